Context: an optimization exercise on an open-source flow, tuned for small area, a short achievable clock period and few clock cycles. The choices shown serve that exercise and are no tape-out recipe.
At most, simulation tests tie the RTL to the original design; equivalence was not proved.
Runs are listed by start time; runs that overlapped did not see each other's results, and the first one shown may already differ from the original design.
Some runs may be left out. An edit can pass the tests and still lose a function that they never use.
For runs 2 to 5, 7, 17, 18 and 28, only the layout was checked, not whether the RTL still works.
The flow treats the clock pin as an ideal source, which a real chip does not have.
Power figures rest on the tool's default switching activity, not on a simulated workload.

File: design/flow/design.v
module branch_alu (A, B, opcode, bcond);
	input [16-1:0] A, B;
	input [3:0] opcode;
	output reg bcond;
	always @(*) begin
		case (opcode)
			0: bcond = A != B;
			1: bcond = A == B;
			2: bcond = (A[15] == 0) && (A != 0);
			3: bcond = A[15] == 1;
			default: bcond = 0;
		endcase
	end
endmodule		
module alu (A, B, func_code, alu_out);
	input [16-1:0] A;
	input [16-1:0] B;
	input [3:0] func_code;
	output reg [16-1:0] alu_out;
	always @(*) begin
		case (func_code)
			0 : alu_out = A + B;
			1 : alu_out = A - B;
			2 : alu_out = A & B;
			3 : alu_out = A | B;
			4 : alu_out = ~A;
			5 : alu_out = -A;
			6 : alu_out = A << 1;
			7 : alu_out = A >> 1;
			8 : alu_out = B << 8;
			9 : alu_out = A;
			default: alu_out = A + B;
		endcase
	end
endmodule
module register_file (read_out1, read_out2, read1, read2, dest, write_data, reg_write, clk, reset_n);
	input clk, reset_n;
	input [1:0] read1;
	input [1:0] read2;
	input [1:0] dest;
	input reg_write;
	input [16-1:0] write_data;
	output [16-1:0] read_out1;
	output [16-1:0] read_out2;
	reg [15:0] register[3:0];
	assign read_out1 = register[read1];
	assign read_out2 = register[read2];
	always @(negedge clk)begin
		if (!reset_n) begin
			register[0] <= 16'b0;
			register[1] <= 16'b0;
			register[2] <= 16'b0;
			register[3] <= 16'b0;	
		end
		else begin
			if (reg_write == 1)
				register[dest] <= write_data;
		end
	end
endmodule
module control_unit (opcode, func_code, is_available, clk, reset_n, branch, reg_dst, alu_op, alu_src, mem_write, mem_read, mem_to_reg, pc_src, pc_to_reg, halt, wwd, reg_write, alu,jr, use_rs, use_rt, id_use_rs, id_use_rt);
	input [3:0] opcode;
	input [5:0] func_code;
	input is_available;
	input clk;
	input reset_n;
	output branch, alu_src, mem_write, mem_read, mem_to_reg;
  	output pc_to_reg, halt, wwd, reg_write, alu, jr, use_rs, use_rt, id_use_rs, id_use_rt;
  	output [1:0] reg_dst, pc_src;
	output [3:0] alu_op;
	wire br, alui, lwd, swd, jmp, jal, jpr, jrl, rtype, jimm;
	assign rtype = opcode == 15;
	assign branch = is_available && opcode == 0 || opcode == 1 || opcode == 2 || opcode == 3;
	assign alu = rtype && ~func_code[5] && ~func_code[4] && ~func_code[3];
	assign alui = opcode == 4 || opcode == 5 || opcode == 6;
	assign lwd = opcode == 7;
	assign swd = opcode == 8;
	assign jmp = opcode == 9;
	assign jal = opcode == 10;
	assign jpr = rtype && func_code == 25;
	assign jrl = rtype && func_code == 26;
	assign jimm = jmp || jal;
	assign jr = jpr || jrl;
	assign reg_dst[1] = jal || jrl;
	assign reg_dst[0] = lwd || alui;  
	assign alu_src = ~rtype;
	assign mem_write = swd;
	assign mem_read = lwd;
	assign mem_to_reg = lwd;
	assign pc_to_reg = jal || jrl;
	assign pc_src[1] = jimm || jr;
	assign pc_src[0] = is_available && branch || jr;  
	assign wwd = rtype && func_code == 28;
	assign halt = rtype && func_code == 29; 
	assign reg_write = alu || alui || lwd || jal || jrl;
	assign alu_op = alu ? func_code[2:0] :
					(opcode == 5) ? 4'd3 :
					(opcode == 6) ? 4'd8 :
					(wwd || jr) ? 4'd9 : 4'd0;
	assign id_use_rs = branch || jr;
	assign id_use_rt = is_available && (opcode == 0 || opcode == 1);  
	assign use_rs = !(opcode == 6 || jmp || jal || halt);
	assign use_rt = rtype && !func_code[3] && !func_code[2] || mem_write || id_use_rt; 
endmodule
module forwarding(IDEX_rs, IDEX_rt, id_rs, id_rt, id_use_rs, id_use_rt, EXMEM_rdest, MEMWB_rdest, EXMEMC_regwrite, MEMWBC_regwrite, ALU1_sel, ALU2_sel, id1_sel, id2_sel);
	input [1:0] IDEX_rs, IDEX_rt, id_rs, id_rt, EXMEM_rdest, MEMWB_rdest;  
	input id_use_rs, id_use_rt;
	input EXMEMC_regwrite, MEMWBC_regwrite;
	output [1:0] ALU1_sel, ALU2_sel;
	output [1:0] id1_sel, id2_sel;
	assign ALU1_sel[1] = EXMEMC_regwrite && IDEX_rs == EXMEM_rdest;
	assign ALU1_sel[0] = MEMWBC_regwrite && IDEX_rs == MEMWB_rdest;
	assign ALU2_sel[1] = EXMEMC_regwrite && IDEX_rt == EXMEM_rdest;
	assign ALU2_sel[0] = MEMWBC_regwrite && IDEX_rt == MEMWB_rdest;
	assign id1_sel[1] = id_use_rs && EXMEMC_regwrite && id_rs == EXMEM_rdest;
	assign id1_sel[0] = id_use_rs && MEMWBC_regwrite && id_rs == MEMWB_rdest;
	assign id2_sel[1] = id_use_rt && EXMEMC_regwrite && id_rt == EXMEM_rdest;
	assign id2_sel[0] = id_use_rt && MEMWBC_regwrite && id_rt == MEMWB_rdest;
endmodule
module hazard_detect(id_rs, id_rt, id_jpr, id_branch, id_users, id_usert, idex_memread, exmem_memread, idex_rd, idex_rw, exmem_rd, exmem_rw, ex_datahazard, id_datahazard);
	input [1:0] id_rs, id_rt;
	input id_users, id_usert, id_jpr, id_branch, idex_memread, exmem_memread;
	input [1:0] idex_rd, exmem_rd;
	input idex_rw, exmem_rw;
	output ex_datahazard;
	output id_datahazard;
	wire ieh, emh, mwh;
	assign ieh = (idex_rd == id_rs && id_users || idex_rd == id_rt && id_usert) && idex_rw;
	assign emh = (exmem_rd == id_rs && id_users || exmem_rd == id_rt && id_usert) && exmem_rw;
	assign ex_datahazard = idex_memread && ieh;
	assign id_datahazard = (id_jpr || id_branch) && (ieh || emh && exmem_memread);
endmodule
module branch_predictor(clk, reset_n, PC, is_flush, taken, datahazard, is_branch, is_jump, actual_next_PC, actual_PC, next_PC);
	input clk;
	input reset_n;
	input [16-1:0] PC;
	input is_flush;
	input taken;
	input datahazard;
	input is_branch, is_jump;
	input [16-1:0] actual_next_PC;  
	input [16-1:0] actual_PC;  
	output [16-1:0] next_PC;
	wire [7:0] actual_pc_idx;
	wire [7:0] actual_pc_tag;
	wire [7:0] pc_idx;
	wire [7:0] pc_tag;
	wire cache_hit;
	reg [255:0] VALID;
	reg [7:0] TAG [0:255];
	reg [16-1:0] TARGET [0:255];
	reg [1:0] SATURATION;
	assign actual_pc_idx = actual_PC[7:0];
	assign actual_pc_tag = actual_PC[15:8];
	assign pc_idx = PC[7:0];
	assign pc_tag = PC[15:8];
	assign cache_hit = VALID[pc_idx] && pc_tag == TAG[pc_idx];
	assign next_PC = is_flush ? actual_next_PC : ((cache_hit && (SATURATION[1] || is_jump)) ? TARGET[pc_idx] : PC + 1);
	always @(posedge clk) begin
		if (!reset_n) begin
			VALID <= 0;
			SATURATION <= 2;
		end
		else begin
			if ((is_branch || is_jump) && !datahazard) begin
				if (is_branch) begin
					if (taken)
						SATURATION <= SATURATION == 3 ? 3 : SATURATION + 1;
					else
						SATURATION <= SATURATION == 0 ? 0 : SATURATION - 1;
				end
				VALID[actual_pc_idx] <= 1'b1;
			end	
		end
	end
	always @(posedge clk) begin
		if (reset_n && (is_branch || is_jump) && !datahazard) begin
			TAG[actual_pc_idx] <= actual_pc_tag;
			TARGET[actual_pc_idx] <= actual_next_PC;
		end
	end
endmodule
module datapath(clk, reset_n, read_m1, address1, data1, read_m2, write_m2, address2, data2_in, data2_out, num_inst, output_port, is_halted);
	input clk;
	input reset_n;
	output read_m1;
	output [16-1:0] address1;
	output read_m2;
	output write_m2;
	output [16-1:0] address2;
	input [16-1:0] data1;
	input [16-1:0] data2_in;
	output [16-1:0] data2_out;
	output reg [16-1:0] num_inst;
	output reg [16-1:0] output_port;
	output is_halted;
	reg [16-1:0] PRE_PC;
	reg IFID_EVAL_BCOND;
	reg [16-1:0] IFID_PC, IFID_INSTR;
	reg [16-1:0] IDEX_PC, IDEX_REG1, IDEX_REG2, IDEX_IMM;
	reg [16-1:0] EXMEM_PC, EXMEM_ALUOUT, EXMEM_ALUIN2;
	reg [16-1:0] MEMWB_PC, MEMWB_MEMOUT, MEMWB_OUT;
	reg [16-1:0] IDEX_INSTR, EXMEM_REG2, EXMEM_INSTR, MEMWB_INSTR;
	reg IDEX_FLUSH;
	reg IDEXC_ALUSRC, IDEXC_REGWRITE, IDEXC_MEMWRITE, IDEXC_MEMREAD, IDEXC_MEMTOREG, IDEXC_PCTOREG, IDEXC_WWD, IDEXC_NEWINST, IDEXC_ALU, IDEXC_HALTED, IDEXC_AVAILABLE;
	reg [1:0] IDEXC_REGDST;
	reg [3:0] IDEXC_ALUOP;
	reg EXMEMC_MEMWRITE, EXMEMC_MEMREAD, EXMEMC_REGWRITE, EXMEMC_MEMTOREG, EXMEMC_PCTOREG, EXMEMC_WWD, EXMEMC_NEWINST, EXMEMC_HALTED, EXMEMC_AVAILABLE;
	reg MEMWBC_PCTOREG, MEMWBC_WWD, MEMWBC_NEWINST, MEMWBC_MEMTOREG, MEMWBC_REGWRITE, MEMWBC_HALTED, MEMWBC_AVAILABLE;
	reg [1:0] IDEX_RS, IDEX_RT, IDEX_RDEST, EXMEM_RDEST, MEMWB_RDEST; 
	wire c_alusrc, c_memwrite, c_regwrite, c_memread, c_memtoreg, c_pctoreg, c_wwd, c_newinst, c_branch, c_alu, c_halted, c_available, c_users, c_usert, c_id_users, c_id_usert;
	wire [3:0] c_aluop;
	wire [1:0] c_pcsrc, c_regdst;
	wire c_jr;
	wire if_stall;
	wire [16-1:0] actual_next_pc, next_PC;
	wire is_flush;
	wire [16-1:0] id_next_pc, id_next_pc_branch, id_next_pc_jmp, id_next_pc_jalr;
	wire [16-1:0] id_instruction, id_immediate, id_reg1, id_reg2;
	wire [16-1:0] id_bj_input1, id_bj_input2;
	wire [3:0] id_instr_opcode;
	wire [1:0] id_instr_rs;
	wire [1:0] id_instr_rt;
	wire [1:0] id_instr_rd;
	wire [1:0] id_rdest;
	wire [5:0] id_instr_func;
	wire [7:0] id_instr_imm;
	wire [11:0] id_instr_jmp;
	wire [1:0] id1_sel;
	wire [1:0] id2_sel;
	wire id_bcond;
	wire ex_datahazard, id_datahazard;
	wire [16-1:0] ex_alu_input1;
	wire [16-1:0] ex_alu_input2;
	wire [16-1:0] ex_alu_output;
	wire [1:0] ex_alu_sel1;
	wire [1:0] ex_alu_sel2;
	wire [16-1:0] ex_alu2_temp;
	wire [16-1:0] ex_writedata;
	wire [16-1:0] wb_writedata;
	assign address1 = PRE_PC;
	assign id_instruction = IFID_INSTR;
	assign id_instr_opcode = id_instruction[15:12];
	assign id_instr_rs = id_instruction[11:10];
	assign id_instr_rt = id_instruction[9:8];
	assign id_instr_rd = id_instruction[7:6];
	assign id_instr_func = id_instruction[5:0];
	assign id_instr_imm = id_instruction[7:0];
	assign id_instr_jmp = id_instruction[11:0];
	assign id_immediate[7:0] = id_instr_imm;
	assign id_immediate[15:8] = id_instr_imm[7] == 1 ? 8'hff : 8'h00;
	assign data2_out = EXMEM_REG2;
	assign address2 = reset_n ? EXMEM_ALUOUT : 0;
	assign read_m1 = 1;
	assign read_m2 = reset_n && EXMEMC_MEMREAD;
	assign write_m2 = reset_n && EXMEMC_MEMWRITE;
	assign is_halted = MEMWBC_HALTED;
	assign c_available = (id_instruction != 0);
	assign c_newinst = !(id_datahazard || ex_datahazard || IDEX_FLUSH);
	assign ex_writedata = EXMEMC_PCTOREG ? EXMEM_PC + 1 : EXMEM_ALUOUT;
	assign wb_writedata = MEMWBC_PCTOREG ? MEMWB_PC + 1 : MEMWB_OUT;
	assign id_rdest = c_regdst == 0 ? id_instr_rd : c_regdst == 1 ? id_instr_rt : 2;
	assign id_bj_input1 = id1_sel[1] ? ex_writedata :
						  id1_sel[0] ? wb_writedata : id_reg1;
	assign id_bj_input2 = id2_sel[1] ? ex_writedata :
						  id2_sel[0] ? wb_writedata : id_reg2;
	assign id_next_pc_branch = id_bcond ? IFID_PC + id_immediate + 1 : IFID_PC + 1;
	assign id_next_pc = IFID_PC + 1;
	assign id_next_pc_jmp[11:0] = id_instr_jmp;
	assign id_next_pc_jmp[15:12] = 4'h0;
	assign id_next_pc_jalr = id_bj_input1;
	assign actual_next_pc = IDEX_FLUSH ? PRE_PC : 
				(c_pcsrc == 1 ? id_next_pc_branch :
				c_pcsrc == 2 ? id_next_pc_jmp :
				c_pcsrc == 3 ? id_next_pc_jalr :
				id_next_pc);
	assign is_flush = PRE_PC != actual_next_pc;
	assign ex_alu2_temp = ex_alu_sel2[1] ? ex_writedata :
						  ex_alu_sel2[0] ? wb_writedata : IDEX_REG2;
	assign ex_alu_input1 = ex_alu_sel1[1] ? ex_writedata :
						   ex_alu_sel1[0] ? wb_writedata : IDEX_REG1;
	assign ex_alu_input2 = IDEXC_ALUSRC ? IDEX_IMM : ex_alu2_temp;
	control_unit unit_control(
		.opcode(id_instr_opcode), 
		.func_code(id_instr_func), 
		.is_available(c_available),
		.clk(clk), 
		.reset_n(reset_n), 
		.branch(c_branch), 
		.reg_dst(c_regdst), 
		.alu_op(c_aluop), 
		.alu_src(c_alusrc), 
		.mem_write(c_memwrite), 
		.mem_read(c_memread), 
		.mem_to_reg(c_memtoreg), 
		.pc_src(c_pcsrc), 
		.pc_to_reg(c_pctoreg), 
		.halt(c_halted), 
		.wwd(c_wwd), 
		.reg_write(c_regwrite),
		.alu(c_alu),
		.jr(c_jr),
		.use_rs(c_users),
		.use_rt(c_usert),
		.id_use_rs(c_id_users),
		.id_use_rt(c_id_usert)
	);
	register_file unit_register(
		.read_out1(id_reg1), 
		.read_out2(id_reg2), 
		.read1(id_instr_rs), 
		.read2(id_instr_rt), 
		.dest(MEMWB_RDEST),
		.write_data(wb_writedata),
		.reg_write(MEMWBC_REGWRITE),
		.clk(clk), 
		.reset_n(reset_n)
	);
	branch_predictor unit_bp(clk, reset_n, PRE_PC, is_flush, id_bcond, id_datahazard, c_branch, c_pcsrc[1], actual_next_pc, IFID_PC, next_PC);
	branch_alu unit_branch_alu(id_bj_input1, id_bj_input2, id_instr_opcode, id_bcond);
	hazard_detect unit_hazard(id_instr_rs, id_instr_rt, c_jr, c_branch, c_users, c_usert, IDEXC_MEMREAD, EXMEMC_MEMREAD, IDEX_RDEST, IDEXC_REGWRITE, EXMEM_RDEST, EXMEMC_REGWRITE, ex_datahazard, id_datahazard);	
	alu unit_alu(ex_alu_input1, ex_alu_input2, IDEXC_ALUOP,ex_alu_output);
	forwarding forwarding_unit(IDEX_RS, IDEX_RT, id_instr_rs, id_instr_rt, c_id_users, c_id_usert, EXMEM_RDEST, MEMWB_RDEST, EXMEMC_REGWRITE, MEMWBC_REGWRITE, ex_alu_sel1, ex_alu_sel2, id1_sel, id2_sel);
	always @(posedge clk) begin
		if (!reset_n) begin
			PRE_PC <= 0;
			IFID_PC <= 0;
			num_inst <= 0;
			output_port <= 0;
			IFID_INSTR <= 16'h0000;
			IDEX_RDEST <= 0;
			IDEX_RS <= 0;
			IDEX_RT <= 0;
			IDEX_RDEST <= 0;
			IDEX_IMM <= 0;
			IDEX_REG1 <= 0;
			IDEX_REG2 <= 0;
			IDEX_PC <= 0;
			IDEX_FLUSH <= 1;
			EXMEM_ALUOUT <= 0;
			EXMEM_ALUIN2 <= 0;
			EXMEM_RDEST <= 0;
			EXMEM_PC <= 0;
			EXMEM_REG2 <= 0;
			MEMWB_MEMOUT <= 0;
			MEMWB_OUT <= 0;
			MEMWB_RDEST <= 0;
			MEMWB_PC <= 0;
			IDEXC_REGDST <= 0;
			IDEXC_ALUOP <= 0;
			IDEXC_ALUSRC <= 0;
			IDEXC_MEMWRITE <= 0;
			IDEXC_MEMREAD <= 0;
			IDEXC_MEMTOREG <= 0;
			IDEXC_PCTOREG <= 0;
			IDEXC_REGWRITE <= 0;
			IDEXC_WWD <= 0;
			IDEXC_NEWINST <= 0;
			IDEXC_ALU <= 0;
			IDEXC_HALTED <= 0;
			IDEXC_AVAILABLE <= 0;
			EXMEMC_MEMWRITE <= 0;
			EXMEMC_MEMREAD <= 0;
			EXMEMC_MEMTOREG <= 0;
			EXMEMC_PCTOREG <= 0;
			EXMEMC_REGWRITE <= 0;
			EXMEMC_WWD <= 0;
			EXMEMC_NEWINST <= 0;
			EXMEMC_HALTED <= 0;
			EXMEMC_AVAILABLE <= 0;
			MEMWBC_MEMTOREG <= 0;
			MEMWBC_PCTOREG <= 0;
			MEMWBC_REGWRITE <= 0;
			MEMWBC_WWD <= 0;
			MEMWBC_NEWINST <= 0;
			MEMWBC_HALTED <= 0;
			MEMWBC_AVAILABLE <= 0;
		end
		else begin	
			if (!id_datahazard && !ex_datahazard) begin
				PRE_PC <= next_PC;
				IFID_PC <= PRE_PC;
				IFID_INSTR <= (is_flush) ? 16'h0000 : data1;
				IDEX_RS <= id_instr_rs;
				IDEX_RT <= id_instr_rt;
				IDEX_RDEST <= id_rdest;
				IDEX_IMM <= id_immediate;
				IDEX_REG1 <= id_reg1;
				IDEX_REG2 <= id_reg2;
				IDEX_PC <= IFID_PC;
				IDEX_INSTR <= IFID_INSTR;
				IDEX_FLUSH <= is_flush;
				IDEXC_REGDST <= c_regdst;
				IDEXC_ALUOP <= c_aluop;
				IDEXC_ALUSRC <= c_alusrc;
				IDEXC_MEMWRITE <= c_memwrite;
				IDEXC_MEMREAD <= c_memread;
				IDEXC_MEMTOREG <= c_memtoreg;
				IDEXC_PCTOREG <= c_pctoreg;
				IDEXC_REGWRITE <= c_regwrite;
				IDEXC_WWD <= c_wwd;
				IDEXC_NEWINST <= c_newinst;
				IDEXC_ALU <= c_alu;
				IDEXC_HALTED <= c_halted;
				IDEXC_AVAILABLE <= c_available;
			end
			else begin
				IDEX_RS <= 0;
				IDEX_RT <= 0;
				IDEX_RDEST <= 0;
				IDEX_IMM <= 0;
				IDEX_REG1 <=0;
				IDEX_REG2 <= 0;
				IDEX_PC <= 0;
				IDEX_INSTR <= 16'h0000;
				IDEXC_REGDST <= 0;
				IDEXC_ALUOP <= 0;
				IDEXC_ALUSRC <= 0;
				IDEXC_MEMWRITE <= 0;
				IDEXC_MEMREAD <= 0;
				IDEXC_MEMTOREG <= 0;
				IDEXC_PCTOREG <= 0;
				IDEXC_REGWRITE <= 0;
				IDEXC_WWD <= 0;
				IDEXC_NEWINST <= 0;
				IDEXC_ALU <= 0;
				IDEXC_HALTED <= 0;
				IDEXC_AVAILABLE <= 0;
			end
			EXMEM_ALUOUT <= ex_alu_output;
			EXMEM_ALUIN2 <= ex_alu_input2;
			EXMEM_RDEST <= IDEX_RDEST;
			EXMEM_PC <= IDEX_PC;
			EXMEM_INSTR <= IDEX_INSTR;
			EXMEM_REG2 <= ex_alu2_temp;
			MEMWB_MEMOUT <= data2_in;
			MEMWB_OUT <= EXMEMC_MEMTOREG ? data2_in : EXMEM_ALUOUT;
			MEMWB_RDEST <= EXMEM_RDEST;
			MEMWB_PC <= EXMEM_PC;
			MEMWB_INSTR <= EXMEM_INSTR;
			EXMEMC_MEMWRITE <= IDEXC_MEMWRITE;
			EXMEMC_MEMREAD <= IDEXC_MEMREAD;
			EXMEMC_MEMTOREG <= IDEXC_MEMTOREG;
			EXMEMC_PCTOREG <= IDEXC_PCTOREG;
			EXMEMC_REGWRITE <= IDEXC_REGWRITE;
			EXMEMC_WWD <= IDEXC_WWD;
			EXMEMC_NEWINST <= IDEXC_NEWINST;
			EXMEMC_HALTED <= IDEXC_HALTED;
			EXMEMC_AVAILABLE <= IDEXC_AVAILABLE;
			MEMWBC_MEMTOREG <= EXMEMC_MEMTOREG;
			MEMWBC_PCTOREG <= EXMEMC_PCTOREG;
			MEMWBC_REGWRITE <= EXMEMC_REGWRITE;
			MEMWBC_WWD <= EXMEMC_WWD;
			MEMWBC_NEWINST <= EXMEMC_NEWINST;
			MEMWBC_HALTED <= EXMEMC_HALTED;
			MEMWBC_AVAILABLE <= EXMEMC_AVAILABLE;
			if (MEMWBC_NEWINST)
				num_inst <= num_inst + 1;
			if (MEMWBC_WWD)
				output_port <= MEMWB_OUT;
		end
	end
endmodule
`timescale 1ns/1ns
module cpu(clk, reset_n, read_m1, address1, data1, read_m2, write_m2, address2, data2_in, data2_out, num_inst, output_port, is_halted);
	input clk;
	input reset_n;
	output read_m1;
	output [16-1:0] address1;
	output read_m2;
	output write_m2;
	output [16-1:0] address2;
	input [16-1:0] data1;
	input [16-1:0] data2_in;
	output [16-1:0] data2_out;
	output [16-1:0] num_inst;
	output [16-1:0] output_port;
	output is_halted;
	datapath main(clk, reset_n, read_m1, address1, data1, read_m2, write_m2, address2, data2_in, data2_out, num_inst, output_port, is_halted);
endmodule
File: design/flow/run.sh
#!/bin/bash
# synth_recipe.tcl (not shown) runs the flow's synth.tcl, then flattens the netlist and writes it again
# the make line also repeats each setting of config.mk as NAME=value (left out here)
make -C /OpenROAD-flow-scripts/flow DESIGN_CONFIG=/design/flow/config.mk WORK_HOME=/design/flow/orfs CLKGATE_MAP_FILE= SYNTH_SCRIPT=/design/flow/synth_recipe.tcl finish
File: design/flow/config.mk
export PLATFORM = sky130hd
export DESIGN_NAME = cpu
export DESIGN_NICKNAME = cpu
export VERILOG_FILES = /design/flow/design.v
export SDC_FILE = /design/flow/constraint.sdc
export NUM_CORES = 4
export LEC_CHECK = 0
export CAP_MARGIN = 20
export CORE_MARGIN = 2
export CORE_UTILIZATION = 40
export PLACE_DENSITY = 0.6
export SLEW_MARGIN = 20
File: design/flow/constraint.sdc
create_clock -name core_clock -period 15.0 [get_ports {clk}]
set_input_delay 3.0000 -clock core_clock [delete_from_list [all_inputs] [get_ports {clk}]]
set_output_delay 3.0000 -clock core_clock [all_outputs]
set_load 0.01 [all_outputs]
==> results of run 1 <==
-- layout by cell type, fill, tap and decap left out, types with 84 or more instances in the layout --
cell type and n:
mux4_2 2157, o21ai_0 135, nand2_1 232, a31oi_1 158, clkinv_2 94, clkbuf_1 144
a21oi_1 272, nor2_4 247, xnor2_1 84, and2_1 101, clkdlybuf4s50_1 115, buf_4 351
dfxtp_1 499, clkinv_1 152, nor2_1 589, inv_1 119, edfxtp_1 6208, clkbuf_16 685
-- state kept, by name (all words and copies together) (netlist names), 64 cells and up, named ones only --
| name | cells |
|---|---|
| main.unit_register.register | 64 |
| main.unit_bp.TAG | 2048 |
| main.unit_bp.VALID | 256 |
| main.unit_bp.TARGET | 4096 |
-- where the power goes --
part,internal [mW],total [mW],switching [mW]
clock,9.50,16.7,7.18
sequential,21.3,21.5,0.230
combinational,3.13,8.23,5.09
-- area by class of cell --
cell class                 count  area (µm²)
multi-input combinational   4856       66100
tap                         8700       10900
clock buffer                 837       17800
fill                       54400      356000
timing repair buffer         549        5640
clock inverter               437        3920
inverter                      58         225
sequential                  6725      197000
antenna                       28        70.1
-- layer usage --
layer / share of wire (%) / track usage (%) / up-vias
met5: 0.0054 / 0 / -
met4: 3.3 / 6.28 / 6
met3: 8.3 / 3.72 / 1093
met2: 48 / 34.6 / 6163
met1: 41 / 30.4 / 72000
li1: - / - / 53000
-- through the flow --
stage	std cells	instance area (µm²)	setup WS (ns)	utilization, %	hold slack [ns]
after floorplan	12400	264000	-2.72	-	0.412
after detailed placement	20900	279000	1.48	42.5	0.418
after global routing	22200	301000	1.00	45.8	0.451
final	22200	301000	1.29	45.8	0.428
after CTS	22100	301000	1.57	45.8	0.428
after global placement	20900	279000	1.53	42.4	0.418
-- cell families after synthesis --
| logic type | after synthesis | share of synthesized area [%] |
|---|---|---|
| adders and majority gates | 49 | 0.235 |
| DFF | 6725 | 74.6 |
| other | 1 | 0.00142 |
| and+or+nand+nor | 1563 | 2.65 |
| buffers and inverters | 856 | 1.24 |
| xor gates and xnor gates | 145 | 0.481 |
| AOI/OAI and AO/OA | 845 | 2.01 |
| muxes | 2253 | 18.8 |
-- worst max-delay path by stage --
| stage | startpoint | endpoint |
|---|---|---|
| detailed placement | main.unit_register.register[2][3] | flip-flop |
| floorplan | main.unit_register.register[3][2] | main.unit_bp.TARGET[0][8] |
| global route | main.unit_register.register[2][3] | flip-flop |
| global placement | main.unit_register.register[3][3] | flip-flop |
| finish | main.unit_register.register[2][3] | flip-flop |
| CTS | main.unit_register.register[2][3] | flip-flop |
-- critical path: cells and delay by family, from the launching register on --
| family | cells | cell delay (ns) |
|---|---|---|
| buf+inv | 1 | 0.31 |
| simple gates | 5 | 2.06 |
| mux | 2 | 0.75 |
| compound gates | 6 | 2.33 |
| flops | 1 | 0.38 |
| xor+xnor | 2 | 0.31 |
==> summary.txt, run 1 <==
DR vias -> 132000
CTS Buf Count -> 668
Crit Path Category -> flip-flop to flip-flop
Hold Path Stages -> 1
Worst R2R Path Depth -> 16
FF-to-FF setup slack -> 1.29 ns
Post-synth ARST share -> 0%
status -> timing/DRC/antenna clean
Horiz. Die Dim -> 816 µm
Routed Antenna Nets -> 0
WP data required -> 16.00 ns
VDD IR max -> 139 µV
Crit-path slowest cell -> nand3_1
initial core utilization -> 40.1%
Hold Crit Start -> main.IDEXC_PCTOREG
Root Buffer Master -> clkbuf_16
Hold Crit Endpoint -> main.EXMEMC_PCTOREG
Crit Path Max Fanout -> 30
crit-path max cell delay -> 0.61 ns
gr ovfl total -> 0
# Post-CTS Setup Buffers -> 0
Synth area leaders -> edfxtp_1, mux4_2, dfxtp_1
row cnt -> 298
Synth warnings -> 5
Synth top cells by count -> edfxtp_1, mux4_2, nor2_1
syn_nets -> 12500
total track usage -> 21.5%
RSZ-0062 raised after global routing -> no
fraction of layout cells with a size suffix above 1 -> 28.9%
Final Setup Violations -> 0
Post-synth top flop -> edfxtp_1
DRC Markers -> 0
Initial DRC Count -> 16700
Via density -> 5.96
Synth top area share -> 70.7%
number of H-tree levels -> 6
Synth area leader -> edfxtp_1
global-route wire length before repair -> 1030000 µm
Leak Pwr -> 93.3 nW
# IOs -> 118
Syn Area/Cell -> 21.2 µm²
number of enable flip-flop cells after synthesis -> 6208
Max Cap Violations -> 0
clk sink count -> 6725
Max Slew Vio Count -> 0
hold_buf cts -> 0
WL/cell -> 33.1 µm
Hold Crit Class -> flip-flop to flip-flop
count of different cell masters after synthesis -> 94
largest net degree at the start of global routing -> 194
Post-Synthesis Cells -> 12400
CP cell instances -> mux4_2, o21a_1, a211oi_1, xor2_1, nor3_1, nand2_1, o31ai_1, nand3_1, mux2i_1, o21ai_0, xnor2_1, nor4b_2, a21oi_4, buf_4, or2_0, a221oi_1
Layout Skew -> 0.0944 ns
worst skew pair latency -> 1.14 ns
P&R area growth vs syn -> 14.3%
final hold vios -> 0
Worst setup SP type -> flip-flop
register area share after synthesis -> 74.6%
r2r startpoint -> main.unit_register.register[2][3]
die area -> 666000 µm²
Post-Route WL -> 734000 µm
routability cong. -> 0.889
post-synthesis cell area -> 264000 µm²
vias in the first global route -> 130000
clk slew on worst S/H paths -> 0.06 ns
nets@finish -> 13000
synthesis-stage register bit count -> 6725
setup TNS -> 0 ns
Arr. time, crit path -> 14.71 ns
die height -> 816 µm
Longest Clk Path Bufs -> 4
antenna violations before repair -> 33
CTS resizes -> 0
Pwr Total -> 46.4 mW
most frequent cell after synthesis -> edfxtp_1
core area -> 658000 µm²
drt pass-1 iters -> 8
CTS tree -> done
Slew headroom -> 9.77%
Slew @ Worst Pin -> 1.35 ns
port bufs -> 116
post-DP HPWL -> 412000 µm
pwr/cell area -> 154 nW/µm²
Worst Setup End Kind -> flip-flop
Testbench counts, summed over its fixed seeds: cycles 42,788.
==> run 2, diff against run 1 <==
==> design/flow/design.v (replaced) <==
`timescale 1ns/1ns
module cpu(clk, reset_n, read_m1, address1, data1, read_m2, write_m2, address2, data2_in, data2_out, num_inst, output_port, is_halted);
	input clk;
	input reset_n;
	output read_m1;
	output [16-1:0] address1;
	output read_m2;
	output write_m2;
	output [16-1:0] address2;
	input [16-1:0] data1;
	input [16-1:0] data2_in;
	output [16-1:0] data2_out;
	output reg [16-1:0] num_inst;
	output reg [16-1:0] output_port;
	output is_halted;
	reg [15:0] pc;                  
	reg        dv;                  
	reg [15:0] di;                  
	reg [15:0] dpc1;                
	reg        mv, m_we, m_ld, m_st, m_wwd, m_hlt;
	reg [1:0]  m_dst;
	reg [15:0] m_res;               
	reg [15:0] m_sd;                
	reg [15:0] r0, r1, r2, r3;
	assign read_m1 = 1'b1;
	assign address1 = pc;
	assign read_m2 = m_ld;
	assign write_m2 = m_st;
	assign address2 = m_res;
	assign data2_out = m_sd;
	assign is_halted = m_hlt;
	wire [3:0] op = di[15:12];
	wire [1:0] rs = di[11:10];
	wire [1:0] rt = di[9:8];
	wire [1:0] rd = di[7:6];
	wire [5:0] fn = di[5:0];
	wire [15:0] imm = {{8{di[7]}}, di[7:0]};
	wire op_br   = (op[3:2] == 2'b00);           
	wire op_adi  = (op == 4'd4);
	wire op_ori  = (op == 4'd5);
	wire op_lhi  = (op == 4'd6);
	wire op_lwd  = (op == 4'd7);
	wire op_swd  = (op == 4'd8);
	wire op_jal  = (op == 4'd10);
	wire op_r    = (op == 4'd15);
	wire r_alu   = op_r & ~fn[3];                
	wire r_spec  = op_r &  fn[3];                
	wire r_jpr   = r_spec & ~fn[2] & ~fn[1];
	wire r_jrl   = r_spec & ~fn[2] &  fn[1];
	wire r_wwd   = r_spec &  fn[2] & ~fn[0];
	wire r_hlt   = r_spec &  fn[2] &  fn[0];
	wire jr      = r_jpr | r_jrl;
	wire use_rs  = ~(op_lhi | op == 4'd9 | op_jal);
	wire use_rt  = (op_br & ~op[1]) | op_swd | (r_alu & ~fn[2]);
	wire we      = op_adi | op_ori | op_lhi | op_lwd | r_alu | op_jal | r_jrl;
	wire [1:0] dst = (op_jal | r_jrl) ? 2'd2 : op_r ? rd : rt;
	wire fwd_ok = mv & m_we & ~m_ld;
	wire [15:0] rf_a = rs[1] ? (rs[0] ? r3 : r2) : (rs[0] ? r1 : r0);
	wire [15:0] rf_b = rt[1] ? (rt[0] ? r3 : r2) : (rt[0] ? r1 : r0);
	wire [15:0] A = (fwd_ok && m_dst == rs) ? m_res : rf_a;
	wire [15:0] B = (fwd_ok && m_dst == rt) ? m_res : rf_b;
	wire stall = dv & mv & m_ld & ((use_rs && m_dst == rs) || (use_rt && m_dst == rt));
	wire d_hlt = dv & r_hlt;
	wire hold  = stall | d_hlt;
	wire issue = dv & ~hold;
	wire is_sub = r_alu & (fn[2:0] == 3'd1);
	wire is_tcp = r_alu & (fn[2:0] == 3'd5);
	wire [15:0] add_x = is_tcp ? ~A : A;
	wire [15:0] add_y = is_tcp ? 16'd0 : r_alu ? (is_sub ? ~B : B) : imm;
	wire [15:0] sum = add_x + add_y + {15'd0, is_sub | is_tcp};
	reg [15:0] res;
	always @(*) begin
		if (op_r) begin
			case (fn[2:0])
				3'd2: res = A & B;
				3'd3: res = A | B;
				3'd4: res = ~A;
				3'd6: res = {A[14:0], 1'b0};
				3'd7: res = {1'b0, A[15:1]};
				default: res = sum;
			endcase
			if (r_spec) res = fn[1] ? dpc1 : A;       
		end
		else if (op_ori) res = A | imm;
		else if (op_lhi) res = {di[7:0], 8'h00};
		else if (op_jal) res = dpc1;
		else res = sum;
	end
	wire a_zero = (A == 16'd0);
	wire eq = (A == B);
	reg taken;
	always @(*) begin
		case (op[1:0])
			2'd0: taken = ~eq;
			2'd1: taken = eq;
			2'd2: taken = ~A[15] & ~a_zero;
			default: taken = A[15];
		endcase
	end
	wire [15:0] btarget = dpc1 + imm;
	wire br_redirect = issue & op_br & taken & (di[7:0] != 8'd0);
	wire jr_redirect = issue & jr;
	wire redirect = br_redirect | jr_redirect;
	wire f_jump = (data1[15:12] == 4'd9) | (data1[15:12] == 4'd10);
	wire [15:0] pc_inc = pc + 16'd1;
	wire [15:0] pc_next = hold ? pc :
	                      br_redirect ? btarget :
	                      jr_redirect ? A :
	                      f_jump ? {4'h0, data1[11:0]} : pc_inc;
	always @(posedge clk) begin
		if (!reset_n) begin
			pc <= 16'd0;
			dv <= 1'b0;
			mv <= 1'b0;
			m_we <= 1'b0;
			m_ld <= 1'b0;
			m_st <= 1'b0;
			m_wwd <= 1'b0;
			m_hlt <= 1'b0;
			num_inst <= 16'd0;
			output_port <= 16'd0;
			r0 <= 16'd0; r1 <= 16'd0; r2 <= 16'd0; r3 <= 16'd0;
		end
		else begin
			pc <= pc_next;
			if (!hold) begin
				dv <= ~redirect;
				di <= data1;
				dpc1 <= pc_inc;
			end
			mv <= issue;
			m_we <= issue & we;
			m_ld <= issue & op_lwd;
			m_st <= issue & op_swd;
			m_wwd <= issue & r_wwd;
			m_hlt <= d_hlt;
			m_dst <= dst;
			m_res <= res;
			m_sd <= B;
			if (mv & m_we) begin
				case (m_dst)
					2'd0: r0 <= m_ld ? data2_in : m_res;
					2'd1: r1 <= m_ld ? data2_in : m_res;
					2'd2: r2 <= m_ld ? data2_in : m_res;
					2'd3: r3 <= m_ld ? data2_in : m_res;
				endcase
			end
			if (mv) num_inst <= num_inst + 16'd1;
			if (mv & m_wwd) output_port <= m_res;
		end
	end
endmodule
==> run 2 against run 1 <==
Global-route usage is 5.3 points higher. Non-clock buffer count is 404 lower. Register-to-register slack better by 8.0 ns. Core utilization increased by 1.5 points. Power is 97% lower. Largest power group unchanged.
==> summary.txt, run 2 <==
worst skew pair latency -> 0.45 ns (was 1.14 ns)
most frequent cells in the layout -> nor2_1, nand2_1, dfxtp_1 (was edfxtp_1, mux4_2, clkbuf_16)
Post-Route WL -> 42400 µm (was 734000 µm)
Slew headroom -> 22.8% (was 9.77%)
Layout Skew -> 0.0136 ns (was 0.0944 ns)
RSZ-0062 raised after global routing -> no (unchanged)
Leak Pwr -> 5.20 nW (was 93.3 nW)
r2r startpoint -> di[11] (was main.unit_register.register[2][3])
number of H-tree levels -> 4 (was 6)
Root Buffer Master -> clkbuf_16 (unchanged)
Crit Path Max Fanout -> 27 (was 30)
gr ovfl total -> 0 (unchanged)
pwr/cell area -> 86.7 nW/µm² (was 154 nW/µm²)
largest net degree at the start of global routing -> 97 (was 194)
Longest Clk Path Bufs -> 2 (was 4)
number of enable flip-flop cells after synthesis -> 66 (was 6208)
status -> timing/DRC/antenna clean (unchanged)
worst r2r dst -> pc[14]
Synth top area share -> 19.5% (was 70.7%)
fmax -> 175 MHz
Hold Path Stages -> 2 (was 1)
setup TNS -> 0 ns (unchanged)
die height -> 179 µm (was 816 µm)
fin util -> 47.3% (was 45.8%)
row cnt -> 64 (was 298)
post-synthesis cell area -> 12200 µm² (was 264000 µm²)
FF-to-FF setup slack -> 9.29 ns (was 1.29 ns)
Final Setup Violations -> 0 (unchanged)
syn_nets -> 1448 (was 12500)
Initial DRC Count -> 1143 (was 16700)
antenna violations before repair -> 1 (was 33)
Hold Crit Class -> flip-flop to flip-flop (unchanged)
core area -> 30300 µm² (was 658000 µm²)
Pwr Total -> 1.25 mW (was 46.4 mW)
hold_ws -> 0.458 ns (was 0.428 ns)
routability cong. -> 1.02 (was 0.889)
commonest non-fill, non-tap cell in the layout -> nor2_1 (was edfxtp_1)
nets@finish -> 1523 (was 13000)
drt pass-1 iters -> 6 (was 8)
port bufs -> 116 (unchanged)
Hold Crit Endpoint -> output_port[10] (was main.EXMEMC_PCTOREG)
WL/cell -> 23.2 µm (was 33.1 µm)
Max Cap Violations -> 0 (unchanged)
Post-synth ARST share -> 0% (unchanged)
clk slew on worst S/H paths -> 0.09 ns (was 0.06 ns)
Hold Crit Start -> output_port[10] (was main.IDEXC_PCTOREG)
Synth top cells by count -> nor2_1, nand2_1, dfxtp_1 (was edfxtp_1, mux4_2, nor2_1)
post-DP HPWL -> 31000 µm (was 412000 µm)
vias in the first global route -> 10600 (was 130000)
Slew @ Worst Pin -> 1.13 ns (was 1.35 ns)
die area -> 32000 µm² (was 666000 µm²)
Syn Area/Cell -> 9.08 µm² (was 21.2 µm²)
most frequent cell after synthesis -> nor2_1 (was edfxtp_1)
DR vias -> 11000 (was 132000)
initial core utilization -> 40.3% (was 40.1%)
CTS Buf Count -> 17 (was 668)
Arr. time, crit path -> 6.06 ns (was 14.71 ns)
# IOs -> 118 (unchanged)
Post-Synthesis Cells -> 1348 (was 12400)
DRC Markers -> 0 (unchanged)
Worst R2R Path Depth -> 13 (was 16)
P&R area growth vs syn -> 17.4% (was 14.3%)
VDD IR max -> 71.8 µV (was 139 µV)
CTS resizes -> 0 (unchanged)
Horiz. Die Dim -> 179 µm (was 816 µm)
fin crit period -> 5.71 ns
Max Slew Vio Count -> 0 (unchanged)
Synth warnings -> 1 (was 5)
Post-synth top flop -> dfxtp_1 (was edfxtp_1)
total track usage -> 26.8% (was 21.5%)
CTS tree -> done (unchanged)
clk sink count -> 185 (was 6725)
setup ws final -> 9.29 ns (was 1.29 ns)
count of different cell masters after synthesis -> 69 (was 94)
Worst setup SP type -> flip-flop (unchanged)
WP data required -> 15.35 ns (was 16.00 ns)
synthesis-stage register bit count -> 185 (was 6725)
Crit Path Category -> flip-flop to flip-flop (unchanged)
Via density -> 6.02 (was 5.96)
# Post-CTS Setup Buffers -> 0 (unchanged)
final hold vios -> 0 (unchanged)
register area share after synthesis -> 35.7% (was 74.6%)
Place WS -> 9.39 ns (was 1.48 ns)
final worst-path cycle share -> 38.0%
Worst Setup End Kind -> flip-flop (unchanged)
fraction of layout cells with a size suffix above 1 -> 9.61% (was 28.9%)
hold_buf cts -> 0 (unchanged)
Synth area leaders -> dfxtp_1, edfxtp_1, ha_1 (was edfxtp_1, mux4_2, dfxtp_1)
global-route wire length before repair -> 64300 µm (was 1030000 µm)
Synth area leader -> dfxtp_1 (was edfxtp_1)
Routed Antenna Nets -> 0 (unchanged)
## run 2: cell count changes after synthesis, sizes merged, moves of 62 or more
cell	delta
a211oi	+62
buf	-213
and3	-62
edfxtp	-6142
a31oi	-149
clkbuf	-495
mux4	-2122
and2	-97
dfxtp	-398
nor2	-712
a21oi	-201
nand2	-123
## run 2: kinds of logic (layout without fill, tap and decap cells)
kind of cell    after synthesis  count (layout)  share of synthesized area (%)
flops                       185             185                           35.6
compound gates              362             362                           19.6
simple gates                406             406                           15.0
xor+xnor                     79              79                           5.65
other cells                   1               2                         0.0306
fa+ha+maj                    66              66                           6.93
mux                         103             103                           12.3
buf+inv                     146             234                           4.83
## run 2: report_power, final
group	switching (mW)	internal, mW	total, mW
Clock	0.242	0.226	0.468
Combinational	0.118	0.0868	0.205
Sequential	0.0325	0.540	0.573
Total	0.393	0.853	1.25
## run 2: stage by stage
stage / cell area, µm² / instances
final: 14400 / 1833
after global routing: 14400 / 1832
after CTS: 14400 / 1832
after detailed placement: 13800 / 1800
after global placement: 13800 / 1800
after floorplan: 12200 / 1348
## run 2: layout make-up
class	count	area, µm²
tap	396	495
clock inverter	15	169
inverter	57	215
fill	2946	16000
sequential	185	4360
antenna	1	2.50
clock buffer	17	425
multi-input combinational	1017	7320
timing repair buffer	145	1370
## run 2: how the worst max path moves through the flow
stage               cells after the start  endpoint  startpoint  slack [ns]
floorplan                               4     di[0]     reset_n        9.76
global placement                       13    pc[11]      di[11]        9.57
detailed placement                     13    pc[14]      di[11]        9.39
CTS                                    13    pc[14]      di[11]        9.40
global route                           13    pc[11]      di[11]        9.02
finish                                 13    pc[14]      di[11]        9.29
## run 2: worst max-delay path: stages (launching register included)
cell	delay (ns)
edfxtp_1	0.97
xor2_1	0.27
nor3_4	0.79
mux2i_1	0.98
inv_1	0.20
ha_1	0.33
nor4_1	0.40
nand4_1	0.22
xor2_1	0.20
o2111ai_1	0.17
a311oi_4	0.23
buf_4	0.37
o21ai_1	0.14
a311oi_1	0.30
## run 2: layer usage
layer	up-vias	GRT usage, %	routed length (µm)
li1	5124	-	-
met1	5282	35.7	17900
met2	546	43.0	19400
met3	78	4.94	3730
met4	0	10.7	1420
met5	-	0	0
==> run 3, diff against run 2 <==
==> design/flow/flow/run.sh (new file) <==
#!/bin/bash
# Standard ORFS layout, with repair_timing asked for extra setup margin so that the
# resizer works on the critical paths even though the clock constraint is loose.
set -euo pipefail
bash standard.sh SETUP_SLACK_MARGIN=11 finish > standard_flow.log 2>&1
==> design/flow/standard.sh (new file) <==
#!/bin/bash
# synth_recipe.tcl (not shown) runs the flow's synth.tcl, then flattens the netlist and writes it again
# the make line also repeats each setting of config.mk as NAME=value (left out here)
make -C /OpenROAD-flow-scripts/flow DESIGN_CONFIG=/design/flow/config.mk WORK_HOME=/design/flow/orfs CLKGATE_MAP_FILE= SYNTH_SCRIPT=/design/flow/synth_recipe.tcl "${@:-finish}"
removed: design/flow/run.sh
==> run 3 against run 2 <==
Clock skew is 0.0032 ns lower. Wire length is 14% higher. Combinational power is 29% higher. Setup slack better by 1.4 ns. Synthesized cell count stayed put. Non-clock buffer count is 139 higher. Design area is 13% higher. Final cell count is 7.6% higher. Largest cell class unchanged. Clock power is 4% lower. Global-route usage is 3.2 points higher. Sequential share of layout area is 2.9 points lower. First-iteration DRC count is 9.3% higher.
==> summary.txt, run 3 <==
status -> timing/DRC/antenna clean (unchanged)
Placed Area -> 13800 µm² (about the same)
Synth area leader -> dfxtp_1 (unchanged)
die area -> 32000 µm² (unchanged)
# IOs -> 118 (unchanged)
synthesis-stage register bit count -> 185 (unchanged)
Root Buffer Master -> clkbuf_16 (unchanged)
Post-Route WL -> 48200 µm (was 42400 µm)
CTS Buf Count -> 17 (unchanged)
Initial DRC Count -> 1249 (was 1143)
antenna violations before repair -> 0 (was 1)
Pwr Total -> 1.28 mW (was 1.25 mW)
fmax -> 233 MHz (was 175 MHz)
Worst setup SP type -> flip-flop (unchanged)
CTS tree -> done (unchanged)
Hold Crit Class -> flip-flop to flip-flop (unchanged)
initial core utilization -> 40.3% (unchanged)
setup ws final -> 10.72 ns (was 9.29 ns)
Final Setup Violations -> 0 (unchanged)
post-DP HPWL -> 31400 µm (was 31000 µm)
vias in the first global route -> 11500 (was 10600)
VDD IR max -> 86.6 µV (was 71.8 µV)
final worst-path cycle share -> 28.6% (was 38.0%)
Setup crit start -> di[15] (was di[11])
Worst Setup End Kind -> flip-flop (unchanged)
RSZ-0062 raised after global routing -> yes (was no)
hold_ws -> 0.450 ns (was 0.458 ns)
syn_nets -> 1448 (unchanged)
P&R area growth vs syn -> 32.8% (was 17.4%)
WP data required -> 15.29 ns (was 15.35 ns)
Max Cap Violations -> 0 (unchanged)
Leak Pwr -> 6.34 nW (was 5.20 nW)
Max Slew Vio Count -> 0 (unchanged)
Slew @ Worst Pin -> 1.03 ns (was 1.13 ns)
Via density -> 6.16 (was 6.02)
Horiz. Die Dim -> 179 µm (unchanged)
Post-synth ARST share -> 0% (unchanged)
core area -> 30300 µm² (unchanged)
Syn Area/Cell -> 9.08 µm² (unchanged)
count of different cell masters after synthesis -> 69 (unchanged)
most frequent cells in the layout -> nor2_1, buf_4, nand2_1 (was nor2_1, nand2_1, dfxtp_1)
clk sink count -> 185 (unchanged)
fin util -> 53.5% (was 47.3%)
r2r startpoint -> di[15] (was di[11])
fin crit period -> 4.28 ns (was 5.71 ns)
FF-to-FF setup slack -> 10.72 ns (was 9.29 ns)
final hold vios -> 0 (unchanged)
number of enable flip-flop cells after synthesis -> 66 (unchanged)
Slew headroom -> 31.2% (was 22.8%)
Crit Path Max Fanout -> 19 (was 27)
Routed Antenna Nets -> 0 (unchanged)
row cnt -> 64 (unchanged)
Layout Skew -> 0.0104 ns (was 0.0136 ns)
number of H-tree levels -> 4 (unchanged)
drt pass-1 iters -> 8 (was 6)
gr ovfl total -> 0 (unchanged)
worst skew pair latency -> 0.44 ns (was 0.45 ns)
Synth warnings -> 1 (unchanged)
post-synthesis cell area -> 12200 µm² (unchanged)
final instance area -> 16300 µm² (was 14400 µm²)
die height -> 179 µm (unchanged)
WL met3 -> 4470 µm (was 3730 µm)
Synth top area share -> 19.5% (unchanged)
port bufs -> 116 (unchanged)
largest net degree at the start of global routing -> 108 (was 97)
Crit Path Category -> flip-flop to flip-flop (unchanged)
pwr/cell area -> 78.6 nW/µm² (was 86.7 nW/µm²)
Met2 Routed Length -> 22000 µm (was 19400 µm)
routability cong. -> 0.962 (was 1.02)
global-route wire length before repair -> 71200 µm (was 64300 µm)
Synth area leaders -> dfxtp_1, edfxtp_1, ha_1 (unchanged)
Non-Filler Instances -> 1972 (was 1833)
WL/cell -> 24.5 µm (was 23.2 µm)
total track usage -> 30.0% (was 26.8%)
worst r2r dst -> m_res[11] (was pc[14])
DRT met1 WL -> 19500 µm (was 17900 µm)
nets@finish -> 1663 (was 1523)
Inserted Diodes -> 0 (was 1)
Highest Signal Layer -> met4 (unchanged)
setup TNS -> 0 ns (unchanged)
Post-synth top flop -> dfxtp_1 (unchanged)
Longest Clk Path Bufs -> 2 (unchanged)
Post-Synthesis Cells -> 1348 (unchanged)
DR vias -> 12100 (was 11000)
Synth top cells by count -> nor2_1, nand2_1, dfxtp_1 (unchanged)
register area share after synthesis -> 35.7% (unchanged)
clk slew on worst S/H paths -> 0.08 ns (was 0.09 ns)
Place WS -> 9.42 ns (was 9.39 ns)
CP Capture Point -> m_res[11] (was pc[14])
fraction of layout cells with a size suffix above 1 -> 32.0% (was 9.61%)
Placed Cells -> 1795 (was 1800)
Worst R2R Path Depth -> 15 (was 13)
Arr. time, crit path -> 4.57 ns (was 6.06 ns)
hold_buf cts -> 0 (unchanged)
DRC Markers -> 0 (unchanged)
most frequent cell after synthesis -> nor2_1 (unchanged)
## run 3: worst max-delay path, cell delays in order (launching register included)
cell and delay (ns):
edfxtp_1 0.46, buf_4 0.21, nand4_1 0.12, buf_4 0.25, nor2_1 0.07, buf_4 0.23, nor2_1 0.58, a21oi_1 0.15
ha_1 0.39, o2111a_1 0.21, o41a_1 0.27, nor3_2 0.07, or3_1 0.32, and2_1 0.14, mux4_2 0.45, o211ai_1 0.17
## run 3: logic make-up after synthesis
logic type | count (synthesis) | synth area share, %
and+or+nand+nor | 406 | 15.0
other | 1 | 0.0306
buffers and inverters | 146 | 4.83
adders and majority gates | 66 | 6.93
muxes | 103 | 12.3
xor gates and xnor gates | 79 | 5.65
DFF | 185 | 35.6
AOI/OAI and AO/OA | 362 | 19.6
## run 3: what timing repair did
| action | 4_1_cts | 5_1_grt |
|---|---|---|
| setup buffers | 117 | 21 |
| setup endpoints to repair | 152 | 66 |
| endpoints found under the hold margin | 0 | 0 |
| cloned | 6 | 1 |
| pin swaps | 56 | 38 |
| resized for setup | 522 | 72 |
## run 3: layout make-up
class,count,area [µm²]
Inverter,57,236
Sequential cell,185,4460
Clock buffer,18,439
Multi-Input combinational cell,1018,8120
Clock inverter,14,129
Timing Repair Buffer,284,2380
Fill cell,2695,14100
Tap cell,396,495
## run 3: how the worst min path moves through the flow
stage	startpoint	to	slack [ns]	depth (start not counted)
2_1_floorplan	output_port[0]	output_port[0]	0.48	2
3_3_place_gp	output_port[10]	output_port[10]	0.44	2
3_5_place_dp	output_port[8]	output_port[8]	0.45	2
4_1_cts	output_port[9]	output_port[9]	0.45	2
5_1_grt	output_port[8]	output_port[8]	0.47	2
6_report	output_port[8]	output_port[8]	0.45	2
## run 3: per-layer routing
layer / vias up / track usage (%)
li1: 5417 / -
met4: 0 / 14.6
met2: 711 / 48.1
met5: - / 0
met3: 130 / 5.03
met1: 5882 / 39.2
## run 3: power by group
part	internal, mW	leakage, nW	switching (mW)
Sequential	0.540	1.65	0.0223
Combinational	0.111	4.41	0.153
Clock	0.225	0.285	0.226
==> run 4, diff against run 3 <==
==> design/flow/flow/run.sh (replaced) <==
#!/bin/bash
# Standard ORFS layout; flow/args adds make variables (a larger SETUP_SLACK_MARGIN makes the
# resizer work on the critical paths even though the clock constraint is loose).
set -euo pipefail
bash standard.sh $(cat flow/args) finish > standard_flow.log 2>&1
==> design/flow/flow/args (new file) <==
SETUP_SLACK_MARGIN=11
--- a/design/flow/config.mk
+++ b/design/flow/config.mk
@@ -6,4 +6,5 @@
 export NUM_CORES = 4
 export LEC_CHECK = 0
+export ABC_AREA = 1
 export CAP_MARGIN = 20
 export CORE_MARGIN = 2
==> run 4 against run 3 <==
Clock-buffer cell count unchanged. Non-clock buffer count down 53. Still clean on timing, DRC and antenna. Highest routed layer unchanged. Core utilization decreased by 4.0 points. Design area decreased by 1.5%. Die area grew 6.1%.
==> summary.txt, run 4 <==
status -> timing/DRC/antenna clean (unchanged)
Hold Crit Start -> num_inst[5] (was output_port[8])
sw frac -> 35.2% (was 31.4%)
CTS tree -> done (unchanged)
Max Cap Violations -> 0 (unchanged)
die area -> 34000 µm² (was 32000 µm²)
antenna violations before repair -> 0 (unchanged)
Placed Cells -> 2356 (was 1795)
drt pass-1 iters -> 5 (was 8)
Multi-input gate area -> 7780 µm² (was 8120 µm²)
register area share after synthesis -> 33.6% (was 35.7%)
commonest non-fill, non-tap cell in the layout -> nand2_1
fin crit period -> 4.19 ns (was 4.28 ns)
largest net degree at the start of global routing -> 71 (was 108)
cell-internal power -> 0.905 mW (was 0.876 mW)
VDD IR max -> 85.0 µV (was 86.6 µV)
Synth area leaders -> dfxtp_1, edfxtp_1, nand2_1 (was dfxtp_1, edfxtp_1, ha_1)
clk slew on worst S/H paths -> 0.08 ns (about the same)
Leak Pwr -> 7.17 nW (was 6.34 nW)
Horiz. Die Dim -> 184 µm (was 179 µm)
port bufs -> 116 (unchanged)
delay-heaviest family, CP -> flip-flops (was simple AND/OR/NAND/NOR gates)
Worst R2R Path Depth -> 20 (was 15)
row cnt -> 66 (was 64)
Post-Route WL -> 51700 µm (was 48200 µm)
Synth warnings -> 1 (unchanged)
Inserted Diodes -> 0 (unchanged)
DR vias -> 13900 (was 12100)
post-DP HPWL -> 36200 µm (was 31400 µm)
worst skew pair latency -> 0.47 ns (was 0.44 ns)
core area -> 32300 µm² (was 30300 µm²)
synthesis-stage register bit count -> 185 (unchanged)
total track usage -> 30.3% (was 30.0%)
Routed Antenna Nets -> 0 (unchanged)
Worst Setup End Kind -> output pin (was flip-flop)
final hold vios -> 0 (unchanged)
DRC Markers -> 0 (unchanged)
fin util -> 49.6% (was 53.5%)
most frequent cells in the layout -> nand2_1, nor2_1, inv_1 (was nor2_1, buf_4, nand2_1)
setup TNS -> 0 ns (unchanged)
Worst setup SP type -> flip-flop (unchanged)
vias in the first global route -> 12700 (was 11500)
r2r startpoint -> di[10] (was di[15])
clk sink count -> 185 (unchanged)
Post-Synthesis Cells -> 1874 (was 1348)
syn_nets -> 1974 (was 1448)
FF+latch area -> 4430 µm² (was 4460 µm²)
most frequent cell after synthesis -> nand2_1 (was nor2_1)
Setup crit start -> m_res[15] (was di[15])
final worst-path cycle share -> 27.9% (was 28.6%)
Max Slew Vio Count -> 0 (unchanged)
die height -> 184 µm (was 179 µm)
# IOs -> 118 (unchanged)
Hold Crit Class -> flip-flop to flip-flop (unchanged)
Syn Area/Cell -> 6.94 µm² (was 9.08 µm²)
initial core utilization -> 40.3% (about the same)
Initial DRC Count -> 1409 (was 1249)
Synth top cells by count -> nand2_1, nor2_1, inv_1 (was nor2_1, nand2_1, dfxtp_1)
Synth top area share -> 18.3% (was 19.5%)
part of the power in registers -> 40.8% (was 44.0%)
Longest Clk Path Bufs -> 2 (unchanged)
Via density -> 5.58 (was 6.16)
CTS Buf Count -> 17 (unchanged)
Place WS -> 9.36 ns (was 9.42 ns)
Non-Filler Instances -> 2490 (was 1972)
number of enable flip-flop cells after synthesis -> 66 (unchanged)
Crit Path Max Fanout -> 2 (was 19)
Crit Path Category -> flip-flop to output pin (was flip-flop to flip-flop)
sw power -> 0.491 mW (was 0.402 mW)
Final Setup Violations -> 0 (unchanged)
Arr. time, crit path -> 1.19 ns (was 4.57 ns)
CP cell instances -> buf_2 (was buf_4, nand4_1, buf_4, nor2_1, buf_4, nor2_1, a21oi_1, ha_1, o2111a_1, o41a_1, nor3_2, or3_1, and2_1, mux4_2, o211ai_1)
Post-synth ARST share -> 0% (unchanged)
hold_buf cts -> 0 (unchanged)
routability cong. -> 1.01 (was 0.962)
Hold Path Stages -> 1 (was 2)
Slew headroom -> 35.2% (was 31.2%)
number of H-tree levels -> 4 (unchanged)
Synth area leader -> dfxtp_1 (unchanged)
Crit-path slowest cell -> edfxtp_1 (was nor2_1)
Clk pwr share -> 33.4% (was 35.3%)
WL/cell -> 20.8 µm (was 24.5 µm)
Buf/Inv on CP -> 1 (was 3)
count of different cell masters after synthesis -> 56 (was 69)
# fillers -> 3246 (was 2695)
fraction of layout cells with a size suffix above 1 -> 18.4% (was 32.0%)
Root Buffer Master -> clkbuf_16 (unchanged)
Stages on worst setup path -> 1 (was 15)
global-route wire length before repair -> 77400 µm (was 71200 µm)
Slew @ Worst Pin -> 0.971 ns (was 1.03 ns)
pwr/cell area -> 87.2 nW/µm² (was 78.6 nW/µm²)
nets@finish -> 2135 (was 1663)
Layout Skew -> 0.0204 ns (was 0.0104 ns)
WP data required -> 12.00 ns (was 15.29 ns)
post-synthesis cell area -> 13000 µm² (was 12200 µm²)
fmax -> 239 MHz (was 233 MHz)
P&R area growth vs syn -> 23.1% (was 32.8%)
Post-synth top flop -> dfxtp_1 (unchanged)
Comb pwr share -> 25.9% (was 20.7%)
gr ovfl total -> 0 (unchanged)
crit-path max cell delay -> 0.53 ns (was 0.58 ns)
setup ws final -> 10.81 ns (was 10.72 ns)
RSZ-0062 raised after global routing -> yes (unchanged)
-- run 4: path summary, 6_finish.rpt --
kind              slack, ns            to
hold reg to reg        0.45   num_inst[5]
setup / recovery      10.81  address2[15]
hold / removal         0.45   num_inst[5]
setup reg to reg      11.06     m_res[12]
-- run 4: metal layers --
layer / track usage [%] / routed length [µm] / vias to the layer above
li1: - / - / 6611
met1: 41.0 / 22200 / 6463
met2: 47.4 / 23200 / 697
met3: 5.87 / 4370 / 113
met4: 12.1 / 1890 / 0
met5: 0 / 0 / -
-- run 4: layout make-up --
type,instances,area share [%]
Multi-Input combinational cell,1381,48.6
Sequential cell,185,27.7
Timing Repair Buffer,231,11.2
Inverter,217,5.32
Tap cell,442,3.45
Clock buffer,18,2.74
Clock inverter,14,0.938
Timing Repair inverter,2,0.0860
-- run 4: cell families after synthesis --
family / after synthesis / share of synthesized area [%]
muxes: 9 / 0.760
and+or+nand+nor: 786 / 26.0
buffers and inverters: 313 / 9.54
xor gates and xnor gates: 56 / 3.92
AOI/OAI and AO/OA: 458 / 19.7
other: 1 / 0.0288
DFF: 185 / 33.6
adders and majority gates: 66 / 6.52
-- run 4: timing repair --
action,4_1_cts,5_1_grt
resized for setup,430,83
cloned,9,0
pin swaps,12,20
setup endpoints to repair,206,85
buffers inserted,67,26
-- run 4: power groups by stage --
stage	Clock, mW	Combinational, mW	Sequential (mW)
final	0.466	0.361	0.570
after CTS	0.472	0.334	0.569
after global placement	0	0.306	0.588
after global routing	0.493	0.391	0.571
after detailed placement	0	0.306	0.588
after floorplan	0	0.190	0.577
-- run 4: through the flow --
step / total power [mW] / cell area, µm² / hold WS (ns)
2_1_floorplan: 0.767 / 13100 / 0.439
3_3_place_gp: 0.894 / 14500 / 0.453
3_5_place_dp: 0.894 / 14500 / 0.458
4_1_cts: 1.37 / 15600 / 0.467
5_1_grt: 1.45 / 16000 / 0.475
6_report: 1.40 / 16000 / 0.454
==> run 5, diff against run 4 <==
==> design/flow/flow/args (replaced) <==
SETUP_SLACK_MARGIN=10.5
--- a/design/flow/config.mk
+++ b/design/flow/config.mk
@@ -6,5 +6,4 @@
 export NUM_CORES = 4
 export LEC_CHECK = 0
-export ABC_AREA = 1
 export CAP_MARGIN = 20
 export CORE_MARGIN = 2
==> run 5 against run 4 <==
Global-route usage shrank 2.9 points. Still clean on timing, DRC and antenna. Clock skew shrank 0.0039 ns. Critical endpoint is now address2[1]. Clock-buffer cell count is the same. First-iteration DRC count shrank 17%. Setup slack lost 0.30 ns. Hold slack gained 0.0021 ns. Flip-flop and latch count is the same. Final cell count shrank 24%.
==> summary.txt, run 5 <==
Comb pwr share -> 18.2% (was 25.9%)
most frequent cell after synthesis -> nor2_1 (was nand2_1)
Clk pwr share -> 37.6% (was 33.4%)
Worst R2R Path Depth -> 16 (was 20)
most frequent cells in the layout -> nor2_1, nand2_1, dfxtp_1 (was nand2_1, nor2_1, inv_1)
Hold Path Stages -> 2 (was 1)
CP cell instances -> clkdlybuf4s50_1 (was buf_2)
sw frac -> 32.2% (was 35.2%)
cell-internal power -> 0.867 mW (was 0.905 mW)
Placed Cells -> 1797 (was 2356)
Post-Route WL -> 44500 µm (was 51700 µm)
final instance area -> 15100 µm² (was 16000 µm²)
Slew headroom -> 34.4% (was 35.2%)
final worst-path cycle share -> 29.9% (was 27.9%)
Synth top cells by count -> nor2_1, nand2_1, dfxtp_1 (was nand2_1, nor2_1, inv_1)
P&R area growth vs syn -> 23.6% (was 23.1%)
fin crit period -> 4.49 ns (was 4.19 ns)
Initial DRC Count -> 1174 (was 1409)
Max Slew Vio Count -> 0 (unchanged)
Root Buffer Master -> clkbuf_16 (unchanged)
gr ovfl total -> 0 (unchanged)
post-synthesis cell area -> 12200 µm² (was 13000 µm²)
initial core utilization -> 40.3% (about the same)
Slew @ Worst Pin -> 0.978 ns (was 0.971 ns)
Non-Filler Instances -> 1888 (was 2490)
syn_nets -> 1448 (was 1974)
Hold Crit Class -> flip-flop to flip-flop (unchanged)
synthesis-stage register bit count -> 185 (unchanged)
Longest Clk Path Bufs -> 2 (unchanged)
Crit-path slowest cell -> clkdlybuf4s50_1 (was edfxtp_1)
Via density -> 6.06 (was 5.58)
Multi-input gate area -> 7550 µm² (was 7780 µm²)
CTS Buf Count -> 17 (unchanged)
total track usage -> 27.4% (was 30.3%)
# fillers -> 2857 (was 3246)
CTS tree -> done (unchanged)
Worst Setup End Kind -> output pin (unchanged)
number of enable flip-flop cells after synthesis -> 66 (unchanged)
# IOs -> 118 (unchanged)
sw power -> 0.412 mW (was 0.491 mW)
Routed Antenna Nets -> 0 (unchanged)
Post-Synthesis Cells -> 1348 (was 1874)
port bufs -> 116 (unchanged)
post-DP HPWL -> 30800 µm (was 36200 µm)
largest net degree at the start of global routing -> 97 (was 71)
row cnt -> 64 (was 66)
nets@finish -> 1578 (was 2135)
final hold vios -> 0 (unchanged)
status -> timing/DRC/antenna clean (unchanged)
Place WS -> 9.43 ns (was 9.36 ns)
met2 GRT Util -> 43.0% (was 47.4%)
grt peak-use layer -> met2 (unchanged)
routability cong. -> 0.969 (was 1.01)
die area -> 32000 µm² (was 34000 µm²)
Layout Skew -> 0.0165 ns (was 0.0204 ns)
WL/cell -> 23.6 µm (was 20.8 µm)
Synth area leaders -> dfxtp_1, edfxtp_1, ha_1 (was dfxtp_1, edfxtp_1, nand2_1)
vias in the first global route -> 10600 (was 12700)
delay-heaviest family, CP -> buffers and inverters (was flip-flops)
Leak Pwr -> 5.60 nW (was 7.17 nW)
count of different cell masters after synthesis -> 69 (was 56)
Placed Area -> 13800 µm² (was 14500 µm²)
grt met3 use -> 5.60% (was 5.87%)
fraction of layout cells with a size suffix above 1 -> 15.4% (was 18.4%)
Synth warnings -> 1 (unchanged)
Crit Path Category -> flip-flop to output pin (unchanged)
Buf/Inv on CP -> 1 (unchanged)
FF+latch area -> 4380 µm² (was 4430 µm²)
Max Cap Violations -> 0 (unchanged)
Syn Area/Cell -> 9.08 µm² (was 6.94 µm²)
part of the power in registers -> 44.2% (was 40.8%)
Synth area leader -> dfxtp_1 (unchanged)
global-route wire length before repair -> 65100 µm (was 77400 µm)
Horiz. Die Dim -> 179 µm (was 184 µm)
Final Setup Violations -> 0 (unchanged)
Post-synth ARST share -> 0% (unchanged)
number of H-tree levels -> 4 (unchanged)
antenna violations before repair -> 3 (was 0)
core area -> 30300 µm² (was 32300 µm²)
crit-path max cell delay -> 0.58 ns (was 0.53 ns)
clk sink count -> 185 (unchanged)
register area share after synthesis -> 35.7% (was 33.6%)
Stages on worst setup path -> 1 (unchanged)
DRC Markers -> 0 (unchanged)
drt pass-1 iters -> 6 (was 5)
die height -> 179 µm (was 184 µm)
WP data required -> 12.00 ns (about the same)
Synth top area share -> 19.5% (was 18.3%)
VDD IR max -> 73.0 µV (was 85.0 µV)
setup ws final -> 10.51 ns (was 10.81 ns)
commonest non-fill, non-tap cell in the layout -> nor2_1 (was nand2_1)
setup TNS -> 0 ns (unchanged)
met1 usage -> 36.9% (was 41.0%)
Worst setup SP type -> flip-flop (unchanged)
pwr/cell area -> 84.5 nW/µm² (was 87.2 nW/µm²)
fmax -> 223 MHz (was 239 MHz)
DR vias -> 11400 (was 13900)
Arr. time, crit path -> 1.49 ns (was 1.19 ns)
RSZ-0062 raised after global routing -> yes (unchanged)
clk slew on worst S/H paths -> 0.08 ns (about the same)
Crit Path Max Fanout -> 2 (unchanged)
worst skew pair latency -> 0.46 ns (was 0.47 ns)
Post-synth top flop -> dfxtp_1 (unchanged)
-- run 5: cell count changes in the layout (fill, tap and decap cells not counted), sizes merged, moves of 69 or more --
cell           change
clkdlybuf4s50     +79
a211oi            +69
a21oi             -74
o21ai            -117
inv              -156
buf              -114
nand2            -270
nor2              -88
-- run 5: final timing paths --
| path | start | end | slack (ns) |
|---|---|---|---|
| setup / recovery | m_res[1] | address2[1] | 10.51 |
| hold / removal | output_port[15] | output_port[15] | 0.46 |
| setup reg to reg | m_ld | pc[14] | 10.57 |
| hold reg to reg | output_port[15] | output_port[15] | 0.46 |
-- run 5: per-stage QoR --
step,hold slack (ns),power [mW],utilization (%)
3_3_place_gp,0.443,0.783,45.3
3_5_place_dp,0.448,0.784,45.3
2_1_floorplan,0.481,0.697,-
6_report,0.456,1.28,49.8
5_1_grt,0.476,1.31,49.8
4_1_cts,0.459,1.27,48.4
-- run 5: kinds of logic (layout without fill, tap and decap cells) --
kind of cell	Yosys count	after routing	share of synthesized area, %
buffers and inverters	146	288	4.83
XOR/XNOR	79	79	5.65
multiplexers	103	103	12.3
adder cells (fa/ha/maj)	66	66	6.93
other	1	2	0.0306
AND/OR/NAND/NOR	406	407	15.0
flip-flops	185	185	35.6
AO/OA/AOI/OAI	362	362	19.6
-- run 5: cell type report --
cell class	instances	area share, %
Multi-Input combinational cell	1018	49.9
Sequential cell	185	28.9
Timing Repair Buffer	199	12.5
Tap cell	396	3.28
Clock buffer	18	2.84
Inverter	57	1.42
Clock inverter	14	1.11
Antenna cell	1	0.0165
-- run 5: what timing repair did --
item,in CTS,in global routing
buffers inserted,28,29
setup endpoints to repair,148,47
gates resized for setup,32,51
endpoints found under the hold margin,0,0
pin swaps,4,19
gates cloned,1,0
hold buffers,0,0
-- run 5: power by group through the flow --
| stage | registers (mW) | clock network [mW] | logic (mW) |
|---|---|---|---|
| 6_report | 0.566 | 0.481 | 0.232 |
| 5_1_grt | 0.567 | 0.499 | 0.249 |
| 4_1_cts | 0.565 | 0.483 | 0.221 |
| 3_5_place_dp | 0.585 | 0 | 0.199 |
| 3_3_place_gp | 0.585 | 0 | 0.198 |
| 2_1_floorplan | 0.571 | 0 | 0.126 |
-- run 5: per-layer routing --
layer,vias to the layer above,share of wire (%)
li1,5227,-
met1,5490,41
met2,600,45
met3,120,9.3
met4,0,4.3
met5,-,0
==> run 6, diff against run 5 <==
--- a/design/flow/design.v
+++ b/design/flow/design.v
@@ -120,13 +120,9 @@
 			num_inst <= 16'd0;
 			output_port <= 16'd0;
-			r0 <= 16'd0; r1 <= 16'd0; r2 <= 16'd0; r3 <= 16'd0;
 		end
 		else begin
 			pc <= pc_next;
-			if (!hold) begin
+			if (!hold)
 				dv <= ~redirect;
-				di <= data1;
-				dpc1 <= pc_inc;
-			end
 			mv <= issue;
 			m_we <= issue & we;
@@ -135,18 +131,24 @@
 			m_wwd <= issue & r_wwd;
 			m_hlt <= d_hlt;
-			m_dst <= dst;
-			m_res <= res;
-			m_sd <= B;
-			if (mv & m_we) begin
-				case (m_dst)
-					2'd0: r0 <= m_ld ? data2_in : m_res;
-					2'd1: r1 <= m_ld ? data2_in : m_res;
-					2'd2: r2 <= m_ld ? data2_in : m_res;
-					2'd3: r3 <= m_ld ? data2_in : m_res;
-				endcase
-			end
 			if (mv) num_inst <= num_inst + 16'd1;
 			if (mv & m_wwd) output_port <= m_res;
 		end
 	end
+	always @(posedge clk) begin
+		if (!hold) begin
+			di <= data1;
+			dpc1 <= pc_inc;
+		end
+		m_dst <= dst;
+		m_res <= res;
+		m_sd <= B;
+	end
+	wire [15:0] wd = reset_n ? (m_ld ? data2_in : m_res) : 16'd0;
+	wire wr = m_we | ~reset_n;
+	always @(posedge clk) begin
+		if (wr && (m_dst == 2'd0 || !reset_n)) r0 <= wd;
+		if (wr && (m_dst == 2'd1 || !reset_n)) r1 <= wd;
+		if (wr && (m_dst == 2'd2 || !reset_n)) r2 <= wd;
+		if (wr && (m_dst == 2'd3 || !reset_n)) r3 <= wd;
+	end
 endmodule
==> design/flow/flow/args (replaced) <==
SETUP_SLACK_MARGIN=11
--- a/design/flow/config.mk
+++ b/design/flow/config.mk
@@ -6,4 +6,5 @@
 export NUM_CORES = 4
 export LEC_CHECK = 0
+export ABC_AREA = 1
 export CAP_MARGIN = 20
 export CORE_MARGIN = 2
==> run 6 against run 5 <==
Non-clock buffer count up 17. Combinational power up 140%. Synthesized area up 1.3%. Design area up 1.9%. Sequential share of layout area up 2.2 points. Clock skew down 0.0062 ns. Maximum frequency up 13%. Clock-buffer cell count up 4. Register-to-register slack better by 0.55 ns. Final cell count up 20%. Core utilization up 0.56 points. Die area up 1.3%.
==> summary.txt, run 6 <==
CP cell instances -> buf_2 (was clkdlybuf4s50_1)
global-route wire length before repair -> 71000 µm (was 65100 µm)
Max Cap Violations -> 0 (unchanged)
Arr. time, crit path -> 0.98 ns (was 1.49 ns)
Post-synth ARST share -> 0% (unchanged)
sw power -> 0.631 mW (was 0.412 mW)
fraction of layout cells with a size suffix above 1 -> 19.4% (was 15.4%)
CTS Buf Count -> 17 (unchanged)
drt pass-1 iters -> 8 (was 6)
post-DP HPWL -> 32600 µm (was 30800 µm)
RSZ-0062 raised after global routing -> yes (unchanged)
Synth area leader -> edfxtp_1 (was dfxtp_1)
FF+latch area -> 4810 µm² (was 4380 µm²)
row cnt -> 64 (unchanged)
Crit Path Max Fanout -> 2 (unchanged)
Hold Crit Class -> flip-flop to flip-flop (unchanged)
Post-synth top flop -> edfxtp_1 (was dfxtp_1)
register area share after synthesis -> 37.6% (was 35.7%)
Synth top area share -> 23.2% (was 19.5%)
clk sink count -> 185 (unchanged)
post-synthesis cell area -> 12400 µm² (was 12200 µm²)
die area -> 32400 µm² (was 32000 µm²)
Final Setup Violations -> 0 (unchanged)
port bufs -> 116 (unchanged)
synthesis-stage register bit count -> 185 (unchanged)
Synth top cells by count -> nand2_1, nor2_1, inv_1 (was nor2_1, nand2_1, dfxtp_1)
fin crit period -> 3.98 ns (was 4.49 ns)
CTS tree -> done (unchanged)
Root Buffer Master -> clkbuf_16 (unchanged)
fin util -> 50.4% (was 49.8%)
Crit-path slowest cell -> dfxtp_4 (was clkdlybuf4s50_1)
commonest non-fill, non-tap cell in the layout -> nand2_1 (was nor2_1)
setup TNS -> 0 ns (unchanged)
die height -> 180 µm (was 179 µm)
Buf/Inv on CP -> 1 (unchanged)
Comb pwr share -> 32.8% (was 18.2%)
# fillers -> 3033 (was 2857)
P&R area growth vs syn -> 24.3% (was 23.6%)
number of enable flip-flop cells after synthesis -> 96 (was 66)
syn_nets -> 1802 (was 1448)
clk slew on worst S/H paths -> 0.07 ns (was 0.08 ns)
gr ovfl total -> 0 (unchanged)
count of different cell masters after synthesis -> 55 (was 69)
Worst setup SP type -> flip-flop (unchanged)
most frequent cell after synthesis -> nand2_1 (was nor2_1)
Leak Pwr -> 7.06 nW (was 5.60 nW)
core area -> 30600 µm² (was 30300 µm²)
fmax -> 251 MHz (was 223 MHz)
pwr/cell area -> 108 nW/µm² (was 84.5 nW/µm²)
delay-heaviest family, CP -> flip-flops (was buffers and inverters)
initial core utilization -> 40.5% (was 40.3%)
Post-Route WL -> 47700 µm (was 44500 µm)
WP data required -> 12.00 ns (about the same)
Horiz. Die Dim -> 180 µm (was 179 µm)
Routed Antenna Nets -> 0 (unchanged)
final hold vios -> 0 (unchanged)
number of H-tree levels -> 4 (unchanged)
worst skew pair latency -> 0.44 ns (was 0.46 ns)
DRC Markers -> 0 (unchanged)
Crit Path Category -> flip-flop to output pin (unchanged)
# IOs -> 118 (unchanged)
Worst Setup End Kind -> output pin (unchanged)
Initial DRC Count -> 1177 (was 1174)
Via density -> 5.66 (was 6.06)
total track usage -> 28.3% (was 27.4%)
nets@finish -> 1966 (was 1578)
cell-internal power -> 1.04 mW (was 0.867 mW)
final worst-path cycle share -> 26.6% (was 29.9%)
Synth warnings -> 1 (unchanged)
part of the power in registers -> 40.0% (was 44.2%)
vias in the first global route -> 11800 (was 10600)
Clk pwr share -> 27.3% (was 37.6%)
Post-Synthesis Cells -> 1702 (was 1348)
Longest Clk Path Bufs -> 2 (unchanged)
Syn Area/Cell -> 7.29 µm² (was 9.08 µm²)
Max Slew Vio Count -> 0 (unchanged)
antenna violations before repair -> 1 (was 3)
Layout Skew -> 0.0103 ns (was 0.0165 ns)
DR vias -> 12900 (was 11400)
most frequent cells in the layout -> nand2_1, nor2_1, inv_1 (was nor2_1, nand2_1, dfxtp_1)
status -> timing/DRC/antenna clean (unchanged)
Inserted Diodes -> 0 (was 1)
crit-path max cell delay -> 0.40 ns (was 0.58 ns)
largest net degree at the start of global routing -> 62 (was 97)
Synth area leaders -> edfxtp_1, dfxtp_1, nand2_1 (was dfxtp_1, edfxtp_1, ha_1)
sw frac -> 37.8% (was 32.2%)
Multi-input gate area -> 7000 µm² (was 7550 µm²)
Slew @ Worst Pin -> 0.762 ns (was 0.978 ns)
Pwr Total -> 1.67 mW (was 1.28 mW)
Slew headroom -> 49.2% (was 34.4%)
routability cong. -> 0.952 (was 0.969)
WL/cell -> 21.0 µm (was 23.6 µm)
VDD IR max -> 64.4 µV (was 73.0 µV)
-- run 6: cell types whose count changed after synthesis, sizes merged, moves of 35 or more --
cell / delta
a211oi: -71
inv: +122
mux2i: -40
mux4: -35
nand2: +281
nand3: +67
nor2: +94
o21ai: +41
-- run 6: repair_timing --
item                                    4_1_cts  5_1_grt
endpoints found under the setup margin      120       53
pin swaps                                    12       17
hold buffers                                  0        0
buffers inserted                             57       15
gates resized for setup                     455       86
cloned                                        6        3
-- run 6: cells by family after synthesis --
family	synth area share (%)
compound gates	16.4
xor+xnor	3.87
fa+ha+maj	6.84
buf+inv	8.09
flops	37.6
other cells	0.0302
simple gates	27.2
-- run 6: area by class of cell --
type	instances	area share [%]
tap	396	3.21
inverter	182	4.76
sequential	185	31.2
clock inverter	10	0.609
multi-input combinational	1262	45.4
clock buffer	22	3.08
timing repair inverter	2	0.0730
timing repair buffer	216	11.7
-- run 6: power by group through the flow --
stage | Combinational [mW] | Clock [mW] | Sequential [mW]
after floorplan | 0.272 | 0 | 0.658
after global placement | 0.453 | 0 | 0.691
after detailed placement | 0.455 | 0 | 0.691
after CTS | 0.514 | 0.460 | 0.664
after global routing | 0.589 | 0.477 | 0.671
final | 0.547 | 0.455 | 0.668
-- run 6: layer usage --
| layer | vias to the layer above | GRT usage, % | share of wire, % |
|---|---|---|---|
| met4 | 0 | 11.6 | 4.0 |
| met1 | 6131 | 40.1 | 44 |
| met5 | - | 0 | 0 |
| met3 | 87 | 3.58 | 7.4 |
| li1 | 6063 | - | - |
| met2 | 585 | 43.8 | 44 |
-- run 6: final timing paths --
check | from | end | slack, ns | depth (start not counted)
worst max-delay path | m_res[5] | address2[5] | 11.02 | 1
worst min-delay path | num_inst[0] | num_inst[0] | 0.47 | 1
worst max register to register | di[9] | m_res[12] | 11.12 | 25
worst min register to register | num_inst[0] | num_inst[0] | 0.47 | 1
-- run 6: metrics by stage --
step           worst slack, ns  std cells  area [µm²]  hold WS, ns
3_5_place_dp              9.67       2162       13900        0.476
4_1_cts                  10.90       2257       15200        0.478
3_3_place_gp              9.67       2162       13900        0.466
2_1_floorplan            10.90       1702       12500        0.489
5_1_grt                  10.94       2275       15400        0.505
6_report                 11.02       2275       15400        0.471
Testbench counts for the RTL of run 6, summed over its fixed seeds: cycles 39,662.
==> run 7, diff against run 6 <==
--- a/design/flow/design.v
+++ b/design/flow/design.v
@@ -17,5 +17,4 @@
 	reg        dv;                  
 	reg [15:0] di;                  
-	reg [15:0] dpc1;                
 	reg        mv, m_we, m_ld, m_st, m_wwd, m_hlt;
 	reg [1:0]  m_dst;
@@ -80,9 +79,9 @@
 				default: res = sum;
 			endcase
-			if (r_spec) res = fn[1] ? dpc1 : A;       
+			if (r_spec) res = fn[1] ? pc : A;         
 		end
 		else if (op_ori) res = A | imm;
 		else if (op_lhi) res = {di[7:0], 8'h00};
-		else if (op_jal) res = dpc1;
+		else if (op_jal) res = pc;
 		else res = sum;
 	end
@@ -98,13 +97,13 @@
 		endcase
 	end
-	wire [15:0] btarget = dpc1 + imm;
+	wire [15:0] btarget = pc + imm;
 	wire br_redirect = issue & op_br & taken & (di[7:0] != 8'd0);
-	wire jr_redirect = issue & jr;
+	wire jr_redirect = issue & (jr | op_jal);
 	wire redirect = br_redirect | jr_redirect;
-	wire f_jump = (data1[15:12] == 4'd9) | (data1[15:12] == 4'd10);
+	wire f_jump = (data1[15:12] == 4'd9);
 	wire [15:0] pc_inc = pc + 16'd1;
 	wire [15:0] pc_next = hold ? pc :
 	                      br_redirect ? btarget :
-	                      jr_redirect ? A :
+	                      jr_redirect ? (op_jal ? {4'h0, di[11:0]} : A) :
 	                      f_jump ? {4'h0, data1[11:0]} : pc_inc;
 	always @(posedge clk) begin
@@ -138,5 +137,4 @@
 		if (!hold) begin
 			di <= data1;
-			dpc1 <= pc_inc;
 		end
 		m_dst <= dst;
==> run 7 against run 6 <==
Via count up 4.0%. Final cell count up 1.5%. Hold slack better by 0.0057 ns. Maximum frequency is 0.43% lower. Global-route usage rose by 3.0 points. Sequential power decreased by 8.7%. Clock skew rose by 0.0087 ns. Die area is 2.3% lower. Design area down 1.6%. First-iteration DRC count is 44% higher. Critical path type unchanged. Largest cell class unchanged.
==> summary.txt, run 7 <==
status -> timing/DRC/antenna clean (unchanged)
worst skew pair latency -> 0.45 ns (was 0.44 ns)
Horiz. Die Dim -> 178 µm (was 180 µm)
Layout Skew -> 0.0190 ns (was 0.0103 ns)
drt pass-1 iters -> 6 (was 8)
FF-to-FF setup slack -> 11.17 ns (was 11.12 ns)
Synth top cells by count -> nand2_1, nor2_1, inv_1 (unchanged)
Post-Route WL -> 50600 µm (was 47700 µm)
Non-Filler Instances -> 2308 (was 2275)
worst r2r dst -> m_res[8] (was m_res[12])
Worst Setup End Kind -> output pin (unchanged)
gr ovfl total -> 0 (unchanged)
largest net degree at the start of global routing -> 59 (was 62)
Worst setup SP type -> flip-flop (unchanged)
Initial DRC Count -> 1694 (was 1177)
fraction of layout cells with a size suffix above 1 -> 19.6% (was 19.4%)
fin crit period -> 4.00 ns (was 3.98 ns)
core area -> 29700 µm² (was 30600 µm²)
RSZ-0062 raised after global routing -> yes (unchanged)
# fillers -> 2993 (was 3033)
syn_nets -> 1837 (was 1802)
crit-path max cell delay -> 0.40 ns (about the same)
Hold Crit Endpoint -> output_port[5] (was num_inst[0])
WP data required -> 12.00 ns (about the same)
Synth top area share -> 19.8% (was 23.2%)
antenna violations before repair -> 2 (was 1)
setup ws final -> 11.00 ns (was 11.02 ns)
Via density -> 5.80 (was 5.66)
vias in the first global route -> 12200 (was 11800)
synthesis-stage register bit count -> 169 (was 185)
Buf/Inv on CP -> 1 (unchanged)
total track usage -> 31.3% (was 28.3%)
Routed Antenna Nets -> 0 (unchanged)
Root Buffer Master -> clkbuf_16 (unchanged)
global-route wire length before repair -> 74200 µm (was 71000 µm)
Crit Path Category -> flip-flop to output pin (unchanged)
r2r startpoint -> di[8] (was di[9])
register area share after synthesis -> 34.6% (was 37.6%)
die height -> 178 µm (was 180 µm)
Syn Area/Cell -> 6.97 µm² (was 7.29 µm²)
most frequent cells in the layout -> nand2_1, nor2_1, inv_1 (unchanged)
row cnt -> 63 (was 64)
Slew headroom -> 42.9% (was 49.2%)
Max Slew Vio Count -> 0 (unchanged)
Slew @ Worst Pin -> 0.853 ns (was 0.762 ns)
hold_buf cts -> 0 (unchanged)
port bufs -> 116 (unchanged)
delay-heaviest family, CP -> flip-flops (unchanged)
Synth area leader -> edfxtp_1 (unchanged)
number of H-tree levels -> 4 (unchanged)
Post-synth ARST share -> 0% (unchanged)
# IOs -> 118 (unchanged)
P&R area growth vs syn -> 25.3% (was 24.3%)
commonest non-fill, non-tap cell in the layout -> nand2_1 (unchanged)
CP cell instances -> buf_2 (unchanged)
post-DP HPWL -> 33400 µm (was 32600 µm)
Post-Synthesis Cells -> 1737 (was 1702)
CTS Buf Count -> 17 (unchanged)
DRC Markers -> 0 (unchanged)
die area -> 31700 µm² (was 32400 µm²)
Crit Path Max Fanout -> 2 (unchanged)
Final Setup Violations -> 0 (unchanged)
clk sink count -> 169 (was 185)
Place WS -> 9.48 ns (was 9.67 ns)
Crit-path slowest cell -> dfxtp_4 (unchanged)
nets@finish -> 2004 (was 1966)
initial core utilization -> 40.7% (was 40.5%)
fmax -> 250 MHz (was 251 MHz)
clk slew on worst S/H paths -> 0.08 ns (was 0.07 ns)
Hold Crit Start -> output_port[5] (was num_inst[0])
Arr. time, crit path -> 1.00 ns (was 0.98 ns)
post-synthesis cell area -> 12100 µm² (was 12400 µm²)
number of enable flip-flop cells after synthesis -> 80 (was 96)
most frequent cell after synthesis -> nand2_1 (unchanged)
count of different cell masters after synthesis -> 53 (was 55)
Hold Path Stages -> 2 (was 1)
Worst R2R Path Depth -> 23 (was 25)
DR vias -> 13400 (was 12900)
Hold Crit Class -> flip-flop to flip-flop (unchanged)
Synth warnings -> 1 (unchanged)
WL/cell -> 21.9 µm (was 21.0 µm)
setup TNS -> 0 ns (unchanged)
Max Cap Violations -> 0 (unchanged)
Leak Pwr -> 6.91 nW (was 7.06 nW)
VDD IR max -> 82.0 µV (was 64.4 µV)
Post-synth top flop -> dfxtp_1 (was edfxtp_1)
routability cong. -> 0.973 (was 0.952)
Longest Clk Path Bufs -> 2 (unchanged)
fin util -> 51.0% (was 50.4%)
final hold vios -> 0 (unchanged)
Placed Cells -> 2178 (was 2162)
Synth area leaders -> edfxtp_1, dfxtp_1, nand2_1 (unchanged)
CTS tree -> done (unchanged)
final worst-path cycle share -> 26.7% (was 26.6%)
pwr/cell area -> 108 nW/µm² (about the same)
-- run 7: cell count changes after synthesis, moves of 6 or more --
cell | previous run | this run
o21ai_0 | 127 | 139
xor2_1 | 26 | 19
clkbuf_1 | 54 | 60
nand3_1 | 93 | 108
edfxtp_1 | 96 | 80
a21oi_1 | 92 | 101
-- run 7: through the flow --
step | area (µm²) | power [mW] | hold slack, ns
finish | 15200 | 1.64 | 0.477
global route | 15200 | 1.71 | 0.498
CTS | 14800 | 1.60 | 0.483
detailed placement | 13500 | 1.09 | 0.478
global placement | 13500 | 1.09 | 0.465
floorplan | 12200 | 0.874 | 0.511
-- run 7: cell type report --
type / count / area (µm²) / area share [%]
Multi-Input combinational cell: 1299 / 7150 / 47.1
Inverter: 188 / 753 / 4.97
Sequential cell: 169 / 4350 / 28.7
Timing Repair inverter: 3 / 21.3 / 0.140
Tap cell: 390 / 488 / 3.22
Clock buffer: 18 / 450 / 2.97
Clock inverter: 14 / 173 / 1.14
Antenna cell: 1 / 2.50 / 0.0165
Timing Repair Buffer: 226 / 1780 / 11.8
-- run 7: power by group --
part | switching, mW | internal [mW]
Combinational | 0.371 | 0.193
Clock | 0.234 | 0.237
Sequential | 0.0546 | 0.555
Total | 0.660 | 0.985
-- run 7: metal layers --
layer	part of all wire (%)	routed length, µm	GRT usage (%)
met5	0.026	13	0
met2	44	22200	49.0
met1	41	20600	41.6
met4	4.9	2490	13.4
met3	10	5220	6.79
-- run 7: worst max path at each step --
| stage | start | to | slack (ns) | cells past startpoint |
|---|---|---|---|---|
| finish | m_res[6] | address2[6] | 11.00 | 1 |
| global route | di[13] | m_res[15] | 10.96 | 22 |
| CTS | di[3] | m_res[8] | 10.96 | 19 |
| detailed placement | di[9] | m_res[8] | 9.48 | 21 |
| global placement | di[9] | m_res[8] | 9.60 | 21 |
| floorplan | data1[13] | pc[10] | 10.90 | 11 |
-- run 7: repair_timing --
item	in CTS	in global routing
resized for setup	453	82
setup buffers	68	19
cloned	5	4
endpoints found under the setup margin	120	46
pin swaps	14	15
-- run 7: worst min-delay path, cell delays in order, from the launching register on --
cell and delay [ns]:
dfxtp_2 0.33, nor2_1 0.04, nor2_1 0.08
-- run 7: kinds of logic after synthesis --
| logic type | count (synthesis) | share of synthesized area (%) |
|---|---|---|
| xor gates and xnor gates | 45 | 3.41 |
| other | 1 | 0.0310 |
| AOI/OAI and AO/OA | 359 | 17.2 |
| and+or+nand+nor | 826 | 28.8 |
| DFF | 169 | 34.6 |
| buffers and inverters | 271 | 8.96 |
| adders and majority gates | 66 | 7.01 |
==> run 8, diff against run 7 <==
--- a/design/flow/design.v
+++ b/design/flow/design.v
@@ -17,4 +17,5 @@
 	reg        dv;                  
 	reg [15:0] di;                  
+	reg [15:0] dpc1;                
 	reg        mv, m_we, m_ld, m_st, m_wwd, m_hlt;
 	reg [1:0]  m_dst;
@@ -79,9 +80,9 @@
 				default: res = sum;
 			endcase
-			if (r_spec) res = fn[1] ? pc : A;         
+			if (r_spec) res = fn[1] ? dpc1 : A;       
 		end
 		else if (op_ori) res = A | imm;
 		else if (op_lhi) res = {di[7:0], 8'h00};
-		else if (op_jal) res = pc;
+		else if (op_jal) res = dpc1;
 		else res = sum;
 	end
@@ -97,13 +98,13 @@
 		endcase
 	end
-	wire [15:0] btarget = pc + imm;
+	wire [15:0] btarget = dpc1 + imm;
 	wire br_redirect = issue & op_br & taken & (di[7:0] != 8'd0);
-	wire jr_redirect = issue & (jr | op_jal);
+	wire jr_redirect = issue & jr;
 	wire redirect = br_redirect | jr_redirect;
-	wire f_jump = (data1[15:12] == 4'd9);
+	wire f_jump = (data1[15:12] == 4'd9) | (data1[15:12] == 4'd10);
 	wire [15:0] pc_inc = pc + 16'd1;
 	wire [15:0] pc_next = hold ? pc :
 	                      br_redirect ? btarget :
-	                      jr_redirect ? (op_jal ? {4'h0, di[11:0]} : A) :
+	                      jr_redirect ? A :
 	                      f_jump ? {4'h0, data1[11:0]} : pc_inc;
 	always @(posedge clk) begin
@@ -137,4 +138,5 @@
 		if (!hold) begin
 			di <= data1;
+			dpc1 <= pc_inc;
 		end
 		m_dst <= dst;
==> design/flow/flow/args (replaced) <==
SETUP_SLACK_MARGIN=11.5
==> run 8 against run 7 <==
Still clean on timing, DRC and antenna. Wire length is 0.99% higher. Synthesized area is 2.5% higher. Critical path depth stayed put. Global-route usage is 1.3 points lower. Via count is 1.5% higher. Clock power is 0.8% lower. Highest routed layer is now met4.
==> summary.txt, run 8 <==
Worst Setup End Kind -> output pin (unchanged)
Crit-path slowest cell -> dfxtp_4 (unchanged)
Compound-Gate Fraction of Synth Area -> 16.4% (was 17.2%)
CTS Buf Count -> 17 (unchanged)
fin crit period -> 3.98 ns (was 4.00 ns)
r2r startpoint -> di[9] (was di[8])
routability cong. -> 0.991 (was 0.973)
Synth area leaders -> edfxtp_1, dfxtp_1, nand2_1 (unchanged)
nets@finish -> 2052 (was 2004)
die height -> 180 µm (was 178 µm)
post-synthesis cell area -> 12400 µm² (was 12100 µm²)
pwr/cell area -> 104 nW/µm² (was 108 nW/µm²)
Leak Pwr -> 7.84 nW (was 6.91 nW)
Routed Antenna Nets -> 0 (unchanged)
drt pass-1 iters -> 6 (unchanged)
Synth Area in Adders -> 6.84% (was 7.01%)
Post-Route WL -> 51100 µm (was 50600 µm)
vias in the first global route -> 12300 (was 12200)
Post-synth top flop -> edfxtp_1 (was dfxtp_1)
Post-Synthesis Cells -> 1702 (was 1737)
Worst setup SP type -> flip-flop (unchanged)
fraction of layout cells with a size suffix above 1 -> 30.1% (was 19.6%)
register area share after synthesis -> 37.6% (was 34.6%)
delay-heaviest family, CP -> flip-flops (unchanged)
hold_ws -> 0.491 ns (was 0.477 ns)
DR vias -> 13600 (was 13400)
gr ovfl total -> 0 (unchanged)
Synth top cells by count -> nand2_1, nor2_1, inv_1 (unchanged)
core area -> 30600 µm² (was 29700 µm²)
worst skew pair latency -> 0.45 ns (about the same)
port bufs -> 116 (unchanged)
Setup crit start -> m_res[6] (unchanged)
setup TNS -> 0 ns (unchanged)
row cnt -> 64 (was 63)
Slew headroom -> 25.9% (was 42.9%)
crit-path max cell delay -> 0.41 ns (was 0.40 ns)
Hold Crit Class -> flip-flop to flip-flop (unchanged)
P&R area growth vs syn -> 41.1% (was 25.3%)
Worst R2R Path Depth -> 25 (was 23)
number of enable flip-flop cells after synthesis -> 96 (was 80)
Max Slew Vio Count -> 0 (unchanged)
DRC Markers -> 0 (unchanged)
Post-synth ARST share -> 0% (unchanged)
final worst-path cycle share -> 26.5% (was 26.7%)
Post-Synth XOR/XNOR Area -> 3.87% (was 3.41%)
number of H-tree levels -> 4 (unchanged)
Longest Clk Path Bufs -> 2 (unchanged)
mux cell area share after synthesis -> 0% (unchanged)
most frequent cells in the layout -> nand2_1, nor2_1, inv_1 (unchanged)
FF-to-FF setup slack -> 11.17 ns (about the same)
syn_nets -> 1802 (was 1837)
initial core utilization -> 40.5% (was 40.7%)
Placed Cells -> 2155 (was 2178)
clk sink count -> 185 (was 169)
Root Buffer Master -> clkbuf_16 (unchanged)
final hold vios -> 0 (unchanged)
Slew @ Worst Pin -> 1.11 ns (was 0.853 ns)
RSZ-0062 raised after global routing -> yes (unchanged)
Max Cap Violations -> 0 (unchanged)
Synth area leader -> edfxtp_1 (unchanged)
Non-Filler Instances -> 2361 (was 2308)
fmax -> 251 MHz (was 250 MHz)
Buf/Inv on CP -> 1 (unchanged)
Placed Area -> 14000 µm² (was 13500 µm²)
most frequent cell after synthesis -> nand2_1 (unchanged)
Syn Area/Cell -> 7.29 µm² (was 6.97 µm²)
count of different cell masters after synthesis -> 55 (was 53)
Layout Skew -> 0.0147 ns (was 0.0190 ns)
Synth Area in Simple Gates -> 27.2% (was 28.8%)
Hold Path Stages -> 2 (unchanged)
VDD IR max -> 78.3 µV (was 82.0 µV)
Crit Path Max Fanout -> 2 (unchanged)
Via density -> 5.76 (was 5.80)
die area -> 32400 µm² (was 31700 µm²)
fin util -> 57.2% (was 51.0%)
global-route wire length before repair -> 74700 µm (was 74200 µm)
commonest non-fill, non-tap cell in the layout -> nand2_1 (unchanged)
total track usage -> 30.0% (was 31.3%)
Synth top area share -> 23.2% (was 19.8%)
Horiz. Die Dim -> 180 µm (was 178 µm)
CP cell instances -> buf_6 (was buf_2)
WL/cell -> 21.6 µm (was 21.9 µm)
synthesis-stage register bit count -> 185 (was 169)
Synth warnings -> 1 (unchanged)
worst r2r dst -> m_res[12] (was m_res[8])
status -> timing/DRC/antenna clean (unchanged)
clk slew on worst S/H paths -> 0.09 ns (was 0.08 ns)
final instance area -> 17500 µm² (was 15200 µm²)
# IOs -> 118 (unchanged)
post-DP HPWL -> 31100 µm (was 33400 µm)
Initial DRC Count -> 1419 (was 1694)
WP data required -> 12.00 ns (about the same)
Hold Crit Endpoint -> output_port[12] (was output_port[5])
Inserted Diodes -> 0 (was 1)
largest net degree at the start of global routing -> 59 (unchanged)
Final Setup Violations -> 0 (unchanged)
Hold Crit Start -> output_port[12] (was output_port[5])
antenna violations before repair -> 0 (was 2)
Crit Path Category -> flip-flop to output pin (unchanged)
CTS tree -> done (unchanged)
largest family of logic cells by synthesized area -> simple AND/OR/NAND/NOR gates (unchanged)
Arr. time, crit path -> 0.98 ns (was 1.00 ns)
## run 8: timing repair
item                       CTS  global route
resized for setup          679           133
cloned                      11             0
hold endpoints to repair     0             0
setup buffers              134            29
hold buffers                 0             0
setup endpoints to repair  275           191
pin swaps                   64            66
## run 8: metrics by stage
step	total power [mW]	worst slack, ns
4_1_cts	1.73	11.02
6_report	1.82	11.02
2_1_floorplan	0.939	10.90
5_1_grt	1.88	10.91
3_3_place_gp	1.15	9.68
3_5_place_dp	1.15	9.67
## run 8: layer usage
metal / vias up / part of all wire [%] / track usage (%)
li1: 6241 / - / -
met3: 154 / 10 / 5.60
met1: 6364 / 42 / 41.8
met4: 0 / 5.5 / 14.1
met2: 832 / 43 / 45.1
met5: - / 0 / 0
## run 8: area by class of cell
type | instances | area, µm²
tap | 396 | 495
clock buffer | 18 | 429
inverter | 182 | 739
fill | 2696 | 13100
clock inverter | 14 | 150
multi-input combinational | 1265 | 7750
timing repair inverter | 2 | 15.0
timing repair buffer | 299 | 3090
sequential | 185 | 4830
## run 8: worst max path at each step
stage                   end  slack, ns  cells after the start
6_report        address2[6]      11.02                      1
5_1_grt               pc[4]      10.91                     12
4_1_cts        address2[13]      11.02                      1
3_5_place_dp          pc[1]       9.67                     12
3_3_place_gp          pc[1]       9.68                     12
2_1_floorplan        pc[13]      10.90                     10
## run 8: cells by family (layout without fill, tap and decap cells)
family | after synthesis | after routing
other cells | 1 | 1
compound gates | 341 | 342
xor+xnor | 54 | 54
buf+inv | 255 | 515
fa+ha+maj | 66 | 66
simple gates | 800 | 802
flops | 185 | 185
## run 8: power breakdown
part / switching, mW / internal [mW]
Combinational: 0.410 / 0.270
Clock: 0.242 / 0.225
Sequential: 0.0606 / 0.611
Testbench counts for the RTL of run 8, summed over its fixed seeds: cycles 39,662.
==> run 9, diff against run 8 <==
==> design/flow/flow/run.sh (replaced) <==
#!/bin/bash
# Standard ORFS layout (standard.sh) with extra make variables from flow/args, one per
# line: a larger SETUP_SLACK_MARGIN makes the resizer work on the critical paths even though the
# clock constraint is loose, and BUFFER_PORTS_ARGS picks the port buffer cell.
set -euo pipefail
mapfile -t extra < flow/args
bash standard.sh "${extra[@]}" finish > standard_flow.log 2>&1
==> design/flow/flow/args (replaced) <==
SETUP_SLACK_MARGIN=11
BUFFER_PORTS_ARGS=-buffer_cell sky130_fd_sc_hd__buf_2
--- a/design/flow/config.mk
+++ b/design/flow/config.mk
@@ -10,4 +10,5 @@
 export CORE_MARGIN = 2
 export CORE_UTILIZATION = 40
-export PLACE_DENSITY = 0.6
+export CTS_CLUSTER_DIAMETER = 150
+export CTS_CLUSTER_SIZE = 50
 export SLEW_MARGIN = 20
==> run 9 against run 8 <==
Still clean on timing, DRC and antenna. Sequential share of layout area rose by 3.9 points. Flip-flop and latch count did not move. First-iteration DRC count fell by 19%. Maximum frequency fell by 0.79%. Clock power barely moved. Power fell by 7.7%. Combinational power fell by 21%. Largest cell class unchanged.
==> summary.txt, run 9 <==
CP cell instances -> buf_6 (unchanged)
Initial DRC Count -> 1155 (was 1419)
synthesis-stage register bit count -> 185 (unchanged)
post-DP HPWL -> 32600 µm (was 31100 µm)
Post-Route WL -> 47000 µm (was 51100 µm)
final worst-path cycle share -> 26.7% (was 26.5%)
post-synthesis cell area -> 12400 µm² (unchanged)
Synth top area share -> 23.2% (unchanged)
commonest non-fill, non-tap cell in the layout -> nand2_1 (unchanged)
WP data required -> 12.00 ns (about the same)
Crit Path Max Fanout -> 2 (unchanged)
count of different cell masters after synthesis -> 55 (unchanged)
port bufs -> 116 (unchanged)
Synth area leader -> edfxtp_1 (unchanged)
register area share after synthesis -> 37.6% (unchanged)
global-route wire length before repair -> 68600 µm (was 74700 µm)
# IOs -> 118 (unchanged)
Arr. time, crit path -> 1.01 ns (was 0.98 ns)
hold_buf cts -> 0 (unchanged)
nets@finish -> 1962 (was 2052)
fmax -> 249 MHz (was 251 MHz)
Placed Cells -> 2161 (was 2155)
Buf/Inv on CP -> 1 (unchanged)
total track usage -> 27.6% (was 30.0%)
gr ovfl total -> 0 (unchanged)
fraction of layout cells with a size suffix above 1 -> 20.1% (was 30.1%)
DRC Markers -> 0 (unchanged)
Crit Path Category -> flip-flop to output pin (unchanged)
WL/cell -> 20.7 µm (was 21.6 µm)
routability cong. -> 0.961 (was 0.991)
Max Slew Vio Count -> 0 (unchanged)
initial core utilization -> 40.5% (unchanged)
Setup crit start -> m_res[13] (was m_res[6])
fin crit period -> 4.01 ns (was 3.98 ns)
CTS tree -> done (unchanged)
Final Setup Violations -> 0 (unchanged)
Hold Crit Endpoint -> num_inst[0] (was output_port[12])
pwr/cell area -> 111 nW/µm² (was 104 nW/µm²)
final hold vios -> 0 (unchanged)
Slew @ Worst Pin -> 0.858 ns (was 1.11 ns)
Post-Synthesis Cells -> 1702 (unchanged)
r2r startpoint -> di[9] (unchanged)
die height -> 180 µm (unchanged)
VDD IR max -> 71.3 µV (was 78.3 µV)
number of enable flip-flop cells after synthesis -> 96 (unchanged)
Post-synth ARST share -> 0% (unchanged)
vias in the first global route -> 11400 (was 12300)
Syn Area/Cell -> 7.29 µm² (unchanged)
RSZ-0062 raised after global routing -> yes (unchanged)
Inserted Diodes -> 0 (unchanged)
die area -> 32400 µm² (unchanged)
Max Cap Violations -> 0 (unchanged)
FF-to-FF setup slack -> 11.08 ns (was 11.17 ns)
most frequent cells in the layout -> nand2_1, nor2_1, inv_1 (unchanged)
Synth area leaders -> edfxtp_1, dfxtp_1, nand2_1 (unchanged)
Slew headroom -> 42.7% (was 25.9%)
Synth warnings -> 1 (unchanged)
clk slew on worst S/H paths -> 0.08 ns (was 0.09 ns)
Layout Skew -> 0.0137 ns (was 0.0147 ns)
Non-Filler Instances -> 2271 (was 2361)
Pwr Total -> 1.68 mW (was 1.82 mW)
# fillers -> 3045 (was 2696)
Routed Antenna Nets -> 0 (unchanged)
DR vias -> 12700 (was 13600)
worst r2r dst -> pc[11] (was m_res[12])
syn_nets -> 1802 (unchanged)
Root Buffer Master -> clkbuf_16 (unchanged)
antenna violations before repair -> 0 (unchanged)
core area -> 30600 µm² (unchanged)
Synth top cells by count -> nand2_1, nor2_1, inv_1 (unchanged)
Post-synth top flop -> edfxtp_1 (unchanged)
Crit-path slowest cell -> dfxtp_4 (unchanged)
delay-heaviest family, CP -> flip-flops (unchanged)
row cnt -> 64 (unchanged)
Worst setup SP type -> flip-flop (unchanged)
Hold Path Stages -> 1 (was 2)
Worst Setup End Kind -> output pin (unchanged)
Horiz. Die Dim -> 180 µm (unchanged)
largest net degree at the start of global routing -> 62 (was 59)
Longest Clk Path Bufs -> 2 (unchanged)
Leak Pwr -> 7.00 nW (was 7.84 nW)
clk sink count -> 185 (unchanged)
number of H-tree levels -> 4 (unchanged)
Hold Crit Class -> flip-flop to flip-flop (unchanged)
most frequent cell after synthesis -> nand2_1 (unchanged)
CTS Buf Count -> 17 (unchanged)
status -> timing/DRC/antenna clean (unchanged)
Worst R2R Path Depth -> 19 (was 25)
worst skew pair latency -> 0.46 ns (was 0.45 ns)
setup TNS -> 0 ns (unchanged)
crit-path max cell delay -> 0.43 ns (was 0.41 ns)
drt pass-1 iters -> 6 (unchanged)
Hold Crit Start -> num_inst[0] (was output_port[12])
P&R area growth vs syn -> 22.3% (was 41.1%)
Via density -> 5.58 (was 5.76)
[run 9: kinds of logic (layout without fill, tap and decap cells)]
| logic type | after synthesis | in the layout | synth area share [%] |
|---|---|---|---|
| other | 1 | 1 | 0.0302 |
| adders and majority gates | 66 | 66 | 6.84 |
| AOI/OAI and AO/OA | 341 | 341 | 16.4 |
| buffers and inverters | 255 | 428 | 8.09 |
| xor gates and xnor gates | 54 | 54 | 3.87 |
| and+or+nand+nor | 800 | 800 | 27.2 |
| DFF | 185 | 185 | 37.6 |
[run 9: worst max-delay path by stage]
stage                    to  slack (ns)  cells past startpoint
2_1_floorplan        pc[15]       10.90                     10
3_3_place_gp      m_res[13]       10.15                     20
3_5_place_dp      m_res[13]       10.14                     20
4_1_cts        address2[13]       10.98                      1
5_1_grt           m_res[15]       10.89                     22
6_report       address2[13]       10.99                      1
[run 9: metrics by stage]
step | hold WS (ns) | util, % | area (µm²) | worst slack [ns]
global placement | 0.464 | 43.7 | 13400 | 10.15
CTS | 0.479 | 47.5 | 14500 | 10.98
detailed placement | 0.471 | 43.7 | 13400 | 10.14
global route | 0.500 | 49.6 | 15200 | 10.89
floorplan | 0.489 | - | 12500 | 10.90
finish | 0.472 | 49.6 | 15200 | 10.99
[run 9: repair_timing]
item / 4_1_cts / 5_1_grt
cloned: 1 / 5
setup buffers: 35 / 37
gates resized for setup: 99 / 79
setup endpoints to repair: 67 / 54
pin swaps: 6 / 12
[run 9: routing by layer]
| metal | up-vias | GRT usage, % | wire [µm] |
|---|---|---|---|
| met3 | 99 | 5.76 | 4040 |
| met4 | 0 | 11.7 | 2060 |
| met2 | 587 | 41.9 | 20300 |
| met5 | - | 0 | 0 |
| li1 | 6055 | - | - |
| met1 | 5922 | 38.1 | 20500 |
[run 9: cell type report]
type | count | area, µm² | area share (%)
clock buffer | 17 | 425 | 2.81
clock inverter | 15 | 171 | 1.13
inverter | 182 | 724 | 4.78
multi-input combinational | 1262 | 7000 | 46.2
sequential | 185 | 4790 | 31.6
tap | 396 | 495 | 3.27
timing repair buffer | 213 | 1560 | 10.3
timing repair inverter | 1 | 5.00 | 0.0330
[run 9: where the power goes]
group | switching, mW | internal, mW | leakage (nW) | total [mW]
registers | 0.0615 | 0.610 | 1.77 | 0.671
clock network | 0.243 | 0.226 | 0.294 | 0.468
logic | 0.349 | 0.191 | 4.94 | 0.540
total | 0.653 | 1.03 | 7.00 | 1.68
==> run 10, diff against run 9 <==
--- a/design/flow/config.mk
+++ b/design/flow/config.mk
@@ -10,5 +10,3 @@
 export CORE_MARGIN = 2
 export CORE_UTILIZATION = 40
-export CTS_CLUSTER_DIAMETER = 150
-export CTS_CLUSTER_SIZE = 50
 export SLEW_MARGIN = 20
==> run 10 against run 9 <==
Flip-flop and latch count unchanged. Wire length unchanged. Clock power about the same. Via count unchanged. Sequential share of layout area unchanged. Still clean on timing, DRC and antenna. Die area unchanged. Sequential power about the same. Hold slack unchanged. Critical endpoint unchanged. Power unchanged.
==> summary.txt, run 10 <==
status -> timing/DRC/antenna clean (unchanged)
Crit Path Category -> flip-flop to output pin (unchanged)
r2r startpoint -> di[9] (unchanged)
Routed Antenna Nets -> 0 (unchanged)
Synth top cells by count -> nand2_1, nor2_1, inv_1 (unchanged)
hold_buf cts -> 0 (unchanged)
most frequent cell after synthesis -> nand2_1 (unchanged)
initial core utilization -> 40.5% (unchanged)
P&R area growth vs syn -> 22.3% (unchanged)
Arr. time, crit path -> 1.01 ns (about the same)
port bufs -> 116 (unchanged)
Worst setup SP type -> flip-flop (unchanged)
Post-synth ARST share -> 0% (unchanged)
Hold Crit Class -> flip-flop to flip-flop (unchanged)
number of enable flip-flop cells after synthesis -> 96 (unchanged)
fraction of layout cells with a size suffix above 1 -> 20.1% (unchanged)
Synth area leader -> edfxtp_1 (unchanged)
register area share after synthesis -> 37.6% (unchanged)
Initial DRC Count -> 1155 (unchanged)
WL/cell -> 20.7 µm (unchanged)
VDD IR max -> 71.3 µV (unchanged)
FF+latch area -> 4790 µm² (unchanged)
final hold vios -> 0 (unchanged)
crit-path max cell delay -> 0.43 ns (about the same)
Crit-path slowest cell -> dfxtp_4 (unchanged)
Leak Pwr -> 7.00 nW (unchanged)
fmax -> 249 MHz (unchanged)
Crit Path Max Fanout -> 2 (unchanged)
# IOs -> 118 (unchanged)
grt peak-use layer -> met2 (unchanged)
met1 usage -> 38.1% (unchanged)
Root Buffer Master -> clkbuf_16 (unchanged)
most frequent cells in the layout -> nand2_1, nor2_1, inv_1 (unchanged)
final instance area -> 15200 µm² (unchanged)
setup TNS -> 0 ns (unchanged)
die area -> 32400 µm² (unchanged)
gr ovfl total -> 0 (unchanged)
antenna violations before repair -> 0 (unchanged)
syn_nets -> 1802 (unchanged)
Longest Clk Path Bufs -> 2 (unchanged)
Horiz. Die Dim -> 180 µm (unchanged)
largest net degree at the start of global routing -> 62 (unchanged)
Inserted Diodes -> 0 (unchanged)
nets@finish -> 1962 (unchanged)
Synth area leaders -> edfxtp_1, dfxtp_1, nand2_1 (unchanged)
CP cell instances -> buf_6 (unchanged)
CTS Buf Count -> 17 (unchanged)
total track usage -> 27.6% (unchanged)
Synth top area share -> 23.2% (unchanged)
core area -> 30600 µm² (unchanged)
Syn Area/Cell -> 7.29 µm² (unchanged)
clk sink count -> 185 (unchanged)
Slew headroom -> 42.7% (unchanged)
RSZ-0062 raised after global routing -> yes (unchanged)
pwr/cell area -> 111 nW/µm² (unchanged)
# fillers -> 3045 (unchanged)
fin crit period -> 4.01 ns (unchanged)
vias in the first global route -> 11400 (unchanged)
WP data required -> 12.00 ns (about the same)
Placed Area -> 13400 µm² (unchanged)
Buf/Inv on CP -> 1 (unchanged)
worst skew pair latency -> 0.46 ns (about the same)
Setup crit start -> m_res[13] (unchanged)
fin util -> 49.6% (unchanged)
drt pass-1 iters -> 6 (unchanged)
Post-Synthesis Cells -> 1702 (unchanged)
Post-Route WL -> 47000 µm (unchanged)
Max Cap Violations -> 0 (unchanged)
global-route wire length before repair -> 68600 µm (unchanged)
Final Setup Violations -> 0 (unchanged)
final worst-path cycle share -> 26.7% (unchanged)
CTS tree -> done (unchanged)
Multi-input gate area -> 7000 µm² (unchanged)
row cnt -> 64 (unchanged)
post-synthesis cell area -> 12400 µm² (unchanged)
die height -> 180 µm (unchanged)
DRC Markers -> 0 (unchanged)
delay-heaviest family, CP -> flip-flops (unchanged)
Via density -> 5.58 (unchanged)
Worst Setup End Kind -> output pin (unchanged)
synthesis-stage register bit count -> 185 (unchanged)
routability cong. -> 0.961 (unchanged)
grt met3 use -> 5.76% (unchanged)
Max Slew Vio Count -> 0 (unchanged)
Layout Skew -> 0.0137 ns (unchanged)
number of H-tree levels -> 4 (unchanged)
count of different cell masters after synthesis -> 55 (unchanged)
Post-synth top flop -> edfxtp_1 (unchanged)
Synth warnings -> 1 (unchanged)
met2 GRT Util -> 41.9% (unchanged)
commonest non-fill, non-tap cell in the layout -> nand2_1 (unchanged)
Slew @ Worst Pin -> 0.858 ns (unchanged)
clk slew on worst S/H paths -> 0.08 ns (about the same)
DR vias -> 12700 (unchanged)
Hold Crit Start -> num_inst[0] (unchanged)
post-DP HPWL -> 32600 µm (unchanged)
run 10: routing by layer:
metal  vias up  wire, µm
li1       6055         -
met3        99      4040
met1      5922     20500
met5         -         0
met4         0      2060
met2       587     20300
run 10: final cells by class:
cell class / instances / area share [%]
inverter: 182 / 4.78
tap: 396 / 3.27
timing repair inverter: 1 / 0.0330
multi-input combinational: 1262 / 46.2
sequential: 185 / 31.6
timing repair buffer: 213 / 10.3
clock inverter: 15 / 1.13
clock buffer: 17 / 2.81
run 10: final timing paths:
path / endpoint / slack, ns / cells after the start
worst max-delay path: address2[13] / 10.99 / 1
worst min-delay path: num_inst[0] / 0.47 / 1
worst max register to register: pc[11] / 11.08 / 19
worst min register to register: num_inst[0] / 0.47 / 1
run 10: metrics by stage:
stage	cells	hold slack (ns)	total power, mW	worst slack (ns)
after floorplan	1702	0.489	0.929	10.90
after global placement	2161	0.464	1.11	10.15
after global routing	2271	0.500	1.75	10.89
after detailed placement	2161	0.471	1.12	10.14
final	2271	0.472	1.68	10.99
after CTS	2229	0.479	1.64	10.98
run 10: kinds of logic after synthesis:
logic type	synth area share (%)
adder cells (fa/ha/maj)	6.84
AO/OA/AOI/OAI	16.4
buffers and inverters	8.09
flip-flops	37.6
other	0.0302
XOR/XNOR	3.87
AND/OR/NAND/NOR	27.2
run 10: power breakdown:
group / leakage, nW / internal [mW] / total, mW / switching, mW
registers: 1.77 / 0.610 / 0.671 / 0.0615
logic: 4.94 / 0.191 / 0.540 / 0.349
clock network: 0.294 / 0.226 / 0.468 / 0.243
total: 7.00 / 1.03 / 1.68 / 0.653
run 10: timing repair:
action                                 in CTS  in global routing
pin swaps                                   6                 12
resized for setup                          99                 79
cloned                                      1                  5
setup buffers                              35                 37
endpoints found under the hold margin       0                  0
setup endpoints to repair                  67                 54
==> run 11, diff against run 10 <==
--- a/design/flow/config.mk
+++ b/design/flow/config.mk
@@ -9,4 +9,5 @@
 export CAP_MARGIN = 20
 export CORE_MARGIN = 2
-export CORE_UTILIZATION = 40
+export CORE_UTILIZATION = 65
+export PLACE_DENSITY = 0.8
 export SLEW_MARGIN = 20
==> run 11 against run 10 <==
Clock power up 2%. Die area down 38%. Global-route usage grew 15 points. Design area is 2.4% lower. Wire length fell by 2.5%. Critical path depth stayed put. Clock-buffer cell count grew 1. Sequential share of layout area grew 0.57 points. Setup slack worse by 0.0044 ns. First-iteration DRC count is 100% higher. Register-to-register slack got worse by 0.07 ns. Maximum frequency fell by 0.11%. Critical endpoint is now address2[14]. Largest cell class unchanged.
==> summary.txt, run 11 <==
status -> timing/DRC/antenna clean (unchanged)
Routed Antenna Nets -> 0 (unchanged)
Crit Path Max Fanout -> 5 (was 2)
CTS Buf Count -> 17 (unchanged)
Synth area leader -> edfxtp_1 (unchanged)
# fillers -> 1312 (was 3045)
most frequent cells in the layout -> nand2_1, nor2_1, inv_1 (unchanged)
Max Cap Violations -> 0 (unchanged)
antenna violations before repair -> 2 (was 0)
clk sink count -> 185 (unchanged)
most frequent cell after synthesis -> nand2_1 (unchanged)
Setup crit start -> m_res[14] (was m_res[13])
Crit Path Category -> flip-flop to output pin (unchanged)
Syn Area/Cell -> 7.29 µm² (unchanged)
row cnt -> 50 (was 64)
Pwr Total -> 1.65 mW (was 1.68 mW)
total track usage -> 42.5% (was 27.6%)
Leak Pwr -> 6.92 nW (was 7.00 nW)
Synth top cells by count -> nand2_1, nor2_1, inv_1 (unchanged)
RSZ-0062 raised after global routing -> yes (unchanged)
synthesis-stage register bit count -> 185 (unchanged)
Synth area leaders -> edfxtp_1, dfxtp_1, nand2_1 (unchanged)
Max Slew Vio Count -> 0 (unchanged)
VDD IR max -> 93.1 µV (was 71.3 µV)
Arr. time, crit path -> 1.02 ns (was 1.01 ns)
Worst Setup End Kind -> output pin (unchanged)
Comb pwr share -> 30.4% (was 32.1%)
Slew headroom -> 32.1% (was 42.7%)
part of the power in registers -> 40.7% (was 40.0%)
post-DP HPWL -> 30300 µm (was 32600 µm)
core area -> 18700 µm² (was 30600 µm²)
post-synthesis cell area -> 12400 µm² (unchanged)
Placed Area -> 13100 µm² (was 13400 µm²)
nets@finish -> 1958 (was 1962)
fmax -> 249 MHz (about the same)
Post-synth ARST share -> 0% (unchanged)
routability cong. -> 1.01 (was 0.961)
number of H-tree levels -> 4 (unchanged)
Root Buffer Master -> clkbuf_16 (unchanged)
drt pass-1 iters -> 13 (was 6)
hold_buf cts -> 0 (unchanged)
Layout Skew -> 0.0177 ns (was 0.0137 ns)
final worst-path cycle share -> 26.8% (was 26.7%)
Non-Filler Instances -> 2107 (was 2271)
Worst setup SP type -> flip-flop (unchanged)
initial core utilization -> 66.3% (was 40.5%)
Synth warnings -> 1 (unchanged)
final instance area -> 14800 µm² (was 15200 µm²)
Via density -> 6.48 (was 5.58)
setup TNS -> 0 ns (unchanged)
Post-synth top flop -> edfxtp_1 (unchanged)
Hold Crit Start -> num_inst[0] (unchanged)
Longest Clk Path Bufs -> 2 (unchanged)
count of different cell masters after synthesis -> 55 (unchanged)
commonest non-fill, non-tap cell in the layout -> nand2_1 (unchanged)
WL/cell -> 21.7 µm (was 20.7 µm)
delay-heaviest family, CP -> flip-flops (unchanged)
WP data required -> 12.00 ns (about the same)
die area -> 20200 µm² (was 32400 µm²)
Clk pwr share -> 28.9% (was 27.9%)
DRC Markers -> 0 (unchanged)
Placed Cells -> 1992 (was 2161)
Slew @ Worst Pin -> 1.02 ns (was 0.858 ns)
Hold Crit Class -> flip-flop to flip-flop (unchanged)
Synth top area share -> 23.2% (unchanged)
Post-Route WL -> 45800 µm (was 47000 µm)
die height -> 142 µm (was 180 µm)
Post-Synthesis Cells -> 1702 (unchanged)
global-route wire length before repair -> 65500 µm (was 68600 µm)
gr ovfl total -> 0 (unchanged)
fraction of layout cells with a size suffix above 1 -> 18.7% (was 20.1%)
largest net degree at the start of global routing -> 62 (unchanged)
cell-internal power -> 1.03 mW (about the same)
setup ws final -> 10.98 ns (was 10.99 ns)
port bufs -> 116 (unchanged)
clk slew on worst S/H paths -> 0.08 ns (about the same)
sw power -> 0.626 mW (was 0.653 mW)
Final Setup Violations -> 0 (unchanged)
syn_nets -> 1802 (unchanged)
sw frac -> 37.9% (was 38.9%)
vias in the first global route -> 12000 (was 11400)
Buf/Inv on CP -> 1 (unchanged)
Place WS -> 9.75 ns (was 10.14 ns)
CP cell instances -> buf_2 (was buf_6)
fin crit period -> 4.02 ns (was 4.01 ns)
Horiz. Die Dim -> 142 µm (was 180 µm)
Initial DRC Count -> 2312 (was 1155)
# IOs -> 118 (unchanged)
register area share after synthesis -> 37.6% (unchanged)
Crit-path slowest cell -> dfxtp_4 (unchanged)
pwr/cell area -> 112 nW/µm² (was 111 nW/µm²)
worst skew pair latency -> 0.46 ns (about the same)
DR vias -> 13600 (was 12700)
CTS tree -> done (unchanged)
r2r startpoint -> di[8] (was di[9])
number of enable flip-flop cells after synthesis -> 96 (unchanged)
P&R area growth vs syn -> 19.3% (was 22.3%)
final hold vios -> 0 (unchanged)
crit-path max cell delay -> 0.42 ns (was 0.43 ns)
-- run 11: cell counts after synthesis --
No cell type changed its count.
-- run 11: power by group through the flow --
stage               Combinational, mW  Sequential [mW]  Clock, mW
floorplan                       0.272            0.658          0
global placement                0.400            0.680          0
detailed placement              0.406            0.682          0
CTS                             0.442            0.670      0.471
global route                    0.537            0.674      0.496
finish                          0.502            0.674      0.478
-- run 11: area by class of cell --
class	instances	area [µm²]	area share, %
well taps	234	293	1.98
flip-flops and latches	185	4750	32.1
diodes	2	5.00	0.0338
multi-input cells	1264	6990	47.2
repair buffers	206	1410	9.52
clock buffers	18	439	2.97
clock inverters	14	179	1.21
inverters	182	719	4.86
repair inverters	2	12.5	0.0845
-- run 11: stage by stage --
stage / util, % / hold WS, ns
2_1_floorplan: - / 0.489
3_3_place_gp: 70.1 / 0.460
3_5_place_dp: 70.1 / 0.472
5_1_grt: 79.1 / 0.503
4_1_cts: 75.9 / 0.488
6_report: 79.1 / 0.480
-- run 11: cells by family (layout without fill, tap and decap cells) --
kind of cell	count (synthesis)	in the layout	synth area share, %
AOI/OAI and AO/OA	341	341	16.4
xor gates and xnor gates	54	54	3.87
adders and majority gates	66	66	6.84
buffers and inverters	255	422	8.09
DFF	185	185	37.6
other	1	3	0.0302
and+or+nand+nor	800	802	27.2
-- run 11: final timing paths --
check            endpoint  slack (ns)  cells past startpoint
max reg2reg         pc[5]       11.01                     21
max          address2[14]       10.98                      1
min reg2reg   num_inst[0]        0.48                      1
min           num_inst[0]        0.48                      1
-- run 11: what timing repair did --
item                                    in CTS  in global routing
resized for setup                           66                 68
buffers inserted                            30                 44
pin swaps                                    5                 14
endpoints found under the setup margin      63                 50
endpoints found under the hold margin        0                  0
cloned                                       3                  4
-- run 11: worst register-to-register path: stages, from the launching register on --
cell,delay [ns]
edfxtp_1,0.33
buf_4,0.18
buf_4,0.16
clkinvlp_4,0.24
buf_4,0.25
nor2_1,0.09
a21oi_1,0.05
o22ai_1,0.14
nand2_1,0.08
o21ai_0,0.15
inv_1,0.16
ha_1,0.33
nor4_1,0.37
nand4_1,0.30
o21ai_0,0.19
o21ai_2,0.11
nand2_4,0.16
nand2_4,0.16
inv_2,0.18
nor2_1,0.07
nor2_1,0.11
nor2_1,0.07
-- run 11: per-layer routing --
| metal | track usage (%) | wire (µm) |
|---|---|---|
| met1 | 53.0 | 16000 |
| met2 | 66.9 | 20200 |
| met3 | 9.52 | 5960 |
| met4 | 27.1 | 3600 |
| met5 | 0 | 13 |
==> run 12, diff against run 11 <==
--- a/design/flow/config.mk
+++ b/design/flow/config.mk
@@ -7,7 +7,6 @@
 export LEC_CHECK = 0
 export ABC_AREA = 1
-export CAP_MARGIN = 20
+export CAP_MARGIN = 0
 export CORE_MARGIN = 2
-export CORE_UTILIZATION = 65
-export PLACE_DENSITY = 0.8
-export SLEW_MARGIN = 20
+export CORE_UTILIZATION = 40
+export SLEW_MARGIN = 0
==> run 12 against run 11 <==
Still clean on timing, DRC and antenna. Combinational power increased by 7.6%. Register-to-register slack improved by 0.07 ns. Critical endpoint is now address2[13]. Clock skew decreased by 0.0040 ns. Via count decreased by 7.2%. Final cell count increased by 7.8%.
==> summary.txt, run 12 <==
CP cell instances -> buf_6 (was buf_2)
Initial DRC Count -> 1155 (was 2312)
CTS Buf Count -> 17 (unchanged)
status -> timing/DRC/antenna clean (unchanged)
DRC Markers -> 0 (unchanged)
count of different cell masters after synthesis -> 55 (unchanged)
worst skew pair latency -> 0.46 ns (about the same)
Routed Antenna Nets -> 0 (unchanged)
global-route wire length before repair -> 68600 µm (was 65500 µm)
# fillers -> 3045 (was 1312)
delay-heaviest family, CP -> flip-flops (unchanged)
Worst Setup End Kind -> output pin (unchanged)
WP data required -> 12.00 ns (about the same)
Synth area leaders -> edfxtp_1, dfxtp_1, nand2_1 (unchanged)
Arr. time, crit path -> 1.01 ns (was 1.02 ns)
Buf/Inv on CP -> 1 (unchanged)
sw power -> 0.653 mW (was 0.626 mW)
final worst-path cycle share -> 26.7% (was 26.8%)
fmax -> 249 MHz (about the same)
RSZ-0062 raised after global routing -> yes (unchanged)
Worst R2R Path Depth -> 19 (was 21)
die area -> 32400 µm² (was 20200 µm²)
Leak Pwr -> 7.00 nW (was 6.92 nW)
Crit-path slowest cell -> dfxtp_4 (unchanged)
nets@finish -> 1962 (was 1958)
pwr/cell area -> 111 nW/µm² (was 112 nW/µm²)
gr ovfl total -> 0 (unchanged)
part of the power in registers -> 40.0% (was 40.7%)
clk sink count -> 185 (unchanged)
Comb pwr share -> 32.1% (was 30.4%)
total track usage -> 27.6% (was 42.5%)
largest net degree at the start of global routing -> 62 (unchanged)
Synth top cells by count -> nand2_1, nor2_1, inv_1 (unchanged)
core area -> 30600 µm² (was 18700 µm²)
Slew headroom -> 42.7% (was 32.1%)
Slew @ Worst Pin -> 0.858 ns (was 1.02 ns)
number of H-tree levels -> 4 (unchanged)
cell-internal power -> 1.03 mW (about the same)
syn_nets -> 1802 (unchanged)
Max Cap Violations -> 0 (unchanged)
Crit Path Category -> flip-flop to output pin (unchanged)
vias in the first global route -> 11400 (was 12000)
Synth area leader -> edfxtp_1 (unchanged)
VDD IR max -> 71.3 µV (was 93.1 µV)
DR vias -> 12700 (was 13600)
crit-path max cell delay -> 0.43 ns (was 0.42 ns)
Root Buffer Master -> clkbuf_16 (unchanged)
Post-Route WL -> 47000 µm (was 45800 µm)
Horiz. Die Dim -> 180 µm (was 142 µm)
final hold vios -> 0 (unchanged)
row cnt -> 64 (was 50)
Synth top area share -> 23.2% (unchanged)
Hold Path Stages -> 1 (unchanged)
die height -> 180 µm (was 142 µm)
routability cong. -> 0.961 (was 1.01)
hold_buf cts -> 0 (unchanged)
setup TNS -> 0 ns (unchanged)
Max Slew Vio Count -> 0 (unchanged)
Clk pwr share -> 27.9% (was 28.9%)
drt pass-1 iters -> 6 (was 13)
register area share after synthesis -> 37.6% (unchanged)
Layout Skew -> 0.0137 ns (was 0.0177 ns)
Post-synth top flop -> edfxtp_1 (unchanged)
Longest Clk Path Bufs -> 2 (unchanged)
most frequent cells in the layout -> nand2_1, nor2_1, inv_1 (unchanged)
initial core utilization -> 40.5% (was 66.3%)
Hold Crit Class -> flip-flop to flip-flop (unchanged)
post-synthesis cell area -> 12400 µm² (unchanged)
# IOs -> 118 (unchanged)
number of enable flip-flop cells after synthesis -> 96 (unchanged)
sw frac -> 38.9% (was 37.9%)
synthesis-stage register bit count -> 185 (unchanged)
Stages on worst setup path -> 1 (unchanged)
fin util -> 49.6% (was 79.1%)
fin crit period -> 4.01 ns (was 4.02 ns)
clk slew on worst S/H paths -> 0.08 ns (about the same)
Crit Path Max Fanout -> 2 (was 5)
Syn Area/Cell -> 7.29 µm² (unchanged)
WL/cell -> 20.7 µm (was 21.7 µm)
CTS tree -> done (unchanged)
port bufs -> 116 (unchanged)
Worst setup SP type -> flip-flop (unchanged)
Synth warnings -> 1 (unchanged)
Post-synth ARST share -> 0% (unchanged)
commonest non-fill, non-tap cell in the layout -> nand2_1 (unchanged)
most frequent cell after synthesis -> nand2_1 (unchanged)
fraction of layout cells with a size suffix above 1 -> 20.1% (was 18.7%)
Inserted Diodes -> 0 (was 2)
post-DP HPWL -> 32600 µm (was 30300 µm)
Final Setup Violations -> 0 (unchanged)
antenna violations before repair -> 0 (was 2)
P&R area growth vs syn -> 22.3% (was 19.3%)
Via density -> 5.58 (was 6.48)
Post-Synthesis Cells -> 1702 (unchanged)
hold_ws -> 0.472 ns (was 0.480 ns)
==> run 12: cell families (layout without fill, tap and decap cells) <==
logic type	after synthesis	in the layout	synth area share (%)
and+or+nand+nor	800	800	27.2
AOI/OAI and AO/OA	341	341	16.4
buffers and inverters	255	428	8.09
DFF	185	185	37.6
adders and majority gates	66	66	6.84
xor gates and xnor gates	54	54	3.87
other	1	1	0.0302
==> run 12: metrics by stage <==
| step | power [mW] | instance area [µm²] | setup slack (ns) | instances |
|---|---|---|---|---|
| detailed placement | 1.12 | 13400 | 10.14 | 2161 |
| finish | 1.68 | 15200 | 10.99 | 2271 |
| floorplan | 0.929 | 12500 | 10.90 | 1702 |
| CTS | 1.64 | 14500 | 10.98 | 2229 |
| global placement | 1.11 | 13400 | 10.15 | 2161 |
| global route | 1.75 | 15200 | 10.89 | 2271 |
==> run 12: power by group through the flow <==
stage / Combinational, mW / Clock, mW / Sequential (mW)
floorplan: 0.272 / 0 / 0.658
global placement: 0.424 / 0 / 0.690
detailed placement: 0.427 / 0 / 0.690
CTS: 0.498 / 0.474 / 0.669
global route: 0.582 / 0.490 / 0.675
finish: 0.540 / 0.468 / 0.671
==> run 12: per-layer routing <==
metal | part of all wire [%] | global-route usage (%) | routed length, µm | vias up
li1 | - | - | - | 6055
met1 | 44 | 38.1 | 20500 | 5922
met5 | 0 | 0 | 0 | -
met2 | 43 | 41.9 | 20300 | 587
met3 | 8.6 | 5.76 | 4040 | 99
met4 | 4.4 | 11.7 | 2060 | 0
==> run 12: worst paths after layout <==
kind	start	endpoint	slack, ns
setup / recovery	m_res[13]	address2[13]	10.99
hold reg to reg	num_inst[0]	num_inst[0]	0.47
hold / removal	num_inst[0]	num_inst[0]	0.47
setup reg to reg	di[9]	pc[11]	11.08
==> run 12: what timing repair did <==
action | 4_1_cts | 5_1_grt
gates resized for setup | 99 | 79
pin swaps | 6 | 12
endpoints found under the setup margin | 67 | 54
buffers inserted | 35 | 37
cloned | 1 | 5
==> run 12: cell type report <==
type / count / area (µm²) / share of cell area, %
Tap cell: 396 / 495 / 3.27
Timing Repair inverter: 1 / 5.00 / 0.0330
Sequential cell: 185 / 4790 / 31.6
Multi-Input combinational cell: 1262 / 7000 / 46.2
Clock buffer: 17 / 425 / 2.81
Clock inverter: 15 / 171 / 1.13
Inverter: 182 / 724 / 4.78
Timing Repair Buffer: 213 / 1560 / 10.3
==> run 13, diff against run 12 <==
--- a/design/flow/design.v
+++ b/design/flow/design.v
@@ -16,4 +16,6 @@
 	reg [15:0] pc;                  
 	reg        dv;                  
+	reg        fwd_a, fwd_b;        
+	reg        ld_use;              
 	reg [15:0] di;                  
 	reg [15:0] dpc1;                
@@ -51,14 +53,11 @@
 	wire r_hlt   = r_spec &  fn[2] &  fn[0];
 	wire jr      = r_jpr | r_jrl;
-	wire use_rs  = ~(op_lhi | op == 4'd9 | op_jal);
-	wire use_rt  = (op_br & ~op[1]) | op_swd | (r_alu & ~fn[2]);
 	wire we      = op_adi | op_ori | op_lhi | op_lwd | r_alu | op_jal | r_jrl;
 	wire [1:0] dst = (op_jal | r_jrl) ? 2'd2 : op_r ? rd : rt;
-	wire fwd_ok = mv & m_we & ~m_ld;
 	wire [15:0] rf_a = rs[1] ? (rs[0] ? r3 : r2) : (rs[0] ? r1 : r0);
 	wire [15:0] rf_b = rt[1] ? (rt[0] ? r3 : r2) : (rt[0] ? r1 : r0);
-	wire [15:0] A = (fwd_ok && m_dst == rs) ? m_res : rf_a;
-	wire [15:0] B = (fwd_ok && m_dst == rt) ? m_res : rf_b;
-	wire stall = dv & mv & m_ld & ((use_rs && m_dst == rs) || (use_rt && m_dst == rt));
+	wire [15:0] A = fwd_a ? m_res : rf_a;
+	wire [15:0] B = fwd_b ? m_res : rf_b;
+	wire stall = dv & ld_use;
 	wire d_hlt = dv & r_hlt;
 	wire hold  = stall | d_hlt;
@@ -104,12 +103,24 @@
 	wire f_jump = (data1[15:12] == 4'd9) | (data1[15:12] == 4'd10);
 	wire [15:0] pc_inc = pc + 16'd1;
-	wire [15:0] pc_next = hold ? pc :
-	                      br_redirect ? btarget :
-	                      jr_redirect ? A :
-	                      f_jump ? {4'h0, data1[11:0]} : pc_inc;
+	wire f_take = f_jump & ~hold & ~redirect;
+	wire [15:0] x_next = hold ? pc :
+	                     br_redirect ? btarget :
+	                     jr_redirect ? A : pc_inc;
+	wire [15:0] pc_next = f_take ? {4'h0, data1[11:0]} : x_next;
+	wire [3:0] f_op = data1[15:12];
+	wire [1:0] f_rs = data1[11:10];
+	wire [1:0] f_rt = data1[9:8];
+	wire f_use_rs = ~(f_op == 4'd6 | f_op == 4'd9 | f_op == 4'd10);
+	wire f_use_rt = (f_op[3:1] == 3'd0) | (f_op == 4'd8) | ((f_op == 4'd15) & ~data1[3] & ~data1[2]);
+	wire x_wr = issue & we;
+	wire f_hit_rs = x_wr & (dst == f_rs);
+	wire f_hit_rt = x_wr & (dst == f_rt);
 	always @(posedge clk) begin
 		if (!reset_n) begin
 			pc <= 16'd0;
 			dv <= 1'b0;
+			fwd_a <= 1'b0;
+			fwd_b <= 1'b0;
+			ld_use <= 1'b0;
 			mv <= 1'b0;
 			m_we <= 1'b0;
@@ -125,4 +136,14 @@
 			if (!hold)
 				dv <= ~redirect;
+			if (!hold) begin
+				fwd_a <= f_hit_rs & ~op_lwd;
+				fwd_b <= f_hit_rt & ~op_lwd;
+				ld_use <= op_lwd & ((f_hit_rs & f_use_rs) | (f_hit_rt & f_use_rt));
+			end
+			else begin
+				fwd_a <= 1'b0;
+				fwd_b <= 1'b0;
+				ld_use <= 1'b0;
+			end
 			mv <= issue;
 			m_we <= issue & we;
--- a/design/flow/config.mk
+++ b/design/flow/config.mk
@@ -7,6 +7,6 @@
 export LEC_CHECK = 0
 export ABC_AREA = 1
-export CAP_MARGIN = 0
+export CAP_MARGIN = 20
 export CORE_MARGIN = 2
 export CORE_UTILIZATION = 40
-export SLEW_MARGIN = 0
+export SLEW_MARGIN = 20
==> run 13 against run 12 <==
Still clean. First-iteration DRC count grew 8.7%. Final cell count shrank 2.4%. Non-clock buffer count shrank 29. Register-to-register slack gained 0.07 ns. Critical endpoint is now address2[14].
==> summary.txt, run 13 <==
status -> timing/DRC/antenna clean (unchanged)
Worst setup SP type -> flip-flop (unchanged)
VDD IR max -> 77.8 µV (was 71.3 µV)
Post-synth top flop -> edfxtp_1 (unchanged)
clk sink count -> 188 (was 185)
crit-path max cell delay -> 0.41 ns (was 0.43 ns)
antenna violations before repair -> 0 (unchanged)
setup TNS -> 0 ns (unchanged)
Post-Route WL -> 45500 µm (was 47000 µm)
Crit Path Category -> flip-flop to output pin (unchanged)
Post-synth ARST share -> 0% (unchanged)
r2r startpoint -> di[14] (was di[9])
final hold vios -> 0 (unchanged)
Synth top cells by count -> nand2_1, inv_1, o21ai_0 (was nand2_1, nor2_1, inv_1)
setup ws final -> 11.01 ns (was 10.99 ns)
fmax -> 251 MHz (was 249 MHz)
register area share after synthesis -> 38.1% (was 37.6%)
clk slew on worst S/H paths -> 0.08 ns (about the same)
Synth area leaders -> edfxtp_1, dfxtp_1, nand2_1 (unchanged)
fraction of layout cells with a size suffix above 1 -> 19.7% (was 20.1%)
Initial DRC Count -> 1256 (was 1155)
Placed Area -> 13300 µm² (was 13400 µm²)
die area -> 32400 µm² (about the same)
FF+latch area -> 4820 µm² (was 4790 µm²)
core area -> 30600 µm² (unchanged)
die height -> 180 µm (about the same)
drt pass-1 iters -> 7 (was 6)
Buf/Inv on CP -> 1 (unchanged)
DR vias -> 12300 (was 12700)
Hold Crit Endpoint -> output_port[1] (was num_inst[0])
Hold Path Stages -> 2 (was 1)
CP cell instances -> buf_6 (unchanged)
Routed Antenna Nets -> 0 (unchanged)
synthesis-stage register bit count -> 188 (was 185)
worst skew pair latency -> 0.46 ns (about the same)
Multi-input gate area -> 6780 µm² (was 7000 µm²)
most frequent cells in the layout -> nand2_1, inv_1, o21ai_0 (was nand2_1, nor2_1, inv_1)
FF-to-FF setup slack -> 11.15 ns (was 11.08 ns)
fin crit period -> 3.99 ns (was 4.01 ns)
total track usage -> 26.9% (was 27.6%)
count of different cell masters after synthesis -> 54 (was 55)
vias in the first global route -> 11400 (about the same)
Synth warnings -> 1 (unchanged)
DRC Markers -> 0 (unchanged)
Slew headroom -> 42.3% (was 42.7%)
post-synthesis cell area -> 12400 µm² (about the same)
final instance area -> 14900 µm² (was 15200 µm²)
Via density -> 5.56 (was 5.58)
WL/cell -> 20.5 µm (was 20.7 µm)
number of enable flip-flop cells after synthesis -> 96 (unchanged)
Hold Crit Start -> output_port[1] (was num_inst[0])
Synth area leader -> edfxtp_1 (unchanged)
Layout Skew -> 0.0176 ns (was 0.0137 ns)
number of H-tree levels -> 4 (unchanged)
Syn Area/Cell -> 7.41 µm² (was 7.29 µm²)
syn_nets -> 1775 (was 1802)
Horiz. Die Dim -> 180 µm (about the same)
Slew @ Worst Pin -> 0.865 ns (was 0.858 ns)
Worst Setup End Kind -> output pin (unchanged)
Hold Crit Class -> flip-flop to flip-flop (unchanged)
Inserted Diodes -> 0 (unchanged)
RSZ-0062 raised after global routing -> yes (unchanged)
final worst-path cycle share -> 26.6% (was 26.7%)
routability cong. -> 1.03 (was 0.961)
port bufs -> 116 (unchanged)
Max Slew Vio Count -> 0 (unchanged)
# fillers -> 3043 (was 3045)
Place WS -> 9.58 ns (was 10.14 ns)
row cnt -> 64 (unchanged)
nets@finish -> 1908 (was 1962)
initial core utilization -> 40.6% (was 40.5%)
Post-Synthesis Cells -> 1675 (was 1702)
Longest Clk Path Bufs -> 2 (unchanged)
gr ovfl total -> 0 (unchanged)
Max Cap Violations -> 0 (unchanged)
WP data required -> 12.00 ns (about the same)
# IOs -> 118 (unchanged)
worst r2r dst -> m_res[13] (was pc[11])
post-DP HPWL -> 32300 µm (was 32600 µm)
largest net degree at the start of global routing -> 51 (was 62)
most frequent cell after synthesis -> nand2_1 (unchanged)
CTS Buf Count -> 17 (unchanged)
Crit-path slowest cell -> dfxtp_4 (unchanged)
delay-heaviest family, CP -> flip-flops (unchanged)
CTS tree -> done (unchanged)
Synth top area share -> 23.2% (about the same)
commonest non-fill, non-tap cell in the layout -> nand2_1 (unchanged)
Final Setup Violations -> 0 (unchanged)
Crit Path Max Fanout -> 3 (was 2)
P&R area growth vs syn -> 19.9% (was 22.3%)
Root Buffer Master -> clkbuf_16 (unchanged)
Worst R2R Path Depth -> 25 (was 19)
Arr. time, crit path -> 0.99 ns (was 1.01 ns)
Leak Pwr -> 6.79 nW (was 7.00 nW)
global-route wire length before repair -> 67900 µm (was 68600 µm)
pwr/cell area -> 113 nW/µm² (was 111 nW/µm²)
[run 13: timing repair]
item                       4_1_cts  5_1_grt
setup endpoints to repair      141       50
cloned                           3        4
setup buffers                   18       29
gates resized for setup        112       75
pin swaps                        4       12
hold buffers                     0        0
[run 13: layout make-up]
type	instances	share of cell area (%)
clock inverter	11	0.917
timing repair buffer	184	8.56
tap	396	3.33
clock buffer	21	3.03
timing repair inverter	2	0.101
sequential	188	32.4
inverter	225	6.04
multi-input combinational	1190	45.6
[run 13: tightest hold or removal path, delay by kind of cell, from the launching register on]
family           cells  cell delay [ns]
AND/OR/NAND/NOR      2             0.12
flip-flops           1             0.33
[run 13: worst max path at each step]
stage	start	to	slack, ns	depth (start not counted)
3_3_place_gp	di[8]	pc[15]	9.66	20
2_1_floorplan	reset_n	r0[0]	10.99	3
5_1_grt	di[8]	m_res[12]	10.94	25
3_5_place_dp	di[8]	pc[15]	9.58	20
4_1_cts	fwd_b	pc[15]	10.92	15
6_report	m_res[14]	address2[14]	11.01	1
[run 13: stage by stage]
step | utilization [%] | hold slack, ns | total power [mW] | std cells
6_report | 48.6 | 0.480 | 1.68 | 2217
4_1_cts | 46.9 | 0.488 | 1.63 | 2184
2_1_floorplan | - | 0.453 | 0.947 | 1675
3_5_place_dp | 43.4 | 0.470 | 1.13 | 2131
5_1_grt | 48.6 | 0.514 | 1.76 | 2217
3_3_place_gp | 43.4 | 0.466 | 1.13 | 2131
[run 13: report_power, final]
group	leakage (nW)	internal (mW)	switching, mW	total [mW]
clock network	0.281	0.253	0.218	0.471
logic	4.72	0.182	0.347	0.529
registers	1.79	0.621	0.0544	0.675
[run 13: cells by family after synthesis]
logic type | after synthesis | share of synthesized area [%]
fa+ha+maj | 66 | 6.84
mux | 1 | 0.0807
flops | 188 | 38.1
other cells | 1 | 0.0302
compound gates | 443 | 20.1
xor+xnor | 59 | 4.17
simple gates | 618 | 21.0
buf+inv | 299 | 9.75
[run 13: per-layer routing]
metal	up-vias	global-route usage, %	wire (µm)
met5	-	0	0
met4	0	10.4	1660
met3	82	4.73	3350
met2	529	41.9	20200
met1	5799	37.4	20400
li1	5920	-	-
Testbench counts for the RTL of run 13, summed over its fixed seeds: cycles 39,662.
==> run 14, diff against run 13 <==
==> design/flow/flow/args (replaced) <==
SETUP_SLACK_MARGIN=11
BUFFER_PORTS_ARGS=-buffer_cell sky130_fd_sc_hd__buf_1
==> run 14 against run 13 <==
Critical endpoint is now m_res[9]. Clock power up 3%. Critical path depth up 7. Still clean on timing, DRC and antenna. Clock-buffer cell count down 2. Power up 0.43%.
==> summary.txt, run 14 <==
WL/cell -> 20.7 µm (was 20.5 µm)
DR vias -> 12400 (was 12300)
fin crit period -> 4.08 ns (was 3.99 ns)
Synth Area in Simple Gates -> 21.0% (unchanged)
Synth top cells by count -> nand2_1, inv_1, o21ai_0 (unchanged)
Worst Setup End Kind -> flip-flop (was output pin)
Critical Path Most Common Cell -> nand2_1
Longest Clk Path Bufs -> 2 (unchanged)
Max Cap Violations -> 0 (unchanged)
die height -> 180 µm (unchanged)
Initial DRC Count -> 1274 (was 1256)
number of enable flip-flop cells after synthesis -> 96 (unchanged)
Setup crit start -> di[1] (was m_res[14])
hold_buf cts -> 0 (unchanged)
routability cong. -> 0.964 (was 1.03)
crit-path max cell delay -> 1.03 ns (was 0.41 ns)
Post-Synth XOR/XNOR Area -> 4.17% (unchanged)
Post-Route WL -> 45500 µm (about the same)
antenna violations before repair -> 0 (unchanged)
syn_nets -> 1775 (unchanged)
port bufs -> 116 (unchanged)
VDD IR max -> 95.9 µV (was 77.8 µV)
CP Capture Point -> m_res[9] (was address2[14])
post-synthesis cell area -> 12400 µm² (unchanged)
setup ws final -> 10.92 ns (was 11.01 ns)
most frequent cell after synthesis -> nand2_1 (unchanged)
die area -> 32400 µm² (unchanged)
P&R area growth vs syn -> 17.8% (was 19.9%)
FF-to-FF setup slack -> 10.92 ns (was 11.15 ns)
fraction of layout cells with a size suffix above 1 -> 14.5% (was 19.7%)
Inserted Diodes -> 0 (unchanged)
row cnt -> 64 (unchanged)
Synth warnings -> 1 (unchanged)
Hold Crit Class -> flip-flop to flip-flop (unchanged)
CTS Buf Count -> 17 (unchanged)
Synth top area share -> 23.2% (unchanged)
Layout Skew -> 0.0308 ns (was 0.0176 ns)
Crit Path Category -> flip-flop to flip-flop (was flip-flop to output pin)
fmax -> 245 MHz (was 251 MHz)
# IOs -> 118 (unchanged)
post-DP HPWL -> 32400 µm (was 32300 µm)
Syn Area/Cell -> 7.41 µm² (unchanged)
CTS tree -> done (unchanged)
core area -> 30600 µm² (unchanged)
Routed Antenna Nets -> 0 (unchanged)
Stages on worst setup path -> 8 (was 1)
delay-heaviest family, CP -> buffers and inverters (was flip-flops)
pwr/cell area -> 115 nW/µm² (was 113 nW/µm²)
Crit-path slowest cell -> a2111oi_0 (was dfxtp_4)
worst r2r dst -> m_res[9] (was m_res[13])
CP cell instances -> buf_4, inv_1, nand2_1, clkinv_1, a2111oi_0, nor2_1, a21oi_1, nand2_1 (was buf_6)
Slew headroom -> 33.6% (was 42.3%)
gr ovfl total -> 0 (unchanged)
Post-synth top flop -> edfxtp_1 (unchanged)
Post-Synthesis Cells -> 1675 (unchanged)
largest family of logic cells by synthesized area -> simple AND/OR/NAND/NOR gates (unchanged)
Root Buffer Master -> clkbuf_16 (unchanged)
setup TNS -> 0 ns (unchanged)
commonest non-fill, non-tap cell in the layout -> nand2_1 (unchanged)
Slew @ Worst Pin -> 0.996 ns (was 0.865 ns)
register area share after synthesis -> 38.1% (unchanged)
Placed Cells -> 2127 (was 2131)
nets@finish -> 1891 (was 1908)
Final Setup Violations -> 0 (unchanged)
WP data required -> 15.32 ns (was 12.00 ns)
status -> timing/DRC/antenna clean (unchanged)
number of H-tree levels -> 4 (unchanged)
Max Slew Vio Count -> 0 (unchanged)
Compound-Gate Fraction of Synth Area -> 20.1% (unchanged)
Arr. time, crit path -> 4.41 ns (was 0.99 ns)
fin util -> 47.8% (was 48.6%)
total track usage -> 26.9% (about the same)
Worst setup SP type -> flip-flop (unchanged)
most frequent cells in the layout -> nand2_1, inv_1, o21ai_0 (unchanged)
vias in the first global route -> 11400 (about the same)
RSZ-0062 raised after global routing -> yes (unchanged)
Buf/Inv on CP -> 3 (was 1)
Synth area leader -> edfxtp_1 (unchanged)
Via density -> 5.64 (was 5.56)
r2r startpoint -> di[1] (was di[14])
count of different cell masters after synthesis -> 54 (unchanged)
Place WS -> 9.41 ns (was 9.58 ns)
initial core utilization -> 40.6% (unchanged)
clk sink count -> 188 (unchanged)
drt pass-1 iters -> 6 (was 7)
synthesis-stage register bit count -> 188 (unchanged)
Non-Filler Instances -> 2200 (was 2217)
Horiz. Die Dim -> 180 µm (unchanged)
clk slew on worst S/H paths -> 0.08 ns (about the same)
final hold vios -> 0 (unchanged)
DRC Markers -> 0 (unchanged)
global-route wire length before repair -> 67500 µm (was 67900 µm)
Synth area leaders -> edfxtp_1, dfxtp_1, nand2_1 (unchanged)
mux cell area share after synthesis -> 0.0807% (unchanged)
Synth Area in Adders -> 6.84% (unchanged)
final worst-path cycle share -> 27.2% (was 26.6%)
Post-synth ARST share -> 0% (unchanged)
worst skew pair latency -> 0.46 ns (about the same)
largest net degree at the start of global routing -> 51 (unchanged)
Leak Pwr -> 6.47 nW (was 6.79 nW)
Worst R2R Path Depth -> 8 (was 25)
Crit Path Max Fanout -> 29 (was 3)
## run 14: cell counts after synthesis
Identical to the previous run, type by type.
## run 14: cell type report
type                            instances  area (µm²)
Sequential cell                       188        4810
Timing Repair inverter                  2        15.0
Tap cell                              396         495
Multi-Input combinational cell       1189        6700
Inverter                              225         897
Clock buffer                           19         443
Timing Repair Buffer                  168        1070
Fill cell                            3138       16000
Clock inverter                         13         176
## run 14: what timing repair did
item | 4_1_cts | 5_1_grt
setup buffers | 27 | 7
pin swaps | 5 | 9
gates cloned | 4 | 3
setup endpoints to repair | 170 | 56
gates resized for setup | 153 | 58
## run 14: worst min path at each step
stage                     cells past startpoint  slack, ns      startpoint             end
after global placement                        2       0.47  output_port[1]  output_port[1]
after detailed placement                      2       0.48  output_port[5]  output_port[5]
after global routing                          2       0.52           pc[5]           pc[5]
after CTS                                     2       0.49  output_port[5]  output_port[5]
after floorplan                               2       0.45              dv           m_hlt
final                                         2       0.49  output_port[5]  output_port[5]
## run 14: metrics by stage
step                      instance area, µm²  power (mW)  hold WS [ns]
final                                  14600        1.68         0.491
after global routing                   14600        1.76         0.518
after CTS                              14300        1.66         0.493
after detailed placement               13100        1.13         0.479
after global placement                 13100        1.12         0.470
after floorplan                        12400       0.947         0.453
## run 14: cells by family (layout without fill, tap and decap cells)
kind of cell               Yosys count  in the layout
AOI/OAI and AO/OA                  443            443
buffers and inverters              299            427
xor gates and xnor gates            59             59
adders and majority gates           66             66
muxes                                1              1
and+or+nand+nor                    618            619
DFF                                188            188
other                                1              1
## run 14: worst register-to-register path, cell delays in order (launching register included)
cell and delay (ns):
edfxtp_1 0.33, buf_4 0.24, inv_1 0.48, nand2_1 0.68
clkinv_1 0.77, a2111oi_0 1.04, nor2_1 0.17, a21oi_1 0.18
nand2_1 0.09
## run 14: power breakdown
group	total (mW)	internal (mW)	switching, mW
Combinational	0.521	0.171	0.349
Sequential	0.676	0.621	0.0550
Clock	0.487	0.271	0.216
## run 14: routing by layer
metal / GRT usage [%] / wire length [µm] / vias up
met1: 37.5 / 20200 / 5851
met2: 41.5 / 20000 / 587
met4: 9.74 / 1470 / 0
met5: 0 / 0 / -
met3: 5.07 / 3790 / 83
li1: - / - / 5884
==> run 15, diff against run 14 <==
==> design/flow/flow/args (replaced) <==
SETUP_SLACK_MARGIN=11
BUFFER_PORTS_ARGS=-buffer_cell sky130_fd_sc_hd__buf_2
--- a/design/flow/config.mk
+++ b/design/flow/config.mk
@@ -11,2 +11,3 @@
 export CORE_UTILIZATION = 40
 export SLEW_MARGIN = 20
+export TNS_END_PERCENT = 20
==> run 15 against run 14 <==
Combinational power fell by 3%. Power fell by 3.5%. Clock skew fell by 0.012 ns. Largest power group unchanged. Still clean. Critical endpoint is now address2[10]. Sequential share of layout area fell by 0.46 points. Critical path type is now flip-flop to output pin. Wire length fell by 1.1%.
==> summary.txt, run 15 <==
Initial DRC Count -> 1297 (was 1274)
crit-path max cell delay -> 0.48 ns (was 1.03 ns)
fraction of layout cells with a size suffix above 1 -> 16.7% (was 14.5%)
Non-Filler Instances -> 2207 (was 2200)
Placed Cells -> 2127 (unchanged)
Crit Path Category -> flip-flop to output pin (was flip-flop to flip-flop)
Crit-path slowest cell -> dfxtp_1 (was a2111oi_0)
Via density -> 5.64 (about the same)
status -> timing/DRC/antenna clean (unchanged)
Syn Area/Cell -> 7.41 µm² (unchanged)
Slew headroom -> 32.4% (was 33.6%)
Inserted Diodes -> 0 (unchanged)
register area share after synthesis -> 38.1% (unchanged)
synthesis-stage register bit count -> 188 (unchanged)
initial core utilization -> 40.6% (unchanged)
global-route wire length before repair -> 65900 µm (was 67500 µm)
Leak Pwr -> 6.69 nW (was 6.47 nW)
Root Buffer Master -> clkbuf_16 (unchanged)
Final Setup Violations -> 0 (unchanged)
FF-to-FF setup slack -> 11.18 ns (was 10.92 ns)
Worst setup SP type -> flip-flop (unchanged)
fin crit period -> 4.12 ns (was 4.08 ns)
most frequent cells in the layout -> nand2_1, inv_1, o21ai_0 (unchanged)
syn_nets -> 1775 (unchanged)
nets@finish -> 1898 (was 1891)
Synth top cells by count -> nand2_1, inv_1, o21ai_0 (unchanged)
Hold Crit Endpoint -> output_port[1] (was output_port[5])
setup TNS -> 0 ns (unchanged)
Hold Crit Class -> flip-flop to flip-flop (unchanged)
WP data required -> 12.00 ns (was 15.32 ns)
DRC Markers -> 0 (unchanged)
VDD IR max -> 101 µV (was 95.9 µV)
final hold vios -> 0 (unchanged)
antenna violations before repair -> 1 (was 0)
core area -> 30600 µm² (unchanged)
Synth warnings -> 1 (unchanged)
vias in the first global route -> 11300 (was 11400)
number of enable flip-flop cells after synthesis -> 96 (unchanged)
largest family of logic cells by synthesized area -> simple AND/OR/NAND/NOR gates (unchanged)
Buf/Inv on CP -> 1 (was 3)
post-synthesis cell area -> 12400 µm² (unchanged)
CTS Buf Count -> 17 (unchanged)
clk slew on worst S/H paths -> 0.09 ns (was 0.08 ns)
WL/cell -> 20.4 µm (was 20.7 µm)
count of different cell masters after synthesis -> 54 (unchanged)
gr ovfl total -> 0 (unchanged)
drt pass-1 iters -> 7 (was 6)
commonest non-fill, non-tap cell in the layout -> nand2_1 (unchanged)
row cnt -> 64 (unchanged)
total track usage -> 26.2% (was 26.9%)
Post-synth top flop -> edfxtp_1 (unchanged)
RSZ-0062 raised after global routing -> yes (unchanged)
Synth area leaders -> edfxtp_1, dfxtp_1, nand2_1 (unchanged)
port bufs -> 116 (unchanged)
Max Slew Vio Count -> 0 (unchanged)
CP cell instances -> buf_2 (was buf_4, inv_1, nand2_1, clkinv_1, a2111oi_0, nor2_1, a21oi_1, nand2_1)
Compound-Gate Fraction of Synth Area -> 20.1% (unchanged)
CTS tree -> done (unchanged)
Max Cap Violations -> 0 (unchanged)
P&R area growth vs syn -> 17.5% (was 17.8%)
pwr/cell area -> 111 nW/µm² (was 115 nW/µm²)
routability cong. -> 0.976 (was 0.964)
Post-Synthesis Cells -> 1675 (unchanged)
Pwr Total -> 1.62 mW (was 1.68 mW)
Slew @ Worst Pin -> 1.01 ns (was 0.996 ns)
r2r startpoint -> di[1] (unchanged)
Synth Area in Adders -> 6.84% (unchanged)
Arr. time, crit path -> 1.12 ns (was 4.41 ns)
die height -> 180 µm (unchanged)
final worst-path cycle share -> 27.5% (was 27.2%)
DR vias -> 12500 (was 12400)
die area -> 32400 µm² (unchanged)
# IOs -> 118 (unchanged)
Routed Antenna Nets -> 0 (unchanged)
mux cell area share after synthesis -> 0.0807% (unchanged)
Worst R2R Path Depth -> 22 (was 8)
most frequent cell after synthesis -> nand2_1 (unchanged)
Worst Setup End Kind -> output pin (was flip-flop)
Hold Crit Start -> output_port[1] (was output_port[5])
worst r2r dst -> m_res[13] (was m_res[9])
Post-synth ARST share -> 0% (unchanged)
post-DP HPWL -> 32000 µm (was 32400 µm)
Longest Clk Path Bufs -> 2 (unchanged)
Horiz. Die Dim -> 180 µm (unchanged)
worst skew pair latency -> 0.45 ns (was 0.46 ns)
clk sink count -> 188 (unchanged)
largest net degree at the start of global routing -> 51 (unchanged)
number of H-tree levels -> 4 (unchanged)
Synth top area share -> 23.2% (unchanged)
Layout Skew -> 0.0187 ns (was 0.0308 ns)
fmax -> 242 MHz (was 245 MHz)
Hold Path Stages -> 2 (unchanged)
delay-heaviest family, CP -> flip-flops (was buffers and inverters)
Post-Synth XOR/XNOR Area -> 4.17% (unchanged)
Post-Route WL -> 45000 µm (was 45500 µm)
Synth Area in Simple Gates -> 21.0% (unchanged)
Crit Path Max Fanout -> 2 (was 29)
Synth area leader -> edfxtp_1 (unchanged)
==> run 15: cell counts after synthesis <==
Identical to the previous run, type by type.
==> run 15: cell families after synthesis <==
logic type | after synthesis
flip-flops | 188
XOR/XNOR | 59
AND/OR/NAND/NOR | 618
buffers and inverters | 299
multiplexers | 1
AO/OA/AOI/OAI | 443
adder cells (fa/ha/maj) | 66
other | 1
==> run 15: per-layer routing <==
layer / vias to the layer above / global-route usage (%) / wire length, µm
li1: 5898 / - / -
met1: 5860 / 36.4 / 19500
met2: 622 / 41.0 / 20000
met3: 74 / 5.36 / 4170
met4: 0 / 8.52 / 1350
met5: - / 0 / 0
==> run 15: per-stage QoR <==
| step | util [%] | instance area [µm²] | hold WS [ns] | setup slack (ns) |
|---|---|---|---|---|
| global route | 47.7 | 14600 | 0.507 | 10.90 |
| CTS | 46.5 | 14200 | 0.491 | 10.83 |
| detailed placement | 43.3 | 13200 | 0.478 | 9.57 |
| finish | 47.7 | 14600 | 0.490 | 10.88 |
| floorplan | - | 12400 | 0.453 | 10.99 |
| global placement | 43.3 | 13200 | 0.466 | 9.55 |
==> run 15: power breakdown <==
part	total (mW)	internal (mW)	switching, mW
Sequential	0.668	0.613	0.0548
Clock	0.453	0.232	0.221
Combinational	0.503	0.163	0.340
Total	1.62	1.01	0.615
==> run 15: what timing repair did <==
action	in CTS	in global routing
setup buffers	28	14
hold buffers	0	0
gates cloned	1	5
pin swaps	2	9
setup endpoints to repair	143	73
resized for setup	59	59
==> run 15: cell type report <==
| cell class | count | area, µm² |
|---|---|---|
| Timing Repair inverter | 2 | 15.0 |
| Fill cell | 3031 | 16000 |
| Tap cell | 396 | 495 |
| Sequential cell | 188 | 4740 |
| Timing Repair Buffer | 174 | 1160 |
| Clock inverter | 11 | 95.1 |
| Inverter | 225 | 905 |
| Multi-Input combinational cell | 1190 | 6710 |
| Clock buffer | 21 | 472 |
==> run 15: how the worst max path moves through the flow <==
| stage | startpoint | end | slack, ns | cells past startpoint |
|---|---|---|---|---|
| 2_1_floorplan | reset_n | r0[0] | 10.99 | 3 |
| 3_3_place_gp | di[9] | pc[15] | 9.55 | 19 |
| 3_5_place_dp | di[9] | pc[15] | 9.57 | 19 |
| 4_1_cts | m_res[12] | address2[12] | 10.83 | 1 |
| 5_1_grt | m_res[8] | address2[8] | 10.90 | 1 |
| 6_report | m_res[10] | address2[10] | 10.88 | 1 |
==> run 16, diff against run 15 <==
==> design/flow/flow/args (replaced) <==
SETUP_SLACK_MARGIN=10.8
BUFFER_PORTS_ARGS=-buffer_cell sky130_fd_sc_hd__buf_2
--- a/design/flow/config.mk
+++ b/design/flow/config.mk
@@ -11,3 +11,2 @@
 export CORE_UTILIZATION = 40
 export SLEW_MARGIN = 20
-export TNS_END_PERCENT = 20
==> run 16 against run 15 <==
Critical path depth unchanged. Non-clock buffer count fell by 10. Combinational power shrank 3%. Clock power grew 2%. Hold slack got worse by 0.0075 ns. Critical endpoint is now address2[14].
==> summary.txt, run 16 <==
status -> timing/DRC/antenna clean (unchanged)
WL/cell -> 20.3 µm (was 20.4 µm)
gr ovfl total -> 0 (unchanged)
Post-synth top flop -> edfxtp_1 (unchanged)
WP data required -> 12.00 ns (about the same)
Synth top area share -> 23.2% (unchanged)
Post-Route WL -> 44500 µm (was 45000 µm)
VDD IR max -> 78.8 µV (was 101 µV)
Slew @ Worst Pin -> 1.01 ns (about the same)
total track usage -> 26.6% (was 26.2%)
DRC Markers -> 0 (unchanged)
# IOs -> 118 (unchanged)
row cnt -> 64 (unchanged)
count of different cell masters after synthesis -> 54 (unchanged)
Crit Path Category -> flip-flop to output pin (unchanged)
fmax -> 238 MHz (was 242 MHz)
Layout Skew -> 0.0140 ns (was 0.0187 ns)
port bufs -> 116 (unchanged)
number of enable flip-flop cells after synthesis -> 96 (unchanged)
vias in the first global route -> 11100 (was 11300)
Synth area leaders -> edfxtp_1, dfxtp_1, nand2_1 (unchanged)
Synth area leader -> edfxtp_1 (unchanged)
fin crit period -> 4.19 ns (was 4.12 ns)
crit-path max cell delay -> 0.54 ns (was 0.48 ns)
Synth top cells by count -> nand2_1, inv_1, o21ai_0 (unchanged)
drt pass-1 iters -> 7 (unchanged)
clk sink count -> 188 (unchanged)
RSZ-0062 raised after global routing -> yes (unchanged)
clk slew on worst S/H paths -> 0.08 ns (was 0.09 ns)
antenna violations before repair -> 2 (was 1)
register area share after synthesis -> 38.1% (unchanged)
post-synthesis cell area -> 12400 µm² (unchanged)
CTS Buf Count -> 17 (unchanged)
hold_ws -> 0.482 ns (was 0.490 ns)
commonest non-fill, non-tap cell in the layout -> nand2_1 (unchanged)
worst skew pair latency -> 0.45 ns (about the same)
Worst setup SP type -> flip-flop (unchanged)
Crit-path slowest cell -> dfxtp_1 (unchanged)
pwr/cell area -> 113 nW/µm² (was 111 nW/µm²)
Syn Area/Cell -> 7.41 µm² (unchanged)
final hold vios -> 0 (unchanged)
nets@finish -> 1885 (was 1898)
DR vias -> 12200 (was 12500)
die area -> 32400 µm² (unchanged)
Initial DRC Count -> 1120 (was 1297)
most frequent cell after synthesis -> nand2_1 (unchanged)
Hold Crit Class -> flip-flop to flip-flop (unchanged)
final worst-path cycle share -> 28.0% (was 27.5%)
Max Cap Violations -> 0 (unchanged)
Horiz. Die Dim -> 180 µm (unchanged)
most frequent cells in the layout -> nand2_1, inv_1, o21ai_0 (unchanged)
post-DP HPWL -> 32200 µm (was 32000 µm)
setup TNS -> 0 ns (unchanged)
CTS tree -> done (unchanged)
routability cong. -> 0.969 (was 0.976)
CP cell instances -> buf_2 (unchanged)
fraction of layout cells with a size suffix above 1 -> 14.7% (was 16.7%)
Max Slew Vio Count -> 0 (unchanged)
Worst Setup End Kind -> output pin (unchanged)
Post-synth ARST share -> 0% (unchanged)
synthesis-stage register bit count -> 188 (unchanged)
hold_buf cts -> 0 (unchanged)
Arr. time, crit path -> 1.19 ns (was 1.12 ns)
delay-heaviest family, CP -> flip-flops (unchanged)
Root Buffer Master -> clkbuf_16 (unchanged)
largest net degree at the start of global routing -> 50 (was 51)
number of H-tree levels -> 4 (unchanged)
Via density -> 5.56 (was 5.64)
Buf/Inv on CP -> 1 (unchanged)
Slew headroom -> 32.5% (was 32.4%)
global-route wire length before repair -> 66300 µm (was 65900 µm)
Leak Pwr -> 6.61 nW (was 6.69 nW)
core area -> 30600 µm² (unchanged)
Crit Path Max Fanout -> 3 (was 2)
initial core utilization -> 40.6% (unchanged)
Synth warnings -> 1 (unchanged)
die height -> 180 µm (unchanged)
Post-Synthesis Cells -> 1675 (unchanged)
P&R area growth vs syn -> 15.5% (was 17.5%)
Final Setup Violations -> 0 (unchanged)
Routed Antenna Nets -> 0 (unchanged)
syn_nets -> 1775 (unchanged)
Longest Clk Path Bufs -> 2 (unchanged)
run 16: cells by family after synthesis:
kind of cell / count (synthesis) / share of synthesized area (%)
compound gates: 443 / 20.1
fa+ha+maj: 66 / 6.84
xor+xnor: 59 / 4.17
buf+inv: 299 / 9.75
mux: 1 / 0.0807
flops: 188 / 38.1
simple gates: 618 / 21.0
other cells: 1 / 0.0302
run 16: worst paths after layout:
check | startpoint | to | slack, ns | depth (start not counted)
setup / recovery | m_res[14] | address2[14] | 10.81 | 1
hold / removal | output_port[5] | output_port[5] | 0.48 | 2
setup reg to reg | di[15] | m_res[13] | 11.00 | 22
hold reg to reg | output_port[5] | output_port[5] | 0.48 | 2
run 16: where the power goes:
group	switching, mW	internal, mW
clock	0.211	0.249
sequential	0.0579	0.613
combinational	0.330	0.156
run 16: through the flow:
step	setup slack, ns	util [%]	instance area (µm²)	instances	power (mW)
after detailed placement	9.78	43.3	13200	2129	1.13
after CTS	10.76	45.7	14000	2168	1.60
after floorplan	10.78	-	12400	1675	0.946
after global routing	10.75	46.8	14300	2194	1.70
after global placement	9.84	43.3	13200	2129	1.13
final	10.81	46.8	14300	2195	1.62
run 16: what timing repair did:
item	4_1_cts	5_1_grt
buffers inserted	7	23
pin swaps	1	5
setup endpoints to repair	68	30
hold endpoints to repair	0	0
gates cloned	0	2
resized for setup	33	38
run 16: layout make-up:
class / instances / area (µm²)
Fill cell: 3121 / 16300
Timing Repair Buffer: 164 / 1020
Sequential cell: 188 / 4730
Tap cell: 396 / 495
Multi-Input combinational cell: 1189 / 6610
Antenna cell: 1 / 2.50
Clock inverter: 9 / 70.1
Inverter: 225 / 881
Clock buffer: 23 / 522
run 16: tightest hold or removal path, stage by stage (launching register included):
cell and delay [ns]:
dfxtp_1 0.32, nor2_1 0.04, nor2_1 0.08
run 16: metal layers:
layer  up-vias  wire length (µm)  global-route usage, %
met5         -                18                      0
met4         2              1060                   8.23
met3        66              4020                   5.92
met2       572             19800                   41.1
met1      5713             19600                   37.0
li1       5862                 -                      -
==> run 17, diff against run 16 <==
--- a/design/flow/design.v
+++ b/design/flow/design.v
@@ -65,5 +65,5 @@
 	wire is_sub = r_alu & (fn[2:0] == 3'd1);
 	wire is_tcp = r_alu & (fn[2:0] == 3'd5);
-	wire [15:0] add_x = is_tcp ? ~A : A;
+	wire [15:0] add_x = op_br ? dpc1 : is_tcp ? ~A : A;      
 	wire [15:0] add_y = is_tcp ? 16'd0 : r_alu ? (is_sub ? ~B : B) : imm;
 	wire [15:0] sum = add_x + add_y + {15'd0, is_sub | is_tcp};
@@ -97,5 +97,5 @@
 		endcase
 	end
-	wire [15:0] btarget = dpc1 + imm;
+	wire [15:0] btarget = sum;
 	wire br_redirect = issue & op_br & taken & (di[7:0] != 8'd0);
 	wire jr_redirect = issue & jr;
==> design/flow/flow/args (replaced) <==
SETUP_SLACK_MARGIN=11
BUFFER_PORTS_ARGS=-buffer_cell sky130_fd_sc_hd__buf_2
==> run 17 against run 16 <==
Highest routed layer is now met4. Die area decreased by 3.0%. Combinational power increased by 6.4%. Design area increased by 1.7%. Still clean.
==> summary.txt, run 17 <==
status -> timing/DRC/antenna clean (unchanged)
# fillers -> 2962 (was 3121)
Longest Clk Path Bufs -> 2 (unchanged)
initial core utilization -> 40.6% (about the same)
drt pass-1 iters -> 5 (was 7)
post-synthesis cell area -> 12000 µm² (was 12400 µm²)
Synth area leader -> edfxtp_1 (unchanged)
register area share after synthesis -> 39.3% (was 38.1%)
pwr/cell area -> 113 nW/µm² (about the same)
antenna violations before repair -> 0 (was 2)
# IOs -> 118 (unchanged)
Buf/Inv on CP -> 1 (unchanged)
part of the power in registers -> 40.6% (was 41.5%)
Placed Cells -> 2090 (was 2129)
Worst Setup End Kind -> output pin (unchanged)
crit-path max cell delay -> 0.39 ns (was 0.54 ns)
fin crit period -> 3.99 ns (was 4.19 ns)
number of enable flip-flop cells after synthesis -> 96 (unchanged)
setup TNS -> 0 ns (unchanged)
P&R area growth vs syn -> 21.1% (was 15.5%)
Synth top cells by count -> nand2_1, inv_1, o21ai_0 (unchanged)
clk slew on worst S/H paths -> 0.07 ns (was 0.08 ns)
row cnt -> 63 (was 64)
Slew headroom -> 24.6% (was 32.5%)
Crit-path slowest cell -> dfxtp_1 (unchanged)
cell-internal power -> 1.03 mW (was 1.02 mW)
CP cell instances -> buf_2 (unchanged)
Horiz. Die Dim -> 177 µm (was 180 µm)
Routed Antenna Nets -> 0 (unchanged)
synthesis-stage register bit count -> 188 (unchanged)
Layout Skew -> 0.0232 ns (was 0.0140 ns)
syn_nets -> 1727 (was 1775)
Root Buffer Master -> clkbuf_16 (unchanged)
Worst setup SP type -> flip-flop (unchanged)
Max Cap Violations -> 0 (unchanged)
Inserted Diodes -> 0 (was 1)
delay-heaviest family, CP -> flip-flops (unchanged)
WL/cell -> 21.0 µm (was 20.3 µm)
fraction of layout cells with a size suffix above 1 -> 21.2% (was 14.7%)
clk sink count -> 188 (unchanged)
post-DP HPWL -> 32000 µm (was 32200 µm)
RSZ-0062 raised after global routing -> yes (unchanged)
final worst-path cycle share -> 26.6% (was 28.0%)
die area -> 31500 µm² (was 32400 µm²)
Setup crit start -> m_res[0] (was m_res[14])
most frequent cells in the layout -> nand2_1, inv_1, o21ai_0 (unchanged)
Clk pwr share -> 28.0% (was 28.4%)
FF-to-FF setup slack -> 11.13 ns (was 11.00 ns)
nets@finish -> 1869 (was 1885)
Post-Route WL -> 46000 µm (was 44500 µm)
Final Setup Violations -> 0 (unchanged)
WP data required -> 12.00 ns (about the same)
Stages on worst setup path -> 1 (unchanged)
Crit Path Max Fanout -> 2 (was 3)
port bufs -> 116 (unchanged)
Max Slew Vio Count -> 0 (unchanged)
CP Capture Point -> address2[0] (was address2[14])
gr ovfl total -> 0 (unchanged)
Post-synth top flop -> edfxtp_1 (unchanged)
number of H-tree levels -> 4 (unchanged)
Slew @ Worst Pin -> 1.12 ns (was 1.01 ns)
hold_buf cts -> 0 (unchanged)
Post-Synthesis Cells -> 1643 (was 1675)
CTS tree -> done (unchanged)
Synth top area share -> 24.0% (was 23.2%)
Worst R2R Path Depth -> 22 (unchanged)
vias in the first global route -> 11400 (was 11100)
worst r2r dst -> m_res[14] (was m_res[13])
Non-Filler Instances -> 2188 (was 2195)
fmax -> 251 MHz (was 238 MHz)
DRC Markers -> 0 (unchanged)
final hold vios -> 0 (unchanged)
Leak Pwr -> 6.64 nW (was 6.61 nW)
CTS Buf Count -> 17 (unchanged)
VDD IR max -> 72.3 µV (was 78.8 µV)
Synth warnings -> 1 (unchanged)
Via density -> 5.67 (was 5.56)
core area -> 29600 µm² (was 30600 µm²)
Initial DRC Count -> 1315 (was 1120)
commonest non-fill, non-tap cell in the layout -> nand2_1 (unchanged)
count of different cell masters after synthesis -> 54 (unchanged)
Comb pwr share -> 31.4% (was 30.1%)
Arr. time, crit path -> 0.99 ns (was 1.19 ns)
Post-synth ARST share -> 0% (unchanged)
global-route wire length before repair -> 66500 µm (was 66300 µm)
worst skew pair latency -> 0.46 ns (was 0.45 ns)
r2r startpoint -> di[0] (was di[15])
DR vias -> 12400 (was 12200)
sw power -> 0.617 mW (was 0.599 mW)
sw frac -> 37.5% (was 37.1%)
die height -> 177 µm (was 180 µm)
most frequent cell after synthesis -> nand2_1 (unchanged)
routability cong. -> 0.977 (was 0.969)
Crit Path Category -> flip-flop to output pin (unchanged)
largest net degree at the start of global routing -> 52 (was 50)
Synth area leaders -> edfxtp_1, dfxtp_1, nand2_1 (unchanged)
total track usage -> 28.0% (was 26.6%)
Hold Crit Class -> flip-flop to flip-flop (unchanged)
Syn Area/Cell -> 7.32 µm² (was 7.41 µm²)
run 17: changes by cell type after synthesis, sizes merged, moves of 7 or more:
cell	change
a21oi	-19
o21ai	+16
xor2	-16
ha	-15
nand2	+13
nand3	-9
nand4	+8
nor3	-8
xnor2	-8
buf	+7
run 17: stage by stage:
| step | power [mW] | setup WS, ns | util, % | instance area, µm² | hold slack (ns) |
|---|---|---|---|---|---|
| floorplan | 0.934 | 11.01 | - | 12000 | 0.471 |
| global placement | 1.12 | 9.84 | 43.4 | 12900 | 0.491 |
| detailed placement | 1.12 | 9.73 | 43.4 | 12900 | 0.490 |
| CTS | 1.59 | 10.97 | 46.7 | 13800 | 0.467 |
| global route | 1.72 | 10.92 | 49.1 | 14600 | 0.486 |
| finish | 1.65 | 11.01 | 49.1 | 14600 | 0.464 |
run 17: how the worst min path moves through the flow:
stage / startpoint / slack [ns] / cells past startpoint / to
4_1_cts: num_inst[0] / 0.47 / 1 / num_inst[0]
3_3_place_gp: num_inst[12] / 0.49 / 2 / num_inst[12]
5_1_grt: num_inst[0] / 0.49 / 1 / num_inst[0]
6_report: num_inst[0] / 0.46 / 1 / num_inst[0]
3_5_place_dp: num_inst[0] / 0.49 / 1 / num_inst[0]
2_1_floorplan: dv / 0.47 / 2 / m_ld
run 17: repair_timing:
item	CTS	global route
cloned	1	7
setup endpoints to repair	132	44
setup buffers	22	36
gates resized for setup	89	95
pin swaps	4	17
run 17: kinds of logic (layout without fill, tap and decap cells):
family | count (synthesis) | count (layout) | synth area share (%)
AND/OR/NAND/NOR | 622 | 623 | 21.7
multiplexers | 1 | 1 | 0.0833
XOR/XNOR | 35 | 35 | 2.55
adder cells (fa/ha/maj) | 50 | 50 | 5.33
flip-flops | 188 | 188 | 39.3
AO/OA/AOI/OAI | 433 | 433 | 20.4
other | 1 | 1 | 0.0312
buffers and inverters | 313 | 467 | 10.6
run 17: power groups by stage:
stage / clock (mW) / sequential [mW] / combinational, mW
final: 0.461 / 0.669 / 0.518
after floorplan: 0 / 0.666 / 0.269
after global routing: 0.486 / 0.674 / 0.563
after CTS: 0.464 / 0.668 / 0.461
after detailed placement: 0 / 0.676 / 0.441
after global placement: 0 / 0.676 / 0.440
run 17: cell type report:
class	count	area (µm²)	area share, %
clock inverters	12	103	0.705
repair buffers	203	1420	9.73
repair inverters	2	12.5	0.0859
clock buffers	20	478	3.28
multi-input cells	1143	6330	43.4
inverters	230	923	6.34
flip-flops and latches	188	4810	33.1
well taps	390	488	3.35
run 17: per-layer routing:
layer	track usage, %	routed length [µm]	vias to the layer above
met5	0	0	-
met4	10.0	1420	0
met3	4.24	3850	97
met2	44.6	20800	675
met1	38.7	19900	5848
li1	-	-	5787
==> run 18, diff against run 17 <==
--- a/design/flow/design.v
+++ b/design/flow/design.v
@@ -19,5 +19,4 @@
 	reg        ld_use;              
 	reg [15:0] di;                  
-	reg [15:0] dpc1;                
 	reg        mv, m_we, m_ld, m_st, m_wwd, m_hlt;
 	reg [1:0]  m_dst;
@@ -64,24 +63,18 @@
 	wire issue = dv & ~hold;
 	wire is_sub = r_alu & (fn[2:0] == 3'd1);
-	wire is_tcp = r_alu & (fn[2:0] == 3'd5);
-	wire [15:0] add_x = op_br ? dpc1 : is_tcp ? ~A : A;      
-	wire [15:0] add_y = is_tcp ? 16'd0 : r_alu ? (is_sub ? ~B : B) : imm;
-	wire [15:0] sum = add_x + add_y + {15'd0, is_sub | is_tcp};
+	wire inv_a  = r_alu & fn[2] & ~fn[1];            
+	wire [15:0] yv = r_alu ? B : imm;
+	wire [15:0] add_x = op_br ? pc : inv_a ? ~A : A;
+	wire [15:0] add_y = (inv_a | r_spec) ? 16'd0 : is_sub ? ~yv : yv;
+	wire [15:0] jal_target = {4'h0, di[11:0]};
+	wire [15:0] sum = add_x + add_y + {15'd0, is_sub | (inv_a & fn[0])};
 	reg [15:0] res;
 	always @(*) begin
-		if (op_r) begin
-			case (fn[2:0])
-				3'd2: res = A & B;
-				3'd3: res = A | B;
-				3'd4: res = ~A;
-				3'd6: res = {A[14:0], 1'b0};
-				3'd7: res = {1'b0, A[15:1]};
-				default: res = sum;
-			endcase
-			if (r_spec) res = fn[1] ? dpc1 : A;       
-		end
-		else if (op_ori) res = A | imm;
-		else if (op_lhi) res = {di[7:0], 8'h00};
-		else if (op_jal) res = dpc1;
+		if (op_lhi) res = {di[7:0], 8'h00};
+		else if (op_jal | r_jrl) res = pc;                             
+		else if (op_ori | (r_alu & fn[2:0] == 3'd3)) res = A | yv;
+		else if (r_alu & fn[2:0] == 3'd2) res = A & yv;
+		else if (r_alu & fn[2:0] == 3'd6) res = {A[14:0], 1'b0};
+		else if (r_alu & fn[2:0] == 3'd7) res = {1'b0, A[15:1]};
 		else res = sum;
 	end
@@ -97,14 +90,12 @@
 		endcase
 	end
-	wire [15:0] btarget = sum;
-	wire br_redirect = issue & op_br & taken & (di[7:0] != 8'd0);
-	wire jr_redirect = issue & jr;
+		wire br_redirect = issue & op_br & taken & (di[7:0] != 8'd0);
+	wire jr_redirect = issue & (jr | op_jal);
 	wire redirect = br_redirect | jr_redirect;
-	wire f_jump = (data1[15:12] == 4'd9) | (data1[15:12] == 4'd10);
+	wire f_jump = (data1[15:12] == 4'd9);
 	wire [15:0] pc_inc = pc + 16'd1;
 	wire f_take = f_jump & ~hold & ~redirect;
 	wire [15:0] x_next = hold ? pc :
-	                     br_redirect ? btarget :
-	                     jr_redirect ? A : pc_inc;
+	                     redirect ? (op_jal ? jal_target : sum) : pc_inc;
 	wire [15:0] pc_next = f_take ? {4'h0, data1[11:0]} : x_next;
 	wire [3:0] f_op = data1[15:12];
@@ -159,5 +150,4 @@
 		if (!hold) begin
 			di <= data1;
-			dpc1 <= pc_inc;
 		end
 		m_dst <= dst;
==> run 18 against run 17 <==
Setup slack worse by 0.0038 ns. Synthesized cell count up 1.2%. Sequential power shrank 5.1%. Critical path depth rose by 1. Non-clock buffer count shrank 11. First-iteration DRC count down 9.2%. Clock power is essentially flat. Sequential share of layout area decreased by 1.1 points. Largest power group unchanged.
==> summary.txt, run 18 <==
P&R area growth vs syn -> 20.5% (was 21.1%)
Routed Antenna Nets -> 0 (unchanged)
sw frac -> 38.9% (was 37.5%)
largest net degree at the start of global routing -> 51 (was 52)
CTS Buf Count -> 17 (unchanged)
total track usage -> 29.8% (was 28.0%)
most frequent cell after synthesis -> nand2_1 (unchanged)
global-route wire length before repair -> 66000 µm (was 66500 µm)
synthesis-stage register bit count -> 172 (was 188)
# fillers -> 2881 (was 2962)
syn_nets -> 1715 (was 1727)
number of enable flip-flop cells after synthesis -> 80 (was 96)
routability cong. -> 0.992 (was 0.977)
clk sink count -> 172 (was 188)
Horiz. Die Dim -> 172 µm (was 177 µm)
row cnt -> 61 (was 63)
worst r2r dst -> m_res[12] (was m_res[14])
post-DP HPWL -> 30500 µm (was 32000 µm)
Hold Path Stages -> 2 (was 1)
commonest non-fill, non-tap cell in the layout -> nand2_1 (unchanged)
CTS tree -> done (unchanged)
Crit Path Max Fanout -> 2 (unchanged)
# IOs -> 118 (unchanged)
Arr. time, crit path -> 0.99 ns (about the same)
Synth top area share -> 21.3% (was 24.0%)
hold_ws -> 0.484 ns (was 0.464 ns)
vias in the first global route -> 11200 (was 11400)
Slew headroom -> 31.5% (was 24.6%)
die area -> 29600 µm² (was 31500 µm²)
count of different cell masters after synthesis -> 60 (was 54)
Leak Pwr -> 6.46 nW (was 6.64 nW)
Initial DRC Count -> 1194 (was 1315)
Slew @ Worst Pin -> 1.03 ns (was 1.12 ns)
setup TNS -> 0 ns (unchanged)
r2r startpoint -> di[12] (was di[0])
FF-to-FF setup slack -> 11.12 ns (was 11.13 ns)
WL/cell -> 20.0 µm (was 21.0 µm)
Post-Synthesis Cells -> 1663 (was 1643)
initial core utilization -> 40.6% (about the same)
DR vias -> 12100 (was 12400)
register area share after synthesis -> 37.6% (was 39.3%)
Crit Path Category -> flip-flop to output pin (unchanged)
Post-synth top flop -> dfxtp_1 (was edfxtp_1)
final hold vios -> 0 (unchanged)
die height -> 172 µm (was 177 µm)
number of H-tree levels -> 4 (unchanged)
Synth top cells by count -> nand2_1, inv_1, nand3_1 (was nand2_1, inv_1, o21ai_0)
Post-Route WL -> 43900 µm (was 46000 µm)
final worst-path cycle share -> 26.6% (about the same)
Syn Area/Cell -> 6.78 µm² (was 7.32 µm²)
fmax -> 250 MHz (was 251 MHz)
antenna violations before repair -> 2 (was 0)
part of the power in registers -> 39.0% (was 40.6%)
Synth warnings -> 1 (unchanged)
Worst setup SP type -> flip-flop (unchanged)
pwr/cell area -> 120 nW/µm² (was 113 nW/µm²)
Root Buffer Master -> clkbuf_16 (unchanged)
cell-internal power -> 0.996 mW (was 1.03 mW)
VDD IR max -> 69.3 µV (was 72.3 µV)
Hold Crit Start -> output_port[11] (was num_inst[0])
Setup crit start -> pc[6] (was m_res[0])
Clk pwr share -> 28.1% (was 28.0%)
fin crit period -> 3.99 ns (about the same)
Via density -> 5.50 (was 5.67)
post-synthesis cell area -> 11300 µm² (was 12000 µm²)
Synth area leader -> edfxtp_1 (unchanged)
Final Setup Violations -> 0 (unchanged)
WP data required -> 12.00 ns (about the same)
sw power -> 0.633 mW (was 0.617 mW)
Layout Skew -> 0.0137 ns (was 0.0232 ns)
port bufs -> 116 (unchanged)
nets@finish -> 1852 (was 1869)
core area -> 27800 µm² (was 29600 µm²)
Post-synth ARST share -> 0% (unchanged)
most frequent cells in the layout -> nand2_1, inv_1, nand3_1 (was nand2_1, inv_1, o21ai_0)
Comb pwr share -> 32.9% (was 31.4%)
drt pass-1 iters -> 5 (unchanged)
Hold Crit Class -> flip-flop to flip-flop (unchanged)
Worst Setup End Kind -> output pin (unchanged)
status -> timing/DRC/antenna clean (unchanged)
worst skew pair latency -> 0.44 ns (was 0.46 ns)
Worst R2R Path Depth -> 26 (was 22)
Max Cap Violations -> 0 (unchanged)
fraction of layout cells with a size suffix above 1 -> 20.5% (was 21.2%)
RSZ-0062 raised after global routing -> yes (unchanged)
Synth area leaders -> edfxtp_1, nand2_1, dfxtp_1 (was edfxtp_1, dfxtp_1, nand2_1)
clk slew on worst S/H paths -> 0.08 ns (was 0.07 ns)
DRC Markers -> 0 (unchanged)
gr ovfl total -> 0 (unchanged)
Max Slew Vio Count -> 0 (unchanged)
Longest Clk Path Bufs -> 2 (unchanged)
Hold Crit Endpoint -> output_port[11] (was num_inst[0])
## run 18: power by group through the flow
| stage | clock (mW) | combinational, mW | sequential [mW] |
|---|---|---|---|
| floorplan | 0 | 0.290 | 0.627 |
| global placement | 0 | 0.457 | 0.645 |
| detailed placement | 0 | 0.458 | 0.644 |
| CTS | 0.461 | 0.491 | 0.630 |
| global route | 0.482 | 0.583 | 0.640 |
| finish | 0.458 | 0.536 | 0.635 |
## run 18: final cells by class
| class | count | area [µm²] | share of cell area [%] |
|---|---|---|---|
| clock buffers | 17 | 425 | 3.13 |
| multi-input cells | 1224 | 6120 | 45.0 |
| flip-flops and latches | 172 | 4350 | 32.0 |
| inverters | 191 | 796 | 5.85 |
| diodes | 1 | 2.50 | 0.0184 |
| well taps | 378 | 473 | 3.48 |
| repair inverters | 2 | 15.0 | 0.110 |
| clock inverters | 15 | 171 | 1.26 |
| repair buffers | 192 | 1250 | 9.20 |
## run 18: routing by layer
metal  up-vias  global-route usage (%)  wire length [µm]
met1      5627                    40.5             18800
met2       619                    47.8             19700
met4         2                    11.7              1650
met3       107                    4.62              3710
li1       5704                       -                 -
met5         -                       0                13
## run 18: stage by stage
step	instances	instance area [µm²]	util, %	power [mW]	setup slack [ns]
final	2192	13600	48.9	1.63	11.01
after global routing	2191	13600	48.9	1.70	10.88
after CTS	2155	13000	46.9	1.58	11.00
after detailed placement	2096	12000	43.4	1.10	9.91
after global placement	2096	12000	43.4	1.10	10.01
after floorplan	1663	11300	-	0.917	10.98
## run 18: logic make-up after synthesis
logic type / count (synthesis) / synth area share (%)
buffers and inverters: 267 / 10.2
other: 1 / 0.0332
adders and majority gates: 18 / 2.13
and+or+nand+nor: 886 / 33.0
muxes: 1 / 0.0887
xor gates and xnor gates: 38 / 2.95
AOI/OAI and AO/OA: 280 / 14.0
DFF: 172 / 37.6
## run 18: critical path, stage by stage (launching register included)
cell     delay [ns]
dfxtp_1        0.33
buf_6          0.13
buf_6          0.10
## run 18: timing repair
item | in CTS | in global routing
pin swaps | 6 | 32
buffers inserted | 25 | 36
gates resized for setup | 80 | 84
endpoints found under the hold margin | 0 | 0
gates cloned | 2 | 0
hold buffers | 0 | 0
endpoints found under the setup margin | 131 | 45
## run 18: worst max path at each step
| stage | endpoint | slack [ns] | cells after the start |
|---|---|---|---|
| 4_1_cts | m_res[14] | 11.00 | 28 |
| 2_1_floorplan | r0[0] | 10.98 | 3 |
| 3_3_place_gp | pc[11] | 10.01 | 7 |
| 3_5_place_dp | m_st | 9.91 | 7 |
| 6_report | address1[6] | 11.01 | 2 |
| 5_1_grt | m_res[14] | 10.88 | 24 |
==> run 19, diff against run 18 <==
--- a/design/flow/design.v
+++ b/design/flow/design.v
@@ -19,4 +19,5 @@
 	reg        ld_use;              
 	reg [15:0] di;                  
+	reg [15:0] dpc1;                
 	reg        mv, m_we, m_ld, m_st, m_wwd, m_hlt;
 	reg [1:0]  m_dst;
@@ -65,12 +66,11 @@
 	wire inv_a  = r_alu & fn[2] & ~fn[1];            
 	wire [15:0] yv = r_alu ? B : imm;
-	wire [15:0] add_x = op_br ? pc : inv_a ? ~A : A;
+	wire [15:0] add_x = op_br ? dpc1 : inv_a ? ~A : A;
 	wire [15:0] add_y = (inv_a | r_spec) ? 16'd0 : is_sub ? ~yv : yv;
-	wire [15:0] jal_target = {4'h0, di[11:0]};
 	wire [15:0] sum = add_x + add_y + {15'd0, is_sub | (inv_a & fn[0])};
 	reg [15:0] res;
 	always @(*) begin
 		if (op_lhi) res = {di[7:0], 8'h00};
-		else if (op_jal | r_jrl) res = pc;                             
+		else if (op_jal | r_jrl) res = dpc1;                           
 		else if (op_ori | (r_alu & fn[2:0] == 3'd3)) res = A | yv;
 		else if (r_alu & fn[2:0] == 3'd2) res = A & yv;
@@ -91,11 +91,11 @@
 	end
 		wire br_redirect = issue & op_br & taken & (di[7:0] != 8'd0);
-	wire jr_redirect = issue & (jr | op_jal);
+	wire jr_redirect = issue & jr;
 	wire redirect = br_redirect | jr_redirect;
-	wire f_jump = (data1[15:12] == 4'd9);
+	wire f_jump = (data1[15:12] == 4'd9) | (data1[15:12] == 4'd10);
 	wire [15:0] pc_inc = pc + 16'd1;
 	wire f_take = f_jump & ~hold & ~redirect;
 	wire [15:0] x_next = hold ? pc :
-	                     redirect ? (op_jal ? jal_target : sum) : pc_inc;
+	                     redirect ? sum : pc_inc;
 	wire [15:0] pc_next = f_take ? {4'h0, data1[11:0]} : x_next;
 	wire [3:0] f_op = data1[15:12];
@@ -150,4 +150,5 @@
 		if (!hold) begin
 			di <= data1;
+			dpc1 <= pc_inc;
 		end
 		m_dst <= dst;
==> run 19 against run 18 <==
Power increased by 2.9%. Sequential power increased by 8.8%. Largest power group unchanged. Clock skew decreased by 0.00083 ns. Highest routed layer is now met4. Core utilization decreased by 1.0 points. Still clean.
==> summary.txt, run 19 <==
status -> timing/DRC/antenna clean (unchanged)
pwr/cell area -> 122 nW/µm² (was 120 nW/µm²)
largest net degree at the start of global routing -> 53 (was 51)
Post-Synthesis Cells -> 1633 (was 1663)
Layout Skew -> 0.0128 ns (was 0.0137 ns)
Synth area leaders -> edfxtp_1, nand2_1, dfxtp_1 (unchanged)
Arr. time, crit path -> 1.00 ns (was 0.99 ns)
fin util -> 47.9% (was 48.9%)
final hold vios -> 0 (unchanged)
Hold Crit Class -> flip-flop to flip-flop (unchanged)
fin crit period -> 4.00 ns (was 3.99 ns)
hold_buf cts -> 0 (unchanged)
WP data required -> 12.00 ns (about the same)
global-route wire length before repair -> 63600 µm (was 66000 µm)
nets@finish -> 1808 (was 1852)
post-DP HPWL -> 30200 µm (was 30500 µm)
antenna violations before repair -> 1 (was 2)
Crit Path Category -> flip-flop to output pin (unchanged)
DRC Markers -> 0 (unchanged)
WL/cell -> 19.9 µm (was 20.0 µm)
grt met3 use -> 5.77% (was 4.62%)
P&R area growth vs syn -> 18.4% (was 20.5%)
die area -> 30300 µm² (was 29600 µm²)
Synth area leader -> edfxtp_1 (unchanged)
row cnt -> 62 (was 61)
fraction of layout cells with a size suffix above 1 -> 18.4% (was 20.5%)
Post-Route WL -> 42900 µm (was 43900 µm)
RSZ-0062 raised after global routing -> yes (unchanged)
core area -> 28600 µm² (was 27800 µm²)
Horiz. Die Dim -> 174 µm (was 172 µm)
Post-synth top flop -> edfxtp_1 (was dfxtp_1)
synthesis-stage register bit count -> 188 (was 172)
commonest non-fill, non-tap cell in the layout -> nand2_1 (unchanged)
Slew headroom -> 37.2% (was 31.5%)
syn_nets -> 1685 (was 1715)
Max Cap Violations -> 0 (unchanged)
count of different cell masters after synthesis -> 56 (was 60)
met2 GRT Util -> 42.6% (was 47.8%)
fmax -> 250 MHz (about the same)
Leak Pwr -> 6.49 nW (was 6.46 nW)
final worst-path cycle share -> 26.6% (about the same)
vias in the first global route -> 11000 (was 11200)
crit-path max cell delay -> 0.39 ns (was 0.33 ns)
Crit Path Max Fanout -> 1 (was 2)
DR vias -> 11800 (was 12100)
most frequent cell after synthesis -> nand2_1 (unchanged)
register area share after synthesis -> 40.8% (was 37.6%)
Crit-path slowest cell -> dfxtp_1 (unchanged)
delay-heaviest family, CP -> flip-flops (unchanged)
VDD IR max -> 61.9 µV (was 69.3 µV)
die height -> 174 µm (was 172 µm)
Via density -> 5.49 (was 5.50)
Max Slew Vio Count -> 0 (unchanged)
number of H-tree levels -> 4 (unchanged)
Slew @ Worst Pin -> 0.941 ns (was 1.03 ns)
worst skew pair latency -> 0.46 ns (was 0.44 ns)
clk sink count -> 188 (was 172)
drt pass-1 iters -> 6 (was 5)
port bufs -> 116 (unchanged)
Final Setup Violations -> 0 (unchanged)
most frequent cells in the layout -> nand2_1, inv_1, nand3_1 (unchanged)
total track usage -> 27.5% (was 29.8%)
number of enable flip-flop cells after synthesis -> 96 (was 80)
Buf/Inv on CP -> 1 (was 2)
CP cell instances -> buf_2 (was buf_6, buf_6)
# IOs -> 118 (unchanged)
CTS Buf Count -> 17 (unchanged)
CTS tree -> done (unchanged)
Worst Setup End Kind -> output pin (unchanged)
Root Buffer Master -> clkbuf_16 (unchanged)
grt peak-use layer -> met2 (unchanged)
Initial DRC Count -> 1324 (was 1194)
gr ovfl total -> 0 (unchanged)
Post-synth ARST share -> 0% (unchanged)
met1 usage -> 37.5% (was 40.5%)
routability cong. -> 1.02 (was 0.992)
Longest Clk Path Bufs -> 2 (unchanged)
Synth warnings -> 1 (unchanged)
Synth top area share -> 24.9% (was 21.3%)
clk slew on worst S/H paths -> 0.08 ns (about the same)
setup TNS -> 0 ns (unchanged)
post-synthesis cell area -> 11600 µm² (was 11300 µm²)
initial core utilization -> 40.4% (was 40.6%)
Worst setup SP type -> flip-flop (unchanged)
Syn Area/Cell -> 7.09 µm² (was 6.78 µm²)
# fillers -> 2912 (was 2881)
Routed Antenna Nets -> 0 (unchanged)
Inserted Diodes -> 0 (was 1)
Synth top cells by count -> nand2_1, inv_1, nand3_1 (unchanged)
## run 19: cell types whose count changed in the layout (fill, tap and decap cells not counted), moves of 6 or more
cell        change
buf_4          -17
buf_6           -7
clkinvlp_4      -6
dfxtp_2         +9
dfxtp_4         -8
edfxtp_1       +16
inv_2          -10
nand2_1        -36
nand3_1        +12
nand4_1         -8
nor2_1         +23
o211ai_1        -8
## run 19: final timing paths
path              slack (ns)  cells past startpoint            to          from
setup / recovery       11.00                      1  data2_out[2]       m_sd[2]
hold / removal          0.45                      1  num_inst[14]  num_inst[13]
setup reg to reg       11.17                     23     m_res[13]         di[8]
hold reg to reg         0.45                      1  num_inst[14]  num_inst[13]
## run 19: cells by family (layout without fill, tap and decap cells)
logic type,count (synthesis),count (layout),synth area share [%]
XOR/XNOR,42,42,3.18
AO/OA/AOI/OAI,263,263,12.8
buffers and inverters,251,385,9.49
AND/OR/NAND/NOR,870,872,31.6
other,1,1,0.0324
flip-flops,188,188,40.8
adder cells (fa/ha/maj),18,18,2.08
## run 19: cell type report
| class | instances | area (µm²) | area share [%] |
|---|---|---|---|
| Multi-Input combinational cell | 1196 | 5960 | 43.5 |
| Sequential cell | 188 | 4810 | 35.1 |
| Timing Repair Buffer | 173 | 1120 | 8.20 |
| Inverter | 180 | 737 | 5.38 |
| Tap cell | 384 | 480 | 3.50 |
| Clock buffer | 18 | 450 | 3.29 |
| Clock inverter | 14 | 150 | 1.10 |
## run 19: power breakdown
| group | switching [mW] | internal (mW) | total [mW] |
|---|---|---|---|
| sequential | 0.0615 | 0.629 | 0.691 |
| clock | 0.228 | 0.246 | 0.474 |
| combinational | 0.338 | 0.173 | 0.512 |
## run 19: through the flow
step | cell area [µm²] | hold WS (ns) | std cells | power (mW) | setup slack [ns]
finish | 13700 | 0.446 | 2153 | 1.68 | 11.00
global route | 13700 | 0.469 | 2153 | 1.75 | 10.92
CTS | 13200 | 0.487 | 2128 | 1.64 | 11.00
detailed placement | 12400 | 0.475 | 2077 | 1.15 | 9.94
global placement | 12400 | 0.461 | 2077 | 1.15 | 9.97
floorplan | 11600 | 0.459 | 1633 | 0.965 | 11.00
## run 19: metal layers
layer | wire [µm] | part of all wire, %
met1 | 18600 | 43
met2 | 18800 | 44
met5 | 0 | 0
met4 | 1650 | 3.8
met3 | 3780 | 8.8
## run 19: what timing repair did
item | CTS | global route
endpoints found under the setup margin | 71 | 48
resized for setup | 58 | 74
buffers inserted | 19 | 21
pin swaps | 4 | 12
gates cloned | 0 | 4
Testbench counts for the RTL of run 19, summed over its fixed seeds: cycles 39,662.
==> run 20, diff against run 19 <==
--- a/design/flow/config.mk
+++ b/design/flow/config.mk
@@ -6,5 +6,4 @@
 export NUM_CORES = 4
 export LEC_CHECK = 0
-export ABC_AREA = 1
 export CAP_MARGIN = 20
 export CORE_MARGIN = 2
==> run 20 against run 19 <==
Hold slack improved by 0.015 ns. Core utilization grew 3.8 points. Clock skew up 0.0040 ns. Clock power increased by 3%. Setup slack got worse by 0.23 ns. Critical endpoint is now m_res[15]. Largest cell class unchanged. Still clean. Via count shrank 15%.
==> summary.txt, run 20 <==
status -> timing/DRC/antenna clean (unchanged)
Crit-path slowest cell -> mux4_2 (was dfxtp_1)
Synth top area share -> 25.8% (was 24.9%)
Root Buffer Master -> clkbuf_16 (unchanged)
Post-Route WL -> 39200 µm (was 42900 µm)
Non-Filler Instances -> 1734 (was 2153)
most frequent cell after synthesis -> nand2_1 (unchanged)
Stages on worst setup path -> 17 (was 1)
Syn Area/Cell -> 9.66 µm² (was 7.09 µm²)
Routed Antenna Nets -> 0 (unchanged)
sw frac -> 37.5% (about the same)
hold_ws -> 0.461 ns (was 0.446 ns)
post-DP HPWL -> 26200 µm (was 30200 µm)
final hold vios -> 0 (unchanged)
most frequent cells in the layout -> nand2_1, buf_2, buf_4 (was nand2_1, inv_1, nand3_1)
grt met3 use -> 5.11% (was 5.77%)
Multi-input gate area -> 6430 µm² (was 5960 µm²)
CTS tree -> done (unchanged)
gr ovfl total -> 0 (unchanged)
Hold Crit Start -> output_port[8] (was num_inst[13])
Max Cap Violations -> 0 (unchanged)
Post-synth top flop -> edfxtp_1 (unchanged)
synthesis-stage register bit count -> 188 (unchanged)
fin util -> 51.7% (was 47.9%)
Crit Path Category -> flip-flop to flip-flop (was flip-flop to output pin)
Hold Crit Class -> flip-flop to flip-flop (unchanged)
Critical Path Most Common Cell -> o21ai_1
Synth top cells by count -> nand2_1, nor2_1, edfxtp_1 (was nand2_1, inv_1, nand3_1)
core area -> 27600 µm² (was 28600 µm²)
WP data required -> 15.39 ns (was 12.00 ns)
row cnt -> 61 (was 62)
drt pass-1 iters -> 5 (was 6)
post-synthesis cell area -> 11200 µm² (was 11600 µm²)
total track usage -> 26.8% (was 27.5%)
RSZ-0062 raised after global routing -> yes (unchanged)
Worst setup SP type -> flip-flop (unchanged)
Leak Pwr -> 5.83 nW (was 6.49 nW)
number of H-tree levels -> 4 (unchanged)
FF+latch area -> 4870 µm² (was 4810 µm²)
FF-to-FF setup slack -> 10.77 ns (was 11.17 ns)
DRC Markers -> 0 (unchanged)
syn_nets -> 1207 (was 1685)
Post-synth ARST share -> 0% (unchanged)
register area share after synthesis -> 42.3% (was 40.8%)
largest net degree at the start of global routing -> 79 (was 53)
Slew @ Worst Pin -> 1.05 ns (was 0.941 ns)
Initial DRC Count -> 1117 (was 1324)
Clk pwr share -> 25.4% (was 28.3%)
CTS Buf Count -> 17 (unchanged)
Post-Synthesis Cells -> 1155 (was 1633)
Layout Skew -> 0.0168 ns (was 0.0128 ns)
Worst R2R Path Depth -> 17 (was 23)
clk slew on worst S/H paths -> 0.09 ns (was 0.08 ns)
met2 GRT Util -> 42.0% (was 42.6%)
Buf/Inv on CP -> 1 (unchanged)
nets@finish -> 1394 (was 1808)
Placed Cells -> 1594 (was 2077)
worst skew pair latency -> 0.46 ns (about the same)
WL/cell -> 22.6 µm (was 19.9 µm)
Crit Path Max Fanout -> 6 (was 1)
Synth warnings -> 1 (unchanged)
Synth area leader -> edfxtp_1 (unchanged)
pwr/cell area -> 135 nW/µm² (was 122 nW/µm²)
setup TNS -> 0 ns (unchanged)
port bufs -> 116 (unchanged)
Worst Setup End Kind -> flip-flop (was output pin)
number of enable flip-flop cells after synthesis -> 96 (unchanged)
VDD IR max -> 67.5 µV (was 61.9 µV)
grt peak-use layer -> met2 (unchanged)
die height -> 171 µm (was 174 µm)
met1 usage -> 36.8% (was 37.5%)
CP Capture Point -> m_res[15] (was data2_out[2])
# IOs -> 118 (unchanged)
clk sink count -> 188 (unchanged)
Horiz. Die Dim -> 171 µm (was 174 µm)
P&R area growth vs syn -> 28.0% (was 18.4%)
die area -> 29300 µm² (was 30300 µm²)
r2r startpoint -> di[8] (unchanged)
Slew headroom -> 29.9% (was 37.2%)
Setup crit start -> di[8] (was m_sd[2])
# fillers -> 2547 (was 2912)
Longest Clk Path Bufs -> 2 (unchanged)
antenna violations before repair -> 1 (unchanged)
final worst-path cycle share -> 28.2% (was 26.6%)
Pwr Total -> 1.93 mW (was 1.68 mW)
fmax -> 237 MHz (was 250 MHz)
Final Setup Violations -> 0 (unchanged)
commonest non-fill, non-tap cell in the layout -> nand2_1 (unchanged)
global-route wire length before repair -> 58100 µm (was 63600 µm)
sw power -> 0.721 mW (was 0.628 mW)
Max Slew Vio Count -> 0 (unchanged)
Via density -> 5.83 (was 5.49)
Comb pwr share -> 37.5% (was 30.5%)
crit-path max cell delay -> 0.56 ns (was 0.39 ns)
fin crit period -> 4.23 ns (was 4.00 ns)
CP cell instances -> buf_12, mux4_2, mux2i_4, nor2_1, a21oi_2, xor2_1, nor2_1, ha_1, or3_1, a221oi_2, o211ai_1, o41ai_2, o21ai_1, xnor2_1, o311ai_1, o21ai_1, o21ai_1 (was buf_2)
DR vias -> 10100 (was 11800)
Arr. time, crit path -> 4.61 ns (was 1.00 ns)
fraction of layout cells with a size suffix above 1 -> 33.4% (was 18.4%)
Synth area leaders -> edfxtp_1, dfxtp_1, mux4_2 (was edfxtp_1, nand2_1, dfxtp_1)
cell-internal power -> 1.20 mW (was 1.05 mW)
initial core utilization -> 40.4% (about the same)
routability cong. -> 0.950 (was 1.02)
count of different cell masters after synthesis -> 77 (was 56)
delay-heaviest family, CP -> compound AO/OA/AOI/OAI gates (was flip-flops)
worst r2r dst -> m_res[15] (was m_res[13])
part of the power in registers -> 37.1% (was 41.2%)
vias in the first global route -> 9443 (was 11000)
## run 20: cell types whose count changed in the layout (fill, tap and decap cells not counted), moves of 18 or more
| cell | before | now |
|---|---|---|
| a21oi_1 | 86 | 49 |
| xor2_1 | 28 | 46 |
| inv_1 | 165 | 38 |
| nor2b_1 | 0 | 27 |
| mux2i_1 | 0 | 36 |
| xnor2_1 | 12 | 41 |
| o21ai_0 | 88 | 50 |
| nand3_1 | 151 | 24 |
| nand2_1 | 522 | 118 |
| buf_4 | 50 | 104 |
| dfxtp_4 | 12 | 32 |
| a21boi_0 | 1 | 23 |
| mux4_2 | 0 | 31 |
| nor2_1 | 131 | 100 |
## run 20: kinds of logic (layout without fill, tap and decap cells)
group           Yosys count  in the layout  synth area share, %
other cells               1              2               0.0336
mux                      81             81                 10.8
compound gates          298            298                 17.8
simple gates            362            364                 15.2
xor+xnor                 93             93                 7.30
buf+inv                 114            312                 4.48
fa+ha+maj                18             18                 2.15
flops                   188            188                 42.3
## run 20: power groups by stage
stage	Clock (mW)	Combinational, mW	Sequential, mW
floorplan	0	0.354	0.703
detailed placement	0	0.521	0.737
global route	0.515	0.771	0.719
global placement	0	0.517	0.737
CTS	0.496	0.662	0.716
finish	0.490	0.722	0.714
## run 20: stage by stage
step	area [µm²]	worst slack, ns
final	14300	10.77
after global routing	14300	10.53
after CTS	13800	10.86
after detailed placement	12100	10.04
after global placement	12100	10.14
after floorplan	11300	10.76
## run 20: worst min path at each step
stage                           endpoint  slack (ns)  cells past startpoint
after global placement    output_port[8]        0.45                      2
after floorplan                m_res[12]        0.47                      2
after global routing      output_port[6]        0.48                      2
final                     output_port[8]        0.46                      2
after CTS                 output_port[7]        0.47                      2
after detailed placement  output_port[6]        0.46                      2
## run 20: per-layer routing
metal  routed length [µm]  part of all wire, %
met1                16300                   42
met2                17900                   46
met3                 3490                  8.9
met5                    0                    0
met4                 1450                  3.7
## run 20: worst register-to-register path: stages (launching register included)
cell      delay [ns]
edfxtp_1        0.40
buf_12          0.15
mux4_2          0.57
mux2i_4         0.19
nor2_1          0.07
a21oi_2         0.18
xor2_1          0.27
nor2_1          0.08
ha_1            0.29
or3_1           0.35
a221oi_2        0.23
o211ai_1        0.21
o41ai_2         0.32
o21ai_1         0.16
xnor2_1         0.17
o311ai_1        0.29
o21ai_1         0.12
o21ai_1         0.12
## run 20: repair_timing
item / 4_1_cts / 5_1_grt
gates cloned: 2 / 2
pin swaps: 30 / 40
gates resized for setup: 153 / 58
buffers inserted: 74 / 29
hold buffers: 0 / 0
setup endpoints to repair: 145 / 53
## run 20: cell type report
type / instances / share of cell area (%)
inverters: 45 / 1.23
flip-flops and latches: 188 / 34.1
diodes: 1 / 0.0175
well taps: 378 / 3.31
clock buffers: 19 / 3.25
clock inverters: 13 / 1.23
repair buffers: 235 / 11.8
multi-input cells: 855 / 45.0
==> run 21, diff against run 20 <==
==> design/flow/flow/args (replaced) <==
SETUP_SLACK_MARGIN=11
BUFFER_PORTS_ARGS=-buffer_cell sky130_fd_sc_hd__buf_2
CTS_ARGS=-sink_clustering_enable -repair_clock_nets -dont_use_dummy_load
--- a/design/flow/config.mk
+++ b/design/flow/config.mk
@@ -6,4 +6,5 @@
 export NUM_CORES = 4
 export LEC_CHECK = 0
+export ABC_AREA = 1
 export CAP_MARGIN = 20
 export CORE_MARGIN = 2
==> run 21 against run 20 <==
Still clean. Hold slack lost 0.019 ns. Critical path depth shrank 16. Synthesized area rose by 3.7%. Flip-flop and latch count unchanged. Register-to-register slack better by 0.41 ns. Combinational power shrank 31%. Maximum frequency up 5.9%. Via count up 17%. Setup slack better by 0.24 ns. Core utilization down 4.6 points. Highest routed layer is now met5.
==> summary.txt, run 21 <==
row cnt -> 62 (was 61)
Slew headroom -> 38.2% (was 29.9%)
total track usage -> 27.4% (was 26.8%)
post-synthesis cell area -> 11600 µm² (was 11200 µm²)
pwr/cell area -> 117 nW/µm² (was 135 nW/µm²)
Comb pwr share -> 31.8% (was 37.5%)
final hold vios -> 0 (unchanged)
drt pass-1 iters -> 9 (was 5)
WP data required -> 12.00 ns (was 15.39 ns)
number of enable flip-flop cells after synthesis -> 96 (unchanged)
status -> timing/DRC/antenna clean (unchanged)
Layout Skew -> 0.0263 ns (was 0.0168 ns)
Max Cap Violations -> 0 (unchanged)
Placed Area -> 12400 µm² (was 12100 µm²)
P&R area growth vs syn -> 16.4% (was 28.0%)
DR vias -> 11800 (was 10100)
delay-heaviest family, CP -> flip-flops (was compound AO/OA/AOI/OAI gates)
syn_nets -> 1685 (was 1207)
most frequent cell after synthesis -> nand2_1 (unchanged)
Slew @ Worst Pin -> 0.926 ns (was 1.05 ns)
Leak Pwr -> 6.38 nW (was 5.83 nW)
nets@finish -> 1807 (was 1394)
fraction of layout cells with a size suffix above 1 -> 17.2% (was 33.4%)
Synth top cells by count -> nand2_1, inv_1, nand3_1 (was nand2_1, nor2_1, edfxtp_1)
sw frac -> 36.9% (was 37.5%)
final worst-path cycle share -> 26.6% (was 28.2%)
Worst Setup End Kind -> output pin (was flip-flop)
CP cell instances -> buf_2 (was buf_12, mux4_2, mux2i_4, nor2_1, a21oi_2, xor2_1, nor2_1, ha_1, or3_1, a221oi_2, o211ai_1, o41ai_2, o21ai_1, xnor2_1, o311ai_1, o21ai_1, o21ai_1)
Crit-path slowest cell -> dfxtp_4 (was mux4_2)
worst skew pair latency -> 0.45 ns (was 0.46 ns)
cell-internal power -> 0.993 mW (was 1.20 mW)
Post-Route WL -> 42600 µm (was 39200 µm)
DRC Markers -> 0 (unchanged)
clk slew on worst S/H paths -> 0.07 ns (was 0.09 ns)
routability cong. -> 1.02 (was 0.950)
number of H-tree levels -> 4 (unchanged)
Routed Antenna Nets -> 0 (unchanged)
Max Slew Vio Count -> 0 (unchanged)
Hold Crit Start -> num_inst[13] (was output_port[8])
WL/cell -> 19.9 µm (was 22.6 µm)
Inserted Diodes -> 0 (was 1)
Post-synth top flop -> edfxtp_1 (unchanged)
Synth area leaders -> edfxtp_1, nand2_1, dfxtp_1 (was edfxtp_1, dfxtp_1, mux4_2)
Worst R2R Path Depth -> 26 (was 17)
Post-synth ARST share -> 0% (unchanged)
Synth area leader -> edfxtp_1 (unchanged)
post-DP HPWL -> 30200 µm (was 26200 µm)
Root Buffer Master -> clkbuf_16 (unchanged)
Buf/Inv on CP -> 1 (unchanged)
Hold Crit Class -> flip-flop to flip-flop (unchanged)
Final Setup Violations -> 0 (unchanged)
sw power -> 0.580 mW (was 0.721 mW)
Syn Area/Cell -> 7.09 µm² (was 9.66 µm²)
commonest non-fill, non-tap cell in the layout -> nand2_1 (unchanged)
Clk pwr share -> 24.3% (was 25.4%)
hold_ws -> 0.442 ns (was 0.461 ns)
Horiz. Die Dim -> 174 µm (was 171 µm)
RSZ-0062 raised after global routing -> no (was yes)
port bufs -> 116 (unchanged)
Arr. time, crit path -> 0.99 ns (was 4.61 ns)
count of different cell masters after synthesis -> 56 (was 77)
Non-Filler Instances -> 2137 (was 1734)
Crit Path Max Fanout -> 2 (was 6)
vias in the first global route -> 11000 (was 9443)
synthesis-stage register bit count -> 188 (unchanged)
hold_buf cts -> 0 (unchanged)
setup TNS -> 0 ns (unchanged)
fin crit period -> 3.99 ns (was 4.23 ns)
Post-Synthesis Cells -> 1633 (was 1155)
Worst setup SP type -> flip-flop (unchanged)
register area share after synthesis -> 40.8% (was 42.3%)
VDD IR max -> 66.7 µV (was 67.5 µV)
antenna violations before repair -> 1 (unchanged)
Crit Path Category -> flip-flop to output pin (was flip-flop to flip-flop)
part of the power in registers -> 43.9% (was 37.1%)
die height -> 174 µm (was 171 µm)
FF-to-FF setup slack -> 11.18 ns (was 10.77 ns)
Via density -> 5.54 (was 5.83)
Synth top area share -> 24.9% (was 25.8%)
worst r2r dst -> m_res[14] (was m_res[15])
largest net degree at the start of global routing -> 53 (was 79)
global-route wire length before repair -> 63500 µm (was 58100 µm)
Longest Clk Path Bufs -> 2 (unchanged)
fmax -> 251 MHz (was 237 MHz)
die area -> 30300 µm² (was 29300 µm²)
gr ovfl total -> 0 (unchanged)
# IOs -> 118 (unchanged)
final instance area -> 13500 µm² (was 14300 µm²)
Setup crit start -> m_res[15] (was di[8])
# fillers -> 2928 (was 2547)
crit-path max cell delay -> 0.40 ns (was 0.56 ns)
Synth warnings -> 1 (unchanged)
CTS Buf Count -> 17 (unchanged)
core area -> 28600 µm² (was 27600 µm²)
initial core utilization -> 40.4% (about the same)
Hold Path Stages -> 1 (was 2)
r2r startpoint -> di[12] (was di[8])
Initial DRC Count -> 1340 (was 1117)
most frequent cells in the layout -> nand2_1, inv_1, nand3_1 (was nand2_1, buf_2, buf_4)
Hold Crit Endpoint -> num_inst[14] (was output_port[8])
CTS tree -> done (unchanged)
clk sink count -> 188 (unchanged)
Placed Cells -> 2077 (was 1594)
-- run 21: cell count changes in the layout (fill, tap and decap cells not counted), moves of 36 or more --
cell | previous run | this run
a21oi_1 | 49 | 86
nand2_1 | 118 | 523
buf_4 | 104 | 48
o21ai_0 | 50 | 88
nand3_1 | 24 | 151
inv_1 | 38 | 165
mux2i_1 | 36 | 0
-- run 21: cell type report --
| cell class | count | area (µm²) | share of cell area [%] |
|---|---|---|---|
| clock buffers | 17 | 425 | 3.16 |
| flip-flops and latches | 188 | 4790 | 35.5 |
| well taps | 384 | 480 | 3.56 |
| multi-input cells | 1196 | 5940 | 44.1 |
| inverters | 180 | 739 | 5.49 |
| repair buffers | 172 | 1100 | 8.18 |
-- run 21: worst max path at each step --
stage / slack [ns] / to / cells after the start
2_1_floorplan: 11.00 / r0[0] / 3
3_3_place_gp: 9.97 / fwd_a / 6
3_5_place_dp: 9.94 / m_ld / 8
4_1_cts: 11.00 / num_inst[8] / 1
5_1_grt: 10.93 / m_res[14] / 26
6_report: 11.01 / address2[15] / 1
-- run 21: cell families after synthesis --
kind of cell	synth area share, %
AND/OR/NAND/NOR	31.6
AO/OA/AOI/OAI	12.8
buffers and inverters	9.49
flip-flops	40.8
XOR/XNOR	3.18
adder cells (fa/ha/maj)	2.08
other	0.0324
-- run 21: what timing repair did --
action                                  in CTS  in global routing
resized for setup                           54                 63
endpoints found under the hold margin        0                  0
setup buffers                               18                 21
gates cloned                                 0                  4
pin swaps                                    5                 10
endpoints found under the setup margin      66                 42
-- run 21: metal layers --
metal	vias up	global-route usage, %	share of wire [%]
met5	-	0	0.20
met4	2	11.4	4.0
met3	108	5.53	8.8
met2	622	42.4	44
met1	5520	37.5	43
li1	5579	-	-
-- run 21: per-stage QoR --
| stage | setup slack [ns] | utilization [%] | power, mW |
|---|---|---|---|
| after global routing | 10.93 | 47.1 | 1.65 |
| after detailed placement | 9.94 | 43.2 | 1.15 |
| final | 11.01 | 47.1 | 1.57 |
| after CTS | 11.00 | 45.5 | 1.54 |
| after global placement | 9.97 | 43.2 | 1.15 |
| after floorplan | 11.00 | - | 0.965 |
-- run 21: power groups by stage --
stage	Sequential [mW]	Combinational [mW]	Clock (mW)
4_1_cts	0.688	0.470	0.385
3_3_place_gp	0.700	0.446	0
2_1_floorplan	0.681	0.284	0
5_1_grt	0.695	0.550	0.403
6_report	0.691	0.501	0.382
3_5_place_dp	0.700	0.446	0
==> run 22, diff against run 21 <==
==> design/flow/flow/args (replaced) <==
SETUP_SLACK_MARGIN=11
BUFFER_PORTS_ARGS=-buffer_cell sky130_fd_sc_hd__buf_2
--- a/design/flow/config.mk
+++ b/design/flow/config.mk
@@ -9,4 +9,5 @@
 export CAP_MARGIN = 20
 export CORE_MARGIN = 2
-export CORE_UTILIZATION = 40
+export CORE_UTILIZATION = 50
+export PLACE_DENSITY = 0.7
 export SLEW_MARGIN = 20
==> run 22 against run 21 <==
Still clean. Combinational power is 2% lower. Setup slack improved by 0.0015 ns. Hold slack better by 0.036 ns. Flip-flop and latch count stayed put. Critical endpoint is now address2[11]. Largest cell class unchanged.
==> summary.txt, run 22 <==
Multi-input gate area -> 5860 µm² (was 5940 µm²)
Routed Antenna Nets -> 0 (unchanged)
vias in the first global route -> 10800 (was 11000)
FF+latch area -> 4820 µm² (was 4790 µm²)
number of enable flip-flop cells after synthesis -> 96 (unchanged)
setup TNS -> 0 ns (unchanged)
Placed Area -> 12200 µm² (was 12400 µm²)
Worst Setup End Kind -> output pin (unchanged)
Syn Area/Cell -> 7.09 µm² (unchanged)
Post-synth top flop -> edfxtp_1 (unchanged)
# IOs -> 118 (unchanged)
delay-heaviest family, CP -> flip-flops (unchanged)
Synth warnings -> 1 (unchanged)
total track usage -> 32.9% (was 27.4%)
worst skew pair latency -> 0.46 ns (was 0.45 ns)
post-DP HPWL -> 28300 µm (was 30200 µm)
Arr. time, crit path -> 0.99 ns (about the same)
status -> timing/DRC/antenna clean (unchanged)
clk sink count -> 188 (unchanged)
die height -> 156 µm (was 174 µm)
most frequent cells in the layout -> nand2_1, inv_1, nand3_1 (unchanged)
Leak Pwr -> 6.41 nW (was 6.38 nW)
fin crit period -> 3.99 ns (about the same)
number of H-tree levels -> 4 (unchanged)
Synth area leader -> edfxtp_1 (unchanged)
post-synthesis cell area -> 11600 µm² (unchanged)
hold_ws -> 0.478 ns (was 0.442 ns)
row cnt -> 55 (was 62)
Longest Clk Path Bufs -> 2 (unchanged)
CTS tree -> done (unchanged)
Initial DRC Count -> 1310 (was 1340)
nets@finish -> 1801 (was 1807)
fin util -> 59.2% (was 47.1%)
Pwr Total -> 1.65 mW (was 1.57 mW)
FF-to-FF setup slack -> 11.15 ns (was 11.18 ns)
Final Setup Violations -> 0 (unchanged)
synthesis-stage register bit count -> 188 (unchanged)
DRC Markers -> 0 (unchanged)
antenna violations before repair -> 2 (was 1)
Worst R2R Path Depth -> 17 (was 26)
CP cell instances -> buf_2 (unchanged)
RSZ-0062 raised after global routing -> yes (was no)
CP Capture Point -> address2[11] (was address2[15])
core area -> 22700 µm² (was 28600 µm²)
Crit-path slowest cell -> dfxtp_4 (unchanged)
final instance area -> 13400 µm² (was 13500 µm²)
syn_nets -> 1685 (unchanged)
# fillers -> 2102 (was 2928)
fmax -> 251 MHz (about the same)
Buf/Inv on CP -> 1 (unchanged)
Setup crit start -> m_res[11] (was m_res[15])
Slew headroom -> 37.9% (was 38.2%)
Synth top cells by count -> nand2_1, inv_1, nand3_1 (unchanged)
Synth top area share -> 24.9% (unchanged)
gr ovfl total -> 0 (unchanged)
Place WS -> 9.67 ns (was 9.94 ns)
Synth area leaders -> edfxtp_1, nand2_1, dfxtp_1 (unchanged)
Placed Cells -> 1977 (was 2077)
Hold Crit Class -> flip-flop to flip-flop (unchanged)
Horiz. Die Dim -> 156 µm (was 174 µm)
fraction of layout cells with a size suffix above 1 -> 17.7% (was 17.2%)
Max Cap Violations -> 0 (unchanged)
register area share after synthesis -> 40.8% (unchanged)
r2r startpoint -> di[15] (was di[12])
Worst setup SP type -> flip-flop (unchanged)
port bufs -> 116 (unchanged)
initial core utilization -> 51.0% (was 40.4%)
Post-Route WL -> 40900 µm (was 42600 µm)
largest net degree at the start of global routing -> 53 (unchanged)
CTS Buf Count -> 17 (unchanged)
final hold vios -> 0 (unchanged)
Stages on worst setup path -> 1 (unchanged)
most frequent cell after synthesis -> nand2_1 (unchanged)
Max Slew Vio Count -> 0 (unchanged)
die area -> 24400 µm² (was 30300 µm²)
final worst-path cycle share -> 26.6% (about the same)
clk slew on worst S/H paths -> 0.09 ns (was 0.07 ns)
WL/cell -> 19.9 µm (about the same)
P&R area growth vs syn -> 16.1% (was 16.4%)
routability cong. -> 1.03 (was 1.02)
Slew @ Worst Pin -> 0.931 ns (was 0.926 ns)
Crit Path Category -> flip-flop to output pin (unchanged)
VDD IR max -> 73.4 µV (was 66.7 µV)
worst r2r dst -> m_res[10] (was m_res[14])
Via density -> 5.84 (was 5.54)
hold_buf cts -> 0 (unchanged)
WP data required -> 12.00 ns (about the same)
pwr/cell area -> 123 nW/µm² (was 117 nW/µm²)
global-route wire length before repair -> 60600 µm (was 63500 µm)
setup ws final -> 11.01 ns (about the same)
Crit Path Max Fanout -> 3 (was 2)
Post-synth ARST share -> 0% (unchanged)
commonest non-fill, non-tap cell in the layout -> nand2_1 (unchanged)
crit-path max cell delay -> 0.39 ns (was 0.40 ns)
drt pass-1 iters -> 6 (was 9)
Layout Skew -> 0.0205 ns (was 0.0263 ns)
Non-Filler Instances -> 2048 (was 2137)
Post-Synthesis Cells -> 1633 (unchanged)
DR vias -> 12000 (was 11800)
Root Buffer Master -> clkbuf_16 (unchanged)
count of different cell masters after synthesis -> 56 (unchanged)
run 22: cell counts after synthesis:
Identical to the previous run, type by type.
run 22: final cells by class:
| class | count | share of cell area [%] |
|---|---|---|
| flip-flops and latches | 188 | 35.9 |
| diodes | 1 | 0.0186 |
| multi-input cells | 1195 | 43.6 |
| well taps | 285 | 2.65 |
| inverters | 180 | 5.50 |
| clock buffers | 18 | 3.35 |
| repair inverters | 1 | 0.0372 |
| clock inverters | 14 | 1.10 |
| repair buffers | 166 | 7.87 |
run 22: timing repair:
| action | in CTS | in global routing |
|---|---|---|
| gates cloned | 0 | 3 |
| gates resized for setup | 60 | 60 |
| pin swaps | 4 | 9 |
| setup endpoints to repair | 118 | 55 |
| setup buffers | 14 | 21 |
run 22: worst min-delay path by stage:
stage | startpoint | to | cells after the start
2_1_floorplan | di[4] | m_res[12] | 2
3_3_place_gp | num_inst[13] | num_inst[14] | 1
3_5_place_dp | num_inst[13] | num_inst[14] | 1
4_1_cts | num_inst[14] | num_inst[14] | 1
5_1_grt | num_inst[13] | num_inst[14] | 1
6_report | num_inst[13] | num_inst[14] | 1
run 22: where the power goes:
| part | total, mW | internal (mW) | switching (mW) |
|---|---|---|---|
| registers | 0.691 | 0.630 | 0.0614 |
| logic | 0.492 | 0.166 | 0.326 |
| clock network | 0.468 | 0.232 | 0.235 |
| total | 1.65 | 1.03 | 0.622 |
run 22: layer usage:
metal	GRT usage, %	wire, µm
met1	44.9	16600
met2	50.6	17800
met3	6.33	4660
met4	15.1	1760
met5	0	7
run 22: kinds of logic (layout without fill, tap and decap cells):
| family | count (synthesis) | count (layout) | synth area share [%] |
|---|---|---|---|
| AO/OA/AOI/OAI | 263 | 263 | 12.8 |
| XOR/XNOR | 42 | 42 | 3.18 |
| adder cells (fa/ha/maj) | 18 | 18 | 2.08 |
| buffers and inverters | 251 | 379 | 9.49 |
| flip-flops | 188 | 188 | 40.8 |
| other | 1 | 2 | 0.0324 |
| AND/OR/NAND/NOR | 870 | 871 | 31.6 |
==> run 23, diff against run 22 <==
==> design/flow/flow/args (replaced) <==
SETUP_SLACK_MARGIN=11
BUFFER_PORTS_ARGS=-buffer_cell sky130_fd_sc_hd__buf_2
CTS_ARGS=-sink_clustering_enable -repair_clock_nets -dont_use_dummy_load -buf_list {sky130_fd_sc_hd__clkbuf_8 sky130_fd_sc_hd__clkbuf_16}
--- a/design/flow/config.mk
+++ b/design/flow/config.mk
@@ -9,5 +9,5 @@
 export CAP_MARGIN = 20
 export CORE_MARGIN = 2
-export CORE_UTILIZATION = 50
-export PLACE_DENSITY = 0.7
+export CORE_UTILIZATION = 40
+export CTS_BUF_LIST = sky130_fd_sc_hd__clkbuf_8 sky130_fd_sc_hd__clkbuf_16
 export SLEW_MARGIN = 20
==> run 23 against run 22 <==
Still clean. Final cell count grew 4.3%. Hold slack got worse by 0.036 ns. Clock-buffer cell count down 1. Register-to-register slack improved by 0.03 ns. Highest routed layer unchanged. Wire length rose by 4.3%. Core utilization decreased by 12 points. Flip-flop and latch count unchanged. Synthesized cell count did not move. Sequential share of layout area fell by 0.31 points. Critical path depth stayed put. Largest cell class unchanged. First-iteration DRC count up 2.3%. Synthesized area unchanged. Critical path type unchanged.
==> summary.txt, run 23 <==
Crit Path Category -> flip-flop to output pin (unchanged)
Crit Path Max Fanout -> 2 (was 3)
Slew @ Worst Pin -> 0.926 ns (was 0.931 ns)
clk slew on worst S/H paths -> 0.07 ns (was 0.09 ns)
Leak Pwr -> 6.38 nW (was 6.41 nW)
row cnt -> 62 (was 55)
Via density -> 5.54 (was 5.84)
die area -> 30300 µm² (was 24400 µm²)
Post-synth top flop -> edfxtp_1 (unchanged)
DRC Markers -> 0 (unchanged)
Hold Crit Class -> flip-flop to flip-flop (unchanged)
Horiz. Die Dim -> 174 µm (was 156 µm)
Synth top area share -> 24.9% (unchanged)
final instance area -> 13500 µm² (was 13400 µm²)
VDD IR max -> 66.7 µV (was 73.4 µV)
setup ws final -> 11.01 ns (about the same)
Routed Antenna Nets -> 0 (unchanged)
syn_nets -> 1685 (unchanged)
Max Slew Vio Count -> 0 (unchanged)
# fillers -> 2928 (was 2102)
P&R area growth vs syn -> 16.4% (was 16.1%)
final worst-path cycle share -> 26.6% (about the same)
number of enable flip-flop cells after synthesis -> 96 (unchanged)
initial core utilization -> 40.4% (was 51.0%)
Inserted Diodes -> 0 (was 1)
fin util -> 47.1% (was 59.2%)
worst skew pair latency -> 0.45 ns (was 0.46 ns)
fmax -> 251 MHz (about the same)
port bufs -> 116 (unchanged)
crit-path max cell delay -> 0.40 ns (was 0.39 ns)
fin crit period -> 3.99 ns (about the same)
Worst Setup End Kind -> output pin (unchanged)
Synth warnings -> 1 (unchanged)
setup TNS -> 0 ns (unchanged)
Non-Filler Instances -> 2137 (was 2048)
number of H-tree levels -> 4 (unchanged)
Max Cap Violations -> 0 (unchanged)
most frequent cell after synthesis -> nand2_1 (unchanged)
pwr/cell area -> 117 nW/µm² (was 123 nW/µm²)
Synth area leader -> edfxtp_1 (unchanged)
commonest non-fill, non-tap cell in the layout -> nand2_1 (unchanged)
register area share after synthesis -> 40.8% (unchanged)
gr ovfl total -> 0 (unchanged)
total track usage -> 27.4% (was 32.9%)
most frequent cells in the layout -> nand2_1, inv_1, nand3_1 (unchanged)
core area -> 28600 µm² (was 22700 µm²)
Place WS -> 9.94 ns (was 9.67 ns)
final hold vios -> 0 (unchanged)
Slew headroom -> 38.2% (was 37.9%)
CTS tree -> done (unchanged)
Final Setup Violations -> 0 (unchanged)
Placed Cells -> 2077 (was 1977)
Worst setup SP type -> flip-flop (unchanged)
Buf/Inv on CP -> 1 (unchanged)
Synth area leaders -> edfxtp_1, nand2_1, dfxtp_1 (unchanged)
Placed Area -> 12400 µm² (was 12200 µm²)
CP cell instances -> buf_2 (unchanged)
routability cong. -> 1.02 (was 1.03)
nets@finish -> 1807 (was 1801)
# IOs -> 118 (unchanged)
post-synthesis cell area -> 11600 µm² (unchanged)
Crit-path slowest cell -> dfxtp_4 (unchanged)
WP data required -> 12.00 ns (about the same)
WL/cell -> 19.9 µm (about the same)
Root Buffer Master -> clkbuf_16 (unchanged)
antenna violations before repair -> 1 (was 2)
Worst R2R Path Depth -> 26 (was 17)
synthesis-stage register bit count -> 188 (unchanged)
clk sink count -> 188 (unchanged)
count of different cell masters after synthesis -> 56 (unchanged)
status -> timing/DRC/antenna clean (unchanged)
Syn Area/Cell -> 7.09 µm² (unchanged)
Post-synth ARST share -> 0% (unchanged)
Pwr Total -> 1.57 mW (was 1.65 mW)
Hold Path Stages -> 1 (unchanged)
Initial DRC Count -> 1340 (was 1310)
RSZ-0062 raised after global routing -> no (was yes)
hold_buf cts -> 0 (unchanged)
CTS Buf Count -> 17 (unchanged)
hold_ws -> 0.442 ns (was 0.478 ns)
vias in the first global route -> 11000 (was 10800)
Arr. time, crit path -> 0.99 ns (about the same)
Post-Route WL -> 42600 µm (was 40900 µm)
post-DP HPWL -> 30200 µm (was 28300 µm)
delay-heaviest family, CP -> flip-flops (unchanged)
drt pass-1 iters -> 9 (was 6)
Post-Synthesis Cells -> 1633 (unchanged)
Synth top cells by count -> nand2_1, inv_1, nand3_1 (unchanged)
die height -> 174 µm (was 156 µm)
global-route wire length before repair -> 63500 µm (was 60600 µm)
Longest Clk Path Bufs -> 2 (unchanged)
largest net degree at the start of global routing -> 53 (unchanged)
Layout Skew -> 0.0263 ns (was 0.0205 ns)
DR vias -> 11800 (was 12000)
Stages on worst setup path -> 1 (unchanged)
fraction of layout cells with a size suffix above 1 -> 17.2% (was 17.7%)
run 23: cell count changes in the layout (fill, tap and decap cells not counted), moves of 3 or more:
cell	before	now
dfxtp_1	50	55
inv_8	5	2
dfxtp_2	25	29
buf_2	113	116
clkinv_4	4	1
clkinv_8	3	0
buf_4	42	48
dfxtp_4	17	8
run 23: worst paths after layout:
kind	startpoint	endpoint	slack (ns)
max reg2reg	di[12]	m_res[14]	11.18
max	m_res[15]	address2[15]	11.01
min	num_inst[13]	num_inst[14]	0.44
min reg2reg	num_inst[13]	num_inst[14]	0.44
run 23: layout make-up:
cell class	instances	area, µm²	area share (%)
multi-input combinational	1196	5940	44.1
sequential	188	4790	35.5
timing repair buffer	172	1100	8.18
inverter	180	739	5.49
tap	384	480	3.56
clock buffer	17	425	3.16
run 23: what timing repair did:
action,4_1_cts,5_1_grt
cloned,0,4
setup buffers,18,21
hold endpoints to repair,0,0
endpoints found under the setup margin,66,42
pin swaps,5,10
resized for setup,54,63
run 23: power breakdown:
group | total (mW) | internal [mW] | switching (mW) | leakage, nW
clock | 0.382 | 0.197 | 0.184 | 0.209
combinational | 0.501 | 0.167 | 0.334 | 4.39
sequential | 0.691 | 0.629 | 0.0619 | 1.78
total | 1.57 | 0.993 | 0.580 | 6.38
run 23: worst register-to-register path, cell delays in order (launching register included):
cell      delay, ns
edfxtp_1       0.42
nand2_2        0.16
nor2_8         0.07
nand2_8        0.14
inv_4          0.08
nand2_4        0.10
nor2_8         0.04
buf_12         0.15
inv_8          0.12
nand2_1        0.11
a31oi_4        0.18
fa_2           0.25
inv_1          0.07
fa_2           0.43
o21ai_4        0.22
a21oi_4        0.09
o21ai_2        0.22
a21oi_2        0.10
o21bai_1       0.20
a21oi_1        0.09
nand2_1        0.08
nand3_1        0.07
nand2_1        0.07
nand2_1        0.05
nand2_1        0.07
nand2_1        0.04
a21oi_1        0.11
run 23: kinds of logic (layout without fill, tap and decap cells):
group	count (synthesis)	count (layout)	synth area share, %
simple gates	870	872	31.6
compound gates	263	263	12.8
buf+inv	251	369	9.49
flops	188	188	40.8
xor+xnor	42	42	3.18
fa+ha+maj	18	18	2.08
other cells	1	1	0.0324
run 23: metal layers:
layer	share of wire [%]	GRT usage (%)
met1	43	37.5
met2	44	42.4
met3	8.8	5.53
met4	4.0	11.4
met5	0.20	0
==> run 24, diff against run 23 <==
==> design/flow/flow/args (replaced) <==
SETUP_SLACK_MARGIN=11
BUFFER_PORTS_ARGS=-buffer_cell sky130_fd_sc_hd__buf_2
CTS_ARGS=-sink_clustering_enable -repair_clock_nets -dont_use_dummy_load
--- a/design/flow/config.mk
+++ b/design/flow/config.mk
@@ -9,5 +9,5 @@
 export CAP_MARGIN = 20
 export CORE_MARGIN = 2
-export CORE_UTILIZATION = 40
-export CTS_BUF_LIST = sky130_fd_sc_hd__clkbuf_8 sky130_fd_sc_hd__clkbuf_16
+export CORE_UTILIZATION = 50
+export PLACE_DENSITY = 0.7
 export SLEW_MARGIN = 20
==> run 24 against run 23 <==
Flip-flop and latch count stayed put. Via count decreased by 0.26%. Critical endpoint is now address2[9]. Register-to-register slack about the same. Critical path type unchanged.
==> summary.txt, run 24 <==
Max Cap Violations -> 0 (unchanged)
CTS tree -> done (unchanged)
FF+latch area -> 4800 µm² (was 4790 µm²)
worst skew pair latency -> 0.44 ns (was 0.45 ns)
Worst Setup End Kind -> output pin (unchanged)
Arr. time, crit path -> 1.00 ns (was 0.99 ns)
delay-heaviest family, CP -> flip-flops (unchanged)
setup TNS -> 0 ns (unchanged)
synthesis-stage register bit count -> 188 (unchanged)
final instance area -> 13200 µm² (was 13500 µm²)
Post-synth ARST share -> 0% (unchanged)
DR vias -> 11800 (about the same)
crit-path max cell delay -> 0.40 ns (about the same)
antenna violations before repair -> 2 (was 1)
hold_buf cts -> 0 (unchanged)
RSZ-0062 raised after global routing -> yes (was no)
Post-synth top flop -> edfxtp_1 (unchanged)
clk sink count -> 188 (unchanged)
# fillers -> 2150 (was 2928)
row cnt -> 55 (was 62)
die height -> 156 µm (was 174 µm)
Synth area leader -> edfxtp_1 (unchanged)
Longest Clk Path Bufs -> 2 (unchanged)
core area -> 22700 µm² (was 28600 µm²)
post-synthesis cell area -> 11600 µm² (unchanged)
Slew headroom -> 37.5% (was 38.2%)
register area share after synthesis -> 40.8% (unchanged)
gr ovfl total -> 0 (unchanged)
DRC Markers -> 0 (unchanged)
Worst setup SP type -> flip-flop (unchanged)
Max Slew Vio Count -> 0 (unchanged)
WL/cell -> 19.9 µm (about the same)
final hold vios -> 0 (unchanged)
count of different cell masters after synthesis -> 56 (unchanged)
Slew @ Worst Pin -> 0.937 ns (was 0.926 ns)
Via density -> 5.82 (was 5.54)
Layout Skew -> 0.0276 ns (was 0.0263 ns)
Synth warnings -> 1 (unchanged)
Crit Path Category -> flip-flop to output pin (unchanged)
most frequent cell after synthesis -> nand2_1 (unchanged)
Crit-path slowest cell -> dfxtp_1 (was dfxtp_4)
Multi-input gate area -> 5860 µm² (was 5940 µm²)
final worst-path cycle share -> 26.6% (about the same)
routability cong. -> 1.03 (was 1.02)
Routed Antenna Nets -> 0 (unchanged)
CP cell instances -> buf_4 (was buf_2)
largest net degree at the start of global routing -> 53 (unchanged)
# IOs -> 118 (unchanged)
Leak Pwr -> 6.31 nW (was 6.38 nW)
Post-Route WL -> 40300 µm (was 42600 µm)
Synth top area share -> 24.9% (unchanged)
global-route wire length before repair -> 60300 µm (was 63500 µm)
VDD IR max -> 70.8 µV (was 66.7 µV)
nets@finish -> 1798 (was 1807)
fmax -> 250 MHz (was 251 MHz)
Hold Crit Class -> flip-flop to flip-flop (unchanged)
commonest non-fill, non-tap cell in the layout -> nand2_1 (unchanged)
CTS Buf Count -> 17 (unchanged)
Synth area leaders -> edfxtp_1, nand2_1, dfxtp_1 (unchanged)
Initial DRC Count -> 1289 (was 1340)
Placed Area -> 12200 µm² (was 12400 µm²)
number of enable flip-flop cells after synthesis -> 96 (unchanged)
most frequent cells in the layout -> nand2_1, inv_1, nand3_1 (unchanged)
Post-Synthesis Cells -> 1633 (unchanged)
Syn Area/Cell -> 7.09 µm² (unchanged)
die area -> 24400 µm² (was 30300 µm²)
Buf/Inv on CP -> 1 (unchanged)
drt pass-1 iters -> 7 (was 9)
Horiz. Die Dim -> 156 µm (was 174 µm)
Synth top cells by count -> nand2_1, inv_1, nand3_1 (unchanged)
Root Buffer Master -> clkbuf_16 (unchanged)
P&R area growth vs syn -> 14.0% (was 16.4%)
syn_nets -> 1685 (unchanged)
Final Setup Violations -> 0 (unchanged)
total track usage -> 32.7% (was 27.4%)
fraction of layout cells with a size suffix above 1 -> 16.7% (was 17.2%)
fin crit period -> 4.00 ns (was 3.99 ns)
WP data required -> 12.00 ns (about the same)
post-DP HPWL -> 28300 µm (was 30200 µm)
clk slew on worst S/H paths -> 0.08 ns (was 0.07 ns)
status -> timing/DRC/antenna clean (unchanged)
Inserted Diodes -> 0 (unchanged)
port bufs -> 116 (unchanged)
number of H-tree levels -> 4 (unchanged)
initial core utilization -> 51.0% (was 40.4%)
Crit Path Max Fanout -> 4 (was 2)
vias in the first global route -> 10800 (was 11000)
pwr/cell area -> 118 nW/µm² (was 117 nW/µm²)
run 24: final timing paths:
check / startpoint / endpoint / slack (ns) / cells after the start
max: m_res[9] / address2[9] / 11.00 / 1
min reg2reg: num_inst[13] / num_inst[14] / 0.46 / 1
max reg2reg: di[15] / m_res[14] / 11.18 / 19
min: num_inst[13] / num_inst[14] / 0.46 / 1
run 24: metal layers:
layer / track usage (%) / wire length, µm / vias up / share of wire (%)
li1: - / - / 5547 / -
met1: 44.5 / 16600 / 5409 / 41
met2: 49.8 / 17500 / 733 / 43
met3: 6.78 / 4390 / 109 / 11
met4: 16.1 / 1770 / 2 / 4.4
met5: 0 / 13 / - / 0.032
run 24: timing repair:
action                     CTS  global route
hold endpoints to repair     0             0
setup endpoints to repair  131            50
pin swaps                    3            11
resized for setup           50            62
cloned                       0             3
buffers inserted            10            22
run 24: kinds of logic after synthesis:
logic type / after synthesis / synth area share (%)
fa+ha+maj: 18 / 2.08
buf+inv: 251 / 9.49
flops: 188 / 40.8
other cells: 1 / 0.0324
xor+xnor: 42 / 3.18
simple gates: 870 / 31.6
compound gates: 263 / 12.8
run 24: power by group:
part           switching [mW]  internal (mW)  total (mW)
clock                   0.182          0.198       0.379
combinational           0.321          0.161       0.482
sequential             0.0635          0.628       0.691
total                   0.566          0.987        1.55
run 24: area by class of cell:
cell class | count | area share, %
tap | 285 | 2.70
multi-input combinational | 1195 | 44.4
clock buffer | 17 | 3.22
timing repair inverter | 1 | 0.0379
inverter | 180 | 5.64
timing repair buffer | 163 | 7.64
sequential | 188 | 36.3
run 24: stage by stage:
step,util [%],cells,setup WS (ns),hold slack [ns],total power [mW]
4_1_cts,56.5,2004,10.96,0.466,1.52
3_5_place_dp,53.8,1977,9.67,0.469,1.14
6_report,58.1,2029,11.00,0.456,1.55
2_1_floorplan,-,1633,11.00,0.459,0.965
3_3_place_gp,53.8,1977,9.74,0.457,1.13
5_1_grt,58.1,2029,10.98,0.491,1.62
==> run 25, diff against run 24 <==
--- a/design/flow/config.mk
+++ b/design/flow/config.mk
@@ -9,5 +9,5 @@
 export CAP_MARGIN = 20
 export CORE_MARGIN = 2
-export CORE_UTILIZATION = 50
-export PLACE_DENSITY = 0.7
+export CORE_UTILIZATION = 60
+export PLACE_DENSITY = 0.8
 export SLEW_MARGIN = 20
==> run 25 against run 24 <==
Setup slack gained 0.0039 ns. Design area grew 0.29%. Synthesized area is the same. Clock skew grew 0.010 ns. Power grew 0.47%. Core utilization grew 12 points. Die area shrank 16%. Non-clock buffer count shrank 3. First-iteration DRC count grew 31%. Clock-buffer cell count is the same. Critical path type unchanged.
==> summary.txt, run 25 <==
status -> timing/DRC/antenna clean (unchanged)
Max Cap Violations -> 0 (unchanged)
port bufs -> 116 (unchanged)
CTS tree -> done (unchanged)
Final Setup Violations -> 0 (unchanged)
Via density -> 6.04 (was 5.82)
Crit Path Max Fanout -> 5 (was 4)
Hold Crit Class -> flip-flop to flip-flop (unchanged)
Post-synth top flop -> edfxtp_1 (unchanged)
syn_nets -> 1685 (unchanged)
most frequent cells in the layout -> nand2_1, inv_1, nand3_1 (unchanged)
Post-Route WL -> 40900 µm (was 40300 µm)
fmax -> 250 MHz (about the same)
post-synthesis cell area -> 11600 µm² (unchanged)
WP data required -> 12.00 ns (about the same)
Synth top cells by count -> nand2_1, inv_1, nand3_1 (unchanged)
row cnt -> 50 (was 55)
fin crit period -> 3.99 ns (was 4.00 ns)
register area share after synthesis -> 40.8% (unchanged)
Synth warnings -> 1 (unchanged)
most frequent cell after synthesis -> nand2_1 (unchanged)
Worst setup SP type -> flip-flop (unchanged)
# fillers -> 1550 (was 2150)
Max Slew Vio Count -> 0 (unchanged)
VDD IR max -> 79.3 µV (was 70.8 µV)
largest net degree at the start of global routing -> 53 (unchanged)
gr ovfl total -> 0 (unchanged)
Initial DRC Count -> 1688 (was 1289)
drt pass-1 iters -> 7 (unchanged)
Inserted Diodes -> 0 (unchanged)
CTS Buf Count -> 17 (unchanged)
Syn Area/Cell -> 7.09 µm² (unchanged)
nets@finish -> 1795 (was 1798)
die area -> 20400 µm² (was 24400 µm²)
global-route wire length before repair -> 60500 µm (was 60300 µm)
Slew headroom -> 36.4% (was 37.5%)
WL/cell -> 20.4 µm (was 19.9 µm)
Placed Cells -> 1951 (was 1977)
final hold vios -> 0 (unchanged)
core area -> 18800 µm² (was 22700 µm²)
delay-heaviest family, CP -> flip-flops (unchanged)
clk sink count -> 188 (unchanged)
clk slew on worst S/H paths -> 0.08 ns (about the same)
Horiz. Die Dim -> 143 µm (was 156 µm)
post-DP HPWL -> 28300 µm (about the same)
Slew @ Worst Pin -> 0.953 ns (was 0.937 ns)
hold_ws -> 0.460 ns (was 0.456 ns)
vias in the first global route -> 11000 (was 10800)
total track usage -> 39.5% (was 32.7%)
Post-Synthesis Cells -> 1633 (unchanged)
Post-synth ARST share -> 0% (unchanged)
initial core utilization -> 61.5% (was 51.0%)
routability cong. -> 1.07 (was 1.03)
# IOs -> 118 (unchanged)
number of H-tree levels -> 4 (unchanged)
CP cell instances -> buf_2 (was buf_4)
Buf/Inv on CP -> 1 (unchanged)
fraction of layout cells with a size suffix above 1 -> 16.5% (was 16.7%)
Multi-input gate area -> 5930 µm² (was 5860 µm²)
worst skew pair latency -> 0.45 ns (was 0.44 ns)
DR vias -> 12100 (was 11800)
Non-Filler Instances -> 2001 (was 2029)
Synth area leaders -> edfxtp_1, nand2_1, dfxtp_1 (unchanged)
Crit Path Category -> flip-flop to output pin (unchanged)
Longest Clk Path Bufs -> 2 (unchanged)
Worst Setup End Kind -> output pin (unchanged)
Crit-path slowest cell -> dfxtp_2 (was dfxtp_1)
Synth area leader -> edfxtp_1 (unchanged)
count of different cell masters after synthesis -> 56 (unchanged)
Routed Antenna Nets -> 0 (unchanged)
P&R area growth vs syn -> 14.4% (was 14.0%)
antenna violations before repair -> 0 (was 2)
synthesis-stage register bit count -> 188 (unchanged)
crit-path max cell delay -> 0.40 ns (about the same)
commonest non-fill, non-tap cell in the layout -> nand2_1 (unchanged)
Layout Skew -> 0.0376 ns (was 0.0276 ns)
Arr. time, crit path -> 0.99 ns (was 1.00 ns)
RSZ-0062 raised after global routing -> yes (unchanged)
DRC Markers -> 0 (unchanged)
die height -> 143 µm (was 156 µm)
FF+latch area -> 4780 µm² (was 4800 µm²)
Root Buffer Master -> clkbuf_16 (unchanged)
number of enable flip-flop cells after synthesis -> 96 (unchanged)
final worst-path cycle share -> 26.6% (about the same)
setup TNS -> 0 ns (unchanged)
Synth top area share -> 24.9% (unchanged)
Leak Pwr -> 6.33 nW (was 6.31 nW)
pwr/cell area -> 118 nW/µm² (about the same)
-- run 25: changes by cell type in the layout (fill, tap and decap cells not counted), sizes merged --
cell,before,now
buf,161,158
nand3,154,155
clkinvlp,3,0
inv,175,177
-- run 25: cell type report --
type                       count  share of cell area [%]
multi-input combinational   1196                    44.8
timing repair buffer         160                    7.85
inverter                     180                    5.55
tap                          260                    2.46
sequential                   188                    36.1
clock buffer                  17                    3.21
-- run 25: cell families after synthesis --
family | synth area share [%]
XOR/XNOR | 3.18
flip-flops | 40.8
AO/OA/AOI/OAI | 12.8
adder cells (fa/ha/maj) | 2.08
other | 0.0324
AND/OR/NAND/NOR | 31.6
buffers and inverters | 9.49
-- run 25: stage by stage --
step / power, mW / area, µm² / worst slack, ns / utilization [%]
after detailed placement: 1.14 / 12200 / 9.60 / 64.7
after global routing: 1.62 / 13200 / 10.94 / 70.3
final: 1.56 / 13200 / 11.01 / 70.3
after global placement: 1.13 / 12200 / 9.71 / 64.7
after floorplan: 0.965 / 11600 / 11.00 / -
after CTS: 1.52 / 12800 / 11.00 / 68.0
-- run 25: path summary, 6_finish.rpt --
kind           startpoint            to  cells past startpoint  slack [ns]
max                 pc[5]   address1[5]                      1       11.01
min          num_inst[13]  num_inst[14]                      1        0.46
max reg2reg        di[14]        ld_use                     13       11.10
min reg2reg  num_inst[13]  num_inst[14]                      1        0.46
-- run 25: where the power goes --
part           total, mW  switching, mW  internal (mW)
clock              0.374          0.177          0.197
sequential         0.692         0.0637          0.628
combinational      0.494          0.330          0.164
total               1.56          0.570          0.990
-- run 25: routing by layer --
layer	share of wire (%)	vias up	wire length, µm	global-route usage (%)
met5	0	-	0	0
met4	5.7	0	2320	21.8
met3	13	166	5160	8.32
met2	43	849	17800	59.0
met1	38	5520	15600	53.6
li1	-	5556	-	-
-- run 25: timing repair --
| item | in CTS | in global routing |
|---|---|---|
| pin swaps | 4 | 15 |
| setup buffers | 10 | 19 |
| gates cloned | 0 | 4 |
| setup endpoints to repair | 133 | 38 |
| gates resized for setup | 55 | 61 |
| hold buffers | 0 | 0 |
==> run 26, diff against run 25 <==
==> design/flow/flow/args (replaced) <==
SETUP_SLACK_MARGIN=11.1
BUFFER_PORTS_ARGS=-buffer_cell sky130_fd_sc_hd__buf_2
CTS_ARGS=-sink_clustering_enable -repair_clock_nets -dont_use_dummy_load
--- a/design/flow/config.mk
+++ b/design/flow/config.mk
@@ -9,5 +9,5 @@
 export CAP_MARGIN = 20
 export CORE_MARGIN = 2
-export CORE_UTILIZATION = 60
-export PLACE_DENSITY = 0.8
+export CORE_UTILIZATION = 50
+export PLACE_DENSITY = 0.7
 export SLEW_MARGIN = 20
==> run 26 against run 25 <==
Still clean on timing, DRC and antenna. Final cell count increased by 4.3%. Critical path depth unchanged. Via count increased by 1.8%. Register-to-register slack improved by 0.12 ns. Clock power increased by 2%. Setup slack improved by 0.042 ns. Die area increased by 19%.
==> summary.txt, run 26 <==
status -> timing/DRC/antenna clean (unchanged)
count of different cell masters after synthesis -> 56 (unchanged)
FF+latch area -> 4850 µm² (was 4780 µm²)
Root Buffer Master -> clkbuf_16 (unchanged)
row cnt -> 55 (was 50)
Worst Setup End Kind -> output pin (unchanged)
RSZ-0062 raised after global routing -> yes (unchanged)
routability cong. -> 1.05 (was 1.07)
fin util -> 63.1% (was 70.3%)
Synth top cells by count -> nand2_1, inv_1, nand3_1 (unchanged)
CTS tree -> done (unchanged)
DR vias -> 12300 (was 12100)
fmax -> 253 MHz (was 250 MHz)
worst skew pair latency -> 0.46 ns (was 0.45 ns)
nets@finish -> 1856 (was 1795)
sw power -> 0.596 mW (was 0.570 mW)
number of enable flip-flop cells after synthesis -> 96 (unchanged)
CTS Buf Count -> 17 (unchanged)
Synth area leader -> edfxtp_1 (unchanged)
initial core utilization -> 51.0% (was 61.5%)
Crit Path Category -> flip-flop to output pin (unchanged)
register area share after synthesis -> 40.8% (unchanged)
FF-to-FF setup slack -> 11.22 ns (was 11.10 ns)
clk sink count -> 188 (unchanged)
core area -> 22700 µm² (was 18800 µm²)
Synth warnings -> 1 (unchanged)
Multi-input gate area -> 6020 µm² (was 5930 µm²)
drt pass-1 iters -> 7 (unchanged)
Crit-path slowest cell -> dfxtp_4 (was dfxtp_2)
cell-internal power -> 1.04 mW (was 0.990 mW)
syn_nets -> 1685 (unchanged)
WP data required -> 12.00 ns (about the same)
crit-path max cell delay -> 0.40 ns (about the same)
hold_buf cts -> 0 (unchanged)
delay-heaviest family, CP -> flip-flops (unchanged)
Slew @ Worst Pin -> 1.04 ns (was 0.953 ns)
Inserted Diodes -> 0 (unchanged)
Hold Crit Class -> flip-flop to flip-flop (unchanged)
Worst setup SP type -> flip-flop (unchanged)
Final Setup Violations -> 0 (unchanged)
post-DP HPWL -> 28800 µm (was 28300 µm)
Post-synth ARST share -> 0% (unchanged)
Max Slew Vio Count -> 0 (unchanged)
# fillers -> 2022 (was 1550)
Crit Path Max Fanout -> 3 (was 5)
Max Cap Violations -> 0 (unchanged)
port bufs -> 116 (unchanged)
Post-Route WL -> 43900 µm (was 40900 µm)
Synth top area share -> 24.9% (unchanged)
die height -> 156 µm (was 143 µm)
antenna violations before repair -> 0 (unchanged)
post-synthesis cell area -> 11600 µm² (unchanged)
part of the power in registers -> 42.0% (was 44.4%)
DRC Markers -> 0 (unchanged)
Placed Area -> 12300 µm² (was 12200 µm²)
synthesis-stage register bit count -> 188 (unchanged)
Post-synth top flop -> edfxtp_1 (unchanged)
WL/cell -> 21.0 µm (was 20.4 µm)
Clk pwr share -> 23.4% (was 24.0%)
final instance area -> 14300 µm² (was 13200 µm²)
Initial DRC Count -> 1388 (was 1688)
Routed Antenna Nets -> 0 (unchanged)
most frequent cell after synthesis -> nand2_1 (unchanged)
Buf/Inv on CP -> 1 (unchanged)
gr ovfl total -> 0 (unchanged)
Comb pwr share -> 34.7% (was 31.7%)
Synth area leaders -> edfxtp_1, nand2_1, dfxtp_1 (unchanged)
most frequent cells in the layout -> nand2_1, inv_1, nand3_1 (unchanged)
final hold vios -> 0 (unchanged)
fraction of layout cells with a size suffix above 1 -> 22.0% (was 16.5%)
vias in the first global route -> 11200 (was 11000)
fin crit period -> 3.95 ns (was 3.99 ns)
sw frac -> 36.4% (was 36.5%)
pwr/cell area -> 114 nW/µm² (was 118 nW/µm²)
Syn Area/Cell -> 7.09 µm² (unchanged)
total track usage -> 34.6% (was 39.5%)
Non-Filler Instances -> 2087 (was 2001)
setup TNS -> 0 ns (unchanged)
Pwr Total -> 1.64 mW (was 1.56 mW)
Post-Synthesis Cells -> 1633 (unchanged)
commonest non-fill, non-tap cell in the layout -> nand2_1 (unchanged)
die area -> 24400 µm² (was 20400 µm²)
CP cell instances -> buf_6 (was buf_2)
Arr. time, crit path -> 0.95 ns (was 0.99 ns)
final worst-path cycle share -> 26.3% (was 26.6%)
Layout Skew -> 0.0289 ns (was 0.0376 ns)
Placed Cells -> 1976 (was 1951)
Horiz. Die Dim -> 156 µm (was 143 µm)
Leak Pwr -> 6.73 nW (was 6.33 nW)
largest net degree at the start of global routing -> 53 (unchanged)
clk slew on worst S/H paths -> 0.08 ns (about the same)
number of H-tree levels -> 4 (unchanged)
VDD IR max -> 76.0 µV (was 79.3 µV)
P&R area growth vs syn -> 23.7% (was 14.4%)
Longest Clk Path Bufs -> 2 (unchanged)
# IOs -> 118 (unchanged)
Via density -> 5.90 (was 6.04)
global-route wire length before repair -> 63500 µm (was 60500 µm)
Slew headroom -> 30.6% (was 36.4%)
-- run 26: cell types whose count changed in the layout (fill, tap and decap cells not counted), moves of 5 or more --
cell        change
clkinvlp_4      +5
buf_4          +56
buf_6          +64
dfxtp_4        +11
buf_2          -63
dfxtp_1        -35
dfxtp_2        +24
-- run 26: worst paths after layout --
path / cells after the start / from / to
setup / recovery: 1 / m_res[11] / address2[11]
hold / removal: 2 / pc[7] / pc[7]
setup reg to reg: 19 / fwd_a / m_res[14]
hold reg to reg: 2 / pc[7] / pc[7]
-- run 26: logic make-up after synthesis --
family	after synthesis	synth area share [%]
and+or+nand+nor	870	31.6
DFF	188	40.8
buffers and inverters	251	9.49
AOI/OAI and AO/OA	263	12.8
xor gates and xnor gates	42	3.18
adders and majority gates	18	2.08
other	1	0.0324
-- run 26: timing repair --
item | in CTS | in global routing
gates cloned | 1 | 9
pin swaps | 5 | 17
gates resized for setup | 162 | 79
hold endpoints to repair | 0 | 0
setup buffers | 54 | 30
setup endpoints to repair | 120 | 93
-- run 26: layout make-up --
cell class                 instances  area share, %
sequential                       188           33.9
clock buffer                      17           2.97
inverter                         180           5.35
tap                              285           2.49
multi-input combinational       1197           42.0
timing repair buffer             217           13.2
timing repair inverter             3          0.140
-- run 26: metal layers --
layer / up-vias / GRT usage [%] / part of all wire, %
met4: 0 / 17.4 / 5.4
met1: 5680 / 46.7 / 40
li1: 5679 / - / -
met5: - / 0 / 0
met2: 810 / 53.9 / 44
met3: 144 / 5.75 / 11
-- run 26: stage by stage --
stage          hold WS [ns]  worst slack [ns]
2_1_floorplan         0.459             11.10
3_3_place_gp          0.461             10.20
3_5_place_dp          0.466             10.13
4_1_cts               0.494             11.06
5_1_grt               0.516             10.94
6_report              0.492             11.05
-- run 26: power by group through the flow --
| stage | clock network (mW) | logic, mW | registers [mW] |
|---|---|---|---|
| finish | 0.383 | 0.568 | 0.688 |
| global placement | 0 | 0.438 | 0.695 |
| floorplan | 0 | 0.286 | 0.681 |
| CTS | 0.381 | 0.524 | 0.682 |
| global route | 0.400 | 0.614 | 0.692 |
| detailed placement | 0 | 0.441 | 0.696 |
==> run 27, diff against run 26 <==
==> design/flow/flow/args (replaced) <==
SETUP_SLACK_MARGIN=11
BUFFER_PORTS_ARGS=-buffer_cell sky130_fd_sc_hd__buf_2
CTS_ARGS=-sink_clustering_enable -repair_clock_nets -dont_use_dummy_load
--- a/design/flow/config.mk
+++ b/design/flow/config.mk
@@ -8,4 +8,6 @@
 export ABC_AREA = 1
 export CAP_MARGIN = 20
+export CELL_PAD_IN_SITES_DETAIL_PLACEMENT = 0
+export CELL_PAD_IN_SITES_GLOBAL_PLACEMENT = 0
 export CORE_MARGIN = 2
 export CORE_UTILIZATION = 50
==> run 27 against run 26 <==
Critical path type unchanged. Die area unchanged. Synthesized cell count unchanged. Synthesized area unchanged. Still clean on timing, DRC and antenna. Hold slack worse by 0.037 ns. Non-clock buffer count decreased by 54. Clock skew shrank 0.0013 ns. Core utilization shrank 4.9 points. Critical endpoint is now address2[9].
==> summary.txt, run 27 <==
Horiz. Die Dim -> 156 µm (unchanged)
RSZ-0062 raised after global routing -> yes (unchanged)
Slew @ Worst Pin -> 0.937 ns (was 1.04 ns)
Worst Setup End Kind -> output pin (unchanged)
grt peak-use layer -> met2 (unchanged)
CTS tree -> done (unchanged)
commonest non-fill, non-tap cell in the layout -> nand2_1 (unchanged)
routability cong. -> 1.03 (was 1.05)
Crit-path slowest cell -> dfxtp_1 (was dfxtp_4)
WL/cell -> 19.9 µm (was 21.0 µm)
P&R area growth vs syn -> 14.0% (was 23.7%)
Synth area leaders -> edfxtp_1, nand2_1, dfxtp_1 (unchanged)
sw frac -> 36.5% (was 36.4%)
WP data required -> 12.00 ns (about the same)
Max Cap Violations -> 0 (unchanged)
Routed Antenna Nets -> 0 (unchanged)
Via density -> 5.82 (was 5.90)
Leak Pwr -> 6.31 nW (was 6.73 nW)
fmax -> 250 MHz (was 253 MHz)
Buf/Inv on CP -> 1 (unchanged)
Post-synth top flop -> edfxtp_1 (unchanged)
Post-Synthesis Cells -> 1633 (unchanged)
clk slew on worst S/H paths -> 0.08 ns (about the same)
initial core utilization -> 51.0% (unchanged)
row cnt -> 55 (unchanged)
status -> timing/DRC/antenna clean (unchanged)
delay-heaviest family, CP -> flip-flops (unchanged)
Worst setup SP type -> flip-flop (unchanged)
register area share after synthesis -> 40.8% (unchanged)
Arr. time, crit path -> 1.00 ns (was 0.95 ns)
Comb pwr share -> 31.0% (was 34.7%)
setup TNS -> 0 ns (unchanged)
die height -> 156 µm (unchanged)
port bufs -> 116 (unchanged)
synthesis-stage register bit count -> 188 (unchanged)
Max Slew Vio Count -> 0 (unchanged)
Initial DRC Count -> 1289 (was 1388)
Layout Skew -> 0.0276 ns (was 0.0289 ns)
worst skew pair latency -> 0.44 ns (was 0.46 ns)
pwr/cell area -> 118 nW/µm² (was 114 nW/µm²)
final worst-path cycle share -> 26.6% (was 26.3%)
# IOs -> 118 (unchanged)
total track usage -> 32.7% (was 34.6%)
most frequent cell after synthesis -> nand2_1 (unchanged)
grt met3 use -> 6.78% (was 5.75%)
Synth top cells by count -> nand2_1, inv_1, nand3_1 (unchanged)
CP cell instances -> buf_4 (was buf_6)
hold_ws -> 0.456 ns (was 0.492 ns)
Inserted Diodes -> 0 (unchanged)
fin crit period -> 4.00 ns (was 3.95 ns)
most frequent cells in the layout -> nand2_1, inv_1, nand3_1 (unchanged)
CTS Buf Count -> 17 (unchanged)
Hold Crit Class -> flip-flop to flip-flop (unchanged)
Synth top area share -> 24.9% (unchanged)
Clk pwr share -> 24.4% (was 23.4%)
count of different cell masters after synthesis -> 56 (unchanged)
final hold vios -> 0 (unchanged)
vias in the first global route -> 10800 (was 11200)
Syn Area/Cell -> 7.09 µm² (unchanged)
Synth area leader -> edfxtp_1 (unchanged)
met1 usage -> 44.5% (was 46.7%)
post-synthesis cell area -> 11600 µm² (unchanged)
core area -> 22700 µm² (unchanged)
clk sink count -> 188 (unchanged)
Slew headroom -> 37.5% (was 30.6%)
syn_nets -> 1685 (unchanged)
Crit Path Category -> flip-flop to output pin (unchanged)
Longest Clk Path Bufs -> 2 (unchanged)
part of the power in registers -> 44.5% (was 42.0%)
Final Setup Violations -> 0 (unchanged)
VDD IR max -> 70.8 µV (was 76.0 µV)
cell-internal power -> 0.987 mW (was 1.04 mW)
post-DP HPWL -> 28300 µm (was 28800 µm)
DR vias -> 11800 (was 12300)
Non-Filler Instances -> 2029 (was 2087)
fraction of layout cells with a size suffix above 1 -> 16.7% (was 22.0%)
Post-synth ARST share -> 0% (unchanged)
global-route wire length before repair -> 60300 µm (was 63500 µm)
number of H-tree levels -> 4 (unchanged)
drt pass-1 iters -> 7 (unchanged)
gr ovfl total -> 0 (unchanged)
Placed Cells -> 1977 (was 1976)
sw power -> 0.566 mW (was 0.596 mW)
crit-path max cell delay -> 0.40 ns (about the same)
die area -> 24400 µm² (unchanged)
met2 GRT Util -> 49.8% (was 53.9%)
Crit Path Max Fanout -> 4 (was 3)
Post-Route WL -> 40300 µm (was 43900 µm)
DRC Markers -> 0 (unchanged)
Synth warnings -> 1 (unchanged)
antenna violations before repair -> 2 (was 0)
nets@finish -> 1798 (was 1856)
Root Buffer Master -> clkbuf_16 (unchanged)
largest net degree at the start of global routing -> 53 (unchanged)
number of enable flip-flop cells after synthesis -> 96 (unchanged)
run 27: cell counts after synthesis:
No cell type changed its count.
run 27: cells by family (layout without fill, tap and decap cells):
kind of cell	Yosys count	count (layout)	synth area share, %
and+or+nand+nor	870	871	31.6
other	1	1	0.0324
AOI/OAI and AO/OA	263	263	12.8
buffers and inverters	251	361	9.49
adders and majority gates	18	18	2.08
DFF	188	188	40.8
xor gates and xnor gates	42	42	3.18
run 27: layout make-up:
cell class	instances	area, µm²
repair buffers	163	1010
fillers	2150	9510
inverters	180	744
well taps	285	357
multi-input cells	1195	5860
flip-flops and latches	188	4800
repair inverters	1	5.00
clock buffers	17	425
run 27: what timing repair did:
item                       4_1_cts  5_1_grt
setup buffers                   10       22
setup endpoints to repair      131       50
pin swaps                        3       11
gates cloned                     0        3
hold buffers                     0        0
resized for setup               50       62
run 27: worst paths after layout:
check / slack (ns) / cells after the start / endpoint / start
setup reg to reg: 11.18 / 19 / m_res[14] / di[15]
setup / recovery: 11.00 / 1 / address2[9] / m_res[9]
hold / removal: 0.46 / 1 / num_inst[14] / num_inst[13]
hold reg to reg: 0.46 / 1 / num_inst[14] / num_inst[13]
run 27: layer usage:
metal / vias to the layer above / part of all wire, %
li1: 5547 / -
met1: 5409 / 41
met2: 733 / 43
met3: 109 / 11
met4: 2 / 4.4
met5: - / 0.032
run 27: stage by stage:
step	utilization [%]	worst slack (ns)	instance area, µm²	total power, mW
after floorplan	-	11.00	11600	0.965
after global placement	53.8	9.74	12200	1.13
final	58.1	11.00	13200	1.55
after detailed placement	53.8	9.67	12200	1.14
after global routing	58.1	10.98	13200	1.62
after CTS	56.5	10.96	12800	1.52
run 27: power by group through the flow:
stage	clock, mW	combinational (mW)	sequential (mW)
2_1_floorplan	0	0.284	0.681
3_3_place_gp	0	0.433	0.696
3_5_place_dp	0	0.439	0.698
4_1_cts	0.381	0.455	0.688
5_1_grt	0.398	0.527	0.696
6_report	0.379	0.482	0.691
==> run 28, diff against run 27 <==
--- a/design/flow/design.v
+++ b/design/flow/design.v
@@ -16,4 +16,5 @@
 	reg [15:0] pc;                  
 	reg        dv;                  
+	reg        dpred;               
 	reg        fwd_a, fwd_b;        
 	reg        ld_use;              
@@ -67,5 +68,5 @@
 	wire [15:0] yv = r_alu ? B : imm;
 	wire [15:0] add_x = op_br ? dpc1 : inv_a ? ~A : A;
-	wire [15:0] add_y = (inv_a | r_spec) ? 16'd0 : is_sub ? ~yv : yv;
+	wire [15:0] add_y = (inv_a | r_spec | dpred) ? 16'd0 : is_sub ? ~yv : yv;    
 	wire [15:0] sum = add_x + add_y + {15'd0, is_sub | (inv_a & fn[0])};
 	reg [15:0] res;
@@ -90,13 +91,17 @@
 		endcase
 	end
-		wire br_redirect = issue & op_br & taken & (di[7:0] != 8'd0);
+		wire br_redirect = issue & op_br & (dpred ? ~taken : taken & (di[7:0] != 8'd0));
 	wire jr_redirect = issue & jr;
 	wire redirect = br_redirect | jr_redirect;
 	wire f_jump = (data1[15:12] == 4'd9) | (data1[15:12] == 4'd10);
 	wire [15:0] pc_inc = pc + 16'd1;
-	wire f_take = f_jump & ~hold & ~redirect;
+	wire f_bpred = (data1[15:14] == 2'b00) & data1[7];
+	wire [8:0] f_lo = {1'b0, pc_inc[7:0]} + {1'b0, data1[7:0]};
+	wire [7:0] pc_inc_hm1 = pc_inc[15:8] - 8'd1;
+	wire [15:0] f_target = f_jump ? {4'h0, data1[11:0]} : {f_lo[8] ? pc_inc[15:8] : pc_inc_hm1, f_lo[7:0]};
+	wire f_take = (f_jump | f_bpred) & ~hold & ~redirect;
 	wire [15:0] x_next = hold ? pc :
 	                     redirect ? sum : pc_inc;
-	wire [15:0] pc_next = f_take ? {4'h0, data1[11:0]} : x_next;
+	wire [15:0] pc_next = f_take ? f_target : x_next;
 	wire [3:0] f_op = data1[15:12];
 	wire [1:0] f_rs = data1[11:10];
@@ -151,4 +156,5 @@
 			di <= data1;
 			dpc1 <= pc_inc;
+			dpred <= f_bpred;
 		end
 		m_dst <= dst;
--- a/design/flow/config.mk
+++ b/design/flow/config.mk
@@ -8,6 +8,4 @@
 export ABC_AREA = 1
 export CAP_MARGIN = 20
-export CELL_PAD_IN_SITES_DETAIL_PLACEMENT = 0
-export CELL_PAD_IN_SITES_GLOBAL_PLACEMENT = 0
 export CORE_MARGIN = 2
 export CORE_UTILIZATION = 50
==> run 28 against run 27 <==
First-iteration DRC count rose by 11%. Sequential power rose by 2%. Critical path depth rose by 13. Non-clock buffer count rose by 13. Clock-buffer cell count did not move. Global-route usage fell by 1.0 points. Die area rose by 5.9%. Clock power barely moved. Clock skew rose by 0.0013 ns. Via count rose by 6.8%. Flip-flop and latch count rose by 1.
==> summary.txt, run 28 <==
Critical Path Most Common Cell -> nand3_1
Longest Clk Path Bufs -> 2 (unchanged)
Syn Area/Cell -> 7.02 µm² (was 7.09 µm²)
count of different cell masters after synthesis -> 62 (was 56)
VDD IR max -> 62.2 µV (was 70.8 µV)
final worst-path cycle share -> 31.1% (was 26.6%)
Post-Route WL -> 41800 µm (was 40300 µm)
gr ovfl total -> 0 (unchanged)
FF+latch area -> 4820 µm² (was 4800 µm²)
synthesis-stage register bit count -> 189 (was 188)
final hold vios -> 0 (unchanged)
Final Setup Violations -> 0 (unchanged)
commonest non-fill, non-tap cell in the layout -> nand2_1 (unchanged)
Post-synth ARST share -> 0% (unchanged)
Arr. time, crit path -> 5.02 ns (was 1.00 ns)
part of the power in registers -> 41.7% (was 44.5%)
sw power -> 0.634 mW (was 0.566 mW)
CTS Buf Count -> 17 (unchanged)
fraction of layout cells with a size suffix above 1 -> 18.5% (was 16.7%)
fin crit period -> 4.66 ns (was 4.00 ns)
nets@finish -> 1937 (was 1798)
Worst Setup End Kind -> flip-flop (was output pin)
delay-heaviest family, CP -> compound AO/OA/AOI/OAI gates (was flip-flops)
DR vias -> 12600 (was 11800)
Crit Path Max Fanout -> 3 (was 4)
clk sink count -> 189 (was 188)
fin util -> 59.1% (was 58.1%)
largest net degree at the start of global routing -> 59 (was 53)
# IOs -> 118 (unchanged)
number of enable flip-flop cells after synthesis -> 97 (was 96)
Synth warnings -> 1 (unchanged)
WP data required -> 15.36 ns (was 12.00 ns)
Inserted Diodes -> 0 (unchanged)
Clk pwr share -> 22.6% (was 24.4%)
vias in the first global route -> 11600 (was 10800)
post-DP HPWL -> 29200 µm (was 28300 µm)
RSZ-0062 raised after global routing -> yes (unchanged)
Slew headroom -> 29.9% (was 37.5%)
die area -> 25800 µm² (was 24400 µm²)
setup ws final -> 10.34 ns (was 11.00 ns)
hold_buf cts -> 0 (unchanged)
Placed Area -> 13100 µm² (was 12200 µm²)
Layout Skew -> 0.0289 ns (was 0.0276 ns)
Buf/Inv on CP -> 1 (unchanged)
Crit Path Category -> primary input to flip-flop (was flip-flop to output pin)
DRC Markers -> 0 (unchanged)
Synth area leader -> edfxtp_1 (unchanged)
Initial DRC Count -> 1436 (was 1289)
Slew @ Worst Pin -> 1.05 ns (was 0.937 ns)
Routed Antenna Nets -> 0 (unchanged)
Max Slew Vio Count -> 0 (unchanged)
final instance area -> 14300 µm² (was 13200 µm²)
pwr/cell area -> 118 nW/µm² (about the same)
Max Cap Violations -> 0 (unchanged)
fmax -> 215 MHz (was 250 MHz)
Synth area leaders -> edfxtp_1, nand2_1, dfxtp_1 (unchanged)
row cnt -> 57 (was 55)
routability cong. -> 0.982 (was 1.03)
# fillers -> 2308 (was 2150)
cell-internal power -> 1.06 mW (was 0.987 mW)
syn_nets -> 1812 (was 1685)
number of H-tree levels -> 4 (unchanged)
Multi-input gate area -> 6690 µm² (was 5860 µm²)
status -> timing/DRC/antenna clean (unchanged)
worst skew pair latency -> 0.45 ns (was 0.44 ns)
P&R area growth vs syn -> 16.7% (was 14.0%)
Comb pwr share -> 35.7% (was 31.0%)
initial core utilization -> 50.6% (was 51.0%)
Worst setup SP type -> primary input (was flip-flop)
Post-Synthesis Cells -> 1750 (was 1633)
die height -> 161 µm (was 156 µm)
most frequent cell after synthesis -> nand2_1 (unchanged)
Hold Crit Class -> flip-flop to flip-flop (unchanged)
Via density -> 5.74 (was 5.82)
setup TNS -> 0 ns (unchanged)
most frequent cells in the layout -> nand2_1, inv_1, nand3_1 (unchanged)
total track usage -> 31.7% (was 32.7%)
port bufs -> 116 (unchanged)
CP cell instances -> buf_8, ha_4, fa_2, a21oi_2, o21bai_2, nand2_2, o311ai_4, nor3_2, nand3_2, o21ai_1, nand3_1, nand4_1, nand3_1, a21oi_1 (was buf_4)
Horiz. Die Dim -> 161 µm (was 156 µm)
Pwr Total -> 1.69 mW (was 1.55 mW)
Leak Pwr -> 6.82 nW (was 6.31 nW)
Synth top cells by count -> nand2_1, inv_1, nand3_1 (unchanged)
drt pass-1 iters -> 8 (was 7)
post-synthesis cell area -> 12300 µm² (was 11600 µm²)
antenna violations before repair -> 0 (was 2)
Root Buffer Master -> clkbuf_16 (unchanged)
Synth top area share -> 23.7% (was 24.9%)
clk slew on worst S/H paths -> 0.08 ns (about the same)
Place WS -> 9.67 ns (about the same)
sw frac -> 37.5% (was 36.5%)
global-route wire length before repair -> 63600 µm (was 60300 µm)
CTS tree -> done (unchanged)
Post-synth top flop -> edfxtp_1 (unchanged)
crit-path max cell delay -> 0.37 ns (was 0.40 ns)
Crit-path slowest cell -> fa_2 (was dfxtp_1)
WL/cell -> 19.0 µm (was 19.9 µm)
register area share after synthesis -> 38.7% (was 40.8%)
core area -> 24200 µm² (was 22700 µm²)
-- run 28: cell types whose count changed in the layout (fill, tap and decap cells not counted), sizes merged, moves of 9 or more --
cell / delta
nand4: +16
buf: +11
nand2: +32
o21ai: +19
a21oi: +13
inv: +17
ha: +9
-- run 28: path summary, 6_finish.rpt --
path | from | to | slack, ns | cells after the start
worst max-delay path | data1[0] | pc[14] | 10.34 | 14
worst min-delay path | num_inst[0] | num_inst[0] | 0.47 | 1
worst min register to register | num_inst[0] | num_inst[0] | 0.47 | 1
worst max register to register | di[12] | m_res[14] | 10.75 | 28
-- run 28: kinds of logic after synthesis --
family	count (synthesis)	synth area share [%]
AO/OA/AOI/OAI	297	13.4
XOR/XNOR	46	3.28
adder cells (fa/ha/maj)	28	3.04
buffers and inverters	270	9.52
flip-flops	189	38.7
multiplexers	3	0.245
other	1	0.0305
AND/OR/NAND/NOR	916	31.8
-- run 28: final cells by class --
cell class	instances	share of cell area (%)
clock buffer	17	2.97
inverter	198	5.52
multi-input combinational	1291	46.7
sequential	189	33.6
tap	324	2.83
timing repair buffer	176	8.25
timing repair inverter	2	0.0961
-- run 28: power groups by stage --
| stage | Combinational [mW] | Sequential (mW) | Clock, mW |
|---|---|---|---|
| floorplan | 0.354 | 0.698 | 0 |
| global placement | 0.517 | 0.709 | 0 |
| detailed placement | 0.523 | 0.710 | 0 |
| CTS | 0.560 | 0.700 | 0.383 |
| global route | 0.665 | 0.712 | 0.402 |
| finish | 0.604 | 0.705 | 0.382 |
-- run 28: stage by stage --
step | cells | hold WS, ns
final | 2197 | 0.474
after global routing | 2197 | 0.488
after CTS | 2172 | 0.482
after detailed placement | 2129 | 0.483
after floorplan | 1750 | 0.467
after global placement | 2129 | 0.462
-- run 28: timing repair --
item	CTS	global route
resized for setup	78	63
endpoints found under the setup margin	85	41
cloned	1	3
setup buffers	25	22
pin swaps	19	34
-- run 28: per-layer routing --
metal  share of wire (%)  track usage (%)  vias up
met1                  42             43.2     5857
met5                   0                0        -
li1                    -                -     5978
met4                 2.7             9.98        0
met2                  46             51.3      680
met3                 9.7             6.04       85
==> run 29, diff against run 28 <==
--- a/design/flow/design.v
+++ b/design/flow/design.v
@@ -16,5 +16,4 @@
 	reg [15:0] pc;                  
 	reg        dv;                  
-	reg        dpred;               
 	reg        fwd_a, fwd_b;        
 	reg        ld_use;              
@@ -68,5 +67,5 @@
 	wire [15:0] yv = r_alu ? B : imm;
 	wire [15:0] add_x = op_br ? dpc1 : inv_a ? ~A : A;
-	wire [15:0] add_y = (inv_a | r_spec | dpred) ? 16'd0 : is_sub ? ~yv : yv;    
+	wire [15:0] add_y = (inv_a | r_spec) ? 16'd0 : is_sub ? ~yv : yv;
 	wire [15:0] sum = add_x + add_y + {15'd0, is_sub | (inv_a & fn[0])};
 	reg [15:0] res;
@@ -91,17 +90,13 @@
 		endcase
 	end
-		wire br_redirect = issue & op_br & (dpred ? ~taken : taken & (di[7:0] != 8'd0));
+		wire br_redirect = issue & op_br & taken & (di[7:0] != 8'd0);
 	wire jr_redirect = issue & jr;
 	wire redirect = br_redirect | jr_redirect;
 	wire f_jump = (data1[15:12] == 4'd9) | (data1[15:12] == 4'd10);
 	wire [15:0] pc_inc = pc + 16'd1;
-	wire f_bpred = (data1[15:14] == 2'b00) & data1[7];
-	wire [8:0] f_lo = {1'b0, pc_inc[7:0]} + {1'b0, data1[7:0]};
-	wire [7:0] pc_inc_hm1 = pc_inc[15:8] - 8'd1;
-	wire [15:0] f_target = f_jump ? {4'h0, data1[11:0]} : {f_lo[8] ? pc_inc[15:8] : pc_inc_hm1, f_lo[7:0]};
-	wire f_take = (f_jump | f_bpred) & ~hold & ~redirect;
+	wire f_take = f_jump & ~hold & ~redirect;
 	wire [15:0] x_next = hold ? pc :
 	                     redirect ? sum : pc_inc;
-	wire [15:0] pc_next = f_take ? f_target : x_next;
+	wire [15:0] pc_next = f_take ? {4'h0, data1[11:0]} : x_next;
 	wire [3:0] f_op = data1[15:12];
 	wire [1:0] f_rs = data1[11:10];
@@ -156,5 +151,4 @@
 			di <= data1;
 			dpc1 <= pc_inc;
-			dpred <= f_bpred;
 		end
 		m_dst <= dst;
--- a/design/flow/config.mk
+++ b/design/flow/config.mk
@@ -9,5 +9,5 @@
 export CAP_MARGIN = 20
 export CORE_MARGIN = 2
-export CORE_UTILIZATION = 50
-export PLACE_DENSITY = 0.7
+export CORE_UTILIZATION = 45
+export PLACE_DENSITY = 0.75
 export SLEW_MARGIN = 20
==> run 29 against run 28 <==
Still clean on timing, DRC and antenna. Critical path depth decreased by 13. Global-route usage fell by 1.1 points. Design area decreased by 6.9%. Power shrank 6.8%. Wire length decreased by 0.72%. Critical endpoint is now address2[15]. Highest routed layer unchanged.
==> summary.txt, run 29 <==
Post-Synth XOR/XNOR Area -> 3.18% (was 3.28%)
crit-path max cell delay -> 0.41 ns (was 0.37 ns)
total track usage -> 30.6% (was 31.7%)
Worst setup SP type -> flip-flop (was primary input)
fmax -> 250 MHz (was 215 MHz)
CTS tree -> done (unchanged)
VDD IR max -> 59.4 µV (was 62.2 µV)
P&R area growth vs syn -> 15.2% (was 16.7%)
nets@finish -> 1798 (was 1937)
number of H-tree levels -> 4 (unchanged)
routability cong. -> 1.00 (was 0.982)
RSZ-0062 raised after global routing -> no (was yes)
most frequent cell after synthesis -> nand2_1 (unchanged)
setup TNS -> 0 ns (unchanged)
commonest non-fill, non-tap cell in the layout -> nand2_1 (unchanged)
Slew @ Worst Pin -> 0.874 ns (was 1.05 ns)
fraction of layout cells with a size suffix above 1 -> 17.1% (was 18.5%)
Synth area leader -> edfxtp_1 (unchanged)
DR vias -> 12000 (was 12600)
Synth Area in Adders -> 2.08% (was 3.04%)
clk sink count -> 188 (was 189)
Placed Area -> 12300 µm² (was 13100 µm²)
largest net degree at the start of global routing -> 53 (was 59)
Post-Route WL -> 41500 µm (was 41800 µm)
largest family of logic cells by synthesized area -> simple AND/OR/NAND/NOR gates (unchanged)
Post-synth top flop -> edfxtp_1 (unchanged)
DRC Markers -> 0 (unchanged)
Compound-Gate Fraction of Synth Area -> 12.8% (was 13.4%)
register area share after synthesis -> 40.8% (was 38.7%)
Arr. time, crit path -> 1.00 ns (was 5.02 ns)
antenna violations before repair -> 1 (was 0)
WL/cell -> 20.0 µm (was 19.0 µm)
Routed Antenna Nets -> 0 (unchanged)
synthesis-stage register bit count -> 188 (was 189)
Synth area leaders -> edfxtp_1, nand2_1, dfxtp_1 (unchanged)
Synth top cells by count -> nand2_1, inv_1, nand3_1 (unchanged)
Post-synth ARST share -> 0% (unchanged)
Longest Clk Path Bufs -> 2 (unchanged)
pwr/cell area -> 118 nW/µm² (about the same)
Max Cap Violations -> 0 (unchanged)
# IOs -> 118 (unchanged)
Leak Pwr -> 6.31 nW (was 6.82 nW)
Buf/Inv on CP -> 1 (unchanged)
Worst Setup End Kind -> output pin (was flip-flop)
Synth Area in Simple Gates -> 31.6% (was 31.8%)
Via density -> 5.78 (was 5.74)
worst skew pair latency -> 0.44 ns (was 0.45 ns)
count of different cell masters after synthesis -> 56 (was 62)
Crit Path Category -> flip-flop to output pin (was primary input to flip-flop)
status -> timing/DRC/antenna clean (unchanged)
initial core utilization -> 45.8% (was 50.6%)
FF-to-FF setup slack -> 11.16 ns (was 10.75 ns)
Hold Crit Class -> flip-flop to flip-flop (unchanged)
Synth top area share -> 24.9% (was 23.7%)
Slew headroom -> 41.6% (was 29.9%)
CP cell instances -> buf_2 (was buf_8, ha_4, fa_2, a21oi_2, o21bai_2, nand2_2, o311ai_4, nor3_2, nand3_2, o21ai_1, nand3_1, nand4_1, nand3_1, a21oi_1)
Max Slew Vio Count -> 0 (unchanged)
number of enable flip-flop cells after synthesis -> 96 (was 97)
final worst-path cycle share -> 26.6% (was 31.1%)
final hold vios -> 0 (unchanged)
post-synthesis cell area -> 11600 µm² (was 12300 µm²)
clk slew on worst S/H paths -> 0.07 ns (was 0.08 ns)
most frequent cells in the layout -> nand2_1, inv_1, nand3_1 (unchanged)
drt pass-1 iters -> 6 (was 8)
Synth warnings -> 1 (unchanged)
Syn Area/Cell -> 7.09 µm² (was 7.02 µm²)
post-DP HPWL -> 29500 µm (was 29200 µm)
core area -> 25300 µm² (was 24200 µm²)
Crit Path Max Fanout -> 6 (was 3)
vias in the first global route -> 11000 (was 11600)
die area -> 27000 µm² (was 25800 µm²)
fin crit period -> 4.00 ns (was 4.66 ns)
syn_nets -> 1685 (was 1812)
row cnt -> 58 (was 57)
Final Setup Violations -> 0 (unchanged)
gr ovfl total -> 0 (unchanged)
Layout Skew -> 0.0273 ns (was 0.0289 ns)
Horiz. Die Dim -> 164 µm (was 161 µm)
Post-Synthesis Cells -> 1633 (was 1750)
Crit-path slowest cell -> dfxtp_4 (was fa_2)
WP data required -> 12.00 ns (was 15.36 ns)
port bufs -> 116 (unchanged)
delay-heaviest family, CP -> flip-flops (was compound AO/OA/AOI/OAI gates)
Root Buffer Master -> clkbuf_16 (unchanged)
global-route wire length before repair -> 62500 µm (was 63600 µm)
CTS Buf Count -> 17 (unchanged)
mux cell area share after synthesis -> 0% (was 0.245%)
Initial DRC Count -> 1343 (was 1436)
final instance area -> 13300 µm² (was 14300 µm²)
die height -> 164 µm (was 161 µm)
[run 29: cell count changes in the layout (fill, tap and decap cells not counted), moves of 6 or more]
cell,before,now
a21oi_1,95,85
buf_2,109,115
buf_4,52,40
ha_1,22,15
inv_1,176,164
nand2_1,549,521
nand3_1,142,151
nand4_1,22,6
o21ai_0,101,87
xor2_1,33,27
[run 29: cell type report]
class,count,area [µm²]
repair buffers,164,1020
inverters,180,742
fillers,2443,11900
multi-input cells,1195,5950
clock buffers,17,425
well taps,330,413
flip-flops and latches,188,4780
diodes,1,2.50
[run 29: final timing paths]
path                                     end    startpoint  depth (start not counted)
worst max register to register     m_res[10]         di[8]                         23
worst max-delay path            address2[15]     m_res[15]                          1
worst min register to register  num_inst[14]  num_inst[14]                          1
worst min-delay path            num_inst[14]  num_inst[14]                          1
[run 29: cells by family (layout without fill, tap and decap cells)]
group           count (synthesis)  after routing
compound gates                263            263
xor+xnor                       42             42
other cells                     1              2
flops                         188            188
fa+ha+maj                      18             18
buf+inv                       251            361
simple gates                  870            871
[run 29: through the flow]
stage	instances	setup WS, ns	hold slack (ns)	utilization (%)	total power [mW]
after CTS	2055	10.99	0.495	51.3	1.54
after floorplan	1633	11.00	0.459	-	0.965
after global placement	2022	9.75	0.460	48.6	1.14
after global routing	2074	10.95	0.503	52.8	1.64
final	2075	11.00	0.483	52.8	1.58
after detailed placement	2022	9.69	0.471	48.6	1.15
[run 29: what timing repair did]
item / 4_1_cts / 5_1_grt
pin swaps: 4 / 14
setup endpoints to repair: 113 / 42
setup buffers: 16 / 17
cloned: 0 / 2
hold buffers: 0 / 0
resized for setup: 52 / 65
[run 29: power breakdown]
group	switching, mW	internal [mW]	total [mW]
logic	0.334	0.166	0.500
registers	0.0669	0.628	0.695
clock network	0.184	0.198	0.382
total	0.585	0.991	1.58
[run 29: per-layer routing]
metal  up-vias  share of wire [%]  global-route usage, %
met2       715                 43                   46.8
li1       5551                  -                      -
met1      5585                 42                   41.6
met3       139                9.5                   5.60
met4         0                5.3                   15.7
met5         -                  0                      0
Testbench counts for the RTL of run 29, summed over its fixed seeds: cycles 39,662.
==> run 30, diff against run 29 <==
--- a/design/flow/config.mk
+++ b/design/flow/config.mk
@@ -9,5 +9,5 @@
 export CAP_MARGIN = 20
 export CORE_MARGIN = 2
-export CORE_UTILIZATION = 45
-export PLACE_DENSITY = 0.75
+export CORE_UTILIZATION = 50
+export PLACE_DENSITY = 0.6
 export SLEW_MARGIN = 20
==> run 30 against run 29 <==
Clock-buffer cell count is the same. Flip-flop and latch count unchanged. Non-clock buffer count rose by 1. Final cell count shrank 2.1%. Hold slack got worse by 0.018 ns. Wire length decreased by 0.58%. Sequential power fell by 0.6%. Synthesized area unchanged. Critical endpoint is now address2[10]. Highest routed layer unchanged.
==> summary.txt, run 30 <==
total track usage -> 33.8% (was 30.6%)
drt pass-1 iters -> 8 (was 6)
clk slew on worst S/H paths -> 0.08 ns (was 0.07 ns)
r2r startpoint -> di[15] (was di[8])
Post-synth top flop -> edfxtp_1 (unchanged)
sw power -> 0.577 mW (was 0.585 mW)
fin crit period -> 3.99 ns (was 4.00 ns)
Slew @ Worst Pin -> 0.901 ns (was 0.874 ns)
most frequent cells in the layout -> nand2_1, inv_1, nand3_1 (unchanged)
worst skew pair latency -> 0.45 ns (was 0.44 ns)
Crit Path Category -> flip-flop to output pin (unchanged)
register area share after synthesis -> 40.8% (unchanged)
Comb pwr share -> 31.8% (was 31.7%)
Worst setup SP type -> flip-flop (unchanged)
Inserted Diodes -> 0 (was 1)
CP cell instances -> buf_6 (was buf_2)
part of the power in registers -> 44.0% (was 44.1%)
DRC Markers -> 0 (unchanged)
syn_nets -> 1685 (unchanged)
port bufs -> 116 (unchanged)
clk sink count -> 188 (unchanged)
synthesis-stage register bit count -> 188 (unchanged)
Post-Route WL -> 41300 µm (was 41500 µm)
cell-internal power -> 0.993 mW (was 0.991 mW)
worst r2r dst -> m_res[10] (unchanged)
fmax -> 251 MHz (was 250 MHz)
most frequent cell after synthesis -> nand2_1 (unchanged)
Synth top area share -> 24.9% (unchanged)
CTS tree -> done (unchanged)
RSZ-0062 raised after global routing -> no (unchanged)
Initial DRC Count -> 1334 (was 1343)
post-DP HPWL -> 29400 µm (was 29500 µm)
Hold Crit Start -> num_inst[13] (was num_inst[14])
Slew headroom -> 39.9% (was 41.6%)
Layout Skew -> 0.0406 ns (was 0.0273 ns)
FF-to-FF setup slack -> 11.18 ns (was 11.16 ns)
status -> timing/DRC/antenna clean (unchanged)
initial core utilization -> 51.0% (was 45.8%)
Synth warnings -> 1 (unchanged)
WP data required -> 12.00 ns (about the same)
core area -> 22700 µm² (was 25300 µm²)
final instance area -> 13300 µm² (about the same)
vias in the first global route -> 10800 (was 11000)
count of different cell masters after synthesis -> 56 (unchanged)
Syn Area/Cell -> 7.09 µm² (unchanged)
row cnt -> 55 (was 58)
number of enable flip-flop cells after synthesis -> 96 (unchanged)
CTS Buf Count -> 17 (unchanged)
Hold Path Stages -> 1 (unchanged)
final hold vios -> 0 (unchanged)
# fillers -> 2190 (was 2443)
Crit Path Max Fanout -> 6 (unchanged)
sw frac -> 36.7% (was 37.1%)
Hold Crit Endpoint -> num_inst[14] (unchanged)
pwr/cell area -> 118 nW/µm² (about the same)
# IOs -> 118 (unchanged)
Non-Filler Instances -> 2032 (was 2075)
Placed Area -> 12200 µm² (was 12300 µm²)
number of H-tree levels -> 4 (unchanged)
WL/cell -> 20.3 µm (was 20.0 µm)
Hold Crit Class -> flip-flop to flip-flop (unchanged)
Max Cap Violations -> 0 (unchanged)
Via density -> 5.76 (was 5.78)
Synth Area in Adders -> 2.08% (unchanged)
gr ovfl total -> 0 (unchanged)
die height -> 156 µm (was 164 µm)
Post-Synth XOR/XNOR Area -> 3.18% (unchanged)
Longest Clk Path Bufs -> 2 (unchanged)
antenna violations before repair -> 2 (was 1)
setup TNS -> 0 ns (unchanged)
Leak Pwr -> 6.32 nW (was 6.31 nW)
delay-heaviest family, CP -> flip-flops (unchanged)
Buf/Inv on CP -> 1 (unchanged)
Synth area leaders -> edfxtp_1, nand2_1, dfxtp_1 (unchanged)
Final Setup Violations -> 0 (unchanged)
Crit-path slowest cell -> dfxtp_4 (unchanged)
post-synthesis cell area -> 11600 µm² (unchanged)
Arr. time, crit path -> 0.99 ns (was 1.00 ns)
Placed Cells -> 1979 (was 2022)
Root Buffer Master -> clkbuf_16 (unchanged)
Max Slew Vio Count -> 0 (unchanged)
largest family of logic cells by synthesized area -> simple AND/OR/NAND/NOR gates (unchanged)
die area -> 24400 µm² (was 27000 µm²)
Worst R2R Path Depth -> 24 (was 23)
VDD IR max -> 62.3 µV (was 59.4 µV)
Routed Antenna Nets -> 0 (unchanged)
Compound-Gate Fraction of Synth Area -> 12.8% (unchanged)
mux cell area share after synthesis -> 0% (unchanged)
nets@finish -> 1801 (was 1798)
crit-path max cell delay -> 0.42 ns (was 0.41 ns)
Synth top cells by count -> nand2_1, inv_1, nand3_1 (unchanged)
final worst-path cycle share -> 26.6% (about the same)
Post-Synthesis Cells -> 1633 (unchanged)
Post-synth ARST share -> 0% (unchanged)
DR vias -> 11700 (was 12000)
routability cong. -> 0.992 (was 1.00)
commonest non-fill, non-tap cell in the layout -> nand2_1 (unchanged)
Clk pwr share -> 24.2% (about the same)
largest net degree at the start of global routing -> 53 (unchanged)
Horiz. Die Dim -> 156 µm (was 164 µm)
P&R area growth vs syn -> 14.7% (was 15.2%)
Synth area leader -> edfxtp_1 (unchanged)
Synth Area in Simple Gates -> 31.6% (unchanged)
fraction of layout cells with a size suffix above 1 -> 17.3% (was 17.1%)
Worst Setup End Kind -> output pin (unchanged)
hold_buf cts -> 0 (unchanged)
global-route wire length before repair -> 61900 µm (was 62500 µm)
## run 30: cell count changes in the layout (fill, tap and decap cells not counted), sizes merged
cell	before	now
clkinvlp	2	3
buf	163	164
diode	1	0
nand3	154	155
## run 30: cells by family after synthesis
group                      count (synthesis)
AOI/OAI and AO/OA                        263
xor gates and xnor gates                  42
adders and majority gates                 18
buffers and inverters                    251
DFF                                      188
other                                      1
and+or+nand+nor                          870
## run 30: area by class of cell
cell class / instances / area [µm²] / share of cell area, %
tap: 285 / 357 / 2.69
inverter: 180 / 737 / 5.55
multi-input combinational: 1196 / 5930 / 44.6
clock buffer: 17 / 425 / 3.20
timing repair buffer: 165 / 1030 / 7.75
sequential: 188 / 4800 / 36.1
timing repair inverter: 1 / 5.00 / 0.0377
## run 30: per-stage QoR
stage	total power, mW	setup slack, ns	hold slack (ns)	util (%)
after floorplan	0.965	11.00	0.459	-
after global placement	1.14	9.66	0.460	53.9
after detailed placement	1.14	9.63	0.458	53.9
after CTS	1.54	10.99	0.465	56.9
after global routing	1.64	10.98	0.502	58.5
final	1.57	11.01	0.465	58.5
## run 30: how the worst max path moves through the flow
stage	startpoint	endpoint	slack, ns	cells past startpoint
detailed placement	reset_n	fwd_a	9.63	5
global route	di[2]	m_res[14]	10.98	22
finish	m_res[10]	address2[10]	11.01	1
global placement	reset_n	fwd_a	9.66	5
floorplan	reset_n	r0[0]	11.00	3
CTS	reset_n	m_st	10.99	7
## run 30: layer usage
layer	track usage, %	vias up	share of wire [%]
met5	0	-	0
met4	12.7	0	3.5
met3	5.64	99	8.9
met2	52.6	617	44
met1	47.4	5432	44
li1	-	5566	-
## run 30: power by group through the flow
stage                     Clock (mW)  Sequential [mW]  Combinational, mW
after floorplan                    0            0.681              0.284
after global placement             0            0.696              0.445
after detailed placement           0            0.695              0.448
after CTS                      0.383            0.687              0.470
after global routing           0.402            0.695              0.548
final                          0.380            0.691              0.500
## run 30: what timing repair did
item | CTS | global route
cloned | 0 | 4
pin swaps | 4 | 10
buffers inserted | 16 | 16
gates resized for setup | 63 | 60
setup endpoints to repair | 132 | 46
==> run 31, diff against run 30 <==
--- a/design/flow/design.v
+++ b/design/flow/design.v
@@ -90,5 +90,5 @@
 		endcase
 	end
-		wire br_redirect = issue & op_br & taken & (di[7:0] != 8'd0);
+	wire br_redirect = issue & op_br & taken & (di[7:0] != 8'd0);
 	wire jr_redirect = issue & jr;
 	wire redirect = br_redirect | jr_redirect;
==> design/flow/flow/run.sh (replaced) <==
#!/bin/bash
# Standard ORFS layout (standard.sh) with extra make variables from flow/args, one per
# line:
#   SETUP_SLACK_MARGIN=11  repair_timing aims for 11 ns of slack at the 15 ns clock, so the
#                          resizer works on the critical paths even though the constraint is loose
#   BUFFER_PORTS_ARGS      port buffers are buf_2 (the default pick is a slow delay cell)
#   CTS_ARGS               the standard clock_tree_synthesis arguments, without dummy loads
# Everything the flow prints goes to standard_flow.log in this folder.
set -euo pipefail
mapfile -t extra < flow/args
bash standard.sh "${extra[@]}" finish > standard_flow.log 2>&1
--- a/design/flow/config.mk
+++ b/design/flow/config.mk
@@ -10,4 +10,4 @@
 export CORE_MARGIN = 2
 export CORE_UTILIZATION = 50
-export PLACE_DENSITY = 0.6
+export PLACE_DENSITY = 0.7
 export SLEW_MARGIN = 20
==> run 31 against run 30 <==
Setup slack got worse by 0.0078 ns. Maximum frequency decreased by 0.20%. Final cell count is 0.15% lower. Combinational power shrank 4%. Core utilization fell by 0.36 points. Register-to-register slack barely moved. Clock-buffer cell count did not move. Sequential power is essentially flat. Critical path depth unchanged. Sequential share of layout area is 0.19 points higher. Global-route usage decreased by 1.1 points. Design area down 0.61%. Critical endpoint is now address2[9]. Largest cell class unchanged.
==> summary.txt, run 31 <==
Worst setup SP type -> flip-flop (unchanged)
die area -> 24400 µm² (unchanged)
Post-synth top flop -> edfxtp_1 (unchanged)
Placed Cells -> 1977 (was 1979)
Post-Route WL -> 40300 µm (was 41300 µm)
WP data required -> 12.00 ns (about the same)
DRC Markers -> 0 (unchanged)
port bufs -> 116 (unchanged)
RSZ-0062 raised after global routing -> yes (was no)
fraction of layout cells with a size suffix above 1 -> 16.7% (was 17.3%)
Crit Path Max Fanout -> 4 (was 6)
# IOs -> 118 (unchanged)
Crit-path slowest cell -> dfxtp_1 (was dfxtp_4)
Synth warnings -> 1 (unchanged)
Worst Setup End Kind -> output pin (unchanged)
Leak Pwr -> 6.31 nW (was 6.32 nW)
Crit Path Category -> flip-flop to output pin (unchanged)
number of enable flip-flop cells after synthesis -> 96 (unchanged)
Non-Filler Instances -> 2029 (was 2032)
fin crit period -> 4.00 ns (was 3.99 ns)
core area -> 22700 µm² (unchanged)
pwr/cell area -> 118 nW/µm² (about the same)
Via density -> 5.82 (was 5.76)
nets@finish -> 1798 (was 1801)
Buf/Inv on CP -> 1 (unchanged)
Post-synth ARST share -> 0% (unchanged)
clk slew on worst S/H paths -> 0.08 ns (about the same)
crit-path max cell delay -> 0.40 ns (was 0.42 ns)
most frequent cells in the layout -> nand2_1, inv_1, nand3_1 (unchanged)
syn_nets -> 1685 (unchanged)
Horiz. Die Dim -> 156 µm (unchanged)
CTS Buf Count -> 17 (unchanged)
antenna violations before repair -> 2 (unchanged)
Syn Area/Cell -> 7.09 µm² (unchanged)
register area share after synthesis -> 40.8% (unchanged)
FF-to-FF setup slack -> 11.18 ns (about the same)
delay-heaviest family, CP -> flip-flops (unchanged)
initial core utilization -> 51.0% (unchanged)
Max Slew Vio Count -> 0 (unchanged)
total track usage -> 32.7% (was 33.8%)
drt pass-1 iters -> 7 (was 8)
Max Cap Violations -> 0 (unchanged)
clk sink count -> 188 (unchanged)
Slew headroom -> 37.5% (was 39.9%)
Inserted Diodes -> 0 (unchanged)
Pwr Total -> 1.55 mW (was 1.57 mW)
status -> timing/DRC/antenna clean (unchanged)
Initial DRC Count -> 1289 (was 1334)
final worst-path cycle share -> 26.6% (about the same)
Synth top area share -> 24.9% (unchanged)
die height -> 156 µm (unchanged)
gr ovfl total -> 0 (unchanged)
row cnt -> 55 (unchanged)
Hold Crit Class -> flip-flop to flip-flop (unchanged)
commonest non-fill, non-tap cell in the layout -> nand2_1 (unchanged)
Synth area leaders -> edfxtp_1, nand2_1, dfxtp_1 (unchanged)
vias in the first global route -> 10800 (about the same)
Layout Skew -> 0.0276 ns (was 0.0406 ns)
largest net degree at the start of global routing -> 53 (unchanged)
Synth area leader -> edfxtp_1 (unchanged)
post-DP HPWL -> 28300 µm (was 29400 µm)
DR vias -> 11800 (was 11700)
Slew @ Worst Pin -> 0.937 ns (was 0.901 ns)
Synth top cells by count -> nand2_1, inv_1, nand3_1 (unchanged)
Arr. time, crit path -> 1.00 ns (was 0.99 ns)
global-route wire length before repair -> 60300 µm (was 61900 µm)
hold_ws -> 0.456 ns (was 0.465 ns)
Final Setup Violations -> 0 (unchanged)
WL/cell -> 19.9 µm (was 20.3 µm)
P&R area growth vs syn -> 14.0% (was 14.7%)
post-synthesis cell area -> 11600 µm² (unchanged)
synthesis-stage register bit count -> 188 (unchanged)
CTS tree -> done (unchanged)
most frequent cell after synthesis -> nand2_1 (unchanged)
worst skew pair latency -> 0.44 ns (was 0.45 ns)
final hold vios -> 0 (unchanged)
routability cong. -> 1.03 (was 0.992)
fmax -> 250 MHz (was 251 MHz)
count of different cell masters after synthesis -> 56 (unchanged)
fin util -> 58.1% (was 58.5%)
setup TNS -> 0 ns (unchanged)
# fillers -> 2150 (was 2190)
VDD IR max -> 70.8 µV (was 62.3 µV)
CP cell instances -> buf_4 (was buf_6)
Post-Synthesis Cells -> 1633 (unchanged)
hold_buf cts -> 0 (unchanged)
Routed Antenna Nets -> 0 (unchanged)
[run 31: cell counts after synthesis]
Identical to the previous run, type by type.
[run 31: routing by layer]
layer  track usage (%)  vias up  share of wire, %
li1                  -     5547                 -
met1              44.5     5409                41
met2              49.8      733                43
met3              6.78      109                11
met4              16.1        2               4.4
met5                 0        -             0.032
[run 31: logic make-up after synthesis]
group	Yosys count	synth area share, %
XOR/XNOR	42	3.18
other	1	0.0324
buffers and inverters	251	9.49
adder cells (fa/ha/maj)	18	2.08
AND/OR/NAND/NOR	870	31.6
flip-flops	188	40.8
AO/OA/AOI/OAI	263	12.8
[run 31: path summary, 6_finish.rpt]
path / start / end / cells after the start
hold reg to reg: num_inst[13] / num_inst[14] / 1
hold / removal: num_inst[13] / num_inst[14] / 1
setup / recovery: m_res[9] / address2[9] / 1
setup reg to reg: di[15] / m_res[14] / 19
[run 31: metrics by stage]
step,setup WS [ns],cell area [µm²]
finish,11.00,13200
global route,10.98,13200
CTS,10.96,12800
detailed placement,9.67,12200
global placement,9.74,12200
floorplan,11.00,11600
[run 31: report_power, final]
| group | leakage [nW] | switching [mW] | internal [mW] |
|---|---|---|---|
| logic | 4.31 | 0.321 | 0.161 |
| clock network | 0.209 | 0.182 | 0.198 |
| registers | 1.78 | 0.0635 | 0.628 |
| total | 6.31 | 0.566 | 0.987 |
[run 31: cell type report]
type                    instances  area [µm²]  share of cell area, %
clock buffers                  17         425                   3.22
inverters                     180         744                   5.64
multi-input cells            1195        5860                   44.4
flip-flops and latches        188        4800                   36.3
well taps                     285         357                   2.70
repair buffers                163        1010                   7.64
repair inverters                1        5.00                 0.0379
[run 31: what timing repair did]
action                                  in CTS  in global routing
cloned                                       0                  3
pin swaps                                    3                 11
buffers inserted                            10                 22
endpoints found under the setup margin     131                 50
hold endpoints to repair                     0                  0
gates resized for setup                     50                 62
Testbench counts for the RTL of run 31, summed over its fixed seeds: cycles 39,662.

==> re-timing with driven ports <==
The flow's constraints put no driver on any port. The routed layouts listed below were extracted and timed again, unchanged, in two steps.
Step 1, drivers: a clkbuf_16 drives clk and a buf_2 each remaining input, both assumed.
Step 2 times the ports against the registers' clock, not the clock port: input delays grow and output delays shrink by t, the midpoint of the rising clock arrivals with the driver on.
a / b / c = ideal ports / drivers / drivers and shift; a / b = the first two.
run	shift t [ns]	slack for setup (ns)	worst setup path at the end	worst slew at a driven data input, ns
run 2	0.495	9.293 / 9.293 / 9.293	register to register	0.06
run 3	0.494	10.717 / 10.717 / 10.478	input to register	0.06
run 4	0.517	10.809 / 10.754 / 10.554	input to register	0.04
run 5	0.499	10.508 / 10.458 / 10.141	input to register	0.05
run 6	0.486	11.016 / 10.965 / 10.665	input to register	0.04
run 7	0.491	10.998 / 10.947 / 10.657	input to register	0.04
run 8	0.500	11.020 / 10.966 / 10.553	input to register	0.06
run 9	0.501	10.989 / 10.939 / 10.626	input to register	0.04
run 10	0.501	10.989 / 10.939 / 10.626	input to register	0.04
run 11	0.494	10.984 / 10.937 / 10.589	input to register	0.04
run 12	0.501	10.989 / 10.939 / 10.626	input to register	0.04
run 13	0.502	11.008 / 10.961 / 10.647	input to register	0.04
run 14	0.490	10.916 / 10.916 / 10.607	input to register	0.04
run 15	0.488	10.875 / 10.829 / 10.685	input to register	0.04
run 16	0.497	10.807 / 10.756 / 10.545	input to register	0.04
run 17	0.504	11.010 / 10.956 / 10.620	input to register	0.04
run 18	0.489	11.006 / 10.953 / 10.669	input to register	0.04
run 19	0.502	11.003 / 10.952 / 10.690	input to register	0.05
run 20	0.495	10.772 / 10.772 / 10.522	input to register	0.04
run 21	0.492	11.009 / 10.956 / 10.655	input to register	0.05
run 22	0.500	11.010 / 10.958 / 10.656	input to register	0.06
run 23	0.492	11.009 / 10.956 / 10.655	input to register	0.05
run 24	0.476	11.003 / 10.952 / 10.665	input to register	0.06
run 25	0.476	11.007 / 10.962 / 10.590	input to register	0.05
run 26	0.497	11.049 / 10.995 / 10.649	input to register	0.05
run 27	0.476	11.003 / 10.952 / 10.665	input to register	0.06
run 28	0.486	10.338 / 10.351 / 9.864	input to register	0.07
run 29	0.478	11.004 / 10.953 / 10.637	input to register	0.06
run 30	0.484	11.011 / 10.960 / 10.670	input to register	0.05
run 31	0.476	11.003 / 10.952 / 10.665	input to register	0.06
After both steps setup and hold are still met in every run listed. The setup slack of run 28, which loses most, moves by +0.013 ns with the drivers and by -0.474 ns with both steps.
